Source: an optimization exercise on an open RTL-to-GDS flow (aim: small area, a short achievable clock period and few clock cycles). Production flows keep margins and buffers that such runs may drop.
RTL that was checked went through simulation tests only; none was proved equivalent to the original.
The runs stand in the order in which they began. Some may have run side by side, so a run need not build on the results above it, and the first need not be the original design.
Some runs may be left out. An edit can pass the tests and still lose a function that they never use.
The RTL of runs 4 to 6, 22, 24, 27, 28, 50 to 53, 60, 61, 64, 65, 67 to 69 and 75 to 77 was laid out without a check of its function.

`flow/design.v`:
```
module SimpleCPU(clk, rst, data_fromRAM, wrEn, addr_toRAM, data_toRAM);
parameter SIZE = 10;
input clk, rst;
input wire [31:0] data_fromRAM;
output reg wrEn;
output reg [SIZE-1:0] addr_toRAM;
output reg [31:0] data_toRAM;
reg [2:0] state_current, state_next;
reg [SIZE-1:0] pc_current, pc_next;  
reg [31:0] iw_current, iw_next;  
reg [31:0] r1_current, r1_next;  
reg [31:0] r2_current, r2_next;  
always@(posedge clk) begin
	if(rst) begin
		state_current 	<= 0;
		pc_current		<= 10'b0;
		iw_current 		<= 32'b0;
		r1_current 		<= 32'b0;
		r2_current 		<= 32'b0;
	end
	else begin
		state_current 	<= state_next;
		pc_current 		<= pc_next;
		iw_current 		<= iw_next;
		r1_current 		<= r1_next;
		r2_current 		<= r2_next;
	end
end
always@(*) begin
	state_next 	= state_current;  
	pc_next 	= pc_current;  
	iw_next 	= iw_current;  
	r1_next 	= r1_current;  
	r2_next 	= r2_current;  
	wrEn 		= 0;  
	addr_toRAM 	= 0;  
	data_toRAM 	= 0;  
	case(state_current)
		0: begin
			pc_next 	= 0;
			iw_next 	= 0;
			r1_next 	= 0;
			r2_next 	= 0;
			state_next	= 1;
		end
		1: begin
			addr_toRAM 	= pc_current;
			state_next	= 2;
		end
		2: begin
			iw_next 	= data_fromRAM;			
			state_next 	= 3;
		end
		3: begin
			if(iw_current[31:28]=={3'b100, 1'b0}) begin  
				state_next = 4;
				end
			else if(iw_current[31:28]=={3'b100, 1'b1})begin 
        		r2_next=iw_current[13:0];
				state_next = 6;
				end  
			else if(iw_current[31:28]=={3'b101, 1'b0})begin 
                addr_toRAM = iw_current[13:0];
                state_next = 4;
              	end
			else  begin  
				addr_toRAM = iw_current[27:14];
                state_next = 4;
                end	
		end
		4: begin
			case(iw_current[31:28])          
              {3'b000, 1'b0}: begin 
                r1_next= data_fromRAM;
                addr_toRAM= iw_current[13:0];
                state_next= 5;
              end
              {3'b000, 1'b1}: begin 
                r1_next= data_fromRAM;
                r2_next= iw_current[13:0];
                state_next = 6;
              end    
              {3'b001, 1'b0}: begin 
                r1_next= data_fromRAM;
                addr_toRAM= iw_current[13:0];
                state_next = 5;
              end
              {3'b001, 1'b1}: begin 
                r1_next= data_fromRAM;
                r2_next= iw_current[13:0];
                state_next = 6;
              end  
              {3'b010, 1'b0}: begin 
                r1_next= data_fromRAM;
                addr_toRAM= iw_current[13:0];
                state_next = 5;
              end
              {3'b010, 1'b1}: begin 
                r1_next= data_fromRAM;
                r2_next= iw_current[13:0];
                state_next = 6;
              end  
              {3'b011, 1'b0}: begin 
                r1_next= data_fromRAM;
                addr_toRAM= iw_current[13:0];
                state_next = 5;
              end
              {3'b011, 1'b1}: begin 
                r1_next= data_fromRAM;
                r2_next= iw_current[13:0];
                state_next = 6;
              end
              {3'b100, 1'b0}: begin 
				addr_toRAM= iw_current[13:0];
				state_next 	= 5;
			  end 
              {3'b101, 1'b0}: begin 
                r1_next= data_fromRAM;
                addr_toRAM=data_fromRAM;
                state_next = 5;
              end
              {3'b101, 1'b1}: begin 
                r1_next= data_fromRAM;
                addr_toRAM= iw_current[13:0];
                state_next = 5;
              end
              {3'b110, 1'b0}: begin 
                r1_next= data_fromRAM;
                addr_toRAM= iw_current[13:0];
                state_next = 5;
              end
              {3'b110, 1'b1}: begin 
                r1_next= data_fromRAM;
                r2_next= iw_current[13:0];
                state_next = 6;
              end
              {3'b111, 1'b0}: begin 
                r1_next= data_fromRAM; 
                addr_toRAM= iw_current[13:0];
                state_next = 5;
              end
              {3'b111, 1'b1}: begin 
                r1_next= data_fromRAM;
                r2_next= iw_current[13:0];
                state_next = 6;
              end
			endcase
		end
		5: begin
          if(iw_current[31:28]=={3'b101, 1'b0}) begin 
                r1_next= data_fromRAM;
                state_next = 6;
              end
          else begin 
           		r2_next= data_fromRAM;
                state_next = 6;
          	  end  
		end
		6: begin
			casex(iw_current[31:28])
              {3'b000, 1'bx}: begin 
                wrEn= 1'b1;
                pc_next= pc_current+1;
                addr_toRAM= iw_current[27:14];
                data_toRAM= (r1_current+r2_current);
                state_next = 1;
              end
              {3'b001, 1'bx}: begin 
                wrEn = 1'b1;
                pc_next= pc_current+1;
                addr_toRAM= iw_current[27:14];
                data_toRAM= ~(r1_current & r2_current);
                state_next = 1;
              end
              {3'b010, 1'bx}: begin 
                wrEn= 1'b1;
                pc_next= pc_current+1;
                addr_toRAM= iw_current[27:14];
                data_toRAM= (r2_current < 32)? (r1_current >> r2_current) : (r1_current << (r2_current));
                state_next = 1;
              end  
              {3'b011, 1'bx}: begin 
                wrEn= 1'b1;
                pc_next= pc_current+1;
                addr_toRAM= iw_current[27:14];
                if (r1_current<r2_current)
                	data_toRAM=1;
                else
                	data_toRAM=0;
                state_next = 1;
              end
              {3'b100,1'bx}: begin 
				wrEn= 1'b1;
				pc_next= pc_current+1;
				addr_toRAM= iw_current[27:14];
				data_toRAM= r2_current;
				state_next 	= 1;
			  end
              {3'b101,1'b0}: begin 
				wrEn= 1'b1;
				pc_next= pc_current+1;
				addr_toRAM= iw_current[27:14];
				data_toRAM= r1_current;
				state_next 	= 1;
			  end
              {3'b101,1'b1}: begin 
				wrEn= 1'b1;
				pc_next= pc_current+1;
				addr_toRAM= r1_current;
				data_toRAM= r2_current;
				state_next 	= 1;
			  end  
              {3'b110, 1'b0}: begin 
                pc_next= (r2_current == 0)? r1_current : (pc_current+1);
                state_next = 1;
              end  
              {3'b110, 1'b1}: begin 
                pc_next= (r1_current + r2_current);
                state_next = 1;
              end
              {3'b111, 1'bx}: begin 
                wrEn= 1'b1;
                pc_next= pc_current+1;
                addr_toRAM= iw_current[27:14];
                data_toRAM= (r1_current*r2_current);
                state_next = 1;
              end
			endcase
		end
	endcase
end
endmodule
```
`flow/run.sh`:
```
#!/bin/bash
# synth_recipe.tcl (not shown) runs the flow's synth.tcl, then flattens the netlist and writes it again
# the make line also repeats each setting of config.mk as NAME=value (left out here)
make -C /OpenROAD-flow-scripts/flow DESIGN_CONFIG=/design/flow/config.mk WORK_HOME=/design/flow/orfs CLKGATE_MAP_FILE= SYNTH_SCRIPT=/design/flow/synth_recipe.tcl finish
```
`flow/config.mk`:
```
export PLATFORM = sky130hd
export DESIGN_NAME = SimpleCPU
export DESIGN_NICKNAME = SimpleCPU
export VERILOG_FILES = /design/flow/design.v
export SDC_FILE = /design/flow/constraint.sdc
export NUM_CORES = 4
export LEC_CHECK = 0
export CAP_MARGIN = 20
export CORE_MARGIN = 2
export CORE_UTILIZATION = 40
export SETUP_SLACK_MARGIN = 1.0
export SLEW_MARGIN = 20
```
`flow/constraint.sdc`:
```
create_clock -name core_clock -period 11.0 [get_ports {clk}]
set_input_delay 2.2000 -clock core_clock [delete_from_list [all_inputs] [get_ports {clk}]]
set_output_delay 2.2000 -clock core_clock [all_outputs]
set_load 0.01 [all_outputs]
```
==> results of run 1 <==
kinds of logic after synthesis:
family | after synthesis
flip-flops | 105
AND/OR/NAND/NOR | 1047
XOR/XNOR | 107
buffers and inverters | 661
adder cells (fa/ha/maj) | 597
multiplexers | 48
AO/OA/AOI/OAI | 577
placed cells by master (no fill, tap or decap), types with 13 or more instances in the layout:
master           Yosys  layout
ha_1               188     175
a21oi_1            266     260
mux4_2              19      19
o21ai_0             63      61
dfxtp_4              0      20
clkdlybuf4s50_1      0      64
dfxtp_1            105      67
buf_6                0      23
inv_1              433     427
xnor2_1             79      78
and3_1              23      22
nand2b_1            23      23
nor2b_1             15      14
a22oi_1             13      13
a221oi_1            43      39
nor2_1             168     164
xor2_1              27      26
dfxtp_2              0      18
a31oi_1             20      18
a21o_1              17      17
o221ai_1            17      17
buf_4                0     141
nand3_1             98      96
mux2i_1             24      24
and2_1             237     232
nand2_1            391     391
a211oi_1            41      32
nor3_1              31      30
fa_1               409     401
cell type report:
type                       instances  area share [%]
multi-input combinational       2376            74.1
timing repair buffer             248            7.80
sequential                       105            7.62
inverter                         440            5.73
tap                              846            3.67
clock buffer                       9           0.781
clock inverter                     7           0.308
metrics by stage:
| step | util (%) | hold WS [ns] |
|---|---|---|
| floorplan | - | 0.432 |
| CTS | 45.0 | 0.457 |
| global placement | 43.7 | 0.442 |
| finish | 45.7 | 0.459 |
| global route | 45.7 | 0.484 |
| detailed placement | 43.7 | 0.446 |
worst max path at each step:
| stage | endpoint | slack [ns] |
|---|---|---|
| after global placement | data_toRAM[31] | 0.58 |
| after global routing | data_toRAM[31] | 0.73 |
| after detailed placement | data_toRAM[31] | 0.47 |
| after CTS | data_toRAM[26] | 0.86 |
| after floorplan | data_toRAM[31] | 1.40 |
| final | data_toRAM[31] | 0.88 |
timing repair:
item / CTS / global route
gates cloned: 0 / 1
gates resized for setup: 102 / 86
setup buffers: 19 / 23
pin swaps: 10 / 66
endpoints found under the setup margin: 18 / 17
per-layer routing:
| metal | up-vias | GRT usage [%] |
|---|---|---|
| li1 | 10289 | - |
| met1 | 11871 | 41.8 |
| met2 | 1434 | 48.2 |
| met3 | 307 | 5.08 |
| met4 | 0 | 14.7 |
| met5 | - | 0 |
critical path, cell delays in order (launching register included):
cell	delay, ns
dfxtp_1	0.95
nand2_1	0.19
fa_1	0.51
fa_1	0.55
inv_1	0.05
fa_1	0.50
fa_1	0.50
inv_1	0.06
fa_1	0.47
fa_1	0.51
fa_1	0.44
fa_1	0.42
xnor2_1	0.16
xnor2_1	0.25
xnor2_1	0.17
xnor2_1	0.10
xnor2_1	0.26
xnor3_1	0.34
a211oi_1	0.08
or4_1	0.49
a221oi_4	0.37
buf_2	0.20
sequential cells by signal (all words and copies together) (netlist names):
register       count
r1_current        32
r2_current        32
state_current      3
pc_current        10
iw_current        28
==> reports/summary.txt, run 1 <==
============================================================================================
Global-route usage over all layers                                                     30.9%
Reg2reg path depth                                                                        12
Required time of the critical path                                                   8.80 ns
Worst Setup Slack post-DPL                                                          0.470 ns
Post-Syn Nets                                                                           3773
Final TNS setup                                                                         0 ns
CTS Root Buffer Type                                                               clkbuf_16
Critical Path End Type                                                            output pin
Prevailing post-synth register cell                                                  dfxtp_1
Max-slew headroom at the worst pin                                                     21.7%
Total CTS buffers                                                                          9
Die Height                                                                       257 microns
Number of vias in the routed layout                                                    23901
Final hold vios                                                                            0
Endpoint of the worst-slack reg-to-reg timing path                              pc_current[8]$_SDFFE_PP0P_
Site row count                                                                            92
Total length of routed wires                                                          104 mm
CTS HTree Levels                                                                           3
Minimum period implied by the final worst setup slack                               10.12 ns
Share of the synthesized netlist area taken by xor and xnor gates                      3.72%
Setup repair after global routing missed its margin                                     true
CTS Hold Bufs                                                                              0
Highest metal layer with signal wires                                                   met4
Seq/Total Area, Yosys                                                                  8.23%
Placed Instances                                                                        3972
Outcome                                                     no timing/DRC/antenna violations
Main combinational cell family by area after synthesis                           adder cells
Die width                                                                        257 microns
Area of all placed cells without fillers                                         28900 sq um
Worst setup path startpoint                                                     r2_current[23]$_SDFFE_PP0P_
Worst r2r src                                                                   r2_current[2]$_SDFFE_PP0P_
Register-to-register setup slack                                                     7.29 ns
Ports                                                                                     77
CTS tree                                                                               built
Global-route wire length before repair                                                153 mm
Basic-gate share of the synthesized area counting and, or, nand and nor cells          19.8%
Endpoint of the worst hold-timing path                                          iw_current[10]$_SDFFE_PP0P_
Setup violators final                                                                      0
Count of maximum capacitance violations                                                    0
Ant diodes                                                                                 0
Antenna violations before repair                                                           4
Transition time at the pin with the least slew margin                                1.17 ns
Synth async-reset ratio                                                                   0%
Max Clock Freq                                                                    0.0988 GHz
Biggest area consumer among synthesized cells                                           fa_1
Number of cells in the finished layout apart from fillers                               4031
Vias per Instance                                                                       5.93
Clock transition at path regs                                                        0.09 ns
Min-delay src                                                                   iw_current[10]$_SDFFE_PP0P_
HPWL after DPL                                                                       79.4 mm
Initial standard-cell utilization of the core                                          40.5%
Core outline area                                                                63100 sq um
Drt pass-1 iters                                                                           6
Post-synth cell types                                                                     81
Number of flops mapped to enable cells by yosys                                            0
Top post-synthesis cells by count                                               433 x inv_1, 409 x fa_1, 391 x nand2_1, 266 x a21oi_1, 237 x and2_1
Final Wtd Congestion                                                                    1.04
DR iter-0 viols                                                                         2724
Detail Route met2 WL                                                                 46.0 mm
Routed length on met3                                                                10.7 mm
Total routed wire length on the met1 layer                                           41.1 mm
Count of antenna-violating nets left after detailed routing                                0
Syn Std Cell Area                                                                25500 sq um
Skew final                                                                         0.0155 ns
Placed inst area                                                                 27600 sq um
Total grt overflow                                                                         0
Setup crit start kind                                                                   flop
Final routed DRC violation total                                                           0
Insertion delay of the later-clocked pin in the worst-skew pair                      0.36 ns
Fill cells                                                                              6394
Share of the clock period used by the worst path after layout                          92.0%
Post-synthesis mux area share                                                          2.84%
Peak fanout along the critical path                                                       12
Clock Sink Count                                                                         105
Layout cell share with drive strength beyond 1                                         11.0%
Most frequent cell after synthesis                                                     inv_1
Share of the synthesized area in the top cell type                                     32.1%
Number of buffers on the longest clock path                                                2
Critical path data arrival time                                                      7.92 ns
Complex-gate fraction of the synthesized area                                          14.4%
Post-Synthesis Mean Instance Area                                                 8.13 sq um
Area of the die                                                                  65900 sq um
Pin count of the biggest net entering global routing                                      81
Post-route worst setup slack                                                        0.884 ns
Cell count after synthesis                                                              3142
Final max-slew violation count                                                             0
Synth top area cells                                                            fa_1 32%, ha_1 9.2%, dfxtp_1 8.2%
Register area                                                                     2200 sq um
Synthesis-to-layout area growth                                                        13.0%
Worst min-delay path category                                                   flop to flop
Multi-input gate area                                                            21400 sq um
Worst setup path category                                                       flop to output pin
Hold Path Stages                                                                           2
Wire length per cell after detailed routing                                     25.7 microns
Number of global-route vias before repair                                              23522
# nets final                                                                            3811
IO Port Bufs                                                                              76
Yosys warns                                                                                1
Flop and latch count out of synthesis                                                    105
Adder and majority gate portion of the synthesized area                                41.3%
============================================================================================
Testbench counts, summed over its fixed seeds: cycles 267,216.
Power of run 1 is not shown: the default activity estimate is doubtful for this run.
==> run 2: changes to the inputs <==
==> flow/design.v (replaced) <==
module SimpleCPU(clk, rst, data_fromRAM, wrEn, addr_toRAM, data_toRAM);
input clk, rst;
input wire [31:0] data_fromRAM;
output reg wrEn;
output reg [9:0] addr_toRAM;
output reg [31:0] data_toRAM;    
localparam S_F0  = 4'd0,   
           S_F1  = 4'd1,   
           S_2   = 4'd2,   
           S_3   = 4'd3,   
           S_4   = 4'd4,   
           S_5   = 4'd5,   
           S_IT  = 4'd6,   
           S_J   = 4'd7,   
           S_BR  = 4'd8,   
           S_NFX = 4'd9,   
           S_NFL = 4'd10,  
           S_NFH = 4'd11;  
localparam OP_ADD = 4'd0, OP_ADDi = 4'd1, OP_NAND = 4'd2, OP_NANDi = 4'd3,
           OP_SRL = 4'd4, OP_SRLi = 4'd5, OP_LT = 4'd6, OP_LTi = 4'd7,
           OP_CP = 4'd8, OP_CPi = 4'd9, OP_CPI = 4'd10, OP_CPIi = 4'd11,
           OP_BZJ = 4'd12, OP_BZJi = 4'd13, OP_MUL = 4'd14, OP_MULi = 4'd15;
reg [3:0]  state;
reg        hz;           
reg [9:0]  pc;
reg [3:0]  op;
reg [9:0]  fa;
reg [13:0] fb;
reg [31:0] r2;           
reg [31:0] r3;           
wire [31:0] d  = data_fromRAM;
wire [31:0] r1 = data_toRAM;
wire [9:0]  pc1 = pc + 10'd1;
wire        mulstep = (state == S_IT);
wire [31:0] addb = mulstep ? (r3[0] ? r2 : 32'd0) : r2;
wire [31:0] sum  = r1 + addb;
wire        ge32  = |r2[31:5];
wire        sh8   = |r2[4:3];
wire        sh1   = |r2[2:0];
wire [31:0] srl_r = ge32 ? 32'd0 : sh8 ? (r1 >> 8) : sh1 ? (r1 >> 1) : r1;
wire        srl_last = ge32 | (r2[4:0] == 5'd0) | (r2[4:0] == 5'd8) |
                       (r2[4:3] == 2'd0 && r2[2:0] == 3'd1);
reg  [31:0] alu;
always @(*) begin
	case (op)
		OP_ADD, OP_ADDi:   alu = sum;
		OP_NAND, OP_NANDi: alu = ~(r1 & r2);
		OP_LT, OP_LTi:     alu = {31'd0, r1 < r2};
		default:           alu = srl_r;
	endcase
end
wire r2z = (r2 == 32'd0);
wire r3z = (r3 == 32'd0);
wire mul_last = (r3[31:1] == 31'd0) | (r2[30:0] == 31'd0);
task automatic take_iw;
	begin
		op   <= d[31:28];
		fa   <= d[23:14];
		fb   <= d[13:0];
		addr_toRAM <= d[23:14];
		data_toRAM <= {18'd0, d[13:0]};
		r2   <= {18'd0, d[13:0]};
		state <= S_2;
	end
endtask
task automatic next_fetch;
	begin
		addr_toRAM <= pc1;
		pc <= pc1;
	end
endtask
always @(posedge clk) begin
	if (rst) begin
		state <= S_F0;
		pc <= 10'd0;
		addr_toRAM <= 10'd0;
		wrEn <= 1'b0;
		hz <= 1'b0;
	end else begin
		wrEn <= 1'b0;
		case (state)
		S_F0: begin
			hz <= 1'b0;
			state <= S_F1;
		end
		S_F1: begin
			if (hz) begin
				addr_toRAM <= pc;
				state <= S_F0;
			end else
				take_iw;
		end
		S_2: begin
			addr_toRAM <= fb[9:0];
			state <= S_3;
			case (op)
				OP_CPi: begin next_fetch; state <= S_NFH; end
				OP_MULi: begin r3 <= {18'd0, fb}; data_toRAM <= 32'd0; end
				OP_MUL: data_toRAM <= 32'd0;
				default: ;
			endcase
		end
		S_3: begin
			case (op)
				OP_ADDi, OP_NANDi, OP_LTi: begin
					data_toRAM <= d; next_fetch; state <= S_NFX;
				end
				OP_SRLi: begin
					data_toRAM <= d;
					if (srl_last) begin next_fetch; state <= S_NFX; end
					else state <= S_IT;
				end
				OP_MULi: begin r2 <= d; state <= S_IT; end
				OP_MUL: begin r2 <= d; state <= S_4; end
				OP_BZJi: begin data_toRAM <= d; state <= S_J; end
				OP_BZJ: begin data_toRAM <= d; next_fetch; state <= S_4; end
				OP_CPIi: begin fa <= d[9:0]; next_fetch; state <= S_NFL; end
				OP_CP: begin next_fetch; state <= S_NFL; end
				OP_CPI: state <= S_4;
				default: begin data_toRAM <= d; state <= S_4; end  
			endcase
		end
		S_4: begin
			case (op)
				OP_SRL: begin r2 <= d; state <= S_IT; end
				OP_MUL: begin
					r3 <= d;
					if (r2z) begin next_fetch; state <= S_NFH; end
					else state <= S_IT;
				end
				OP_CPI: begin addr_toRAM <= d[9:0]; state <= S_5; end
				OP_BZJ: begin r3 <= d; addr_toRAM <= r1[9:0]; state <= S_BR; end
				default: begin r2 <= d; next_fetch; state <= S_NFX; end  
			endcase
		end
		S_5: begin
			next_fetch; state <= S_NFL;
		end
		S_IT: begin
			if (op[3]) begin  
				if (r2z | r3z) begin
					next_fetch; state <= S_NFH;
				end else begin
					data_toRAM <= sum;
					r2 <= {r2[30:0], 1'b0};
					r3 <= {1'b0, r3[31:1]};
					if (mul_last) begin next_fetch; state <= S_NFH; end
				end
			end else begin    
				data_toRAM <= srl_r;
				if (sh8 & ~ge32) r2[4:3] <= r2[4:3] - 2'd1;
				else if (sh1 & ~ge32) r2[2:0] <= r2[2:0] - 3'd1;
				if (srl_last) begin next_fetch; state <= S_NFH; end
			end
		end
		S_J: begin
			addr_toRAM <= sum[9:0];
			pc <= sum[9:0];
			state <= S_F0;
		end
		S_BR: begin
			if (r3z) begin
				pc <= r1[9:0];
				state <= S_F1;
			end else begin
				take_iw;
			end
		end
		S_NFX, S_NFL, S_NFH: begin
			if (state == S_NFX) data_toRAM <= alu;
			if (state == S_NFL) data_toRAM <= d;
			addr_toRAM <= fa;
			wrEn <= 1'b1;
			hz <= (fa == pc);
			state <= S_F1;
		end
		default: state <= S_F0;
		endcase
	end
end
endmodule
==> run 2 against run 1 <==
Compared with the run above:
- flip-flop and latch count up 45
- cell count decreased by 46%
- setup slack improved by 5.1 ns
- utilization hardly changed
- non-clock buffer count down 133
- largest cell class unchanged
==> reports/summary.txt, run 2 <==
====================================================================
Outcome                             no timing/DRC/antenna violations   unchanged
Critical path data arrival time                              5.24 ns   was 7.92 ns
Prevailing post-synth register cell                         edfxtp_1   was dfxtp_1
Non-clock inverter count in the final layout                      51   was 440
Max Clock Freq                                             0.199 GHz   was 0.0988 GHz
Proportion of cell area occupied by multi-input gates          56.3%   was 74.1%
Die Height                                               187 microns   was 257 microns
Commonest cells after routing, fill and taps aside      280 x nand2_1, 170 x nor2_1, 163 x o21ai_0   was 427 x inv_1, 401 x fa_1, 391 x nand2_1
Antenna violations before repair                                   0   was 4
Total grt overflow                                                 0   unchanged
Skew final                                                 0.0164 ns   was 0.0155 ns
Count of maximum capacitance violations                            0   unchanged
Setup violators final                                              0   unchanged
Sequential fraction of total cell area                         27.9%   was 7.62%
Post-Synthesis Mean Instance Area                         7.88 sq um   was 8.13 sq um
Total length of routed wires                                 56.1 mm   was 104 mm
Required time of the critical path                          11.21 ns   was 8.80 ns
Global-route wire length before repair                       84.4 mm   was 153 mm
Ant diodes                                                         0   unchanged
HPWL after DPL                                               39.6 mm   was 79.4 mm
Worst setup path category                               flop to flop   was flop to output pin
Die width                                                187 microns   was 257 microns
Largest registers ranked by flip-flop count             data_toRAM x32, r2 x32, r3 x32   was r1_current x32, r2_current x32, iw_current x28
Wire length per cell after detailed routing             25.7 microns   about the same
CTS tree                                                       built   unchanged
Post-synth cell types                                             74   was 81
Number of non-clock buffers                                      115   was 248
Multi-Input Combinational                                       1386   was 2376
Critical Path End Type                                          flop   was output pin
Number of flops mapped to enable cells by yosys                  124   was 0
Final routed DRC violation total                                   0   unchanged
Setup repair after global routing missed its margin            false   was true
Final hold vios                                                    0   unchanged
Final max-slew violation count                                     0   unchanged
====================================================================
## run 2: cell families after synthesis
kind of cell	share of synthesized area [%]
AO/OA/AOI/OAI	28.1
XOR/XNOR	3.32
adder cells (fa/ha/maj)	9.67
buffers and inverters	4.75
flip-flops	31.7
multiplexers	1.57
AND/OR/NAND/NOR	20.9
## run 2: path summary, 6_finish.rpt
kind,from,end,slack (ns),depth (start not counted)
hold reg to reg,addr_toRAM[0]$_SDFFE_PP0P_,addr_toRAM[0]$_SDFFE_PP0P_,0.48,2
setup reg to reg,state[2]$_SDFFE_PP0P_,data_toRAM[24]$_DFFE_PP_,5.97,15
setup / recovery,state[2]$_SDFFE_PP0P_,data_toRAM[24]$_DFFE_PP_,5.97,15
hold / removal,addr_toRAM[0]$_SDFFE_PP0P_,addr_toRAM[0]$_SDFFE_PP0P_,0.48,2
## run 2: through the flow
step           area (sq um)  hold WS, ns
2_1_floorplan         13400        0.485
3_3_place_gp          14600        0.463
3_5_place_dp          14600        0.475
4_1_cts               15200        0.484
5_1_grt               15200        0.519
6_report              15200        0.480
## run 2: layer usage
metal  share of wire, %  global-route usage (%)
met1                 41                    42.6
met2                 44                    48.8
met3                 10                    6.47
met4                4.3                    14.1
met5                  0                       0
## run 2: worst max-delay path: cells and delay by family, from the launching register on
family / cells / cell delay (ns)
compound gates: 6 / 1.82
xor+xnor: 1 / 0.16
fa+ha+maj: 1 / 0.36
buf+inv: 1 / 0.33
flops: 1 / 0.97
simple gates: 6 / 1.09
Testbench counts for the RTL of run 2, summed over its fixed seeds: cycles 251,499.
Power of run 2 is not shown: the default activity estimate is doubtful for this run.
==> run 3: changes to the inputs <==
==> flow/design.v (replaced) <==
module SimpleCPU(clk, rst, data_fromRAM, wrEn, addr_toRAM, data_toRAM);
input clk, rst;
input wire [31:0] data_fromRAM;
output reg wrEn;
output reg [9:0] addr_toRAM;
output reg [31:0] data_toRAM;    
localparam S_F0  = 4'd0,   
           S_F1  = 4'd1,   
           S_2   = 4'd2,   
           S_3   = 4'd3,   
           S_4   = 4'd4,   
           S_5   = 4'd5,   
           S_IT  = 4'd6,   
           S_J   = 4'd7,   
           S_BR  = 4'd8,   
           S_NFX = 4'd9,   
           S_NFL = 4'd10,  
           S_NFH = 4'd11;  
localparam OP_ADD = 4'd0, OP_ADDi = 4'd1, OP_NAND = 4'd2, OP_NANDi = 4'd3,
           OP_SRL = 4'd4, OP_SRLi = 4'd5, OP_LT = 4'd6, OP_LTi = 4'd7,
           OP_CP = 4'd8, OP_CPi = 4'd9, OP_CPI = 4'd10, OP_CPIi = 4'd11,
           OP_BZJ = 4'd12, OP_BZJi = 4'd13, OP_MUL = 4'd14, OP_MULi = 4'd15;
reg [3:0]  state;
reg        hz;           
reg [9:0]  pc;
reg [3:0]  op;
reg [9:0]  fa;           
reg [31:0] r2;           
reg [31:0] r3;           
wire [31:0] d  = data_fromRAM;
wire [31:0] r1 = data_toRAM;
wire [9:0]  pc1 = pc + 10'd1;
wire        mulstep = (state == S_IT);
wire        sub  = ~mulstep & op[2] & op[1];           
wire [31:0] addb = ((mulstep & ~r3[0]) ? 32'd0 : r2) ^ {32{sub}};
wire [32:0] sum  = {1'b0, r1} + {1'b0, addb} + {32'd0, sub};
wire        lt   = ~sum[32];
wire        ge32  = |r2[31:5];
wire        sh8   = |r2[4:3];
wire        sh1   = |r2[2:0];
wire [31:0] srl_r = ge32 ? 32'd0 : sh8 ? (r1 >> 8) : sh1 ? (r1 >> 1) : r1;
wire        srl_last = ge32 | (r2[4:0] == 5'd0) | (r2[4:0] == 5'd8) |
                       (r2[4:3] == 2'd0 && r2[2:0] == 3'd1);
reg  [31:0] alu;
always @(*) begin
	case (op[2:1])
		2'b00:   alu = sum[31:0];         
		2'b01:   alu = ~(r1 & r2);        
		2'b11:   alu = {31'd0, lt};       
		default: alu = srl_r;             
	endcase
end
wire r3hz = (r3[31:1] == 31'd0);
wire r2lz = (r2[30:0] == 31'd0);
wire r2z  = r2lz & ~r2[31];
wire r3z  = r3hz & ~r3[0];
wire mul_last = r3hz | r2lz;
always @(posedge clk) begin
	if (rst) begin
		state <= S_F0;
		pc <= 10'd0;
		addr_toRAM <= 10'd0;
		wrEn <= 1'b0;
		hz <= 1'b0;
	end else begin
		wrEn <= 1'b0;
		case (state)
		S_F0: begin
			hz <= 1'b0;
			state <= S_F1;
		end
		S_F1: begin
			if (hz) begin
				addr_toRAM <= pc;
				state <= S_F0;
			end else begin
				addr_toRAM <= d[23:14];
				state <= S_2;
			end
		end
		S_2: begin
			addr_toRAM <= r2[9:0];
			state <= S_3;
			if (op == OP_CPi) begin addr_toRAM <= pc1; pc <= pc1; state <= S_NFH; end
		end
		S_3: begin
			case (op)
				OP_ADDi, OP_NANDi, OP_LTi: begin addr_toRAM <= pc1; pc <= pc1; state <= S_NFX; end
				OP_SRLi: begin
					if (srl_last) begin addr_toRAM <= pc1; pc <= pc1; state <= S_NFX; end
					else state <= S_IT;
				end
				OP_MULi: state <= S_IT;
				OP_BZJi: state <= S_J;
				OP_BZJ, OP_CPIi, OP_CP: begin
					addr_toRAM <= pc1; pc <= pc1;
					state <= (op == OP_BZJ) ? S_4 : S_NFL;
				end
				default: state <= S_4;  
			endcase
		end
		S_4: begin
			case (op)
				OP_SRL: state <= S_IT;
				OP_MUL: begin
					if (r2z) begin addr_toRAM <= pc1; pc <= pc1; state <= S_NFH; end
					else state <= S_IT;
				end
				OP_CPI: begin addr_toRAM <= d[9:0]; state <= S_5; end
				OP_BZJ: begin addr_toRAM <= r1[9:0]; state <= S_BR; end
				default: begin addr_toRAM <= pc1; pc <= pc1; state <= S_NFX; end  
			endcase
		end
		S_5: begin
			addr_toRAM <= pc1; pc <= pc1; state <= S_NFL;
		end
		S_IT: begin
			if (op[3] ? (r2z | r3z | mul_last) : srl_last) begin
				addr_toRAM <= pc1; pc <= pc1; state <= S_NFH;
			end
		end
		S_J: begin
			addr_toRAM <= sum[9:0];
			pc <= sum[9:0];
			state <= S_F0;
		end
		S_BR: begin
			if (r3z) begin
				pc <= r1[9:0];
				state <= S_F1;
			end else begin
				addr_toRAM <= d[23:14];
				state <= S_2;
			end
		end
		S_NFX, S_NFL, S_NFH: begin
			addr_toRAM <= fa;
			wrEn <= 1'b1;
			hz <= (fa == pc);
			state <= S_F1;
		end
		default: state <= S_F0;
		endcase
	end
end
wire take = (state == S_F1 && !hz) || (state == S_BR && !r3z);
always @(posedge clk) begin
	if (take) begin
		op <= d[31:28];
		fa <= d[23:14];
	end else if (state == S_3 && op == OP_CPIi)
		fa <= d[9:0];
	if (take)
		data_toRAM <= {18'd0, d[13:0]};
	else case (state)
		S_2: if (op[3:1] == 3'b111) data_toRAM <= 32'd0;             
		S_3: if (!op[3] || op[3:1] == 3'b110) data_toRAM <= d;       
		S_NFX: data_toRAM <= alu;
		S_NFL: data_toRAM <= d;
		S_IT: if (op[3]) begin
				if (!(r2z | r3z)) data_toRAM <= sum[31:0];
			end else data_toRAM <= srl_r;
		default: ;
	endcase
	if (take)
		r2 <= {18'd0, d[13:0]};
	else case (state)
		S_3: if (op[3:1] == 3'b111) r2 <= d;                         
		S_4: if (!op[3]) r2 <= d;                                    
		S_IT: if (op[3]) r2 <= {r2[30:0], 1'b0};
			else if (sh8 & ~ge32) r2[4:3] <= r2[4:3] - 2'd1;
			else if (sh1 & ~ge32) r2[2:0] <= r2[2:0] - 3'd1;
		default: ;
	endcase
	if (state == S_4) r3 <= d;
	else if (state == S_3) r3 <= {18'd0, r2[13:0]};
	else r3 <= {1'b0, r3[31:1]};
end
endmodule
--- a/flow/config.mk
+++ b/flow/config.mk
@@ -5,6 +5,7 @@
 export SDC_FILE = /design/flow/constraint.sdc
 export NUM_CORES = 4
 export LEC_CHECK = 0
+export ABC_AREA = 1
 export CAP_MARGIN = 20
 export CORE_MARGIN = 2
 export CORE_UTILIZATION = 40
==> run 3 against run 2 <==
Compared with the run above:
- count of clock-buffer cells in the layout up 7
- still clean
- non-clock buffer count down 22
- critical endpoint is now data_toRAM[30]$_SDFFE_PN0P_
- hold slack got worse by 0.018 ns
- sequential share of layout area decreased by 4.0 points
- critical path depth is 9 higher
- wire length down 8.6%
==> reports/summary.txt, run 3 <==
==============================================================================
Outcome                                       no timing/DRC/antenna violations   unchanged
Final hold vios                                                              0   unchanged
Global-route wire length before repair                                 77.2 mm   was 84.4 mm
Routed length on met3                                                  4.96 mm   was 5.85 mm
Total CTS buffers                                                           17   unchanged
Minimum period implied by the final worst setup slack                  4.33 ns   was 5.03 ns
Critical Path End Type                                                    flop   unchanged
Clock transition at path regs                                          0.06 ns   was 0.08 ns
Required time of the critical path                                    11.27 ns   was 11.21 ns
Placed Instances                                                          2177   was 2150
Setup repair after global routing missed its margin                      false   unchanged
Post-Syn Nets                                                             1860   was 1838
Commonest cells after routing, fill and taps aside                436 x nand2_1, 185 x inv_1, 150 x o21ai_0   was 280 x nand2_1, 170 x nor2_1, 163 x o21ai_0
Setup crit start kind                                                     flop   unchanged
Skew final                                                           0.0144 ns   was 0.0164 ns
Final core occ                                                           46.1%   was 45.8%
Final TNS setup                                                           0 ns   unchanged
Worst Setup Slack post-DPL                                             6.77 ns   was 6.11 ns
CP top delay family                                               simple AND/OR/NAND/NOR gates   was compound AO/OA/AOI/OAI gates
Biggest area consumer among synthesized cells                          dfxtp_1   was edfxtp_1
Syn Std Cell Area                                                  11600 sq um   was 13400 sq um
Prevailing post-synth register cell                                    dfxtp_1   was edfxtp_1
Initial standard-cell utilization of the core                            40.6%   was 40.3%
Insertion delay of the later-clocked pin in the worst-skew pair        0.43 ns   was 0.47 ns
Transition time at the pin with the least slew margin                  1.07 ns   was 1.11 ns
Die width                                                          174 microns   was 187 microns
Number of flops mapped to enable cells by yosys                             42   was 124
Placed inst area                                                   12600 sq um   was 14600 sq um
Area of the die                                                    30400 sq um   was 35000 sq um
IO Port Bufs                                                                76   unchanged
Reg2reg path depth                                                          24   was 15
Delay contributed by the slowest stage of the critical path            0.52 ns   was 0.97 ns
Antenna violations before repair                                             1   was 0
Yosys warns                                                                  1   unchanged
==============================================================================
==> run 3: cell families (layout without fill, tap and decap cells) <==
logic type | count (synthesis) | after routing | synth area share, %
AOI/OAI and AO/OA | 484 | 484 | 25.1
DFF | 136 | 136 | 27.0
muxes | 2 | 2 | 0.172
buffers and inverters | 294 | 330 | 10.0
and+or+nand+nor | 772 | 772 | 28.8
xor gates and xnor gates | 64 | 64 | 4.82
adders and majority gates | 37 | 37 | 4.05
==> run 3: worst min-delay path: cells and delay by family, from the launching register on <==
kind	cells	cell delay, ns
simple gates	1	0.05
compound gates	1	0.05
flops	1	0.33
==> run 3: area by class of cell <==
type / count / area, sq um
timing repair buffer: 93 / 888
inverter: 205 / 769
fill: 2993 / 15400
clock buffer: 24 / 524
multi-input combinational: 1359 / 7330
sequential: 136 / 3140
tap: 384 / 480
clock inverter: 8 / 56.3
==> run 3: worst paths after layout <==
check                                      startpoint  slack, ns                           to
worst max register to register  state[2]$_SDFFE_PP0N_       6.67  data_toRAM[30]$_SDFFE_PN0P_
worst min register to register         r3[17]$_DFF_P_       0.46               r3[16]$_DFF_P_
worst min-delay path                   r3[17]$_DFF_P_       0.46               r3[16]$_DFF_P_
worst max-delay path            state[2]$_SDFFE_PP0N_       6.67  data_toRAM[30]$_SDFFE_PN0P_
==> run 3: metal layers <==
metal | track usage [%] | up-vias
li1 | - | 6180
met5 | 0 | -
met2 | 52.7 | 840
met1 | 43.6 | 6347
met4 | 15.6 | 2
met3 | 5.82 | 161
Testbench counts for the RTL of run 3, summed over its fixed seeds: cycles 251,499.
Power of run 3 is not shown: the default activity estimate is doubtful for this run.
==> run 4: changes to the inputs <==
==> flow/design.v (replaced) <==
module SimpleCPU(clk, rst, data_fromRAM, wrEn, addr_toRAM, data_toRAM);
input clk, rst;
input wire [31:0] data_fromRAM;
output reg wrEn;
output reg [9:0] addr_toRAM;
output reg [31:0] data_toRAM;    
localparam S_F0  = 4'd0,   
           S_F1  = 4'd1,   
           S_2   = 4'd2,   
           S_3   = 4'd3,   
           S_4   = 4'd4,   
           S_5   = 4'd5,   
           S_IT  = 4'd6,   
           S_J   = 4'd7,   
           S_BR  = 4'd8,   
           S_NFX = 4'd9,   
           S_NFL = 4'd10,  
           S_NFH = 4'd11;  
localparam OP_ADD = 4'd0, OP_ADDi = 4'd1, OP_NAND = 4'd2, OP_NANDi = 4'd3,
           OP_SRL = 4'd4, OP_SRLi = 4'd5, OP_LT = 4'd6, OP_LTi = 4'd7,
           OP_CP = 4'd8, OP_CPi = 4'd9, OP_CPI = 4'd10, OP_CPIi = 4'd11,
           OP_BZJ = 4'd12, OP_BZJi = 4'd13, OP_MUL = 4'd14, OP_MULi = 4'd15;
reg [3:0]  state;
reg        hz;           
reg [9:0]  pc;
reg [3:0]  op;
reg [9:0]  fa;           
reg [31:0] r2;           
reg [31:0] r3;           
wire [31:0] d  = data_fromRAM;
wire [31:0] r1 = data_toRAM;
wire [9:0]  pc1 = pc + 10'd1;
wire st_f1  = state == S_F1;
wire st_2   = state == S_2;
wire st_3   = state == S_3;
wire st_4   = state == S_4;
wire st_5   = state == S_5;
wire st_it  = state == S_IT;
wire st_j   = state == S_J;
wire st_br  = state == S_BR;
wire st_nfx = state == S_NFX;
wire st_nfl = state == S_NFL;
wire st_nf  = state == S_NFX || state == S_NFL || state == S_NFH;
wire op_mul  = op[3:1] == 3'b111;
wire op_alu  = ~op[3];                  
wire op_imm  = op[0];
wire op_srl  = op[3:1] == 3'b010;
wire [32:0] sum  = {1'b0, r1} + {1'b0, r2};
wire        lt   = sum[32];
wire        ge32     = |r2[31:5];
wire        srl_last = ge32 | (r2[4:1] == 4'd0);
wire r3hz = (r3[31:1] == 31'd0);
wire r2lz = (r2[30:0] == 31'd0);
wire r3z  = r3hz & ~r3[0];
wire r2z  = r2lz & ~r2[31];
wire mul_last = r3hz | r2lz;
wire take = (st_f1 & ~hz) | (st_br & ~r3z);
reg [3:0] state_n;
reg       nf;            
always @(*) begin
	nf = 1'b0;
	state_n = state;
	case (state)
	S_F0: state_n = S_F1;
	S_F1: state_n = hz ? S_F0 : S_2;
	S_2:  if (op == OP_CPi) begin nf = 1'b1; state_n = S_NFH; end
	      else state_n = S_3;
	S_3:  case (op)
		OP_ADDi, OP_NANDi, OP_LTi: begin nf = 1'b1; state_n = S_NFX; end
		OP_SRLi: if (srl_last) begin nf = 1'b1; state_n = S_NFX; end
		         else state_n = S_IT;
		OP_MULi: state_n = S_IT;
		OP_BZJi: state_n = S_J;
		OP_CPIi, OP_CP: begin nf = 1'b1; state_n = S_NFL; end
		default: state_n = S_4;  
	      endcase
	S_4:  case (op)
		OP_SRL: state_n = S_IT;
		OP_MUL: if (r2z) begin nf = 1'b1; state_n = S_NFH; end
		        else state_n = S_IT;
		OP_CPI: state_n = S_5;
		OP_BZJ: state_n = S_BR;
		default: begin nf = 1'b1; state_n = S_NFX; end  
	      endcase
	S_5:  begin nf = 1'b1; state_n = S_NFL; end
	S_IT: if (op[3] ? mul_last : srl_last) begin nf = 1'b1; state_n = S_NFH; end
	S_J:  state_n = S_F0;
	S_BR: state_n = r3z ? S_F1 : S_2;
	S_NFX, S_NFL, S_NFH: state_n = S_F1;
	default: state_n = S_F0;
	endcase
end
wire nf_bzj = st_3 & (op == OP_BZJ);
wire pc_inc = nf | nf_bzj;
always @(posedge clk) begin
	if (rst) begin
		state <= S_F0;
		pc <= 10'd0;
		addr_toRAM <= 10'd0;
		wrEn <= 1'b0;
		hz <= 1'b0;
	end else begin
		state <= state_n;
		wrEn <= st_nf;
		hz <= st_nf & (fa == pc);
		if (pc_inc) pc <= pc1;
		else if (st_j | (st_br & r3z)) pc <= sum[9:0];
		if (take) addr_toRAM <= d[23:14];
		else if (pc_inc) addr_toRAM <= pc1;
		else if (st_2) addr_toRAM <= r2[9:0];
		else if (st_4 & (op == OP_CPI)) addr_toRAM <= d[9:0];
		else if (st_4 | st_j) addr_toRAM <= sum[9:0];    
		else addr_toRAM <= fa;                            
	end
end
always @(posedge clk) begin
	if (take) begin
		op <= d[31:28];
		fa <= d[23:14];
	end else if (st_3 & (op == OP_CPIi))
		fa <= d[9:0];
	if (take)
		data_toRAM <= {18'd0, d[13:0]};
	else if (st_2 & (op_mul | op == OP_BZJ))
		data_toRAM <= 32'd0;
	else if (st_3 & op_alu & op[2] & op[1])       
		data_toRAM <= ~d;
	else if ((st_3 & op_alu) | (st_3 & op == OP_BZJi) | st_nfl)
		data_toRAM <= d;
	else if ((st_nfx & op[2:1] == 2'b00) | (st_it & op[3] & r3[0]))
		data_toRAM <= sum[31:0];
	else if (st_nfx & op[2:1] == 2'b01)
		data_toRAM <= ~(r1 & r2);
	else if (st_nfx & op[2:1] == 2'b11)
		data_toRAM <= {31'd0, lt};
	else if ((st_nfx | st_it) & op_srl) begin
		if (ge32) data_toRAM <= 32'd0;
		else if (r2[4:0] != 5'd0) data_toRAM <= {1'b0, r1[31:1]};
	end
	if (take)
		r2 <= {18'd0, d[13:0]};
	else if ((st_3 & (op_mul | op == OP_BZJ)) | (st_4 & op_alu))
		r2 <= d;
	else if (st_it & op[3])
		r2 <= {r2[30:0], 1'b0};
	else if (st_it & ~ge32 & (r2[4:0] != 5'd0))
		r2[4:0] <= r2[4:0] - 5'd1;
	if (st_4) r3 <= d;
	else if (st_3) r3 <= {18'd0, r2[13:0]};
	else r3 <= {1'b0, r3[31:1]};
end
endmodule
==> run 4 against run 3 <==
Compared with the run above:
- still clean
- non-clock buffer count fell by 9
- critical path depth fell by 11
- via count decreased by 17%
- die area is 13% lower
- synthesized area down 14%
==> reports/summary.txt, run 4 <==
=====================================================================================
Outcome                                              no timing/DRC/antenna violations   unchanged
Max-slew headroom at the worst pin                                              25.4%   was 28.6%
Main combinational cell family by area after synthesis                   simple AND/OR/NAND/NOR gates   unchanged
Initial standard-cell utilization of the core                                   40.4%   was 40.6%
Delay contributed by the slowest stage of the critical path                   0.73 ns   was 0.52 ns
Register area                                                              3140 sq um   unchanged
CTS Root Buffer Type                                                        clkbuf_16   unchanged
Total CTS buffers                                                                  17   unchanged
Critical Path End Type                                                           flop   unchanged
Area of the die                                                           26400 sq um   was 30400 sq um
Syn Std Cell Area                                                         10000 sq um   was 11600 sq um
Top post-synthesis cells by count                                        465 x nand2_1, 165 x inv_1, 156 x nor2_1, 142 x a21oi_1, 122 x o21ai_0   was 436 x nand2_1, 185 x inv_1, 151 x o21ai_0, 138 x a21oi_1, 138 x nor2_1
Pin count of the biggest net entering global routing                               47   was 68
Number of gates resized after cts                                                   0   unchanged
Worst setup path category                                                flop to flop   unchanged
Critical path data arrival time                                               4.34 ns   was 4.61 ns
Synthesis-to-layout area growth                                                 16.2%   was 13.5%
Biggest area consumer among synthesized cells                                 dfxtp_1   unchanged
Final Wtd Congestion                                                            0.982   was 0.968
Transition time at the pin with the least slew margin                         1.12 ns   was 1.07 ns
Layout cell share with drive strength beyond 1                                  4.48%   was 5.70%
Yosys warns                                                                         1   unchanged
Ant diodes                                                                          0   unchanged
Worst min-delay path category                                            flop to flop   unchanged
Number of buffer and inverter stages on the critical path                           2   was 5
Adder and majority gate portion of the synthesized area                         4.56%   was 4.05%
Core outline area                                                         24900 sq um   was 28600 sq um
Post-synth cell types                                                              49   was 65
Final hold vios                                                                     0   unchanged
Ports                                                                              77   unchanged
Drt pass-1 iters                                                                    6   unchanged
Share of the synthesized area in the top cell type                              18.7%   was 16.2%
Max Clock Freq                                                              0.252 GHz   was 0.231 GHz
Most frequent cell after synthesis                                            nand2_1   unchanged
Post-Synthesis Mean Instance Area                                          6.29 sq um   was 6.50 sq um
Insertion delay of the later-clocked pin in the worst-skew pair               0.44 ns   was 0.43 ns
Synth async-reset ratio                                                            0%   unchanged
Die Height                                                                162 microns   was 174 microns
Skew final                                                                  0.0136 ns   was 0.0144 ns
Largest registers ranked by flip-flop count                              data_toRAM x32, r2 x32, r3 x32   unchanged
Flop and latch count out of synthesis                                             136   unchanged
Global-route wire length before repair                                        59.6 mm   was 77.2 mm
Antenna violations before repair                                                    0   was 1
Global-route usage over all layers                                              29.7%   was 33.1%
Most frequent standard cell in the layout excluding fill and tap cells        nand2_1   unchanged
Total grt overflow                                                                  0   unchanged
IO Port Bufs                                                                       76   unchanged
Total length of routed wires                                                  39.0 mm   was 51.2 mm
Final core occ                                                                  46.9%   was 46.1%
=====================================================================================
run 4: per-layer routing:
| metal | part of all wire [%] | track usage [%] | vias up |
|---|---|---|---|
| met5 | 0 | 0 | - |
| met4 | 4.4 | 13.6 | 0 |
| met3 | 5.8 | 3.64 | 95 |
| met2 | 48 | 50.0 | 489 |
| met1 | 42 | 38.0 | 5257 |
| li1 | - | - | 5395 |
run 4: per-stage QoR:
stage	cell area [sq um]	instances	hold WS [ns]	setup WS (ns)
4_1_cts	11700	1980	0.468	7.12
5_1_grt	11700	1981	0.503	6.71
3_3_place_gp	11000	1948	0.456	7.08
3_5_place_dp	11000	1948	0.459	7.10
2_1_floorplan	10000	1597	0.445	8.08
6_report	11700	1981	0.467	7.02
run 4: path summary, 6_finish.rpt:
kind,to,slack (ns),depth (start not counted)
setup / recovery,data_toRAM[31]$_SDFFE_PP0P_,7.02,13
hold / removal,r3[15]$_DFF_P_,0.47,2
setup reg to reg,data_toRAM[31]$_SDFFE_PP0P_,7.02,13
hold reg to reg,r3[15]$_DFF_P_,0.47,2
run 4: layout make-up:
type / count / share of cell area (%)
Clock buffer: 18 / 3.68
Clock inverter: 14 / 1.55
Inverter: 182 / 5.85
Multi-Input combinational cell: 1217 / 51.4
Sequential cell: 136 / 26.9
Tap cell: 330 / 3.54
Timing Repair Buffer: 84 / 7.10
Power of run 4 is not shown: the default activity estimate is doubtful for this run.
==> run 5: changes to the inputs <==
--- a/flow/config.mk
+++ b/flow/config.mk
@@ -6,8 +6,8 @@
 export NUM_CORES = 4
 export LEC_CHECK = 0
 export ABC_AREA = 1
-export CAP_MARGIN = 20
+export CAP_MARGIN = 60
 export CORE_MARGIN = 2
 export CORE_UTILIZATION = 40
 export SETUP_SLACK_MARGIN = 1.0
-export SLEW_MARGIN = 20
+export SLEW_MARGIN = 60
==> run 5 against run 4 <==
Compared with the run above:
- setup slack improved by 0.23 ns
- flip-flop and latch count did not move
- maximum frequency grew 6.2%
- count of clock-buffer cells in the layout rose by 3
- cell count increased by 0.10%
- wire length fell by 0.11%
- clock skew decreased by 0.0055 ns
- synthesized cell count did not move
- utilization hardly changed
- non-clock buffer count rose by 2
- sequential share of layout area about the same
- critical path depth down 12
- critical endpoint is now data_toRAM[17]
==> reports/summary.txt, run 5 <==
=====================================================================================
Insertion delay of the later-clocked pin in the worst-skew pair               0.43 ns   was 0.44 ns
Most frequent standard cell in the layout excluding fill and tap cells        nand2_1   unchanged
Flop and latch count out of synthesis                                             136   unchanged
Endpoint of the worst-slack reg-to-reg timing path                       data_toRAM[31]$_SDFFE_PP0P_   unchanged
HPWL after DPL                                                                29.7 mm   about the same
Layout cell share with drive strength beyond 1                                  4.96%   was 4.48%
Peak fanout along the critical path                                                 4   was 22
Total number of sequential cells                                                  136   unchanged
Commonest cells after routing, fill and taps aside                       460 x nand2_1, 162 x inv_1, 156 x nor2_1   was 465 x nand2_1, 165 x inv_1, 156 x nor2_1
Share of the synthesized area in the top cell type                              18.7%   unchanged
Endpoint of the worst hold-timing path                                   r3[15]$_DFF_P_   unchanged
Max Clock Freq                                                              0.267 GHz   was 0.252 GHz
CP max stage cell                                                        clkdlybuf4s50_1   was nor2_2
Worst setup path category                                                flop to output pin   was flop to flop
CTS Root Buffer Type                                                        clkbuf_16   unchanged
Most frequent cell after synthesis                                            nand2_1   unchanged
CP top delay family                                                      buffers and inverters   was simple AND/OR/NAND/NOR gates
Core outline area                                                         24900 sq um   unchanged
Number of flops mapped to enable cells by yosys                                    42   unchanged
Yosys warns                                                                         1   unchanged
IO Port Bufs                                                                       76   unchanged
Highest metal layer with signal wires                                            met4   unchanged
Required time of the critical path                                            8.80 ns   was 11.37 ns
Final max-slew violation count                                                      0   unchanged
Skew final                                                                 0.00814 ns   was 0.0136 ns
Critical path cell sequence                                              clkdlybuf4s50_1   was nor2_1 -> nand2_1 -> nor2_1 -> nand2_1 -> nor2_4 -> inv_1 -> nor2_2 -> nand2_1 -> a21oi_4 -> nand2_2 -> inv_2 -> nand2_1 -> nand3_1
Register area                                                              3140 sq um   unchanged
Outcome                                              no timing/DRC/antenna violations   unchanged
Setup violators final                                                               0   unchanged
Sequential fraction of total cell area                                          27.0%   was 26.9%
Largest registers ranked by flip-flop count                              data_toRAM x32, r2 x32, r3 x32   unchanged
Final routed DRC violation total                                                    0   unchanged
Total grt overflow                                                                  0   unchanged
Antenna violations before repair                                                    0   unchanged
=====================================================================================
[run 5: cell types whose count changed in the layout (fill, tap and decap cells not counted), sizes merged]
| cell | change |
|---|---|
| clkinvlp | -1 |
| clkinv | +1 |
| buf | +3 |
| clkbuf | +3 |
| bufinv | -2 |
| inv | -1 |
| clkdlybuf4s50 | -1 |
[run 5: per-stage QoR]
step | hold WS, ns | setup slack [ns] | std cells | area [sq um] | util [%]
6_report | 0.470 | 7.26 | 1983 | 11700 | 46.8
5_1_grt | 0.502 | 6.98 | 1983 | 11700 | 46.8
4_1_cts | 0.469 | 7.28 | 1983 | 11700 | 46.8
3_5_place_dp | 0.460 | 7.28 | 1951 | 11100 | 44.6
3_3_place_gp | 0.456 | 7.08 | 1948 | 11000 | 44.3
2_1_floorplan | 0.445 | 8.08 | 1597 | 10000 | -
[run 5: logic make-up after synthesis]
kind of cell	after synthesis	share of synthesized area [%]
AO/OA/AOI/OAI	378	20.8
XOR/XNOR	15	1.31
adder cells (fa/ha/maj)	36	4.56
buffers and inverters	244	9.54
flip-flops	136	31.3
multiplexers	3	0.324
AND/OR/NAND/NOR	785	32.2
[run 5: routing by layer]
| layer | GRT usage (%) | vias to the layer above |
|---|---|---|
| met5 | 0 | - |
| met4 | 14.3 | 0 |
| met3 | 4.58 | 113 |
| met2 | 49.5 | 527 |
| met1 | 37.4 | 5179 |
| li1 | - | 5395 |
Power of run 5 is not shown: the default activity estimate is doubtful for this run.
==> run 6: changes to the inputs <==
--- a/flow/config.mk
+++ b/flow/config.mk
@@ -6,8 +6,8 @@
 export NUM_CORES = 4
 export LEC_CHECK = 0
 export ABC_AREA = 1
-export CAP_MARGIN = 60
+export CAP_MARGIN = 85
 export CORE_MARGIN = 2
 export CORE_UTILIZATION = 40
 export SETUP_SLACK_MARGIN = 1.0
-export SLEW_MARGIN = 60
+export SLEW_MARGIN = 85
==> run 6 against run 5 <==
Compared with the run above:
- synthesized area unchanged
- largest cell class unchanged
- critical endpoint is now fa[4]$_DFFE_PP_
- via count up 3.5%
- global-route usage up 0.80 points
- first-iteration DRC count down 9.4%
- register-to-register slack worse by 1.5 ns
- design area up 13%
- cell count up 4.0%
==> reports/summary.txt, run 6 <==
============================================================================================
Outcome                                                     no timing/DRC/antenna violations   unchanged
Main combinational cell family by area after synthesis                          simple AND/OR/NAND/NOR gates   unchanged
Post-CTS Setup Inserts                                                                     0   unchanged
Layout cell share with drive strength beyond 1                                         17.8%   was 4.96%
Placed inst area                                                                 12200 sq um   was 11100 sq um
Number of vias in the routed layout                                                    11607   was 11214
Count of maximum capacitance violations                                                    0   unchanged
IO Port Bufs                                                                              76   unchanged
Synth async-reset ratio                                                                   0%   unchanged
Prevailing post-synth register cell                                                  dfxtp_1   unchanged
Final TNS setup                                                                         0 ns   unchanged
Minimum period implied by the final worst setup slack                                5.20 ns   was 3.74 ns
Final routed DRC violation total                                                           0   unchanged
WHS                                                                                 0.470 ns   about the same
Synthesis-to-layout area growth                                                        30.8%   was 16.1%
Adder and majority gate portion of the synthesized area                                4.56%   unchanged
Number of buffers on the longest clock path                                                2   unchanged
Syn Std Cell Area                                                                10000 sq um   unchanged
Ports                                                                                     77   unchanged
Core outline area                                                                24900 sq um   unchanged
Post-synthesis mux area share                                                         0.324%   unchanged
Share of the synthesized area in the top cell type                                     18.7%   unchanged
Wire length per cell after detailed routing                                     19.6 microns   was 19.7 microns
Largest registers ranked by flip-flop count                                     data_toRAM x32, r2 x32, r3 x32   unchanged
Worst setup path category                                                       flop to flop   was flop to output pin
Total grt overflow                                                                         0   unchanged
Max Clock Freq                                                                     0.192 GHz   was 0.267 GHz
CTS Hold Bufs                                                                              0   unchanged
Skew final                                                                         0.0107 ns   was 0.00814 ns
Drt pass-1 iters                                                                           5   was 8
Antenna violations before repair                                                           0   unchanged
Setup repair after global routing missed its margin                                    false   unchanged
# nets final                                                                            1789   was 1710
Clock transition at path regs                                                        0.06 ns   about the same
Flop and latch count out of synthesis                                                    136   unchanged
Cell count after synthesis                                                              1597   unchanged
Clock Sink Count                                                                         136   unchanged
Post-Synthesis Mean Instance Area                                                 6.29 sq um   unchanged
Basic-gate share of the synthesized area counting and, or, nand and nor cells          32.2%   unchanged
Placed Instances                                                                        2017   was 1951
Post-synth cell types                                                                     49   unchanged
Complex-gate fraction of the synthesized area                                          20.8%   unchanged
CTS HTree Levels                                                                           4   unchanged
Insertion delay of the later-clocked pin in the worst-skew pair                      0.44 ns   was 0.43 ns
Seq/Total Area, Yosys                                                                  31.3%   unchanged
CTS Root Buffer Type                                                               clkbuf_16   unchanged
Global-route usage over all layers                                                     30.4%   was 29.6%
Synth top area cells                                                            dfxtp_1 19%, nand2_1 17%, edfxtp_1 13%   unchanged
Yosys warns                                                                                1   unchanged
============================================================================================
run 6: cell counts after synthesis:
No cell type changed its count.
run 6: worst paths after layout:
kind,startpoint,endpoint,slack (ns)
hold reg to reg,r3[18]$_DFF_P_,r3[17]$_DFF_P_,0.47
setup / recovery,state[3]$_SDFFE_PP0P_,fa[4]$_DFFE_PP_,5.80
setup reg to reg,state[3]$_SDFFE_PP0P_,fa[4]$_DFFE_PP_,5.80
hold / removal,r3[18]$_DFF_P_,r3[17]$_DFF_P_,0.47
run 6: critical path: stages (launching register included):
cell and delay [ns]:
dfxtp_1 0.35, nor2_1 0.18, inv_1 0.14, nor2_4 0.09, buf_2 0.18, inv_8 0.08
buf_8 0.16, buf_16 0.16, o41ai_4 0.29, clkdlybuf4s50_1 0.54, clkdlybuf4s50_1 0.47, clkdlybuf4s50_1 0.51
clkdlybuf4s50_1 0.51, clkdlybuf4s50_1 0.49, buf_1 0.11, buf_1 0.18, buf_1 0.16, buf_1 0.14
buf_1 0.15
run 6: routing by layer:
metal  GRT usage [%]  up-vias  wire length, microns
met4            14.9        0                  1950
met5               0        -                     0
li1                -     5578                     -
met2            52.0      524                 19400
met1            37.8     5389                 16500
met3            3.90      116                  2480
run 6: final cells by class:
class	instances	area [sq um]	area share, %
multi-input combinational	1217	6690	50.9
sequential	136	3170	24.1
timing repair buffer	165	1490	11.3
inverter	182	753	5.73
clock buffer	22	454	3.46
tap	330	413	3.14
clock inverter	10	175	1.33
Power of run 6 is not shown: the default activity estimate is doubtful for this run.
==> run 7: changes to the inputs <==
--- a/flow/design.v
+++ b/flow/design.v
@@ -27,6 +27,8 @@
 reg [9:0]  fa;           
 reg [31:0] r2;           
 reg [31:0] r3;           
+reg        g32;          
+reg        bz;           
 wire [31:0] d  = data_fromRAM;
 wire [31:0] r1 = data_toRAM;
 wire [9:0]  pc1 = pc + 10'd1;
@@ -45,16 +47,16 @@
 wire op_alu  = ~op[3];                  
 wire op_imm  = op[0];
 wire op_srl  = op[3:1] == 3'b010;
-wire [32:0] sum  = {1'b0, r1} + {1'b0, r2};
+wire [32:0] sum;
+add32 adder (.a(r1), .b(r2), .s(sum));
 wire        lt   = sum[32];
-wire        ge32     = |r2[31:5];
-wire        srl_last = ge32 | (r2[4:1] == 4'd0);
+wire        srl_last = g32 | (r2[4:1] == 4'd0);
+wire        srl_nz   = ~g32 & (r2[4:0] != 5'd0);
 wire r3hz = (r3[31:1] == 31'd0);
 wire r2lz = (r2[30:0] == 31'd0);
-wire r3z  = r3hz & ~r3[0];
 wire r2z  = r2lz & ~r2[31];
 wire mul_last = r3hz | r2lz;
-wire take = (st_f1 & ~hz) | (st_br & ~r3z);
+wire take = (st_f1 & ~hz) | (st_br & ~bz);
 reg [3:0] state_n;
 reg       nf;            
 always @(*) begin
@@ -85,7 +87,7 @@
 	S_5:  begin nf = 1'b1; state_n = S_NFL; end
 	S_IT: if (op[3] ? mul_last : srl_last) begin nf = 1'b1; state_n = S_NFH; end
 	S_J:  state_n = S_F0;
-	S_BR: state_n = r3z ? S_F1 : S_2;
+	S_BR: state_n = bz ? S_F1 : S_2;
 	S_NFX, S_NFL, S_NFH: state_n = S_F1;
 	default: state_n = S_F0;
 	endcase
@@ -104,7 +106,7 @@
 		wrEn <= st_nf;
 		hz <= st_nf & (fa == pc);
 		if (pc_inc) pc <= pc1;
-		else if (st_j | (st_br & r3z)) pc <= sum[9:0];
+		else if (st_j | (st_br & bz)) pc <= sum[9:0];
 		if (take) addr_toRAM <= d[23:14];
 		else if (pc_inc) addr_toRAM <= pc1;
 		else if (st_2) addr_toRAM <= r2[9:0];
@@ -113,40 +115,99 @@
 		else addr_toRAM <= fa;                            
 	end
 end
+wire op_lt   = ~op[3] & op[2] & op[1];
+wire sel_imm  = take;
+wire sel_zero = (st_2 & (op_mul | op == OP_BZJ)) | ((st_nfx | st_it) & op_srl & g32);
+wire sel_nd   = st_3 & op_lt;
+wire sel_d    = (st_3 & ((op_alu & ~op_lt) | op == OP_BZJi)) | st_nfl;
+wire sel_sum  = (st_nfx & op[2:1] == 2'b00) | (st_it & op[3] & r3[0]);
+wire sel_nand = st_nfx & op[2:1] == 2'b01;
+wire sel_lt   = st_nfx & op[2:1] == 2'b11;
+wire sel_shr  = (st_nfx | st_it) & op_srl & srl_nz;
+wire r1_en = sel_imm | sel_zero | sel_nd | sel_d | sel_sum | sel_nand | sel_lt | sel_shr;
+wire [31:0] r1_n = ({32{sel_d}} & d) | ({32{sel_imm}} & {18'd0, d[13:0]}) |
+                   ({32{sel_nd}} & ~d) | ({32{sel_sum}} & sum[31:0]) |
+                   ({32{sel_nand}} & ~(r1 & r2)) | {31'd0, sel_lt & lt} |
+                   ({32{sel_shr}} & {1'b0, r1[31:1]});
 always @(posedge clk) begin
 	if (take) begin
 		op <= d[31:28];
 		fa <= d[23:14];
 	end else if (st_3 & (op == OP_CPIi))
 		fa <= d[9:0];
-	if (take)
-		data_toRAM <= {18'd0, d[13:0]};
-	else if (st_2 & (op_mul | op == OP_BZJ))
-		data_toRAM <= 32'd0;
-	else if (st_3 & op_alu & op[2] & op[1])       
-		data_toRAM <= ~d;
-	else if ((st_3 & op_alu) | (st_3 & op == OP_BZJi) | st_nfl)
-		data_toRAM <= d;
-	else if ((st_nfx & op[2:1] == 2'b00) | (st_it & op[3] & r3[0]))
-		data_toRAM <= sum[31:0];
-	else if (st_nfx & op[2:1] == 2'b01)
-		data_toRAM <= ~(r1 & r2);
-	else if (st_nfx & op[2:1] == 2'b11)
-		data_toRAM <= {31'd0, lt};
-	else if ((st_nfx | st_it) & op_srl) begin
-		if (ge32) data_toRAM <= 32'd0;
-		else if (r2[4:0] != 5'd0) data_toRAM <= {1'b0, r1[31:1]};
-	end
+	if (r1_en) data_toRAM <= r1_n;
 	if (take)
 		r2 <= {18'd0, d[13:0]};
 	else if ((st_3 & (op_mul | op == OP_BZJ)) | (st_4 & op_alu))
 		r2 <= d;
 	else if (st_it & op[3])
 		r2 <= {r2[30:0], 1'b0};
-	else if (st_it & ~ge32 & (r2[4:0] != 5'd0))
+	else if (st_it & srl_nz)
 		r2[4:0] <= r2[4:0] - 5'd1;
+	if (take) g32 <= |d[13:5];
+	else if (st_4) g32 <= |d[31:5];
+	if (st_4) bz <= (d == 32'd0);
 	if (st_4) r3 <= d;
 	else if (st_3) r3 <= {18'd0, r2[13:0]};
 	else r3 <= {1'b0, r3[31:1]};
 end
 endmodule
+module add32(input [31:0] a, input [31:0] b, output [32:0] s);
+  wire [31:0] p0 = a ^ b, g0 = a & b;
+  wire [31:0] g1, p1, g2, p2, g3, p3, g4, p4, g5, p5, c;
+  genvar i;
+  generate for (i = 0; i < 32; i = i + 1) begin : l1
+    if (i % 2 == 1) begin
+      assign g1[i] = g0[i] | p0[i] & g0[i-1]; assign p1[i] = p0[i] & p0[i-1];
+    end else begin
+      assign g1[i] = g0[i]; assign p1[i] = p0[i];
+    end
+  end endgenerate
+  generate for (i = 0; i < 32; i = i + 1) begin : l2
+    if (i % 4 == 3) begin
+      assign g2[i] = g1[i] | p1[i] & g1[i-2]; assign p2[i] = p1[i] & p1[i-2];
+    end else begin
+      assign g2[i] = g1[i]; assign p2[i] = p1[i];
+    end
+  end endgenerate
+  generate for (i = 0; i < 32; i = i + 1) begin : l3
+    if (i % 8 == 7) begin
+      assign g3[i] = g2[i] | p2[i] & g2[i-4]; assign p3[i] = p2[i] & p2[i-4];
+    end else begin
+      assign g3[i] = g2[i]; assign p3[i] = p2[i];
+    end
+  end endgenerate
+  generate for (i = 0; i < 32; i = i + 1) begin : l4
+    if (i % 16 == 15) begin
+      assign g4[i] = g3[i] | p3[i] & g3[i-8]; assign p4[i] = p3[i] & p3[i-8];
+    end else begin
+      assign g4[i] = g3[i]; assign p4[i] = p3[i];
+    end
+  end endgenerate
+  generate for (i = 0; i < 32; i = i + 1) begin : l5
+    if (i == 31) begin
+      assign g5[i] = g4[i] | p4[i] & g4[i-16]; assign p5[i] = p4[i] & p4[i-16];
+    end else begin
+      assign g5[i] = g4[i]; assign p5[i] = p4[i];
+    end
+  end endgenerate
+  generate for (i = 0; i < 32; i = i + 1) begin : dn
+    if (i == 0 || i == 1 || i == 3 || i == 7 || i == 15 || i == 31)
+      assign c[i] = g5[i];
+    else if (i == 23)
+      assign c[i] = g5[i] | p5[i] & c[15];
+    else if (i % 8 == 7)
+      assign c[i] = g5[i] | p5[i] & c[i-8];
+    else if (i % 4 == 3)
+      assign c[i] = g5[i] | p5[i] & c[i-4];
+    else if (i % 2 == 1)
+      assign c[i] = g5[i] | p5[i] & c[i-2];
+    else
+      assign c[i] = g0[i] | p0[i] & c[i-1];
+  end endgenerate
+  assign s[0] = p0[0];
+  generate for (i = 1; i < 32; i = i + 1) begin : so
+    assign s[i] = p0[i] ^ c[i-1];
+  end endgenerate
+  assign s[32] = c[31];
+endmodule
--- a/flow/config.mk
+++ b/flow/config.mk
@@ -6,8 +6,8 @@
 export NUM_CORES = 4
 export LEC_CHECK = 0
 export ABC_AREA = 1
-export CAP_MARGIN = 85
+export CAP_MARGIN = 65
 export CORE_MARGIN = 2
 export CORE_UTILIZATION = 40
 export SETUP_SLACK_MARGIN = 1.0
-export SLEW_MARGIN = 85
+export SLEW_MARGIN = 65
==> run 7 against run 6 <==
Compared with the run above:
- flip-flop and latch count grew 2
- first-iteration DRC count shrank 27%
- die area shrank 13%
- critical path depth fell by 17
- sequential share of layout area rose by 8.6 points
- setup slack better by 1.4 ns
- register-to-register slack better by 1.6 ns
- synthesized cell count down 30%
- cell count down 29%
- count of clock-buffer cells in the layout down 2
- synthesized area down 13%
- critical endpoint is now data_toRAM[1]
- highest routed layer unchanged
==> reports/summary.txt, run 7 <==
============================================================================================
Outcome                                                     no timing/DRC/antenna violations   unchanged
Number of buffer and inverter stages on the critical path                                  1   was 15
Most frequent cell after synthesis                                                   nand2_1   unchanged
Multi-input gate area                                                             4730 sq um   was 6690 sq um
Largest registers ranked by flip-flop count                                     data_toRAM x32, r2 x32, r3 x32   unchanged
Top post-synthesis cells by count                                               201 x nand2_1, 105 x inv_1, 98 x nor2_1, 97 x a21oi_1, 94 x o21ai_0   was 465 x nand2_1, 165 x inv_1, 156 x nor2_1, 142 x a21oi_1, 122 x o21ai_0
Post-synth cell types                                                                     49   unchanged
Drt pass-1 iters                                                                           5   unchanged
Yosys warns                                                                                1   unchanged
Ant diodes                                                                                 0   unchanged
Number of buffers on the longest clock path                                                2   unchanged
Share of the synthesized netlist area taken by xor and xnor gates                      3.42%   was 1.31%
Fill cells                                                                              2078   was 2533
Vias per Instance                                                                       5.67   was 5.63
Skew final                                                                         0.0164 ns   was 0.0107 ns
Non-clock inverter count in the final layout                                             118   was 182
Final Wtd Congestion                                                                   0.945   was 0.982
Layout buffering overhead excluding clock cells                                        8.32%   was 11.3%
Number of flops mapped to enable cells by yosys                                           62   was 42
Total number of sequential cells                                                         138   was 136
Setup crit start kind                                                                   flop   unchanged
Commonest cells after routing, fill and taps aside                              198 x nand2_1, 103 x inv_1, 98 x nor2_1   was 445 x nand2_1, 149 x inv_1, 135 x nor2_1
Multi-Input Combinational                                                                809   was 1217
Transition time at the pin with the least slew margin                               0.513 ns   was 0.241 ns
Synth async-reset ratio                                                                   0%   unchanged
Prevailing post-synth register cell                                                  dfxtp_1   unchanged
Basic-gate share of the synthesized area counting and, or, nand and nor cells          21.5%   was 32.2%
Most frequent standard cell in the layout excluding fill and tap cells               nand2_1   unchanged
Peak fanout along the critical path                                                        4   was 17
IO Port Bufs                                                                              76   unchanged
Wire length per cell after detailed routing                                     19.0 microns   was 19.6 microns
Clock transition at path regs                                                        0.06 ns   about the same
HPWL after DPL                                                                       20.5 mm   was 31.4 mm
Final routed DRC violation total                                                           0   unchanged
============================================================================================
## run 7: final timing paths
check                                  end  slack (ns)  cells after the start                     from
setup / recovery             data_toRAM[1]        7.25                      1  data_toRAM[1]$_DFFE_PP_
hold / removal              r3[28]$_DFF_P_        0.48                      2           r3[29]$_DFF_P_
setup reg to reg  data_toRAM[30]$_DFFE_PP_        7.43                     17          r2[0]$_DFFE_PP_
hold reg to reg             r3[28]$_DFF_P_        0.48                      2           r3[29]$_DFF_P_
## run 7: stage by stage
stage / hold slack [ns] / std cells / setup WS, ns
2_1_floorplan: 0.446 / 1110 / 7.86
3_3_place_gp: 0.462 / 1425 / 7.06
3_5_place_dp: 0.468 / 1430 / 7.12
4_1_cts: 0.477 / 1462 / 7.24
5_1_grt: 0.500 / 1462 / 7.17
6_report: 0.478 / 1462 / 7.25
## run 7: logic make-up after synthesis
group                    count (synthesis)
flip-flops                             138
adder cells (fa/ha/maj)                 50
AO/OA/AOI/OAI                          300
AND/OR/NAND/NOR                        425
XOR/XNOR                                34
buffers and inverters                  163
## run 7: metal layers
metal	global-route usage (%)	routed length [microns]	vias up	share of wire [%]
met2	39.7	12600	324	45
met1	35.2	12800	3919	46
met4	8.93	755	0	2.7
met3	4.04	1690	52	6.1
met5	0	0	-	0
li1	-	-	3988	-
Testbench counts for the RTL of run 7, summed over its fixed seeds: cycles 257,548.
Power of run 7 is not shown: the default activity estimate is doubtful for this run.
==> run 8: changes to the inputs <==
--- a/flow/config.mk
+++ b/flow/config.mk
@@ -6,8 +6,8 @@
 export NUM_CORES = 4
 export LEC_CHECK = 0
 export ABC_AREA = 1
-export CAP_MARGIN = 65
+export CAP_MARGIN = 45
 export CORE_MARGIN = 2
 export CORE_UTILIZATION = 40
 export SETUP_SLACK_MARGIN = 1.0
-export SLEW_MARGIN = 65
+export SLEW_MARGIN = 45
==> run 8 against run 7 <==
Compared with the run above:
- still clean on timing, DRC and antenna
- count of clock-buffer cells in the layout down 2
- maximum frequency down 2.2%
- non-clock buffer count down 1
- first-iteration DRC count down 17%
- die area unchanged
- sequential share of layout area up 0.13 points
- utilization down 0.19 points
- synthesized cell count unchanged
- global-route usage down 0.23 points
- wire length down 0.17%
- cell count about the same
- via count down 0.39%
==> reports/summary.txt, run 8 <==
=====================================================================================
Die Height                                                                151 microns   unchanged
Post-CTS Setup Inserts                                                              0   unchanged
Final max-slew violation count                                                      0   unchanged
Antenna violations before repair                                                    0   unchanged
Count of maximum capacitance violations                                             0   unchanged
Biggest area consumer among synthesized cells                                edfxtp_1   unchanged
Insertion delay of the later-clocked pin in the worst-skew pair               0.44 ns   about the same
Pin count of the biggest net entering global routing                               50   unchanged
CTS Root Buffer Type                                                        clkbuf_16   unchanged
Number of vias in the routed layout                                              8251   was 8283
Outcome                                              no timing/DRC/antenna violations   unchanged
Required time of the critical path                                           11.17 ns   was 8.80 ns
Global-route usage over all layers                                              25.0%   was 25.2%
Post-Syn Nets                                                                    1194   unchanged
Fill cells                                                                       2096   was 2078
DR iter-0 viols                                                                   677   was 817
CP top delay family                                                       adder cells   was buffers and inverters
Most frequent standard cell in the layout excluding fill and tap cells        nand2_1   unchanged
CP max stage cell                                                            edfxtp_1   was clkdlybuf4s50_1
# nets final                                                                     1257   was 1258
Core outline area                                                         21200 sq um   unchanged
Synthesis-to-layout area growth                                                 18.5%   was 19.0%
Count of antenna-violating nets left after detailed routing                         0   unchanged
Max Clock Freq                                                              0.261 GHz   was 0.266 GHz
Minimum period implied by the final worst setup slack                         3.84 ns   was 3.75 ns
Final TNS setup                                                                  0 ns   unchanged
Met2 track demand over resource in global routing                               39.7%   about the same
Post-synth cell types                                                              49   unchanged
Total CTS buffers                                                                  17   unchanged
Initial standard-cell utilization of the core                                   41.1%   unchanged
Top post-synthesis cells by count                                        201 x nand2_1, 105 x inv_1, 98 x nor2_1, 97 x a21oi_1, 94 x o21ai_0   unchanged
Most frequent cell after synthesis                                            nand2_1   unchanged
Number of buffers on the longest clock path                                         2   unchanged
Final routed DRC violation total                                                    0   unchanged
Site row count                                                                     53   unchanged
Post-Synthesis Mean Instance Area                                          7.84 sq um   unchanged
Ant diodes                                                                          0   unchanged
Share of the clock period used by the worst path after layout                   34.9%   was 34.1%
Synth async-reset ratio                                                            0%   unchanged
Largest registers ranked by flip-flop count                              data_toRAM x32, r2 x32, r3 x32   unchanged
Register area                                                              3380 sq um   unchanged
IO Port Bufs                                                                       76   unchanged
Final hold vios                                                                     0   unchanged
Flop and latch count out of synthesis                                             138   unchanged
Ports                                                                              77   unchanged
Seq/Total Area, Yosys                                                           38.9%   unchanged
Area of the die                                                           22900 sq um   unchanged
Drt pass-1 iters                                                                    5   unchanged
Routed length on met3                                                         1.78 mm   was 1.69 mm
=====================================================================================
[run 8: cell counts after synthesis]
No cell type changed its count.
[run 8: final cells by class]
class,count,area share [%]
multi-input combinational,809,45.5
sequential,138,32.8
timing repair buffer,89,8.44
inverter,118,4.30
clock buffer,18,4.16
tap,275,3.34
clock inverter,14,1.43
[run 8: final timing paths]
kind	cells past startpoint	start	slack [ns]	end
setup / recovery	17	r2[0]$_DFFE_PP_	7.16	data_toRAM[30]$_DFFE_PP_
hold / removal	2	r3[14]$_DFF_P_	0.48	r3[13]$_DFF_P_
setup reg to reg	17	r2[0]$_DFFE_PP_	7.16	data_toRAM[30]$_DFFE_PP_
hold reg to reg	2	r3[14]$_DFF_P_	0.48	r3[13]$_DFF_P_
[run 8: kinds of logic after synthesis]
group,share of synthesized area (%)
adders and majority gates,8.57
and+or+nand+nor,21.5
DFF,38.9
AOI/OAI and AO/OA,20.2
xor gates and xnor gates,3.42
buffers and inverters,7.38
[run 8: through the flow]
| step | util, % | setup WS [ns] | hold slack (ns) | std cells |
|---|---|---|---|---|
| floorplan | - | 7.86 | 0.446 | 1110 |
| global placement | 45.8 | 7.06 | 0.462 | 1425 |
| detailed placement | 45.9 | 7.12 | 0.464 | 1428 |
| CTS | 48.7 | 7.19 | 0.477 | 1460 |
| global route | 48.7 | 6.84 | 0.508 | 1461 |
| finish | 48.7 | 7.16 | 0.476 | 1461 |
Power of run 8 is not shown: the default activity estimate is doubtful for this run.
==> run 9: changes to the inputs <==
==> flow/flow/run.sh (new file) <==
#!/bin/bash
# The standard layout, with plain buffers instead of delay cells on the ports.
set -euo pipefail
export BUFFER_PORTS_ARGS="-buffer_cell sky130_fd_sc_hd__buf_4"
bash standard.sh > standard.log 2>&1
==> flow/standard.sh (new file) <==
#!/bin/bash
# synth_recipe.tcl (not shown) runs the flow's synth.tcl, then flattens the netlist and writes it again
# the make line also repeats each setting of config.mk as NAME=value (left out here)
make -C /OpenROAD-flow-scripts/flow DESIGN_CONFIG=/design/flow/config.mk WORK_HOME=/design/flow/orfs CLKGATE_MAP_FILE= SYNTH_SCRIPT=/design/flow/synth_recipe.tcl "${@:-finish}"
--- a/flow/config.mk
+++ b/flow/config.mk
@@ -6,8 +6,8 @@
 export NUM_CORES = 4
 export LEC_CHECK = 0
 export ABC_AREA = 1
-export CAP_MARGIN = 45
+export CAP_MARGIN = 65
 export CORE_MARGIN = 2
 export CORE_UTILIZATION = 40
 export SETUP_SLACK_MARGIN = 1.0
-export SLEW_MARGIN = 45
+export SLEW_MARGIN = 65
removed: flow/run.sh
==> run 9 against run 8 <==
Compared with the run above:
- utilization decreased by 0.85 points
- critical path depth unchanged
- highest routed layer unchanged
- synthesized cell count unchanged
- global-route usage about the same
- die area stayed put
- flip-flop and latch count unchanged
- critical endpoint unchanged
- setup slack improved by 0.37 ns
==> reports/summary.txt, run 9 <==
========================================================================
Number of flops mapped to enable cells by yosys                       62   unchanged
Clock Sink Count                                                     138   unchanged
Skew final                                                     0.0124 ns   was 0.0127 ns
Critical path cell sequence                                 ha_1 -> fa_1 -> inv_1 -> nor2_1 -> a211oi_2 -> o21ai_1 -> nand3_1 -> nand2_1 -> nand2_1 -> nand2_1 -> nand2_1 -> nand2_1 -> nand3_1 -> nand2_1 -> fa_1 -> a21oi_1 -> o211ai_1   was ha_1 -> fa_1 -> inv_1 -> nor2_1 -> a211oi_1 -> o21ai_0 -> nand3_1 -> nand2_1 -> nand2_1 -> nand2_1 -> nand2_1 -> nand2_1 -> nand3_1 -> nand2_1 -> fa_1 -> a21oi_1 -> o211ai_1
Number of cells in the finished layout apart from fillers           1457   was 1461
CTS tree                                                           built   unchanged
Worst min-delay path category                               flop to flop   unchanged
Routed length on met3                                            1.98 mm   was 1.78 mm
Total grt overflow                                                     0   unchanged
Site row count                                                        53   unchanged
Required time of the critical path                              11.18 ns   was 11.17 ns
Count of maximum capacitance violations                                0   unchanged
CTS Root Buffer Type                                           clkbuf_16   unchanged
Number of buffer and inverter stages on the critical path              1   unchanged
Number of buffers on the longest clock path                            2   unchanged
Die width                                                    151 microns   unchanged
Met2 track demand over resource in global routing                  40.7%   was 39.7%
Peak fanout along the critical path                                    5   unchanged
Final max-slew violation count                                         0   unchanged
Setup repair after global routing missed its margin                false   unchanged
Worst path most repeated cell                                    nand2_1   unchanged
Number of global-route vias before repair                           7872   was 7776
CTS Hold Bufs                                                          0   unchanged
Die Height                                                   151 microns   unchanged
Endpoint of the worst-slack reg-to-reg timing path          data_toRAM[30]$_DFFE_PP_   unchanged
Vias per Instance                                                   5.60   was 5.65
IO Port Bufs                                                          76   unchanged
Min-delay src                                               r3[23]$_DFF_P_   was r3[14]$_DFF_P_
Yosys warns                                                            1   unchanged
HPWL after DPL                                                   20.1 mm   was 20.4 mm
Worst setup path category                                   flop to flop   unchanged
Initial standard-cell utilization of the core                      41.1%   unchanged
CTS HTree Levels                                                       4   unchanged
Outcome                                 no timing/DRC/antenna violations   unchanged
========================================================================
[run 9: cell types whose count changed in the layout (fill, tap and decap cells not counted), sizes merged]
cell,delta
buf,+72
bufinv,-1
clkbuf,-1
clkdlybuf4s50,-76
clkinv,+2
[run 9: how the worst max path moves through the flow]
| stage | startpoint | endpoint | slack [ns] | depth (start not counted) |
|---|---|---|---|---|
| global placement | r2[0]$_DFFE_PP_ | data_toRAM[30]$_DFFE_PP_ | 7.32 | 17 |
| floorplan | data_toRAM[0]$_DFFE_PP_ | data_toRAM[30]$_DFFE_PP_ | 7.86 | 17 |
| CTS | r2[0]$_DFFE_PP_ | data_toRAM[30]$_DFFE_PP_ | 7.35 | 17 |
| detailed placement | r2[0]$_DFFE_PP_ | data_toRAM[30]$_DFFE_PP_ | 7.38 | 17 |
| global route | r2[0]$_DFFE_PP_ | data_toRAM[30]$_DFFE_PP_ | 7.29 | 17 |
| finish | r2[0]$_DFFE_PP_ | data_toRAM[30]$_DFFE_PP_ | 7.53 | 17 |
[run 9: area by class of cell]
class / instances / area [sq um]
Inverter: 118 / 450
Timing Repair Buffer: 85 / 651
Sequential cell: 138 / 3380
Tap cell: 275 / 344
Fill cell: 2091 / 11000
Multi-Input combinational cell: 809 / 4730
Clock buffer: 17 / 425
Clock inverter: 15 / 143
Power of run 9 is not shown: the default activity estimate is doubtful for this run.
==> run 10: changes to the inputs <==
==> flow/flow/run.sh (replaced) <==
#!/bin/bash
# The standard layout, with plain buffers instead of delay cells on the ports,
# and timing repair aimed at a shorter period than the clock's.
set -euo pipefail
export BUFFER_PORTS_ARGS="-buffer_cell sky130_fd_sc_hd__buf_4"
export SETUP_SLACK_MARGIN=7.7
bash standard.sh > standard.log 2>&1
--- a/flow/config.mk
+++ b/flow/config.mk
@@ -9,5 +9,4 @@
 export CAP_MARGIN = 65
 export CORE_MARGIN = 2
 export CORE_UTILIZATION = 40
-export SETUP_SLACK_MARGIN = 1.0
 export SLEW_MARGIN = 65
==> run 10 against run 9 <==
Compared with the run above:
- synthesized area unchanged
- design area up 1.2%
- via count up 0.47%
- die area unchanged
- non-clock buffer count up 13
- global-route usage up 0.096 points
- setup slack better by 0.14 ns
- highest routed layer unchanged
==> reports/summary.txt, run 10 <==
============================================================================
Outcome                                     no timing/DRC/antenna violations   unchanged
Transition time at the pin with the least slew margin               0.534 ns   was 0.515 ns
CTS tree                                                               built   unchanged
Complex-gate fraction of the synthesized area                          20.2%   unchanged
CTS Hold Bufs                                                              0   unchanged
Total routed wire length on the met1 layer                           12.3 mm   was 12.1 mm
Post-route worst setup slack                                         7.67 ns   was 7.53 ns
Commonest cells after routing, fill and taps aside              197 x nand2_1, 103 x inv_1, 98 x nor2_1   was 199 x nand2_1, 103 x inv_1, 98 x nor2_1
Final routed DRC violation total                                           0   unchanged
Max Clock Freq                                                     0.301 GHz   was 0.289 GHz
Drt pass-1 iters                                                           5   unchanged
Max-slew headroom at the worst pin                                     64.3%   was 65.6%
Most frequent cell after synthesis                                   nand2_1   unchanged
Share of the clock period used by the worst path after layout          30.2%   was 31.5%
Routed length on met3                                                1.89 mm   was 1.98 mm
Vias per Instance                                                       5.58   was 5.60
# nets final                                                            1266   was 1253
Cell count after synthesis                                              1110   unchanged
Ports                                                                     77   unchanged
HPWL after DPL                                                       20.1 mm   unchanged
Required time of the critical path                                   8.80 ns   was 11.18 ns
Ant diodes                                                                 0   unchanged
Syn Std Cell Area                                                 8700 sq um   unchanged
Number of buffers on the longest clock path                                2   unchanged
Pin count of the biggest net entering global routing                      50   unchanged
Layout cell share with drive strength beyond 1                         15.0%   was 13.6%
Site row count                                                            53   unchanged
Worst Setup Slack post-DPL                                           7.38 ns   unchanged
Die width                                                        151 microns   unchanged
Initial standard-cell utilization of the core                          41.1%   unchanged
Post-synthesis mux area share                                             0%   unchanged
Core outline area                                                21200 sq um   unchanged
Total length of routed wires                                         27.6 mm   about the same
Critical Path End Type                                            output pin   was flop
============================================================================
run 10: cell types whose count changed in the layout (fill, tap and decap cells not counted), sizes merged:
cell and change:
buf +13
run 10: area by class of cell:
| class | count | area (sq um) |
|---|---|---|
| Tap cell | 275 | 344 |
| Clock inverter | 15 | 143 |
| Inverter | 118 | 450 |
| Fill cell | 2080 | 10900 |
| Clock buffer | 17 | 425 |
| Timing Repair Buffer | 98 | 752 |
| Multi-Input combinational cell | 809 | 4750 |
| Sequential cell | 138 | 3380 |
run 10: critical path: stages (launching register included):
cell	delay (ns)
edfxtp_1	0.40
buf_4	0.15
buf_4	0.14
run 10: timing repair:
item                       in CTS  in global routing
setup endpoints to repair      19                  9
gates resized for setup         3                  4
pin swaps                       1                  2
buffers inserted                8                  5
run 10: worst paths after layout:
path                           start                  endpoint  slack, ns  cells past startpoint
min reg2reg           r3[23]$_DFF_P_            r3[22]$_DFF_P_       0.47                      2
max reg2reg  data_toRAM[0]$_DFFE_PP_  data_toRAM[30]$_DFFE_PP_       7.86                     17
max          data_toRAM[0]$_DFFE_PP_             data_toRAM[0]       7.67                      2
min                   r3[23]$_DFF_P_            r3[22]$_DFF_P_       0.47                      2
run 10: stage by stage:
stage                     hold WS, ns  std cells  util [%]  area, sq um
final                           0.470       1470      48.4        10200
after global routing            0.495       1470      48.4        10200
after CTS                       0.470       1464      48.2        10200
after detailed placement        0.466       1424      45.1         9550
after global placement          0.456       1422      44.8         9470
after floorplan                 0.446       1110         -         8700
Power of run 10 is not shown: the default activity estimate is doubtful for this run.
==> run 11: changes to the inputs <==
--- a/flow/design.v
+++ b/flow/design.v
@@ -57,6 +57,8 @@
 wire r2z  = r2lz & ~r2[31];
 wire mul_last = r3hz | r2lz;
 wire take = (st_f1 & ~hz) | (st_br & ~bz);
+wire d_cpi = d[31:28] == OP_CPi;
+wire d_cpb = d[31] & ~d[30] & ~d[28];    
 reg [3:0] state_n;
 reg       nf;            
 always @(*) begin
@@ -64,8 +66,8 @@
 	state_n = state;
 	case (state)
 	S_F0: state_n = S_F1;
-	S_F1: state_n = hz ? S_F0 : S_2;
-	S_2:  if (op == OP_CPi) begin nf = 1'b1; state_n = S_NFH; end
+	S_F1: state_n = hz ? S_F0 : d_cpi ? S_NFH : S_2;
+	S_2:  if (op == OP_CP) begin nf = 1'b1; state_n = S_NFL; end
 	      else state_n = S_3;
 	S_3:  case (op)
 		OP_ADDi, OP_NANDi, OP_LTi: begin nf = 1'b1; state_n = S_NFX; end
@@ -73,27 +75,27 @@
 		         else state_n = S_IT;
 		OP_MULi: state_n = S_IT;
 		OP_BZJi: state_n = S_J;
-		OP_CPIi, OP_CP: begin nf = 1'b1; state_n = S_NFL; end
+		OP_CPIi: begin nf = 1'b1; state_n = S_NFL; end
+		OP_CPI: state_n = S_5;
 		default: state_n = S_4;  
 	      endcase
 	S_4:  case (op)
 		OP_SRL: state_n = S_IT;
 		OP_MUL: if (r2z) begin nf = 1'b1; state_n = S_NFH; end
 		        else state_n = S_IT;
-		OP_CPI: state_n = S_5;
 		OP_BZJ: state_n = S_BR;
 		default: begin nf = 1'b1; state_n = S_NFX; end  
 	      endcase
 	S_5:  begin nf = 1'b1; state_n = S_NFL; end
 	S_IT: if (op[3] ? mul_last : srl_last) begin nf = 1'b1; state_n = S_NFH; end
 	S_J:  state_n = S_F0;
-	S_BR: state_n = bz ? S_F1 : S_2;
+	S_BR: state_n = bz ? S_F1 : d_cpi ? S_NFH : S_2;
 	S_NFX, S_NFL, S_NFH: state_n = S_F1;
 	default: state_n = S_F0;
 	endcase
 end
 wire nf_bzj = st_3 & (op == OP_BZJ);
-wire pc_inc = nf | nf_bzj;
+wire pc_inc = nf | nf_bzj | (take & d_cpi);
 always @(posedge clk) begin
 	if (rst) begin
 		state <= S_F0;
@@ -107,10 +109,11 @@
 		hz <= st_nf & (fa == pc);
 		if (pc_inc) pc <= pc1;
 		else if (st_j | (st_br & bz)) pc <= sum[9:0];
-		if (take) addr_toRAM <= d[23:14];
-		else if (pc_inc) addr_toRAM <= pc1;
+		if (pc_inc) addr_toRAM <= pc1;
+		else if (take & d_cpb) addr_toRAM <= d[9:0];
+		else if (take) addr_toRAM <= d[23:14];
 		else if (st_2) addr_toRAM <= r2[9:0];
-		else if (st_4 & (op == OP_CPI)) addr_toRAM <= d[9:0];
+		else if (st_3 & (op == OP_CPI)) addr_toRAM <= d[9:0];
 		else if (st_4 | st_j) addr_toRAM <= sum[9:0];    
 		else addr_toRAM <= fa;                            
 	end
==> run 11 against run 10 <==
Compared with the run above:
- utilization shrank 0.32 points
- flip-flop and latch count is the same
- count of clock-buffer cells in the layout grew 5
- design area grew 5.3%
- maximum frequency grew 0.38%
- critical endpoint unchanged
- register-to-register slack lost 0.02 ns
- critical path type unchanged
- via count grew 9.7%
==> reports/summary.txt, run 11 <==
=====================================================================================
Outcome                                              no timing/DRC/antenna violations   unchanged
Most frequent standard cell in the layout excluding fill and tap cells        nand2_1   unchanged
Insertion delay of the later-clocked pin in the worst-skew pair               0.43 ns   was 0.44 ns
Number of buffers on the longest clock path                                         2   unchanged
Final Wtd Congestion                                                            0.925   was 0.907
Vias per Instance                                                                5.76   was 5.58
Final TNS setup                                                                  0 ns   unchanged
Final hold vios                                                                     0   unchanged
Synthesis-to-layout area growth                                                 19.2%   was 17.8%
Max Clock Freq                                                              0.302 GHz   was 0.301 GHz
Die width                                                                 155 microns   was 151 microns
Fill cells                                                                       2235   was 2080
Number of vias in the routed layout                                              8993   was 8199
Critical path data arrival time                                               1.11 ns   was 1.13 ns
Worst min-delay path category                                            flop to flop   unchanged
Share of the synthesized area in the top cell type                              20.5%   was 21.4%
Largest registers ranked by flip-flop count                              data_toRAM x32, r2 x32, r3 x32   unchanged
HPWL after DPL                                                                23.0 mm   was 20.1 mm
Main combinational cell family by area after synthesis                   simple AND/OR/NAND/NOR gates   unchanged
Required time of the critical path                                            8.80 ns   about the same
Final max-slew violation count                                                      0   unchanged
Clock transition at path regs                                                 0.06 ns   about the same
Wire length per cell after detailed routing                              20.2 microns   was 18.8 microns
Ant diodes                                                                          0   unchanged
Transition time at the pin with the least slew margin                        0.495 ns   was 0.534 ns
Drt pass-1 iters                                                                    6   was 5
Minimum period implied by the final worst setup slack                         3.31 ns   was 3.33 ns
# nets final                                                                     1346   was 1266
Synth top area cells                                                     edfxtp_1 21%, dfxtp_1 17%, nand2_1 9.4%   was edfxtp_1 21%, dfxtp_1 17%, nand2_1 8.7%
Adder and majority gate portion of the synthesized area                         8.23%   was 8.57%
Area of the die                                                           23900 sq um   was 22900 sq um
Die Height                                                                155 microns   was 151 microns
Number of cells in the finished layout apart from fillers                        1560   was 1470
Post-Syn Nets                                                                    1265   was 1194
=====================================================================================
-- run 11: cell types whose count changed in the layout (fill, tap and decap cells not counted), sizes merged, moves of 8 or more --
cell and change:
buf +10, inv +34, nand2 +33, nor2 +18, o211ai +12, o21ai -51
o21bai +9, o22ai +21, xnor2 -8
-- run 11: worst max-delay path: cells and delay by family (launching register included) --
family	cells	cell delay (ns)
buffers and inverters	2	0.28
flip-flops	1	0.41
-- run 11: routing by layer --
metal | routed length, microns | share of wire, %
met1 | 13200 | 42
met5 | 0 | 0
met3 | 2370 | 7.5
met4 | 983 | 3.1
met2 | 15000 | 47
-- run 11: final timing paths --
path / from / depth (start not counted) / end
worst max-delay path: data_toRAM[0]$_DFFE_PP_ / 2 / data_toRAM[0]
worst max register to register: r2[3]$_DFFE_PP_ / 13 / data_toRAM[15]$_DFFE_PP_
worst min register to register: r3[25]$_DFF_P_ / 2 / r3[24]$_DFF_P_
worst min-delay path: r3[25]$_DFF_P_ / 2 / r3[24]$_DFF_P_
-- run 11: final cells by class --
type	count	area, sq um	area share, %
Sequential cell	138	3380	31.3
Clock inverter	10	136	1.26
Inverter	155	587	5.44
Multi-Input combinational cell	842	5010	46.4
Timing Repair Buffer	108	846	7.83
Clock buffer	22	475	4.40
Tap cell	285	357	3.30
-- run 11: timing repair --
item,4_1_cts,5_1_grt
pin swaps,1,2
resized for setup,5,16
hold buffers,0,0
endpoints found under the setup margin,39,35
gates cloned,1,1
buffers inserted,11,8
Testbench counts for the RTL of run 11, summed over its fixed seeds: cycles 248,206.
Power of run 11 is not shown: the default activity estimate is doubtful for this run.
==> run 12: changes to the inputs <==
--- a/flow/config.mk
+++ b/flow/config.mk
@@ -9,4 +9,7 @@
 export CAP_MARGIN = 65
 export CORE_MARGIN = 2
 export CORE_UTILIZATION = 40
+export CTS_BUF_LIST = sky130_fd_sc_hd__clkbuf_8
+export CTS_CLUSTER_DIAMETER = 100
+export CTS_CLUSTER_SIZE = 40
 export SLEW_MARGIN = 65
==> run 12 against run 11 <==
Compared with the run above:
- design area barely moved
- utilization barely moved
- non-clock buffer count rose by 20
- synthesized area did not move
- global-route usage rose by 0.21 points
- die area did not move
- clock skew rose by 0.0047 ns
- sequential share of layout area barely moved
- first-iteration DRC count fell by 13%
- largest cell class unchanged
==> reports/summary.txt, run 12 <==
=====================================================================================
Critical path data arrival time                                               1.09 ns   was 1.11 ns
Skew final                                                                  0.0148 ns   was 0.0101 ns
Worst Setup Slack post-DPL                                                    6.99 ns   unchanged
Seq/Total Area, Yosys                                                           37.3%   unchanged
Max-slew headroom at the worst pin                                              66.6%   was 67.0%
Wire length per cell after detailed routing                              20.1 microns   was 20.2 microns
Met2 track demand over resource in global routing                               44.5%   was 43.7%
Critical Path End Type                                                     output pin   unchanged
Minimum period implied by the final worst setup slack                         3.29 ns   was 3.31 ns
Share of the synthesized area in the top cell type                              20.5%   unchanged
Most frequent standard cell in the layout excluding fill and tap cells        nand2_1   unchanged
Total grt overflow                                                                  0   unchanged
Insertion delay of the later-clocked pin in the worst-skew pair               0.46 ns   was 0.43 ns
Flop and latch count out of synthesis                                             138   unchanged
Final max-slew violation count                                                      0   unchanged
Number of global-route vias before repair                                        8499   was 8486
Transition time at the pin with the least slew margin                        0.500 ns   was 0.495 ns
Met3 layer usage reported by global route                                       4.46%   was 3.89%
Register-to-register setup slack                                              7.86 ns   was 7.84 ns
Number of flops mapped to enable cells by yosys                                    62   unchanged
Die width                                                                 155 microns   unchanged
Drt pass-1 iters                                                                    8   was 6
Post-route worst setup slack                                                  7.71 ns   was 7.69 ns
Most frequent cell after synthesis                                            nand2_1   unchanged
CTS HTree Levels                                                                    4   unchanged
Post-Syn Nets                                                                    1265   unchanged
Outcome                                              no timing/DRC/antenna violations   unchanged
DR iter-0 viols                                                                   864   was 991
Vias per Instance                                                                5.70   was 5.76
Ports                                                                              77   unchanged
CTS tree                                                                        built   unchanged
Global-route usage over all layers                                              26.6%   was 26.3%
Highest metal layer with signal wires                                            met4   unchanged
CP max stage cell                                                            edfxtp_1   unchanged
=====================================================================================
[run 12: cell count changes in the layout (fill, tap and decap cells not counted), sizes merged]
| cell | previous run | this run |
|---|---|---|
| buf | 108 | 127 |
| clkbuf | 22 | 19 |
| inv | 154 | 157 |
| bufinv | 3 | 4 |
| nand3 | 53 | 52 |
[run 12: stage by stage]
stage	utilization, %	area (sq um)	cells
finish	48.1	10800	1579
global route	48.1	10800	1579
CTS	47.0	10600	1563
detailed placement	44.2	9920	1506
global placement	43.8	9820	1503
floorplan	-	9070	1181
[run 12: final timing paths]
kind / end / start / cells after the start
max reg2reg: data_toRAM[30]$_DFFE_PP_ / data_toRAM[0]$_DFFE_PP_ / 17
max: data_toRAM[21] / data_toRAM[21]$_DFFE_PP_ / 1
min reg2reg: r3[22]$_DFF_P_ / r3[23]$_DFF_P_ / 2
min: r3[22]$_DFF_P_ / r3[23]$_DFF_P_ / 2
[run 12: cell type report]
type,count,share of cell area [%]
multi-input cells,841,46.2
flip-flops and latches,138,31.3
repair buffers,128,9.78
inverters,155,5.44
well taps,285,3.30
clock buffers,18,2.29
clock inverters,14,1.65
[run 12: logic make-up (layout without fill, tap and decap cells)]
kind of cell / after synthesis / count (layout) / share of synthesized area, %
AOI/OAI and AO/OA: 294 / 295 / 19.8
xor gates and xnor gates: 30 / 30 / 2.90
adders and majority gates: 50 / 50 / 8.23
buffers and inverters: 203 / 315 / 9.16
DFF: 138 / 138 / 37.3
and+or+nand+nor: 466 / 466 / 22.5
Power of run 12 is not shown: the default activity estimate is doubtful for this run.
==> run 13: changes to the inputs <==
--- a/flow/config.mk
+++ b/flow/config.mk
@@ -9,7 +9,5 @@
 export CAP_MARGIN = 65
 export CORE_MARGIN = 2
 export CORE_UTILIZATION = 40
-export CTS_BUF_LIST = sky130_fd_sc_hd__clkbuf_8
-export CTS_CLUSTER_DIAMETER = 100
-export CTS_CLUSTER_SIZE = 40
+export CTS_BUF_LIST = sky130_fd_sc_hd__clkbuf_4 sky130_fd_sc_hd__clkbuf_8
 export SLEW_MARGIN = 65
==> run 13 against run 12 <==
Compared with the run above:
- still clean on timing, DRC and antenna
- count of clock-buffer cells in the layout increased by 3
- utilization decreased by 0.050 points
- hold slack is essentially flat
- sequential share of layout area about the same
- synthesized area stayed put
- first-iteration DRC count increased by 6.0%
- flip-flop and latch count is the same
- via count grew 0.54%
- register-to-register slack hardly changed
- critical endpoint unchanged
==> reports/summary.txt, run 13 <==
=====================================================================================
Outcome                                              no timing/DRC/antenna violations   unchanged
Post-synthesis mux area share                                                      0%   unchanged
Syn Std Cell Area                                                          9060 sq um   unchanged
Post-Syn Nets                                                                    1265   unchanged
Adder and majority gate portion of the synthesized area                         8.23%   unchanged
Routed length on met3                                                         2.27 mm   was 2.34 mm
Final hold vios                                                                     0   unchanged
CTS tree                                                                        built   unchanged
Layout cell share with drive strength beyond 1                                  18.2%   about the same
Area of the die                                                           23900 sq um   unchanged
Register-to-register setup slack                                              7.86 ns   about the same
Core outline area                                                         22400 sq um   unchanged
Yosys warns                                                                         1   unchanged
Drt pass-1 iters                                                                    7   was 8
Critical path cell sequence                                                     buf_6   unchanged
Placed Instances                                                                 1506   unchanged
Most frequent standard cell in the layout excluding fill and tap cells        nand2_1   unchanged
Critical Path End Type                                                     output pin   unchanged
Placed inst area                                                           9920 sq um   unchanged
Required time of the critical path                                            8.80 ns   about the same
Biggest area consumer among synthesized cells                                edfxtp_1   unchanged
Synth async-reset ratio                                                            0%   unchanged
Global-route usage over all layers                                              26.6%   about the same
Setup crit start kind                                                            flop   unchanged
Transition time at the pin with the least slew margin                        0.494 ns   was 0.500 ns
Seq/Total Area, Yosys                                                           37.3%   unchanged
Final TNS setup                                                                  0 ns   unchanged
Worst setup path category                                                flop to output pin   unchanged
Die width                                                                 155 microns   unchanged
Cell class with the largest area share                                   multi-input gates   unchanged
Count of antenna-violating nets left after detailed routing                         0   unchanged
Area of all placed cells without fillers                                  10800 sq um   about the same
DR iter-0 viols                                                                   916   was 864
Synthesis-to-layout area growth                                                 19.0%   was 19.2%
Total grt overflow                                                                  0   unchanged
Top post-synthesis cells by count                                        228 x nand2_1, 142 x inv_1, 111 x nor2_1, 99 x a21oi_1, 76 x dfxtp_1   unchanged
Met3 layer usage reported by global route                                       4.54%   was 4.46%
Complex-gate fraction of the synthesized area                                   19.8%   unchanged
Share of the synthesized area in the top cell type                              20.5%   unchanged
Routing layer with the top usage in global route                                 met2   unchanged
Fill cells                                                                       2249   was 2247
CTS Root Buffer Type                                                         clkbuf_8   unchanged
Count of maximum capacitance violations                                             0   unchanged
Site row count                                                                     55   unchanged
HPWL after DPL                                                                23.0 mm   unchanged
Number of buffers on the longest clock path                                         2   unchanged
Number of well-tap cells placed                                                   285   unchanged
Number of global-route vias before repair                                        8538   was 8499
Met2 track demand over resource in global routing                               44.6%   was 44.5%
=====================================================================================
==> run 13: cell counts after synthesis <==
No cell type changed its count.
==> run 13: kinds of logic (layout without fill, tap and decap cells) <==
logic type               count (synthesis)  in the layout
XOR/XNOR                                30             30
AND/OR/NAND/NOR                        466            467
adder cells (fa/ha/maj)                 50             50
buffers and inverters                  203            312
AO/OA/AOI/OAI                          294            295
flip-flops                             138            138
==> run 13: final timing paths <==
check,from,endpoint,depth (start not counted)
setup / recovery,data_toRAM[21]$_DFFE_PP_,data_toRAM[21],1
hold / removal,r3[23]$_DFF_P_,r3[22]$_DFF_P_,2
setup reg to reg,data_toRAM[4]$_DFFE_PP_,data_toRAM[15]$_DFFE_PP_,13
hold reg to reg,r3[23]$_DFF_P_,r3[22]$_DFF_P_,2
==> run 13: what timing repair did <==
item / in CTS / in global routing
endpoints found under the setup margin: 52 / 43
cloned: 2 / 0
pin swaps: 1 / 1
hold buffers: 0 / 0
setup buffers: 22 / 14
resized for setup: 8 / 25
==> run 13: per-stage QoR <==
stage               utilization (%)  hold slack [ns]  worst slack, ns
floorplan                         -            0.449             7.71
global placement               43.8            0.455             6.98
detailed placement             44.2            0.459             6.99
CTS                            47.1            0.468             7.68
global route                   48.1            0.501             7.63
finish                         48.1            0.472             7.70
Power of run 13 is not shown: the default activity estimate is doubtful for this run.
==> run 14: changes to the inputs <==
--- a/flow/design.v
+++ b/flow/design.v
@@ -57,8 +57,6 @@
 wire r2z  = r2lz & ~r2[31];
 wire mul_last = r3hz | r2lz;
 wire take = (st_f1 & ~hz) | (st_br & ~bz);
-wire d_cpi = d[31:28] == OP_CPi;
-wire d_cpb = d[31] & ~d[30] & ~d[28];    
 reg [3:0] state_n;
 reg       nf;            
 always @(*) begin
@@ -66,8 +64,8 @@
 	state_n = state;
 	case (state)
 	S_F0: state_n = S_F1;
-	S_F1: state_n = hz ? S_F0 : d_cpi ? S_NFH : S_2;
-	S_2:  if (op == OP_CP) begin nf = 1'b1; state_n = S_NFL; end
+	S_F1: state_n = hz ? S_F0 : S_2;
+	S_2:  if (op == OP_CPi) begin nf = 1'b1; state_n = S_NFH; end
 	      else state_n = S_3;
 	S_3:  case (op)
 		OP_ADDi, OP_NANDi, OP_LTi: begin nf = 1'b1; state_n = S_NFX; end
@@ -75,27 +73,27 @@
 		         else state_n = S_IT;
 		OP_MULi: state_n = S_IT;
 		OP_BZJi: state_n = S_J;
-		OP_CPIi: begin nf = 1'b1; state_n = S_NFL; end
-		OP_CPI: state_n = S_5;
+		OP_CPIi, OP_CP: begin nf = 1'b1; state_n = S_NFL; end
 		default: state_n = S_4;  
 	      endcase
 	S_4:  case (op)
 		OP_SRL: state_n = S_IT;
 		OP_MUL: if (r2z) begin nf = 1'b1; state_n = S_NFH; end
 		        else state_n = S_IT;
+		OP_CPI: state_n = S_5;
 		OP_BZJ: state_n = S_BR;
 		default: begin nf = 1'b1; state_n = S_NFX; end  
 	      endcase
 	S_5:  begin nf = 1'b1; state_n = S_NFL; end
 	S_IT: if (op[3] ? mul_last : srl_last) begin nf = 1'b1; state_n = S_NFH; end
 	S_J:  state_n = S_F0;
-	S_BR: state_n = bz ? S_F1 : d_cpi ? S_NFH : S_2;
+	S_BR: state_n = bz ? S_F1 : S_2;
 	S_NFX, S_NFL, S_NFH: state_n = S_F1;
 	default: state_n = S_F0;
 	endcase
 end
 wire nf_bzj = st_3 & (op == OP_BZJ);
-wire pc_inc = nf | nf_bzj | (take & d_cpi);
+wire pc_inc = nf | nf_bzj;
 always @(posedge clk) begin
 	if (rst) begin
 		state <= S_F0;
@@ -109,11 +107,10 @@
 		hz <= st_nf & (fa == pc);
 		if (pc_inc) pc <= pc1;
 		else if (st_j | (st_br & bz)) pc <= sum[9:0];
-		if (pc_inc) addr_toRAM <= pc1;
-		else if (take & d_cpb) addr_toRAM <= d[9:0];
-		else if (take) addr_toRAM <= d[23:14];
+		if (take) addr_toRAM <= d[23:14];
+		else if (pc_inc) addr_toRAM <= pc1;
 		else if (st_2) addr_toRAM <= r2[9:0];
-		else if (st_3 & (op == OP_CPI)) addr_toRAM <= d[9:0];
+		else if (st_4 & (op == OP_CPI)) addr_toRAM <= d[9:0];
 		else if (st_4 | st_j) addr_toRAM <= sum[9:0];    
 		else addr_toRAM <= fa;                            
 	end
==> flow/flow/run.sh (replaced) <==
#!/bin/bash
# The standard layout, with plain buffers instead of delay cells on the ports,
# and timing repair aimed at a shorter period than the clock's.
set -euo pipefail
export BUFFER_PORTS_ARGS="-buffer_cell sky130_fd_sc_hd__buf_4"
export SETUP_SLACK_MARGIN=7.4
bash standard.sh > standard.log 2>&1
--- a/flow/config.mk
+++ b/flow/config.mk
@@ -9,5 +9,4 @@
 export CAP_MARGIN = 65
 export CORE_MARGIN = 2
 export CORE_UTILIZATION = 40
-export CTS_BUF_LIST = sky130_fd_sc_hd__clkbuf_4 sky130_fd_sc_hd__clkbuf_8
 export SLEW_MARGIN = 65
==> run 14 against run 13 <==
Compared with the run above:
- flip-flop and latch count unchanged
- first-iteration DRC count down 28%
- clock skew down 0.0030 ns
==> reports/summary.txt, run 14 <==
=====================================================================================
Biggest area consumer among synthesized cells                                edfxtp_1   unchanged
Number of buffer and inverter stages on the critical path                           1   unchanged
Drt pass-1 iters                                                                    5   was 7
Count of maximum capacitance violations                                             0   unchanged
Site row count                                                                     53   was 55
Setup violators final                                                               0   unchanged
Share of the clock period used by the worst path after layout                   30.5%   was 30.0%
Routed length on met3                                                         1.90 mm   was 2.27 mm
Hold Path Stages                                                                    2   unchanged
Number of vias in the routed layout                                              8162   was 9049
Prevailing post-synth register cell                                           dfxtp_1   unchanged
Final max-slew violation count                                                      0   unchanged
CTS Hold Bufs                                                                       0   unchanged
Crit. path cell count                                                              17   was 1
Post-Syn Nets                                                                    1194   was 1265
Insertion delay of the later-clocked pin in the worst-skew pair               0.44 ns   was 0.47 ns
Synthesis-to-layout area growth                                                 16.8%   was 19.0%
Highest metal layer with signal wires                                            met4   unchanged
Min-delay src                                                            r3[23]$_DFF_P_   unchanged
# nets final                                                                     1256   was 1363
Endpoint of the worst-slack reg-to-reg timing path                       data_toRAM[30]$_DFFE_PP_   was data_toRAM[15]$_DFFE_PP_
Share of the synthesized area in the top cell type                              21.4%   was 20.5%
Worst setup path startpoint                                              r2[0]$_DFFE_PP_   was data_toRAM[21]$_DFFE_PP_
Clock transition at path regs                                                 0.06 ns   was 0.09 ns
Required time of the critical path                                           11.18 ns   was 8.80 ns
Peak fanout along the critical path                                                 5   was 3
Register-to-register setup slack                                              7.64 ns   was 7.86 ns
Synth top area cells                                                     edfxtp_1 21%, dfxtp_1 17%, nand2_1 8.7%   was edfxtp_1 21%, dfxtp_1 17%, nand2_1 9.4%
CP top delay family                                                       adder cells   was flip-flops
Number of flops mapped to enable cells by yosys                                    62   unchanged
DR iter-0 viols                                                                   662   was 916
Most frequent standard cell in the layout excluding fill and tap cells        nand2_1   unchanged
Outcome                                              no timing/DRC/antenna violations   unchanged
WHS                                                                          0.470 ns   was 0.472 ns
=====================================================================================
run 14: changes by cell type after synthesis, sizes merged, moves of 12 or more:
cell    previous run  this run
inv              152       117
nand2            239       206
nor2             127       109
o211ai            25        13
o21ai             56       107
o22ai             48        27
run 14: worst reg2reg max path, stage by stage, from the launching register on:
cell and delay [ns]:
edfxtp_1 0.46, ha_1 0.25, fa_1 0.36, inv_1 0.09, nor2_1 0.07, a211oi_2 0.31
o21ai_2 0.15, nand3_1 0.09, nand2_1 0.11, nand2_1 0.10, nand2_2 0.10, nand2_1 0.08
nand2_1 0.08, nand3_1 0.10, nand2_1 0.07, fa_1 0.45, a21oi_1 0.16, o211ai_1 0.10
run 14: routing by layer:
metal  global-route usage [%]  up-vias
met2                     40.6      318
met3                     4.22       45
met4                     9.02        0
met1                     33.8     3801
li1                         -     3998
met5                        0        -
run 14: cells by family after synthesis:
group / share of synthesized area (%)
buffers and inverters: 7.38
AOI/OAI and AO/OA: 20.2
adders and majority gates: 8.57
xor gates and xnor gates: 3.42
DFF: 38.9
and+or+nand+nor: 21.5
run 14: area by class of cell:
type	instances	area (sq um)	share of cell area (%)
multi-input cells	809	4740	46.6
clock inverters	15	143	1.40
inverters	118	450	4.43
clock buffers	17	425	4.19
repair buffers	88	673	6.63
well taps	275	344	3.39
flip-flops and latches	138	3380	33.3
run 14: what timing repair did:
item,CTS,global route
buffers inserted,0,3
pin swaps,0,1
setup endpoints to repair,1,3
resized for setup,1,2
hold endpoints to repair,0,0
Testbench counts for the RTL of run 14, summed over its fixed seeds: cycles 257,548.
Power of run 14 is not shown: the default activity estimate is doubtful for this run.
==> run 15: changes to the inputs <==
==> flow/flow/run.sh (replaced) <==
#!/bin/bash
# The standard layout, with plain buffers instead of delay cells on the ports,
# and timing repair aimed at a shorter period than the clock's.
set -euo pipefail
export BUFFER_PORTS_ARGS="-buffer_cell sky130_fd_sc_hd__buf_4"
export SETUP_SLACK_MARGIN=8.1
bash standard.sh > standard.log 2>&1
==> run 15 against run 14 <==
Compared with the run above:
- still clean on timing, DRC and antenna
- synthesized cell count did not move
- hold slack improved by 0.0073 ns
- critical path depth fell by 15
- global-route usage rose by 0.90 points
- wire length rose by 6.5%
- setup slack improved by 0.016 ns
- critical endpoint is now data_toRAM[2]
==> reports/summary.txt, run 15 <==
=====================================================================================
Antenna violations before repair                                                    0   unchanged
Routed length on met3                                                         2.00 mm   was 1.90 mm
Met2 track demand over resource in global routing                               40.5%   was 40.6%
Placed Instances                                                                 1427   was 1424
Met3 layer usage reported by global route                                       4.94%   was 4.22%
Endpoint of the worst-slack reg-to-reg timing path                       data_toRAM[30]$_DFFE_PP_   unchanged
Number of flops mapped to enable cells by yosys                                    62   unchanged
Clock Sink Count                                                                  138   unchanged
Outcome                                              no timing/DRC/antenna violations   unchanged
Die width                                                                 151 microns   unchanged
Vias per Instance                                                                5.66   was 5.59
Die Height                                                                151 microns   unchanged
Multi-input gate area                                                      5200 sq um   was 4740 sq um
Critical Path End Type                                                     output pin   was flop
Count of antenna-violating nets left after detailed routing                         0   unchanged
Share of the clock period used by the worst path after layout                   30.4%   was 30.5%
CTS tree                                                                        built   unchanged
Met1 Use GR                                                                     35.8%   was 33.8%
Highest metal layer with signal wires                                            met4   unchanged
Critical path cell sequence                                              buf_4 -> buf_6   was ha_1 -> fa_1 -> inv_1 -> nor2_1 -> a211oi_2 -> o21ai_2 -> nand3_1 -> nand2_1 -> nand2_1 -> nand2_2 -> nand2_1 -> nand2_1 -> nand3_1 -> nand2_1 -> fa_1 -> a21oi_1 -> o211ai_1
Final TNS setup                                                                  0 ns   unchanged
Wire length per cell after detailed routing                              19.2 microns   was 18.9 microns
Final max-slew violation count                                                      0   unchanged
Global-route wire length before repair                                        45.3 mm   was 43.4 mm
Crit. path cell count                                                               2   was 17
Setup violators final                                                               0   unchanged
Initial standard-cell utilization of the core                                   41.1%   unchanged
Number of buffers on the longest clock path                                         2   unchanged
Prevailing post-synth register cell                                           dfxtp_1   unchanged
Flop and latch count out of synthesis                                             138   unchanged
HPWL after DPL                                                                20.6 mm   was 20.1 mm
CP top delay family                                                        flip-flops   was adder cells
Setup repair after global routing missed its margin                              true   was false
Synthesis-to-layout area growth                                                 31.6%   was 16.8%
Final Wtd Congestion                                                            0.914   was 0.907
Max-slew headroom at the worst pin                                              66.4%   was 64.0%
Most frequent standard cell in the layout excluding fill and tap cells        nand2_1   unchanged
Global-route usage over all layers                                              26.0%   was 25.1%
IO Port Bufs                                                                       76   unchanged
Max Clock Freq                                                              0.299 GHz   was 0.298 GHz
Site row count                                                                     53   unchanged
Total CTS buffers                                                                  17   unchanged
Post-Syn Nets                                                                    1194   unchanged
Minimum period implied by the final worst setup slack                         3.34 ns   was 3.36 ns
Worst Setup Slack post-DPL                                                    7.51 ns   was 7.38 ns
Worst min-delay path category                                            flop to flop   unchanged
Yosys warns                                                                         1   unchanged
Post-Synthesis Mean Instance Area                                          7.84 sq um   unchanged
Worst setup path category                                                flop to output pin   was flop to flop
=====================================================================================
## run 15: cell counts after synthesis
No cell type changed its count.
## run 15: cell type report
cell class / instances / area share, %
timing repair buffer: 160 / 12.4
inverter: 118 / 4.11
sequential: 138 / 29.7
clock buffer: 19 / 3.87
multi-input combinational: 809 / 45.4
clock inverter: 13 / 1.53
tap: 275 / 3.00
## run 15: cells by family (layout without fill, tap and decap cells)
kind of cell / Yosys count / count (layout) / share of synthesized area [%]
compound gates: 300 / 300 / 20.2
xor+xnor: 34 / 34 / 3.42
fa+ha+maj: 50 / 50 / 8.57
buf+inv: 163 / 310 / 7.38
flops: 138 / 138 / 38.9
simple gates: 425 / 425 / 21.5
## run 15: worst max-delay path by stage
stage,from,endpoint,slack (ns)
2_1_floorplan,data_fromRAM[26],g32$_DFFE_PP_,7.88
3_3_place_gp,state[1]$_SDFFE_PP0P_,data_toRAM[30]$_DFFE_PP_,7.25
3_5_place_dp,data_fromRAM[26],g32$_DFFE_PP_,7.51
4_1_cts,data_toRAM[1]$_DFFE_PP_,data_toRAM[1],7.69
5_1_grt,data_toRAM[2]$_DFFE_PP_,data_toRAM[2],7.63
6_report,data_toRAM[2]$_DFFE_PP_,data_toRAM[2],7.66
## run 15: tightest hold or removal path, cell delays in order (launching register included)
cell and delay (ns):
dfxtp_1 0.31, nand3_1 0.08, nand2_1 0.05
Power of run 15 is not shown: the default activity estimate is doubtful for this run.
==> run 16: changes to the inputs <==
==> flow/flow/run.sh (replaced) <==
#!/bin/bash
# The standard layout, with plain buffers instead of delay cells on the ports,
# and timing repair aimed at a shorter period than the clock's.
set -euo pipefail
export BUFFER_PORTS_ARGS="-buffer_cell sky130_fd_sc_hd__buf_4"
export SETUP_SLACK_MARGIN=7.7
bash standard.sh > standard.log 2>&1
--- a/flow/config.mk
+++ b/flow/config.mk
@@ -8,5 +8,6 @@
 export ABC_AREA = 1
 export CAP_MARGIN = 65
 export CORE_MARGIN = 2
-export CORE_UTILIZATION = 40
+export CORE_UTILIZATION = 60
+export PLACE_DENSITY = 0.7
 export SLEW_MARGIN = 65
==> run 16 against run 15 <==
Compared with the run above:
- still clean
- count of clock-buffer cells in the layout decreased by 2
- global-route usage increased by 9.1 points
- hold slack got worse by 0.0087 ns
- sequential share of layout area increased by 3.8 points
- wire length decreased by 7.6%
- synthesized area unchanged
- critical path depth unchanged
- flip-flop and latch count unchanged
- via count decreased by 0.72%
- utilization increased by 16 points
==> reports/summary.txt, run 16 <==
==========================================================================
Outcome                                   no timing/DRC/antenna violations   unchanged
Max-slew headroom at the worst pin                                   67.9%   was 66.4%
Multi-Input Combinational                                              809   unchanged
Number of global-route vias before repair                             8102   was 8263
Final max-slew violation count                                           0   unchanged
Post-Synthesis Mean Instance Area                               7.84 sq um   unchanged
Required time of the critical path                                 8.80 ns   about the same
Total number of sequential cells                                       138   unchanged
Antenna violations before repair                                         0   unchanged
Largest registers ranked by flip-flop count                   data_toRAM x32, r2 x32, r3 x32   unchanged
Critical Path End Type                                          output pin   unchanged
Vias per Instance                                                     6.26   was 5.66
Number of vias in the routed layout                                   8602   was 8664
Proportion of cell area occupied by multi-input gates                47.0%   was 45.4%
WHS                                                               0.468 ns   was 0.477 ns
Total length of routed wires                                       27.1 mm   was 29.4 mm
Setup crit start kind                                                 flop   unchanged
Die width                                                      124 microns   was 151 microns
Endpoint of the worst-slack reg-to-reg timing path            data_toRAM[30]$_DFFE_PP_   unchanged
Total grt overflow                                                       0   unchanged
Seq/Total Area, Yosys                                                38.9%   unchanged
Number of well-tap cells placed                                        184   was 275
Skew final                                                      0.00727 ns   was 0.0166 ns
Setup violators final                                                    0   unchanged
Hold Path Stages                                                         2   unchanged
Wire length per cell after detailed routing                   19.7 microns   was 19.2 microns
Most frequent cell after synthesis                                 nand2_1   unchanged
Register area                                                   3380 sq um   was 3400 sq um
Total routed wire length on the met1 layer                         11.3 mm   was 12.9 mm
Global-route usage over all layers                                   35.1%   was 26.0%
Area of the die                                                15500 sq um   was 22900 sq um
Sequential fraction of total cell area                               33.4%   was 29.7%
Count of antenna-violating nets left after detailed routing              0   unchanged
Pin count of the biggest net entering global routing                    50   unchanged
==========================================================================
[run 16: cell counts after synthesis]
No cell type changed its count.
[run 16: timing repair]
item	4_1_cts	5_1_grt
setup buffers	3	7
setup endpoints to repair	6	21
pin swaps	2	3
gates resized for setup	3	5
[run 16: worst max path at each step]
stage	start	to	slack, ns	cells after the start
floorplan	data_toRAM[0]$_DFFE_PP_	data_toRAM[30]$_DFFE_PP_	7.86	17
global placement	r2[0]$_DFFE_PP_	data_toRAM[30]$_DFFE_PP_	7.33	17
detailed placement	data_fromRAM[18]	g32$_DFFE_PP_	7.49	6
CTS	data_toRAM[22]$_DFFE_PP_	data_toRAM[22]	7.70	1
global route	data_toRAM[0]$_DFFE_PP_	data_toRAM[30]$_DFFE_PP_	7.61	17
finish	data_toRAM[0]$_DFFE_PP_	data_toRAM[0]	7.65	2
[run 16: kinds of logic after synthesis]
family          count (synthesis)  share of synthesized area [%]
simple gates                  425                           21.5
compound gates                300                           20.2
buf+inv                       163                           7.38
flops                         138                           38.9
fa+ha+maj                      50                           8.57
xor+xnor                       34                           3.42
[run 16: per-stage QoR]
stage	cells	setup WS (ns)
2_1_floorplan	1110	7.86
3_3_place_gp	1332	7.33
3_5_place_dp	1333	7.49
4_1_cts	1368	7.70
5_1_grt	1375	7.61
6_report	1375	7.65
[run 16: worst max-delay path: stages, from the launching register on]
cell	delay, ns
edfxtp_1	0.41
buf_4	0.16
buf_4	0.14
Power of run 16 is not shown: the default activity estimate is doubtful for this run.
==> run 17: changes to the inputs <==
--- a/flow/config.mk
+++ b/flow/config.mk
@@ -6,8 +6,7 @@
 export NUM_CORES = 4
 export LEC_CHECK = 0
 export ABC_AREA = 1
-export CAP_MARGIN = 65
+export CAP_MARGIN = 40
 export CORE_MARGIN = 2
-export CORE_UTILIZATION = 60
-export PLACE_DENSITY = 0.7
-export SLEW_MARGIN = 65
+export CORE_UTILIZATION = 40
+export SLEW_MARGIN = 40
==> run 17 against run 16 <==
Compared with the run above:
- hold slack improved by 0.0022 ns
- wire length grew 2.7%
- maximum frequency increased by 2.4%
- setup slack gained 0.078 ns
- largest cell class unchanged
==> reports/summary.txt, run 17 <==
==============================================================================
Outcome                                       no timing/DRC/antenna violations   unchanged
CP top delay family                                                 flip-flops   unchanged
Total length of routed wires                                           27.9 mm   was 27.1 mm
Ant diodes                                                                   0   unchanged
Adder and majority gate portion of the synthesized area                  8.57%   unchanged
Pin count of the biggest net entering global routing                        50   unchanged
Skew final                                                           0.0129 ns   was 0.00727 ns
Register-to-register setup slack                                       7.79 ns   was 7.76 ns
Max Clock Freq                                                       0.306 GHz   was 0.299 GHz
Register area                                                       3380 sq um   unchanged
Transition time at the pin with the least slew margin                 0.816 ns   was 0.480 ns
CTS Root Buffer Type                                                 clkbuf_16   unchanged
Insertion delay of the later-clocked pin in the worst-skew pair        0.44 ns   was 0.43 ns
Commonest cells after routing, fill and taps aside                199 x nand2_1, 104 x inv_1, 98 x nor2_1   was 197 x nand2_1, 102 x inv_1, 98 x nor2_1
Share of the clock period used by the worst path after layout            29.7%   was 30.4%
Layout buffering overhead excluding clock cells                          7.35%   was 7.12%
Multi-Input Combinational                                                  809   unchanged
Site row count                                                              53   was 44
Largest registers ranked by flip-flop count                       data_toRAM x32, r2 x32, r3 x32   unchanged
Endpoint of the worst-slack reg-to-reg timing path                data_toRAM[30]$_DFFE_PP_   unchanged
Number of buffer and inverter stages on the critical path                    1   was 2
Worst setup path category                                         flop to output pin   unchanged
CP max stage cell                                                     edfxtp_1   unchanged
Peak fanout along the critical path                                          4   was 2
Total number of sequential cells                                           138   unchanged
CTS Hold Bufs                                                                0   unchanged
IO Port Bufs                                                                76   unchanged
Ports                                                                       77   unchanged
Setup repair after global routing missed its margin                       true   unchanged
Critical path data arrival time                                        1.07 ns   was 1.15 ns
Final max-slew violation count                                               0   unchanged
Post-route worst setup slack                                           7.73 ns   was 7.65 ns
Synth top area cells                                              edfxtp_1 21%, dfxtp_1 17%, nand2_1 8.7%   unchanged
Minimum period implied by the final worst setup slack                  3.27 ns   was 3.35 ns
Flop and latch count out of synthesis                                      138   unchanged
Worst min-delay path category                                     flop to flop   unchanged
Synthesis-to-layout area growth                                          17.5%   was 16.4%
CTS tree                                                                 built   unchanged
Number of non-clock buffers                                                 99   was 94
Die width                                                          151 microns   was 124 microns
Number of gates resized after cts                                            4   was 3
Drt pass-1 iters                                                             6   was 8
Final TNS setup                                                           0 ns   unchanged
Count of maximum capacitance violations                                      0   unchanged
Antenna violations before repair                                             0   unchanged
Cell count after synthesis                                                1110   unchanged
Main combinational cell family by area after synthesis            simple AND/OR/NAND/NOR gates   unchanged
Delay contributed by the slowest stage of the critical path            0.46 ns   was 0.41 ns
Share of the synthesized area in the top cell type                       21.4%   unchanged
==============================================================================
## run 17: how the worst min path moves through the flow
stage	end	slack, ns	startpoint	cells after the start
after floorplan	r3[16]$_DFF_P_	0.45	r3[17]$_DFF_P_	2
after global placement	r3[22]$_DFF_P_	0.46	r3[23]$_DFF_P_	2
after detailed placement	r3[22]$_DFF_P_	0.46	r3[23]$_DFF_P_	2
after CTS	r3[22]$_DFF_P_	0.47	r3[23]$_DFF_P_	2
after global routing	r3[22]$_DFF_P_	0.50	r3[23]$_DFF_P_	2
final	r3[22]$_DFF_P_	0.47	r3[23]$_DFF_P_	2
## run 17: routing by layer
layer  wire, microns  share of wire, %
met1           12200                44
met2           12900                46
met3            2000               7.2
met4             692               2.5
met5               0                 0
## run 17: stage by stage
step	util, %	std cells	hold slack, ns	cell area (sq um)
floorplan	-	1110	0.446	8700
global placement	44.8	1422	0.456	9470
detailed placement	44.8	1422	0.464	9480
CTS	47.7	1462	0.467	10100
global route	48.3	1471	0.497	10200
finish	48.3	1471	0.470	10200
## run 17: worst register-to-register path, cell delays in order, from the launching register on
cell	delay, ns
edfxtp_1	0.41
ha_2	0.22
fa_1	0.37
inv_2	0.08
nor2_1	0.05
a211oi_2	0.23
o21ai_2	0.12
buf_4	0.16
nand3_2	0.06
nand2_2	0.07
nand2_1	0.08
nand2_2	0.09
nand2_1	0.07
nand2_1	0.08
nand3_1	0.09
nand2_1	0.08
fa_2	0.44
a21oi_1	0.15
o211ai_1	0.10
Power of run 17 is not shown: the default activity estimate is doubtful for this run.
==> run 18: changes to the inputs <==
==> flow/flow/run.sh (replaced) <==
#!/bin/bash
# The standard layout, with plain buffers instead of delay cells on the ports,
# and timing repair aimed at a shorter period than the clock's.
set -euo pipefail
export BUFFER_PORTS_ARGS="-buffer_cell sky130_fd_sc_hd__buf_2"
export SETUP_SLACK_MARGIN=7.7
bash standard.sh > standard.log 2>&1
--- a/flow/config.mk
+++ b/flow/config.mk
@@ -6,7 +6,7 @@
 export NUM_CORES = 4
 export LEC_CHECK = 0
 export ABC_AREA = 1
-export CAP_MARGIN = 40
+export CAP_MARGIN = 65
 export CORE_MARGIN = 2
 export CORE_UTILIZATION = 40
-export SLEW_MARGIN = 40
+export SLEW_MARGIN = 65
==> run 18 against run 17 <==
Compared with the run above:
- still clean
- setup slack got worse by 0.021 ns
- hold slack better by 0.0028 ns
- register-to-register slack improved by 0.02 ns
- design area shrank 0.91%
- cell count increased by 0.27%
- synthesized area unchanged
- synthesized cell count unchanged
- global-route usage rose by 0.39 points
- utilization decreased by 0.44 points
- critical endpoint is now data_toRAM[1]
- largest cell class unchanged
==> reports/summary.txt, run 18 <==
================================================================================
Met3 layer usage reported by global route                                  3.71%   was 4.28%
Die Height                                                           151 microns   unchanged
Max-slew headroom at the worst pin                                         66.5%   was 45.4%
Top post-synthesis cells by count                                   201 x nand2_1, 105 x inv_1, 98 x nor2_1, 97 x a21oi_1, 94 x o21ai_0   unchanged
Commonest cells after routing, fill and taps aside                  196 x nand2_1, 102 x inv_1, 98 x nor2_1   was 199 x nand2_1, 104 x inv_1, 98 x nor2_1
Min-delay src                                                       r3[23]$_DFF_P_   unchanged
Final max-slew violation count                                                 0   unchanged
Synth async-reset ratio                                                       0%   unchanged
Delay contributed by the slowest stage of the critical path              0.48 ns   was 0.46 ns
Antenna violations before repair                                               0   unchanged
Clock transition at path regs                                            0.07 ns   was 0.06 ns
Share of the synthesized netlist area taken by xor and xnor gates          3.42%   unchanged
Post-Synthesis Mean Instance Area                                     7.84 sq um   unchanged
Worst min-delay path category                                       flop to flop   unchanged
Insertion delay of the later-clocked pin in the worst-skew pair          0.44 ns   about the same
Final TNS setup                                                             0 ns   unchanged
Wire length per cell after detailed routing                         19.2 microns   was 18.9 microns
Drt pass-1 iters                                                               5   was 6
Complex-gate fraction of the synthesized area                              20.2%   unchanged
Outcome                                         no timing/DRC/antenna violations   unchanged
Critical path data arrival time                                          1.09 ns   was 1.07 ns
Total grt overflow                                                             0   unchanged
Hold Path Stages                                                               2   unchanged
CP max stage cell                                                       edfxtp_1   unchanged
DR iter-0 viols                                                              738   was 749
Register-to-register setup slack                                         7.81 ns   was 7.79 ns
Count of maximum capacitance violations                                        0   unchanged
Number of gates resized after cts                                              8   was 4
Fill cells                                                                  2081   was 2099
Ports                                                                         77   unchanged
Adder and majority gate portion of the synthesized area                    8.57%   unchanged
Reg2reg path depth                                                            17   was 18
Layout cell share with drive strength beyond 1                             15.9%   was 15.1%
Routed length on met3                                                    1.90 mm   was 2.00 mm
================================================================================
==> run 18: cell types whose count changed in the layout (fill, tap and decap cells not counted), moves of 3 or more <==
| cell | change |
|---|---|
| inv_6 | +6 |
| nand2_1 | -3 |
| nand2_2 | +3 |
| clkinv_4 | -3 |
| buf_2 | +77 |
| buf_4 | -74 |
==> run 18: cells by family (layout without fill, tap and decap cells) <==
| kind of cell | after synthesis | in the layout |
|---|---|---|
| flip-flops | 138 | 138 |
| XOR/XNOR | 34 | 34 |
| AND/OR/NAND/NOR | 425 | 425 |
| buffers and inverters | 163 | 253 |
| AO/OA/AOI/OAI | 300 | 300 |
| adder cells (fa/ha/maj) | 50 | 50 |
==> run 18: final cells by class <==
| class | instances | area [sq um] | share of cell area, % |
|---|---|---|---|
| multi-input cells | 809 | 4770 | 47.1 |
| flip-flops and latches | 138 | 3380 | 33.4 |
| repair buffers | 103 | 596 | 5.88 |
| inverters | 118 | 458 | 4.52 |
| clock buffers | 18 | 439 | 4.34 |
| well taps | 275 | 344 | 3.40 |
| clock inverters | 14 | 136 | 1.35 |
==> run 18: metrics by stage <==
stage                     hold slack [ns]  worst slack (ns)  cell area (sq um)  util [%]  std cells
after floorplan                     0.446              7.86               8700         -       1110
after global placement              0.451              7.27               9280      43.9       1423
after detailed placement            0.465              7.33               9360      44.2       1426
after CTS                           0.481              7.67              10000      47.3       1465
after global routing                0.500              7.64              10100      47.9       1475
final                               0.473              7.71              10100      47.9       1475
Power of run 18 is not shown: the default activity estimate is doubtful for this run.
==> run 19: changes to the inputs <==
==> flow/flow/run.sh (replaced) <==
#!/bin/bash
# The standard layout, with plain buffers instead of delay cells on the ports,
# and timing repair aimed at a shorter period than the clock's.
set -euo pipefail
export BUFFER_PORTS_ARGS="-buffer_cell sky130_fd_sc_hd__buf_4"
export SETUP_SLACK_MARGIN=7.7
bash standard.sh > standard.log 2>&1
--- a/flow/config.mk
+++ b/flow/config.mk
@@ -9,4 +9,5 @@
 export CAP_MARGIN = 65
 export CORE_MARGIN = 2
 export CORE_UTILIZATION = 40
+export CTS_BUF_LIST = sky130_fd_sc_hd__clkbuf_8
 export SLEW_MARGIN = 65
==> run 19 against run 18 <==
Compared with the run above:
- via count shrank 1.8%
- maximum frequency shrank 1.6%
- hold slack got worse by 0.0020 ns
- still clean
- register-to-register slack barely moved
- design area grew 1.1%
- clock skew up 0.0019 ns
- highest routed layer unchanged
- die area is the same
- sequential share of layout area shrank 0.38 points
- setup slack lost 0.053 ns
- flip-flop and latch count unchanged
- critical path depth grew 1
- global-route usage down 0.34 points
==> reports/summary.txt, run 19 <==
================================================================================
Critical Path End Type                                                output pin   unchanged
Total grt overflow                                                             0   unchanged
Final TNS setup                                                             0 ns   unchanged
Final routed DRC violation total                                               0   unchanged
Main combinational cell family by area after synthesis              simple AND/OR/NAND/NOR gates   unchanged
Final Wtd Congestion                                                       0.907   was 0.926
Minimum period implied by the final worst setup slack                    3.34 ns   was 3.29 ns
Register-to-register setup slack                                         7.81 ns   about the same
Ant diodes                                                                     0   unchanged
Complex-gate fraction of the synthesized area                              20.2%   unchanged
Share of the clock period used by the worst path after layout              30.4%   was 29.9%
Top post-synthesis cells by count                                   201 x nand2_1, 105 x inv_1, 98 x nor2_1, 97 x a21oi_1, 94 x o21ai_0   unchanged
Share of the synthesized netlist area taken by xor and xnor gates          3.42%   unchanged
Yosys warns                                                                    1   unchanged
Wire length per cell after detailed routing                         18.6 microns   was 19.2 microns
Vias per Instance                                                           5.56   was 5.73
Global-route usage over all layers                                         25.1%   was 25.5%
Required time of the critical path                                       8.80 ns   about the same
Met2 track demand over resource in global routing                          40.4%   was 39.5%
Final hold vios                                                                0   unchanged
Highest metal layer with signal wires                                       met4   unchanged
Seq/Total Area, Yosys                                                      38.9%   unchanged
Min-delay src                                                       r3[23]$_DFF_P_   unchanged
Insertion delay of the later-clocked pin in the worst-skew pair          0.47 ns   was 0.44 ns
Prevailing post-synth register cell                                      dfxtp_1   unchanged
HPWL after DPL                                                           20.1 mm   was 20.6 mm
WHS                                                                     0.471 ns   was 0.473 ns
Outcome                                         no timing/DRC/antenna violations   unchanged
Pin count of the biggest net entering global routing                          50   unchanged
Met3 layer usage reported by global route                                  4.13%   was 3.71%
Critical path data arrival time                                          1.14 ns   was 1.09 ns
Max-slew headroom at the worst pin                                         64.7%   was 66.5%
Synth async-reset ratio                                                       0%   unchanged
Placed Instances                                                            1424   was 1426
================================================================================
## run 19: timing repair
action,CTS,global route
hold buffers,0,0
setup endpoints to repair,33,15
gates cloned,0,0
endpoints found under the hold margin,0,0
resized for setup,3,11
pin swaps,1,4
buffers inserted,23,11
## run 19: worst max-delay path by stage
stage,startpoint,to
after floorplan,data_toRAM[0]$_DFFE_PP_,data_toRAM[30]$_DFFE_PP_
after global placement,r2[0]$_DFFE_PP_,data_toRAM[30]$_DFFE_PP_
after detailed placement,r2[0]$_DFFE_PP_,data_toRAM[30]$_DFFE_PP_
after CTS,data_toRAM[0]$_DFFE_PP_,data_toRAM[30]$_DFFE_PP_
after global routing,data_toRAM[1]$_DFFE_PP_,data_toRAM[30]$_DFFE_PP_
final,data_toRAM[0]$_DFFE_PP_,data_toRAM[0]
## run 19: area by class of cell
| class | count | area, sq um | area share (%) |
|---|---|---|---|
| inverters | 118 | 450 | 4.40 |
| repair buffers | 119 | 928 | 9.07 |
| flip-flops and latches | 138 | 3380 | 33.0 |
| well taps | 275 | 344 | 3.36 |
| clock inverters | 15 | 143 | 1.39 |
| clock buffers | 17 | 234 | 2.28 |
| multi-input cells | 809 | 4760 | 46.5 |
## run 19: critical path, cell delays in order (launching register included)
cell and delay, ns:
edfxtp_1 0.42, buf_6 0.14, buf_6 0.12
Power of run 19 is not shown: the default activity estimate is doubtful for this run.
==> run 20: changes to the inputs <==
==> flow/flow/run.sh (replaced) <==
#!/bin/bash
# The standard layout, with plain buffers instead of delay cells on the ports,
# and timing repair aimed at a shorter period than the clock's.
set -euo pipefail
export BUFFER_PORTS_ARGS="-buffer_cell sky130_fd_sc_hd__buf_2"
export SETUP_SLACK_MARGIN=7.7
bash standard.sh > standard.log 2>&1
--- a/flow/config.mk
+++ b/flow/config.mk
@@ -6,8 +6,7 @@
 export NUM_CORES = 4
 export LEC_CHECK = 0
 export ABC_AREA = 1
-export CAP_MARGIN = 65
+export CAP_MARGIN = 40
 export CORE_MARGIN = 2
 export CORE_UTILIZATION = 40
-export CTS_BUF_LIST = sky130_fd_sc_hd__clkbuf_8
-export SLEW_MARGIN = 65
+export SLEW_MARGIN = 40
==> run 20 against run 19 <==
Compared with the run above:
- count of clock-buffer cells in the layout unchanged
- critical path depth shrank 1
- wire length rose by 1.1%
- critical endpoint is now data_toRAM[1]
- clock skew shrank 0.0018 ns
- cell count shrank 1.3%
- largest cell class unchanged
- synthesized cell count is the same
- first-iteration DRC count up 15%
- still clean
- highest routed layer unchanged
==> reports/summary.txt, run 20 <==
=====================================================================================
IO Port Bufs                                                                       76   unchanged
Top post-synthesis cells by count                                        201 x nand2_1, 105 x inv_1, 98 x nor2_1, 97 x a21oi_1, 94 x o21ai_0   unchanged
Clock Sink Count                                                                  138   unchanged
Post-synthesis mux area share                                                      0%   unchanged
Insertion delay of the later-clocked pin in the worst-skew pair               0.44 ns   was 0.47 ns
Outcome                                              no timing/DRC/antenna violations   unchanged
Die Height                                                                151 microns   unchanged
Share of the clock period used by the worst path after layout                   29.9%   was 30.4%
CTS Root Buffer Type                                                        clkbuf_16   was clkbuf_8
Commonest cells after routing, fill and taps aside                       197 x nand2_1, 103 x inv_1, 98 x nor2_1   was 197 x nand2_1, 109 x buf_4, 103 x inv_1
Seq/Total Area, Yosys                                                           38.9%   unchanged
Total CTS buffers                                                                  17   unchanged
Worst min-delay path category                                            flop to flop   unchanged
Critical Path End Type                                                     output pin   unchanged
Yosys warns                                                                         1   unchanged
Global-route wire length before repair                                        43.8 mm   was 43.7 mm
Number of global-route vias before repair                                        7860   was 8036
Number of buffer and inverter stages on the critical path                           1   was 2
Biggest area consumer among synthesized cells                                edfxtp_1   unchanged
Critical path data arrival time                                               1.09 ns   was 1.14 ns
Count of antenna-violating nets left after detailed routing                         0   unchanged
Pin count of the biggest net entering global routing                               50   unchanged
Number of vias in the routed layout                                              8307   was 8297
Synth top area cells                                                     edfxtp_1 21%, dfxtp_1 17%, nand2_1 8.7%   unchanged
Peak fanout along the critical path                                                 4   was 2
Most frequent standard cell in the layout excluding fill and tap cells        nand2_1   unchanged
Layout cell share with drive strength beyond 1                                  15.4%   was 16.6%
Post-Syn Nets                                                                    1194   unchanged
Total length of routed wires                                                  28.1 mm   was 27.8 mm
Site row count                                                                     53   unchanged
Final routed DRC violation total                                                    0   unchanged
Ant diodes                                                                          0   unchanged
Worst setup path startpoint                                              data_toRAM[1]$_DFFE_PP_   was data_toRAM[0]$_DFFE_PP_
DR iter-0 viols                                                                   714   was 622
=====================================================================================
==> run 20: final timing paths <==
path / endpoint / cells past startpoint
worst max register to register: data_toRAM[30]$_DFFE_PP_ / 17
worst min-delay path: r3[24]$_DFF_P_ / 2
worst max-delay path: data_toRAM[1] / 1
worst min register to register: r3[24]$_DFF_P_ / 2
==> run 20: metal layers <==
metal	vias to the layer above	global-route usage [%]	wire length, microns
met1	3994	35.2	13100
met5	-	0	0
met3	37	3.92	1520
met4	0	8.46	632
li1	4022	-	-
met2	254	40.0	12800
==> run 20: through the flow <==
stage	instances	util, %	area, sq um	hold slack [ns]	worst slack, ns
final	1471	47.7	10100	0.476	7.71
after floorplan	1110	-	8700	0.446	7.86
after global routing	1471	47.7	10100	0.503	7.65
after detailed placement	1424	44.0	9300	0.459	7.24
after global placement	1423	43.9	9280	0.451	7.27
after CTS	1465	47.2	9980	0.479	7.68
==> run 20: area by class of cell <==
class	count	area [sq um]
Fill cell	2099	11100
Multi-Input combinational cell	809	4750
Sequential cell	138	3380
Timing Repair Buffer	99	559
Inverter	118	452
Clock buffer	17	425
Tap cell	275	344
Clock inverter	15	168
==> run 20: repair_timing <==
| action | 4_1_cts | 5_1_grt |
|---|---|---|
| resized for setup | 7 | 18 |
| setup buffers | 9 | 6 |
| pin swaps | 2 | 12 |
| hold buffers | 0 | 0 |
| endpoints found under the setup margin | 47 | 42 |
Power of run 20 is not shown: the default activity estimate is doubtful for this run.
==> run 21: changes to the inputs <==
--- a/flow/config.mk
+++ b/flow/config.mk
@@ -9,4 +9,5 @@
 export CAP_MARGIN = 40
 export CORE_MARGIN = 2
 export CORE_UTILIZATION = 40
+export CTS_BUF_LIST = sky130_fd_sc_hd__clkbuf_8
 export SLEW_MARGIN = 40
==> run 21 against run 20 <==
Compared with the run above:
- hold slack better by 0.0047 ns
- maximum frequency is 1.2% lower
- synthesized area stayed put
- utilization shrank 0.16 points
- wire length up 0.87%
- synthesized cell count is the same
- design area down 0.34%
- critical path depth is 1 higher
- count of clock-buffer cells in the layout unchanged
==> reports/summary.txt, run 21 <==
==============================================================================
Outcome                                       no timing/DRC/antenna violations   unchanged
Number of non-clock buffers                                                117   was 99
Max-slew headroom at the worst pin                                       47.7%   was 47.5%
IO Port Bufs                                                                76   unchanged
Number of cells in the finished layout apart from fillers                 1489   was 1471
Number of global-route vias before repair                                 7865   was 7860
Skew final                                                           0.0201 ns   was 0.0133 ns
Minimum period implied by the final worst setup slack                  3.33 ns   was 3.29 ns
Die width                                                          151 microns   unchanged
Prevailing post-synth register cell                                    dfxtp_1   unchanged
Worst min-delay path category                                     flop to flop   unchanged
Placed Instances                                                          1424   unchanged
Peak fanout along the critical path                                          2   was 4
Required time of the critical path                                     8.80 ns   about the same
CTS Root Buffer Type                                                  clkbuf_8   was clkbuf_16
Global-route wire length before repair                                 43.7 mm   was 43.8 mm
Yosys warns                                                                  1   unchanged
Max Clock Freq                                                       0.300 GHz   was 0.304 GHz
Commonest cells after routing, fill and taps aside                197 x nand2_1, 103 x inv_1, 98 x nor2_1   unchanged
Core outline area                                                  21200 sq um   unchanged
Final routed DRC violation total                                             0   unchanged
Clock Sink Count                                                           138   unchanged
Antenna violations before repair                                             1   unchanged
Initial standard-cell utilization of the core                            41.1%   unchanged
Ant diodes                                                                   0   unchanged
Global-route usage over all layers                                       25.1%   was 25.2%
Layout cell share with drive strength beyond 1                           16.7%   was 15.4%
Post-Synthesis Mean Instance Area                                   7.84 sq um   unchanged
Multi-input gate area                                               4770 sq um   was 4750 sq um
Met1 Use GR                                                              35.0%   was 35.2%
Vias per Instance                                                         5.64   was 5.65
Cell count after synthesis                                                1110   unchanged
Sequential fraction of total cell area                                   33.7%   was 33.5%
DR iter-0 viols                                                            804   was 714
Critical path data arrival time                                        1.13 ns   was 1.09 ns
Layout buffering overhead excluding clock cells                          7.01%   was 5.55%
Fill cells                                                                2106   was 2099
Transition time at the pin with the least slew margin                 0.783 ns   was 0.786 ns
CTS HTree Levels                                                             4   unchanged
Insertion delay of the later-clocked pin in the worst-skew pair        0.47 ns   was 0.44 ns
Area of the die                                                    22900 sq um   unchanged
Post-Syn Nets                                                             1194   unchanged
Number of flops mapped to enable cells by yosys                             62   unchanged
# nets final                                                              1285   was 1267
Drt pass-1 iters                                                             5   was 10
Worst setup path category                                         flop to output pin   unchanged
Critical Path End Type                                              output pin   unchanged
Share of the clock period used by the worst path after layout            30.3%   was 29.9%
Register area                                                       3380 sq um   unchanged
==============================================================================
[run 21: worst max-delay path, cell delays in order (launching register included)]
cell      delay, ns
edfxtp_1       0.42
buf_6          0.14
buf_6          0.11
[run 21: cells by family (layout without fill, tap and decap cells)]
| kind of cell | after synthesis | after routing | share of synthesized area [%] |
|---|---|---|---|
| AND/OR/NAND/NOR | 425 | 425 | 21.5 |
| AO/OA/AOI/OAI | 300 | 300 | 20.2 |
| adder cells (fa/ha/maj) | 50 | 50 | 8.57 |
| flip-flops | 138 | 138 | 38.9 |
| XOR/XNOR | 34 | 34 | 3.42 |
| buffers and inverters | 163 | 267 | 7.38 |
[run 21: worst paths after layout]
kind,start,to,slack (ns),cells after the start
worst max-delay path,data_toRAM[3]$_DFFE_PP_,data_toRAM[3],7.67,2
worst max register to register,r2[0]$_DFFE_PP_,data_toRAM[30]$_DFFE_PP_,7.83,17
worst min register to register,r3[25]$_DFF_P_,r3[24]$_DFF_P_,0.48,2
worst min-delay path,r3[25]$_DFF_P_,r3[24]$_DFF_P_,0.48,2
[run 21: through the flow]
stage	worst slack (ns)	area (sq um)
floorplan	7.86	8700
global placement	7.27	9280
detailed placement	7.24	9300
CTS	7.64	9850
global route	7.64	10100
finish	7.67	10100
[run 21: metal layers]
layer  vias up  wire [microns]
met5         -               0
met4         0             603
met3        36            1790
met2       290           13100
met1      4025           12900
li1       4047               -
Power of run 21 is not shown: the default activity estimate is doubtful for this run.
==> run 22: changes to the inputs <==
--- a/flow/design.v
+++ b/flow/design.v
@@ -50,8 +50,10 @@
 wire [32:0] sum;
 add32 adder (.a(r1), .b(r2), .s(sum));
 wire        lt   = sum[32];
-wire        srl_last = g32 | (r2[4:1] == 4'd0);
-wire        srl_nz   = ~g32 & (r2[4:0] != 5'd0);
+wire        srl4     = ~g32 & (r2[4:2] != 3'd0);
+wire        srl1     = ~g32 & (r2[4:2] == 3'd0) & (r2[1:0] != 2'd0);
+wire        srl_nz   = srl4 | srl1;
+wire        srl_last = g32 | (r2[4:0] == 5'd4) | ((r2[4:2] == 3'd0) & (r2[1] == 1'b0));
 wire r3hz = (r3[31:1] == 31'd0);
 wire r2lz = (r2[30:0] == 31'd0);
 wire r2z  = r2lz & ~r2[31];
@@ -123,12 +125,13 @@
 wire sel_sum  = (st_nfx & op[2:1] == 2'b00) | (st_it & op[3] & r3[0]);
 wire sel_nand = st_nfx & op[2:1] == 2'b01;
 wire sel_lt   = st_nfx & op[2:1] == 2'b11;
-wire sel_shr  = (st_nfx | st_it) & op_srl & srl_nz;
-wire r1_en = sel_imm | sel_zero | sel_nd | sel_d | sel_sum | sel_nand | sel_lt | sel_shr;
+wire sel_shr  = (st_nfx | st_it) & op_srl & srl1;
+wire sel_shr4 = (st_nfx | st_it) & op_srl & srl4;
+wire r1_en = sel_imm | sel_zero | sel_nd | sel_d | sel_sum | sel_nand | sel_lt | sel_shr | sel_shr4;
 wire [31:0] r1_n = ({32{sel_d}} & d) | ({32{sel_imm}} & {18'd0, d[13:0]}) |
                    ({32{sel_nd}} & ~d) | ({32{sel_sum}} & sum[31:0]) |
                    ({32{sel_nand}} & ~(r1 & r2)) | {31'd0, sel_lt & lt} |
-                   ({32{sel_shr}} & {1'b0, r1[31:1]});
+                   ({32{sel_shr}} & {1'b0, r1[31:1]}) | ({32{sel_shr4}} & {4'd0, r1[31:4]});
 always @(posedge clk) begin
 	if (take) begin
 		op <= d[31:28];
@@ -142,8 +145,10 @@
 		r2 <= d;
 	else if (st_it & op[3])
 		r2 <= {r2[30:0], 1'b0};
-	else if (st_it & srl_nz)
-		r2[4:0] <= r2[4:0] - 5'd1;
+	else if (st_it & srl4)
+		r2[4:2] <= r2[4:2] - 3'd1;
+	else if (st_it & srl1)
+		r2[1:0] <= r2[1:0] - 2'd1;
 	if (take) g32 <= |d[13:5];
 	else if (st_4) g32 <= |d[31:5];
 	if (st_4) bz <= (d == 32'd0);
--- a/flow/config.mk
+++ b/flow/config.mk
@@ -9,5 +9,4 @@
 export CAP_MARGIN = 40
 export CORE_MARGIN = 2
 export CORE_UTILIZATION = 40
-export CTS_BUF_LIST = sky130_fd_sc_hd__clkbuf_8
 export SLEW_MARGIN = 40
==> run 22 against run 21 <==
Compared with the run above:
- still clean
- setup slack improved by 0.028 ns
- global-route usage is 1.0 points higher
- synthesized cell count grew 4.9%
- wire length grew 8.8%
==> reports/summary.txt, run 22 <==
==============================================================================
Outcome                                       no timing/DRC/antenna violations   unchanged
Final TNS setup                                                           0 ns   unchanged
Antenna violations before repair                                             0   was 1
# nets final                                                              1351   was 1285
Worst setup path category                                         flop to output pin   unchanged
Final Wtd Congestion                                                     0.917   was 0.926
Delay contributed by the slowest stage of the critical path            0.48 ns   was 0.42 ns
Total length of routed wires                                           30.9 mm   was 28.4 mm
Setup violators final                                                        0   unchanged
Placed inst area                                                    9540 sq um   was 9300 sq um
Final routed DRC violation total                                             0   unchanged
Setup repair after global routing missed its margin                       true   unchanged
Placed Instances                                                          1487   was 1424
Initial standard-cell utilization of the core                            40.7%   was 41.1%
Drt pass-1 iters                                                             8   was 5
Endpoint of the worst hold-timing path                            r3[29]$_DFF_P_   was r3[24]$_DFF_P_
Transition time at the pin with the least slew margin                 0.874 ns   was 0.783 ns
Post-synth cell types                                                       49   unchanged
Global-route usage over all layers                                       26.1%   was 25.1%
Site row count                                                              54   was 53
Insertion delay of the later-clocked pin in the worst-skew pair        0.43 ns   was 0.47 ns
Critical path cell sequence                                              buf_2   was buf_6 -> buf_6
Area of all placed cells without fillers                           10500 sq um   was 10100 sq um
IO Port Bufs                                                                76   unchanged
Commonest cells after routing, fill and taps aside                244 x nand2_1, 135 x inv_1, 97 x nor2_1   was 197 x nand2_1, 103 x inv_1, 98 x nor2_1
Number of buffer and inverter stages on the critical path                    1   was 2
Synth async-reset ratio                                                     0%   unchanged
Reg2reg path depth                                                          19   was 17
Total CTS buffers                                                           17   unchanged
Area of the die                                                    23400 sq um   was 22900 sq um
Number of vias in the routed layout                                       8856   was 8398
Cell count after synthesis                                                1164   was 1110
Setup crit start kind                                                     flop   unchanged
Core outline area                                                  21800 sq um   was 21200 sq um
Clock Sink Count                                                           138   unchanged
Max Clock Freq                                                       0.303 GHz   was 0.300 GHz
Seq/Total Area, Yosys                                                    38.1%   was 38.9%
Worst r2r src                                                     r2[0]$_DFFE_PP_   unchanged
Endpoint of the worst-slack reg-to-reg timing path                data_toRAM[23]$_DFFE_PP_   was data_toRAM[30]$_DFFE_PP_
Global-route wire length before repair                                 47.9 mm   was 43.7 mm
Die Height                                                         153 microns   was 151 microns
Post-Synthesis Mean Instance Area                                   7.63 sq um   was 7.84 sq um
Syn Std Cell Area                                                   8880 sq um   was 8700 sq um
Biggest area consumer among synthesized cells                         edfxtp_1   unchanged
Critical Path End Type                                              output pin   unchanged
Post-route worst setup slack                                           7.70 ns   was 7.67 ns
Final max-slew violation count                                               0   unchanged
Number of buffers on the longest clock path                                  2   unchanged
Pin count of the biggest net entering global routing                        40   was 50
==============================================================================
run 22: changes by cell type after synthesis, sizes merged, moves of 6 or more:
cell,before,now
nand3,54,48
nand2,206,256
o22ai,27,38
nand4,27,16
nor3,16,9
a31oi,12,20
o2111ai,0,20
o21ai,107,101
inv,117,146
o221ai,24,2
a21oi,98,78
run 22: timing repair:
action | CTS | global route
endpoints found under the setup margin | 16 | 44
hold buffers | 0 | 0
buffers inserted | 11 | 26
resized for setup | 6 | 24
gates cloned | 0 | 0
pin swaps | 1 | 4
run 22: logic make-up (layout without fill, tap and decap cells):
kind of cell	Yosys count	in the layout	share of synthesized area, %
simple gates	447	447	21.2
compound gates	302	302	20.4
fa+ha+maj	53	53	8.82
flops	138	138	38.1
buf+inv	192	305	8.39
xor+xnor	32	32	3.15
run 22: cell type report:
type	instances	area [sq um]	area share [%]
multi-input cells	834	4850	46.1
repair buffers	126	786	7.47
clock inverters	14	146	1.39
well taps	280	350	3.33
flip-flops and latches	138	3380	32.2
inverters	147	563	5.35
clock buffers	18	439	4.17
run 22: tightest hold or removal path, stage by stage, from the launching register on:
cell	delay [ns]
dfxtp_1	0.31
nand3_1	0.07
nand2_1	0.04
run 22: layer usage:
metal | GRT usage (%) | vias to the layer above | share of wire [%]
li1 | - | 4204 | -
met2 | 41.0 | 446 | 45
met5 | 0 | - | 0
met4 | 9.88 | 0 | 3.0
met1 | 36.1 | 4138 | 43
met3 | 4.42 | 68 | 8.6
Power of run 22 is not shown: the default activity estimate is doubtful for this run.
==> run 23: changes to the inputs <==
==> flow/design.v: back to that of run 11 <==
--- a/flow/config.mk
+++ b/flow/config.mk
@@ -6,7 +6,7 @@
 export NUM_CORES = 4
 export LEC_CHECK = 0
 export ABC_AREA = 1
-export CAP_MARGIN = 40
+export CAP_MARGIN = 20
 export CORE_MARGIN = 2
 export CORE_UTILIZATION = 40
-export SLEW_MARGIN = 40
+export SLEW_MARGIN = 20
==> run 23 against run 22 <==
Compared with the run above:
- via count up 0.78%
- flip-flop and latch count is the same
- clock skew decreased by 0.0020 ns
- synthesized area rose by 2.0%
- highest routed layer unchanged
==> reports/summary.txt, run 23 <==
==========================================================================
Highest metal layer with signal wires                                 met4   unchanged
Cell count after synthesis                                            1181   was 1164
Total CTS buffers                                                       17   unchanged
Placed inst area                                                9630 sq um   was 9540 sq um
Reg2reg path depth                                                      17   was 19
Syn Std Cell Area                                               9060 sq um   was 8880 sq um
Post-synth cell types                                                   55   was 49
Layout cell share with drive strength beyond 1                       16.4%   about the same
Final TNS setup                                                       0 ns   unchanged
Outcome                                   no timing/DRC/antenna violations   unchanged
Peak fanout along the critical path                                      2   was 4
Post-route worst setup slack                                       7.69 ns   was 7.70 ns
Minimum period implied by the final worst setup slack              3.31 ns   was 3.30 ns
Final Wtd Congestion                                                 0.927   was 0.917
Synth top area cells                                          edfxtp_1 21%, dfxtp_1 17%, nand2_1 9.4%   was edfxtp_1 21%, dfxtp_1 17%, nand2_1 11%
Total routed wire length on the met1 layer                         13.3 mm   was 13.4 mm
Number of cells in the finished layout apart from fillers             1557   unchanged
Register-to-register setup slack                                   7.81 ns   was 7.75 ns
Die width                                                      155 microns   was 153 microns
Delay contributed by the slowest stage of the critical path        0.42 ns   was 0.48 ns
Crit. path cell count                                                    2   was 1
Synth async-reset ratio                                                 0%   unchanged
Endpoint of the worst-slack reg-to-reg timing path            data_toRAM[30]$_DFFE_PP_   was data_toRAM[23]$_DFFE_PP_
Number of flops mapped to enable cells by yosys                         62   unchanged
Skew final                                                      0.00758 ns   was 0.00955 ns
Most frequent cell after synthesis                                 nand2_1   unchanged
Detail Route met2 WL                                               14.7 mm   was 13.9 mm
Worst setup path startpoint                                   data_toRAM[0]$_DFFE_PP_   was data_toRAM[4]$_DFFE_PP_
Synthesis-to-layout area growth                                      17.4%   was 18.4%
CTS HTree Levels                                                         4   unchanged
Seq/Total Area, Yosys                                                37.3%   was 38.1%
Final routed DRC violation total                                         0   unchanged
Final hold vios                                                          0   unchanged
Worst Setup Slack post-DPL                                         6.78 ns   was 7.31 ns
==========================================================================
-- run 23: cell count changes in the layout (fill, tap and decap cells not counted), moves of 11 or more --
cell	change
o21ai_1	-19
o21ai_0	-27
o221ai_1	+18
o211ai_1	+14
o2111ai_1	-20
buf_4	-18
nand2_1	-19
a21oi_1	+21
nor2_1	+11
-- run 23: logic make-up after synthesis --
group,share of synthesized area [%]
fa+ha+maj,8.23
flops,37.3
buf+inv,9.16
xor+xnor,2.90
compound gates,19.8
simple gates,22.5
-- run 23: layout make-up --
| cell class | count | area, sq um |
|---|---|---|
| Fill cell | 2232 | 11800 |
| Multi-Input combinational cell | 842 | 5000 |
| Sequential cell | 138 | 3380 |
| Timing Repair Buffer | 105 | 611 |
| Inverter | 155 | 587 |
| Clock buffer | 20 | 458 |
| Tap cell | 285 | 357 |
| Clock inverter | 12 | 240 |
-- run 23: how the worst min path moves through the flow --
| stage | depth (start not counted) | to | from |
|---|---|---|---|
| 6_report | 2 | r3[14]$_DFF_P_ | r3[15]$_DFF_P_ |
| 5_1_grt | 2 | r3[14]$_DFF_P_ | r3[15]$_DFF_P_ |
| 4_1_cts | 2 | r3[21]$_DFF_P_ | r3[22]$_DFF_P_ |
| 3_5_place_dp | 2 | r3[21]$_DFF_P_ | r3[22]$_DFF_P_ |
| 3_3_place_gp | 2 | r3[22]$_DFF_P_ | r3[23]$_DFF_P_ |
| 2_1_floorplan | 2 | r3[14]$_DFF_P_ | r3[15]$_DFF_P_ |
Testbench counts for the RTL of run 23, summed over its fixed seeds: cycles 248,206.
Power of run 23 is not shown: the default activity estimate is doubtful for this run.
==> run 24: changes to the inputs <==
--- a/flow/design.v
+++ b/flow/design.v
@@ -58,7 +58,7 @@
 wire mul_last = r3hz | r2lz;
 wire take = (st_f1 & ~hz) | (st_br & ~bz);
 wire d_cpi = d[31:28] == OP_CPi;
-wire d_cpb = d[31] & ~d[30] & ~d[28];    
+wire d_cpb = 1'b0;
 reg [3:0] state_n;
 reg       nf;            
 always @(*) begin
@@ -67,22 +67,21 @@
 	case (state)
 	S_F0: state_n = S_F1;
 	S_F1: state_n = hz ? S_F0 : d_cpi ? S_NFH : S_2;
-	S_2:  if (op == OP_CP) begin nf = 1'b1; state_n = S_NFL; end
-	      else state_n = S_3;
+	S_2:  state_n = S_3;
 	S_3:  case (op)
 		OP_ADDi, OP_NANDi, OP_LTi: begin nf = 1'b1; state_n = S_NFX; end
 		OP_SRLi: if (srl_last) begin nf = 1'b1; state_n = S_NFX; end
 		         else state_n = S_IT;
 		OP_MULi: state_n = S_IT;
 		OP_BZJi: state_n = S_J;
-		OP_CPIi: begin nf = 1'b1; state_n = S_NFL; end
-		OP_CPI: state_n = S_5;
+		OP_CPIi, OP_CP: begin nf = 1'b1; state_n = S_NFL; end
 		default: state_n = S_4;  
 	      endcase
 	S_4:  case (op)
 		OP_SRL: state_n = S_IT;
 		OP_MUL: if (r2z) begin nf = 1'b1; state_n = S_NFH; end
 		        else state_n = S_IT;
+		OP_CPI: state_n = S_5;
 		OP_BZJ: state_n = S_BR;
 		default: begin nf = 1'b1; state_n = S_NFX; end  
 	      endcase
@@ -113,7 +112,7 @@
 		else if (take & d_cpb) addr_toRAM <= d[9:0];
 		else if (take) addr_toRAM <= d[23:14];
 		else if (st_2) addr_toRAM <= r2[9:0];
-		else if (st_3 & (op == OP_CPI)) addr_toRAM <= d[9:0];
+		else if (st_4 & (op == OP_CPI)) addr_toRAM <= d[9:0];
 		else if (st_4 | st_j) addr_toRAM <= sum[9:0];    
 		else addr_toRAM <= fa;                            
 	end
==> run 24 against run 23 <==
Compared with the run above:
- still clean
- global-route usage down 1.7 points
- setup slack better by 0.0042 ns
- register-to-register slack gained 0.06 ns
- largest cell class unchanged
==> reports/summary.txt, run 24 <==
==========================================================================
Outcome                                   no timing/DRC/antenna violations   unchanged
CTS tree                                                             built   unchanged
Number of well-tap cells placed                                        280   was 285
Worst min-delay path category                                 flop to flop   unchanged
Endpoint of the worst setup timing path                       data_toRAM[1]   was data_toRAM[0]
Die Height                                                     152 microns   was 155 microns
Total routed wire length on the met1 layer                         12.8 mm   was 13.3 mm
Met2 track demand over resource in global routing                    38.2%   was 43.1%
Final TNS setup                                                       0 ns   unchanged
Register area                                                   3380 sq um   unchanged
Max Clock Freq                                                   0.302 GHz   about the same
CTS Root Buffer Type                                             clkbuf_16   unchanged
Synth async-reset ratio                                                 0%   unchanged
Top post-synthesis cells by count                             183 x nand2_1, 114 x inv_1, 107 x a21oi_1, 82 x o21ai_0, 80 x nor2_1   was 228 x nand2_1, 142 x inv_1, 111 x nor2_1, 99 x a21oi_1, 76 x dfxtp_1
Max-slew headroom at the worst pin                                   41.2%   was 37.5%
Post-synth cell types                                                   51   was 55
Met1 Use GR                                                          34.6%   was 34.7%
Setup violators final                                                    0   unchanged
Count of antenna-violating nets left after detailed routing              0   unchanged
Number of vias in the routed layout                                   8467   was 8925
Clock Sink Count                                                       138   unchanged
Required time of the critical path                                 8.80 ns   about the same
Critical Path End Type                                          output pin   unchanged
Share of the synthesized area in the top cell type                   21.2%   was 20.5%
Ports                                                                   77   unchanged
Routed length on met3                                              1.93 mm   was 2.38 mm
Peak fanout along the critical path                                      2   unchanged
Site row count                                                          54   was 55
Yosys warns                                                              1   unchanged
Multi-Input Combinational                                              794   was 842
Total length of routed wires                                       28.5 mm   was 31.4 mm
Non-clock inverter count in the final layout                           139   was 155
Post-Syn Nets                                                         1200   was 1265
Die width                                                      152 microns   was 155 microns
Minimum period implied by the final worst setup slack              3.31 ns   about the same
Total grt overflow                                                       0   unchanged
Area of the die                                                23200 sq um   was 23900 sq um
Number of buffers on the longest clock path                              2   unchanged
Worst setup path category                                     flop to output pin   unchanged
Ant diodes                                                               0   unchanged
Core outline area                                              21700 sq um   was 22400 sq um
Skew final                                                       0.0138 ns   was 0.00758 ns
Proportion of cell area occupied by multi-input gates                46.7%   was 47.0%
Number of global-route vias before repair                             8107   was 8453
Register-to-register setup slack                                   7.87 ns   was 7.81 ns
Commonest cells after routing, fill and taps aside            172 x nand2_1, 112 x inv_1, 106 x a21oi_1   was 225 x nand2_1, 137 x inv_1, 108 x nor2_1
Setup repair after global routing missed its margin                   true   unchanged
Synth top area cells                                          edfxtp_1 21%, dfxtp_1 17%, nand2_1 7.8%   was edfxtp_1 21%, dfxtp_1 17%, nand2_1 9.4%
Setup crit start kind                                                 flop   unchanged
==========================================================================
-- run 24: changes by cell type in the layout (fill, tap and decap cells not counted), moves of 6 or more --
cell | previous run | this run
a21oi_1 | 99 | 106
a31oi_1 | 14 | 7
inv_1 | 137 | 112
inv_2 | 14 | 20
nand2_1 | 225 | 172
nand4_1 | 22 | 28
nor2_1 | 108 | 78
o211ai_1 | 25 | 6
o21ai_0 | 51 | 81
o21ai_1 | 2 | 28
o21bai_1 | 10 | 1
o22ai_1 | 48 | 31
xnor2_1 | 10 | 18
-- run 24: cell families after synthesis --
logic type      after synthesis  share of synthesized area (%)
simple gates                390                           19.9
compound gates              318                           21.4
buf+inv                     186                           8.38
flops                       138                           38.5
fa+ha+maj                    50                           8.48
xor+xnor                     34                           3.39
-- run 24: timing repair --
action,4_1_cts,5_1_grt
cloned,2,0
endpoints found under the setup margin,81,63
setup buffers,12,11
pin swaps,5,10
gates resized for setup,16,33
-- run 24: metrics by stage --
stage          worst slack, ns  hold WS [ns]  cell area (sq um)  utilization [%]  instances
2_1_floorplan             7.67         0.446               8800                -       1116
3_3_place_gp              6.56         0.468               9370             43.2       1431
3_5_place_dp              6.49         0.465               9370             43.2       1431
4_1_cts                   7.67         0.476              10100             46.8       1477
5_1_grt                   7.64         0.507              10400             47.7       1488
6_report                  7.69         0.478              10400             47.7       1488
Power of run 24 is not shown: the default activity estimate is doubtful for this run.
==> run 25: changes to the inputs <==
--- a/flow/design.v
+++ b/flow/design.v
@@ -57,8 +57,6 @@
 wire r2z  = r2lz & ~r2[31];
 wire mul_last = r3hz | r2lz;
 wire take = (st_f1 & ~hz) | (st_br & ~bz);
-wire d_cpi = d[31:28] == OP_CPi;
-wire d_cpb = 1'b0;
 reg [3:0] state_n;
 reg       nf;            
 always @(*) begin
@@ -66,8 +64,9 @@
 	state_n = state;
 	case (state)
 	S_F0: state_n = S_F1;
-	S_F1: state_n = hz ? S_F0 : d_cpi ? S_NFH : S_2;
-	S_2:  state_n = S_3;
+	S_F1: state_n = hz ? S_F0 : S_2;
+	S_2:  if (op == OP_CPi) begin nf = 1'b1; state_n = S_NFH; end
+	      else state_n = S_3;
 	S_3:  case (op)
 		OP_ADDi, OP_NANDi, OP_LTi: begin nf = 1'b1; state_n = S_NFX; end
 		OP_SRLi: if (srl_last) begin nf = 1'b1; state_n = S_NFX; end
@@ -88,13 +87,13 @@
 	S_5:  begin nf = 1'b1; state_n = S_NFL; end
 	S_IT: if (op[3] ? mul_last : srl_last) begin nf = 1'b1; state_n = S_NFH; end
 	S_J:  state_n = S_F0;
-	S_BR: state_n = bz ? S_F1 : d_cpi ? S_NFH : S_2;
+	S_BR: state_n = bz ? S_F1 : S_2;
 	S_NFX, S_NFL, S_NFH: state_n = S_F1;
 	default: state_n = S_F0;
 	endcase
 end
 wire nf_bzj = st_3 & (op == OP_BZJ);
-wire pc_inc = nf | nf_bzj | (take & d_cpi);
+wire pc_inc = nf | nf_bzj;
 always @(posedge clk) begin
 	if (rst) begin
 		state <= S_F0;
@@ -108,9 +107,8 @@
 		hz <= st_nf & (fa == pc);
 		if (pc_inc) pc <= pc1;
 		else if (st_j | (st_br & bz)) pc <= sum[9:0];
-		if (pc_inc) addr_toRAM <= pc1;
-		else if (take & d_cpb) addr_toRAM <= d[9:0];
-		else if (take) addr_toRAM <= d[23:14];
+		if (take) addr_toRAM <= d[23:14];
+		else if (pc_inc) addr_toRAM <= pc1;
 		else if (st_2) addr_toRAM <= r2[9:0];
 		else if (st_4 & (op == OP_CPI)) addr_toRAM <= d[9:0];
 		else if (st_4 | st_j) addr_toRAM <= sum[9:0];    
--- a/flow/config.mk
+++ b/flow/config.mk
@@ -5,7 +5,7 @@
 export SDC_FILE = /design/flow/constraint.sdc
 export NUM_CORES = 4
 export LEC_CHECK = 0
-export ABC_AREA = 1
+export ABC_AREA = 0
 export CAP_MARGIN = 20
 export CORE_MARGIN = 2
 export CORE_UTILIZATION = 40
==> run 25 against run 24 <==
Compared with the run above:
- non-clock buffer count is 16 higher
- wire length up 1.4%
- sequential share of layout area grew 0.068 points
- via count decreased by 4.5%
- hold slack got worse by 0.011 ns
- register-to-register slack worse by 0.28 ns
- count of clock-buffer cells in the layout rose by 8
- critical path type is now flop to flop
- maximum frequency shrank 3.0%
- critical path depth increased by 12
- cell count down 11%
- utilization up 0.97 points
- design area is 0.17% lower
==> reports/summary.txt, run 25 <==
=====================================================================================
Outcome                                              no timing/DRC/antenna violations   unchanged
Critical path cell sequence                                              ha_2 -> fa_2 -> a21o_1 -> nand4_1 -> a2111oi_4 -> o2111ai_2 -> a21boi_2 -> a21boi_2 -> inv_1 -> fa_2 -> xor2_1 -> nand2_1 -> o221ai_2 -> a221o_1   was buf_4 -> buf_2
Count of maximum capacitance violations                                             0   unchanged
WHS                                                                          0.467 ns   was 0.478 ns
Transition time at the pin with the least slew margin                        0.899 ns   was 0.879 ns
Share of the clock period used by the worst path after layout                   31.0%   was 30.1%
Setup repair after global routing missed its margin                              true   unchanged
Worst setup path startpoint                                              data_toRAM[0]$_DFFE_PP_   was data_toRAM[1]$_DFFE_PP_
Number of global-route vias before repair                                        7516   was 8107
Most frequent standard cell in the layout excluding fill and tap cells        nand2_1   unchanged
Global-route wire length before repair                                        44.3 mm   was 45.3 mm
Skew final                                                                  0.0135 ns   was 0.0138 ns
CTS HTree Levels                                                                    4   unchanged
Clock transition at path regs                                                 0.06 ns   about the same
Clock Sink Count                                                                  138   unchanged
# nets final                                                                     1126   was 1279
CP max stage cell                                                            edfxtp_1   unchanged
Delay contributed by the slowest stage of the critical path                   0.41 ns   was 0.39 ns
Ant diodes                                                                          0   unchanged
Total length of routed wires                                                  28.8 mm   was 28.5 mm
Post-synth cell types                                                              72   was 51
HPWL after DPL                                                                20.0 mm   was 19.8 mm
Number of buffers on the longest clock path                                         2   unchanged
Area of the die                                                           23000 sq um   was 23200 sq um
Synthesis-to-layout area growth                                                 18.7%   was 17.8%
Critical Path End Type                                                           flop   was output pin
Die width                                                                 152 microns   about the same
Post-Synthesis Mean Instance Area                                          9.05 sq um   was 7.88 sq um
Post-Syn Nets                                                                    1046   was 1200
Count of antenna-violating nets left after detailed routing                         0   unchanged
Number of vias in the routed layout                                              8090   was 8467
Worst min-delay path category                                            flop to flop   unchanged
Initial standard-cell utilization of the core                                   41.0%   was 40.5%
Seq/Total Area, Yosys                                                           38.9%   was 38.5%
=====================================================================================
## run 25: changes by cell type after synthesis, sizes merged, moves of 21 or more
| cell | previous run | this run |
|---|---|---|
| nand3 | 54 | 23 |
| nor2 | 95 | 59 |
| inv | 136 | 46 |
| nand2 | 191 | 135 |
| o21ai | 111 | 56 |
| a21oi | 108 | 42 |
| nor4 | 5 | 26 |
## run 25: layer usage
metal  share of wire (%)  global-route usage (%)  vias to the layer above
li1                    -                       -                     3794
met1                  45                    37.1                     3890
met2                  45                    38.9                      363
met3                 7.7                    4.22                       43
met4                 2.3                    8.15                        0
met5                   0                       0                        -
## run 25: cell type report
cell class                      instances  area [sq um]  share of cell area, %
Sequential cell                       138          3380                   32.7
Tap cell                              275           344                   3.33
Inverter                               46           173                   1.67
Multi-Input combinational cell        718          5140                   49.7
Timing Repair Buffer                  121           732                   7.08
Clock inverter                          6          33.8                  0.327
Clock buffer                           26           531                   5.13
## run 25: per-stage QoR
| stage | cells | setup WS, ns |
|---|---|---|
| final | 1330 | 7.59 |
| after global routing | 1330 | 7.44 |
| after CTS | 1319 | 7.65 |
| after floorplan | 962 | 7.64 |
| after detailed placement | 1269 | 6.98 |
| after global placement | 1269 | 7.08 |
## run 25: cells by family after synthesis
group | share of synthesized area, %
xor+xnor | 3.52
mux | 2.60
simple gates | 18.3
fa+ha+maj | 8.57
buf+inv | 4.93
compound gates | 23.2
flops | 38.9
Testbench counts for the RTL of run 25, summed over its fixed seeds: cycles 257,548.
Power of run 25 is not shown: the default activity estimate is doubtful for this run.
==> run 26: changes to the inputs <==
--- a/flow/config.mk
+++ b/flow/config.mk
@@ -5,7 +5,7 @@
 export SDC_FILE = /design/flow/constraint.sdc
 export NUM_CORES = 4
 export LEC_CHECK = 0
-export ABC_AREA = 0
+export ABC_AREA = 1
 export CAP_MARGIN = 20
 export CORE_MARGIN = 2
 export CORE_UTILIZATION = 40
==> run 26 against run 25 <==
Compared with the run above:
- maximum frequency rose by 3.7%
- sequential share of layout area rose by 0.88 points
- via count rose by 3.0%
- hold slack improved by 0.0058 ns
- non-clock buffer count fell by 22
- count of clock-buffer cells in the layout fell by 9
- critical path depth fell by 13
- utilization fell by 1.1 points
- flip-flop and latch count did not move
- design area fell by 2.7%
- synthesized area barely moved
==> reports/summary.txt, run 26 <==
=====================================================================================
Layout cell share with drive strength beyond 1                                  15.1%   was 19.1%
CP max stage cell                                                            edfxtp_1   unchanged
Most frequent standard cell in the layout excluding fill and tap cells        nand2_1   unchanged
CTS tree                                                                        built   unchanged
WHS                                                                          0.473 ns   was 0.467 ns
Final TNS setup                                                                  0 ns   unchanged
Max Clock Freq                                                              0.304 GHz   was 0.293 GHz
Skew final                                                                  0.0127 ns   was 0.0135 ns
Flop and latch count out of synthesis                                             138   unchanged
IO Port Bufs                                                                       76   unchanged
Required time of the critical path                                            8.80 ns   was 11.18 ns
Final max-slew violation count                                                      0   unchanged
Minimum period implied by the final worst setup slack                         3.29 ns   was 3.41 ns
Clock Sink Count                                                                  138   unchanged
DR iter-0 viols                                                                   718   was 945
CTS HTree Levels                                                                    4   unchanged
Post-synth cell types                                                              49   was 72
Vias per Instance                                                                5.66   was 6.08
Setup violators final                                                               0   unchanged
Syn Std Cell Area                                                          8700 sq um   about the same
Total grt overflow                                                                  0   unchanged
Largest registers ranked by flip-flop count                              data_toRAM x32, r2 x32, r3 x32   unchanged
Peak fanout along the critical path                                                 4   unchanged
Transition time at the pin with the least slew margin                        0.782 ns   was 0.899 ns
Share of the synthesized area in the top cell type                              21.4%   about the same
Outcome                                              no timing/DRC/antenna violations   unchanged
Synth async-reset ratio                                                            0%   unchanged
Pin count of the biggest net entering global routing                               50   was 36
Setup repair after global routing missed its margin                              true   unchanged
Setup crit start kind                                                            flop   unchanged
CTS Root Buffer Type                                                        clkbuf_16   unchanged
Worst min-delay path category                                            flop to flop   unchanged
Insertion delay of the later-clocked pin in the worst-skew pair               0.44 ns   was 0.43 ns
Register-to-register setup slack                                              7.81 ns   was 7.59 ns
=====================================================================================
[run 26: final timing paths]
kind / start / cells past startpoint / endpoint
worst min-delay path: r3[14]$_DFF_P_ / 2 / r3[13]$_DFF_P_
worst min register to register: r3[14]$_DFF_P_ / 2 / r3[13]$_DFF_P_
worst max-delay path: data_toRAM[24]$_DFFE_PP_ / 1 / data_toRAM[24]
worst max register to register: r2[0]$_DFFE_PP_ / 17 / data_toRAM[30]$_DFFE_PP_
[run 26: cells by family (layout without fill, tap and decap cells)]
logic type               Yosys count  after routing  synth area share [%]
flip-flops                       138            138                  38.9
AO/OA/AOI/OAI                    300            300                  20.2
adder cells (fa/ha/maj)           50             50                  8.57
buffers and inverters            163            249                  7.38
AND/OR/NAND/NOR                  425            425                  21.5
XOR/XNOR                          34             34                  3.42
[run 26: what timing repair did]
| action | 4_1_cts | 5_1_grt |
|---|---|---|
| buffers inserted | 10 | 6 |
| hold buffers | 0 | 0 |
| gates resized for setup | 8 | 10 |
| setup endpoints to repair | 57 | 45 |
| pin swaps | 3 | 3 |
[run 26: layout make-up]
class                   instances  area [sq um]
clock inverters                15           169
repair buffers                 99           559
fillers                      2110         11100
multi-input cells             809          4730
well taps                     275           344
clock buffers                  17           425
inverters                     118           450
flip-flops and latches        138          3380
[run 26: routing by layer]
layer	share of wire (%)	up-vias	global-route usage [%]
met5	0	-	0
met4	2.5	0	8.55
met3	5.8	46	3.65
met2	46	295	40.3
met1	46	3978	35.5
li1	-	4012	-
Power of run 26 is not shown: the default activity estimate is doubtful for this run.
==> run 27: changes to the inputs <==
--- a/flow/design.v
+++ b/flow/design.v
@@ -86,6 +86,9 @@
 	      endcase
 	S_5:  begin nf = 1'b1; state_n = S_NFL; end
 	S_IT: if (op[3] ? mul_last : srl_last) begin nf = 1'b1; state_n = S_NFH; end
+	      else if (op[3] ? (r3[31:2] == 30'd0) : (r2[4:0] == 5'd2)) begin
+	          nf = 1'b1; state_n = S_NFX;
+	      end
 	S_J:  state_n = S_F0;
 	S_BR: state_n = bz ? S_F1 : S_2;
 	S_NFX, S_NFL, S_NFH: state_n = S_F1;
@@ -120,9 +123,9 @@
 wire sel_zero = (st_2 & (op_mul | op == OP_BZJ)) | ((st_nfx | st_it) & op_srl & g32);
 wire sel_nd   = st_3 & op_lt;
 wire sel_d    = (st_3 & ((op_alu & ~op_lt) | op == OP_BZJi)) | st_nfl;
-wire sel_sum  = (st_nfx & op[2:1] == 2'b00) | (st_it & op[3] & r3[0]);
-wire sel_nand = st_nfx & op[2:1] == 2'b01;
-wire sel_lt   = st_nfx & op[2:1] == 2'b11;
+wire sel_sum  = (st_nfx & ~op[3] & op[2:1] == 2'b00) | ((st_it | st_nfx) & op[3] & r3[0]);
+wire sel_nand = st_nfx & ~op[3] & op[2:1] == 2'b01;
+wire sel_lt   = st_nfx & ~op[3] & op[2:1] == 2'b11;
 wire sel_shr  = (st_nfx | st_it) & op_srl & srl_nz;
 wire r1_en = sel_imm | sel_zero | sel_nd | sel_d | sel_sum | sel_nand | sel_lt | sel_shr;
 wire [31:0] r1_n = ({32{sel_d}} & d) | ({32{sel_imm}} & {18'd0, d[13:0]}) |
==> run 27 against run 26 <==
Compared with the run above:
- global-route usage is 0.50 points higher
- synthesized area rose by 2.0%
- clock skew grew 0.00084 ns
- count of clock-buffer cells in the layout is 8 higher
- critical path type unchanged
- wire length up 5.9%
- largest cell class unchanged
- hold slack better by 0.024 ns
==> reports/summary.txt, run 27 <==
=====================================================================================
Yosys warns                                                                         1   unchanged
Site row count                                                                     54   was 53
Number of cells in the finished layout apart from fillers                        1512   was 1471
Post-Synthesis Mean Instance Area                                          7.75 sq um   was 7.84 sq um
Count of antenna-violating nets left after detailed routing                         0   unchanged
Ant diodes                                                                          0   unchanged
CP max stage cell                                                            edfxtp_1   unchanged
Drt pass-1 iters                                                                    5   unchanged
Global-route usage over all layers                                              25.9%   was 25.4%
Minimum period implied by the final worst setup slack                         3.29 ns   about the same
Number of buffer and inverter stages on the critical path                           1   unchanged
Setup crit start kind                                                            flop   unchanged
Register-to-register setup slack                                              7.80 ns   was 7.81 ns
Insertion delay of the later-clocked pin in the worst-skew pair               0.43 ns   was 0.44 ns
Most frequent standard cell in the layout excluding fill and tap cells        nand2_1   unchanged
Number of global-route vias before repair                                        8388   was 7884
Number of gates resized after cts                                                   9   was 8
Hold Path Stages                                                                    2   unchanged
Critical path data arrival time                                               1.09 ns   about the same
Clock Sink Count                                                                  138   unchanged
Clock transition at path regs                                                 0.07 ns   was 0.08 ns
Delay contributed by the slowest stage of the critical path                   0.47 ns   about the same
Met3 layer usage reported by global route                                       4.42%   was 3.65%
Post-route worst setup slack                                                  7.71 ns   about the same
Post-CTS Setup Inserts                                                              7   was 10
Share of the clock period used by the worst path after layout                   30.0%   was 29.9%
Final hold vios                                                                     0   unchanged
WHS                                                                          0.497 ns   was 0.473 ns
Ports                                                                              77   unchanged
Biggest area consumer among synthesized cells                                edfxtp_1   unchanged
Die Height                                                                153 microns   was 151 microns
Setup violators final                                                               0   unchanged
Initial standard-cell utilization of the core                                   40.6%   was 41.1%
CTS Hold Bufs                                                                       0   unchanged
Synth async-reset ratio                                                            0%   unchanged
Reg2reg path depth                                                                 19   was 17
Max-slew headroom at the worst pin                                              41.2%   was 47.8%
Worst setup path category                                                flop to output pin   unchanged
Post-Syn Nets                                                                    1229   was 1194
Die width                                                                 153 microns   was 151 microns
Global-route wire length before repair                                        47.3 mm   was 44.3 mm
Syn Std Cell Area                                                          8870 sq um   was 8700 sq um
Skew final                                                                  0.0135 ns   was 0.0127 ns
Wire length per cell after detailed routing                              19.9 microns   was 19.3 microns
Total length of routed wires                                                  30.1 mm   was 28.5 mm
Number of vias in the routed layout                                              8716   was 8331
Final TNS setup                                                                  0 ns   unchanged
CTS tree                                                                        built   unchanged
Outcome                                              no timing/DRC/antenna violations   unchanged
=====================================================================================
==> run 27: cells by family (layout without fill, tap and decap cells) <==
family	after synthesis	after routing	share of synthesized area [%]
buffers and inverters	189	277	8.53
AND/OR/NAND/NOR	429	429	21.3
adder cells (fa/ha/maj)	51	51	8.55
AO/OA/AOI/OAI	314	314	21.2
flip-flops	138	138	38.1
XOR/XNOR	23	23	2.27
==> run 27: layout make-up <==
class / count / area [sq um] / area share (%)
clock inverter: 7 / 47.5 / 0.464
inverter: 147 / 558 / 5.44
timing repair buffer: 98 / 546 / 5.32
tap: 280 / 350 / 3.42
multi-input combinational: 817 / 4810 / 46.9
sequential: 138 / 3380 / 33.0
clock buffer: 25 / 559 / 5.45
==> run 27: worst max-delay path by stage <==
stage	startpoint	endpoint	slack, ns	cells after the start
floorplan	data_toRAM[0]$_DFFE_PP_	data_toRAM[23]$_DFFE_PP_	7.80	18
global placement	r2[0]$_DFFE_PP_	data_toRAM[30]$_DFFE_PP_	7.46	19
detailed placement	r2[0]$_DFFE_PP_	data_toRAM[30]$_DFFE_PP_	7.38	19
CTS	data_toRAM[0]$_DFFE_PP_	data_toRAM[30]$_DFFE_PP_	7.69	19
global route	r2[0]$_DFFE_PP_	data_toRAM[30]$_DFFE_PP_	7.60	19
finish	data_toRAM[1]$_DFFE_PP_	data_toRAM[1]	7.71	1
Power of run 27 is not shown: the default activity estimate is doubtful for this run.
==> run 28: changes to the inputs <==
--- a/flow/design.v
+++ b/flow/design.v
@@ -56,7 +56,8 @@
 wire r2lz = (r2[30:0] == 31'd0);
 wire r2z  = r2lz & ~r2[31];
 wire mul_last = r3hz | r2lz;
-wire take = (st_f1 & ~hz) | (st_br & ~bz);
+wire jz   = st_j & (r1[9:0] == 10'd0);
+wire take = (st_f1 & ~hz) | (st_br & ~bz) | jz;
 reg [3:0] state_n;
 reg       nf;            
 always @(*) begin
@@ -86,10 +87,7 @@
 	      endcase
 	S_5:  begin nf = 1'b1; state_n = S_NFL; end
 	S_IT: if (op[3] ? mul_last : srl_last) begin nf = 1'b1; state_n = S_NFH; end
-	      else if (op[3] ? (r3[31:2] == 30'd0) : (r2[4:0] == 5'd2)) begin
-	          nf = 1'b1; state_n = S_NFX;
-	      end
-	S_J:  state_n = S_F0;
+	S_J:  state_n = jz ? S_2 : S_F0;
 	S_BR: state_n = bz ? S_F1 : S_2;
 	S_NFX, S_NFL, S_NFH: state_n = S_F1;
 	default: state_n = S_F0;
@@ -123,9 +121,9 @@
 wire sel_zero = (st_2 & (op_mul | op == OP_BZJ)) | ((st_nfx | st_it) & op_srl & g32);
 wire sel_nd   = st_3 & op_lt;
 wire sel_d    = (st_3 & ((op_alu & ~op_lt) | op == OP_BZJi)) | st_nfl;
-wire sel_sum  = (st_nfx & ~op[3] & op[2:1] == 2'b00) | ((st_it | st_nfx) & op[3] & r3[0]);
-wire sel_nand = st_nfx & ~op[3] & op[2:1] == 2'b01;
-wire sel_lt   = st_nfx & ~op[3] & op[2:1] == 2'b11;
+wire sel_sum  = (st_nfx & op[2:1] == 2'b00) | (st_it & op[3] & r3[0]);
+wire sel_nand = st_nfx & op[2:1] == 2'b01;
+wire sel_lt   = st_nfx & op[2:1] == 2'b11;
 wire sel_shr  = (st_nfx | st_it) & op_srl & srl_nz;
 wire r1_en = sel_imm | sel_zero | sel_nd | sel_d | sel_sum | sel_nand | sel_lt | sel_shr;
 wire [31:0] r1_n = ({32{sel_d}} & d) | ({32{sel_imm}} & {18'd0, d[13:0]}) |
==> run 28 against run 27 <==
Compared with the run above:
- wire length down 2.9%
- still clean on timing, DRC and antenna
- utilization grew 1.2 points
- non-clock buffer count increased by 8
- synthesized cell count down 1.9%
- sequential share of layout area increased by 0.11 points
- flip-flop and latch count is the same
- count of clock-buffer cells in the layout increased by 1
- cell count fell by 1.3%
- largest cell class unchanged
- critical path depth increased by 2
==> reports/summary.txt, run 28 <==
=====================================================================================
Outcome                                              no timing/DRC/antenna violations   unchanged
Post-CTS Setup Inserts                                                              9   was 7
Initial standard-cell utilization of the core                                   41.1%   was 40.6%
Final routed DRC violation total                                                    0   unchanged
Worst path most repeated cell                                                   buf_6
Reg2reg path depth                                                                 17   was 19
CP max stage cell                                                            edfxtp_1   unchanged
Endpoint of the worst-slack reg-to-reg timing path                       data_toRAM[27]$_DFFE_PP_   was data_toRAM[30]$_DFFE_PP_
CTS Root Buffer Type                                                        clkbuf_16   unchanged
Critical path data arrival time                                               1.21 ns   was 1.09 ns
Skew final                                                                  0.0128 ns   was 0.0135 ns
Min-delay src                                                            r3[31]$_SDFF_PN0_   was r3[30]$_DFF_P_
Post-Synthesis Mean Instance Area                                          7.76 sq um   was 7.75 sq um
Fill cells                                                                       2126   was 2179
Area of the die                                                           23000 sq um   was 23400 sq um
DR iter-0 viols                                                                   860   was 825
Delay contributed by the slowest stage of the critical path                   0.41 ns   was 0.47 ns
Most frequent cell after synthesis                                            nand2_1   unchanged
Total grt overflow                                                                  0   unchanged
Hold Path Stages                                                                    2   unchanged
Peak fanout along the critical path                                                 2   was 4
CP top delay family                                                        flip-flops   unchanged
Flop and latch count out of synthesis                                             138   unchanged
Biggest area consumer among synthesized cells                                edfxtp_1   unchanged
Post-synth cell types                                                              50   was 52
# nets final                                                                     1288   was 1304
CTS tree                                                                        built   unchanged
Drt pass-1 iters                                                                    5   unchanged
Total CTS buffers                                                                  17   unchanged
Largest registers ranked by flip-flop count                              data_toRAM x32, r2 x32, r3 x32   unchanged
Core outline area                                                         21200 sq um   was 21800 sq um
Synth async-reset ratio                                                            0%   unchanged
Required time of the critical path                                            8.80 ns   about the same
Count of antenna-violating nets left after detailed routing                         0   unchanged
Setup crit start kind                                                            flop   unchanged
CTS HTree Levels                                                                    4   unchanged
Most frequent standard cell in the layout excluding fill and tap cells        nand2_1   unchanged
Cell count after synthesis                                                       1122   was 1144
Minimum period implied by the final worst setup slack                         3.41 ns   was 3.29 ns
Clock Sink Count                                                                  138   unchanged
Number of global-route vias before repair                                        8107   was 8388
Synthesis-to-layout area growth                                                 17.3%   was 15.6%
Critical Path End Type                                                     output pin   unchanged
Max-slew headroom at the worst pin                                              27.2%   was 41.2%
Final TNS setup                                                                  0 ns   unchanged
Number of buffer and inverter stages on the critical path                           3   was 1
Post-Syn Nets                                                                    1206   was 1229
Yosys warns                                                                         1   unchanged
Number of buffers on the longest clock path                                         2   unchanged
=====================================================================================
## run 28: cell count changes after synthesis, sizes merged, moves of 8 or more
cell / previous run / this run
inv: 145 / 130
a221oi: 15 / 6
nand2: 189 / 206
nor2: 135 / 124
a21oi: 79 / 95
o211ai: 9 / 17
xnor2: 8 / 20
o21ai: 132 / 100
## run 28: layer usage
metal | share of wire [%] | vias up | track usage [%]
li1 | - | 4059 | -
met3 | 8.1 | 63 | 5.24
met1 | 44 | 3990 | 36.0
met2 | 45 | 384 | 39.8
met4 | 2.9 | 0 | 10.2
met5 | 0 | - | 0
## run 28: through the flow
stage          setup slack (ns)  area, sq um  instances  util [%]
2_1_floorplan              7.85         8710       1122         -
3_3_place_gp               7.17         9310       1438      43.9
3_5_place_dp               7.06         9310       1438      43.9
4_1_cts                    7.68        10100       1479      47.4
5_1_grt                    7.58        10200       1492      48.2
6_report                   7.59        10200       1492      48.2
## run 28: area by class of cell
type                    instances  area [sq um]  area share (%)
multi-input cells             810          4730            46.3
clock inverters                 6          62.6           0.612
clock buffers                  26           597            5.84
well taps                     275           344            3.37
flip-flops and latches        138          3380            33.1
inverters                     131           492            4.81
repair buffers                106           616            6.02
## run 28: cell families after synthesis
group	after synthesis	synth area share [%]
simple gates	432	21.2
flops	138	38.8
xor+xnor	32	3.22
buf+inv	174	7.90
fa+ha+maj	50	8.56
compound gates	296	20.3
Power of run 28 is not shown: the default activity estimate is doubtful for this run.
==> run 29: changes to the inputs <==
--- a/flow/design.v
+++ b/flow/design.v
@@ -29,6 +29,7 @@
 reg [31:0] r3;           
 reg        g32;          
 reg        bz;           
+reg        az;           
 wire [31:0] d  = data_fromRAM;
 wire [31:0] r1 = data_toRAM;
 wire [9:0]  pc1 = pc + 10'd1;
@@ -56,7 +57,7 @@
 wire r2lz = (r2[30:0] == 31'd0);
 wire r2z  = r2lz & ~r2[31];
 wire mul_last = r3hz | r2lz;
-wire jz   = st_j & (r1[9:0] == 10'd0);
+wire jz   = st_j & az;
 wire take = (st_f1 & ~hz) | (st_br & ~bz) | jz;
 reg [3:0] state_n;
 reg       nf;            
@@ -148,6 +149,7 @@
 	if (take) g32 <= |d[13:5];
 	else if (st_4) g32 <= |d[31:5];
 	if (st_4) bz <= (d == 32'd0);
+	if (st_3) az <= (d[9:0] == 10'd0);
 	if (st_4) r3 <= d;
 	else if (st_3) r3 <= {18'd0, r2[13:0]};
 	else r3 <= {1'b0, r3[31:1]};
==> run 29 against run 28 <==
Compared with the run above:
- still clean
- critical path depth is 1 lower
- register-to-register slack better by 0.02 ns
- wire length is 1.1% lower
- first-iteration DRC count is 11% lower
- maximum frequency is 1.9% higher
- flip-flop and latch count is 1 higher
- design area is 0.92% lower
- utilization is 1.6 points lower
- count of clock-buffer cells in the layout is 6 lower
- non-clock buffer count is 10 lower
- critical path type unchanged
- critical endpoint unchanged
- largest cell class unchanged
- highest routed layer unchanged
==> reports/summary.txt, run 29 <==
=====================================================================================
Final hold vios                                                                     0   unchanged
Area of the die                                                           23300 sq um   was 23000 sq um
Most frequent standard cell in the layout excluding fill and tap cells        nand2_1   unchanged
Site row count                                                                     54   was 53
Flop and latch count out of synthesis                                             139   was 138
Outcome                                              no timing/DRC/antenna violations   unchanged
Minimum period implied by the final worst setup slack                         3.35 ns   was 3.41 ns
Biggest area consumer among synthesized cells                                edfxtp_1   unchanged
Setup crit start kind                                                            flop   unchanged
Total CTS buffers                                                                  17   unchanged
Die Height                                                                153 microns   was 152 microns
Number of flops mapped to enable cells by yosys                                    63   was 62
Setup repair after global routing missed its margin                              true   unchanged
Number of buffers on the longest clock path                                         2   unchanged
Synth top area cells                                                     edfxtp_1 21%, dfxtp_1 17%, nand2_1 7.9%   was edfxtp_1 21%, dfxtp_1 17%, nand2_1 8.8%
Global-route usage over all layers                                              24.7%   was 25.9%
Final TNS setup                                                                  0 ns   unchanged
Ant diodes                                                                          0   unchanged
Pin count of the biggest net entering global routing                               54   was 49
Max Clock Freq                                                              0.299 GHz   was 0.293 GHz
Reg2reg path depth                                                                 16   was 17
Vias per Instance                                                                5.66   was 5.69
Worst Setup Slack post-DPL                                                    6.97 ns   was 7.06 ns
Number of vias in the routed layout                                              8407   was 8496
Transition time at the pin with the least slew margin                         1.02 ns   was 1.09 ns
Total length of routed wires                                                  29.0 mm   was 29.3 mm
Critical path data arrival time                                               1.15 ns   was 1.21 ns
CTS HTree Levels                                                                    4   unchanged
Share of the clock period used by the worst path after layout                   30.4%   was 31.0%
Seq/Total Area, Yosys                                                           38.6%   was 38.8%
Most frequent cell after synthesis                                            nand2_1   unchanged
Cell count after synthesis                                                       1120   was 1122
HPWL after DPL                                                                21.5 mm   was 21.3 mm
Worst setup path category                                                flop to output pin   unchanged
=====================================================================================
## run 29: layer usage
layer,GRT usage (%),part of all wire (%),up-vias
met3,4.47,7.4,58
met4,9.66,3.1,0
met5,0,0,-
li1,-,-,4032
met1,34.6,45,3957
met2,37.8,44,360
## run 29: repair_timing
item / CTS / global route
setup endpoints to repair: 51 / 13
buffers inserted: 6 / 7
gates resized for setup: 6 / 6
hold endpoints to repair: 0 / 0
pin swaps: 2 / 3
## run 29: path summary, 6_finish.rpt
check                               start                        to  slack, ns
setup reg to reg  data_toRAM[0]$_DFFE_PP_  data_toRAM[27]$_DFFE_PP_       7.81
hold reg to reg            r3[28]$_DFF_P_            r3[27]$_DFF_P_       0.47
hold / removal             r3[28]$_DFF_P_            r3[27]$_DFF_P_       0.47
setup / recovery  data_toRAM[0]$_DFFE_PP_             data_toRAM[0]       7.65
## run 29: critical path, cell delays in order, from the launching register on
cell and delay [ns]:
edfxtp_1 0.41, buf_4 0.15, buf_2 0.15
## run 29: cell families after synthesis
logic type | share of synthesized area [%]
simple gates | 21.3
compound gates | 20.5
buf+inv | 8.28
flops | 38.6
fa+ha+maj | 8.44
xor+xnor | 2.78
## run 29: layout make-up
| cell class | instances | area (sq um) |
|---|---|---|
| fillers | 2235 | 11600 |
| multi-input cells | 798 | 4750 |
| flip-flops and latches | 139 | 3410 |
| repair buffers | 96 | 531 |
| inverters | 140 | 528 |
| clock buffers | 20 | 437 |
| well taps | 280 | 350 |
| clock inverters | 12 | 125 |
Testbench counts for the RTL of run 29, summed over its fixed seeds: cycles 252,232.
Power of run 29 is not shown: the default activity estimate is doubtful for this run.
==> run 30: changes to the inputs <==
==> flow/flow/run.sh (replaced) <==
#!/bin/bash
# The standard layout, with plain buffers instead of delay cells on the ports,
# and timing repair aimed at a shorter period than the clock's.
set -euo pipefail
export BUFFER_PORTS_ARGS="-buffer_cell sky130_fd_sc_hd__buf_2"
export SETUP_SLACK_MARGIN=7.6
bash standard.sh > standard.log 2>&1
==> run 30 against run 29 <==
Compared with the run above:
- clock skew is 0.0022 ns lower
- largest cell class unchanged
- setup slack improved by 0.022 ns
- critical endpoint is now data_toRAM[30]
- cell count is 0.67% lower
- synthesized cell count did not move
==> reports/summary.txt, run 30 <==
==============================================================================
Setup violators final                                                        0   unchanged
Clock Sink Count                                                           139   unchanged
Initial standard-cell utilization of the core                            40.6%   unchanged
Drt pass-1 iters                                                             5   unchanged
Most frequent cell after synthesis                                     nand2_1   unchanged
Met2 track demand over resource in global routing                        37.8%   about the same
Layout cell share with drive strength beyond 1                           15.1%   was 15.9%
IO Port Bufs                                                                76   unchanged
Global-route usage over all layers                                       24.6%   was 24.7%
Max Clock Freq                                                       0.301 GHz   was 0.299 GHz
Global-route wire length before repair                                 44.9 mm   was 45.0 mm
Syn Std Cell Area                                                   8840 sq um   unchanged
Total length of routed wires                                           28.8 mm   was 29.0 mm
Yosys warns                                                                  1   unchanged
# nets final                                                              1266   was 1276
Vias per Instance                                                         5.66   about the same
Setup crit start kind                                                     flop   unchanged
Antenna violations before repair                                             0   unchanged
Required time of the critical path                                     8.80 ns   about the same
Insertion delay of the later-clocked pin in the worst-skew pair        0.44 ns   about the same
Routed length on met3                                                  2.13 mm   was 2.14 mm
Synth async-reset ratio                                                     0%   unchanged
Routing layer with the top usage in global route                          met2   unchanged
Synth top area cells                                              edfxtp_1 21%, dfxtp_1 17%, nand2_1 7.9%   unchanged
CTS Hold Bufs                                                                0   unchanged
Clock transition at path regs                                          0.06 ns   about the same
Worst r2r src                                                     r2[0]$_DFFE_PP_   was data_toRAM[0]$_DFFE_PP_
Final Wtd Congestion                                                     0.918   unchanged
DR iter-0 viols                                                            718   was 766
Transition time at the pin with the least slew margin                  1.01 ns   was 1.02 ns
Total grt overflow                                                           0   unchanged
Total CTS buffers                                                           17   unchanged
Worst setup path category                                         flop to output pin   unchanged
Biggest area consumer among synthesized cells                         edfxtp_1   unchanged
Number of buffer and inverter stages on the critical path                    1   was 2
CTS Root Buffer Type                                                 clkbuf_16   unchanged
Share of the clock period used by the worst path after layout            30.2%   was 30.4%
CP top delay family                                                 flip-flops   unchanged
Prevailing post-synth register cell                                    dfxtp_1   unchanged
Ant diodes                                                                   0   unchanged
Outcome                                       no timing/DRC/antenna violations   unchanged
Count of maximum capacitance violations                                      0   unchanged
Core outline area                                                  21800 sq um   unchanged
Number of flops mapped to enable cells by yosys                             63   unchanged
Commonest cells after routing, fill and taps aside                185 x nand2_1, 125 x inv_1, 111 x nor2_1   unchanged
Worst min-delay path category                                     flop to flop   unchanged
Area of the die                                                    23300 sq um   unchanged
Skew final                                                           0.0114 ns   was 0.0136 ns
Wire length per cell after detailed routing                       19.5 microns   about the same
==============================================================================
run 30: path summary, 6_finish.rpt:
| check | to | cells past startpoint | slack, ns |
|---|---|---|---|
| worst min register to register | r3[27]$_DFF_P_ | 2 | 0.47 |
| worst min-delay path | r3[27]$_DFF_P_ | 2 | 0.47 |
| worst max register to register | data_toRAM[27]$_DFFE_PP_ | 16 | 7.70 |
| worst max-delay path | data_toRAM[30] | 1 | 7.68 |
run 30: layout make-up:
cell class	instances	area, sq um
fill	2237	11700
multi-input combinational	798	4740
sequential	139	3410
inverter	140	528
timing repair buffer	86	455
clock buffer	20	437
tap	280	350
clock inverter	12	125
run 30: logic make-up (layout without fill, tap and decap cells):
kind of cell,count (synthesis),count (layout),share of synthesized area [%]
compound gates,295,295,20.5
buf+inv,183,258,8.28
xor+xnor,28,28,2.78
flops,139,139,38.6
simple gates,425,425,21.3
fa+ha+maj,50,50,8.44
run 30: what timing repair did:
item | 4_1_cts | 5_1_grt
setup buffers | 1 | 2
endpoints found under the hold margin | 0 | 0
gates resized for setup | 5 | 6
pin swaps | 1 | 3
setup endpoints to repair | 44 | 6
run 30: stage by stage:
stage	worst slack (ns)	util [%]	instances	cell area (sq um)	hold WS (ns)
after floorplan	7.86	-	1120	8840	0.449
after CTS	7.62	46.1	1473	10000	0.474
after global routing	7.55	46.2	1475	10000	0.492
after detailed placement	6.97	43.4	1440	9430	0.464
final	7.68	46.2	1475	10000	0.471
after global placement	7.12	43.4	1440	9430	0.463
Power of run 30 is not shown: the default activity estimate is doubtful for this run.
==> run 31: changes to the inputs <==
==> flow/flow/run.sh (replaced) <==
#!/bin/bash
# The standard layout, with plain buffers instead of delay cells on the ports,
# and timing repair aimed at a shorter period than the clock's.
set -euo pipefail
export BUFFER_PORTS_ARGS="-buffer_cell sky130_fd_sc_hd__buf_2"
export SETUP_SLACK_MARGIN=7.85
bash standard.sh > standard.log 2>&1
==> run 31 against run 30 <==
Compared with the run above:
- global-route usage increased by 0.36 points
- non-clock buffer count increased by 40
- clock skew increased by 0.0025 ns
- design area increased by 4.4%
- die area unchanged
- sequential share of layout area decreased by 1.4 points
- synthesized area unchanged
- utilization increased by 2.0 points
- critical path type unchanged
- critical endpoint is now data_toRAM[12]
- synthesized cell count unchanged
- register-to-register slack improved by 0.12 ns
- cell count increased by 2.7%
==> reports/summary.txt, run 31 <==
=====================================================================================
Skew final                                                                  0.0138 ns   was 0.0114 ns
Die Height                                                                153 microns   unchanged
Layout cell share with drive strength beyond 1                                  19.8%   was 15.1%
Clock Sink Count                                                                  139   unchanged
Vias per Instance                                                                5.66   about the same
Final max-slew violation count                                                      0   unchanged
CTS Hold Bufs                                                                       0   unchanged
Worst r2r src                                                            data_toRAM[1]$_DFFE_PP_   was r2[0]$_DFFE_PP_
Pin count of the biggest net entering global routing                               54   unchanged
Ant diodes                                                                          0   unchanged
Number of vias in the routed layout                                              8575   was 8343
Met3 layer usage reported by global route                                       4.27%   was 4.61%
Biggest area consumer among synthesized cells                                edfxtp_1   unchanged
Yosys warns                                                                         1   unchanged
Worst setup path category                                                flop to output pin   unchanged
Detail Route met2 WL                                                          13.0 mm   was 12.7 mm
Routing layer with the top usage in global route                                 met2   unchanged
Area of the die                                                           23300 sq um   unchanged
Final routed DRC violation total                                                    0   unchanged
Routed length on met3                                                         2.25 mm   was 2.13 mm
Worst setup path startpoint                                              data_toRAM[12]$_DFFE_PP_   was data_toRAM[30]$_DFFE_PP_
Min-delay src                                                            r3[28]$_DFF_P_   unchanged
Cell count after synthesis                                                       1120   unchanged
Synth async-reset ratio                                                            0%   unchanged
Met2 track demand over resource in global routing                               38.4%   was 37.8%
Most frequent standard cell in the layout excluding fill and tap cells        nand2_1   unchanged
Syn Std Cell Area                                                          8840 sq um   unchanged
Global-route wire length before repair                                        45.6 mm   was 44.9 mm
Critical path cell sequence                                                     buf_2   unchanged
Outcome                                              no timing/DRC/antenna violations   unchanged
Top post-synthesis cells by count                                        187 x nand2_1, 125 x inv_1, 113 x nor2_1, 100 x o21ai_0, 76 x dfxtp_1   unchanged
Post-CTS Setup Inserts                                                             33   was 1
Delay contributed by the slowest stage of the critical path                   0.45 ns   was 0.50 ns
Clock transition at path regs                                                 0.06 ns   about the same
Setup crit start kind                                                            flop   unchanged
Global-route usage over all layers                                              25.0%   was 24.6%
Highest metal layer with signal wires                                            met4   unchanged
Total CTS buffers                                                                  17   unchanged
CP max stage cell                                                            edfxtp_1   unchanged
Minimum period implied by the final worst setup slack                         3.25 ns   was 3.32 ns
Area of all placed cells without fillers                                  10500 sq um   was 10000 sq um
Number of gates resized after cts                                                  15   was 5
Worst min-delay path category                                            flop to flop   unchanged
DR iter-0 viols                                                                   855   was 718
Met1 Use GR                                                                     35.0%   was 34.5%
CP top delay family                                                        flip-flops   unchanged
# nets final                                                                     1306   was 1266
Die width                                                                 153 microns   unchanged
CTS HTree Levels                                                                    4   unchanged
=====================================================================================
-- run 31: cell count changes in the layout (fill, tap and decap cells not counted), sizes merged --
cell | previous run | this run
buf | 86 | 126
-- run 31: layout make-up --
| class | count | area share, % |
|---|---|---|
| Multi-Input combinational cell | 798 | 46.5 |
| Sequential cell | 139 | 32.5 |
| Timing Repair Buffer | 126 | 7.26 |
| Inverter | 140 | 5.06 |
| Clock buffer | 20 | 4.16 |
| Tap cell | 280 | 3.34 |
| Clock inverter | 12 | 1.19 |
-- run 31: logic make-up after synthesis --
kind of cell | count (synthesis) | share of synthesized area, %
buf+inv | 183 | 8.28
flops | 139 | 38.6
xor+xnor | 28 | 2.78
fa+ha+maj | 50 | 8.44
compound gates | 295 | 20.5
simple gates | 425 | 21.3
-- run 31: worst paths after layout --
| path | to | slack [ns] | cells past startpoint |
|---|---|---|---|
| worst max-delay path | data_toRAM[12] | 7.75 | 1 |
| worst min-delay path | r3[27]$_DFF_P_ | 0.47 | 2 |
| worst max register to register | data_toRAM[27]$_DFFE_PP_ | 7.82 | 18 |
| worst min register to register | r3[27]$_DFF_P_ | 0.47 | 2 |
-- run 31: through the flow --
stage	std cells	worst slack, ns
global placement	1440	7.12
floorplan	1120	7.86
global route	1515	7.73
detailed placement	1440	6.97
finish	1515	7.75
CTS	1505	7.75
Power of run 31 is not shown: the default activity estimate is doubtful for this run.
==> run 32: changes to the inputs <==
==> flow/flow/run.sh (replaced) <==
#!/bin/bash
# The standard layout, with plain buffers instead of delay cells on the ports,
# and timing repair aimed at a shorter period than the clock's.
set -euo pipefail
export BUFFER_PORTS_ARGS="-buffer_cell sky130_fd_sc_hd__buf_2"
export SETUP_SLACK_MARGIN=7.7
bash standard.sh > standard.log 2>&1
--- a/flow/config.mk
+++ b/flow/config.mk
@@ -8,5 +8,5 @@
 export ABC_AREA = 1
 export CAP_MARGIN = 20
 export CORE_MARGIN = 2
-export CORE_UTILIZATION = 40
+export CORE_UTILIZATION = 50
 export SLEW_MARGIN = 20
==> run 32 against run 31 <==
Compared with the run above:
- still clean on timing, DRC and antenna
- critical path depth unchanged
- flip-flop and latch count unchanged
- global-route usage increased by 6.6 points
- die area decreased by 20%
- first-iteration DRC count decreased by 11%
- design area decreased by 3.6%
- wire length decreased by 0.56%
- via count decreased by 0.75%
==> reports/summary.txt, run 32 <==
================================================================================
CP max stage cell                                                       edfxtp_1   unchanged
Prevailing post-synth register cell                                      dfxtp_1   unchanged
Count of maximum capacitance violations                                        0   unchanged
Min-delay src                                                       r3[27]$_DFF_P_   was r3[28]$_DFF_P_
Outcome                                         no timing/DRC/antenna violations   unchanged
Wire length per cell after detailed routing                         20.5 microns   was 19.5 microns
Final TNS setup                                                             0 ns   unchanged
Worst setup path category                                           flop to output pin   unchanged
Global-route usage over all layers                                         31.6%   was 25.0%
Site row count                                                                48   was 54
Share of the clock period used by the worst path after layout              29.8%   was 29.6%
Core outline area                                                    17300 sq um   was 21800 sq um
Main combinational cell family by area after synthesis              simple AND/OR/NAND/NOR gates   unchanged
Sequential fraction of total cell area                                     33.7%   was 32.5%
Worst setup path startpoint                                         data_toRAM[2]$_DFFE_PP_   was data_toRAM[12]$_DFFE_PP_
Top post-synthesis cells by count                                   187 x nand2_1, 125 x inv_1, 113 x nor2_1, 100 x o21ai_0, 76 x dfxtp_1   unchanged
Proportion of cell area occupied by multi-input gates                      47.0%   was 46.5%
Layout cell share with drive strength beyond 1                             16.1%   was 19.8%
Area of the die                                                      18800 sq um   was 23300 sq um
CTS Root Buffer Type                                                   clkbuf_16   unchanged
Flop and latch count out of synthesis                                        139   unchanged
Number of well-tap cells placed                                              225   was 280
Final routed DRC violation total                                               0   unchanged
CTS Hold Bufs                                                                  0   unchanged
Count of antenna-violating nets left after detailed routing                    0   unchanged
Synthesis-to-layout area growth                                            14.5%   was 18.7%
Pin count of the biggest net entering global routing                          54   unchanged
Register-to-register setup slack                                         7.77 ns   was 7.82 ns
Worst Setup Slack post-DPL                                               7.28 ns   was 6.97 ns
Clock transition at path regs                                            0.06 ns   about the same
WHS                                                                     0.487 ns   was 0.473 ns
Final Wtd Congestion                                                       0.918   about the same
Post-Synthesis Mean Instance Area                                     7.89 sq um   unchanged
Post-synthesis mux area share                                                 0%   unchanged
Total grt overflow                                                             0   unchanged
Clock Sink Count                                                             139   unchanged
Met3 layer usage reported by global route                                  5.96%   was 4.27%
Initial standard-cell utilization of the core                              51.1%   was 40.6%
Insertion delay of the later-clocked pin in the worst-skew pair          0.43 ns   was 0.44 ns
Skew final                                                            0.00953 ns   was 0.0138 ns
Number of buffer and inverter stages on the critical path                      1   unchanged
Post-Syn Nets                                                               1204   unchanged
Hold Path Stages                                                               2   unchanged
Max Clock Freq                                                         0.305 GHz   was 0.307 GHz
Biggest area consumer among synthesized cells                           edfxtp_1   unchanged
Clock buffer count                                                            24   was 20
Critical path cell sequence                                                buf_2   unchanged
Adder and majority gate portion of the synthesized area                    8.44%   unchanged
Share of the synthesized netlist area taken by xor and xnor gates          2.78%   unchanged
================================================================================
-- run 32: cell counts after synthesis --
No cell type changed its count.
-- run 32: metrics by stage --
| stage | instance area [sq um] | cells |
|---|---|---|
| 2_1_floorplan | 8840 | 1120 |
| 3_3_place_gp | 9370 | 1386 |
| 3_5_place_dp | 9370 | 1386 |
| 4_1_cts | 10000 | 1423 |
| 5_1_grt | 10100 | 1433 |
| 6_report | 10100 | 1433 |
-- run 32: cell families (layout without fill, tap and decap cells) --
logic type / after synthesis / after routing
compound gates: 295 / 295
xor+xnor: 28 / 28
fa+ha+maj: 50 / 50
buf+inv: 183 / 271
flops: 139 / 139
simple gates: 425 / 425
-- run 32: worst max path at each step --
stage | to | slack, ns | depth (start not counted)
after floorplan | data_toRAM[27]$_DFFE_PP_ | 7.86 | 16
after global placement | data_toRAM[27]$_DFFE_PP_ | 7.36 | 16
after detailed placement | data_toRAM[27]$_DFFE_PP_ | 7.28 | 16
after CTS | data_toRAM[27]$_DFFE_PP_ | 7.67 | 16
after global routing | data_toRAM[27]$_DFFE_PP_ | 7.65 | 16
final | data_toRAM[2] | 7.72 | 1
-- run 32: metal layers --
layer	wire, microns	up-vias	share of wire, %
met2	13300	366	45
met4	487	0	1.7
met5	0	-	0
met3	2470	31	8.4
li1	-	4036	-
met1	13100	4078	45
Power of run 32 is not shown: the default activity estimate is doubtful for this run.
==> run 33: changes to the inputs <==
--- a/flow/config.mk
+++ b/flow/config.mk
@@ -8,5 +8,6 @@
 export ABC_AREA = 1
 export CAP_MARGIN = 20
 export CORE_MARGIN = 2
-export CORE_UTILIZATION = 50
+export CORE_UTILIZATION = 40
+export PLACE_DENSITY = 0.5
 export SLEW_MARGIN = 20
==> run 33 against run 32 <==
Compared with the run above:
- highest routed layer unchanged
- synthesized cell count did not move
- cell count is 4.2% higher
- global-route usage fell by 5.4 points
- via count fell by 2.1%
- die area rose by 24%
- maximum frequency barely moved
- register-to-register slack better by 0.05 ns
- sequential share of layout area fell by 0.38 points
- synthesized area is the same
- hold slack got worse by 0.011 ns
- count of clock-buffer cells in the layout is 7 lower
==> reports/summary.txt, run 33 <==
==============================================================================
Cell count after synthesis                                                1120   unchanged
Core outline area                                                  21800 sq um   was 17300 sq um
Share of the clock period used by the worst path after layout            29.8%   about the same
Final max-slew violation count                                               0   unchanged
Number of buffers on the longest clock path                                  2   unchanged
Setup violators final                                                        0   unchanged
Total grt overflow                                                           0   unchanged
Count of antenna-violating nets left after detailed routing                  0   unchanged
Share of the synthesized area in the top cell type                       21.4%   unchanged
Area of all placed cells without fillers                           10200 sq um   was 10100 sq um
Outcome                                       no timing/DRC/antenna violations   unchanged
Global-route usage over all layers                                       26.2%   was 31.6%
Final TNS setup                                                           0 ns   unchanged
Final routed DRC violation total                                             0   unchanged
Flop and latch count out of synthesis                                      139   unchanged
Ports                                                                       77   unchanged
Area of the die                                                    23300 sq um   was 18800 sq um
Number of gates resized after cts                                            3   unchanged
Synth top area cells                                              edfxtp_1 21%, dfxtp_1 17%, nand2_1 7.9%   unchanged
Setup crit start kind                                                     flop   unchanged
Placed Instances                                                          1443   was 1386
Layout cell share with drive strength beyond 1                           17.0%   was 16.1%
Site row count                                                              54   was 48
Post-Syn Nets                                                             1204   unchanged
Total length of routed wires                                           30.7 mm   was 29.4 mm
Critical path cell sequence                                              buf_6   was buf_2
Critical path data arrival time                                        1.08 ns   about the same
Post-Synthesis Mean Instance Area                                   7.89 sq um   unchanged
Syn Std Cell Area                                                   8840 sq um   unchanged
Largest registers ranked by flip-flop count                       data_toRAM x32, r2 x32, r3 x32   unchanged
Insertion delay of the later-clocked pin in the worst-skew pair        0.44 ns   was 0.43 ns
CTS Hold Bufs                                                                0   unchanged
Critical Path End Type                                              output pin   unchanged
Synth async-reset ratio                                                     0%   unchanged
==============================================================================
==> run 33: cell counts after synthesis <==
No cell type changed its count.
==> run 33: path summary, 6_finish.rpt <==
| kind | startpoint | end | slack (ns) | cells after the start |
|---|---|---|---|---|
| worst max-delay path | data_toRAM[1]$_DFFE_PP_ | data_toRAM[1] | 7.72 | 1 |
| worst min-delay path | r3[25]$_DFF_P_ | r3[24]$_DFF_P_ | 0.48 | 2 |
| worst max register to register | r2[0]$_DFFE_PP_ | data_toRAM[25]$_DFFE_PP_ | 7.82 | 16 |
| worst min register to register | r3[25]$_DFF_P_ | r3[24]$_DFF_P_ | 0.48 | 2 |
==> run 33: metal layers <==
metal,routed length (microns),track usage [%],vias to the layer above
met1,14700,37.8,3981
met3,1630,4.10,46
met5,0,0,-
li1,-,-,4050
met4,782,9.04,0
met2,13500,39.9,254
==> run 33: cells by family after synthesis <==
group,Yosys count,share of synthesized area (%)
simple gates,425,21.3
compound gates,295,20.5
buf+inv,183,8.28
flops,139,38.6
fa+ha+maj,50,8.44
xor+xnor,28,2.78
==> run 33: area by class of cell <==
| class | count | area [sq um] | area share (%) |
|---|---|---|---|
| clock buffers | 17 | 425 | 4.16 |
| inverters | 140 | 528 | 5.16 |
| clock inverters | 15 | 150 | 1.47 |
| flip-flops and latches | 139 | 3410 | 33.4 |
| repair buffers | 104 | 601 | 5.87 |
| multi-input cells | 798 | 4760 | 46.6 |
| well taps | 280 | 350 | 3.42 |
Power of run 33 is not shown: the default activity estimate is doubtful for this run.
==> run 34: changes to the inputs <==
--- a/flow/design.v
+++ b/flow/design.v
@@ -67,7 +67,7 @@
 	case (state)
 	S_F0: state_n = S_F1;
 	S_F1: state_n = hz ? S_F0 : S_2;
-	S_2:  if (op == OP_CPi) begin nf = 1'b1; state_n = S_NFH; end
+	S_2:  if (op == OP_CPi) begin nf = 1'b1; state_n = S_NFX; end    
 	      else state_n = S_3;
 	S_3:  case (op)
 		OP_ADDi, OP_NANDi, OP_LTi: begin nf = 1'b1; state_n = S_NFX; end
@@ -118,16 +118,15 @@
 	end
 end
 wire op_lt   = ~op[3] & op[2] & op[1];
-wire sel_imm  = take;
-wire sel_zero = (st_2 & (op_mul | op == OP_BZJ)) | ((st_nfx | st_it) & op_srl & g32);
+wire sel_zero = (st_2 & (op_mul | op == OP_BZJ | op == OP_CPi)) | ((st_nfx | st_it) & op_srl & g32);
 wire sel_nd   = st_3 & op_lt;
 wire sel_d    = (st_3 & ((op_alu & ~op_lt) | op == OP_BZJi)) | st_nfl;
 wire sel_sum  = (st_nfx & op[2:1] == 2'b00) | (st_it & op[3] & r3[0]);
 wire sel_nand = st_nfx & op[2:1] == 2'b01;
 wire sel_lt   = st_nfx & op[2:1] == 2'b11;
 wire sel_shr  = (st_nfx | st_it) & op_srl & srl_nz;
-wire r1_en = sel_imm | sel_zero | sel_nd | sel_d | sel_sum | sel_nand | sel_lt | sel_shr;
-wire [31:0] r1_n = ({32{sel_d}} & d) | ({32{sel_imm}} & {18'd0, d[13:0]}) |
+wire r1_en = sel_zero | sel_nd | sel_d | sel_sum | sel_nand | sel_lt | sel_shr;
+wire [31:0] r1_n = ({32{sel_d}} & d) |
                    ({32{sel_nd}} & ~d) | ({32{sel_sum}} & sum[31:0]) |
                    ({32{sel_nand}} & ~(r1 & r2)) | {31'd0, sel_lt & lt} |
                    ({32{sel_shr}} & {1'b0, r1[31:1]});
==> run 34 against run 33 <==
Compared with the run above:
- critical endpoint unchanged
- still clean
- synthesized area down 0.41%
- setup slack gained 0.0091 ns
- non-clock buffer count is 4 lower
- die area is 0.40% lower
- critical path depth unchanged
- global-route usage fell by 0.31 points
- count of clock-buffer cells in the layout increased by 3
- hold slack got worse by 0.0031 ns
- utilization is essentially flat
==> reports/summary.txt, run 34 <==
==============================================================================
Number of flops mapped to enable cells by yosys                             63   unchanged
Layout cell share with drive strength beyond 1                           14.5%   was 17.0%
Worst setup path startpoint                                       data_toRAM[1]$_DFFE_PP_   unchanged
Critical path cell sequence                                              buf_2   was buf_6
Endpoint of the worst setup timing path                           data_toRAM[1]   unchanged
Clock Sink Count                                                           139   unchanged
Layout buffering overhead excluding clock cells                          5.49%   was 5.87%
Site row count                                                              54   unchanged
Area of the die                                                    23200 sq um   was 23300 sq um
Drt pass-1 iters                                                             5   was 8
Number of vias in the routed layout                                       8373   was 8331
Number of well-tap cells placed                                            280   unchanged
Final Wtd Congestion                                                     0.895   was 0.892
Worst min-delay path category                                     flop to flop   unchanged
Post-Syn Nets                                                             1217   was 1204
Outcome                                       no timing/DRC/antenna violations   unchanged
Cell class with the largest area share                            multi-input gates   unchanged
Syn Std Cell Area                                                   8800 sq um   was 8840 sq um
Routed length on met3                                                  1.57 mm   was 1.63 mm
Global-route usage over all layers                                       25.9%   was 26.2%
Worst setup path category                                         flop to output pin   unchanged
Critical path data arrival time                                        1.07 ns   was 1.08 ns
Highest metal layer with signal wires                                     met4   unchanged
Insertion delay of the later-clocked pin in the worst-skew pair        0.43 ns   was 0.44 ns
Global-route wire length before repair                                 47.1 mm   was 47.2 mm
Commonest cells after routing, fill and taps aside                229 x nand2_1, 113 x inv_1, 99 x o21ai_0   was 184 x nand2_1, 124 x inv_1, 111 x nor2_1
Wire length per cell after detailed routing                       19.9 microns   was 20.6 microns
Share of the clock period used by the worst path after layout            29.7%   was 29.8%
Yosys warns                                                                  1   unchanged
Number of cells in the finished layout apart from fillers                 1498   was 1493
Setup violators final                                                        0   unchanged
Transition time at the pin with the least slew margin                 0.956 ns   was 0.903 ns
Clock transition at path regs                                          0.06 ns   was 0.07 ns
Synthesis-to-layout area growth                                          16.0%   was 15.8%
==============================================================================
-- run 34: cell count changes in the layout (fill, tap and decap cells not counted), moves of 6 or more --
| cell | before | now |
|---|---|---|
| nand2_1 | 184 | 229 |
| a21oi_1 | 74 | 95 |
| a22oi_1 | 21 | 1 |
| nor2_1 | 111 | 94 |
| a31oi_1 | 6 | 18 |
| a221oi_1 | 12 | 1 |
| inv_1 | 124 | 113 |
| o221ai_1 | 18 | 28 |
| nor3_1 | 11 | 5 |
| or2_2 | 6 | 0 |
-- run 34: per-stage QoR --
| stage | util [%] | instance area (sq um) | hold WS, ns |
|---|---|---|---|
| after floorplan | - | 8800 | 0.445 |
| after global placement | 43.7 | 9470 | 0.463 |
| after detailed placement | 43.7 | 9470 | 0.459 |
| after CTS | 46.8 | 10200 | 0.471 |
| after global routing | 47.1 | 10200 | 0.495 |
| final | 47.1 | 10200 | 0.474 |
-- run 34: repair_timing --
item,CTS,global route
pin swaps,1,3
hold buffers,0,0
setup buffers,3,5
cloned,0,0
endpoints found under the setup margin,18,11
resized for setup,4,5
-- run 34: cells by family after synthesis --
| group | Yosys count | share of synthesized area [%] |
|---|---|---|
| xor+xnor | 30 | 2.99 |
| buf+inv | 171 | 7.75 |
| simple gates | 443 | 21.8 |
| flops | 139 | 38.8 |
| compound gates | 300 | 20.2 |
| fa+ha+maj | 50 | 8.47 |
-- run 34: worst min-delay path: stages, from the launching register on --
cell and delay (ns):
dfxtp_1 0.31, nand3_1 0.08, nand2_1 0.04
Testbench counts for the RTL of run 34, summed over its fixed seeds: cycles 252,232.
Power of run 34 is not shown: the default activity estimate is doubtful for this run.
==> run 35: changes to the inputs <==
--- a/flow/config.mk
+++ b/flow/config.mk
@@ -8,6 +8,5 @@
 export ABC_AREA = 1
 export CAP_MARGIN = 20
 export CORE_MARGIN = 2
-export CORE_UTILIZATION = 40
-export PLACE_DENSITY = 0.5
+export CORE_UTILIZATION = 50
 export SLEW_MARGIN = 20
==> run 35 against run 34 <==
Compared with the run above:
- still clean
- synthesized area stayed put
- global-route usage increased by 6.2 points
- clock skew fell by 0.0011 ns
- register-to-register slack worse by 0.02 ns
- critical endpoint is now data_toRAM[0]
- largest cell class unchanged
==> reports/summary.txt, run 35 <==
============================================================================================
Cell count after synthesis                                                              1133   unchanged
Wire length per cell after detailed routing                                     20.2 microns   was 19.9 microns
Cell class with the largest area share                                          multi-input gates   unchanged
Largest registers ranked by flip-flop count                                     data_toRAM x32, r2 x32, r3 x32   unchanged
Transition time at the pin with the least slew margin                               0.963 ns   was 0.956 ns
Proportion of cell area occupied by multi-input gates                                  47.1%   was 46.6%
Max-slew headroom at the worst pin                                                     35.7%   was 36.2%
CTS tree                                                                               built   unchanged
Number of global-route vias before repair                                               7939   was 8144
Pin count of the biggest net entering global routing                                      49   was 43
Worst r2r src                                                                   data_toRAM[0]$_DFFE_PP_   was r2[0]$_DFFE_PP_
Number of well-tap cells placed                                                          225   was 280
Non-clock inverter count in the final layout                                             124   unchanged
Skew final                                                                         0.0130 ns   was 0.0140 ns
Synth async-reset ratio                                                                   0%   unchanged
Total routed wire length on the met1 layer                                           12.9 mm   was 13.4 mm
Minimum period implied by the final worst setup slack                                3.29 ns   was 3.27 ns
Adder and majority gate portion of the synthesized area                                8.47%   unchanged
Outcome                                                     no timing/DRC/antenna violations   unchanged
Final core occ                                                                         58.5%   was 47.1%
Basic-gate share of the synthesized area counting and, or, nand and nor cells          21.8%   unchanged
Top post-synthesis cells by count                                               231 x nand2_1, 115 x inv_1, 100 x o21ai_0, 95 x a21oi_1, 94 x nor2_1   unchanged
Delay contributed by the slowest stage of the critical path                          0.40 ns   was 0.46 ns
CP top delay family                                                               flip-flops   unchanged
Max Clock Freq                                                                     0.304 GHz   was 0.306 GHz
Sequential fraction of total cell area                                                 33.8%   was 33.4%
Global-route usage over all layers                                                     32.0%   was 25.9%
Count of maximum capacitance violations                                                    0   unchanged
Critical Path End Type                                                            output pin   unchanged
Setup violators final                                                                      0   unchanged
CTS Root Buffer Type                                                               clkbuf_16   unchanged
# nets final                                                                            1292   was 1289
Final TNS setup                                                                         0 ns   unchanged
Area of the die                                                                  18700 sq um   was 23200 sq um
Required time of the critical path                                                   8.80 ns   about the same
Most frequent standard cell in the layout excluding fill and tap cells               nand2_1   unchanged
Synthesis-to-layout area growth                                                        14.6%   was 16.0%
Syn Std Cell Area                                                                 8800 sq um   unchanged
Number of buffer and inverter stages on the critical path                                  2   was 1
Yosys warns                                                                                1   unchanged
Reg2reg path depth                                                                        17   was 14
Clock Sink Count                                                                         139   unchanged
Worst setup path startpoint                                                     data_toRAM[0]$_DFFE_PP_   was data_toRAM[1]$_DFFE_PP_
HPWL after DPL                                                                       20.8 mm   was 21.5 mm
Final Wtd Congestion                                                                   0.874   was 0.895
Ports                                                                                     77   unchanged
Seq/Total Area, Yosys                                                                  38.8%   unchanged
Initial standard-cell utilization of the core                                          51.1%   was 40.6%
Number of vias in the routed layout                                                     8548   was 8373
============================================================================================
run 35: cell types whose count changed in the layout (fill, tap and decap cells not counted), sizes merged:
cell    delta
inv        -3
clkbuf     +7
bufinv     -4
buf        +3
run 35: worst register-to-register path: cells and delay by family, from the launching register on:
family / cells / cell delay (ns)
compound gates: 3 / 0.48
xor+xnor: 1 / 0.13
fa+ha+maj: 3 / 1.01
buf+inv: 1 / 0.10
flops: 1 / 0.40
simple gates: 9 / 0.75
run 35: stage by stage:
stage / hold slack, ns / std cells / area, sq um
after floorplan: 0.445 / 1133 / 8800
after global placement: 0.459 / 1404 / 9410
after detailed placement: 0.458 / 1404 / 9410
after CTS: 0.467 / 1440 / 10000
after global routing: 0.487 / 1446 / 10100
final: 0.467 / 1446 / 10100
run 35: cell families after synthesis:
kind of cell | after synthesis
compound gates | 300
xor+xnor | 30
fa+ha+maj | 50
buf+inv | 171
flops | 139
simple gates | 443
run 35: layer usage:
| layer | track usage (%) | vias up |
|---|---|---|
| met4 | 11.5 | 0 |
| li1 | - | 4068 |
| met2 | 49.3 | 379 |
| met3 | 7.22 | 67 |
| met1 | 44.3 | 4034 |
| met5 | 0 | - |
run 35: timing repair:
action	in CTS	in global routing
gates resized for setup	3	7
setup buffers	4	6
endpoints found under the setup margin	16	11
hold buffers	0	0
pin swaps	1	2
Power of run 35 is not shown: the default activity estimate is doubtful for this run.
==> run 36: changes to the inputs <==
--- a/flow/config.mk
+++ b/flow/config.mk
@@ -8,5 +8,6 @@
 export ABC_AREA = 1
 export CAP_MARGIN = 20
 export CORE_MARGIN = 2
-export CORE_UTILIZATION = 50
+export CORE_UTILIZATION = 40
+export PLACE_DENSITY = 0.7
 export SLEW_MARGIN = 20
==> run 36 against run 35 <==
Compared with the run above:
- flip-flop and latch count unchanged
- maximum frequency up 1.0%
- critical path depth down 1
- utilization down 12 points
- first-iteration DRC count down 5.6%
- setup slack better by 0.033 ns
- die area up 24%
- wire length down 5.2%
- non-clock buffer count up 1
- critical path type unchanged
- critical endpoint is now data_toRAM[3]
- highest routed layer unchanged
==> reports/summary.txt, run 36 <==
=====================================================================================
Most frequent standard cell in the layout excluding fill and tap cells        nand2_1   unchanged
Syn Std Cell Area                                                          8800 sq um   unchanged
Die Height                                                                152 microns   was 137 microns
Number of flops mapped to enable cells by yosys                                    63   unchanged
Hold Path Stages                                                                    2   unchanged
Outcome                                              no timing/DRC/antenna violations   unchanged
Number of global-route vias before repair                                        8276   was 7939
Area of all placed cells without fillers                                  10200 sq um   was 10100 sq um
Placed Instances                                                                 1457   was 1404
Top post-synthesis cells by count                                        231 x nand2_1, 115 x inv_1, 100 x o21ai_0, 95 x a21oi_1, 94 x nor2_1   unchanged
Adder and majority gate portion of the synthesized area                         8.47%   unchanged
Register-to-register setup slack                                              7.79 ns   was 7.88 ns
Complex-gate fraction of the synthesized area                                   20.2%   unchanged
Number of buffer and inverter stages on the critical path                           1   was 2
HPWL after DPL                                                                20.0 mm   was 20.8 mm
Clock buffer count                                                                 18   was 27
Post-Syn Nets                                                                    1217   unchanged
Worst setup path category                                                flop to output pin   unchanged
Synthesis-to-layout area growth                                                 15.5%   was 14.6%
Peak fanout along the critical path                                                 3   was 2
Endpoint of the worst-slack reg-to-reg timing path                       data_toRAM[5]$_DFFE_PP_   was data_toRAM[31]$_DFFE_PP_
Initial standard-cell utilization of the core                                   40.6%   was 51.1%
Required time of the critical path                                            8.80 ns   about the same
Biggest area consumer among synthesized cells                                edfxtp_1   unchanged
Yosys warns                                                                         1   unchanged
Share of the synthesized area in the top cell type                              21.5%   unchanged
Flop and latch count out of synthesis                                             139   unchanged
Core outline area                                                         21700 sq um   was 17200 sq um
Sequential fraction of total cell area                                          33.6%   was 33.8%
Final routed DRC violation total                                                    0   unchanged
Endpoint of the worst hold-timing path                                   r3[19]$_DFF_P_   unchanged
CP top delay family                                                        flip-flops   unchanged
Proportion of cell area occupied by multi-input gates                           46.9%   was 47.1%
Worst min-delay path category                                            flop to flop   unchanged
Number of buffers on the longest clock path                                         2   unchanged
Share of the clock period used by the worst path after layout                   29.6%   was 29.9%
# nets final                                                                     1293   was 1292
Pin count of the biggest net entering global routing                               49   unchanged
Skew final                                                                  0.0102 ns   was 0.0130 ns
Multi-input gate area                                                      4760 sq um   was 4750 sq um
Number of non-clock buffers                                                       104   was 103
Total CTS buffers                                                                  17   unchanged
Setup crit start kind                                                            flop   unchanged
Non-clock inverter count in the final layout                                      124   unchanged
Global-route usage over all layers                                              23.7%   was 32.0%
Most frequent cell after synthesis                                            nand2_1   unchanged
Clock network contribution to total cell area                                   5.73%   was 5.74%
Layout buffering overhead excluding clock cells                                 5.81%   was 5.90%
Vias per Instance                                                                5.75   was 5.91
=====================================================================================
-- run 36: cell count changes in the layout (fill, tap and decap cells not counted), moves of 2 or more --
cell,before,now
clkbuf_1,5,0
fa_2,0,2
fa_1,16,14
clkinv_4,1,4
clkbuf_8,4,0
nand2_1,230,228
buf_6,2,0
buf_2,74,76
inv_6,0,5
nand2_2,9,11
-- run 36: what timing repair did --
item,in CTS,in global routing
pin swaps,1,4
endpoints found under the setup margin,20,20
resized for setup,3,8
buffers inserted,10,3
endpoints found under the hold margin,0,0
-- run 36: layer usage --
metal	vias up	global-route usage (%)	share of wire [%]
li1	4079	-	-
met5	-	0	0
met1	4040	30.8	42
met2	431	38.4	46
met4	0	9.92	3.8
met3	81	5.26	8.5
-- run 36: worst max path at each step --
stage	from	to	slack, ns
6_report	data_toRAM[3]$_DFFE_PP_	data_toRAM[3]	7.74
5_1_grt	r2[0]$_DFFE_PP_	addr_toRAM[4]$_SDFF_PP0_	7.69
4_1_cts	data_toRAM[0]$_DFFE_PP_	data_toRAM[31]$_DFFE_PP_	7.74
3_5_place_dp	r2[0]$_DFFE_PP_	data_toRAM[31]$_DFFE_PP_	7.31
3_3_place_gp	r2[0]$_DFFE_PP_	data_toRAM[31]$_DFFE_PP_	7.36
2_1_floorplan	data_fromRAM[20]	g32$_DFFE_PP_	7.77
Power of run 36 is not shown: the default activity estimate is doubtful for this run.
==> run 37: changes to the inputs <==
==> flow/flow/run.sh (replaced) <==
#!/bin/bash
# The standard layout, with plain buffers instead of delay cells on the ports,
# and timing repair aimed at a shorter period than the clock's.
set -euo pipefail
export BUFFER_PORTS_ARGS="-buffer_cell sky130_fd_sc_hd__buf_2"
export SETUP_SLACK_MARGIN=7.6
bash standard.sh > standard.log 2>&1
--- a/flow/config.mk
+++ b/flow/config.mk
@@ -9,5 +9,4 @@
 export CAP_MARGIN = 20
 export CORE_MARGIN = 2
 export CORE_UTILIZATION = 40
-export PLACE_DENSITY = 0.7
 export SLEW_MARGIN = 20
==> run 37 against run 36 <==
Compared with the run above:
- cell count fell by 0.53%
- hold slack improved by 0.0094 ns
- still clean on timing, DRC and antenna
- sequential share of layout area barely moved
- wire length rose by 2.0%
- register-to-register slack barely moved
- setup slack got worse by 0.043 ns
- critical path type unchanged
==> reports/summary.txt, run 37 <==
=====================================================================================
Outcome                                              no timing/DRC/antenna violations   unchanged
Endpoint of the worst-slack reg-to-reg timing path                       data_toRAM[23]$_DFFE_PP_   was data_toRAM[5]$_DFFE_PP_
WHS                                                                          0.481 ns   was 0.472 ns
Routed length on met3                                                         1.89 mm   was 2.36 mm
Seq/Total Area, Yosys                                                           38.8%   unchanged
IO Port Bufs                                                                       76   unchanged
Final Wtd Congestion                                                            0.943   was 0.970
CP top delay family                                                        flip-flops   unchanged
Post-synth cell types                                                              53   unchanged
Met3 layer usage reported by global route                                       4.69%   was 5.26%
CTS Hold Bufs                                                                       0   unchanged
Most frequent standard cell in the layout excluding fill and tap cells        nand2_1   unchanged
Final hold vios                                                                     0   unchanged
Yosys warns                                                                         1   unchanged
Share of the synthesized area in the top cell type                              21.5%   unchanged
Minimum period implied by the final worst setup slack                         3.30 ns   was 3.26 ns
Final routed DRC violation total                                                    0   unchanged
HPWL after DPL                                                                20.2 mm   was 20.0 mm
Setup crit start kind                                                            flop   unchanged
Transition time at the pin with the least slew margin                        0.931 ns   was 1.04 ns
Register-to-register setup slack                                              7.80 ns   was 7.79 ns
Final core occ                                                                  46.9%   about the same
Insertion delay of the later-clocked pin in the worst-skew pair               0.43 ns   was 0.44 ns
Vias per Instance                                                                5.62   was 5.75
Met2 track demand over resource in global routing                               39.4%   was 38.4%
Largest registers ranked by flip-flop count                              data_toRAM x32, r2 x32, r3 x32   unchanged
Count of maximum capacitance violations                                             0   unchanged
Final TNS setup                                                                  0 ns   unchanged
Total routed wire length on the met1 layer                                    12.8 mm   was 11.7 mm
Initial standard-cell utilization of the core                                   40.6%   unchanged
Post-Synthesis Mean Instance Area                                          7.77 sq um   unchanged
Synth top area cells                                                     edfxtp_1 21%, dfxtp_1 17%, nand2_1 9.9%   unchanged
Final max-slew violation count                                                      0   unchanged
Post-route worst setup slack                                                  7.70 ns   was 7.74 ns
Detail Route met2 WL                                                          13.0 mm   was 12.7 mm
Critical path cell sequence                                                     buf_2   unchanged
Global-route wire length before repair                                        45.4 mm   was 44.1 mm
CTS HTree Levels                                                                    4   unchanged
Clock Sink Count                                                                  139   unchanged
Post-Syn Nets                                                                    1217   unchanged
Die width                                                                 152 microns   unchanged
Number of buffers on the longest clock path                                         2   unchanged
CP max stage cell                                                            edfxtp_1   unchanged
Max Clock Freq                                                              0.303 GHz   was 0.307 GHz
Die Height                                                                152 microns   unchanged
Ports                                                                              77   unchanged
Placed inst area                                                           9460 sq um   unchanged
Drt pass-1 iters                                                                    7   was 9
Total grt overflow                                                                  0   unchanged
=====================================================================================
==> run 37: cell counts after synthesis <==
No cell type changed its count.
==> run 37: worst max-delay path by stage <==
stage                                to  cells past startpoint  slack (ns)
4_1_cts        data_toRAM[31]$_DFFE_PP_                     17        7.62
3_3_place_gp   data_toRAM[31]$_DFFE_PP_                     17        7.33
6_report                 data_toRAM[24]                      1        7.70
5_1_grt        data_toRAM[23]$_DFFE_PP_                     15        7.61
2_1_floorplan             g32$_DFFE_PP_                      3        7.77
3_5_place_dp   data_toRAM[31]$_DFFE_PP_                     17        7.26
==> run 37: cell type report <==
| type | count | area (sq um) | area share, % |
|---|---|---|---|
| Inverter | 124 | 465 | 4.58 |
| Tap cell | 280 | 350 | 3.45 |
| Sequential cell | 139 | 3410 | 33.6 |
| Multi-Input combinational cell | 823 | 4760 | 46.9 |
| Clock inverter | 14 | 189 | 1.86 |
| Clock buffer | 18 | 450 | 4.43 |
| Timing Repair Buffer | 96 | 531 | 5.22 |
==> run 37: kinds of logic after synthesis <==
| logic type | Yosys count | synth area share, % |
|---|---|---|
| xor gates and xnor gates | 30 | 2.99 |
| DFF | 139 | 38.8 |
| and+or+nand+nor | 443 | 21.8 |
| AOI/OAI and AO/OA | 300 | 20.2 |
| adders and majority gates | 50 | 8.47 |
| buffers and inverters | 171 | 7.75 |
Power of run 37 is not shown: the default activity estimate is doubtful for this run.
==> run 38: changes to the inputs <==
==> flow/flow/run.sh (replaced) <==
#!/bin/bash
# The standard layout, with plain buffers instead of delay cells on the ports,
# and timing repair aimed at a shorter period than the clock's.
set -euo pipefail
export BUFFER_PORTS_ARGS="-buffer_cell sky130_fd_sc_hd__buf_2"
export SETUP_SLACK_MARGIN=7.8
bash standard.sh > standard.log 2>&1
==> run 38 against run 37 <==
Compared with the run above:
- first-iteration DRC count decreased by 13%
- hold slack got worse by 0.0085 ns
- die area unchanged
- count of clock-buffer cells in the layout rose by 2
- critical endpoint is now data_toRAM[12]
- synthesized area is the same
- design area is 3.3% higher
- setup slack improved by 0.077 ns
- sequential share of layout area decreased by 1.1 points
- still clean on timing, DRC and antenna
- wire length increased by 1.7%
- cell count grew 3.0%
==> reports/summary.txt, run 38 <==
=====================================================================================
Fill cells                                                                       2131   was 2127
Peak fanout along the critical path                                                 2   was 4
Vias per Instance                                                                5.66   was 5.62
Final TNS setup                                                                  0 ns   unchanged
Met2 track demand over resource in global routing                               39.0%   was 39.4%
Critical path data arrival time                                               1.02 ns   was 1.10 ns
Number of global-route vias before repair                                        8233   was 8093
Syn Std Cell Area                                                          8800 sq um   unchanged
Die width                                                                 152 microns   unchanged
Worst Setup Slack post-DPL                                                    7.27 ns   was 7.26 ns
Share of the synthesized area in the top cell type                              21.5%   unchanged
CTS HTree Levels                                                                    4   unchanged
Global-route wire length before repair                                        45.3 mm   was 45.4 mm
Skew final                                                                  0.0140 ns   was 0.0151 ns
Share of the clock period used by the worst path after layout                   29.3%   was 30.0%
Synthesis-to-layout area growth                                                 19.2%   was 15.5%
CP max stage cell                                                            edfxtp_1   unchanged
Transition time at the pin with the least slew margin                        0.944 ns   was 0.931 ns
Ports                                                                              77   unchanged
Die Height                                                                152 microns   unchanged
Post-route worst setup slack                                                  7.78 ns   was 7.70 ns
Worst min-delay path category                                            flop to flop   unchanged
Pin count of the biggest net entering global routing                               49   unchanged
Post-Synthesis Mean Instance Area                                          7.77 sq um   unchanged
CP top delay family                                                        flip-flops   unchanged
Number of buffer and inverter stages on the critical path                           1   unchanged
Layout cell share with drive strength beyond 1                                  18.2%   was 14.4%
Post-Syn Nets                                                                    1217   unchanged
Initial standard-cell utilization of the core                                   40.6%   unchanged
Critical Path End Type                                                     output pin   unchanged
Ant diodes                                                                          0   unchanged
Hold Path Stages                                                                    2   unchanged
Required time of the critical path                                            8.80 ns   about the same
Met3 layer usage reported by global route                                       4.18%   was 4.69%
Placed Instances                                                                 1457   unchanged
Final Wtd Congestion                                                            0.951   was 0.943
CTS tree                                                                        built   unchanged
Most frequent standard cell in the layout excluding fill and tap cells        nand2_1   unchanged
Top post-synthesis cells by count                                        231 x nand2_1, 115 x inv_1, 100 x o21ai_0, 95 x a21oi_1, 94 x nor2_1   unchanged
Biggest area consumer among synthesized cells                                edfxtp_1   unchanged
Met1 Use GR                                                                     33.8%   was 33.7%
Insertion delay of the later-clocked pin in the worst-skew pair               0.43 ns   about the same
Cell count after synthesis                                                       1133   unchanged
Total routed wire length on the met1 layer                                    12.9 mm   was 12.8 mm
Outcome                                              no timing/DRC/antenna violations   unchanged
Detail Route met2 WL                                                          13.3 mm   was 13.0 mm
CTS Root Buffer Type                                                        clkbuf_16   unchanged
Post-synth cell types                                                              53   unchanged
Clock transition at path regs                                                 0.07 ns   about the same
=====================================================================================
## run 38: cell counts after synthesis
Identical to the previous run, type by type.
## run 38: final timing paths
path                                 start                       end  slack [ns]
hold reg to reg             r3[20]$_DFF_P_            r3[19]$_DFF_P_        0.47
setup reg to reg           r2[0]$_DFFE_PP_  addr_toRAM[6]$_SDFF_PP0_        7.87
hold / removal              r3[20]$_DFF_P_            r3[19]$_DFF_P_        0.47
setup / recovery  data_toRAM[12]$_DFFE_PP_            data_toRAM[12]        7.78
## run 38: per-stage QoR
| stage | instance area [sq um] | util [%] |
|---|---|---|
| floorplan | 8800 | - |
| global placement | 9460 | 43.6 |
| detailed placement | 9460 | 43.6 |
| CTS | 10300 | 47.6 |
| global route | 10500 | 48.4 |
| finish | 10500 | 48.4 |
## run 38: final cells by class
type	count	area, sq um	area share, %
multi-input cells	823	4810	45.9
flip-flops and latches	139	3410	32.5
repair buffers	141	891	8.49
inverters	124	469	4.47
clock buffers	20	437	4.16
well taps	280	350	3.34
clock inverters	12	123	1.17
## run 38: cell families after synthesis
family	after synthesis	share of synthesized area (%)
xor+xnor	30	2.99
compound gates	300	20.2
fa+ha+maj	50	8.47
buf+inv	171	7.75
flops	139	38.8
simple gates	443	21.8
## run 38: what timing repair did
action	CTS	global route
hold buffers	0	0
setup buffers	37	13
gates resized for setup	6	25
pin swaps	3	12
setup endpoints to repair	63	95
Power of run 38 is not shown: the default activity estimate is doubtful for this run.
==> run 39: changes to the inputs <==
==> flow/flow/run.sh (replaced) <==
#!/bin/bash
# The standard layout, with plain buffers instead of delay cells on the ports,
# and timing repair aimed at a shorter period than the clock's.
set -euo pipefail
export BUFFER_PORTS_ARGS="-buffer_cell sky130_fd_sc_hd__buf_4"
export SETUP_SLACK_MARGIN=7.7
bash standard.sh > standard.log 2>&1
==> run 39 against run 38 <==
Compared with the run above:
- die area did not move
- largest cell class unchanged
- count of clock-buffer cells in the layout rose by 6
- non-clock buffer count fell by 38
- global-route usage fell by 0.24 points
- sequential share of layout area rose by 0.63 points
- setup slack got worse by 0.035 ns
- synthesized area did not move
- register-to-register slack got worse by 0.02 ns
- synthesized cell count did not move
==> reports/summary.txt, run 39 <==
================================================================================
DR iter-0 viols                                                              758   was 709
Routing layer with the top usage in global route                            met2   unchanged
Skew final                                                             0.0135 ns   was 0.0140 ns
Number of buffer and inverter stages on the critical path                      1   unchanged
CTS Hold Bufs                                                                  0   unchanged
Seq/Total Area, Yosys                                                      38.8%   unchanged
Peak fanout along the critical path                                            3   was 2
Share of the synthesized netlist area taken by xor and xnor gates          2.99%   unchanged
Global-route wire length before repair                                   44.8 mm   was 45.3 mm
Site row count                                                                54   unchanged
Register-to-register setup slack                                         7.85 ns   was 7.87 ns
Count of maximum capacitance violations                                        0   unchanged
Clock transition at path regs                                            0.06 ns   was 0.07 ns
Wire length per cell after detailed routing                         18.9 microns   was 18.7 microns
Min-delay src                                                       r3[20]$_DFF_P_   unchanged
Met2 track demand over resource in global routing                          38.9%   was 39.0%
Count of antenna-violating nets left after detailed routing                    0   unchanged
Final Wtd Congestion                                                       0.943   was 0.951
Total length of routed wires                                             28.4 mm   was 28.8 mm
Drt pass-1 iters                                                               5   unchanged
Post-Syn Nets                                                               1217   unchanged
Insertion delay of the later-clocked pin in the worst-skew pair          0.44 ns   was 0.43 ns
Pin count of the biggest net entering global routing                          49   unchanged
Outcome                                         no timing/DRC/antenna violations   unchanged
Worst r2r src                                                       data_toRAM[0]$_DFFE_PP_   was r2[0]$_DFFE_PP_
Biggest area consumer among synthesized cells                           edfxtp_1   unchanged
Prevailing post-synth register cell                                      dfxtp_1   unchanged
Critical path data arrival time                                          1.06 ns   was 1.02 ns
Required time of the critical path                                       8.80 ns   about the same
Setup crit start kind                                                       flop   unchanged
Number of buffers on the longest clock path                                    2   unchanged
Minimum period implied by the final worst setup slack                    3.26 ns   was 3.22 ns
Hold Path Stages                                                               2   unchanged
Post-synth cell types                                                         53   unchanged
================================================================================
[run 39: cell counts after synthesis]
No cell type changed its count.
[run 39: layout make-up]
type                    count  area (sq um)  area share [%]
flip-flops and latches    139          3410            33.2
clock buffers              26           500            4.86
inverters                 124           469            4.56
well taps                 280           350            3.40
multi-input cells         823          4750            46.2
clock inverters             6          36.3           0.352
repair buffers            103           773            7.51
[run 39: timing repair]
item                                    4_1_cts  5_1_grt
gates resized for setup                       4        2
setup buffers                                 6        7
pin swaps                                     1        2
endpoints found under the setup margin       31       24
[run 39: metrics by stage]
step	std cells	cell area, sq um	hold WS, ns
2_1_floorplan	1133	8800	0.445
6_report	1501	10300	0.473
3_3_place_gp	1456	9640	0.459
3_5_place_dp	1456	9640	0.466
5_1_grt	1501	10300	0.501
4_1_cts	1494	10200	0.475
[run 39: metal layers]
| layer | up-vias | share of wire, % |
|---|---|---|
| li1 | 4081 | - |
| met1 | 4011 | 45 |
| met2 | 317 | 47 |
| met3 | 43 | 6.6 |
| met4 | 0 | 2.2 |
| met5 | - | 0 |
[run 39: worst min-delay path, delay by kind of cell, from the launching register on]
kind | cells | cell delay [ns]
DFF | 1 | 0.31
and+or+nand+nor | 2 | 0.11
Power of run 39 is not shown: the default activity estimate is doubtful for this run.
==> run 40: changes to the inputs <==
==> flow/flow/run.sh (replaced) <==
#!/bin/bash
# The standard layout, with plain buffers instead of delay cells on the ports,
# and timing repair aimed at a shorter period than the clock's.
set -euo pipefail
export BUFFER_PORTS_ARGS="-buffer_cell sky130_fd_sc_hd__buf_2"
export SETUP_SLACK_MARGIN=7.7
bash standard.sh > standard.log 2>&1
--- a/flow/config.mk
+++ b/flow/config.mk
@@ -8,5 +8,5 @@
 export ABC_AREA = 1
 export CAP_MARGIN = 20
 export CORE_MARGIN = 2
-export CORE_UTILIZATION = 40
+export CORE_UTILIZATION = 30
 export SLEW_MARGIN = 20
==> run 40 against run 39 <==
Compared with the run above:
- count of clock-buffer cells in the layout shrank 7
- critical path depth is the same
- synthesized cell count is the same
- utilization shrank 12 points
- setup slack lost 0.031 ns
- clock skew shrank 0.0033 ns
- hold slack lost 0.0087 ns
- first-iteration DRC count shrank 3.8%
- design area grew 0.44%
- maximum frequency shrank 0.94%
- register-to-register slack is essentially flat
- sequential share of layout area shrank 0.14 points
- critical endpoint is now data_toRAM[1]
- largest cell class unchanged
- highest routed layer unchanged
==> reports/summary.txt, run 40 <==
========================================================================
CTS Hold Bufs                                                          0   unchanged
Syn Std Cell Area                                             8800 sq um   unchanged
Register-to-register setup slack                                 7.86 ns   was 7.85 ns
HPWL after DPL                                                   21.6 mm   was 20.2 mm
Layout cell share with drive strength beyond 1                     14.6%   was 14.2%
CTS tree                                                           built   unchanged
Critical path cell sequence                                        buf_6   was buf_4
Final Wtd Congestion                                               0.917   was 0.943
Number of global-route vias before repair                           8254   was 7950
Required time of the critical path                               8.80 ns   about the same
CTS Root Buffer Type                                           clkbuf_16   unchanged
Endpoint of the worst hold-timing path                      r3[19]$_DFF_P_   unchanged
Antenna violations before repair                                       0   unchanged
Max Clock Freq                                                 0.304 GHz   was 0.307 GHz
Ant diodes                                                             0   unchanged
Worst r2r src                                               r2[0]$_DFFE_PP_   was data_toRAM[0]$_DFFE_PP_
Total grt overflow                                                     0   unchanged
Die width                                                    175 microns   was 152 microns
Max-slew headroom at the worst pin                                 34.4%   was 34.7%
Area of the die                                              30700 sq um   was 23200 sq um
Number of buffers on the longest clock path                            2   unchanged
# nets final                                                        1290   was 1292
Clock transition at path regs                                    0.06 ns   about the same
Synth top area cells                                        edfxtp_1 21%, dfxtp_1 17%, nand2_1 9.9%   unchanged
Largest registers ranked by flip-flop count                 data_toRAM x32, r2 x32, r3 x32   unchanged
Post-Synthesis Mean Instance Area                             7.77 sq um   unchanged
Endpoint of the worst setup timing path                     data_toRAM[1]   was data_toRAM[5]
Final max-slew violation count                                         0   unchanged
Final hold vios                                                        0   unchanged
DR iter-0 viols                                                      729   was 758
Site row count                                                        62   was 54
Share of the synthesized area in the top cell type                 21.5%   unchanged
Outcome                                 no timing/DRC/antenna violations   unchanged
Number of buffer and inverter stages on the critical path              1   unchanged
Minimum period implied by the final worst setup slack            3.29 ns   was 3.26 ns
Flop and latch count out of synthesis                                139   unchanged
Post-synth cell types                                                 53   unchanged
Wire length per cell after detailed routing                 18.2 microns   was 18.9 microns
Hold Path Stages                                                       2   unchanged
Transition time at the pin with the least slew margin           0.983 ns   was 0.980 ns
Prevailing post-synth register cell                              dfxtp_1   unchanged
Setup repair after global routing missed its margin                 true   was false
IO Port Bufs                                                          76   unchanged
Global-route wire length before repair                           46.3 mm   was 44.8 mm
Biggest area consumer among synthesized cells                   edfxtp_1   unchanged
Final core occ                                                     35.9%   was 47.5%
Ports                                                                 77   unchanged
Endpoint of the worst-slack reg-to-reg timing path          addr_toRAM[3]$_SDFF_PP0_   was data_toRAM[31]$_DFFE_PP_
Worst setup path category                                   flop to output pin   unchanged
========================================================================
-- run 40: cell counts after synthesis --
Identical to the previous run, type by type.
-- run 40: layer usage --
layer,part of all wire [%],up-vias,GRT usage [%]
li1,-,4075,-
met1,44,4060,25.2
met2,46,322,32.0
met3,6.4,59,3.20
met4,3.0,0,6.53
met5,0,-,0
-- run 40: cell type report --
| class | instances | area, sq um |
|---|---|---|
| multi-input combinational | 823 | 4770 |
| fill | 3016 | 18400 |
| timing repair buffer | 101 | 574 |
| clock buffer | 19 | 443 |
| inverter | 124 | 469 |
| tap | 384 | 480 |
| clock inverter | 13 | 189 |
| sequential | 139 | 3410 |
-- run 40: stage by stage --
stage	worst slack (ns)	hold WS, ns	std cells	instance area [sq um]
final	7.71	0.464	1603	10300
after global routing	7.68	0.492	1603	10300
after CTS	7.70	0.464	1599	10300
after detailed placement	7.24	0.454	1562	9600
after global placement	7.26	0.452	1562	9600
after floorplan	7.77	0.445	1133	8800
-- run 40: logic make-up after synthesis --
kind of cell | after synthesis | share of synthesized area, %
AO/OA/AOI/OAI | 300 | 20.2
XOR/XNOR | 30 | 2.99
adder cells (fa/ha/maj) | 50 | 8.47
buffers and inverters | 171 | 7.75
flip-flops | 139 | 38.8
AND/OR/NAND/NOR | 443 | 21.8
Power of run 40 is not shown: the default activity estimate is doubtful for this run.
==> run 41: changes to the inputs <==
--- a/flow/config.mk
+++ b/flow/config.mk
@@ -8,5 +8,5 @@
 export ABC_AREA = 1
 export CAP_MARGIN = 20
 export CORE_MARGIN = 2
-export CORE_UTILIZATION = 30
+export CORE_UTILIZATION = 40
 export SLEW_MARGIN = 20
==> run 41 against run 40 <==
Compared with the run above:
- still clean
- global-route usage rose by 5.4 points
- clock skew rose by 0.00063 ns
- sequential share of layout area increased by 0.44 points
- first-iteration DRC count rose by 3.7%
- setup slack better by 0.024 ns
- synthesized area stayed put
- synthesized cell count unchanged
- count of clock-buffer cells in the layout is 1 lower
- design area shrank 1.3%
- hold slack improved by 0.018 ns
- wire length fell by 2.6%
- largest cell class unchanged
==> reports/summary.txt, run 41 <==
==========================================================================
Endpoint of the worst hold-timing path                        r3[24]$_DFF_P_   was r3[19]$_DFF_P_
Hold Path Stages                                                         2   unchanged
Met1 Use GR                                                          34.0%   was 25.2%
Worst Setup Slack post-DPL                                         7.26 ns   was 7.24 ns
Initial standard-cell utilization of the core                        40.6%   was 30.6%
Worst setup path category                                     flop to output pin   unchanged
Commonest cells after routing, fill and taps aside            229 x nand2_1, 115 x inv_1, 98 x o21ai_0   was 228 x nand2_1, 115 x inv_1, 99 x o21ai_0
Outcome                                   no timing/DRC/antenna violations   unchanged
Adder and majority gate portion of the synthesized area              8.47%   unchanged
Prevailing post-synth register cell                                dfxtp_1   unchanged
Required time of the critical path                                 8.80 ns   about the same
Clock Sink Count                                                       139   unchanged
Largest registers ranked by flip-flop count                   data_toRAM x32, r2 x32, r3 x32   unchanged
Post-Syn Nets                                                         1217   unchanged
Syn Std Cell Area                                               8800 sq um   unchanged
Drt pass-1 iters                                                         5   unchanged
Final Wtd Congestion                                                 0.943   was 0.917
Number of global-route vias before repair                             8104   was 8254
Detail Route met2 WL                                               13.1 mm   was 13.6 mm
Count of antenna-violating nets left after detailed routing              0   unchanged
Global-route usage over all layers                                   24.6%   was 19.2%
Vias per Instance                                                     5.63   was 5.31
Post-Synthesis Mean Instance Area                               7.77 sq um   unchanged
IO Port Bufs                                                            76   unchanged
Register-to-register setup slack                                   7.84 ns   was 7.86 ns
Cell count after synthesis                                            1133   unchanged
Reg2reg path depth                                                      17   was 16
Top post-synthesis cells by count                             231 x nand2_1, 115 x inv_1, 100 x o21ai_0, 95 x a21oi_1, 94 x nor2_1   unchanged
Ports                                                                   77   unchanged
Transition time at the pin with the least slew margin             0.947 ns   was 0.983 ns
Routed length on met3                                              1.69 mm   was 1.87 mm
Flop and latch count out of synthesis                                  139   unchanged
Worst r2r src                                                 data_toRAM[0]$_DFFE_PP_   was r2[0]$_DFFE_PP_
CTS HTree Levels                                                         4   unchanged
==========================================================================
==> run 41: final cells by class <==
class / instances / share of cell area [%]
multi-input cells: 823 / 46.6
flip-flops and latches: 139 / 33.5
repair buffers: 101 / 5.63
inverters: 124 / 4.60
clock buffers: 18 / 4.41
well taps: 280 / 3.43
clock inverters: 14 / 1.85
==> run 41: what timing repair did <==
item | CTS | global route
resized for setup | 4 | 7
buffers inserted | 4 | 6
setup endpoints to repair | 17 | 45
gates cloned | 0 | 0
pin swaps | 1 | 2
==> run 41: through the flow <==
step | hold WS (ns) | cell area (sq um)
after floorplan | 0.445 | 8800
after global placement | 0.458 | 9460
after detailed placement | 0.465 | 9460
after CTS | 0.486 | 10100
after global routing | 0.499 | 10200
final | 0.482 | 10200
==> run 41: worst max-delay path by stage <==
stage / endpoint / depth (start not counted) / startpoint
final: data_toRAM[1] / 1 / data_toRAM[1]$_DFFE_PP_
after floorplan: g32$_DFFE_PP_ / 3 / data_fromRAM[20]
after global placement: data_toRAM[31]$_DFFE_PP_ / 17 / r2[0]$_DFFE_PP_
after CTS: data_toRAM[30] / 1 / data_toRAM[30]$_DFFE_PP_
after detailed placement: data_toRAM[31]$_DFFE_PP_ / 17 / r2[0]$_DFFE_PP_
after global routing: data_toRAM[31]$_DFFE_PP_ / 17 / data_toRAM[0]$_DFFE_PP_
Power of run 41 is not shown: the default activity estimate is doubtful for this run.
==> run 42: changes to the inputs <==
--- a/flow/design.v
+++ b/flow/design.v
@@ -130,25 +130,25 @@
                    ({32{sel_nd}} & ~d) | ({32{sel_sum}} & sum[31:0]) |
                    ({32{sel_nand}} & ~(r1 & r2)) | {31'd0, sel_lt & lt} |
                    ({32{sel_shr}} & {1'b0, r1[31:1]});
+wire s2_imm = take;
+wire s2_d   = (st_3 & (op_mul | op == OP_BZJ)) | (st_4 & op_alu);
+wire s2_shl = st_it & op[3];
+wire s2_dec = st_it & ~op[3] & srl_nz;
+wire s2_keep = ~(s2_imm | s2_d | s2_shl | s2_dec);
+wire [31:0] r2_n = ({32{s2_d}} & d) | ({32{s2_imm}} & {18'd0, d[13:0]}) |
+                   ({32{s2_shl}} & {r2[30:0], 1'b0}) |
+                   ({32{s2_dec}} & {r2[31:5], r2[4:0] - 5'd1}) |
+                   ({32{s2_keep}} & r2);
+wire fa_cpii = st_3 & (op == OP_CPIi);
+wire fa_keep = ~(take | fa_cpii);
 always @(posedge clk) begin
-	if (take) begin
-		op <= d[31:28];
-		fa <= d[23:14];
-	end else if (st_3 & (op == OP_CPIi))
-		fa <= d[9:0];
-	if (r1_en) data_toRAM <= r1_n;
-	if (take)
-		r2 <= {18'd0, d[13:0]};
-	else if ((st_3 & (op_mul | op == OP_BZJ)) | (st_4 & op_alu))
-		r2 <= d;
-	else if (st_it & op[3])
-		r2 <= {r2[30:0], 1'b0};
-	else if (st_it & srl_nz)
-		r2[4:0] <= r2[4:0] - 5'd1;
-	if (take) g32 <= |d[13:5];
-	else if (st_4) g32 <= |d[31:5];
-	if (st_4) bz <= (d == 32'd0);
-	if (st_3) az <= (d[9:0] == 10'd0);
+	op <= ({4{take}} & d[31:28]) | ({4{~take}} & op);
+	fa <= ({10{take}} & d[23:14]) | ({10{fa_cpii}} & d[9:0]) | ({10{fa_keep}} & fa);
+	data_toRAM <= r1_n | ({32{~r1_en}} & r1);
+	r2 <= r2_n;
+	g32 <= (take & |d[13:5]) | (st_4 & |d[31:5]) | (~take & ~st_4 & g32);
+	bz  <= (st_4 & (d == 32'd0)) | (~st_4 & bz);
+	az  <= (st_3 & (d[9:0] == 10'd0)) | (~st_3 & az);
 	if (st_4) r3 <= d;
 	else if (st_3) r3 <= {18'd0, r2[13:0]};
 	else r3 <= {1'b0, r3[31:1]};
==> run 42 against run 41 <==
Compared with the run above:
- still clean
- hold slack got worse by 0.016 ns
- critical path type unchanged
- count of clock-buffer cells in the layout increased by 3
- synthesized cell count increased by 3.3%
- critical endpoint unchanged
- clock skew increased by 0.0021 ns
- design area decreased by 4.1%
- die area decreased by 2.6%
- highest routed layer unchanged
==> reports/summary.txt, run 42 <==
=====================================================================================
Outcome                                              no timing/DRC/antenna violations   unchanged
Clock Sink Count                                                                  139   unchanged
Insertion delay of the later-clocked pin in the worst-skew pair               0.43 ns   about the same
Routed length on met3                                                         1.60 mm   was 1.69 mm
CTS HTree Levels                                                                    4   unchanged
Biggest area consumer among synthesized cells                                 dfxtp_1   was edfxtp_1
Final TNS setup                                                                  0 ns   unchanged
Most frequent cell after synthesis                                            nand2_1   unchanged
Final max-slew violation count                                                      0   unchanged
Global-route wire length before repair                                        43.1 mm   was 45.5 mm
Worst min-delay path category                                            flop to flop   unchanged
CP max stage cell                                                             dfxtp_1   was edfxtp_1
Total length of routed wires                                                  27.0 mm   was 28.5 mm
Setup repair after global routing missed its margin                              true   unchanged
CP top delay family                                                        flip-flops   unchanged
Syn Std Cell Area                                                          8570 sq um   was 8800 sq um
IO Port Bufs                                                                       76   unchanged
Die Height                                                                150 microns   was 152 microns
Detail Route met2 WL                                                          12.5 mm   was 13.1 mm
Count of antenna-violating nets left after detailed routing                         0   unchanged
Placed Instances                                                                 1477   was 1457
Post-CTS Setup Inserts                                                              1   was 4
Max-slew headroom at the worst pin                                              43.5%   was 36.8%
Number of buffer and inverter stages on the critical path                           1   unchanged
Synthesis-to-layout area growth                                                 14.3%   was 15.9%
Post-Syn Nets                                                                    1254   was 1217
Number of vias in the routed layout                                              8482   was 8432
Critical path cell sequence                                                     buf_2   was buf_6
Highest metal layer with signal wires                                            met4   unchanged
Die width                                                                 150 microns   was 152 microns
Prevailing post-synth register cell                                           dfxtp_1   unchanged
Most frequent standard cell in the layout excluding fill and tap cells        nand2_1   unchanged
Final Wtd Congestion                                                            0.916   was 0.943
Worst setup path category                                                flop to output pin   unchanged
=====================================================================================
[run 42: cell count changes in the layout (fill, tap and decap cells not counted), sizes merged, moves of 29 or more]
cell / delta
nand2: -65
dfxtp: +57
edfxtp: -57
o22ai: +38
inv: +37
a22oi: +29
[run 42: area by class of cell]
type / count / area (sq um)
well taps: 275 / 344
clock buffers: 21 / 470
inverters: 162 / 611
flip-flops and latches: 139 / 2840
clock inverters: 11 / 116
multi-input cells: 820 / 4960
fillers: 2134 / 11200
repair buffers: 84 / 440
[run 42: per-stage QoR]
step / setup WS, ns / hold WS, ns
2_1_floorplan: 7.91 / 0.445
3_3_place_gp: 7.31 / 0.456
3_5_place_dp: 7.18 / 0.459
4_1_cts: 7.70 / 0.471
5_1_grt: 7.67 / 0.493
6_report: 7.73 / 0.467
[run 42: kinds of logic after synthesis]
family,synth area share (%)
DFF,33.2
and+or+nand+nor,20.2
adders and majority gates,8.71
xor gates and xnor gates,3.27
AOI/OAI and AO/OA,24.8
buffers and inverters,9.80
[run 42: path summary, 6_finish.rpt]
kind / start / end / slack (ns) / cells past startpoint
worst max-delay path: data_toRAM[1]$_DFF_P_ / data_toRAM[1] / 7.73 / 1
worst max register to register: r2[0]$_DFF_P_ / addr_toRAM[7]$_SDFF_PP0_ / 7.89 / 19
worst min-delay path: r3[15]$_DFF_P_ / r3[14]$_DFF_P_ / 0.47 / 2
worst min register to register: r3[15]$_DFF_P_ / r3[14]$_DFF_P_ / 0.47 / 2
Testbench counts for the RTL of run 42, summed over its fixed seeds: cycles 252,232.
Power of run 42 is not shown: the default activity estimate is doubtful for this run.
==> run 43: changes to the inputs <==
==> flow/flow/run.sh (replaced) <==
#!/bin/bash
# The standard layout, with plain buffers instead of delay cells on the ports,
# and timing repair aimed at a shorter period than the clock's.
set -euo pipefail
export BUFFER_PORTS_ARGS="-buffer_cell sky130_fd_sc_hd__buf_2"
export SETUP_SLACK_MARGIN=7.85
bash standard.sh > standard.log 2>&1
==> run 43 against run 42 <==
Compared with the run above:
- still clean on timing, DRC and antenna
- via count is 0.39% higher
- non-clock buffer count is 13 higher
- setup slack better by 0.16 ns
- first-iteration DRC count is 1.2% higher
- global-route usage hardly changed
- critical path type unchanged
- largest cell class unchanged
- highest routed layer unchanged
==> reports/summary.txt, run 43 <==
================================================================================
Outcome                                         no timing/DRC/antenna violations   unchanged
Complex-gate fraction of the synthesized area                              24.8%   unchanged
Critical Path End Type                                                output pin   unchanged
IO Port Bufs                                                                  76   unchanged
Site row count                                                                53   unchanged
Skew final                                                             0.0112 ns   was 0.0129 ns
Adder and majority gate portion of the synthesized area                    8.71%   unchanged
Post-synth cell types                                                         54   unchanged
Prevailing post-synth register cell                                      dfxtp_1   unchanged
Synth top area cells                                                dfxtp_1 31%, nand2_1 7.5%, inv_1 6.5%   unchanged
Cell count after synthesis                                                  1170   unchanged
Clock transition at path regs                                            0.06 ns   about the same
Worst min-delay path category                                       flop to flop   unchanged
Insertion delay of the later-clocked pin in the worst-skew pair          0.43 ns   about the same
Critical path cell sequence                                                buf_2   unchanged
Fill cells                                                                  2121   was 2134
Core outline area                                                    21000 sq um   unchanged
# nets final                                                                1322   was 1308
Number of global-route vias before repair                                   8069   was 8017
Minimum period implied by the final worst setup slack                    3.11 ns   was 3.27 ns
Share of the synthesized netlist area taken by xor and xnor gates          3.27%   unchanged
Transition time at the pin with the least slew margin                   0.839 ns   was 0.847 ns
Number of flops mapped to enable cells by yosys                                6   unchanged
Post-Synthesis Mean Instance Area                                     7.32 sq um   unchanged
Max Clock Freq                                                         0.321 GHz   was 0.306 GHz
Pin count of the biggest net entering global routing                          48   unchanged
Highest metal layer with signal wires                                       met4   unchanged
Met2 track demand over resource in global routing                          39.2%   was 39.3%
Number of buffer and inverter stages on the critical path                      1   unchanged
Setup repair after global routing missed its margin                         true   unchanged
Final TNS setup                                                             0 ns   unchanged
Initial standard-cell utilization of the core                              40.7%   unchanged
Seq/Total Area, Yosys                                                      33.2%   unchanged
Post-Syn Nets                                                               1254   unchanged
================================================================================
-- run 43: cells by family (layout without fill, tap and decap cells) --
group	count (synthesis)	count (layout)
and+or+nand+nor	392	393
xor gates and xnor gates	32	32
AOI/OAI and AO/OA	346	346
buffers and inverters	211	291
adders and majority gates	50	50
DFF	139	139
-- run 43: stage by stage --
| step | area, sq um | utilization (%) |
|---|---|---|
| final | 10000 | 47.7 |
| after global routing | 10000 | 47.7 |
| after CTS | 9810 | 46.7 |
| after detailed placement | 9110 | 43.3 |
| after global placement | 9110 | 43.3 |
| after floorplan | 8570 | - |
-- run 43: worst paths after layout --
check | slack [ns] | endpoint | cells after the start
worst min register to register | 0.46 | r3[14]$_DFF_P_ | 2
worst max-delay path | 7.89 | data_toRAM[4] | 1
worst min-delay path | 0.46 | r3[14]$_DFF_P_ | 2
worst max register to register | 8.01 | data_toRAM[23]$_DFF_P_ | 17
-- run 43: area by class of cell --
| cell class | count | area [sq um] | area share, % |
|---|---|---|---|
| sequential | 139 | 2900 | 28.9 |
| inverter | 162 | 613 | 6.11 |
| clock buffer | 21 | 470 | 4.69 |
| tap | 275 | 344 | 3.43 |
| timing repair buffer | 97 | 562 | 5.60 |
| clock inverter | 11 | 116 | 1.16 |
| multi-input combinational | 821 | 5020 | 50.1 |
-- run 43: timing repair --
action / CTS / global route
pin swaps: 7 / 17
gates cloned: 0 / 1
endpoints found under the setup margin: 55 / 73
setup buffers: 3 / 13
resized for setup: 36 / 43
Power of run 43 is not shown: the default activity estimate is doubtful for this run.
==> run 44: changes to the inputs <==
==> flow/flow/run.sh (replaced) <==
#!/bin/bash
# The standard layout, with plain buffers instead of delay cells on the ports,
# and timing repair aimed at a shorter period than the clock's.
set -euo pipefail
export BUFFER_PORTS_ARGS="-buffer_cell sky130_fd_sc_hd__buf_2"
export SETUP_SLACK_MARGIN=8.15
bash standard.sh > standard.log 2>&1
==> run 44 against run 43 <==
Compared with the run above:
- still clean
- setup slack got worse by 0.015 ns
- critical path type is now flop to flop
- global-route usage rose by 1.8 points
- cell count rose by 3.3%
- hold slack improved by 0.0032 ns
- maximum frequency fell by 0.48%
- synthesized area did not move
- via count rose by 4.7%
- critical path depth rose by 18
- register-to-register slack got worse by 0.14 ns
- utilization rose by 5.0 points
==> reports/summary.txt, run 44 <==
======================================================================
Outcome                               no timing/DRC/antenna violations   unchanged
Setup repair after global routing missed its margin               true   unchanged
Setup violators final                                                0   unchanged
Total routed wire length on the met1 layer                     13.1 mm   was 12.6 mm
Routed length on met3                                          2.16 mm   was 1.53 mm
Post-Synthesis Mean Instance Area                           7.32 sq um   unchanged
Peak fanout along the critical path                                  4   was 3
Drt pass-1 iters                                                     5   unchanged
Total CTS buffers                                                   17   unchanged
Die Height                                                 150 microns   unchanged
Register-to-register setup slack                               7.87 ns   was 8.01 ns
HPWL after DPL                                                 19.9 mm   was 19.7 mm
Post-synth cell types                                               54   unchanged
Detail Route met2 WL                                           13.2 mm   was 12.8 mm
Critical Path End Type                                            flop   was output pin
Flop and latch count out of synthesis                              139   unchanged
Share of the synthesized area in the top cell type               31.1%   unchanged
Prevailing post-synth register cell                            dfxtp_1   unchanged
Number of vias in the routed layout                               8913   was 8515
Critical path cell sequence                               buf_12 -> ha_4 -> fa_2 -> inv_2 -> nor2_2 -> a211oi_2 -> o21ai_2 -> nand3_1 -> nand2_2 -> nand2_2 -> nand2_4 -> buf_4 -> nand3_2 -> nand2_2 -> fa_2 -> xnor2_2 -> o22ai_1 -> a211oi_1 -> o21ai_1   was buf_2
Register area                                               2910 sq um   was 2900 sq um
Site row count                                                      53   unchanged
Adder and majority gate portion of the synthesized area          8.71%   unchanged
Yosys warns                                                          1   unchanged
CP top delay family                                        adder cells   was flip-flops
Multi-input gate area                                       5320 sq um   was 5020 sq um
Complex-gate fraction of the synthesized area                    24.8%   unchanged
Die width                                                  150 microns   unchanged
Top post-synthesis cells by count                         172 x nand2_1, 148 x inv_1, 133 x dfxtp_1, 95 x nor2_1, 67 x a21oi_1   unchanged
Final routed DRC violation total                                     0   unchanged
Required time of the critical path                            11.31 ns   was 8.80 ns
Total length of routed wires                                   29.4 mm   was 27.5 mm
Transition time at the pin with the least slew margin         0.857 ns   was 0.839 ns
Synth async-reset ratio                                             0%   unchanged
======================================================================
[run 44: metrics by stage]
step / cell area (sq um) / instances / setup WS, ns
2_1_floorplan: 8670 / 1170 / 8.06
3_3_place_gp: 9220 / 1478 / 7.48
3_5_place_dp: 9220 / 1478 / 7.54
4_1_cts: 10600 / 1555 / 7.89
5_1_grt: 11100 / 1576 / 7.79
6_report: 11100 / 1576 / 7.87
[run 44: final timing paths]
kind                          from                     end  depth (start not counted)
max          data_toRAM[0]$_DFF_P_  data_toRAM[27]$_DFF_P_                         19
max reg2reg  data_toRAM[0]$_DFF_P_  data_toRAM[27]$_DFF_P_                         19
min reg2reg         r3[24]$_DFF_P_          r3[23]$_DFF_P_                          2
min                 r3[24]$_DFF_P_          r3[23]$_DFF_P_                          2
[run 44: repair_timing]
item                       4_1_cts  5_1_grt
pin swaps                       32       42
hold buffers                     0        0
resized for setup              121       78
gates cloned                     1        0
setup buffers                   44       21
setup endpoints to repair      100      127
[run 44: cells by family after synthesis]
| family | Yosys count |
|---|---|
| AND/OR/NAND/NOR | 392 |
| XOR/XNOR | 32 |
| buffers and inverters | 211 |
| flip-flops | 139 |
| adder cells (fa/ha/maj) | 50 |
| AO/OA/AOI/OAI | 346 |
[run 44: worst min-delay path: cells and delay by family, from the launching register on]
family           cells  cell delay (ns)
AND/OR/NAND/NOR      2             0.11
flip-flops           1             0.31
Power of run 44 is not shown: the default activity estimate is doubtful for this run.
==> run 45: changes to the inputs <==
==> flow/flow/run.sh (replaced) <==
#!/bin/bash
# The standard layout, with plain buffers instead of delay cells on the ports,
# and timing repair aimed at a shorter period than the clock's.
set -euo pipefail
export BUFFER_PORTS_ARGS="-buffer_cell sky130_fd_sc_hd__buf_2"
export SETUP_SLACK_MARGIN=8.0
bash standard.sh > standard.log 2>&1
==> run 45 against run 44 <==
Compared with the run above:
- largest cell class unchanged
- still clean on timing, DRC and antenna
- maximum frequency rose by 0.65%
- first-iteration DRC count rose by 2.2%
- critical path depth is 18 lower
- highest routed layer unchanged
- flip-flop and latch count did not move
- global-route usage down 0.29 points
==> reports/summary.txt, run 45 <==
============================================================================================
Outcome                                                     no timing/DRC/antenna violations   unchanged
DR iter-0 viols                                                                          782   was 765
Post-Syn Nets                                                                           1254   unchanged
Global-route usage over all layers                                                     25.9%   was 26.2%
Number of global-route vias before repair                                               8581   was 8613
Delay contributed by the slowest stage of the critical path                          0.36 ns   about the same
Peak fanout along the critical path                                                        3   was 4
Setup crit start kind                                                                   flop   unchanged
Post-synthesis mux area share                                                             0%   unchanged
Reg2reg path depth                                                                        17   was 19
Number of cells in the finished layout apart from fillers                               1585   was 1576
Total length of routed wires                                                         29.0 mm   was 29.4 mm
Number of flops mapped to enable cells by yosys                                            6   unchanged
Routing layer with the top usage in global route                                        met2   unchanged
Share of the synthesized netlist area taken by xor and xnor gates                      3.27%   unchanged
Minimum period implied by the final worst setup slack                                3.11 ns   was 3.13 ns
Wire length per cell after detailed routing                                     18.3 microns   was 18.6 microns
Die Height                                                                       150 microns   unchanged
Hold Path Stages                                                                           2   unchanged
Total CTS buffers                                                                         17   unchanged
Critical path cell sequence                                                            buf_6   was buf_12 -> ha_4 -> fa_2 -> inv_2 -> nor2_2 -> a211oi_2 -> o21ai_2 -> nand3_1 -> nand2_2 -> nand2_2 -> nand2_4 -> buf_4 -> nand3_2 -> nand2_2 -> fa_2 -> xnor2_2 -> o22ai_1 -> a211oi_1 -> o21ai_1
Seq/Total Area, Yosys                                                                  33.2%   unchanged
Met2 track demand over resource in global routing                                      41.5%   was 41.1%
Count of antenna-violating nets left after detailed routing                                0   unchanged
Synth async-reset ratio                                                                   0%   unchanged
Ports                                                                                     77   unchanged
Basic-gate share of the synthesized area counting and, or, nand and nor cells          20.2%   unchanged
Met3 layer usage reported by global route                                              4.64%   was 5.39%
Number of buffers on the longest clock path                                                2   unchanged
Worst min-delay path category                                                   flop to flop   unchanged
Endpoint of the worst hold-timing path                                          r3[14]$_DFF_P_   was r3[23]$_DFF_P_
Max-slew headroom at the worst pin                                                     44.2%   was 42.8%
Syn Std Cell Area                                                                 8570 sq um   unchanged
Most frequent standard cell in the layout excluding fill and tap cells               nand2_1   unchanged
============================================================================================
-- run 45: cell counts after synthesis --
No cell type changed its count.
-- run 45: area by class of cell --
cell class / count / area [sq um]
sequential: 139 / 2900
timing repair buffer: 157 / 1330
clock inverter: 9 / 206
tap: 275 / 344
clock buffer: 22 / 495
inverter: 162 / 621
multi-input combinational: 821 / 5200
fill: 1999 / 9930
-- run 45: worst max-delay path by stage --
stage,startpoint,to,cells after the start
2_1_floorplan,data_fromRAM[28],g32$_DFF_P_,6
3_3_place_gp,data_fromRAM[24],g32$_DFF_P_,7
3_5_place_dp,data_fromRAM[25],g32$_DFF_P_,7
4_1_cts,data_toRAM[1]$_DFF_P_,data_toRAM[1],1
5_1_grt,data_toRAM[1]$_DFF_P_,data_toRAM[1],1
6_report,data_toRAM[1]$_DFF_P_,data_toRAM[1],1
-- run 45: per-layer routing --
metal	part of all wire, %	up-vias
met5	0	-
met1	44	4186
li1	-	4305
met4	3.2	0
met3	6.2	67
met2	46	325
-- run 45: through the flow --
stage	hold slack (ns)	utilization (%)	setup WS, ns	cell area [sq um]
floorplan	0.445	-	8.01	8580
global route	0.503	52.8	7.88	11100
global placement	0.459	43.4	7.21	9120
finish	0.470	52.8	7.89	11100
CTS	0.468	50.9	7.88	10700
detailed placement	0.458	43.4	7.26	9120
-- run 45: what timing repair did --
action	4_1_cts	5_1_grt
pin swaps	22	35
setup endpoints to repair	87	125
cloned	1	0
setup buffers	62	13
resized for setup	118	70
Power of run 45 is not shown: the default activity estimate is doubtful for this run.
==> run 46: changes to the inputs <==
--- a/flow/design.v
+++ b/flow/design.v
@@ -96,6 +96,14 @@
 end
 wire nf_bzj = st_3 & (op == OP_BZJ);
 wire pc_inc = nf | nf_bzj;
+wire pc_jmp = ~pc_inc & (st_j | (st_br & bz));
+wire pc_keep = ~pc_inc & ~pc_jmp;
+wire a_a   = take;
+wire a_pc1 = ~take & pc_inc;
+wire a_b   = ~take & ~pc_inc & st_2;
+wire a_ind = ~take & ~pc_inc & st_4 & (op == OP_CPI);
+wire a_sum = ~take & ~pc_inc & ~(st_4 & (op == OP_CPI)) & (st_4 | st_j);
+wire a_fa  = ~(a_a | a_pc1 | a_b | a_ind | a_sum);
 always @(posedge clk) begin
 	if (rst) begin
 		state <= S_F0;
@@ -107,14 +115,9 @@
 		state <= state_n;
 		wrEn <= st_nf;
 		hz <= st_nf & (fa == pc);
-		if (pc_inc) pc <= pc1;
-		else if (st_j | (st_br & bz)) pc <= sum[9:0];
-		if (take) addr_toRAM <= d[23:14];
-		else if (pc_inc) addr_toRAM <= pc1;
-		else if (st_2) addr_toRAM <= r2[9:0];
-		else if (st_4 & (op == OP_CPI)) addr_toRAM <= d[9:0];
-		else if (st_4 | st_j) addr_toRAM <= sum[9:0];    
-		else addr_toRAM <= fa;                            
+		pc <= ({10{pc_inc}} & pc1) | ({10{pc_jmp}} & sum[9:0]) | ({10{pc_keep}} & pc);
+		addr_toRAM <= ({10{a_a}} & d[23:14]) | ({10{a_pc1}} & pc1) | ({10{a_b}} & r2[9:0]) |
+		              ({10{a_ind}} & d[9:0]) | ({10{a_sum}} & sum[9:0]) | ({10{a_fa}} & fa);
 	end
 end
 wire op_lt   = ~op[3] & op[2] & op[1];
@@ -149,9 +152,8 @@
 	g32 <= (take & |d[13:5]) | (st_4 & |d[31:5]) | (~take & ~st_4 & g32);
 	bz  <= (st_4 & (d == 32'd0)) | (~st_4 & bz);
 	az  <= (st_3 & (d[9:0] == 10'd0)) | (~st_3 & az);
-	if (st_4) r3 <= d;
-	else if (st_3) r3 <= {18'd0, r2[13:0]};
-	else r3 <= {1'b0, r3[31:1]};
+	r3 <= ({32{st_4}} & d) | ({32{st_3}} & {18'd0, r2[13:0]}) |
+	      ({32{~st_3 & ~st_4}} & {1'b0, r3[31:1]});
 end
 endmodule
 module add32(input [31:0] a, input [31:0] b, output [32:0] s);
==> flow/flow/run.sh (replaced) <==
#!/bin/bash
# The standard layout, with plain buffers instead of delay cells on the ports,
# and timing repair aimed at a shorter period than the clock's.
set -euo pipefail
export BUFFER_PORTS_ARGS="-buffer_cell sky130_fd_sc_hd__buf_2"
export SETUP_SLACK_MARGIN=7.85
bash standard.sh > standard.log 2>&1
==> run 46 against run 45 <==
Compared with the run above:
- design area decreased by 11%
- global-route usage shrank 0.36 points
- synthesized cell count shrank 6.1%
- register-to-register slack worse by 0.12 ns
- critical endpoint is now data_toRAM[15]
- hold slack worse by 0.0087 ns
- first-iteration DRC count shrank 0.90%
- critical path depth did not move
- non-clock buffer count down 66
- largest cell class unchanged
- flip-flop and latch count unchanged
- count of clock-buffer cells in the layout increased by 2
- cell count shrank 8.5%
- still clean
- via count shrank 6.5%
==> reports/summary.txt, run 46 <==
==================================================================
Clock Sink Count                                               139   unchanged
Register-to-register setup slack                           7.90 ns   was 8.02 ns
Reg2reg path depth                                              17   unchanged
Endpoint of the worst-slack reg-to-reg timing path    data_toRAM[12]$_DFF_P_   was data_toRAM[28]$_DFF_P_
DR iter-0 viols                                                775   was 782
Synthesis-to-layout area growth                              17.2%   was 29.5%
Cell count after synthesis                                    1099   was 1170
Ant diodes                                                       0   unchanged
Routing layer with the top usage in global route              met2   unchanged
Met3 layer usage reported by global route                    4.04%   was 4.64%
Die Height                                             149 microns   was 150 microns
Setup repair after global routing missed its margin           true   unchanged
Prevailing post-synth register cell                        dfxtp_1   unchanged
Seq/Total Area, Yosys                                        33.9%   was 33.2%
Global-route usage over all layers                           25.6%   was 25.9%
Max-slew headroom at the worst pin                           33.5%   was 44.2%
Post-CTS Setup Inserts                                           2   was 62
Critical path data arrival time                            1.00 ns   was 0.91 ns
Skew final                                              0.00603 ns   was 0.00753 ns
CP top delay family                                     flip-flops   unchanged
Critical Path End Type                                  output pin   unchanged
Total length of routed wires                               28.3 mm   was 29.0 mm
# nets final                                                  1252   was 1382
CTS Root Buffer Type                                     clkbuf_16   unchanged
Highest metal layer with signal wires                         met4   unchanged
Post-Synthesis Mean Instance Area                       7.63 sq um   was 7.32 sq um
Outcome                           no timing/DRC/antenna violations   unchanged
Die width                                              149 microns   was 150 microns
CP max stage cell                                          dfxtp_1   was dfxtp_4
Detail Route met2 WL                                       12.9 mm   was 13.4 mm
Number of flops mapped to enable cells by yosys                  6   unchanged
Antenna violations before repair                                 0   unchanged
Critical path cell sequence                                  buf_2   was buf_6
Number of buffers on the longest clock path                      2   unchanged
==================================================================
==> run 46: changes by cell type in the layout (fill, tap and decap cells not counted), moves of 12 or more <==
cell | previous run | this run
a31oi_1 | 2 | 17
a21oi_1 | 61 | 24
o221ai_1 | 10 | 35
buf_4 | 65 | 19
nand2_1 | 166 | 181
o22ai_1 | 55 | 41
nor2_1 | 94 | 82
a211oi_1 | 21 | 7
a221oi_1 | 2 | 14
buf_6 | 49 | 1
o21ai_1 | 64 | 4
buf_2 | 37 | 71
==> run 46: stage by stage <==
step           std cells  instance area, sq um  hold WS, ns  util (%)  setup slack, ns
3_3_place_gp        1406                  8930        0.447      43.7             7.51
6_report            1450                  9830        0.461      48.1             7.80
2_1_floorplan       1099                  8390        0.429         -             7.92
4_1_cts             1441                  9630        0.465      47.1             7.76
5_1_grt             1450                  9830        0.490      48.1             7.76
3_5_place_dp        1406                  8930        0.451      43.7             7.44
==> run 46: final cells by class <==
class | instances | area, sq um
inverter | 166 | 629
timing repair buffer | 91 | 509
sequential | 139 | 2910
fill | 2091 | 10600
tap | 270 | 338
clock buffer | 24 | 523
clock inverter | 8 | 78.8
multi-input combinational | 752 | 4840
==> run 46: logic make-up (layout without fill, tap and decap cells) <==
group	after synthesis	count (layout)	share of synthesized area [%]
buf+inv	210	289	9.97
xor+xnor	29	29	3.03
fa+ha+maj	51	51	9.04
flops	139	139	33.9
compound gates	264	264	21.9
simple gates	406	408	22.2
Testbench counts for the RTL of run 46, summed over its fixed seeds: cycles 252,232.
Power of run 46 is not shown: the default activity estimate is doubtful for this run.
==> run 47: changes to the inputs <==
--- a/flow/config.mk
+++ b/flow/config.mk
@@ -9,4 +9,5 @@
 export CAP_MARGIN = 20
 export CORE_MARGIN = 2
 export CORE_UTILIZATION = 40
+export CTS_BUF_LIST = sky130_fd_sc_hd__clkbuf_4 sky130_fd_sc_hd__clkbuf_8 sky130_fd_sc_hd__clkbuf_16
 export SLEW_MARGIN = 20
==> run 47 against run 46 <==
Compared with the run above:
- wire length about the same
- critical path depth unchanged
- first-iteration DRC count increased by 0.13%
- design area about the same
- synthesized area unchanged
- utilization about the same
- non-clock buffer count unchanged
- clock skew about the same
- largest cell class unchanged
==> reports/summary.txt, run 47 <==
=====================================================================================
Outcome                                              no timing/DRC/antenna violations   unchanged
Clock transition at path regs                                                 0.06 ns   about the same
Critical path cell sequence                                                     buf_2   unchanged
Clock Sink Count                                                                  139   unchanged
HPWL after DPL                                                                20.0 mm   unchanged
Max-slew headroom at the worst pin                                              33.3%   was 33.5%
Final hold vios                                                                     0   unchanged
Final core occ                                                                  48.2%   was 48.1%
Ports                                                                              77   unchanged
Total length of routed wires                                                  28.3 mm   about the same
Reg2reg path depth                                                                 17   unchanged
Critical path data arrival time                                               1.00 ns   about the same
Vias per Instance                                                                5.74   was 5.73
Ant diodes                                                                          0   unchanged
Setup violators final                                                               0   unchanged
Most frequent standard cell in the layout excluding fill and tap cells        nand2_1   unchanged
Commonest cells after routing, fill and taps aside                       181 x nand2_1, 139 x inv_1, 101 x dfxtp_1   unchanged
Top post-synthesis cells by count                                        183 x nand2_1, 147 x inv_1, 133 x dfxtp_1, 84 x nor2_1, 54 x nand3_1   unchanged
Worst setup path category                                                flop to output pin   unchanged
CP max stage cell                                                             dfxtp_1   unchanged
Share of the synthesized area in the top cell type                              31.7%   unchanged
Pin count of the biggest net entering global routing                               32   unchanged
Max Clock Freq                                                              0.313 GHz   about the same
Hold Path Stages                                                                    2   unchanged
CTS HTree Levels                                                                    4   unchanged
Number of flops mapped to enable cells by yosys                                     6   unchanged
IO Port Bufs                                                                       76   unchanged
Post-synth cell types                                                              57   unchanged
CTS Hold Bufs                                                                       0   unchanged
Core outline area                                                         20400 sq um   unchanged
Biggest area consumer among synthesized cells                                 dfxtp_1   unchanged
Transition time at the pin with the least slew margin                        0.999 ns   was 0.996 ns
Number of vias in the routed layout                                              8317   was 8304
Post-route worst setup slack                                                  7.80 ns   about the same
Post-Syn Nets                                                                    1184   unchanged
Synthesis-to-layout area growth                                                 17.3%   was 17.2%
Final Wtd Congestion                                                            0.929   unchanged
# nets final                                                                     1252   unchanged
Number of buffer and inverter stages on the critical path                           1   unchanged
Area of the die                                                           22100 sq um   unchanged
Worst r2r src                                                            r2[0]$_DFF_P_   unchanged
Cell count after synthesis                                                       1099   unchanged
Site row count                                                                     52   unchanged
Final max-slew violation count                                                      0   unchanged
Delay contributed by the slowest stage of the critical path                   0.40 ns   about the same
Total CTS buffers                                                                  17   unchanged
Placed Instances                                                                 1406   unchanged
Critical Path End Type                                                     output pin   unchanged
Largest registers ranked by flip-flop count                              data_toRAM x32, r2 x32, r3 x32   unchanged
=====================================================================================
run 47: cell types whose count changed in the layout (fill, tap and decap cells not counted):
cell and delta:
clkbuf_4 +1, clkbuf_1 -1
run 47: layer usage:
layer	GRT usage, %	part of all wire (%)	up-vias
met2	40.9	46	339
met3	4.04	7.4	42
met1	35.3	45	3936
li1	-	-	4000
met4	8.57	2.3	0
met5	0	0	-
run 47: cells by family (layout without fill, tap and decap cells):
| logic type | after synthesis | after routing | share of synthesized area, % |
|---|---|---|---|
| adder cells (fa/ha/maj) | 51 | 51 | 9.04 |
| buffers and inverters | 210 | 289 | 9.97 |
| XOR/XNOR | 29 | 29 | 3.03 |
| AO/OA/AOI/OAI | 264 | 264 | 21.9 |
| AND/OR/NAND/NOR | 406 | 408 | 22.2 |
| flip-flops | 139 | 139 | 33.9 |
run 47: final cells by class:
class	count	area, sq um	share of cell area, %
tap	270	338	3.43
multi-input combinational	752	4840	49.2
inverter	166	629	6.40
clock inverter	8	78.8	0.801
clock buffer	24	527	5.35
timing repair buffer	91	509	5.18
sequential	139	2910	29.6
run 47: repair_timing:
action | in CTS | in global routing
gates resized for setup | 43 | 43
pin swaps | 2 | 19
endpoints found under the hold margin | 0 | 0
gates cloned | 1 | 1
buffers inserted | 2 | 8
endpoints found under the setup margin | 59 | 46
run 47: tightest hold or removal path: cells and delay by family, from the launching register on:
family	cells	cell delay, ns
AO/OA/AOI/OAI	1	0.05
AND/OR/NAND/NOR	1	0.05
flip-flops	1	0.33
Power of run 47 is not shown: the default activity estimate is doubtful for this run.
==> run 48: changes to the inputs <==
--- a/flow/config.mk
+++ b/flow/config.mk
@@ -9,5 +9,5 @@
 export CAP_MARGIN = 20
 export CORE_MARGIN = 2
 export CORE_UTILIZATION = 40
-export CTS_BUF_LIST = sky130_fd_sc_hd__clkbuf_4 sky130_fd_sc_hd__clkbuf_8 sky130_fd_sc_hd__clkbuf_16
+export CTS_BUF_LIST = sky130_fd_sc_hd__clkbuf_8
 export SLEW_MARGIN = 20
==> run 48 against run 47 <==
Compared with the run above:
- flip-flop and latch count is the same
- count of clock-buffer cells in the layout fell by 2
- cell count is 1.8% higher
- design area grew 0.93%
- synthesized area unchanged
- clock skew up 0.013 ns
- register-to-register slack better by 0.02 ns
- sequential share of layout area shrank 0.34 points
- die area did not move
- global-route usage is 0.20 points higher
- critical endpoint is now data_toRAM[0]
==> reports/summary.txt, run 48 <==
============================================================================================
Outcome                                                     no timing/DRC/antenna violations   unchanged
Yosys warns                                                                                1   unchanged
Number of vias in the routed layout                                                     8434   was 8317
Fill cells                                                                              2114   was 2089
Met3 layer usage reported by global route                                              4.37%   was 4.04%
Final Wtd Congestion                                                                   0.929   unchanged
Pin count of the biggest net entering global routing                                      32   unchanged
Synthesis-to-layout area growth                                                        18.4%   was 17.3%
CP max stage cell                                                                    dfxtp_4   was dfxtp_1
Biggest area consumer among synthesized cells                                        dfxtp_1   unchanged
CTS Root Buffer Type                                                                clkbuf_8   was clkbuf_16
Required time of the critical path                                                   8.80 ns   about the same
Post-synthesis mux area share                                                             0%   unchanged
Minimum period implied by the final worst setup slack                                3.16 ns   was 3.20 ns
Clock transition at path regs                                                        0.07 ns   was 0.06 ns
Post-CTS Setup Inserts                                                                    26   was 2
Most frequent standard cell in the layout excluding fill and tap cells               nand2_1   unchanged
Synth async-reset ratio                                                                   0%   unchanged
CP top delay family                                                               flip-flops   unchanged
Prevailing post-synth register cell                                                  dfxtp_1   unchanged
Share of the synthesized netlist area taken by xor and xnor gates                      3.03%   unchanged
Met2 track demand over resource in global routing                                      42.1%   was 40.9%
Number of buffer and inverter stages on the critical path                                  1   unchanged
Adder and majority gate portion of the synthesized area                                9.04%   unchanged
Number of buffers on the longest clock path                                                2   unchanged
Routed length on met3                                                                1.76 mm   was 2.09 mm
Max-slew headroom at the worst pin                                                     33.0%   was 33.3%
Skew final                                                                         0.0192 ns   was 0.00642 ns
Area of all placed cells without fillers                                          9930 sq um   was 9840 sq um
Total routed wire length on the met1 layer                                           13.1 mm   was 12.6 mm
Placed inst area                                                                  8930 sq um   unchanged
Basic-gate share of the synthesized area counting and, or, nand and nor cells          22.2%   unchanged
Critical path cell sequence                                                            buf_4   was buf_2
CTS tree                                                                               built   unchanged
Setup violators final                                                                      0   unchanged
CTS Hold Bufs                                                                              0   unchanged
Number of gates resized after cts                                                         53   was 43
Die width                                                                        149 microns   unchanged
Final routed DRC violation total                                                           0   unchanged
Post-Synthesis Mean Instance Area                                                 7.63 sq um   unchanged
Final max-slew violation count                                                             0   unchanged
Critical Path End Type                                                            output pin   unchanged
# nets final                                                                            1278   was 1252
Post-route worst setup slack                                                         7.84 ns   was 7.80 ns
Wire length per cell after detailed routing                                     19.4 microns   was 19.5 microns
Die Height                                                                       149 microns   unchanged
Main combinational cell family by area after synthesis                          simple AND/OR/NAND/NOR gates   unchanged
Met1 Use GR                                                                            35.2%   was 35.3%
Initial standard-cell utilization of the core                                          41.1%   unchanged
============================================================================================
-- run 48: kinds of logic after synthesis --
group,after synthesis
AOI/OAI and AO/OA,264
and+or+nand+nor,406
adders and majority gates,51
buffers and inverters,210
DFF,139
xor gates and xnor gates,29
-- run 48: final cells by class --
cell class                      count  share of cell area [%]
Multi-Input combinational cell    752                    48.8
Tap cell                          270                    3.40
Clock buffer                       22                    3.05
Timing Repair Buffer              117                    8.03
Sequential cell                   139                    29.3
Inverter                          166                    6.34
Clock inverter                     10                    1.13
-- run 48: worst register-to-register path, cell delays in order, from the launching register on --
cell and delay (ns):
dfxtp_4 0.38, ha_4 0.14, inv_2 0.04, fa_2 0.37
inv_2 0.06, nand3_2 0.06, nand3_2 0.10, a31oi_4 0.10
o21ai_2 0.20, inv_2 0.06, o21a_1 0.21, o21ai_2 0.16
buf_4 0.12, inv_1 0.04, fa_1 0.47, o22ai_1 0.07
a221oi_1 0.22, o221ai_1 0.16
-- run 48: final timing paths --
| check | startpoint | to | slack (ns) | cells past startpoint |
|---|---|---|---|---|
| max reg2reg | r2[0]$_DFF_P_ | data_toRAM[12]$_DFF_P_ | 7.92 | 17 |
| min | r3[15]$_DFF_P_ | r3[14]$_DFF_P_ | 0.47 | 2 |
| max | data_toRAM[0]$_DFF_P_ | data_toRAM[0] | 7.84 | 1 |
| min reg2reg | r3[15]$_DFF_P_ | r3[14]$_DFF_P_ | 0.47 | 2 |
Power of run 48 is not shown: the default activity estimate is doubtful for this run.
==> run 49: changes to the inputs <==
==> flow/flow/run.sh (replaced) <==
#!/bin/bash
# The standard layout, with plain buffers instead of delay cells on the ports,
# and timing repair aimed at a shorter period than the clock's.
set -euo pipefail
export BUFFER_PORTS_ARGS="-buffer_cell sky130_fd_sc_hd__buf_2"
export SETUP_SLACK_MARGIN=7.75
bash standard.sh > standard.log 2>&1
--- a/flow/config.mk
+++ b/flow/config.mk
@@ -9,5 +9,4 @@
 export CAP_MARGIN = 20
 export CORE_MARGIN = 2
 export CORE_UTILIZATION = 40
-export CTS_BUF_LIST = sky130_fd_sc_hd__clkbuf_8
 export SLEW_MARGIN = 20
==> run 49 against run 48 <==
Compared with the run above:
- synthesized cell count unchanged
- design area fell by 2.8%
- utilization down 1.4 points
- critical path type unchanged
- count of clock-buffer cells in the layout rose by 2
- wire length fell by 2.2%
- critical endpoint is now data_toRAM[3]
- synthesized area is the same
- still clean on timing, DRC and antenna
- via count shrank 2.0%
- highest routed layer unchanged
- critical path depth is the same
- global-route usage fell by 0.25 points
- setup slack got worse by 0.056 ns
==> reports/summary.txt, run 49 <==
============================================================================
Outcome                                     no timing/DRC/antenna violations   unchanged
Share of the clock period used by the worst path after layout          29.3%   was 28.8%
Number of global-route vias before repair                               7814   was 7966
Yosys warns                                                                1   unchanged
Number of gates resized after cts                                          8   was 53
Max-slew headroom at the worst pin                                     33.5%   was 33.0%
Critical path data arrival time                                      1.02 ns   was 0.96 ns
Prevailing post-synth register cell                                  dfxtp_1   unchanged
CP top delay family                                               flip-flops   unchanged
Site row count                                                            52   unchanged
Layout cell share with drive strength beyond 1                         16.0%   was 21.6%
Number of vias in the routed layout                                     8266   was 8434
Fill cells                                                              2116   was 2114
Vias per Instance                                                       5.73   was 5.71
CTS Hold Bufs                                                              0   unchanged
Minimum period implied by the final worst setup slack                3.22 ns   was 3.16 ns
Max Clock Freq                                                     0.310 GHz   was 0.316 GHz
Global-route usage over all layers                                     25.5%   was 25.8%
Required time of the critical path                                   8.80 ns   about the same
Final routed DRC violation total                                           0   unchanged
Top post-synthesis cells by count                               183 x nand2_1, 147 x inv_1, 133 x dfxtp_1, 84 x nor2_1, 54 x nand3_1   unchanged
Flop and latch count out of synthesis                                    139   unchanged
Critical path cell sequence                                            buf_2   was buf_4
Pin count of the biggest net entering global routing                      32   unchanged
HPWL after DPL                                                       20.0 mm   unchanged
Area of all placed cells without fillers                          9650 sq um   was 9930 sq um
Worst min-delay path category                                   flop to flop   unchanged
Clock Sink Count                                                         139   unchanged
Placed inst area                                                  8930 sq um   unchanged
Syn Std Cell Area                                                 8390 sq um   unchanged
Largest registers ranked by flip-flop count                     data_toRAM x32, r2 x32, r3 x32   unchanged
Core outline area                                                20400 sq um   unchanged
Number of buffers on the longest clock path                                2   unchanged
CTS Root Buffer Type                                               clkbuf_16   was clkbuf_8
Initial standard-cell utilization of the core                          41.1%   unchanged
Skew final                                                         0.0100 ns   was 0.0192 ns
Wire length per cell after detailed routing                     19.4 microns   about the same
Final max-slew violation count                                             0   unchanged
CTS HTree Levels                                                           4   unchanged
Cell count after synthesis                                              1099   unchanged
Peak fanout along the critical path                                        4   was 3
Worst Setup Slack post-DPL                                           7.44 ns   unchanged
Total grt overflow                                                         0   unchanged
# nets final                                                            1244   was 1278
Total length of routed wires                                         28.0 mm   was 28.6 mm
Synthesis-to-layout area growth                                        15.1%   was 18.4%
Number of cells in the finished layout apart from fillers               1442   was 1476
Critical Path End Type                                            output pin   unchanged
Commonest cells after routing, fill and taps aside              182 x nand2_1, 145 x inv_1, 127 x dfxtp_1   was 181 x nand2_1, 142 x inv_1, 100 x dfxtp_1
============================================================================
-- run 49: per-layer routing --
layer / part of all wire (%) / GRT usage [%] / up-vias
li1: - / - / 3969
met1: 45 / 35.2 / 3915
met2: 46 / 40.8 / 338
met3: 7.0 / 4.04 / 44
met4: 2.4 / 8.57 / 0
met5: 0 / 0 / -
-- run 49: path summary, 6_finish.rpt --
path	slack (ns)	startpoint	to	depth (start not counted)
max	7.78	data_toRAM[3]$_DFF_P_	data_toRAM[3]	1
min	0.46	r3[31]$_DFF_P_	r3[30]$_DFF_P_	2
max reg2reg	7.86	r2[0]$_DFF_P_	data_toRAM[15]$_DFF_P_	17
min reg2reg	0.46	r3[31]$_DFF_P_	r3[30]$_DFF_P_	2
-- run 49: final cells by class --
| cell class | instances | area [sq um] | share of cell area, % |
|---|---|---|---|
| clock buffer | 24 | 523 | 5.42 |
| clock inverter | 8 | 78.8 | 0.817 |
| inverter | 166 | 626 | 6.48 |
| sequential | 139 | 2860 | 29.6 |
| tap | 270 | 338 | 3.50 |
| multi-input combinational | 751 | 4790 | 49.6 |
| timing repair buffer | 84 | 440 | 4.56 |
-- run 49: cells by family after synthesis --
logic type                 after synthesis  share of synthesized area [%]
and+or+nand+nor                        406                           22.2
buffers and inverters                  210                           9.97
DFF                                    139                           33.9
xor gates and xnor gates                29                           3.03
adders and majority gates               51                           9.04
AOI/OAI and AO/OA                      264                           21.9
Power of run 49 is not shown: the default activity estimate is doubtful for this run.
==> run 50: changes to the inputs <==
--- a/flow/design.v
+++ b/flow/design.v
@@ -59,6 +59,9 @@
 wire mul_last = r3hz | r2lz;
 wire jz   = st_j & az;
 wire take = (st_f1 & ~hz) | (st_br & ~bz) | jz;
+wire d_cpi = d[31:28] == OP_CPi;
+wire d_cpb = d[31] & ~d[30] & ~d[28];    
+wire cpi_fast = ((st_f1 & ~hz) | (st_br & ~bz)) & d_cpi;
 reg [3:0] state_n;
 reg       nf;            
 always @(*) begin
@@ -66,8 +69,9 @@
 	state_n = state;
 	case (state)
 	S_F0: state_n = S_F1;
-	S_F1: state_n = hz ? S_F0 : S_2;
-	S_2:  if (op == OP_CPi) begin nf = 1'b1; state_n = S_NFX; end    
+	S_F1: state_n = hz ? S_F0 : d_cpi ? S_NFH : S_2;
+	S_2:  if (op == OP_CP) begin nf = 1'b1; state_n = S_NFL; end
+	      else if (op == OP_CPi) begin nf = 1'b1; state_n = S_NFH; end    
 	      else state_n = S_3;
 	S_3:  case (op)
 		OP_ADDi, OP_NANDi, OP_LTi: begin nf = 1'b1; state_n = S_NFX; end
@@ -75,34 +79,34 @@
 		         else state_n = S_IT;
 		OP_MULi: state_n = S_IT;
 		OP_BZJi: state_n = S_J;
-		OP_CPIi, OP_CP: begin nf = 1'b1; state_n = S_NFL; end
+		OP_CPIi: begin nf = 1'b1; state_n = S_NFL; end
+		OP_CPI: state_n = S_5;
 		default: state_n = S_4;  
 	      endcase
 	S_4:  case (op)
 		OP_SRL: state_n = S_IT;
 		OP_MUL: if (r2z) begin nf = 1'b1; state_n = S_NFH; end
 		        else state_n = S_IT;
-		OP_CPI: state_n = S_5;
 		OP_BZJ: state_n = S_BR;
 		default: begin nf = 1'b1; state_n = S_NFX; end  
 	      endcase
 	S_5:  begin nf = 1'b1; state_n = S_NFL; end
 	S_IT: if (op[3] ? mul_last : srl_last) begin nf = 1'b1; state_n = S_NFH; end
 	S_J:  state_n = jz ? S_2 : S_F0;
-	S_BR: state_n = bz ? S_F1 : S_2;
+	S_BR: state_n = bz ? S_F1 : d_cpi ? S_NFH : S_2;
 	S_NFX, S_NFL, S_NFH: state_n = S_F1;
 	default: state_n = S_F0;
 	endcase
 end
 wire nf_bzj = st_3 & (op == OP_BZJ);
-wire pc_inc = nf | nf_bzj;
+wire pc_inc = nf | nf_bzj | cpi_fast;
 wire pc_jmp = ~pc_inc & (st_j | (st_br & bz));
 wire pc_keep = ~pc_inc & ~pc_jmp;
-wire a_a   = take;
-wire a_pc1 = ~take & pc_inc;
-wire a_b   = ~take & ~pc_inc & st_2;
-wire a_ind = ~take & ~pc_inc & st_4 & (op == OP_CPI);
-wire a_sum = ~take & ~pc_inc & ~(st_4 & (op == OP_CPI)) & (st_4 | st_j);
+wire a_pc1 = pc_inc;
+wire a_a   = take & ~cpi_fast & ~d_cpb;
+wire a_ind = (take & d_cpb) | (st_3 & (op == OP_CPI));    
+wire a_b   = ~pc_inc & st_2;
+wire a_sum = ~take & ~pc_inc & (st_4 | st_j);                     
 wire a_fa  = ~(a_a | a_pc1 | a_b | a_ind | a_sum);
 always @(posedge clk) begin
 	if (rst) begin
@@ -121,15 +125,16 @@
 	end
 end
 wire op_lt   = ~op[3] & op[2] & op[1];
-wire sel_zero = (st_2 & (op_mul | op == OP_BZJ | op == OP_CPi)) | ((st_nfx | st_it) & op_srl & g32);
+wire sel_zero = (st_2 & (op_mul | op == OP_BZJ)) | ((st_nfx | st_it) & op_srl & g32);
 wire sel_nd   = st_3 & op_lt;
 wire sel_d    = (st_3 & ((op_alu & ~op_lt) | op == OP_BZJi)) | st_nfl;
 wire sel_sum  = (st_nfx & op[2:1] == 2'b00) | (st_it & op[3] & r3[0]);
 wire sel_nand = st_nfx & op[2:1] == 2'b01;
 wire sel_lt   = st_nfx & op[2:1] == 2'b11;
 wire sel_shr  = (st_nfx | st_it) & op_srl & srl_nz;
-wire r1_en = sel_zero | sel_nd | sel_d | sel_sum | sel_nand | sel_lt | sel_shr;
-wire [31:0] r1_n = ({32{sel_d}} & d) |
+wire sel_imm  = take;
+wire r1_en = sel_imm | sel_zero | sel_nd | sel_d | sel_sum | sel_nand | sel_lt | sel_shr;
+wire [31:0] r1_n = ({32{sel_d}} & d) | ({32{sel_imm}} & {18'd0, d[13:0]}) |
                    ({32{sel_nd}} & ~d) | ({32{sel_sum}} & sum[31:0]) |
                    ({32{sel_nand}} & ~(r1 & r2)) | {31'd0, sel_lt & lt} |
                    ({32{sel_shr}} & {1'b0, r1[31:1]});
==> run 50 against run 49 <==
Compared with the run above:
- synthesized area up 2.4%
- die area rose by 2.3%
- utilization grew 2.6 points
- non-clock buffer count increased by 21
- largest cell class unchanged
- sequential share of layout area is 2.3 points lower
==> reports/summary.txt, run 50 <==
============================================================================================
Setup violators final                                                                      0   unchanged
Die Height                                                                       151 microns   was 149 microns
Largest registers ranked by flip-flop count                                     data_toRAM x32, r2 x32, r3 x32   unchanged
Number of non-clock buffers                                                              105   was 84
Number of global-route vias before repair                                               8352   was 7814
Highest metal layer with signal wires                                                   met4   unchanged
CP top delay family                                                             simple AND/OR/NAND/NOR gates   was flip-flops
Sequential fraction of total cell area                                                 27.3%   was 29.6%
Total routed wire length on the met1 layer                                           13.6 mm   was 12.6 mm
Main combinational cell family by area after synthesis                          compound AO/OA/AOI/OAI gates   was simple AND/OR/NAND/NOR gates
Global-route wire length before repair                                               46.5 mm   was 43.9 mm
Final max-slew violation count                                                             0   unchanged
Total number of sequential cells                                                         139   unchanged
Number of cells in the finished layout apart from fillers                               1535   was 1442
Ports                                                                                     77   unchanged
Area of all placed cells without fillers                                         10500 sq um   was 9650 sq um
Synth async-reset ratio                                                                   0%   unchanged
Critical path cell sequence                                                     buf_12 -> buf_4 -> nor3_4 -> nor2_2 -> nand2_2 -> buf_12 -> o22ai_2 -> a21oi_1 -> nand2_1 -> nor2_1 -> nor2_1   was buf_2
Ant diodes                                                                                 0   unchanged
Proportion of cell area occupied by multi-input gates                                  50.3%   was 49.6%
Worst min-delay path category                                                   flop to flop   unchanged
Total CTS buffers                                                                         17   unchanged
Clock transition at path regs                                                        0.07 ns   was 0.06 ns
Antenna violations before repair                                                           0   unchanged
Final hold vios                                                                            0   unchanged
Endpoint of the worst setup timing path                                         addr_toRAM[2]$_SDFF_PP0_   was data_toRAM[3]
Placed inst area                                                                  9170 sq um   was 8930 sq um
Number of flops mapped to enable cells by yosys                                            6   unchanged
Worst setup path category                                                       input pin to flop   was flop to output pin
Most frequent standard cell in the layout excluding fill and tap cells               nand2_1   unchanged
Endpoint of the worst-slack reg-to-reg timing path                              data_toRAM[26]$_DFF_P_   was data_toRAM[15]$_DFF_P_
Outcome                                                     no timing/DRC/antenna violations   unchanged
Basic-gate share of the synthesized area counting and, or, nand and nor cells          20.5%   was 22.2%
Flop and latch count out of synthesis                                                    139   unchanged
============================================================================================
## run 50: cell types whose count changed after synthesis, moves of 6 or more
| cell | previous run | this run |
|---|---|---|
| nand2_2 | 12 | 3 |
| inv_1 | 147 | 173 |
| xnor2_1 | 11 | 21 |
| nand2_1 | 183 | 220 |
| nand3_1 | 54 | 23 |
| o22ai_1 | 41 | 61 |
| a211oi_1 | 7 | 15 |
| o21ai_1 | 4 | 10 |
| a32o_1 | 6 | 0 |
| a21oi_1 | 25 | 44 |
| a221oi_1 | 16 | 8 |
| o221ai_1 | 35 | 28 |
| o21ai_0 | 53 | 62 |
## run 50: repair_timing
item | 4_1_cts | 5_1_grt
pin swaps | 12 | 34
endpoints found under the setup margin | 59 | 47
hold buffers | 0 | 0
gates cloned | 3 | 2
setup buffers | 8 | 16
resized for setup | 44 | 68
## run 50: how the worst min path moves through the flow
stage / slack, ns / endpoint / start / cells after the start
global route: 0.49 / r3[1]$_DFF_P_ / r3[2]$_DFF_P_ / 2
CTS: 0.47 / r3[1]$_DFF_P_ / r3[2]$_DFF_P_ / 2
global placement: 0.45 / r3[8]$_DFF_P_ / r3[9]$_DFF_P_ / 2
finish: 0.47 / r3[10]$_DFF_P_ / r3[11]$_DFF_P_ / 2
detailed placement: 0.45 / r3[10]$_DFF_P_ / r3[11]$_DFF_P_ / 2
floorplan: 0.43 / r3[15]$_DFF_P_ / r3[16]$_DFF_P_ / 2
Power of run 50 is not shown: the default activity estimate is doubtful for this run.
==> run 51: changes to the inputs <==
==> flow/flow/run.sh (replaced) <==
#!/bin/bash
# The standard layout, with plain buffers instead of delay cells on the ports,
# and timing repair aimed at a shorter period than the clock's.
set -euo pipefail
export BUFFER_PORTS_ARGS="-buffer_cell sky130_fd_sc_hd__buf_2"
export SETUP_SLACK_MARGIN=7.85
bash standard.sh > standard.log 2>&1
==> run 51 against run 50 <==
Compared with the run above:
- critical endpoint is now addr_toRAM[7]$_SDFF_PP0_
- register-to-register slack improved by 0.10 ns
- design area fell by 0.50%
- hold slack got worse by 0.0030 ns
- sequential share of layout area rose by 0.65 points
- count of clock-buffer cells in the layout fell by 1
- largest cell class unchanged
- still clean
- utilization fell by 0.25 points
- wire length rose by 0.29%
- flip-flop and latch count did not move
==> reports/summary.txt, run 51 <==
==============================================================================
Layout cell share with drive strength beyond 1                           20.3%   was 19.5%
Synth async-reset ratio                                                     0%   unchanged
Number of buffer and inverter stages on the critical path                    6   was 3
Yosys warns                                                                  1   unchanged
Minimum period implied by the final worst setup slack                  3.31 ns   was 3.26 ns
Drt pass-1 iters                                                             5   was 8
Worst path most repeated cell                                            buf_6
Met3 layer usage reported by global route                                3.91%   was 4.45%
Flop and latch count out of synthesis                                      139   unchanged
Worst r2r src                                                     data_toRAM[0]$_DFF_P_   was r2[0]$_DFF_P_
Initial standard-cell utilization of the core                            40.8%   unchanged
Cell count after synthesis                                                1160   unchanged
Largest registers ranked by flip-flop count                       data_toRAM x32, r2 x32, r3 x32   unchanged
Share of the clock period used by the worst path after layout            30.1%   was 29.6%
Total grt overflow                                                           0   unchanged
Total length of routed wires                                           30.4 mm   was 30.3 mm
Endpoint of the worst-slack reg-to-reg timing path                data_toRAM[15]$_DFF_P_   was data_toRAM[26]$_DFF_P_
Critical Path End Type                                                    flop   unchanged
Post-Synthesis Mean Instance Area                                   7.40 sq um   unchanged
Final max-slew violation count                                               0   unchanged
Outcome                                       no timing/DRC/antenna violations   unchanged
Worst min-delay path category                                     flop to flop   unchanged
Count of maximum capacitance violations                                      0   unchanged
Biggest area consumer among synthesized cells                          dfxtp_1   unchanged
Reg2reg path depth                                                          16   was 17
Global-route usage over all layers                                       26.8%   was 26.7%
Area of all placed cells without fillers                           10400 sq um   was 10500 sq um
Delay contributed by the slowest stage of the critical path            0.23 ns   was 0.29 ns
CTS Hold Bufs                                                                0   unchanged
Highest metal layer with signal wires                                     met4   unchanged
Die Height                                                         151 microns   unchanged
Insertion delay of the later-clocked pin in the worst-skew pair        0.43 ns   was 0.44 ns
Final TNS setup                                                           0 ns   unchanged
Commonest cells after routing, fill and taps aside                214 x nand2_1, 164 x inv_1, 98 x dfxtp_1   was 213 x nand2_1, 165 x inv_1, 123 x dfxtp_1
Antenna violations before repair                                             0   unchanged
Final hold vios                                                              0   unchanged
Die width                                                          151 microns   unchanged
Clock Sink Count                                                           139   unchanged
CTS HTree Levels                                                             4   unchanged
Most frequent cell after synthesis                                     nand2_1   unchanged
Number of buffers on the longest clock path                                  2   unchanged
CTS Root Buffer Type                                                 clkbuf_16   unchanged
Total routed wire length on the met1 layer                             13.5 mm   was 13.6 mm
Ant diodes                                                                   0   unchanged
# nets final                                                              1342   was 1332
Endpoint of the worst hold-timing path                            r3[7]$_DFF_P_   was r3[10]$_DFF_P_
Register-to-register setup slack                                       7.96 ns   was 7.86 ns
Vias per Instance                                                         5.76   was 5.74
Skew final                                                          0.00913 ns   was 0.0111 ns
==============================================================================
## run 51: worst max path at each step
stage	from	endpoint	cells past startpoint
after global routing	data_fromRAM[29]	addr_toRAM[3]$_SDFF_PP0_	12
after floorplan	data_fromRAM[30]	addr_toRAM[1]$_SDFF_PP0_	10
after CTS	data_fromRAM[30]	addr_toRAM[7]$_SDFF_PP0_	13
final	data_fromRAM[29]	addr_toRAM[7]$_SDFF_PP0_	13
after detailed placement	data_fromRAM[30]	pc[3]$_SDFF_PP0_	9
after global placement	data_fromRAM[30]	pc[8]$_SDFF_PP0_	9
## run 51: kinds of logic after synthesis
family | after synthesis | synth area share (%)
AOI/OAI and AO/OA | 302 | 23.4
adders and majority gates | 51 | 8.83
DFF | 139 | 33.1
xor gates and xnor gates | 36 | 3.67
and+or+nand+nor | 403 | 20.5
buffers and inverters | 229 | 10.5
## run 51: what timing repair did
item	in CTS	in global routing
resized for setup	81	49
cloned	5	0
pin swaps	18	34
buffers inserted	16	18
endpoints found under the setup margin	82	75
## run 51: area by class of cell
cell class / count / area [sq um] / area share, %
multi-input combinational: 797 / 5130 / 49.3
inverter: 187 / 719 / 6.91
clock buffer: 23 / 479 / 4.60
clock inverter: 7 / 41.3 / 0.396
timing repair buffer: 115 / 788 / 7.57
tap: 275 / 344 / 3.30
sequential: 139 / 2910 / 28.0
Power of run 51 is not shown: the default activity estimate is doubtful for this run.
==> run 52: changes to the inputs <==
--- a/flow/design.v
+++ b/flow/design.v
@@ -28,7 +28,6 @@
 reg [31:0] r2;           
 reg [31:0] r3;           
 reg        g32;          
-reg        bz;           
 reg        az;           
 wire [31:0] d  = data_fromRAM;
 wire [31:0] r1 = data_toRAM;
@@ -57,11 +56,9 @@
 wire r2lz = (r2[30:0] == 31'd0);
 wire r2z  = r2lz & ~r2[31];
 wire mul_last = r3hz | r2lz;
+wire bz   = r3hz & ~r3[0];             
 wire jz   = st_j & az;
 wire take = (st_f1 & ~hz) | (st_br & ~bz) | jz;
-wire d_cpi = d[31:28] == OP_CPi;
-wire d_cpb = d[31] & ~d[30] & ~d[28];    
-wire cpi_fast = ((st_f1 & ~hz) | (st_br & ~bz)) & d_cpi;
 reg [3:0] state_n;
 reg       nf;            
 always @(*) begin
@@ -69,9 +66,8 @@
 	state_n = state;
 	case (state)
 	S_F0: state_n = S_F1;
-	S_F1: state_n = hz ? S_F0 : d_cpi ? S_NFH : S_2;
-	S_2:  if (op == OP_CP) begin nf = 1'b1; state_n = S_NFL; end
-	      else if (op == OP_CPi) begin nf = 1'b1; state_n = S_NFH; end    
+	S_F1: state_n = hz ? S_F0 : S_2;
+	S_2:  if (op == OP_CPi) begin nf = 1'b1; state_n = S_NFX; end    
 	      else state_n = S_3;
 	S_3:  case (op)
 		OP_ADDi, OP_NANDi, OP_LTi: begin nf = 1'b1; state_n = S_NFX; end
@@ -79,34 +75,34 @@
 		         else state_n = S_IT;
 		OP_MULi: state_n = S_IT;
 		OP_BZJi: state_n = S_J;
-		OP_CPIi: begin nf = 1'b1; state_n = S_NFL; end
-		OP_CPI: state_n = S_5;
+		OP_CPIi, OP_CP: begin nf = 1'b1; state_n = S_NFL; end
 		default: state_n = S_4;  
 	      endcase
 	S_4:  case (op)
 		OP_SRL: state_n = S_IT;
 		OP_MUL: if (r2z) begin nf = 1'b1; state_n = S_NFH; end
 		        else state_n = S_IT;
+		OP_CPI: state_n = S_5;
 		OP_BZJ: state_n = S_BR;
 		default: begin nf = 1'b1; state_n = S_NFX; end  
 	      endcase
 	S_5:  begin nf = 1'b1; state_n = S_NFL; end
 	S_IT: if (op[3] ? mul_last : srl_last) begin nf = 1'b1; state_n = S_NFH; end
 	S_J:  state_n = jz ? S_2 : S_F0;
-	S_BR: state_n = bz ? S_F1 : d_cpi ? S_NFH : S_2;
+	S_BR: state_n = bz ? S_F1 : S_2;
 	S_NFX, S_NFL, S_NFH: state_n = S_F1;
 	default: state_n = S_F0;
 	endcase
 end
 wire nf_bzj = st_3 & (op == OP_BZJ);
-wire pc_inc = nf | nf_bzj | cpi_fast;
+wire pc_inc = nf | nf_bzj;
 wire pc_jmp = ~pc_inc & (st_j | (st_br & bz));
 wire pc_keep = ~pc_inc & ~pc_jmp;
-wire a_pc1 = pc_inc;
-wire a_a   = take & ~cpi_fast & ~d_cpb;
-wire a_ind = (take & d_cpb) | (st_3 & (op == OP_CPI));    
-wire a_b   = ~pc_inc & st_2;
-wire a_sum = ~take & ~pc_inc & (st_4 | st_j);                     
+wire a_a   = take;
+wire a_pc1 = ~take & pc_inc;
+wire a_b   = ~take & ~pc_inc & st_2;
+wire a_ind = ~take & ~pc_inc & st_4 & (op == OP_CPI);
+wire a_sum = ~take & ~pc_inc & ~(st_4 & (op == OP_CPI)) & (st_4 | st_j);
 wire a_fa  = ~(a_a | a_pc1 | a_b | a_ind | a_sum);
 always @(posedge clk) begin
 	if (rst) begin
@@ -125,16 +121,15 @@
 	end
 end
 wire op_lt   = ~op[3] & op[2] & op[1];
-wire sel_zero = (st_2 & (op_mul | op == OP_BZJ)) | ((st_nfx | st_it) & op_srl & g32);
+wire sel_zero = (st_2 & (op_mul | op == OP_BZJ | op == OP_CPi)) | ((st_nfx | st_it) & op_srl & g32);
 wire sel_nd   = st_3 & op_lt;
 wire sel_d    = (st_3 & ((op_alu & ~op_lt) | op == OP_BZJi)) | st_nfl;
 wire sel_sum  = (st_nfx & op[2:1] == 2'b00) | (st_it & op[3] & r3[0]);
 wire sel_nand = st_nfx & op[2:1] == 2'b01;
 wire sel_lt   = st_nfx & op[2:1] == 2'b11;
 wire sel_shr  = (st_nfx | st_it) & op_srl & srl_nz;
-wire sel_imm  = take;
-wire r1_en = sel_imm | sel_zero | sel_nd | sel_d | sel_sum | sel_nand | sel_lt | sel_shr;
-wire [31:0] r1_n = ({32{sel_d}} & d) | ({32{sel_imm}} & {18'd0, d[13:0]}) |
+wire r1_en = sel_zero | sel_nd | sel_d | sel_sum | sel_nand | sel_lt | sel_shr;
+wire [31:0] r1_n = ({32{sel_d}} & d) |
                    ({32{sel_nd}} & ~d) | ({32{sel_sum}} & sum[31:0]) |
                    ({32{sel_nand}} & ~(r1 & r2)) | {31'd0, sel_lt & lt} |
                    ({32{sel_shr}} & {1'b0, r1[31:1]});
@@ -155,7 +150,6 @@
 	data_toRAM <= r1_n | ({32{~r1_en}} & r1);
 	r2 <= r2_n;
 	g32 <= (take & |d[13:5]) | (st_4 & |d[31:5]) | (~take & ~st_4 & g32);
-	bz  <= (st_4 & (d == 32'd0)) | (~st_4 & bz);
 	az  <= (st_3 & (d[9:0] == 10'd0)) | (~st_3 & az);
 	r3 <= ({32{st_4}} & d) | ({32{st_3}} & {18'd0, r2[13:0]}) |
 	      ({32{~st_3 & ~st_4}} & {1'b0, r3[31:1]});
==> flow/flow/run.sh (replaced) <==
#!/bin/bash
# The standard layout, with plain buffers instead of delay cells on the ports,
# and timing repair aimed at a shorter period than the clock's.
set -euo pipefail
export BUFFER_PORTS_ARGS="-buffer_cell sky130_fd_sc_hd__buf_2"
export SETUP_SLACK_MARGIN=7.75
bash standard.sh > standard.log 2>&1
==> run 52 against run 51 <==
Compared with the run above:
- synthesized area fell by 2.7%
- via count fell by 6.5%
- register-to-register slack got worse by 0.08 ns
- maximum frequency rose by 1.6%
- global-route usage fell by 1.9 points
- sequential share of layout area rose by 0.87 points
- utilization fell by 1.4 points
- critical endpoint is now data_toRAM[22]
- non-clock buffer count fell by 24
- synthesized cell count fell by 2.8%
- wire length fell by 11%
- cell count fell by 4.5%
- clock skew rose by 0.0024 ns
==> reports/summary.txt, run 52 <==
============================================================================
Delay contributed by the slowest stage of the critical path          0.45 ns   was 0.23 ns
Prevailing post-synth register cell                                  dfxtp_1   unchanged
Skew final                                                         0.0115 ns   was 0.00913 ns
CTS HTree Levels                                                           4   unchanged
Sequential fraction of total cell area                                 28.8%   was 28.0%
Global-route wire length before repair                               43.0 mm   was 46.6 mm
Total grt overflow                                                         0   unchanged
Proportion of cell area occupied by multi-input gates                  49.4%   was 49.3%
Clock transition at path regs                                        0.06 ns   about the same
Final max-slew violation count                                             0   unchanged
Setup violators final                                                      0   unchanged
Area of the die                                                  22100 sq um   was 22700 sq um
Max-slew headroom at the worst pin                                     34.3%   was 37.2%
Number of cells in the finished layout apart from fillers               1473   was 1543
HPWL after DPL                                                       19.5 mm   was 21.3 mm
Clock network contribution to total cell area                          6.91%   was 5.00%
Drt pass-1 iters                                                           6   was 5
Share of the clock period used by the worst path after layout          29.6%   was 30.1%
CTS Root Buffer Type                                               clkbuf_16   unchanged
Total number of sequential cells                                         138   was 139
Final Wtd Congestion                                                   0.920   was 0.909
Required time of the critical path                                   8.80 ns   was 11.30 ns
Number of buffers on the longest clock path                                2   unchanged
Clock Sink Count                                                         138   was 139
Site row count                                                            52   was 53
Count of maximum capacitance violations                                    0   unchanged
Post-Syn Nets                                                           1213   was 1245
Number of buffer and inverter stages on the critical path                  1   was 6
Seq/Total Area, Yosys                                                  33.7%   was 33.1%
Fill cells                                                              2069   was 2089
Outcome                                     no timing/DRC/antenna violations   unchanged
Number of global-route vias before repair                               8009   was 8339
Ant diodes                                                                 0   unchanged
Core outline area                                                20400 sq um   was 21000 sq um
Multi-input gate area                                             4850 sq um   was 5130 sq um
Layout buffering overhead excluding clock cells                        5.10%   was 7.57%
Setup crit start kind                                                   flop   was input pin
Cell count after synthesis                                              1128   was 1160
CTS Hold Bufs                                                              0   unchanged
CTS tree                                                               built   unchanged
Number of flops mapped to enable cells by yosys                            5   was 6
Flop and latch count out of synthesis                                    138   was 139
Wire length per cell after detailed routing                     18.4 microns   was 19.7 microns
Die width                                                        149 microns   was 151 microns
Worst min-delay path category                                   flop to flop   unchanged
Syn Std Cell Area                                                 8350 sq um   was 8590 sq um
Total CTS buffers                                                         17   unchanged
Total length of routed wires                                         27.1 mm   was 30.4 mm
Post-synth cell types                                                     46   was 49
============================================================================
## run 52: worst paths after layout
check / startpoint / endpoint / slack, ns / cells past startpoint
worst min register to register: r3[15]$_DFF_P_ / r3[14]$_DFF_P_ / 0.46 / 2
worst min-delay path: r3[15]$_DFF_P_ / r3[14]$_DFF_P_ / 0.46 / 2
worst max register to register: data_toRAM[0]$_DFF_P_ / data_toRAM[22]$_DFF_P_ / 7.88 / 17
worst max-delay path: data_toRAM[22]$_DFF_P_ / data_toRAM[22] / 7.74 / 1
## run 52: metal layers
layer | track usage, % | vias up | share of wire, %
met1 | 33.9 | 3870 | 45
li1 | - | 4079 | -
met3 | 5.15 | 54 | 6.8
met5 | 0 | - | 0
met2 | 39.5 | 306 | 46
met4 | 8.00 | 0 | 2.7
## run 52: through the flow
stage	utilization (%)	hold slack, ns	setup WS (ns)	instance area (sq um)
floorplan	-	0.446	7.70	8360
global placement	43.7	0.451	7.32	8910
detailed placement	43.7	0.461	7.22	8910
CTS	47.4	0.464	7.67	9650
global route	48.2	0.484	7.67	9820
finish	48.2	0.461	7.74	9820
## run 52: logic make-up after synthesis
logic type	count (synthesis)	share of synthesized area (%)
XOR/XNOR	29	3.04
AND/OR/NAND/NOR	432	22.8
adder cells (fa/ha/maj)	51	9.08
buffers and inverters	211	9.80
AO/OA/AOI/OAI	267	21.6
flip-flops	138	33.7
Power of run 52 is not shown: the default activity estimate is doubtful for this run.
==> run 53: changes to the inputs <==
==> flow/flow/run.sh (replaced) <==
#!/bin/bash
# The standard layout, with plain buffers instead of delay cells on the ports,
# and timing repair aimed at a shorter period than the clock's.
set -euo pipefail
export BUFFER_PORTS_ARGS="-buffer_cell sky130_fd_sc_hd__buf_2"
export SETUP_SLACK_MARGIN=7.8
bash standard.sh > standard.log 2>&1
==> run 53 against run 52 <==
Compared with the run above:
- highest routed layer unchanged
- cell count rose by 0.68%
- setup slack improved by 0.049 ns
- synthesized area did not move
- register-to-register slack barely moved
- design area rose by 2.0%
- die area did not move
- critical path depth rose by 1
- utilization rose by 0.97 points
- first-iteration DRC count rose by 12%
- non-clock buffer count rose by 10
- critical path type unchanged
- clock skew rose by 0.0011 ns
- maximum frequency rose by 1.5%
==> reports/summary.txt, run 53 <==
============================================================================================
Basic-gate share of the synthesized area counting and, or, nand and nor cells          22.8%   unchanged
Worst min-delay path category                                                   flop to flop   unchanged
Outcome                                                     no timing/DRC/antenna violations   unchanged
Final routed DRC violation total                                                           0   unchanged
Synthesis-to-layout area growth                                                        19.9%   was 17.5%
Cell count after synthesis                                                              1128   unchanged
Yosys warns                                                                                1   unchanged
Placed Instances                                                                        1431   unchanged
Transition time at the pin with the least slew margin                               0.886 ns   was 0.979 ns
Count of maximum capacitance violations                                                    0   unchanged
Number of buffers on the longest clock path                                                2   unchanged
Total grt overflow                                                                         0   unchanged
Peak fanout along the critical path                                                        2   was 5
Ant diodes                                                                                 0   unchanged
Final Wtd Congestion                                                                   0.920   unchanged
Area of all placed cells without fillers                                         10000 sq um   was 9820 sq um
Share of the clock period used by the worst path after layout                          29.2%   was 29.6%
WHS                                                                                 0.461 ns   about the same
HPWL after DPL                                                                       19.5 mm   unchanged
# nets final                                                                            1286   was 1276
Largest registers ranked by flip-flop count                                     data_toRAM x32, r2 x32, r3 x32   unchanged
Total length of routed wires                                                         27.2 mm   was 27.1 mm
Required time of the critical path                                                   8.80 ns   about the same
Post-Synthesis Mean Instance Area                                                 7.41 sq um   unchanged
Core outline area                                                                20400 sq um   unchanged
Number of cells in the finished layout apart from fillers                               1483   was 1473
Adder and majority gate portion of the synthesized area                                9.08%   unchanged
Final hold vios                                                                            0   unchanged
Count of antenna-violating nets left after detailed routing                                0   unchanged
Final TNS setup                                                                         0 ns   unchanged
CTS Hold Bufs                                                                              0   unchanged
Commonest cells after routing, fill and taps aside                              192 x nand2_1, 141 x inv_1, 100 x dfxtp_1   was 194 x nand2_1, 141 x inv_1, 120 x dfxtp_1
Worst Setup Slack post-DPL                                                           7.22 ns   unchanged
Top post-synthesis cells by count                                               201 x nand2_1, 151 x inv_1, 133 x dfxtp_1, 85 x nand3_1, 85 x nor2_1   unchanged
============================================================================================
[run 53: cell counts after synthesis]
No cell type changed its count.
[run 53: layer usage]
layer | part of all wire [%] | up-vias | GRT usage, %
met2 | 45 | 330 | 39.5
met1 | 45 | 3958 | 33.8
met5 | 0 | - | 0
met3 | 6.9 | 49 | 4.60
met4 | 2.8 | 0 | 9.19
li1 | - | 4091 | -
[run 53: critical path, cell delays in order (launching register included)]
cell and delay, ns:
dfxtp_2 0.33, buf_4 0.14, buf_6 0.12
[run 53: cell families after synthesis]
family / count (synthesis)
adder cells (fa/ha/maj): 51
flip-flops: 138
buffers and inverters: 211
XOR/XNOR: 29
AO/OA/AOI/OAI: 267
AND/OR/NAND/NOR: 432
[run 53: worst paths after layout]
check                             start                      to  slack, ns  cells past startpoint
setup reg to reg  data_toRAM[0]$_DFF_P_  data_toRAM[30]$_DFF_P_       7.88                     20
hold reg to reg          r3[15]$_DFF_P_          r3[14]$_DFF_P_       0.46                      2
hold / removal           r3[15]$_DFF_P_          r3[14]$_DFF_P_       0.46                      2
setup / recovery  data_toRAM[0]$_DFF_P_           data_toRAM[0]       7.79                      2
[run 53: area by class of cell]
type,instances,area (sq um),share of cell area [%]
Sequential cell,138,2860,28.6
Timing Repair Buffer,101,623,6.22
Tap cell,270,338,3.37
Clock inverter,9,183,1.82
Inverter,164,638,6.37
Multi-Input combinational cell,779,4880,48.7
Clock buffer,22,495,4.95
Power of run 53 is not shown: the default activity estimate is doubtful for this run.
==> run 54: changes to the inputs <==
--- a/flow/design.v
+++ b/flow/design.v
@@ -28,6 +28,7 @@
 reg [31:0] r2;           
 reg [31:0] r3;           
 reg        g32;          
+reg        bz;           
 reg        az;           
 wire [31:0] d  = data_fromRAM;
 wire [31:0] r1 = data_toRAM;
@@ -56,7 +57,6 @@
 wire r2lz = (r2[30:0] == 31'd0);
 wire r2z  = r2lz & ~r2[31];
 wire mul_last = r3hz | r2lz;
-wire bz   = r3hz & ~r3[0];             
 wire jz   = st_j & az;
 wire take = (st_f1 & ~hz) | (st_br & ~bz) | jz;
 reg [3:0] state_n;
@@ -150,6 +150,7 @@
 	data_toRAM <= r1_n | ({32{~r1_en}} & r1);
 	r2 <= r2_n;
 	g32 <= (take & |d[13:5]) | (st_4 & |d[31:5]) | (~take & ~st_4 & g32);
+	bz  <= (st_4 & (d == 32'd0)) | (~st_4 & bz);
 	az  <= (st_3 & (d[9:0] == 10'd0)) | (~st_3 & az);
 	r3 <= ({32{st_4}} & d) | ({32{st_3}} & {18'd0, r2[13:0]}) |
 	      ({32{~st_3 & ~st_4}} & {1'b0, r3[31:1]});
==> flow/flow/run.sh (replaced) <==
#!/bin/bash
# The standard layout, with plain buffers instead of delay cells on the ports,
# and timing repair aimed at a shorter period than the clock's.
set -euo pipefail
export BUFFER_PORTS_ARGS="-buffer_cell sky130_fd_sc_hd__buf_2"
export SETUP_SLACK_MARGIN=7.7
bash standard.sh > standard.log 2>&1
==> run 54 against run 53 <==
Compared with the run above:
- setup slack worse by 0.032 ns
- first-iteration DRC count is 0.14% higher
- synthesized cell count down 2.6%
- hold slack better by 0.0030 ns
- flip-flop and latch count rose by 1
- die area is 0.40% higher
- utilization is 2.2 points lower
- count of clock-buffer cells in the layout is 2 higher
- highest routed layer unchanged
==> reports/summary.txt, run 54 <==
=====================================================================================
Count of antenna-violating nets left after detailed routing                         0   unchanged
Core outline area                                                         20400 sq um   about the same
Worst setup path startpoint                                              data_toRAM[28]$_DFF_P_   was data_toRAM[0]$_DFF_P_
Largest registers ranked by flip-flop count                              data_toRAM x32, r2 x32, r3 x32   unchanged
Main combinational cell family by area after synthesis                   simple AND/OR/NAND/NOR gates   unchanged
Total grt overflow                                                                  0   unchanged
# nets final                                                                     1243   was 1286
IO Port Bufs                                                                       76   unchanged
Max-slew headroom at the worst pin                                              33.7%   was 40.8%
Worst r2r src                                                            r2[0]$_DFF_P_   was data_toRAM[0]$_DFF_P_
Post-synthesis mux area share                                                      0%   unchanged
Number of flops mapped to enable cells by yosys                                     6   was 5
Die Height                                                                149 microns   about the same
Final TNS setup                                                                  0 ns   unchanged
Met2 track demand over resource in global routing                               40.8%   was 39.5%
Synth async-reset ratio                                                            0%   unchanged
Flop and latch count out of synthesis                                             139   was 138
Number of buffers on the longest clock path                                         2   unchanged
Syn Std Cell Area                                                          8390 sq um   was 8350 sq um
Yosys warns                                                                         1   unchanged
Delay contributed by the slowest stage of the critical path                   0.44 ns   was 0.33 ns
Share of the clock period used by the worst path after layout                   29.5%   was 29.2%
Most frequent standard cell in the layout excluding fill and tap cells        nand2_1   unchanged
Top post-synthesis cells by count                                        183 x nand2_1, 147 x inv_1, 133 x dfxtp_1, 84 x nor2_1, 54 x nand3_1   was 201 x nand2_1, 151 x inv_1, 133 x dfxtp_1, 85 x nand3_1, 85 x nor2_1
Routing layer with the top usage in global route                                 met2   unchanged
Worst min-delay path category                                            flop to flop   unchanged
Share of the synthesized area in the top cell type                              31.7%   was 31.9%
Total routed wire length on the met1 layer                                    12.5 mm   was 12.2 mm
Outcome                                              no timing/DRC/antenna violations   unchanged
Site row count                                                                     52   unchanged
Most frequent cell after synthesis                                            nand2_1   unchanged
Skew final                                                                 0.00880 ns   was 0.0126 ns
Count of maximum capacitance violations                                             0   unchanged
Number of global-route vias before repair                                        7814   was 8021
=====================================================================================
[run 54: cell count changes after synthesis, sizes merged, moves of 7 or more]
cell	delta
a21oi	-13
o22ai	+19
o211ai	-19
nand3	-32
nor3	+7
o21ai	-8
nand2	-7
[run 54: path summary, 6_finish.rpt]
check	slack, ns	endpoint
worst max register to register	7.82	data_toRAM[15]$_DFF_P_
worst min-delay path	0.46	r3[14]$_DFF_P_
worst min register to register	0.46	r3[14]$_DFF_P_
worst max-delay path	7.76	data_toRAM[28]
[run 54: through the flow]
step | cells | setup WS, ns | util, % | cell area [sq um]
floorplan | 1099 | 7.92 | - | 8390
global placement | 1406 | 7.51 | 43.7 | 8930
detailed placement | 1406 | 7.44 | 43.7 | 8930
global route | 1441 | 7.58 | 47.0 | 9600
CTS | 1439 | 7.66 | 46.8 | 9550
finish | 1441 | 7.76 | 47.0 | 9600
[run 54: cell type report]
type / count / area (sq um) / area share [%]
flip-flops and latches: 139 / 2850 / 29.6
inverters: 166 / 626 / 6.51
well taps: 270 / 338 / 3.52
repair buffers: 83 / 433 / 4.51
clock buffers: 24 / 523 / 5.45
multi-input cells: 751 / 4760 / 49.6
clock inverters: 8 / 78.8 / 0.821
[run 54: repair_timing]
action                                  4_1_cts  5_1_grt
buffers inserted                              0        2
pin swaps                                     1        5
endpoints found under the setup margin       30       30
cloned                                        1        0
gates resized for setup                       6       11
Testbench counts for the RTL of run 54, summed over its fixed seeds: cycles 252,232.
Power of run 54 is not shown: the default activity estimate is doubtful for this run.
==> run 55: changes to the inputs <==
==> flow/flow/run.sh (replaced) <==
#!/bin/bash
# The standard layout, with plain buffers instead of delay cells on the ports,
# and timing repair aimed at a shorter period than the clock's.
set -euo pipefail
export BUFFER_PORTS_ARGS="-buffer_cell sky130_fd_sc_hd__buf_2"
export SETUP_SLACK_MARGIN=7.75
bash standard.sh > standard.log 2>&1
--- a/flow/config.mk
+++ b/flow/config.mk
@@ -9,4 +9,5 @@
 export CAP_MARGIN = 20
 export CORE_MARGIN = 2
 export CORE_UTILIZATION = 40
+export PLACE_DENSITY = 0.5
 export SLEW_MARGIN = 20
==> run 55 against run 54 <==
Compared with the run above:
- via count is 1.7% lower
- still clean
- count of clock-buffer cells in the layout is 4 lower
- setup slack gained 0.014 ns
- non-clock buffer count grew 3
- largest cell class unchanged
- die area did not move
- synthesized area did not move
- cell count grew 0.21%
- global-route usage up 2.0 points
==> reports/summary.txt, run 55 <==
========================================================================
Outcome                                 no timing/DRC/antenna violations   unchanged
Endpoint of the worst setup timing path                     data_toRAM[31]   was data_toRAM[28]
Count of maximum capacitance violations                                0   unchanged
Number of global-route vias before repair                           7959   was 7814
CTS Root Buffer Type                                           clkbuf_16   unchanged
Global-route wire length before repair                           46.4 mm   was 43.9 mm
Core outline area                                            20400 sq um   unchanged
Post-Synthesis Mean Instance Area                             7.63 sq um   unchanged
Final hold vios                                                        0   unchanged
Critical path cell sequence                                        buf_2   unchanged
HPWL after DPL                                                   21.4 mm   was 20.0 mm
Worst min-delay path category                               flop to flop   unchanged
Drt pass-1 iters                                                       5   unchanged
Crit. path cell count                                                  1   unchanged
Final Wtd Congestion                                               0.875   was 0.929
Number of gates resized after cts                                     11   was 6
Initial standard-cell utilization of the core                      41.1%   unchanged
Number of buffer and inverter stages on the critical path              1   unchanged
Final routed DRC violation total                                       0   unchanged
Layout cell share with drive strength beyond 1                     16.2%   was 15.4%
Area of the die                                              22100 sq um   unchanged
Fill cells                                                          2125   was 2122
Endpoint of the worst hold-timing path                      r3[14]$_DFF_P_   unchanged
Die Height                                                   149 microns   unchanged
Hold Path Stages                                                       2   unchanged
Met2 track demand over resource in global routing                  43.6%   was 40.8%
Worst setup path startpoint                                 data_toRAM[31]$_DFF_P_   was data_toRAM[28]$_DFF_P_
Final max-slew violation count                                         0   unchanged
Yosys warns                                                            1   unchanged
Global-route usage over all layers                                 27.5%   was 25.5%
Synth async-reset ratio                                               0%   unchanged
Antenna violations before repair                                       0   unchanged
Max Clock Freq                                                 0.310 GHz   was 0.308 GHz
Top post-synthesis cells by count                           183 x nand2_1, 147 x inv_1, 133 x dfxtp_1, 84 x nor2_1, 54 x nand3_1   unchanged
Total length of routed wires                                     29.6 mm   was 28.0 mm
Ports                                                                 77   unchanged
Met1 Use GR                                                        39.0%   was 35.2%
Number of flops mapped to enable cells by yosys                        6   unchanged
Setup violators final                                                  0   unchanged
# nets final                                                        1246   was 1243
Required time of the critical path                               8.80 ns   about the same
Routing layer with the top usage in global route                    met2   unchanged
Syn Std Cell Area                                             8390 sq um   unchanged
Site row count                                                        52   unchanged
Most frequent cell after synthesis                               nand2_1   unchanged
Worst setup path category                                   flop to output pin   unchanged
Total grt overflow                                                     0   unchanged
Critical Path End Type                                        output pin   unchanged
Number of buffers on the longest clock path                            2   unchanged
========================================================================
-- run 55: cell types whose count changed in the layout (fill, tap and decap cells not counted), sizes merged --
cell,delta
inv,-2
clkinv,+2
bufinv,+4
buf,+3
clkbuf,-4
-- run 55: area by class of cell --
type	count	area, sq um	area share, %
clock inverter	12	196	2.03
timing repair buffer	86	455	4.70
multi-input combinational	751	4790	49.4
tap	270	338	3.48
clock buffer	20	437	4.50
sequential	139	2860	29.4
inverter	166	626	6.45
-- run 55: layer usage --
metal	vias to the layer above	wire, microns
li1	3976	-
met1	3862	13900
met2	253	13500
met3	22	1880
met4	0	340
met5	-	0
-- run 55: cell families after synthesis --
| family | count (synthesis) | share of synthesized area [%] |
|---|---|---|
| XOR/XNOR | 29 | 3.03 |
| flip-flops | 139 | 33.9 |
| AO/OA/AOI/OAI | 264 | 21.9 |
| AND/OR/NAND/NOR | 406 | 22.2 |
| adder cells (fa/ha/maj) | 51 | 9.04 |
| buffers and inverters | 210 | 9.97 |
-- run 55: metrics by stage --
stage | area, sq um | hold slack (ns) | cells | util [%]
finish | 9700 | 0.461 | 1444 | 47.5
global route | 9700 | 0.487 | 1444 | 47.5
CTS | 9610 | 0.467 | 1441 | 47.0
detailed placement | 8940 | 0.451 | 1406 | 43.7
global placement | 8940 | 0.447 | 1406 | 43.7
floorplan | 8390 | 0.429 | 1099 | -
Power of run 55 is not shown: the default activity estimate is doubtful for this run.
==> run 56: changes to the inputs <==
--- a/flow/config.mk
+++ b/flow/config.mk
@@ -8,6 +8,5 @@
 export ABC_AREA = 1
 export CAP_MARGIN = 20
 export CORE_MARGIN = 2
-export CORE_UTILIZATION = 40
-export PLACE_DENSITY = 0.5
+export CORE_UTILIZATION = 50
 export SLEW_MARGIN = 20
==> run 56 against run 55 <==
Compared with the run above:
- via count grew 2.2%
- flip-flop and latch count is the same
- first-iteration DRC count grew 12%
- non-clock buffer count grew 4
- hold slack gained 0.0016 ns
- still clean
- wire length shrank 6.1%
- synthesized area is the same
- synthesized cell count is the same
- global-route usage grew 4.3 points
==> reports/summary.txt, run 56 <==
==============================================================================
Outcome                                       no timing/DRC/antenna violations   unchanged
Ant diodes                                                                   0   unchanged
Global-route wire length before repair                                 43.8 mm   was 46.4 mm
Most frequent cell after synthesis                                     nand2_1   unchanged
Cell count after synthesis                                                1099   unchanged
Ports                                                                       77   unchanged
Min-delay src                                                     r3[15]$_DFF_P_   unchanged
Routing layer with the top usage in global route                          met2   unchanged
Synthesis-to-layout area growth                                          14.9%   was 15.6%
Detail Route met2 WL                                                   13.0 mm   was 13.5 mm
Clock Sink Count                                                           139   unchanged
Total routed wire length on the met1 layer                             12.2 mm   was 13.9 mm
Max Clock Freq                                                       0.310 GHz   about the same
Largest registers ranked by flip-flop count                       data_toRAM x32, r2 x32, r3 x32   unchanged
Required time of the critical path                                     8.80 ns   about the same
Flop and latch count out of synthesis                                      139   unchanged
Insertion delay of the later-clocked pin in the worst-skew pair        0.43 ns   was 0.44 ns
Hold Path Stages                                                             2   unchanged
Final Wtd Congestion                                                     0.919   was 0.875
Highest metal layer with signal wires                                     met4   unchanged
Transition time at the pin with the least slew margin                 0.969 ns   was 0.934 ns
Setup violators final                                                        0   unchanged
Number of flops mapped to enable cells by yosys                              6   unchanged
Synth top area cells                                              dfxtp_1 32%, nand2_1 8.2%, inv_1 6.6%   unchanged
Endpoint of the worst-slack reg-to-reg timing path                data_toRAM[15]$_DFF_P_   unchanged
Register-to-register setup slack                                       7.86 ns   was 7.88 ns
Drt pass-1 iters                                                             5   unchanged
Synth async-reset ratio                                                     0%   unchanged
Post-synthesis mux area share                                               0%   unchanged
IO Port Bufs                                                                76   unchanged
CTS Root Buffer Type                                                 clkbuf_16   unchanged
Number of global-route vias before repair                                 7890   was 7959
Vias per Instance                                                         5.93   was 5.62
CTS HTree Levels                                                             4   unchanged
Biggest area consumer among synthesized cells                          dfxtp_1   unchanged
Die Height                                                         134 microns   was 149 microns
Number of gates resized after cts                                           11   unchanged
Fill cells                                                                1602   was 2125
Post-CTS Setup Inserts                                                       2   unchanged
Number of vias in the routed layout                                       8294   was 8113
Met2 track demand over resource in global routing                        52.0%   was 43.6%
Critical path cell sequence                                              buf_2   unchanged
Endpoint of the worst hold-timing path                            r3[14]$_DFF_P_   unchanged
Setup crit start kind                                                     flop   unchanged
Met3 layer usage reported by global route                                5.18%   was 4.86%
Routed length on met3                                                  1.91 mm   was 1.88 mm
HPWL after DPL                                                         20.0 mm   was 21.4 mm
Worst min-delay path category                                     flop to flop   unchanged
Max-slew headroom at the worst pin                                       35.3%   was 37.6%
==============================================================================
[run 56: cell counts after synthesis]
Identical to the previous run, type by type.
[run 56: metrics by stage]
| stage | util (%) | setup WS, ns | cell area, sq um |
|---|---|---|---|
| floorplan | - | 7.92 | 8390 |
| global placement | 53.9 | 7.54 | 8870 |
| detailed placement | 53.9 | 7.38 | 8870 |
| CTS | 57.7 | 7.70 | 9510 |
| global route | 58.5 | 7.66 | 9640 |
| finish | 58.5 | 7.77 | 9640 |
[run 56: worst max path at each step]
stage                                startpoint                     end  slack (ns)  depth (start not counted)
after global placement            r2[0]$_DFF_P_  data_toRAM[15]$_DFF_P_        7.54                         17
after detailed placement          r2[0]$_DFF_P_  data_toRAM[15]$_DFF_P_        7.38                         17
final                     data_toRAM[2]$_DFF_P_           data_toRAM[2]        7.77                          1
after global routing              r2[0]$_DFF_P_  data_toRAM[15]$_DFF_P_        7.66                         17
after floorplan           data_toRAM[0]$_DFF_P_  data_toRAM[15]$_DFF_P_        7.92                         17
after CTS                         r2[0]$_DFF_P_  data_toRAM[15]$_DFF_P_        7.70                         17
[run 56: layout make-up]
cell class	instances	area, sq um	area share [%]
repair buffers	90	493	5.11
multi-input cells	751	4800	49.8
well taps	220	275	2.86
inverters	166	626	6.49
flip-flops and latches	139	2860	29.6
clock buffers	23	510	5.30
clock inverters	9	81.3	0.844
Power of run 56 is not shown: the default activity estimate is doubtful for this run.
==> run 57: changes to the inputs <==
==> flow/flow/run.sh (replaced) <==
#!/bin/bash
# The standard layout, with plain buffers instead of delay cells on the ports,
# and timing repair aimed at a shorter period than the clock's.
set -euo pipefail
export BUFFER_PORTS_ARGS="-buffer_cell sky130_fd_sc_hd__buf_2"
export SETUP_SLACK_MARGIN=7.8
bash standard.sh > standard.log 2>&1
--- a/flow/config.mk
+++ b/flow/config.mk
@@ -8,5 +8,5 @@
 export ABC_AREA = 1
 export CAP_MARGIN = 20
 export CORE_MARGIN = 2
-export CORE_UTILIZATION = 50
+export CORE_UTILIZATION = 40
 export SLEW_MARGIN = 20
==> run 57 against run 56 <==
Compared with the run above:
- sequential share of layout area about the same
- hold slack better by 0.00068 ns
- register-to-register slack improved by 0.07 ns
- maximum frequency up 1.1%
- wire length up 1.4%
- setup slack gained 0.034 ns
- flip-flop and latch count did not move
- die area up 24%
- critical endpoint is now data_toRAM[15]
==> reports/summary.txt, run 57 <==
=====================================================================================
Synth async-reset ratio                                                            0%   unchanged
Detail Route met2 WL                                                          12.8 mm   was 13.0 mm
Ant diodes                                                                          0   unchanged
Worst Setup Slack post-DPL                                                    7.44 ns   was 7.38 ns
Top post-synthesis cells by count                                        183 x nand2_1, 147 x inv_1, 133 x dfxtp_1, 84 x nor2_1, 54 x nand3_1   unchanged
Skew final                                                                 0.00943 ns   was 0.00874 ns
Flop and latch count out of synthesis                                             139   unchanged
Setup violators final                                                               0   unchanged
Critical path data arrival time                                               0.99 ns   was 1.03 ns
Number of buffer and inverter stages on the critical path                           1   unchanged
Largest registers ranked by flip-flop count                              data_toRAM x32, r2 x32, r3 x32   unchanged
WHS                                                                          0.464 ns   was 0.463 ns
Global-route wire length before repair                                        43.9 mm   was 43.8 mm
Clock Sink Count                                                                  139   unchanged
Peak fanout along the critical path                                                 4   unchanged
Clock transition at path regs                                                 0.06 ns   about the same
IO Port Bufs                                                                       76   unchanged
# nets final                                                                     1248   was 1250
Die width                                                                 149 microns   was 134 microns
Number of global-route vias before repair                                        7816   was 7890
Worst setup path category                                                flop to output pin   unchanged
Final Wtd Congestion                                                            0.929   was 0.919
Required time of the critical path                                            8.80 ns   about the same
CTS Root Buffer Type                                                        clkbuf_16   unchanged
CTS HTree Levels                                                                    4   unchanged
Seq/Total Area, Yosys                                                           33.9%   unchanged
Post-route worst setup slack                                                  7.81 ns   was 7.77 ns
Highest metal layer with signal wires                                            met4   unchanged
Yosys warns                                                                         1   unchanged
Initial standard-cell utilization of the core                                   41.1%   was 50.9%
Syn Std Cell Area                                                          8390 sq um   unchanged
Count of antenna-violating nets left after detailed routing                         0   unchanged
Post-synth cell types                                                              57   unchanged
Biggest area consumer among synthesized cells                                 dfxtp_1   unchanged
Pin count of the biggest net entering global routing                               32   unchanged
Outcome                                              no timing/DRC/antenna violations   unchanged
Multi-input gate area                                                      4800 sq um   about the same
Final max-slew violation count                                                      0   unchanged
Final hold vios                                                                     0   unchanged
CTS Hold Bufs                                                                       0   unchanged
Most frequent standard cell in the layout excluding fill and tap cells        nand2_1   unchanged
Number of buffers on the longest clock path                                         2   unchanged
Number of cells in the finished layout apart from fillers                        1446   was 1398
DR iter-0 viols                                                                   766   was 716
Routing layer with the top usage in global route                                 met2   unchanged
Wire length per cell after detailed routing                              19.5 microns   was 19.9 microns
Total grt overflow                                                                  0   unchanged
Post-Synthesis Mean Instance Area                                          7.63 sq um   unchanged
Max-slew headroom at the worst pin                                              32.7%   was 35.3%
=====================================================================================
-- run 57: layout make-up --
cell class              count  area share [%]
flip-flops and latches    139            29.6
clock buffers              24            5.39
multi-input cells         752            49.5
clock inverters             8           0.812
inverters                 166            6.45
repair buffers             87            4.80
well taps                 270            3.48
-- run 57: worst paths after layout --
kind | start | cells past startpoint | slack (ns) | endpoint
worst min-delay path | r3[31]$_DFF_P_ | 2 | 0.46 | r3[30]$_DFF_P_
worst max-delay path | data_toRAM[15]$_DFF_P_ | 1 | 7.81 | data_toRAM[15]
worst min register to register | r3[31]$_DFF_P_ | 2 | 0.46 | r3[30]$_DFF_P_
worst max register to register | r2[0]$_DFF_P_ | 17 | 7.93 | data_toRAM[12]$_DFF_P_
-- run 57: kinds of logic after synthesis --
| family | count (synthesis) | share of synthesized area [%] |
|---|---|---|
| buffers and inverters | 210 | 9.97 |
| AO/OA/AOI/OAI | 264 | 21.9 |
| flip-flops | 139 | 33.9 |
| adder cells (fa/ha/maj) | 51 | 9.04 |
| XOR/XNOR | 29 | 3.03 |
| AND/OR/NAND/NOR | 406 | 22.2 |
-- run 57: repair_timing --
action                                 in CTS  in global routing
setup buffers                               1                  5
endpoints found under the hold margin       0                  0
pin swaps                                   2                 13
gates cloned                                1                  1
setup endpoints to repair                  40                 33
resized for setup                          18                 29
Power of run 57 is not shown: the default activity estimate is doubtful for this run.
==> run 58: changes to the inputs <==
--- a/flow/config.mk
+++ b/flow/config.mk
@@ -9,4 +9,5 @@
 export CAP_MARGIN = 20
 export CORE_MARGIN = 2
 export CORE_UTILIZATION = 40
+export GPL_TIMING_DRIVEN = 0
 export SLEW_MARGIN = 20
==> run 58 against run 57 <==
Compared with the run above:
- hold slack got worse by 0.0066 ns
- clock skew rose by 0.0027 ns
- synthesized area did not move
- non-clock buffer count rose by 41
- largest cell class unchanged
- highest routed layer unchanged
==> reports/summary.txt, run 58 <==
=================================================================
Final TNS setup                                              0 ns   unchanged
CP max stage cell                                         dfxtp_4   was dfxtp_1
Vias per Instance                                            5.74   about the same
Commonest cells after routing, fill and taps aside   179 x nand2_1, 142 x inv_1, 110 x dfxtp_1   was 182 x nand2_1, 142 x inv_1, 114 x dfxtp_1
Post-Syn Nets                                                1184   unchanged
Number of buffers on the longest clock path                     2   unchanged
Biggest area consumer among synthesized cells             dfxtp_1   unchanged
Worst setup path category                            flop to output pin   unchanged
Register-to-register setup slack                          7.86 ns   was 7.93 ns
Outcome                          no timing/DRC/antenna violations   unchanged
Critical path data arrival time                           1.02 ns   was 0.99 ns
Drt pass-1 iters                                                5   unchanged
Number of vias in the routed layout                          8523   was 8305
Synth top area cells                                 dfxtp_1 32%, nand2_1 8.2%, inv_1 6.6%   unchanged
Critical path cell sequence                          buf_6 -> buf_6   was buf_2
Share of the synthesized area in the top cell type          31.7%   unchanged
Global-route usage over all layers                          27.1%   was 25.5%
Synth async-reset ratio                                        0%   unchanged
Min-delay src                                        r3[7]$_DFF_P_   was r3[31]$_DFF_P_
CTS Root Buffer Type                                    clkbuf_16   unchanged
Number of gates resized after cts                              37   was 18
Post-Synthesis Mean Instance Area                      7.63 sq um   unchanged
Crit. path cell count                                           2   was 1
Die Height                                            149 microns   unchanged
Endpoint of the worst hold-timing path               r3[6]$_DFF_P_   was r3[30]$_DFF_P_
Final routed DRC violation total                                0   unchanged
Flop and latch count out of synthesis                         139   unchanged
Final hold vios                                                 0   unchanged
Endpoint of the worst-slack reg-to-reg timing path   data_toRAM[24]$_DFF_P_   was data_toRAM[12]$_DFF_P_
IO Port Bufs                                                   76   unchanged
Setup crit start kind                                        flop   unchanged
Global-route wire length before repair                    45.9 mm   was 43.9 mm
Final Wtd Congestion                                        0.880   was 0.929
CP top delay family                                    flip-flops   unchanged
=================================================================
-- run 58: cell counts after synthesis --
No cell type changed its count.
-- run 58: worst reg2reg max path, delay by kind of cell (launching register included) --
| kind | cells | cell delay [ns] |
|---|---|---|
| AOI/OAI and AO/OA | 6 | 0.97 |
| adders and majority gates | 3 | 0.90 |
| and+or+nand+nor | 6 | 0.55 |
| DFF | 1 | 0.37 |
| buffers and inverters | 3 | 0.22 |
-- run 58: through the flow --
step / instances / cell area [sq um] / hold slack, ns / worst slack [ns]
2_1_floorplan: 1099 / 8390 / 0.429 / 7.92
3_3_place_gp: 1445 / 9100 / 0.448 / 7.27
3_5_place_dp: 1445 / 9100 / 0.448 / 7.24
4_1_cts: 1481 / 9850 / 0.462 / 7.78
5_1_grt: 1484 / 9970 / 0.485 / 7.76
6_report: 1484 / 9970 / 0.457 / 7.78
-- run 58: area by class of cell --
cell class / instances / area [sq um] / share of cell area, %
inverters: 166 / 626 / 6.28
well taps: 270 / 338 / 3.39
flip-flops and latches: 139 / 2880 / 28.9
plain buffers: 44 / 210 / 2.11
repair buffers: 84 / 454 / 4.56
clock inverters: 13 / 168 / 1.68
clock buffers: 18 / 439 / 4.41
multi-input cells: 750 / 4850 / 48.7
-- run 58: routing by layer --
layer	share of wire, %	global-route usage [%]	vias to the layer above
met2	46	43.1	353
met5	0	0	-
met1	44	36.4	4044
met4	3.2	10.4	0
met3	7.3	5.54	73
li1	-	-	4053
Power of run 58 is not shown: the default activity estimate is doubtful for this run.
==> run 59: changes to the inputs <==
--- a/flow/config.mk
+++ b/flow/config.mk
@@ -9,5 +9,5 @@
 export CAP_MARGIN = 20
 export CORE_MARGIN = 2
 export CORE_UTILIZATION = 40
-export GPL_TIMING_DRIVEN = 0
+export GPL_ROUTABILITY_DRIVEN = 0
 export SLEW_MARGIN = 20
==> run 59 against run 58 <==
Compared with the run above:
- synthesized area is the same
- register-to-register slack gained 0.07 ns
- clock skew shrank 0.0027 ns
- count of clock-buffer cells in the layout grew 6
- via count shrank 2.6%
- sequential share of layout area grew 0.68 points
- global-route usage shrank 1.6 points
- critical path depth shrank 1
- critical path type unchanged
==> reports/summary.txt, run 59 <==
========================================================================
Outcome                                 no timing/DRC/antenna violations   unchanged
Final hold vios                                                        0   unchanged
CTS Hold Bufs                                                          0   unchanged
Number of flops mapped to enable cells by yosys                        6   unchanged
Minimum period implied by the final worst setup slack            3.19 ns   was 3.22 ns
Drt pass-1 iters                                                       5   unchanged
Post-synth cell types                                                 57   unchanged
Biggest area consumer among synthesized cells                    dfxtp_1   unchanged
CTS HTree Levels                                                       4   unchanged
Die width                                                    149 microns   unchanged
Setup crit start kind                                               flop   unchanged
Clock buffer count                                                    24   was 18
Multi-Input Combinational                                            752   was 750
Top post-synthesis cells by count                           183 x nand2_1, 147 x inv_1, 133 x dfxtp_1, 84 x nor2_1, 54 x nand3_1   unchanged
# nets final                                                        1248   was 1287
Number of global-route vias before repair                           7816   was 8269
Wire length per cell after detailed routing                 19.5 microns   was 19.9 microns
Syn Std Cell Area                                             8390 sq um   unchanged
Area of the die                                              22100 sq um   unchanged
Prevailing post-synth register cell                              dfxtp_1   unchanged
Critical path cell sequence                                        buf_2   was buf_6 -> buf_6
Ports                                                                 77   unchanged
Sequential fraction of total cell area                             29.6%   was 28.9%
Synth async-reset ratio                                               0%   unchanged
Number of non-clock buffers                                           87   was 128
Cell class with the largest area share                      multi-input gates   unchanged
Setup repair after global routing missed its margin                 true   unchanged
Max Clock Freq                                                 0.313 GHz   was 0.311 GHz
Total number of sequential cells                                     139   unchanged
Largest registers ranked by flip-flop count                 data_toRAM x32, r2 x32, r3 x32   unchanged
Number of vias in the routed layout                                 8305   was 8523
Worst min-delay path category                               flop to flop   unchanged
Peak fanout along the critical path                                    4   was 3
Synthesis-to-layout area growth                                    15.7%   was 18.8%
Flop and latch count out of synthesis                                139   unchanged
Synth top area cells                                        dfxtp_1 32%, nand2_1 8.2%, inv_1 6.6%   unchanged
Vias per Instance                                                   5.74   about the same
Number of buffer and inverter stages on the critical path              1   was 2
DR iter-0 viols                                                      766   was 877
Die Height                                                   149 microns   unchanged
Seq/Total Area, Yosys                                              33.9%   unchanged
Number of gates resized after cts                                     18   was 37
Proportion of cell area occupied by multi-input gates              49.5%   was 48.7%
Multi-input gate area                                         4800 sq um   was 4850 sq um
Total length of routed wires                                     28.2 mm   was 29.6 mm
Required time of the critical path                               8.80 ns   about the same
Core outline area                                            20400 sq um   unchanged
Post-Syn Nets                                                       1184   unchanged
Transition time at the pin with the least slew margin            1.01 ns   was 0.955 ns
========================================================================
## run 59: stage by stage
step | hold slack, ns | instances | utilization, % | instance area [sq um] | worst slack [ns]
floorplan | 0.429 | 1099 | - | 8390 | 7.92
global placement | 0.447 | 1406 | 43.7 | 8930 | 7.51
detailed placement | 0.451 | 1406 | 43.7 | 8930 | 7.44
CTS | 0.465 | 1440 | 46.9 | 9580 | 7.69
global route | 0.490 | 1446 | 47.5 | 9700 | 7.76
finish | 0.464 | 1446 | 47.5 | 9700 | 7.81
## run 59: worst paths after layout
kind                           from                     end  slack (ns)  depth (start not counted)
max          data_toRAM[15]$_DFF_P_          data_toRAM[15]        7.81                          1
min                  r3[31]$_DFF_P_          r3[30]$_DFF_P_        0.46                          2
max reg2reg           r2[0]$_DFF_P_  data_toRAM[12]$_DFF_P_        7.93                         17
min reg2reg          r3[31]$_DFF_P_          r3[30]$_DFF_P_        0.46                          2
## run 59: logic make-up (layout without fill, tap and decap cells)
family,after synthesis,in the layout,share of synthesized area [%]
AOI/OAI and AO/OA,264,264,21.9
xor gates and xnor gates,29,29,3.03
DFF,139,139,33.9
and+or+nand+nor,406,408,22.2
adders and majority gates,51,51,9.04
buffers and inverters,210,285,9.97
## run 59: routing by layer
layer | wire, microns | up-vias | GRT usage, %
li1 | - | 3982 | -
met1 | 12700 | 3945 | 35.2
met2 | 12800 | 333 | 40.8
met3 | 1990 | 45 | 4.04
met4 | 682 | 0 | 8.57
met5 | 0 | - | 0
Power of run 59 is not shown: the default activity estimate is doubtful for this run.
==> run 60: changes to the inputs <==
--- a/flow/design.v
+++ b/flow/design.v
@@ -134,7 +134,8 @@
                    ({32{sel_nand}} & ~(r1 & r2)) | {31'd0, sel_lt & lt} |
                    ({32{sel_shr}} & {1'b0, r1[31:1]});
 wire s2_imm = take;
-wire s2_d   = (st_3 & (op_mul | op == OP_BZJ)) | (st_4 & op_alu);
+wire mswap = st_4 & (op == OP_MUL) & (r2[31:12] == 20'd0);
+wire s2_d   = (st_3 & (op_mul | op == OP_BZJ)) | (st_4 & (op_alu | mswap));
 wire s2_shl = st_it & op[3];
 wire s2_dec = st_it & ~op[3] & srl_nz;
 wire s2_keep = ~(s2_imm | s2_d | s2_shl | s2_dec);
@@ -152,7 +153,7 @@
 	g32 <= (take & |d[13:5]) | (st_4 & |d[31:5]) | (~take & ~st_4 & g32);
 	bz  <= (st_4 & (d == 32'd0)) | (~st_4 & bz);
 	az  <= (st_3 & (d[9:0] == 10'd0)) | (~st_3 & az);
-	r3 <= ({32{st_4}} & d) | ({32{st_3}} & {18'd0, r2[13:0]}) |
+	r3 <= ({32{st_4 & ~mswap}} & d) | ({32{mswap}} & r2) | ({32{st_3}} & {18'd0, r2[13:0]}) |
 	      ({32{~st_3 & ~st_4}} & {1'b0, r3[31:1]});
 end
 endmodule
==> flow/flow/run.sh (replaced) <==
#!/bin/bash
# The standard layout, with plain buffers instead of delay cells on the ports,
# and timing repair aimed at a shorter period than the clock's.
set -euo pipefail
export BUFFER_PORTS_ARGS="-buffer_cell sky130_fd_sc_hd__buf_2"
export SETUP_SLACK_MARGIN=7.75
bash standard.sh > standard.log 2>&1
--- a/flow/config.mk
+++ b/flow/config.mk
@@ -9,5 +9,4 @@
 export CAP_MARGIN = 20
 export CORE_MARGIN = 2
 export CORE_UTILIZATION = 40
-export GPL_ROUTABILITY_DRIVEN = 0
 export SLEW_MARGIN = 20
==> run 60 against run 59 <==
Compared with the run above:
- global-route usage increased by 0.55 points
- synthesized cell count increased by 5.0%
- critical path type unchanged
- sequential share of layout area fell by 0.65 points
- critical path depth stayed put
- design area is 1.7% higher
- first-iteration DRC count up 1.6%
==> reports/summary.txt, run 60 <==
=====================================================================================
Hold Path Stages                                                                    2   unchanged
Outcome                                              no timing/DRC/antenna violations   unchanged
Final hold vios                                                                     0   unchanged
# nets final                                                                     1310   was 1248
CP top delay family                                                        flip-flops   unchanged
Placed inst area                                                           8970 sq um   was 8930 sq um
Post-synth cell types                                                              44   was 57
Share of the synthesized area in the top cell type                              31.8%   was 31.7%
IO Port Bufs                                                                       76   unchanged
Final Wtd Congestion                                                            0.887
Final TNS setup                                                                  0 ns   unchanged
Site row count                                                                     52   unchanged
Prevailing post-synth register cell                                           dfxtp_1   unchanged
CTS Root Buffer Type                                                        clkbuf_16   unchanged
Largest registers ranked by flip-flop count                              data_toRAM x32, r2 x32, r3 x32   unchanged
Layout cell share with drive strength beyond 1                                  14.9%   was 17.9%
Number of buffer and inverter stages on the critical path                           1   unchanged
Setup violators final                                                               0   unchanged
Worst min-delay path category                                            flop to flop   unchanged
Die Height                                                                149 microns   about the same
Seq/Total Area, Yosys                                                           33.9%   about the same
Clock Sink Count                                                                  139   unchanged
Post-Synthesis Mean Instance Area                                          7.27 sq um   was 7.63 sq um
Minimum period implied by the final worst setup slack                         3.21 ns   was 3.19 ns
Pin count of the biggest net entering global routing                               32   unchanged
Global-route usage over all layers                                              26.1%   was 25.5%
Required time of the critical path                                            8.80 ns   about the same
Syn Std Cell Area                                                          8390 sq um   about the same
Number of vias in the routed layout                                              8432   was 8305
Max Clock Freq                                                              0.312 GHz   was 0.313 GHz
Endpoint of the worst-slack reg-to-reg timing path                       data_toRAM[27]$_DFF_P_   was data_toRAM[12]$_DFF_P_
Most frequent cell after synthesis                                            nand2_1   unchanged
Synth async-reset ratio                                                            0%   unchanged
Global-route wire length before repair                                        44.7 mm   was 43.9 mm
Synth top area cells                                                     dfxtp_1 32%, nand2_1 10%, inv_1 7.6%   was dfxtp_1 32%, nand2_1 8.2%, inv_1 6.6%
Critical Path End Type                                                     output pin   unchanged
Setup crit start kind                                                            flop   unchanged
Die width                                                                 149 microns   about the same
Register-to-register setup slack                                              7.81 ns   was 7.93 ns
Clock transition at path regs                                                 0.07 ns   was 0.06 ns
CTS tree                                                                        built   unchanged
Yosys warns                                                                         1   unchanged
Max-slew headroom at the worst pin                                              30.7%   was 32.7%
Peak fanout along the critical path                                                 4   unchanged
Most frequent standard cell in the layout excluding fill and tap cells        nand2_1   unchanged
Count of antenna-violating nets left after detailed routing                         0   unchanged
Setup repair after global routing missed its margin                             false   was true
Final max-slew violation count                                                      0   unchanged
Initial standard-cell utilization of the core                                   41.0%   was 41.1%
=====================================================================================
run 60: worst max-delay path by stage:
stage                                  end  slack (ns)  depth (start not counted)
floorplan           data_toRAM[15]$_DFF_P_        7.92                         17
global placement    data_toRAM[20]$_DFF_P_        7.11                         10
detailed placement  data_toRAM[14]$_DFF_P_        7.00                         10
CTS                         data_toRAM[26]        7.75                          1
global route        data_toRAM[29]$_DFF_P_        7.70                         19
finish                       data_toRAM[5]        7.79                          1
run 60: cell families after synthesis:
logic type	after synthesis	synth area share (%)
xor+xnor	32	3.34
simple gates	454	23.2
buf+inv	223	10.3
flops	139	33.9
fa+ha+maj	51	9.04
compound gates	255	20.1
run 60: stage by stage:
step / hold slack (ns) / instances / setup slack [ns] / util, %
after floorplan: 0.429 / 1154 / 7.92 / -
after global placement: 0.443 / 1462 / 7.11 / 43.9
after detailed placement: 0.453 / 1462 / 7.00 / 43.9
after CTS: 0.470 / 1495 / 7.75 / 47.3
after global routing: 0.491 / 1508 / 7.70 / 48.3
final: 0.462 / 1508 / 7.79 / 48.3
run 60: per-layer routing:
metal / part of all wire (%) / global-route usage (%)
met1: 45 / 36.2
met2: 45 / 40.6
met3: 7.3 / 5.26
met4: 3.1 / 8.90
met5: 0 / 0
run 60: area by class of cell:
type                    instances  area [sq um]
repair buffers                 94           536
flip-flops and latches        139          2860
multi-input cells             792          4820
repair inverters                2          12.5
clock buffers                  24           524
well taps                     270           338
clock inverters                 8           104
inverters                     179           679
fillers                      2093         10600
Power of run 60 is not shown: the default activity estimate is doubtful for this run.
==> run 61: changes to the inputs <==
==> flow/flow/run.sh (replaced) <==
#!/bin/bash
# The standard layout, with plain buffers instead of delay cells on the ports,
# and timing repair aimed at a shorter period than the clock's.
set -euo pipefail
export BUFFER_PORTS_ARGS="-buffer_cell sky130_fd_sc_hd__buf_2"
export SETUP_SLACK_MARGIN=7.8
bash standard.sh > standard.log 2>&1
==> run 61 against run 60 <==
Compared with the run above:
- wire length decreased by 0.44%
- highest routed layer unchanged
- sequential share of layout area increased by 0.20 points
- clock skew decreased by 0.0012 ns
- cell count decreased by 0.27%
- synthesized area unchanged
- via count decreased by 0.93%
==> reports/summary.txt, run 61 <==
==============================================================================
Outcome                                       no timing/DRC/antenna violations   unchanged
Wire length per cell after detailed routing                       18.9 microns   about the same
Peak fanout along the critical path                                          3   was 4
Cell count after synthesis                                                1154   unchanged
Number of cells in the finished layout apart from fillers                 1504   was 1508
CP top delay family                                                 flip-flops   unchanged
Endpoint of the worst hold-timing path                            r3[18]$_DFF_P_   was r3[22]$_DFF_P_
Skew final                                                           0.0108 ns   was 0.0121 ns
Number of flops mapped to enable cells by yosys                              6   unchanged
Final TNS setup                                                           0 ns   unchanged
Layout cell share with drive strength beyond 1                           16.0%   was 14.9%
Worst min-delay path category                                     flop to flop   unchanged
Number of buffer and inverter stages on the critical path                    1   unchanged
Worst setup path startpoint                                       data_toRAM[8]$_DFF_P_   was data_toRAM[5]$_DFF_P_
Register-to-register setup slack                                       7.89 ns   was 7.81 ns
Setup crit start kind                                                     flop   unchanged
Most frequent cell after synthesis                                     nand2_1   unchanged
Max-slew headroom at the worst pin                                       30.3%   was 30.7%
Reg2reg path depth                                                          17   was 20
Global-route wire length before repair                                 44.7 mm   about the same
Final hold vios                                                              0   unchanged
Count of antenna-violating nets left after detailed routing                  0   unchanged
Clock transition at path regs                                          0.06 ns   was 0.07 ns
Setup violators final                                                        0   unchanged
Initial standard-cell utilization of the core                            41.0%   unchanged
Count of maximum capacitance violations                                      0   unchanged
Antenna violations before repair                                             0   unchanged
Yosys warns                                                                  1   unchanged
Syn Std Cell Area                                                   8390 sq um   unchanged
Max Clock Freq                                                       0.316 GHz   was 0.312 GHz
Area of the die                                                    22100 sq um   unchanged
Synth async-reset ratio                                                     0%   unchanged
Core outline area                                                  20400 sq um   unchanged
HPWL after DPL                                                         20.6 mm   unchanged
Setup repair after global routing missed its margin                       true   was false
Worst r2r src                                                     data_toRAM[0]$_DFF_P_   unchanged
Final routed DRC violation total                                             0   unchanged
Endpoint of the worst setup timing path                           data_toRAM[8]   was data_toRAM[5]
Insertion delay of the later-clocked pin in the worst-skew pair        0.43 ns   about the same
Post-Synthesis Mean Instance Area                                   7.27 sq um   unchanged
Critical Path End Type                                              output pin   unchanged
Placed Instances                                                          1462   unchanged
Prevailing post-synth register cell                                    dfxtp_1   unchanged
Top post-synthesis cells by count                                 229 x nand2_1, 170 x inv_1, 133 x dfxtp_1, 101 x nor2_1, 57 x o21ai_0   unchanged
# nets final                                                              1306   was 1310
Final Wtd Congestion                                                     0.887   unchanged
Share of the clock period used by the worst path after layout            28.8%   was 29.2%
Fill cells                                                                2082   was 2093
Endpoint of the worst-slack reg-to-reg timing path                data_toRAM[15]$_DFF_P_   was data_toRAM[27]$_DFF_P_
==============================================================================
[run 61: what timing repair did]
item / CTS / global route
gates resized for setup: 34 / 38
setup endpoints to repair: 46 / 46
buffers inserted: 0 / 7
cloned: 1 / 1
pin swaps: 2 / 11
[run 61: per-layer routing]
layer	up-vias	share of wire, %	track usage [%]
li1	4086	-	-
met1	3896	44	36.2
met2	321	45	40.5
met3	51	7.4	5.23
met4	0	3.0	9.05
met5	-	0	0
[run 61: stage by stage]
stage                     hold slack (ns)  utilization [%]  worst slack [ns]  cell area, sq um
final                               0.468             48.4              7.83              9890
after detailed placement            0.453             43.9              7.00              8970
after CTS                           0.470             47.3              7.80              9670
after global routing                0.491             48.4              7.74              9890
after global placement              0.443             43.9              7.11              8970
after floorplan                     0.429                -              7.92              8390
[run 61: kinds of logic after synthesis]
| group | after synthesis | share of synthesized area [%] |
|---|---|---|
| AND/OR/NAND/NOR | 454 | 23.2 |
| AO/OA/AOI/OAI | 255 | 20.1 |
| buffers and inverters | 223 | 10.3 |
| flip-flops | 139 | 33.9 |
| adder cells (fa/ha/maj) | 51 | 9.04 |
| XOR/XNOR | 32 | 3.34 |
[run 61: layout make-up]
type	count	area (sq um)	share of cell area, %
Clock inverter	8	104	1.05
Clock buffer	24	524	5.30
Inverter	179	679	6.87
Multi-Input combinational cell	792	4850	49.0
Timing Repair inverter	2	12.5	0.126
Sequential cell	139	2880	29.1
Tap cell	270	338	3.41
Timing Repair Buffer	90	505	5.11
Power of run 61 is not shown: the default activity estimate is doubtful for this run.
==> run 62: changes to the inputs <==
--- a/flow/design.v
+++ b/flow/design.v
@@ -134,8 +134,7 @@
                    ({32{sel_nand}} & ~(r1 & r2)) | {31'd0, sel_lt & lt} |
                    ({32{sel_shr}} & {1'b0, r1[31:1]});
 wire s2_imm = take;
-wire mswap = st_4 & (op == OP_MUL) & (r2[31:12] == 20'd0);
-wire s2_d   = (st_3 & (op_mul | op == OP_BZJ)) | (st_4 & (op_alu | mswap));
+wire s2_d   = (st_3 & (op_mul | op == OP_BZJ)) | (st_4 & op_alu);
 wire s2_shl = st_it & op[3];
 wire s2_dec = st_it & ~op[3] & srl_nz;
 wire s2_keep = ~(s2_imm | s2_d | s2_shl | s2_dec);
@@ -153,7 +152,7 @@
 	g32 <= (take & |d[13:5]) | (st_4 & |d[31:5]) | (~take & ~st_4 & g32);
 	bz  <= (st_4 & (d == 32'd0)) | (~st_4 & bz);
 	az  <= (st_3 & (d[9:0] == 10'd0)) | (~st_3 & az);
-	r3 <= ({32{st_4 & ~mswap}} & d) | ({32{mswap}} & r2) | ({32{st_3}} & {18'd0, r2[13:0]}) |
+	r3 <= ({32{st_4}} & d) | ({32{st_3}} & {18'd0, r2[13:0]}) |
 	      ({32{~st_3 & ~st_4}} & {1'b0, r3[31:1]});
 end
 endmodule
--- a/flow/config.mk
+++ b/flow/config.mk
@@ -8,5 +8,5 @@
 export ABC_AREA = 1
 export CAP_MARGIN = 20
 export CORE_MARGIN = 2
-export CORE_UTILIZATION = 40
+export CORE_UTILIZATION = 45
 export SLEW_MARGIN = 20
==> run 62 against run 61 <==
Compared with the run above:
- count of clock-buffer cells in the layout fell by 4
- first-iteration DRC count rose by 4.1%
- largest cell class unchanged
- synthesized area barely moved
- cell count fell by 6.4%
- critical path type unchanged
==> reports/summary.txt, run 62 <==
================================================================================
Outcome                                         no timing/DRC/antenna violations   unchanged
Site row count                                                                49   was 52
Total length of routed wires                                             28.4 mm   about the same
Prevailing post-synth register cell                                      dfxtp_1   unchanged
CTS Hold Bufs                                                                  0   unchanged
Delay contributed by the slowest stage of the critical path              0.33 ns   was 0.39 ns
Share of the synthesized netlist area taken by xor and xnor gates          3.03%   was 3.34%
Wire length per cell after detailed routing                         20.2 microns   was 18.9 microns
Area of the die                                                      19700 sq um   was 22100 sq um
Placed Instances                                                            1365   was 1462
Synth async-reset ratio                                                       0%   unchanged
Peak fanout along the critical path                                            2   was 3
Post-Syn Nets                                                               1184   was 1239
Largest registers ranked by flip-flop count                         data_toRAM x32, r2 x32, r3 x32   unchanged
Worst min-delay path category                                       flop to flop   unchanged
Post-CTS Setup Inserts                                                         5   was 0
Ports                                                                         77   unchanged
Yosys warns                                                                    1   unchanged
Final max-slew violation count                                                 0   unchanged
Post-synthesis mux area share                                                 0%   unchanged
Cell count after synthesis                                                  1099   was 1154
Placed inst area                                                      8890 sq um   was 8970 sq um
Required time of the critical path                                       8.80 ns   about the same
Setup violators final                                                          0   unchanged
Synthesis-to-layout area growth                                            15.9%   was 18.0%
Number of flops mapped to enable cells by yosys                                6   unchanged
Post-route worst setup slack                                             7.76 ns   was 7.83 ns
IO Port Bufs                                                                  76   unchanged
Seq/Total Area, Yosys                                                      33.9%   about the same
Drt pass-1 iters                                                               5   unchanged
Die width                                                            141 microns   was 149 microns
Insertion delay of the later-clocked pin in the worst-skew pair          0.44 ns   was 0.43 ns
Global-route usage over all layers                                         29.0%   was 26.1%
Clock Sink Count                                                             139   unchanged
CTS Root Buffer Type                                                   clkbuf_16   unchanged
Number of buffers on the longest clock path                                    2   unchanged
Final Wtd Congestion                                                       0.926   was 0.887
CTS tree                                                                   built   unchanged
Biggest area consumer among synthesized cells                            dfxtp_1   unchanged
Number of gates resized after cts                                             26   was 34
Adder and majority gate portion of the synthesized area                    9.04%   about the same
Number of global-route vias before repair                                   7798   was 7927
Main combinational cell family by area after synthesis              simple AND/OR/NAND/NOR gates   unchanged
Final hold vios                                                                0   unchanged
Most frequent cell after synthesis                                       nand2_1   unchanged
Vias per Instance                                                           5.89   was 5.55
Number of cells in the finished layout apart from fillers                   1408   was 1504
Skew final                                                            0.00978 ns   was 0.0108 ns
Total grt overflow                                                             0   unchanged
================================================================================
-- run 62: cell types whose count changed after synthesis, moves of 13 or more --
| cell | delta |
|---|---|
| inv_1 | -23 |
| nand2_1 | -46 |
| nor2_1 | -17 |
| o22ai_1 | +14 |
| o221ai_1 | +13 |
-- run 62: final cells by class --
cell class	count	area (sq um)
fill	1816	8420
clock buffer	20	458
clock inverter	12	145
inverter	166	633
sequential	139	2880
tap	229	287
timing repair buffer	91	493
multi-input combinational	751	4830
-- run 62: cell families after synthesis --
family,count (synthesis)
compound gates,264
xor+xnor,29
fa+ha+maj,51
buf+inv,210
flops,139
simple gates,406
-- run 62: worst paths after layout --
kind / start / end / slack [ns] / cells after the start
worst min register to register: r3[21]$_DFF_P_ / r3[20]$_DFF_P_ / 0.46 / 2
worst max register to register: r2[1]$_DFF_P_ / data_toRAM[15]$_DFF_P_ / 7.88 / 16
worst min-delay path: r3[21]$_DFF_P_ / r3[20]$_DFF_P_ / 0.46 / 2
worst max-delay path: data_toRAM[0]$_DFF_P_ / data_toRAM[0] / 7.76 / 2
-- run 62: routing by layer --
layer	wire [microns]	GRT usage (%)
met2	13000	45.5
met3	2190	5.03
met4	537	9.74
met5	0	0
met1	12800	40.7
Testbench counts for the RTL of run 62, summed over its fixed seeds: cycles 252,232.
Power of run 62 is not shown: the default activity estimate is doubtful for this run.
==> run 63: changes to the inputs <==
--- a/flow/config.mk
+++ b/flow/config.mk
@@ -8,5 +8,5 @@
 export ABC_AREA = 1
 export CAP_MARGIN = 20
 export CORE_MARGIN = 2
-export CORE_UTILIZATION = 45
+export CORE_UTILIZATION = 35
 export SLEW_MARGIN = 20
==> run 63 against run 62 <==
Compared with the run above:
- non-clock buffer count shrank 4
- critical path depth grew 15
- design area grew 1.8%
- count of clock-buffer cells in the layout grew 3
- synthesized area is the same
- wire length grew 0.53%
- hold slack gained 0.0076 ns
- first-iteration DRC count shrank 7.0%
- die area grew 28%
- via count grew 0.43%
- largest cell class unchanged
==> reports/summary.txt, run 63 <==
=====================================================================================
Outcome                                              no timing/DRC/antenna violations   unchanged
Biggest area consumer among synthesized cells                                 dfxtp_1   unchanged
Most frequent standard cell in the layout excluding fill and tap cells        nand2_1   unchanged
Core outline area                                                         23500 sq um   was 18100 sq um
Wire length per cell after detailed routing                              19.1 microns   was 20.2 microns
Count of antenna-violating nets left after detailed routing                         0   unchanged
Initial standard-cell utilization of the core                                   35.7%   was 46.2%
CTS Root Buffer Type                                                        clkbuf_16   unchanged
Post-CTS Setup Inserts                                                              5   unchanged
Share of the synthesized area in the top cell type                              31.7%   unchanged
CTS Hold Bufs                                                                       0   unchanged
Syn Std Cell Area                                                          8390 sq um   unchanged
Area of the die                                                           25200 sq um   was 19700 sq um
Pin count of the biggest net entering global routing                               32   unchanged
HPWL after DPL                                                                20.3 mm   was 19.9 mm
Hold Path Stages                                                                    2   unchanged
Largest registers ranked by flip-flop count                              data_toRAM x32, r2 x32, r3 x32   unchanged
Critical path data arrival time                                               3.53 ns   was 1.04 ns
Layout cell share with drive strength beyond 1                                  18.4%   was 19.1%
Minimum period implied by the final worst setup slack                         3.24 ns   about the same
Insertion delay of the later-clocked pin in the worst-skew pair               0.43 ns   was 0.44 ns
Max Clock Freq                                                              0.309 GHz   about the same
Number of global-route vias before repair                                        8103   was 7798
# nets final                                                                     1247   was 1251
Final TNS setup                                                                  0 ns   unchanged
Commonest cells after routing, fill and taps aside                       179 x nand2_1, 142 x inv_1, 113 x dfxtp_1   was 181 x nand2_1, 142 x inv_1, 107 x dfxtp_1
Number of buffer and inverter stages on the critical path                           3   was 2
Setup violators final                                                               0   unchanged
Cell count after synthesis                                                       1099   unchanged
Number of vias in the routed layout                                              8336   was 8300
Share of the synthesized netlist area taken by xor and xnor gates               3.03%   unchanged
Post-Synthesis Mean Instance Area                                          7.63 sq um   unchanged
Complex-gate fraction of the synthesized area                                   21.9%   unchanged
CTS tree                                                                        built   unchanged
=====================================================================================
[run 63: area by class of cell]
class / count / area (sq um)
fillers: 2412 / 13600
multi-input cells: 751 / 4880
flip-flops and latches: 139 / 2870
inverters: 166 / 629
repair buffers: 87 / 470
clock buffers: 23 / 468
well taps: 319 / 399
clock inverters: 9 / 185
[run 63: stage by stage]
step	utilization (%)	instance area (sq um)
after global placement	38.3	8990
after floorplan	-	8390
after CTS	41.5	9740
after global routing	42.2	9900
after detailed placement	38.3	8990
final	42.2	9900
[run 63: layer usage]
metal / global-route usage, % / up-vias / share of wire (%)
li1: - / 3974 / -
met1: 31.2 / 3985 / 46
met2: 36.4 / 329 / 46
met3: 3.71 / 48 / 5.9
met4: 6.26 / 0 / 2.3
met5: 0 / - / 0
[run 63: how the worst min path moves through the flow]
stage | end
floorplan | r3[16]$_DFF_P_
global placement | r3[30]$_DFF_P_
detailed placement | r3[4]$_DFF_P_
CTS | r3[10]$_DFF_P_
global route | r3[22]$_DFF_P_
finish | r3[2]$_DFF_P_
[run 63: worst reg2reg max path, delay by kind of cell, from the launching register on]
family / cells / cell delay, ns
XOR/XNOR: 1 / 0.17
flip-flops: 1 / 0.37
adder cells (fa/ha/maj): 3 / 0.89
buffers and inverters: 3 / 0.15
AO/OA/AOI/OAI: 8 / 1.37
AND/OR/NAND/NOR: 2 / 0.17
Power of run 63 is not shown: the default activity estimate is doubtful for this run.
==> run 64: changes to the inputs <==
--- a/flow/design.v
+++ b/flow/design.v
@@ -134,7 +134,8 @@
                    ({32{sel_nand}} & ~(r1 & r2)) | {31'd0, sel_lt & lt} |
                    ({32{sel_shr}} & {1'b0, r1[31:1]});
 wire s2_imm = take;
-wire s2_d   = (st_3 & (op_mul | op == OP_BZJ)) | (st_4 & op_alu);
+wire mswap = st_4 & (op == OP_MUL) & (r2[31:12] == 20'd0);
+wire s2_d   = (st_3 & (op_mul | op == OP_BZJ)) | (st_4 & (op_alu | mswap));
 wire s2_shl = st_it & op[3];
 wire s2_dec = st_it & ~op[3] & srl_nz;
 wire s2_keep = ~(s2_imm | s2_d | s2_shl | s2_dec);
@@ -152,7 +153,7 @@
 	g32 <= (take & |d[13:5]) | (st_4 & |d[31:5]) | (~take & ~st_4 & g32);
 	bz  <= (st_4 & (d == 32'd0)) | (~st_4 & bz);
 	az  <= (st_3 & (d[9:0] == 10'd0)) | (~st_3 & az);
-	r3 <= ({32{st_4}} & d) | ({32{st_3}} & {18'd0, r2[13:0]}) |
+	r3 <= ({32{st_4 & ~mswap}} & d) | ({32{mswap}} & r2) | ({32{st_3}} & {18'd0, r2[13:0]}) |
 	      ({32{~st_3 & ~st_4}} & {1'b0, r3[31:1]});
 end
 endmodule
==> flow/flow/run.sh (replaced) <==
#!/bin/bash
# The standard layout, with plain buffers instead of delay cells on the ports,
# and timing repair aimed at a shorter period than the clock's.
set -euo pipefail
export BUFFER_PORTS_ARGS="-buffer_cell sky130_fd_sc_hd__buf_2"
export SETUP_SLACK_MARGIN=7.85
bash standard.sh > standard.log 2>&1
--- a/flow/config.mk
+++ b/flow/config.mk
@@ -8,5 +8,5 @@
 export ABC_AREA = 1
 export CAP_MARGIN = 20
 export CORE_MARGIN = 2
-export CORE_UTILIZATION = 35
+export CORE_UTILIZATION = 40
 export SLEW_MARGIN = 20
==> run 64 against run 63 <==
Compared with the run above:
- still clean on timing, DRC and antenna
- flip-flop and latch count unchanged
- cell count increased by 1.5%
- global-route usage grew 3.7 points
- synthesized cell count increased by 5.0%
- synthesized area hardly changed
- die area decreased by 12%
- setup slack improved by 0.089 ns
- register-to-register slack better by 0.097 ns
- utilization grew 7.1 points
- first-iteration DRC count up 4.9%
- via count grew 2.4%
- largest cell class unchanged
==> reports/summary.txt, run 64 <==
==========================================================================
Outcome                                   no timing/DRC/antenna violations   unchanged
Synth top area cells                                          dfxtp_1 32%, nand2_1 10%, inv_1 7.6%   was dfxtp_1 32%, nand2_1 8.2%, inv_1 6.6%
CP max stage cell                                                  dfxtp_2   was fa_2
CP top delay family                                             flip-flops   was compound AO/OA/AOI/OAI gates
DR iter-0 viols                                                        799   was 762
Synthesis-to-layout area growth                                      20.0%   was 18.1%
Share of the synthesized area in the top cell type                   31.8%   was 31.7%
Antenna violations before repair                                         0   unchanged
Pin count of the biggest net entering global routing                    32   unchanged
Post-Synthesis Mean Instance Area                               7.27 sq um   was 7.63 sq um
Final hold vios                                                          0   unchanged
Fill cells                                                            2071   was 2412
Die Height                                                     149 microns   was 159 microns
Yosys warns                                                              1   unchanged
# nets final                                                          1319   was 1247
IO Port Bufs                                                            76   unchanged
Worst min-delay path category                                 flop to flop   unchanged
Most frequent cell after synthesis                                 nand2_1   unchanged
Global-route wire length before repair                             45.0 mm   was 45.4 mm
Clock Sink Count                                                       139   unchanged
Clock transition at path regs                                      0.07 ns   was 0.06 ns
Global-route usage over all layers                                   26.3%   was 22.6%
Drt pass-1 iters                                                         7   was 6
Required time of the critical path                                 8.80 ns   was 11.29 ns
Total CTS buffers                                                       17   unchanged
Ant diodes                                                               0   unchanged
Placed inst area                                                8970 sq um   was 8990 sq um
Transition time at the pin with the least slew margin              1.04 ns   was 1.10 ns
Final routed DRC violation total                                         0   unchanged
Delay contributed by the slowest stage of the critical path        0.36 ns   was 0.38 ns
Max Clock Freq                                                   0.318 GHz   was 0.309 GHz
Skew final                                                       0.0116 ns   was 0.0159 ns
Number of global-route vias before repair                             7996   was 8103
Post-route worst setup slack                                       7.85 ns   was 7.76 ns
CTS Root Buffer Type                                             clkbuf_16   unchanged
Critical Path End Type                                          output pin   was flop
Setup repair after global routing missed its margin                   true   unchanged
Count of maximum capacitance violations                                  0   unchanged
Area of the die                                                22100 sq um   was 25200 sq um
Prevailing post-synth register cell                                dfxtp_1   unchanged
Reg2reg path depth                                                      17   unchanged
Syn Std Cell Area                                               8390 sq um   about the same
Initial standard-cell utilization of the core                        41.0%   was 35.7%
Core outline area                                              20400 sq um   was 23500 sq um
Post-Syn Nets                                                         1239   was 1184
Crit. path cell count                                                    1   was 17
Wire length per cell after detailed routing                   19.1 microns   about the same
CTS tree                                                             built   unchanged
Post-synth cell types                                                   44   was 57
==========================================================================
run 64: layout make-up:
class	count	area [sq um]	share of cell area, %
timing repair inverter	2	12.5	0.124
timing repair buffer	103	618	6.14
tap	270	338	3.36
clock buffer	24	524	5.21
sequential	139	2940	29.2
clock inverter	8	104	1.03
inverter	179	679	6.75
multi-input combinational	792	4850	48.2
run 64: kinds of logic (layout without fill, tap and decap cells):
logic type | count (synthesis) | count (layout) | synth area share, %
AOI/OAI and AO/OA | 255 | 255 | 20.1
DFF | 139 | 139 | 33.9
buffers and inverters | 223 | 316 | 10.3
xor gates and xnor gates | 32 | 32 | 3.34
and+or+nand+nor | 454 | 454 | 23.2
adders and majority gates | 51 | 51 | 9.04
run 64: path summary, 6_finish.rpt:
kind	from	to	slack, ns
hold / removal	r3[23]$_DFF_P_	r3[22]$_DFF_P_	0.47
hold reg to reg	r3[23]$_DFF_P_	r3[22]$_DFF_P_	0.47
setup / recovery	data_toRAM[0]$_DFF_P_	data_toRAM[0]	7.85
setup reg to reg	data_toRAM[0]$_DFF_P_	data_toRAM[15]$_DFF_P_	7.86
run 64: timing repair:
item                                    CTS  global route
gates cloned                              2             0
endpoints found under the setup margin   62            54
hold endpoints to repair                  0             0
gates resized for setup                  58            42
setup buffers                             2            18
pin swaps                                 4            15
run 64: routing by layer:
layer	track usage, %	vias up	routed length [microns]
met4	9.43	0	867
met2	41.1	349	13200
li1	-	4113	-
met3	5.26	50	2370
met5	0	-	0
met1	36.3	4025	12500
Power of run 64 is not shown: the default activity estimate is doubtful for this run.
==> run 65: changes to the inputs <==
==> flow/flow/run.sh (replaced) <==
#!/bin/bash
# The standard layout, with plain buffers instead of delay cells on the ports,
# and timing repair aimed at a shorter period than the clock's.
set -euo pipefail
export BUFFER_PORTS_ARGS="-buffer_cell sky130_fd_sc_hd__buf_2"
export SETUP_SLACK_MARGIN=7.7
bash standard.sh > standard.log 2>&1
==> run 65 against run 64 <==
Compared with the run above:
- synthesized area unchanged
- non-clock buffer count decreased by 11
- cell count decreased by 0.73%
- flip-flop and latch count unchanged
- synthesized cell count unchanged
- count of clock-buffer cells in the layout unchanged
- first-iteration DRC count decreased by 6.4%
==> reports/summary.txt, run 65 <==
================================================================================
Worst min-delay path category                                       flop to flop   unchanged
Synth top area cells                                                dfxtp_1 32%, nand2_1 10%, inv_1 7.6%   unchanged
Placed Instances                                                            1462   unchanged
Met2 track demand over resource in global routing                          41.1%   unchanged
HPWL after DPL                                                           20.6 mm   unchanged
Top post-synthesis cells by count                                   229 x nand2_1, 170 x inv_1, 133 x dfxtp_1, 101 x nor2_1, 57 x o21ai_0   unchanged
Share of the synthesized netlist area taken by xor and xnor gates          3.34%   unchanged
Peak fanout along the critical path                                            5   was 3
Required time of the critical path                                       8.80 ns   about the same
Final TNS setup                                                             0 ns   unchanged
Pin count of the biggest net entering global routing                          32   unchanged
Vias per Instance                                                           5.59   was 5.63
Ant diodes                                                                     0   unchanged
Setup violators final                                                          0   unchanged
Placed inst area                                                      8970 sq um   unchanged
Number of vias in the routed layout                                         8413   was 8537
Worst setup path category                                           flop to output pin   unchanged
Global-route usage over all layers                                         26.0%   was 26.3%
Total length of routed wires                                             28.5 mm   was 28.9 mm
CTS HTree Levels                                                               4   unchanged
Routed length on met3                                                    1.96 mm   was 2.37 mm
Adder and majority gate portion of the synthesized area                    9.04%   unchanged
Flop and latch count out of synthesis                                        139   unchanged
IO Port Bufs                                                                  76   unchanged
Total routed wire length on the met1 layer                               12.9 mm   was 12.5 mm
Endpoint of the worst setup timing path                             data_toRAM[22]   was data_toRAM[0]
Area of all placed cells without fillers                              9820 sq um   was 10100 sq um
Minimum period implied by the final worst setup slack                    3.27 ns   was 3.15 ns
Cell count after synthesis                                                  1154   unchanged
CTS Root Buffer Type                                                   clkbuf_16   unchanged
Clock Sink Count                                                             139   unchanged
Insertion delay of the later-clocked pin in the worst-skew pair          0.43 ns   about the same
Worst setup path startpoint                                         data_toRAM[22]$_DFF_P_   was data_toRAM[0]$_DFF_P_
WHS                                                                     0.467 ns   was 0.469 ns
Crit. path cell count                                                          1   unchanged
Number of cells in the finished layout apart from fillers                   1506   was 1517
Synth async-reset ratio                                                       0%   unchanged
Global-route wire length before repair                                   44.6 mm   was 45.0 mm
CTS Hold Bufs                                                                  0   unchanged
Final routed DRC violation total                                               0   unchanged
Outcome                                         no timing/DRC/antenna violations   unchanged
Delay contributed by the slowest stage of the critical path              0.46 ns   was 0.36 ns
Post-Syn Nets                                                               1239   unchanged
Total CTS buffers                                                             17   unchanged
Max-slew headroom at the worst pin                                         30.5%   was 30.4%
Share of the clock period used by the worst path after layout              29.7%   was 28.6%
Count of antenna-violating nets left after detailed routing                    0   unchanged
Final Wtd Congestion                                                       0.887   unchanged
Reg2reg path depth                                                            17   unchanged
================================================================================
## run 65: cell counts after synthesis
Identical to the previous run, type by type.
## run 65: stage by stage
step,utilization (%),setup WS (ns)
6_report,48.1,7.73
5_1_grt,48.1,7.62
4_1_cts,47.2,7.70
3_5_place_dp,43.9,7.00
3_3_place_gp,43.9,7.11
2_1_floorplan,-,7.92
## run 65: logic make-up (layout without fill, tap and decap cells)
group                      after synthesis  after routing
xor gates and xnor gates                32             32
adders and majority gates               51             51
DFF                                    139            139
and+or+nand+nor                        454            454
buffers and inverters                  223            305
AOI/OAI and AO/OA                      255            255
## run 65: layout make-up
| class | count | area, sq um | share of cell area, % |
|---|---|---|---|
| clock inverter | 8 | 104 | 1.06 |
| multi-input combinational | 792 | 4790 | 48.8 |
| timing repair inverter | 2 | 12.5 | 0.127 |
| inverter | 179 | 679 | 6.92 |
| timing repair buffer | 92 | 520 | 5.30 |
| sequential | 139 | 2850 | 29.0 |
| clock buffer | 24 | 524 | 5.34 |
| tap | 270 | 338 | 3.44 |
## run 65: repair_timing
action                     CTS  global route
setup endpoints to repair   28            26
cloned                       1             1
buffers inserted             0             9
gates resized for setup     15            21
hold endpoints to repair     0             0
pin swaps                    0            12
Power of run 65 is not shown: the default activity estimate is doubtful for this run.
==> run 66: changes to the inputs <==
--- a/flow/design.v
+++ b/flow/design.v
@@ -134,8 +134,7 @@
                    ({32{sel_nand}} & ~(r1 & r2)) | {31'd0, sel_lt & lt} |
                    ({32{sel_shr}} & {1'b0, r1[31:1]});
 wire s2_imm = take;
-wire mswap = st_4 & (op == OP_MUL) & (r2[31:12] == 20'd0);
-wire s2_d   = (st_3 & (op_mul | op == OP_BZJ)) | (st_4 & (op_alu | mswap));
+wire s2_d   = (st_3 & (op_mul | op == OP_BZJ)) | (st_4 & op_alu);
 wire s2_shl = st_it & op[3];
 wire s2_dec = st_it & ~op[3] & srl_nz;
 wire s2_keep = ~(s2_imm | s2_d | s2_shl | s2_dec);
@@ -153,7 +152,7 @@
 	g32 <= (take & |d[13:5]) | (st_4 & |d[31:5]) | (~take & ~st_4 & g32);
 	bz  <= (st_4 & (d == 32'd0)) | (~st_4 & bz);
 	az  <= (st_3 & (d[9:0] == 10'd0)) | (~st_3 & az);
-	r3 <= ({32{st_4 & ~mswap}} & d) | ({32{mswap}} & r2) | ({32{st_3}} & {18'd0, r2[13:0]}) |
+	r3 <= ({32{st_4}} & d) | ({32{st_3}} & {18'd0, r2[13:0]}) |
 	      ({32{~st_3 & ~st_4}} & {1'b0, r3[31:1]});
 end
 endmodule
==> flow/flow/run.sh (replaced) <==
#!/bin/bash
# The standard layout, with plain buffers instead of delay cells on the ports,
# and timing repair aimed at a shorter period than the clock's.
set -euo pipefail
export BUFFER_PORTS_ARGS="-buffer_cell sky130_fd_sc_hd__buf_2"
export SETUP_SLACK_MARGIN=7.8
export CTS_ARGS="-sink_clustering_enable -repair_clock_nets -buf_list sky130_fd_sc_hd__clkbuf_16 -root_buf sky130_fd_sc_hd__clkbuf_16 -sink_clustering_size 30 -sink_clustering_max_diameter 200"
bash standard.sh > standard.log 2>&1
==> run 66 against run 65 <==
Compared with the run above:
- synthesized area about the same
- register-to-register slack better by 0.17 ns
- via count down 1.6%
- wire length is 1.4% lower
- cell count down 4.0%
- count of clock-buffer cells in the layout decreased by 6
- clock skew increased by 0.0016 ns
- non-clock buffer count down 5
- global-route usage decreased by 0.53 points
- flip-flop and latch count unchanged
- maximum frequency grew 2.4%
- utilization shrank 0.80 points
- critical endpoint is now data_toRAM[15]
==> reports/summary.txt, run 66 <==
================================================================================
Final routed DRC violation total                                               0   unchanged
Syn Std Cell Area                                                     8390 sq um   about the same
Synthesis-to-layout area growth                                            15.1%   was 17.1%
Initial standard-cell utilization of the core                              41.1%   was 41.0%
Area of the die                                                      22100 sq um   about the same
Routed length on met3                                                    1.92 mm   was 1.96 mm
Ports                                                                         77   unchanged
Met3 layer usage reported by global route                                  4.10%   was 5.20%
Delay contributed by the slowest stage of the critical path              0.41 ns   was 0.46 ns
Biggest area consumer among synthesized cells                            dfxtp_1   unchanged
Worst Setup Slack post-DPL                                               7.44 ns   was 7.00 ns
# nets final                                                                1248   was 1308
Max Clock Freq                                                         0.313 GHz   was 0.306 GHz
Flop and latch count out of synthesis                                        139   unchanged
Seq/Total Area, Yosys                                                      33.9%   about the same
Setup violators final                                                          0   unchanged
Met1 Use GR                                                                35.2%   was 36.2%
Outcome                                         no timing/DRC/antenna violations   unchanged
Yosys warns                                                                    1   unchanged
Post-synth cell types                                                         57   was 44
Fill cells                                                                  2117   was 2105
CTS Root Buffer Type                                                   clkbuf_16   unchanged
Post-route worst setup slack                                             7.81 ns   was 7.73 ns
Layout cell share with drive strength beyond 1                             17.4%   was 13.9%
Post-Syn Nets                                                               1184   was 1239
Die width                                                            149 microns   about the same
Setup repair after global routing missed its margin                         true   was false
Met2 track demand over resource in global routing                          40.6%   was 41.1%
Share of the synthesized netlist area taken by xor and xnor gates          3.03%   was 3.34%
Total CTS buffers                                                             17   unchanged
Worst setup path category                                           flop to output pin   unchanged
Worst r2r src                                                       r2[0]$_DFF_P_   was data_toRAM[0]$_DFF_P_
Endpoint of the worst-slack reg-to-reg timing path                  data_toRAM[12]$_DFF_P_   was data_toRAM[15]$_DFF_P_
Peak fanout along the critical path                                            4   was 5
================================================================================
run 66: cell type report:
type                    instances  share of cell area [%]
clock buffers                  18                    4.67
clock inverters                14                    1.05
inverters                     166                    6.48
multi-input cells             752                    49.7
flip-flops and latches        139                    29.7
well taps                     270                    3.50
repair buffers                 87                    4.82
run 66: worst max path at each step:
stage | slack [ns] | cells past startpoint | startpoint | end
6_report | 7.81 | 1 | data_toRAM[15]$_DFF_P_ | data_toRAM[15]
5_1_grt | 7.76 | 17 | r2[0]$_DFF_P_ | data_toRAM[15]$_DFF_P_
4_1_cts | 7.69 | 17 | r2[0]$_DFF_P_ | data_toRAM[15]$_DFF_P_
3_5_place_dp | 7.44 | 17 | r2[0]$_DFF_P_ | data_toRAM[15]$_DFF_P_
3_3_place_gp | 7.51 | 17 | r2[0]$_DFF_P_ | data_toRAM[15]$_DFF_P_
2_1_floorplan | 7.92 | 17 | data_toRAM[0]$_DFF_P_ | data_toRAM[15]$_DFF_P_
run 66: through the flow:
stage	utilization, %	hold WS [ns]	instance area (sq um)
after global routing	47.3	0.490	9650
after detailed placement	43.7	0.451	8930
after CTS	46.6	0.465	9530
after floorplan	-	0.429	8390
final	47.3	0.462	9650
after global placement	43.7	0.447	8930
run 66: what timing repair did:
item / 4_1_cts / 5_1_grt
setup endpoints to repair: 40 / 33
cloned: 1 / 1
endpoints found under the hold margin: 0 / 0
gates resized for setup: 18 / 29
setup buffers: 1 / 5
pin swaps: 2 / 13
Testbench counts for the RTL of run 66, summed over its fixed seeds: cycles 252,232.
Power of run 66 is not shown: the default activity estimate is doubtful for this run.
==> run 67: changes to the inputs <==
--- a/flow/design.v
+++ b/flow/design.v
@@ -68,6 +68,7 @@
 	S_F0: state_n = S_F1;
 	S_F1: state_n = hz ? S_F0 : S_2;
 	S_2:  if (op == OP_CPi) begin nf = 1'b1; state_n = S_NFX; end    
+	      else if (op == OP_CP) begin nf = 1'b1; state_n = S_NFL; end
 	      else state_n = S_3;
 	S_3:  case (op)
 		OP_ADDi, OP_NANDi, OP_LTi: begin nf = 1'b1; state_n = S_NFX; end
@@ -75,14 +76,14 @@
 		         else state_n = S_IT;
 		OP_MULi: state_n = S_IT;
 		OP_BZJi: state_n = S_J;
-		OP_CPIi, OP_CP: begin nf = 1'b1; state_n = S_NFL; end
+		OP_CPIi: begin nf = 1'b1; state_n = S_NFL; end
+		OP_CPI: state_n = S_5;
 		default: state_n = S_4;  
 	      endcase
 	S_4:  case (op)
 		OP_SRL: state_n = S_IT;
 		OP_MUL: if (r2z) begin nf = 1'b1; state_n = S_NFH; end
 		        else state_n = S_IT;
-		OP_CPI: state_n = S_5;
 		OP_BZJ: state_n = S_BR;
 		default: begin nf = 1'b1; state_n = S_NFX; end  
 	      endcase
@@ -98,12 +99,12 @@
 wire pc_inc = nf | nf_bzj;
 wire pc_jmp = ~pc_inc & (st_j | (st_br & bz));
 wire pc_keep = ~pc_inc & ~pc_jmp;
-wire a_a   = take;
-wire a_pc1 = ~take & pc_inc;
-wire a_b   = ~take & ~pc_inc & st_2;
-wire a_ind = ~take & ~pc_inc & st_4 & (op == OP_CPI);
-wire a_sum = ~take & ~pc_inc & ~(st_4 & (op == OP_CPI)) & (st_4 | st_j);
-wire a_fa  = ~(a_a | a_pc1 | a_b | a_ind | a_sum);
+wire a_pc1 = pc_inc;
+wire a_a   = take & d[28];
+wire a_ind = (take & ~d[28]) | (st_3 & (op == OP_CPI)) | (st_4 & (op == OP_BZJ));
+wire a_b   = ~pc_inc & st_2 & op[0];
+wire a_sum = ~take & st_j;                                  
+wire a_fa  = ~(a_a | a_pc1 | a_b | a_ind | a_sum);           
 always @(posedge clk) begin
 	if (rst) begin
 		state <= S_F0;
@@ -122,8 +123,9 @@
 end
 wire op_lt   = ~op[3] & op[2] & op[1];
 wire sel_zero = (st_2 & (op_mul | op == OP_BZJ | op == OP_CPi)) | ((st_nfx | st_it) & op_srl & g32);
-wire sel_nd   = st_3 & op_lt;
-wire sel_d    = (st_3 & ((op_alu & ~op_lt) | op == OP_BZJi)) | st_nfl;
+wire sel_nd   = (op[0] ? st_3 : st_4) & op_lt;
+wire sel_d    = (st_3 & ((op_alu & op[0] & ~op_lt) | op == OP_BZJi)) |
+                (st_4 & op_alu & ~op[0] & ~op_lt) | st_nfl;
 wire sel_sum  = (st_nfx & op[2:1] == 2'b00) | (st_it & op[3] & r3[0]);
 wire sel_nand = st_nfx & op[2:1] == 2'b01;
 wire sel_lt   = st_nfx & op[2:1] == 2'b11;
@@ -134,7 +136,8 @@
                    ({32{sel_nand}} & ~(r1 & r2)) | {31'd0, sel_lt & lt} |
                    ({32{sel_shr}} & {1'b0, r1[31:1]});
 wire s2_imm = take;
-wire s2_d   = (st_3 & (op_mul | op == OP_BZJ)) | (st_4 & op_alu);
+wire mswap  = st_4 & (op == OP_MUL) & (r2[31:12] == 20'd0);
+wire s2_d   = (st_3 & (op_mul | (op_alu & ~op[0]))) | (st_4 & ((op == OP_BZJ) | mswap));
 wire s2_shl = st_it & op[3];
 wire s2_dec = st_it & ~op[3] & srl_nz;
 wire s2_keep = ~(s2_imm | s2_d | s2_shl | s2_dec);
@@ -149,10 +152,10 @@
 	fa <= ({10{take}} & d[23:14]) | ({10{fa_cpii}} & d[9:0]) | ({10{fa_keep}} & fa);
 	data_toRAM <= r1_n | ({32{~r1_en}} & r1);
 	r2 <= r2_n;
-	g32 <= (take & |d[13:5]) | (st_4 & |d[31:5]) | (~take & ~st_4 & g32);
-	bz  <= (st_4 & (d == 32'd0)) | (~st_4 & bz);
+	g32 <= (take & |d[13:5]) | (st_3 & ~op[0] & |d[31:5]) | (~take & ~(st_3 & ~op[0]) & g32);
+	bz  <= (st_3 & (d == 32'd0)) | (~st_3 & bz);
 	az  <= (st_3 & (d[9:0] == 10'd0)) | (~st_3 & az);
-	r3 <= ({32{st_4}} & d) | ({32{st_3}} & {18'd0, r2[13:0]}) |
+	r3 <= ({32{st_4 & ~mswap}} & d) | ({{18{mswap}}, {14{st_3 | mswap}}} & r2) |
 	      ({32{~st_3 & ~st_4}} & {1'b0, r3[31:1]});
 end
 endmodule
==> flow/flow/run.sh (replaced) <==
#!/bin/bash
# The standard layout, with plain buffers instead of delay cells on the ports,
# and timing repair aimed at a shorter period than the clock's.
set -euo pipefail
export BUFFER_PORTS_ARGS="-buffer_cell sky130_fd_sc_hd__buf_2"
export SETUP_SLACK_MARGIN=7.8
bash standard.sh > standard.log 2>&1
--- a/flow/config.mk
+++ b/flow/config.mk
@@ -5,7 +5,7 @@
 export SDC_FILE = /design/flow/constraint.sdc
 export NUM_CORES = 4
 export LEC_CHECK = 0
-export ABC_AREA = 1
+export ABC_AREA = 0
 export CAP_MARGIN = 20
 export CORE_MARGIN = 2
 export CORE_UTILIZATION = 40
==> run 67 against run 66 <==
Compared with the run above:
- sequential share of layout area decreased by 1.1 points
- setup slack worse by 0.18 ns
- maximum frequency is 5.5% lower
- hold slack gained 0.0077 ns
- design area is 4.9% higher
- largest cell class unchanged
==> reports/summary.txt, run 67 <==
=====================================================================================
Die width                                                                 149 microns   about the same
Peak fanout along the critical path                                                 2   was 4
Post-synth cell types                                                              84   was 57
Outcome                                              no timing/DRC/antenna violations   unchanged
Critical path cell sequence                                              ha_4 -> inv_2 -> fa_2 -> nor2b_4 -> o2111ai_4 -> a2111oi_4 -> nor2_1 -> nor2_1 -> nor2_2 -> o21ba_2 -> fa_1 -> xor2_1 -> o22ai_1 -> a211o_1 -> a221o_1   was buf_2
Total CTS buffers                                                                  17   unchanged
Commonest cells after routing, fill and taps aside                       108 x nand2_1, 92 x dfxtp_1, 73 x buf_2   was 182 x nand2_1, 143 x inv_1, 114 x dfxtp_1
Transition time at the pin with the least slew margin                        0.747 ns   was 1.02 ns
CTS Hold Bufs                                                                       0   unchanged
Post-Synthesis Mean Instance Area                                          8.62 sq um   was 7.63 sq um
Worst setup path startpoint                                              r2[0]$_DFF_P_   was data_toRAM[15]$_DFF_P_
Biggest area consumer among synthesized cells                                 dfxtp_1   unchanged
Vias per Instance                                                                6.18   was 5.72
Max-slew headroom at the worst pin                                              50.2%   was 32.2%
Global-route usage over all layers                                              25.4%   was 25.5%
Worst Setup Slack post-DPL                                                    7.16 ns   was 7.44 ns
Share of the synthesized netlist area taken by xor and xnor gates               3.64%   was 3.03%
Required time of the critical path                                           11.32 ns   was 8.80 ns
Wire length per cell after detailed routing                              21.2 microns   was 19.5 microns
Layout cell share with drive strength beyond 1                                  24.3%   was 17.4%
Synthesis-to-layout area growth                                                 20.1%   was 15.1%
Final Wtd Congestion                                                            0.890   was 0.929
Flop and latch count out of synthesis                                             139   unchanged
Critical path data arrival time                                               3.69 ns   was 0.99 ns
Minimum period implied by the final worst setup slack                         3.38 ns   was 3.19 ns
Area of all placed cells without fillers                                  10100 sq um   was 9650 sq um
Most frequent standard cell in the layout excluding fill and tap cells        nand2_1   unchanged
Clock Sink Count                                                                  139   unchanged
Worst min-delay path category                                            flop to flop   unchanged
IO Port Bufs                                                                       76   unchanged
Antenna violations before repair                                                    0   unchanged
Total length of routed wires                                                  28.2 mm   was 28.1 mm
Main combinational cell family by area after synthesis                   compound AO/OA/AOI/OAI gates   was simple AND/OR/NAND/NOR gates
WHS                                                                          0.470 ns   was 0.462 ns
=====================================================================================
-- run 67: cell types whose count changed after synthesis, sizes merged, moves of 15 or more --
cell,before,now
o22ai,41,26
o21ai,57,17
a222oi,0,37
o221ai,35,4
inv,165,74
a22o,1,19
nand4,33,15
nor2,96,71
a221o,4,25
nand3,55,24
nand2,196,110
-- run 67: final cells by class --
class / instances / area [sq um] / share of cell area, %
Inverter: 74 / 282 / 2.78
Tap cell: 275 / 344 / 3.40
Timing Repair Buffer: 111 / 666 / 6.57
Multi-Input combinational cell: 702 / 5320 / 52.5
Clock inverter: 13 / 166 / 1.64
Sequential cell: 139 / 2900 / 28.7
Clock buffer: 19 / 443 / 4.37
-- run 67: timing repair --
item,CTS,global route
buffers inserted,8,15
pin swaps,34,28
gates resized for setup,57,45
setup endpoints to repair,73,61
cloned,0,1
-- run 67: per-layer routing --
layer  GRT usage [%]  vias up  part of all wire [%]
li1                -     3867                     -
met1            35.4     3983                    45
met2            39.3      338                    45
met3            4.92       52                   7.5
met4            9.14        0                   2.7
met5               0        -                     0
-- run 67: critical path, delay by kind of cell, from the launching register on --
family | cells | cell delay, ns
compound gates | 6 | 1.37
xor+xnor | 1 | 0.13
fa+ha+maj | 3 | 0.88
buf+inv | 1 | 0.03
flops | 1 | 0.36
simple gates | 4 | 0.49
Power of run 67 is not shown: the default activity estimate is doubtful for this run.
==> run 68: changes to the inputs <==
--- a/flow/design.v
+++ b/flow/design.v
@@ -136,8 +136,7 @@
                    ({32{sel_nand}} & ~(r1 & r2)) | {31'd0, sel_lt & lt} |
                    ({32{sel_shr}} & {1'b0, r1[31:1]});
 wire s2_imm = take;
-wire mswap  = st_4 & (op == OP_MUL) & (r2[31:12] == 20'd0);
-wire s2_d   = (st_3 & (op_mul | (op_alu & ~op[0]))) | (st_4 & ((op == OP_BZJ) | mswap));
+wire s2_d   = (st_3 & (op_mul | (op_alu & ~op[0]))) | (st_4 & (op == OP_BZJ));
 wire s2_shl = st_it & op[3];
 wire s2_dec = st_it & ~op[3] & srl_nz;
 wire s2_keep = ~(s2_imm | s2_d | s2_shl | s2_dec);
@@ -155,7 +154,7 @@
 	g32 <= (take & |d[13:5]) | (st_3 & ~op[0] & |d[31:5]) | (~take & ~(st_3 & ~op[0]) & g32);
 	bz  <= (st_3 & (d == 32'd0)) | (~st_3 & bz);
 	az  <= (st_3 & (d[9:0] == 10'd0)) | (~st_3 & az);
-	r3 <= ({32{st_4 & ~mswap}} & d) | ({{18{mswap}}, {14{st_3 | mswap}}} & r2) |
+	r3 <= ({32{st_4}} & d) | ({32{st_3}} & {18'd0, r2[13:0]}) |
 	      ({32{~st_3 & ~st_4}} & {1'b0, r3[31:1]});
 end
 endmodule
--- a/flow/config.mk
+++ b/flow/config.mk
@@ -5,7 +5,7 @@
 export SDC_FILE = /design/flow/constraint.sdc
 export NUM_CORES = 4
 export LEC_CHECK = 0
-export ABC_AREA = 0
+export ABC_AREA = 1
 export CAP_MARGIN = 20
 export CORE_MARGIN = 2
 export CORE_UTILIZATION = 40
==> run 68 against run 67 <==
Compared with the run above:
- still clean
- register-to-register slack better by 0.30 ns
- hold slack worse by 0.012 ns
- design area is 4.0% lower
- count of clock-buffer cells in the layout is 1 lower
- die area is 1.6% lower
- largest cell class unchanged
==> reports/summary.txt, run 68 <==
============================================================================
Outcome                                     no timing/DRC/antenna violations   unchanged
Worst min-delay path category                                   flop to flop   unchanged
Initial standard-cell utilization of the core                          40.8%   was 40.5%
Number of buffers on the longest clock path                                2   unchanged
IO Port Bufs                                                              76   unchanged
Required time of the critical path                                   8.80 ns   was 11.32 ns
HPWL after DPL                                                       20.2 mm   was 18.8 mm
Share of the clock period used by the worst path after layout          29.0%   was 30.7%
CTS tree                                                               built   unchanged
Drt pass-1 iters                                                           5   was 7
Post-Synthesis Mean Instance Area                                 7.39 sq um   was 8.62 sq um
Site row count                                                            52   was 53
Cell count after synthesis                                              1122   was 978
Global-route wire length before repair                               43.9 mm   was 44.2 mm
Wire length per cell after detailed routing                     19.0 microns   was 21.2 microns
CTS Root Buffer Type                                               clkbuf_16   unchanged
Worst Setup Slack post-DPL                                           7.29 ns   was 7.16 ns
DR iter-0 viols                                                          853   was 1102
Core outline area                                                20300 sq um   was 20800 sq um
Synthesis-to-layout area growth                                        17.3%   was 20.1%
Biggest area consumer among synthesized cells                        dfxtp_1   unchanged
Die width                                                        148 microns   was 149 microns
Clock transition at path regs                                        0.06 ns   about the same
CP max stage cell                                                    dfxtp_1   was fa_2
Seq/Total Area, Yosys                                                  34.3%   was 33.7%
Commonest cells after routing, fill and taps aside              176 x nand2_1, 161 x inv_1, 121 x dfxtp_1   was 108 x nand2_1, 92 x dfxtp_1, 73 x buf_2
Ant diodes                                                                 0   unchanged
Post-Syn Nets                                                           1207   was 1063
Synth async-reset ratio                                                   0%   unchanged
CTS Hold Bufs                                                              0   unchanged
Fill cells                                                              2104   was 1997
Worst setup path category                                       flop to output pin   was flop to flop
Die Height                                                       148 microns   was 149 microns
Area of the die                                                  21900 sq um   was 22200 sq um
Setup violators final                                                      0   unchanged
Post-route worst setup slack                                         7.81 ns   was 7.62 ns
Largest registers ranked by flip-flop count                     data_toRAM x32, r2 x32, r3 x32   unchanged
Antenna violations before repair                                           0   unchanged
Final Wtd Congestion                                                   0.925   was 0.890
Final hold vios                                                            0   unchanged
Most frequent cell after synthesis                                   nand2_1   was dfxtp_1
Top post-synthesis cells by count                               183 x nand2_1, 165 x inv_1, 133 x dfxtp_1, 106 x nor2_1, 71 x o21ai_0   was 133 x dfxtp_1, 109 x nand2_1, 74 x inv_1, 71 x nor2_1, 39 x clkbuf_1
Number of flops mapped to enable cells by yosys                            6   unchanged
Final max-slew violation count                                             0   unchanged
Yosys warns                                                                1   unchanged
Placed inst area                                                  8890 sq um   was 9000 sq um
Setup crit start kind                                                   flop   unchanged
Register area                                                     2860 sq um   was 2900 sq um
Number of cells in the finished layout apart from fillers               1473   was 1333
============================================================================
-- run 68: worst paths after layout --
| kind | endpoint | start | slack (ns) | cells past startpoint |
|---|---|---|---|---|
| max | data_toRAM[29] | data_toRAM[29]$_DFF_P_ | 7.81 | 1 |
| min | r3[22]$_DFF_P_ | r3[23]$_DFF_P_ | 0.46 | 2 |
| max reg2reg | data_toRAM[22]$_DFF_P_ | data_toRAM[0]$_DFF_P_ | 7.92 | 18 |
| min reg2reg | r3[22]$_DFF_P_ | r3[23]$_DFF_P_ | 0.46 | 2 |
-- run 68: metal layers --
layer,GRT usage (%),part of all wire (%),vias up
li1,-,-,4018
met1,36.7,47,3974
met2,39.4,44,340
met3,5.03,7.5,40
met4,6.43,1.7,0
met5,0,0,-
-- run 68: cell families (layout without fill, tap and decap cells) --
kind of cell | after synthesis | after routing | share of synthesized area (%)
AO/OA/AOI/OAI | 305 | 305 | 23.6
XOR/XNOR | 31 | 31 | 3.28
adder cells (fa/ha/maj) | 51 | 51 | 9.15
buffers and inverters | 212 | 293 | 10.0
flip-flops | 139 | 139 | 34.3
AND/OR/NAND/NOR | 384 | 384 | 19.7
-- run 68: final cells by class --
type | instances | share of cell area, %
clock buffers | 18 | 4.52
clock inverters | 14 | 1.87
inverters | 172 | 6.71
multi-input cells | 771 | 48.9
flip-flops and latches | 139 | 29.4
well taps | 270 | 3.48
repair buffers | 89 | 5.06
Power of run 68 is not shown: the default activity estimate is doubtful for this run.
==> run 69: changes to the inputs <==
--- a/flow/design.v
+++ b/flow/design.v
@@ -136,7 +136,8 @@
                    ({32{sel_nand}} & ~(r1 & r2)) | {31'd0, sel_lt & lt} |
                    ({32{sel_shr}} & {1'b0, r1[31:1]});
 wire s2_imm = take;
-wire s2_d   = (st_3 & (op_mul | (op_alu & ~op[0]))) | (st_4 & (op == OP_BZJ));
+wire mswap  = st_4 & (op == OP_MUL) & (r2[31:12] == 20'd0);
+wire s2_d   = (st_3 & (op_mul | (op_alu & ~op[0]))) | (st_4 & ((op == OP_BZJ) | mswap));
 wire s2_shl = st_it & op[3];
 wire s2_dec = st_it & ~op[3] & srl_nz;
 wire s2_keep = ~(s2_imm | s2_d | s2_shl | s2_dec);
@@ -154,7 +155,7 @@
 	g32 <= (take & |d[13:5]) | (st_3 & ~op[0] & |d[31:5]) | (~take & ~(st_3 & ~op[0]) & g32);
 	bz  <= (st_3 & (d == 32'd0)) | (~st_3 & bz);
 	az  <= (st_3 & (d[9:0] == 10'd0)) | (~st_3 & az);
-	r3 <= ({32{st_4}} & d) | ({32{st_3}} & {18'd0, r2[13:0]}) |
+	r3 <= ({32{st_4 & ~mswap}} & d) | ({{18{mswap}}, {14{st_3 | mswap}}} & r2) |
 	      ({32{~st_3 & ~st_4}} & {1'b0, r3[31:1]});
 end
 endmodule
==> run 69 against run 68 <==
Compared with the run above:
- still clean on timing, DRC and antenna
- sequential share of layout area decreased by 1.1 points
- synthesized area increased by 5.0%
- register-to-register slack lost 0.04 ns
- clock skew up 0.0024 ns
- maximum frequency up 0.25%
- die area increased by 4.8%
- synthesized cell count is 2.6% higher
- cell count is 2.4% higher
- global-route usage is 1.2 points higher
- count of clock-buffer cells in the layout rose by 4
- largest cell class unchanged
- highest routed layer unchanged
==> reports/summary.txt, run 69 <==
============================================================================================
Share of the synthesized netlist area taken by xor and xnor gates                      2.32%   was 3.28%
Setup violators final                                                                      0   unchanged
Post-synthesis mux area share                                                             0%   unchanged
Basic-gate share of the synthesized area counting and, or, nand and nor cells          20.5%   was 19.7%
Final TNS setup                                                                         0 ns   unchanged
Final Wtd Congestion                                                                   0.952   was 0.925
Count of antenna-violating nets left after detailed routing                                0   unchanged
Outcome                                                     no timing/DRC/antenna violations   unchanged
Yosys warns                                                                                1   unchanged
Post-synth cell types                                                                     58   was 45
CTS Hold Bufs                                                                              0   unchanged
Minimum period implied by the final worst setup slack                                3.18 ns   was 3.19 ns
Critical path data arrival time                                                      0.98 ns   was 0.99 ns
Total length of routed wires                                                         29.9 mm   was 28.0 mm
Complex-gate fraction of the synthesized area                                          24.9%   was 23.6%
Setup crit start kind                                                                   flop   unchanged
CTS tree                                                                               built   unchanged
CP max stage cell                                                                    dfxtp_1   unchanged
Peak fanout along the critical path                                                        3   unchanged
IO Port Bufs                                                                              76   unchanged
Cell count after synthesis                                                              1151   was 1122
DR iter-0 viols                                                                          612   was 853
Ports                                                                                     77   unchanged
Max Clock Freq                                                                     0.315 GHz   was 0.314 GHz
Biggest area consumer among synthesized cells                                        dfxtp_1   unchanged
Post-Syn Nets                                                                           1236   was 1207
Clock Sink Count                                                                         139   unchanged
Wire length per cell after detailed routing                                     19.8 microns   was 19.0 microns
Required time of the critical path                                                   8.80 ns   about the same
Most frequent standard cell in the layout excluding fill and tap cells               nand2_1   unchanged
Final max-slew violation count                                                             0   unchanged
Die width                                                                        151 microns   was 148 microns
Number of buffer and inverter stages on the critical path                                  1   unchanged
Clock transition at path regs                                                        0.06 ns   about the same
============================================================================================
## run 69: layout make-up
class,instances,area (sq um)
well taps,275,344
fillers,2116,11000
flip-flops and latches,139,2870
clock inverters,9,181
multi-input cells,788,5050
repair buffers,93,510
inverters,183,691
clock buffers,22,485
## run 69: repair_timing
item | CTS | global route
gates cloned | 0 | 1
setup buffers | 4 | 8
endpoints found under the hold margin | 0 | 0
resized for setup | 26 | 31
pin swaps | 3 | 10
setup endpoints to repair | 30 | 22
## run 69: final timing paths
path | start | endpoint | slack (ns) | depth (start not counted)
min reg2reg | fa[8]$_DFF_P_ | fa[8]$_DFF_P_ | 0.48 | 2
max | data_toRAM[31]$_DFF_P_ | data_toRAM[31] | 7.82 | 1
min | fa[8]$_DFF_P_ | fa[8]$_DFF_P_ | 0.48 | 2
max reg2reg | flop | data_toRAM[30]$_DFF_P_ | 7.88 | 7
## run 69: per-stage QoR
step	setup WS, ns	util (%)	std cells	hold WS, ns	cell area, sq um
after floorplan	7.85	-	1151	0.436	8700
after global placement	7.44	43.5	1465	0.458	9200
after detailed placement	7.38	43.5	1465	0.452	9200
after CTS	7.80	47.1	1500	0.471	9960
after global routing	7.74	47.9	1509	0.490	10100
final	7.82	47.9	1509	0.478	10100
## run 69: layer usage
metal | track usage, % | vias to the layer above | wire, microns
li1 | - | 4134 | -
met1 | 37.5 | 4090 | 13500
met2 | 40.2 | 332 | 13400
met3 | 5.93 | 59 | 2200
met4 | 9.58 | 0 | 817
met5 | 0 | - | 0
Power of run 69 is not shown: the default activity estimate is doubtful for this run.
==> run 70: changes to the inputs <==
--- a/flow/design.v
+++ b/flow/design.v
@@ -155,7 +155,7 @@
 	g32 <= (take & |d[13:5]) | (st_3 & ~op[0] & |d[31:5]) | (~take & ~(st_3 & ~op[0]) & g32);
 	bz  <= (st_3 & (d == 32'd0)) | (~st_3 & bz);
 	az  <= (st_3 & (d[9:0] == 10'd0)) | (~st_3 & az);
-	r3 <= ({32{st_4 & ~mswap}} & d) | ({{18{mswap}}, {14{st_3 | mswap}}} & r2) |
+	r3 <= ({32{st_4 & ~mswap}} & d) | ({32{mswap}} & r2) | ({32{st_3}} & {18'd0, r2[13:0]}) |
 	      ({32{~st_3 & ~st_4}} & {1'b0, r3[31:1]});
 end
 endmodule
==> run 70 against run 69 <==
Compared with the run above:
- wire length fell by 2.1%
- flip-flop and latch count did not move
- via count up 0.91%
- hold slack got worse by 0.0012 ns
- setup slack got worse by 0.0025 ns
- critical endpoint is now data_toRAM[0]
- critical path depth is the same
- largest cell class unchanged
- count of clock-buffer cells in the layout is 3 lower
- non-clock buffer count down 9
- highest routed layer unchanged
- first-iteration DRC count is 28% higher
==> reports/summary.txt, run 70 <==
============================================================================
Ports                                                                     77   unchanged
Share of the clock period used by the worst path after layout          28.9%   about the same
Final max-slew violation count                                             0   unchanged
CTS HTree Levels                                                           4   unchanged
Layout cell share with drive strength beyond 1                         18.0%   was 18.7%
Drt pass-1 iters                                                           5   unchanged
Delay contributed by the slowest stage of the critical path          0.37 ns   was 0.39 ns
Minimum period implied by the final worst setup slack                3.18 ns   about the same
Syn Std Cell Area                                                 8720 sq um   was 8700 sq um
Number of global-route vias before repair                               8160   was 8131
Post-route worst setup slack                                         7.82 ns   about the same
Min-delay src                                                   r3[18]$_DFF_P_   was fa[8]$_DFF_P_
Outcome                                     no timing/DRC/antenna violations   unchanged
Total CTS buffers                                                         17   unchanged
Synth top area cells                                            dfxtp_1 31%, inv_1 7.7%, nand2_1 6.6%   was dfxtp_1 31%, nand2_1 7.4%, inv_1 7.2%
Initial standard-cell utilization of the core                          40.3%   was 41.1%
Global-route usage over all layers                                     25.9%   was 26.7%
Worst Setup Slack post-DPL                                           7.25 ns   was 7.38 ns
Endpoint of the worst hold-timing path                          r3[17]$_DFF_P_   was fa[8]$_DFF_P_
Critical path cell sequence                                            buf_2   unchanged
Max-slew headroom at the worst pin                                     31.5%   was 37.8%
DR iter-0 viols                                                          783   was 612
Clock transition at path regs                                        0.06 ns   about the same
Skew final                                                         0.0126 ns   was 0.0151 ns
CP top delay family                                               flip-flops   unchanged
Final Wtd Congestion                                                   0.886   was 0.952
Clock Sink Count                                                         139   unchanged
Required time of the critical path                                   8.80 ns   about the same
Transition time at the pin with the least slew margin                1.02 ns   was 0.929 ns
Max Clock Freq                                                     0.314 GHz   was 0.315 GHz
Placed inst area                                                  9240 sq um   was 9200 sq um
Yosys warns                                                                1   unchanged
Area of all placed cells without fillers                          9960 sq um   was 10100 sq um
Largest registers ranked by flip-flop count                     data_toRAM x32, r2 x32, r3 x32   unchanged
============================================================================
## run 70: changes by cell type in the layout (fill, tap and decap cells not counted), sizes merged, moves of 10 or more
cell   previous run  this run
nor2            112        98
nand3            49        38
a31oi             5        17
inv             181       193
o21ai            62        77
a21oi            64        44
nand2           179       167
nand4            16        26
## run 70: cells by family (layout without fill, tap and decap cells)
kind of cell | after synthesis | count (layout) | share of synthesized area, %
adders and majority gates | 51 | 51 | 8.70
DFF | 139 | 139 | 32.6
xor gates and xnor gates | 30 | 30 | 3.01
buffers and inverters | 237 | 309 | 11.1
AOI/OAI and AO/OA | 317 | 317 | 24.1
and+or+nand+nor | 370 | 370 | 20.5
## run 70: area by class of cell
type | instances | area (sq um) | area share [%]
sequential | 139 | 2860 | 28.7
multi-input combinational | 768 | 5020 | 50.4
tap | 280 | 350 | 3.52
inverter | 195 | 742 | 7.45
clock buffer | 19 | 453 | 4.55
timing repair buffer | 84 | 440 | 4.42
clock inverter | 11 | 95.1 | 0.955
## run 70: metrics by stage
stage               instances  hold slack, ns
detailed placement       1462           0.467
floorplan                1144           0.450
global placement         1462           0.463
global route             1496           0.505
finish                   1496           0.477
CTS                      1494           0.476
## run 70: layer usage
metal / routed length, microns / share of wire [%]
met3: 2070 / 7.1
met2: 13100 / 45
met1: 13400 / 46
met4: 725 / 2.5
met5: 0 / 0
## run 70: timing repair
action	in CTS	in global routing
pin swaps	2	8
setup buffers	2	2
gates resized for setup	20	25
endpoints found under the setup margin	43	19
Testbench counts for the RTL of run 70, summed over its fixed seeds: cycles 245,510.
Power of run 70 is not shown: the default activity estimate is doubtful for this run.
==> run 71: changes to the inputs <==
==> flow/flow/run.sh (replaced) <==
#!/bin/bash
# The standard layout, with plain buffers instead of delay cells on the ports,
# and timing repair aimed at a shorter period than the clock's.
set -euo pipefail
export BUFFER_PORTS_ARGS="-buffer_cell sky130_fd_sc_hd__buf_2"
export SETUP_SLACK_MARGIN=7.75
bash standard.sh > standard.log 2>&1
==> run 71 against run 70 <==
Compared with the run above:
- design area decreased by 0.31%
- critical path depth unchanged
- maximum frequency decreased by 0.95%
- synthesized cell count unchanged
- still clean on timing, DRC and antenna
- wire length about the same
- cell count about the same
- sequential share of layout area about the same
- via count decreased by 1.3%
==> reports/summary.txt, run 71 <==
============================================================================
Top post-synthesis cells by count                               178 x inv_1, 154 x nand2_1, 133 x dfxtp_1, 85 x nor2_1, 76 x o22ai_1   unchanged
Skew final                                                         0.0147 ns   was 0.0126 ns
Worst min-delay path category                                   flop to flop   unchanged
Final TNS setup                                                         0 ns   unchanged
Min-delay src                                                   r3[18]$_DFF_P_   unchanged
Post-Syn Nets                                                           1229   unchanged
Worst r2r src                                                   r2[0]$_DFF_P_   unchanged
Setup crit start kind                                                   flop   unchanged
Total length of routed wires                                         29.3 mm   about the same
CP top delay family                                               flip-flops   unchanged
Share of the clock period used by the worst path after layout          29.2%   was 28.9%
Outcome                                     no timing/DRC/antenna violations   unchanged
Worst setup path category                                       flop to output pin   unchanged
Initial standard-cell utilization of the core                          40.3%   unchanged
Synthesis-to-layout area growth                                        13.9%   was 14.3%
Ports                                                                     77   unchanged
Biggest area consumer among synthesized cells                        dfxtp_1   unchanged
Antenna violations before repair                                           0   unchanged
WHS                                                                 0.477 ns   about the same
Adder and majority gate portion of the synthesized area                8.70%   unchanged
Hold Path Stages                                                           2   unchanged
Area of the die                                                  23000 sq um   unchanged
Yosys warns                                                                1   unchanged
Register-to-register setup slack                                     7.93 ns   was 7.95 ns
Post-route worst setup slack                                         7.79 ns   was 7.82 ns
Endpoint of the worst hold-timing path                          r3[17]$_DFF_P_   unchanged
Global-route wire length before repair                               45.5 mm   about the same
Cell count after synthesis                                              1144   unchanged
Worst Setup Slack post-DPL                                           7.25 ns   unchanged
Wire length per cell after detailed routing                     19.6 microns   about the same
Number of buffer and inverter stages on the critical path                  1   unchanged
Flop and latch count out of synthesis                                    139   unchanged
Number of global-route vias before repair                               8160   unchanged
DR iter-0 viols                                                          810   was 783
Layout cell share with drive strength beyond 1                         17.1%   was 18.0%
Core outline area                                                21600 sq um   unchanged
Minimum period implied by the final worst setup slack                3.21 ns   was 3.18 ns
Crit. path cell count                                                      1   unchanged
Max-slew headroom at the worst pin                                     32.4%   was 31.5%
Seq/Total Area, Yosys                                                  32.6%   unchanged
Required time of the critical path                                   8.80 ns   about the same
Setup repair after global routing missed its margin                     true   unchanged
Placed Instances                                                        1462   unchanged
Critical path data arrival time                                      1.01 ns   was 0.98 ns
Final hold vios                                                            0   unchanged
Worst setup path startpoint                                     data_toRAM[1]$_DFF_P_   was data_toRAM[0]$_DFF_P_
Final max-slew violation count                                             0   unchanged
Commonest cells after routing, fill and taps aside              176 x inv_1, 152 x nand2_1, 125 x dfxtp_1   was 173 x inv_1, 152 x nand2_1, 121 x dfxtp_1
Number of cells in the finished layout apart from fillers               1495   was 1496
============================================================================
==> run 71: cell types whose count changed in the layout (fill, tap and decap cells not counted), sizes merged <==
cell      delta
clkinvlp     -2
inv          +2
buf          -1
==> run 71: per-stage QoR <==
stage / utilization [%] / instance area (sq um)
3_3_place_gp: 42.7 / 9240
5_1_grt: 45.9 / 9930
2_1_floorplan: - / 8720
4_1_cts: 45.5 / 9830
6_report: 45.9 / 9930
3_5_place_dp: 42.7 / 9240
==> run 71: cells by family after synthesis <==
kind of cell	Yosys count
simple gates	370
buf+inv	237
flops	139
xor+xnor	30
fa+ha+maj	51
compound gates	317
==> run 71: final cells by class <==
cell class | count | area [sq um]
fillers | 2213 | 11700
multi-input cells | 768 | 5010
flip-flops and latches | 139 | 2860
inverters | 195 | 734
clock buffers | 19 | 453
repair buffers | 83 | 433
well taps | 280 | 350
clock inverters | 11 | 95.1
==> run 71: layer usage <==
layer	vias to the layer above	GRT usage, %	wire length [microns]
li1	4089	-	-
met1	4068	36.6	13400
met4	0	9.40	699
met5	-	0	0
met2	366	39.6	13000
met3	55	4.10	2160
==> run 71: what timing repair did <==
action	CTS	global route
gates resized for setup	10	23
cloned	0	0
hold endpoints to repair	0	0
pin swaps	2	7
setup endpoints to repair	29	21
setup buffers	2	1
Power of run 71 is not shown: the default activity estimate is doubtful for this run.
==> run 72: changes to the inputs <==
==> flow/flow/run.sh (replaced) <==
#!/bin/bash
# The standard layout, with plain buffers instead of delay cells on the ports,
# and timing repair aimed at a shorter period than the clock's.
set -euo pipefail
export BUFFER_PORTS_ARGS="-buffer_cell sky130_fd_sc_hd__buf_2"
export SETUP_SLACK_MARGIN=7.85
bash standard.sh > standard.log 2>&1
==> run 72 against run 71 <==
Compared with the run above:
- still clean on timing, DRC and antenna
- die area unchanged
- clock skew fell by 0.0021 ns
- critical path depth stayed put
- utilization up 0.87 points
- hold slack got worse by 0.0012 ns
- sequential share of layout area about the same
- setup slack improved by 0.071 ns
- wire length rose by 1.0%
- maximum frequency grew 2.2%
- synthesized cell count stayed put
- global-route usage up 0.12 points
- critical path type unchanged
- critical endpoint is now data_toRAM[0]
- highest routed layer unchanged
==> reports/summary.txt, run 72 <==
=====================================================================================
Post-Synthesis Mean Instance Area                                          7.62 sq um   unchanged
CTS Root Buffer Type                                                        clkbuf_16   unchanged
Met1 Use GR                                                                     36.8%   was 36.6%
Share of the synthesized area in the top cell type                              30.5%   unchanged
Synth async-reset ratio                                                            0%   unchanged
Post-route worst setup slack                                                  7.86 ns   was 7.79 ns
Skew final                                                                  0.0126 ns   was 0.0147 ns
Most frequent cell after synthesis                                              inv_1   unchanged
Total CTS buffers                                                                  17   unchanged
HPWL after DPL                                                                21.1 mm   unchanged
Global-route usage over all layers                                              26.0%   was 25.8%
Seq/Total Area, Yosys                                                           32.6%   unchanged
Most frequent standard cell in the layout excluding fill and tap cells          inv_1   unchanged
Pin count of the biggest net entering global routing                               33   unchanged
Setup crit start kind                                                            flop   unchanged
Met2 track demand over resource in global routing                               40.0%   was 39.6%
Total grt overflow                                                                  0   unchanged
Final routed DRC violation total                                                    0   unchanged
Max Clock Freq                                                              0.318 GHz   was 0.311 GHz
Cell count after synthesis                                                       1144   unchanged
Worst Setup Slack post-DPL                                                    7.25 ns   unchanged
CP top delay family                                                        flip-flops   unchanged
WHS                                                                          0.476 ns   was 0.477 ns
Detail Route met2 WL                                                          13.2 mm   was 13.0 mm
Count of maximum capacitance violations                                             0   unchanged
Outcome                                              no timing/DRC/antenna violations   unchanged
DR iter-0 viols                                                                   809   was 810
Min-delay src                                                            r3[18]$_DFF_P_   unchanged
IO Port Bufs                                                                       76   unchanged
Ports                                                                              77   unchanged
Die width                                                                 152 microns   unchanged
Number of buffers on the longest clock path                                         2   unchanged
Peak fanout along the critical path                                                 3   was 4
Post-synth cell types                                                              56   unchanged
Layout cell share with drive strength beyond 1                                  20.9%   was 17.1%
# nets final                                                                     1295   was 1289
Worst min-delay path category                                            flop to flop   unchanged
Worst setup path category                                                flop to output pin   unchanged
Antenna violations before repair                                                    0   unchanged
Final TNS setup                                                                  0 ns   unchanged
Syn Std Cell Area                                                          8720 sq um   unchanged
Area of the die                                                           23000 sq um   unchanged
Routed length on met3                                                         2.14 mm   was 2.16 mm
Insertion delay of the later-clocked pin in the worst-skew pair               0.44 ns   about the same
Register area                                                              2910 sq um   was 2860 sq um
Highest metal layer with signal wires                                            met4   unchanged
CP max stage cell                                                             dfxtp_2   was dfxtp_1
Total routed wire length on the met1 layer                                    13.5 mm   was 13.4 mm
Critical Path End Type                                                     output pin   unchanged
=====================================================================================
-- run 72: final cells by class --
| cell class | instances | area share [%] |
|---|---|---|
| repair buffers | 89 | 5.00 |
| flip-flops and latches | 139 | 28.7 |
| clock buffers | 19 | 4.48 |
| inverters | 195 | 7.37 |
| well taps | 280 | 3.46 |
| multi-input cells | 768 | 50.0 |
| clock inverters | 11 | 0.940 |
-- run 72: cells by family (layout without fill, tap and decap cells) --
kind of cell             count (synthesis)  count (layout)  share of synthesized area, %
XOR/XNOR                                30              30                          3.01
flip-flops                             139             139                          32.6
AO/OA/AOI/OAI                          317             317                          24.1
AND/OR/NAND/NOR                        370             370                          20.5
buffers and inverters                  237             314                          11.1
adder cells (fa/ha/maj)                 51              51                          8.70
-- run 72: final timing paths --
| kind | end | slack, ns |
|---|---|---|
| worst max-delay path | data_toRAM[0] | 7.86 |
| worst min-delay path | r3[17]$_DFF_P_ | 0.48 |
| worst max register to register | data_toRAM[30]$_DFF_P_ | 7.89 |
| worst min register to register | r3[17]$_DFF_P_ | 0.48 |
-- run 72: worst register-to-register path, delay by kind of cell (launching register included) --
family / cells / cell delay (ns)
compound gates: 7 / 1.00
fa+ha+maj: 3 / 0.98
buf+inv: 2 / 0.11
flops: 1 / 0.38
simple gates: 6 / 0.50
Power of run 72 is not shown: the default activity estimate is doubtful for this run.
==> run 73: changes to the inputs <==
--- a/flow/design.v
+++ b/flow/design.v
@@ -15,7 +15,9 @@
            S_BR  = 4'd8,   
            S_NFX = 4'd9,   
            S_NFL = 4'd10,  
-           S_NFH = 4'd11;  
+           S_NFH = 4'd11,  
+           S_BT  = 4'd12,  
+           S_BJ  = 4'd13;  
 localparam OP_ADD = 4'd0, OP_ADDi = 4'd1, OP_NAND = 4'd2, OP_NANDi = 4'd3,
            OP_SRL = 4'd4, OP_SRLi = 4'd5, OP_LT = 4'd6, OP_LTi = 4'd7,
            OP_CP = 4'd8, OP_CPi = 4'd9, OP_CPI = 4'd10, OP_CPIi = 4'd11,
@@ -41,6 +43,8 @@
 wire st_it  = state == S_IT;
 wire st_j   = state == S_J;
 wire st_br  = state == S_BR;
+wire st_bt  = state == S_BT;
+wire st_bj  = state == S_BJ;
 wire st_nfx = state == S_NFX;
 wire st_nfl = state == S_NFL;
 wire st_nf  = state == S_NFX || state == S_NFL || state == S_NFH;
@@ -78,30 +82,32 @@
 		OP_BZJi: state_n = S_J;
 		OP_CPIi: begin nf = 1'b1; state_n = S_NFL; end
 		OP_CPI: state_n = S_5;
+		OP_BZJ: state_n = S_BR;
 		default: state_n = S_4;  
 	      endcase
 	S_4:  case (op)
 		OP_SRL: state_n = S_IT;
 		OP_MUL: if (r2z) begin nf = 1'b1; state_n = S_NFH; end
 		        else state_n = S_IT;
-		OP_BZJ: state_n = S_BR;
 		default: begin nf = 1'b1; state_n = S_NFX; end  
 	      endcase
 	S_5:  begin nf = 1'b1; state_n = S_NFL; end
 	S_IT: if (op[3] ? mul_last : srl_last) begin nf = 1'b1; state_n = S_NFH; end
 	S_J:  state_n = jz ? S_2 : S_F0;
-	S_BR: state_n = bz ? S_F1 : S_2;
+	S_BR: state_n = bz ? S_BT : S_2;
+	S_BT: state_n = S_BJ;
+	S_BJ: state_n = S_F1;
 	S_NFX, S_NFL, S_NFH: state_n = S_F1;
 	default: state_n = S_F0;
 	endcase
 end
-wire nf_bzj = st_3 & (op == OP_BZJ);
+wire nf_bzj = st_2 & (op == OP_BZJ);
 wire pc_inc = nf | nf_bzj;
-wire pc_jmp = ~pc_inc & (st_j | (st_br & bz));
+wire pc_jmp = ~pc_inc & (st_j | st_bj);
 wire pc_keep = ~pc_inc & ~pc_jmp;
 wire a_pc1 = pc_inc;
 wire a_a   = take & d[28];
-wire a_ind = (take & ~d[28]) | (st_3 & (op == OP_CPI)) | (st_4 & (op == OP_BZJ));
+wire a_ind = (take & ~d[28]) | (st_3 & (op == OP_CPI)) | st_bt;
 wire a_b   = ~pc_inc & st_2 & op[0];
 wire a_sum = ~take & st_j;                                  
 wire a_fa  = ~(a_a | a_pc1 | a_b | a_ind | a_sum);           
@@ -137,7 +143,7 @@
                    ({32{sel_shr}} & {1'b0, r1[31:1]});
 wire s2_imm = take;
 wire mswap  = st_4 & (op == OP_MUL) & (r2[31:12] == 20'd0);
-wire s2_d   = (st_3 & (op_mul | (op_alu & ~op[0]))) | (st_4 & ((op == OP_BZJ) | mswap));
+wire s2_d   = (st_3 & (op_mul | (op_alu & ~op[0]))) | (st_4 & mswap) | st_bt;
 wire s2_shl = st_it & op[3];
 wire s2_dec = st_it & ~op[3] & srl_nz;
 wire s2_keep = ~(s2_imm | s2_d | s2_shl | s2_dec);
==> flow/flow/run.sh (replaced) <==
#!/bin/bash
# The standard layout, with plain buffers instead of delay cells on the ports,
# and timing repair aimed at a shorter period than the clock's.
set -euo pipefail
export BUFFER_PORTS_ARGS="-buffer_cell sky130_fd_sc_hd__buf_2"
export SETUP_SLACK_MARGIN=7.75
bash standard.sh > standard.log 2>&1
==> run 73 against run 72 <==
Compared with the run above:
- clock skew shrank 0.0015 ns
- flip-flop and latch count unchanged
- wire length fell by 1.8%
- design area down 4.0%
- utilization is 0.42 points lower
- register-to-register slack barely moved
==> reports/summary.txt, run 73 <==
==============================================================================
Core outline area                                                  21000 sq um   was 21600 sq um
Largest registers ranked by flip-flop count                       data_toRAM x32, r2 x32, r3 x32   unchanged
Layout cell share with drive strength beyond 1                           14.4%   was 20.9%
Outcome                                       no timing/DRC/antenna violations   unchanged
IO Port Bufs                                                                76   unchanged
Number of vias in the routed layout                                       8658   was 8697
Die width                                                          150 microns   was 152 microns
Initial standard-cell utilization of the core                            40.6%   was 40.3%
Setup crit start kind                                                     flop   unchanged
Total CTS buffers                                                           17   unchanged
Crit. path cell count                                                        1   unchanged
Clock Sink Count                                                           139   unchanged
Post-synthesis mux area share                                               0%   unchanged
Register-to-register setup slack                                       7.90 ns   was 7.89 ns
Main combinational cell family by area after synthesis            compound AO/OA/AOI/OAI gates   unchanged
Number of buffers on the longest clock path                                  2   unchanged
CP top delay family                                                 flip-flops   unchanged
Synth async-reset ratio                                                     0%   unchanged
Hold Path Stages                                                             2   unchanged
Share of the synthesized area in the top cell type                       31.3%   was 30.5%
Setup repair after global routing missed its margin                       true   unchanged
Post-Synthesis Mean Instance Area                                   7.25 sq um   was 7.62 sq um
Ports                                                                       77   unchanged
Transition time at the pin with the least slew margin                 0.977 ns   was 1.00 ns
Critical path data arrival time                                        1.01 ns   was 0.94 ns
Endpoint of the worst hold-timing path                            r3[28]$_DFF_P_   was r3[17]$_DFF_P_
Global-route usage over all layers                                       26.3%   was 26.0%
Vias per Instance                                                         5.68   was 5.79
Flop and latch count out of synthesis                                      139   unchanged
Final Wtd Congestion                                                     0.922   was 0.886
Site row count                                                              53   was 54
Biggest area consumer among synthesized cells                          dfxtp_1   unchanged
Total length of routed wires                                           29.1 mm   was 29.6 mm
Complex-gate fraction of the synthesized area                            23.0%   was 24.1%
Pin count of the biggest net entering global routing                        34   was 33
Max Clock Freq                                                       0.311 GHz   was 0.318 GHz
Insertion delay of the later-clocked pin in the worst-skew pair        0.43 ns   was 0.44 ns
Cell count after synthesis                                                1173   was 1144
Peak fanout along the critical path                                          4   was 3
Minimum period implied by the final worst setup slack                  3.21 ns   was 3.14 ns
Critical Path End Type                                              output pin   unchanged
Clock transition at path regs                                          0.06 ns   about the same
CTS Root Buffer Type                                                 clkbuf_16   unchanged
Number of flops mapped to enable cells by yosys                              6   unchanged
Final TNS setup                                                           0 ns   unchanged
Global-route wire length before repair                                 45.5 mm   was 45.7 mm
Max-slew headroom at the worst pin                                       34.3%   was 33.0%
Syn Std Cell Area                                                   8500 sq um   was 8720 sq um
Area of the die                                                    22400 sq um   was 23000 sq um
==============================================================================
[run 73: repair_timing]
item / in CTS / in global routing
setup endpoints to repair: 19 / 32
resized for setup: 8 / 21
pin swaps: 0 / 7
setup buffers: 0 / 1
[run 73: through the flow]
stage               hold slack (ns)  setup slack (ns)  instance area, sq um  instances  utilization [%]
floorplan                     0.429              7.96                  8500       1173                -
global placement              0.446              7.34                  9100       1491             43.4
detailed placement            0.456              7.30                  9100       1491             43.4
CTS                           0.473              7.75                  9650       1523             46.1
global route                  0.488              7.75                  9720       1524             46.4
finish                        0.465              7.79                  9720       1524             46.4
[run 73: final cells by class]
type | instances | area [sq um]
clock buffers | 23 | 478
clock inverters | 9 | 63.8
fillers | 2221 | 11200
inverters | 172 | 646
multi-input cells | 823 | 4890
flip-flops and latches | 139 | 2860
well taps | 275 | 344
repair buffers | 83 | 433
[run 73: logic make-up (layout without fill, tap and decap cells)]
family | Yosys count | count (layout)
compound gates | 305 | 305
xor+xnor | 28 | 28
fa+ha+maj | 51 | 51
buf+inv | 211 | 287
flops | 139 | 139
simple gates | 439 | 439
[run 73: routing by layer]
metal  track usage (%)  routed length (microns)  vias to the layer above
met5                 0                        0                        -
met4              9.15                      816                        0
met3              4.63                     2230                       68
met2              41.1                    12800                      345
met1              36.5                    13200                     4093
li1                  -                        -                     4152
Testbench counts for the RTL of run 73, summed over its fixed seeds: cycles 242,726.
Power of run 73 is not shown: the default activity estimate is doubtful for this run.
==> run 74: changes to the inputs <==
==> flow/flow/run.sh (replaced) <==
#!/bin/bash
# The standard layout, with plain buffers instead of delay cells on the ports,
# and timing repair aimed at a shorter period than the clock's.
set -euo pipefail
export BUFFER_PORTS_ARGS="-buffer_cell sky130_fd_sc_hd__buf_2"
export SETUP_SLACK_MARGIN=7.8
bash standard.sh > standard.log 2>&1
==> run 74 against run 73 <==
Compared with the run above:
- first-iteration DRC count shrank 5.7%
- synthesized cell count is the same
- still clean on timing, DRC and antenna
- cell count is essentially flat
- critical path depth is the same
==> reports/summary.txt, run 74 <==
=====================================================================================
Post-Synthesis Mean Instance Area                                          7.25 sq um   unchanged
Commonest cells after routing, fill and taps aside                       181 x nand2_1, 159 x inv_1, 144 x nor2_1   unchanged
Synth top area cells                                                     dfxtp_1 31%, nand2_1 8.2%, inv_1 7.0%   unchanged
Total routed wire length on the met1 layer                                    13.1 mm   was 13.2 mm
CTS Hold Bufs                                                                       0   unchanged
Critical path data arrival time                                               0.97 ns   was 1.01 ns
Wire length per cell after detailed routing                              19.0 microns   was 19.1 microns
Share of the synthesized area in the top cell type                              31.3%   unchanged
Total CTS buffers                                                                  17   unchanged
Met2 track demand over resource in global routing                               41.2%   was 41.1%
Adder and majority gate portion of the synthesized area                         8.92%   unchanged
Core outline area                                                         21000 sq um   unchanged
Cell count after synthesis                                                       1173   unchanged
Drt pass-1 iters                                                                    5   was 6
DR iter-0 viols                                                                   739   was 784
Detail Route met2 WL                                                          12.8 mm   about the same
Post-Syn Nets                                                                    1258   unchanged
IO Port Bufs                                                                       76   unchanged
Final hold vios                                                                     0   unchanged
Worst min-delay path category                                            flop to flop   unchanged
Max Clock Freq                                                              0.315 GHz   was 0.311 GHz
Total grt overflow                                                                  0   unchanged
Global-route usage over all layers                                              26.4%   was 26.3%
Clock transition at path regs                                                 0.06 ns   about the same
Highest metal layer with signal wires                                            met4   unchanged
Most frequent standard cell in the layout excluding fill and tap cells        nand2_1   unchanged
Initial standard-cell utilization of the core                                   40.6%   unchanged
Largest registers ranked by flip-flop count                              data_toRAM x32, r2 x32, r3 x32   unchanged
Main combinational cell family by area after synthesis                   compound AO/OA/AOI/OAI gates   unchanged
Delay contributed by the slowest stage of the critical path                   0.39 ns   was 0.41 ns
Complex-gate fraction of the synthesized area                                   23.0%   unchanged
Setup crit start kind                                                            flop   unchanged
Critical path cell sequence                                                     buf_4   was buf_2
Post-synth cell types                                                              49   unchanged
Final max-slew violation count                                                      0   unchanged
Skew final                                                                 0.00969 ns   was 0.0111 ns
Top post-synthesis cells by count                                        186 x nand2_1, 159 x inv_1, 148 x nor2_1, 133 x dfxtp_1, 57 x o21ai_0   unchanged
Insertion delay of the later-clocked pin in the worst-skew pair               0.43 ns   about the same
Routing layer with the top usage in global route                                 met2   unchanged
Share of the synthesized netlist area taken by xor and xnor gates               2.88%   unchanged
Final routed DRC violation total                                                    0   unchanged
Vias per Instance                                                                5.62   was 5.68
Ant diodes                                                                          0   unchanged
Number of buffer and inverter stages on the critical path                           1   unchanged
Outcome                                              no timing/DRC/antenna violations   unchanged
Total length of routed wires                                                  28.9 mm   was 29.1 mm
Required time of the critical path                                            8.80 ns   about the same
Post-CTS Setup Inserts                                                              0   unchanged
# nets final                                                                     1320   was 1321
=====================================================================================
## run 74: repair_timing
item / 4_1_cts / 5_1_grt
gates resized for setup: 15 / 28
pin swaps: 0 / 2
setup endpoints to repair: 36 / 40
## run 74: final timing paths
check / from / end / slack, ns / cells after the start
setup reg to reg: r2[0]$_DFF_P_ / data_toRAM[22]$_DFF_P_ / 7.96 / 17
hold / removal: r3[29]$_DFF_P_ / r3[28]$_DFF_P_ / 0.47 / 2
setup / recovery: data_toRAM[2]$_DFF_P_ / data_toRAM[2] / 7.83 / 1
hold reg to reg: r3[29]$_DFF_P_ / r3[28]$_DFF_P_ / 0.47 / 2
## run 74: layout make-up
cell class / count / area, sq um / share of cell area [%]
multi-input combinational: 823 / 4910 / 50.4
clock buffer: 23 / 478 / 4.90
timing repair buffer: 82 / 428 / 4.39
tap: 275 / 344 / 3.53
clock inverter: 9 / 63.8 / 0.655
inverter: 172 / 646 / 6.62
sequential: 139 / 2870 / 29.5
## run 74: stage by stage
stage,hold WS (ns),std cells,setup WS [ns]
finish,0.467,1523,7.83
global route,0.488,1523,7.76
CTS,0.473,1523,7.78
detailed placement,0.456,1491,7.30
global placement,0.446,1491,7.34
floorplan,0.429,1173,7.96
## run 74: kinds of logic after synthesis
kind of cell / count (synthesis)
buffers and inverters: 211
xor gates and xnor gates: 28
adders and majority gates: 51
AOI/OAI and AO/OA: 305
and+or+nand+nor: 439
DFF: 139
Power of run 74 is not shown: the default activity estimate is doubtful for this run.
==> run 75: changes to the inputs <==
--- a/flow/design.v
+++ b/flow/design.v
@@ -86,7 +86,8 @@
 		default: state_n = S_4;  
 	      endcase
 	S_4:  case (op)
-		OP_SRL: state_n = S_IT;
+		OP_SRL: if (srl_last) begin nf = 1'b1; state_n = S_NFX; end    
+		        else state_n = S_IT;
 		OP_MUL: if (r2z) begin nf = 1'b1; state_n = S_NFH; end
 		        else state_n = S_IT;
 		default: begin nf = 1'b1; state_n = S_NFX; end  
==> run 75 against run 74 <==
Compared with the run above:
- still clean on timing, DRC and antenna
- via count rose by 3.3%
- setup slack got worse by 0.0068 ns
- global-route usage grew 0.93 points
- synthesized cell count decreased by 3.1%
- non-clock buffer count grew 8
- maximum frequency decreased by 0.21%
- flip-flop and latch count did not move
- clock skew up 0.0048 ns
- design area increased by 1.5%
- critical endpoint is now data_toRAM[17]
==> reports/summary.txt, run 75 <==
============================================================================================
Outcome                                                     no timing/DRC/antenna violations   unchanged
Area of the die                                                                  22300 sq um   was 22400 sq um
Synthesis-to-layout area growth                                                        17.0%   was 14.6%
Most frequent standard cell in the layout excluding fill and tap cells                 inv_1   was nand2_1
Number of gates resized after cts                                                         24   was 15
Skew final                                                                         0.0144 ns   was 0.00969 ns
Synth async-reset ratio                                                                   0%   unchanged
Ports                                                                                     77   unchanged
Count of antenna-violating nets left after detailed routing                                0   unchanged
Final max-slew violation count                                                             0   unchanged
Clock Sink Count                                                                         139   unchanged
Top post-synthesis cells by count                                               185 x inv_1, 172 x nand2_1, 133 x dfxtp_1, 93 x nor2_1, 66 x o22ai_1   was 186 x nand2_1, 159 x inv_1, 148 x nor2_1, 133 x dfxtp_1, 57 x o21ai_0
Adder and majority gate portion of the synthesized area                                8.97%   was 8.92%
Die width                                                                        149 microns   was 150 microns
Post-synth cell types                                                                     50   was 49
Post-Synthesis Mean Instance Area                                                 7.44 sq um   was 7.25 sq um
Main combinational cell family by area after synthesis                          compound AO/OA/AOI/OAI gates   unchanged
Final hold vios                                                                            0   unchanged
Global-route usage over all layers                                                     27.3%   was 26.4%
Setup repair after global routing missed its margin                                     true   unchanged
Synth top area cells                                                            dfxtp_1 31%, inv_1 8.2%, nand2_1 7.6%   was dfxtp_1 31%, nand2_1 8.2%, inv_1 7.0%
Number of buffer and inverter stages on the critical path                                  1   unchanged
Max Clock Freq                                                                     0.314 GHz   was 0.315 GHz
Share of the clock period used by the worst path after layout                          28.9%   about the same
Complex-gate fraction of the synthesized area                                          24.1%   was 23.0%
Wire length per cell after detailed routing                                     20.3 microns   was 19.0 microns
Setup crit start kind                                                                   flop   unchanged
Post-synthesis mux area share                                                             0%   unchanged
Final core occ                                                                         47.4%   was 46.5%
CTS tree                                                                               built   unchanged
Total length of routed wires                                                         30.3 mm   was 28.9 mm
Number of buffers on the longest clock path                                                2   unchanged
Initial standard-cell utilization of the core                                          40.5%   was 40.6%
Basic-gate share of the synthesized area counting and, or, nand and nor cells          20.5%   was 22.1%
============================================================================================
## run 75: cell count changes in the layout (fill, tap and decap cells not counted), moves of 12 or more
cell      previous run  this run
inv_1              159       184
nand2_1            181       164
nor2_1             144        91
o21ai_1             23         3
o221ai_1             7        35
o22ai_1             54        66
## run 75: stage by stage
step / hold slack [ns] / instances
6_report: 0.477 / 1494
3_5_place_dp: 0.459 / 1453
4_1_cts: 0.479 / 1486
2_1_floorplan: 0.429 / 1137
3_3_place_gp: 0.454 / 1453
5_1_grt: 0.507 / 1493
## run 75: final timing paths
check | start | to | slack [ns] | cells past startpoint
setup / recovery | data_toRAM[17]$_DFF_P_ | data_toRAM[17] | 7.82 | 1
hold reg to reg | r3[26]$_DFF_P_ | r3[25]$_DFF_P_ | 0.48 | 2
hold / removal | r3[26]$_DFF_P_ | r3[25]$_DFF_P_ | 0.48 | 2
setup reg to reg | data_toRAM[0]$_DFF_P_ | data_toRAM[15]$_DFF_P_ | 7.91 | 15
## run 75: final cells by class
class	count	area [sq um]
antenna	1	2.50
clock buffer	22	495
clock inverter	9	109
fill	2114	11000
inverter	194	734
multi-input combinational	764	4850
sequential	139	2870
tap	275	344
timing repair buffer	90	493
## run 75: routing by layer
metal	share of wire (%)	up-vias	track usage, %
met4	2.7	0	9.52
met3	8.1	74	5.57
met5	0	-	0
met1	44	4210	37.1
li1	-	4116	-
met2	46	438	43.3
Power of run 75 is not shown: the default activity estimate is doubtful for this run.
==> run 76: changes to the inputs <==
==> flow/flow/run.sh (replaced) <==
#!/bin/bash
# The standard layout, with plain buffers instead of delay cells on the ports,
# and timing repair aimed at a shorter period than the clock's.
set -euo pipefail
export BUFFER_PORTS_ARGS="-buffer_cell sky130_fd_sc_hd__buf_2"
export SETUP_SLACK_MARGIN=7.75
bash standard.sh > standard.log 2>&1
==> run 76 against run 75 <==
Compared with the run above:
- global-route usage unchanged
- utilization is 0.13 points lower
- sequential share of layout area barely moved
- design area shrank 0.27%
- hold slack about the same
- die area stayed put
- synthesized area did not move
- critical path type unchanged
- largest cell class unchanged
==> reports/summary.txt, run 76 <==
==========================================================================
Max Clock Freq                                                   0.310 GHz   was 0.314 GHz
Die Height                                                     149 microns   unchanged
Worst min-delay path category                                 flop to flop   unchanged
IO Port Bufs                                                            76   unchanged
Delay contributed by the slowest stage of the critical path        0.43 ns   was 0.39 ns
Worst setup path category                                     flop to output pin   unchanged
Proportion of cell area occupied by multi-input gates                49.0%   about the same
Total length of routed wires                                       30.2 mm   was 30.3 mm
Commonest cells after routing, fill and taps aside            184 x inv_1, 166 x nand2_1, 126 x dfxtp_1   was 184 x inv_1, 164 x nand2_1, 119 x dfxtp_1
Placed inst area                                                9050 sq um   unchanged
Top post-synthesis cells by count                             185 x inv_1, 172 x nand2_1, 133 x dfxtp_1, 93 x nor2_1, 66 x o22ai_1   unchanged
Number of vias in the routed layout                                   8829   was 8838
Adder and majority gate portion of the synthesized area              8.97%   unchanged
Biggest area consumer among synthesized cells                      dfxtp_1   unchanged
Ports                                                                   77   unchanged
Clock transition at path regs                                      0.06 ns   about the same
Final Wtd Congestion                                                 0.961   unchanged
Synth top area cells                                          dfxtp_1 31%, inv_1 8.2%, nand2_1 7.6%   unchanged
Setup crit start kind                                                 flop   unchanged
Synthesis-to-layout area growth                                      16.7%   was 17.0%
Layout buffering overhead excluding clock cells                      4.99%   was 4.98%
Outcome                                   no timing/DRC/antenna violations   unchanged
Setup violators final                                                    0   unchanged
Routed length on met3                                              2.67 mm   was 2.45 mm
Non-clock inverter count in the final layout                           194   unchanged
Final hold vios                                                          0   unchanged
Synth async-reset ratio                                                 0%   unchanged
Critical path data arrival time                                    1.03 ns   was 0.98 ns
Initial standard-cell utilization of the core                        40.5%   unchanged
Final max-slew violation count                                           0   unchanged
Number of well-tap cells placed                                        275   unchanged
Syn Std Cell Area                                               8460 sq um   unchanged
Site row count                                                          53   unchanged
Number of buffer and inverter stages on the critical path                1   unchanged
Clock buffer count                                                      22   unchanged
Ant diodes                                                               0   was 1
Area of all placed cells without fillers                        9870 sq um   was 9900 sq um
Die width                                                      149 microns   unchanged
Vias per Instance                                                     5.91   was 5.92
Cell class with the largest area share                        multi-input gates   unchanged
Final TNS setup                                                       0 ns   unchanged
Total grt overflow                                                       0   unchanged
Register area                                                   2860 sq um   was 2870 sq um
Largest registers ranked by flip-flop count                   data_toRAM x32, r2 x32, r3 x32   unchanged
Post-synth cell types                                                   50   unchanged
CP top delay family                                             flip-flops   unchanged
Fill cells                                                            2115   was 2114
Core outline area                                              20900 sq um   unchanged
Yosys warns                                                              1   unchanged
==========================================================================
[run 76: logic make-up (layout without fill, tap and decap cells)]
family | count (synthesis) | after routing
simple gates | 387 | 387
fa+ha+maj | 51 | 51
compound gates | 307 | 307
buf+inv | 234 | 315
xor+xnor | 19 | 19
flops | 139 | 139
[run 76: what timing repair did]
action | 4_1_cts | 5_1_grt
pin swaps | 4 | 16
resized for setup | 15 | 23
buffers inserted | 2 | 6
hold buffers | 0 | 0
endpoints found under the setup margin | 35 | 12
[run 76: stage by stage]
| step | std cells | util, % | worst slack [ns] | hold slack, ns |
|---|---|---|---|---|
| 5_1_grt | 1493 | 47.2 | 7.73 | 0.507 |
| 3_5_place_dp | 1453 | 43.3 | 7.26 | 0.459 |
| 2_1_floorplan | 1137 | - | 7.93 | 0.429 |
| 3_3_place_gp | 1453 | 43.3 | 7.18 | 0.454 |
| 6_report | 1493 | 47.2 | 7.77 | 0.477 |
| 4_1_cts | 1486 | 46.6 | 7.73 | 0.479 |
[run 76: path summary, 6_finish.rpt]
kind	endpoint	slack, ns	depth (start not counted)
worst min-delay path	r3[25]$_DFF_P_	0.48	2
worst max-delay path	data_toRAM[28]	7.77	1
worst min register to register	r3[25]$_DFF_P_	0.48	2
worst max register to register	data_toRAM[30]$_DFF_P_	7.91	18
[run 76: layer usage]
metal	up-vias	global-route usage, %
li1	4113	-
met1	4177	37.1
met2	487	43.3
met3	52	5.57
met4	0	9.52
met5	-	0
Power of run 76 is not shown: the default activity estimate is doubtful for this run.
==> run 77: changes to the inputs <==
--- a/flow/design.v
+++ b/flow/design.v
@@ -55,8 +55,10 @@
 wire [32:0] sum;
 add32 adder (.a(r1), .b(r2), .s(sum));
 wire        lt   = sum[32];
-wire        srl_last = g32 | (r2[4:1] == 4'd0);
-wire        srl_nz   = ~g32 & (r2[4:0] != 5'd0);
+wire        srl4     = ~g32 & (r2[4:2] != 3'd0);
+wire        srl1     = ~g32 & (r2[4:2] == 3'd0) & (r2[1:0] != 2'd0);
+wire        srl_nz   = srl4 | srl1;
+wire        srl_last = g32 | (r2[4:0] == 5'd4) | ((r2[4:2] == 3'd0) & ~r2[1]);
 wire r3hz = (r3[31:1] == 31'd0);
 wire r2lz = (r2[30:0] == 31'd0);
 wire r2z  = r2lz & ~r2[31];
@@ -86,8 +88,7 @@
 		default: state_n = S_4;  
 	      endcase
 	S_4:  case (op)
-		OP_SRL: if (srl_last) begin nf = 1'b1; state_n = S_NFX; end    
-		        else state_n = S_IT;
+		OP_SRL: state_n = S_IT;
 		OP_MUL: if (r2z) begin nf = 1'b1; state_n = S_NFH; end
 		        else state_n = S_IT;
 		default: begin nf = 1'b1; state_n = S_NFX; end  
@@ -136,12 +137,13 @@
 wire sel_sum  = (st_nfx & op[2:1] == 2'b00) | (st_it & op[3] & r3[0]);
 wire sel_nand = st_nfx & op[2:1] == 2'b01;
 wire sel_lt   = st_nfx & op[2:1] == 2'b11;
-wire sel_shr  = (st_nfx | st_it) & op_srl & srl_nz;
-wire r1_en = sel_zero | sel_nd | sel_d | sel_sum | sel_nand | sel_lt | sel_shr;
+wire sel_shr  = (st_nfx | st_it) & op_srl & srl1;
+wire sel_shr4 = (st_nfx | st_it) & op_srl & srl4;
+wire r1_en = sel_zero | sel_nd | sel_d | sel_sum | sel_nand | sel_lt | sel_shr | sel_shr4;
 wire [31:0] r1_n = ({32{sel_d}} & d) |
                    ({32{sel_nd}} & ~d) | ({32{sel_sum}} & sum[31:0]) |
                    ({32{sel_nand}} & ~(r1 & r2)) | {31'd0, sel_lt & lt} |
-                   ({32{sel_shr}} & {1'b0, r1[31:1]});
+                   ({32{sel_shr}} & {1'b0, r1[31:1]}) | ({32{sel_shr4}} & {4'd0, r1[31:4]});
 wire s2_imm = take;
 wire mswap  = st_4 & (op == OP_MUL) & (r2[31:12] == 20'd0);
 wire s2_d   = (st_3 & (op_mul | (op_alu & ~op[0]))) | (st_4 & mswap) | st_bt;
@@ -150,7 +152,7 @@
 wire s2_keep = ~(s2_imm | s2_d | s2_shl | s2_dec);
 wire [31:0] r2_n = ({32{s2_d}} & d) | ({32{s2_imm}} & {18'd0, d[13:0]}) |
                    ({32{s2_shl}} & {r2[30:0], 1'b0}) |
-                   ({32{s2_dec}} & {r2[31:5], r2[4:0] - 5'd1}) |
+                   ({32{s2_dec}} & (srl4 ? {r2[31:5], r2[4:2] - 3'd1, r2[1:0]} : {r2[31:5], r2[4:0] - 5'd1})) |
                    ({32{s2_keep}} & r2);
 wire fa_cpii = st_3 & (op == OP_CPIi);
 wire fa_keep = ~(take | fa_cpii);
==> flow/flow/run.sh (replaced) <==
#!/bin/bash
# The standard layout, with plain buffers instead of delay cells on the ports,
# and timing repair aimed at a shorter period than the clock's.
set -euo pipefail
export BUFFER_PORTS_ARGS="-buffer_cell sky130_fd_sc_hd__buf_2"
export SETUP_SLACK_MARGIN=7.8
bash standard.sh > standard.log 2>&1
==> run 77 against run 76 <==
Compared with the run above:
- die area grew 3.9%
- count of clock-buffer cells in the layout grew 5
- register-to-register slack worse by 0.22 ns
- largest cell class unchanged
- highest routed layer unchanged
==> reports/summary.txt, run 77 <==
===================================================================
Drt pass-1 iters                                                  7   was 5
Fill cells                                                     2232   was 2115
Ant diodes                                                        0   unchanged
Global-route wire length before repair                      49.9 mm   was 47.0 mm
Pin count of the biggest net entering global routing             34   was 33
Number of vias in the routed layout                            9256   was 8829
Post-synth cell types                                            49   was 50
Clock Sink Count                                                139   unchanged
Skew final                                               0.00737 ns   was 0.0121 ns
Critical path cell sequence                            inv_1 -> ha_1 -> nand2_1 -> nor3_1 -> nand3_2 -> inv_1 -> nand2_1 -> o221ai_1 -> nor2_1 -> o221ai_1   was buf_2
Flop and latch count out of synthesis                           139   unchanged
Outcome                            no timing/DRC/antenna violations   unchanged
Clock transition at path regs                               0.06 ns   about the same
HPWL after DPL                                              23.2 mm   was 21.6 mm
Routed length on met3                                       2.93 mm   was 2.67 mm
Number of global-route vias before repair                      8755   was 8537
CTS Root Buffer Type                                      clkbuf_16   unchanged
# nets final                                                   1366   was 1291
Max Clock Freq                                            0.302 GHz   was 0.310 GHz
Site row count                                                   54   was 53
Met3 layer usage reported by global route                     6.40%   was 5.57%
Wire length per cell after detailed routing            20.3 microns   about the same
Final routed DRC violation total                                  0   unchanged
DR iter-0 viols                                                1099   was 1050
Syn Std Cell Area                                        8790 sq um   was 8460 sq um
Required time of the critical path                         11.33 ns   was 8.80 ns
Total CTS buffers                                                17   unchanged
Post-CTS Setup Inserts                                            7   was 2
Post-Syn Nets                                                  1298   was 1222
Most frequent cell after synthesis                          nand2_1   was inv_1
Worst setup path category                              flop to flop   was flop to output pin
Total length of routed wires                                31.9 mm   was 30.2 mm
Setup violators final                                             0   unchanged
Area of the die                                         23200 sq um   was 22300 sq um
===================================================================
[run 77: final timing paths]
path                            slack, ns            from  cells after the start                      to
worst max-delay path                 7.69   r2[2]$_DFF_P_                     10  data_toRAM[14]$_DFF_P_
worst min-delay path                 0.46  r3[19]$_DFF_P_                      2          r3[18]$_DFF_P_
worst min register to register       0.46  r3[19]$_DFF_P_                      2          r3[18]$_DFF_P_
worst max register to register       7.69   r2[2]$_DFF_P_                     10  data_toRAM[14]$_DFF_P_
[run 77: stage by stage]
stage	worst slack, ns	std cells	util [%]	instance area [sq um]
2_1_floorplan	7.91	1210	-	8790
3_3_place_gp	6.98	1526	43.1	9350
3_5_place_dp	7.06	1526	43.1	9350
4_1_cts	7.75	1563	46.1	10000
5_1_grt	7.61	1569	46.9	10200
6_report	7.69	1569	46.9	10200
[run 77: final cells by class]
| cell class | instances | area, sq um | share of cell area [%] |
|---|---|---|---|
| Clock buffer | 27 | 483 | 4.75 |
| Sequential cell | 139 | 2880 | 28.3 |
| Timing Repair Buffer | 93 | 531 | 5.22 |
| Multi-Input combinational cell | 857 | 5270 | 51.8 |
| Inverter | 170 | 642 | 6.31 |
| Clock inverter | 3 | 15.0 | 0.148 |
| Tap cell | 280 | 350 | 3.45 |
[run 77: cell families after synthesis]
logic type | Yosys count | share of synthesized area (%)
flops | 139 | 32.3
xor+xnor | 27 | 2.69
buf+inv | 215 | 9.78
compound gates | 312 | 23.1
simple gates | 463 | 23.0
fa+ha+maj | 54 | 9.05
Power of run 77 is not shown: the default activity estimate is doubtful for this run.

-- re-timing with driven ports --
The flow's constraints put no driver on any port. The routed layouts listed below were extracted and timed again, unchanged, in two steps.
Step 1 sets driving cells, clkbuf_16 on the clock port and buf_2 on the other inputs (assumed; they add their load-dependent delay and slew).
Step 2, shift: input delay + t, output delay - t, t = (earliest + latest rising clock arrival at the registers) / 2. This alone moves slack from input paths to output paths.
a / b / c = no drivers / after step 1 / after step 2; a / b = the first two.
run	t, ns	setup slack, ns	clock arrival spread, ns
run 1	0.402	0.884 / 0.837 / 1.239	0.015 / 0.016
run 2	0.512	5.973 / 5.973 / 5.973	0.016 / 0.016
run 3	0.476	6.668 / 6.668 / 6.668	0.014 / 0.014
run 4	0.472	7.024 / 7.024 / 7.024	0.014 / 0.013
run 5	0.472	7.257 / 7.213 / 7.213	0.008 / 0.009
run 6	0.476	5.804 / 5.804 / 5.804	0.011 / 0.011
run 7	0.478	7.247 / 7.200 / 7.123	0.017 / 0.016
run 8	0.484	7.163 / 7.163 / 7.125	0.013 / 0.013
run 9	0.491	7.535 / 7.535 / 7.503	0.013 / 0.013
run 10	0.490	7.673 / 7.622 / 7.528	0.011 / 0.012
run 11	0.469	7.686 / 7.644 / 7.309	0.010 / 0.010
run 12	0.492	7.712 / 7.674 / 7.294	0.015 / 0.015
run 13	0.498	7.700 / 7.662 / 7.297	0.015 / 0.014
run 14	0.488	7.642 / 7.639 / 7.484	0.012 / 0.012
run 15	0.475	7.658 / 7.610 / 7.636	0.017 / 0.017
run 16	0.473	7.655 / 7.612 / 7.430	0.007 / 0.007
run 17	0.482	7.733 / 7.683 / 7.500	0.013 / 0.013
run 18	0.481	7.712 / 7.661 / 7.512	0.014 / 0.013
run 19	0.508	7.660 / 7.613 / 7.538	0.016 / 0.015
run 20	0.478	7.707 / 7.659 / 7.503	0.013 / 0.013
run 21	0.508	7.669 / 7.623 / 7.495	0.020 / 0.020
run 22	0.477	7.697 / 7.648 / 7.358	0.009 / 0.010
run 23	0.475	7.686 / 7.640 / 7.355	0.007 / 0.007
run 24	0.479	7.691 / 7.642 / 7.254	0.014 / 0.014
run 25	0.473	7.588 / 7.588 / 7.335	0.014 / 0.014
run 26	0.483	7.709 / 7.658 / 7.473	0.013 / 0.013
run 27	0.476	7.705 / 7.655 / 7.417	0.015 / 0.015
run 28	0.475	7.589 / 7.540 / 7.516	0.013 / 0.013
run 29	0.477	7.654 / 7.604 / 7.432	0.014 / 0.013
run 30	0.478	7.675 / 7.626 / 7.420	0.012 / 0.013
run 31	0.477	7.746 / 7.698 / 7.504	0.014 / 0.015
run 32	0.470	7.720 / 7.672 / 7.464	0.010 / 0.010
run 33	0.478	7.720 / 7.671 / 7.468	0.013 / 0.013
run 34	0.476	7.729 / 7.679 / 7.497	0.018 / 0.018
run 35	0.473	7.710 / 7.663 / 7.448	0.014 / 0.014
run 36	0.476	7.742 / 7.696 / 7.493	0.010 / 0.011
run 37	0.475	7.699 / 7.650 / 7.509	0.016 / 0.017
run 38	0.478	7.776 / 7.725 / 7.482	0.014 / 0.014
run 39	0.485	7.741 / 7.691 / 7.529	0.013 / 0.014
run 40	0.467	7.710 / 7.663 / 7.415	0.010 / 0.010
run 41	0.476	7.734 / 7.685 / 7.492	0.012 / 0.011
run 42	0.475	7.729 / 7.682 / 7.430	0.013 / 0.013
run 43	0.471	7.888 / 7.842 / 7.478	0.011 / 0.011
run 44	0.476	7.873 / 7.845 / 7.632	0.012 / 0.012
run 45	0.473	7.894 / 7.847 / 7.520	0.009 / 0.009
run 46	0.477	7.803 / 7.755 / 7.566	0.006 / 0.006
run 47	0.477	7.803 / 7.756 / 7.570	0.007 / 0.006
run 48	0.499	7.835 / 7.793 / 7.522	0.019 / 0.019
run 49	0.475	7.779 / 7.731 / 7.514	0.010 / 0.010
run 50	0.482	7.739 / 7.712 / 7.258	0.011 / 0.011
run 51	0.469	7.689 / 7.692 / 7.223	0.010 / 0.009
run 52	0.472	7.740 / 7.695 / 7.390	0.012 / 0.012
run 53	0.472	7.788 / 7.742 / 7.401	0.013 / 0.013
run 54	0.472	7.757 / 7.710 / 7.510	0.009 / 0.008
run 55	0.480	7.770 / 7.720 / 7.484	0.015 / 0.015
run 56	0.473	7.774 / 7.730 / 7.534	0.009 / 0.009
run 57	0.473	7.807 / 7.759 / 7.502	0.009 / 0.010
run 58	0.481	7.780 / 7.733 / 7.454	0.012 / 0.012
run 59	0.473	7.807 / 7.759 / 7.502	0.009 / 0.010
run 60	0.469	7.791 / 7.743 / 7.565	0.012 / 0.012
run 61	0.469	7.831 / 7.783 / 7.592	0.011 / 0.010
run 62	0.483	7.759 / 7.709 / 7.536	0.009 / 0.009
run 63	0.473	7.763 / 7.740 / 7.496	0.016 / 0.016
run 64	0.472	7.852 / 7.805 / 7.594	0.012 / 0.012
run 65	0.471	7.730 / 7.682 / 7.602	0.010 / 0.010
run 66	0.474	7.806 / 7.760 / 7.505	0.012 / 0.012
run 67	0.467	7.622 / 7.622 / 7.378	0.012 / 0.012
run 68	0.470	7.813 / 7.769 / 7.444	0.013 / 0.013
run 69	0.481	7.821 / 7.774 / 7.488	0.015 / 0.015
run 70	0.485	7.819 / 7.771 / 7.445	0.012 / 0.013
run 71	0.481	7.788 / 7.741 / 7.405	0.014 / 0.015
run 72	0.480	7.859 / 7.811 / 7.442	0.013 / 0.012
run 73	0.477	7.787 / 7.736 / 7.481	0.011 / 0.012
run 74	0.476	7.826 / 7.776 / 7.504	0.010 / 0.010
run 75	0.473	7.819 / 7.772 / 7.405	0.015 / 0.014
run 76	0.471	7.770 / 7.722 / 7.410	0.012 / 0.013
run 77	0.472	7.692 / 7.692 / 7.414	0.007 / 0.007
After both steps setup and hold are still met in every run listed. The setup slack of run 50, which loses most, moves by -0.027 ns with the drivers and by -0.481 ns with both steps.
